This is an optimization exercise on Yosys and OpenROAD, whose aim is small area, a short achievable clock period and few clock cycles, not a production implementation. RTL that was checked went through simulation tests only; none was proved equivalent to the original. Runs are listed by start time; runs that overlapped did not see each other's results, and the first one shown may already differ from the original design. The series may have gaps, and a smaller design here may also do less where the tests do not look. Only the layout flow was run in runs 3 to 7, 9 to 17, 19 to 24, 29 and 30; the RTL was not checked for function there.

--- flow/design.v ---
module ALU #(parameter WIDTH = 32)
            (input  logic [WIDTH-1:0] i_a,
             input  logic [WIDTH-1:0] i_b,
             input  logic [2:0]       i_alucontrol,
             output logic [WIDTH-1:0] o_result,
             output logic             o_zero);
  logic [WIDTH-1:0] b2, andresult, orresult, sumresult, sltresult;
    assign andresult = i_a & i_b;
    assign orresult = i_a | i_b;
    always_comb begin
        case(i_alucontrol[2])
            1'b1: b2 = ~i_b;
            1'b0: b2 = i_b;
        endcase
    end
    always_comb
/*verilator lint_off WIDTH*/
        sumresult = i_a + b2 + i_alucontrol[2];
    assign sltresult = sumresult[WIDTH-1];
/*verilator lint_on WIDTH*/
    always_comb
        case(i_alucontrol[1:0])
            2'b00: o_result = orresult;
            2'b01: o_result = andresult;
            2'b10: o_result = sumresult;
            2'b11: o_result = sltresult;
        endcase
  assign o_zero = (o_result==0);
endmodule
module ALUmux #  ( parameter WIDTH = 32) (
    input logic                 i_AluSrcA,
    input logic  [1:0]          i_AluSrcB,
    input logic  [WIDTH-1:0]    i_PC,
    input logic  [WIDTH-1:0]    i_RegA,
    input logic  [WIDTH-1:0]    i_RegB,
    input logic  [WIDTH-1:0]    i_Imm,
    output logic [WIDTH-1:0]    o_AluA,
    output logic [WIDTH-1:0]    o_AluB);
logic [WIDTH-1:0] imm_shift;
assign imm_shift = i_Imm;
always_comb begin
    /*verilator lint_off WIDTH*/
    case(i_AluSrcA)
        1'b0 : o_AluA = i_PC;
        1'b1 : o_AluA = i_RegA;
    endcase  
    case(i_AluSrcB)
        2'b00 : o_AluB = i_RegB;
        2'b01 : o_AluB = 'b1;
        2'b10 : o_AluB = i_Imm;
        2'b11 : o_AluB = imm_shift;
    endcase  
end
endmodule  
/*verilator lint_off UNUSED*/
module InstrDecoder #(parameter WIDTH = 32) (
    input logic                i_clk,
    input logic                i_reset,
    input logic                i_instrwrite,
    input logic                i_regdst,
    input logic  [WIDTH-1:0]   i_Memdata,
    output logic [4:0]         o_RegA_addr,
    output logic [4:0]         o_RegB_addr,
    output logic [4:0]         o_RegD_addr,
    output logic [5:0]         o_op,
    output logic [5:0]         o_funct,
    output logic [WIDTH-1:0]   o_Imm);
logic  [WIDTH-1:0] instruction;
always_ff @(posedge i_clk) begin
        if(i_instrwrite) begin
            instruction <= i_Memdata;
    end
end
assign o_RegA_addr = instruction[25:21];
assign o_RegB_addr = instruction[20:16];
assign o_RegD_addr = i_regdst ? instruction[15:11] : instruction[20:16];
assign o_op = instruction[WIDTH-1:WIDTH-6];
assign o_funct = instruction[5:0];
assign o_Imm = {16'b0, instruction[15:0]};
endmodule  
module PCdec #(parameter WIDTH = 32 ) (
    input logic                i_clk,
    input logic                i_reset,
    input logic                i_PCen,
    input logic                i_IorD,
    input logic [1:0]          i_PCsrc,
    input logic [WIDTH-1:0]    i_ALUresult,
    input logic [WIDTH-1:0]    i_Imm,
    output logic [WIDTH-1:0]   o_Address,
    output logic [WIDTH-1:0]   o_ALUout,
    output logic [WIDTH-1:0]   o_PC);
logic [WIDTH-1:0] ALU_sig;
always_ff @(posedge i_clk) begin
    if(i_reset) begin
        ALU_sig <= 'b0;
    end
    else begin
        ALU_sig <= i_ALUresult;
    end
end
always_ff @(posedge i_clk) begin
    if(i_reset) begin
        o_PC <= 'b0;
    end
    else begin
        if(i_PCen) begin
            case (i_PCsrc)
                2'b01 : o_PC <= ALU_sig;
                2'b10 : o_PC <= i_Imm;
                default : o_PC <= i_ALUresult;
            endcase
        end
    end
end
assign o_Address = i_IorD ? ALU_sig : o_PC;
assign o_ALUout = ALU_sig;
endmodule  
/*verilator lint_off WIDTH*/
/*verilator lint_off UNUSED*/
module Registers #(parameter WIDTH = 32) (
    input logic               i_clk,
    input logic               i_reset,
    input logic               i_regwrite,
    input logic               i_memtoreg,
    input logic [4:0]         i_RegA_addr,
    input logic [4:0]         i_RegB_addr,
    input logic [4:0]         i_RegD_addr,
    input logic  [WIDTH-1:0]  i_Memdata,
    input logic  [WIDTH-1:0]  i_ALUout,
    output logic [WIDTH-1:0]    o_RegA,
    output logic [WIDTH-1:0]    o_RegB);
    logic [WIDTH-1:0] RegTable [7:1];
    logic [WIDTH-1:0]    Data;
always_ff @(posedge i_clk) begin : proc_Data
    Data <= i_Memdata;
end
always_ff @(posedge i_clk) begin
    if (i_regwrite && (|i_RegD_addr[2:0])) begin
        if (i_memtoreg)
            RegTable[i_RegD_addr[2:0]] <= Data;
        else
            RegTable[i_RegD_addr[2:0]] <= i_ALUout;
    end
end
always_ff @(posedge i_clk) begin
        o_RegA <= 'b0;
        o_RegB <= 'b0;
        if (|i_RegA_addr[2:0])
            o_RegA <= RegTable[i_RegA_addr[2:0]];
        if (|i_RegB_addr[2:0])
            o_RegB <= RegTable[i_RegB_addr[2:0]];
    end
endmodule  
module Datapath #(parameter WIDTH = 32) (
    input logic              i_clk,
    input logic              i_reset,
    input logic              i_regwrite,
    input logic              i_memtoreg,
    input logic              i_regdst,
    input logic              i_instrwrite,
    input logic              i_PCen,
    input logic              i_IorD,
    input logic              i_AluSrcA,
    input logic  [1:0]       i_PCsrc,
    input logic  [1:0]       i_AluSrcB,
    input logic  [2:0]       i_alucontrol,
    output logic [5:0]       o_op,
    output logic [5:0]       o_funct,
    output logic             o_zero,
    input logic  [WIDTH-1:0] i_Memdata,
    output logic [WIDTH-1:0] o_WriteData,
    output logic [WIDTH-1:0] o_Address);
/*verilator lint_off UNDRIVEN*/
    logic [4:0]        RegA_addr;
    logic [4:0]        RegB_addr;
    logic [4:0]        RegD_addr;
    logic [WIDTH-1:0]  RegA;
    logic [WIDTH-1:0]  RegB;
    logic [WIDTH-1:0]  AluA;
    logic [WIDTH-1:0]  AluB;
    logic [WIDTH-1:0]  ALUresult;
    logic [WIDTH-1:0]  Imm;
    logic [WIDTH-1:0]  ALUout;
    logic [WIDTH-1:0]  PC;
Registers registers(
    .i_clk          ( i_clk ),   
    .i_reset        ( i_reset ),   
    .i_regwrite     ( i_regwrite ),   
    .i_memtoreg     ( i_memtoreg ),   
    .i_RegA_addr    ( RegA_addr ),   
    .i_RegB_addr    ( RegB_addr ),   
    .i_RegD_addr    ( RegD_addr ),   
    .i_Memdata      ( i_Memdata ),   
    .i_ALUout       ( ALUout ),   
    .o_RegA         ( RegA ),   
    .o_RegB         ( RegB )   
);
InstrDecoder instr_decoder(
    .i_clk          ( i_clk ),   
    .i_reset        ( i_reset ),   
    .i_instrwrite   ( i_instrwrite ),   
    .i_regdst       ( i_regdst ),   
    .i_Memdata      ( i_Memdata ),   
    .o_RegA_addr    ( RegA_addr ),   
    .o_RegB_addr    ( RegB_addr ),   
    .o_RegD_addr    ( RegD_addr ),   
    .o_Imm          ( Imm ),   
    .o_op           ( o_op ),   
    .o_funct        ( o_funct )   
);
PCdec pc_decoder(
    .i_clk          ( i_clk ),   
    .i_reset        ( i_reset ),   
    .i_PCen         ( i_PCen ),   
    .i_IorD         ( i_IorD ),   
    .i_PCsrc        ( i_PCsrc ),   
    .i_ALUresult    ( ALUresult ),   
    .i_Imm          ( Imm ),   
    .o_ALUout       ( ALUout ),   
    .o_PC           ( PC ),   
    .o_Address      ( o_Address )   
);
ALU alu(
    .i_a            ( AluA ),   
    .i_b            ( AluB ),   
    .i_alucontrol   ( i_alucontrol ),   
    .o_result       ( ALUresult ),   
    .o_zero         ( o_zero )   
);
ALUmux alu_mux(
    .i_AluSrcA      ( i_AluSrcA ),   
    .i_AluSrcB      ( i_AluSrcB ),   
    .i_PC           ( PC ),   
    .i_RegA         ( RegA ),   
    .i_RegB         ( RegB ),   
    .i_Imm          ( Imm ),   
    .o_AluA         ( AluA ),   
    .o_AluB         ( AluB )   
);
assign o_WriteData = RegB;
endmodule  
module ALUDec(
        input  logic [1:0] i_aluop,
        input  logic [5:0] i_funct,
        output logic [2:0] o_alucontrol);
typedef enum logic [5:0] {ADD = 6'b100000,
                          SUB = 6'b100010,
                          AND = 6'b100100,
                          OR  = 6'b100101,
                          SLT = 6'b101010} functcode;
always_comb
    case (i_aluop)
        2'b01 : o_alucontrol = 3'b110;
        2'b00 : o_alucontrol = 3'b010;
        default : case (i_funct)
            ADD : o_alucontrol = 3'b010;
            SUB : o_alucontrol = 3'b110;
            AND : o_alucontrol = 3'b001;
            OR  : o_alucontrol = 3'b000;
            SLT : o_alucontrol = 3'b111;
            default : o_alucontrol = 3'b010;
        endcase
    endcase
endmodule  
module StateMachine(
    input logic         i_clk,
    input logic         i_reset,
    input logic [5:0]   i_op,
    output logic        o_memwrite,
    output logic        o_alusrca,
    output logic        o_memtoreg,
    output logic        o_instrwrite,
    output logic        o_iord,
    output logic        o_pcwrite,
    output logic        o_regwrite,
    output logic        o_regdst,
    output logic        o_branch,
    output logic [1:0]  o_pcsrc,
    output logic [1:0]  o_alusrcb,
    output logic [1:0]  o_aluop);
typedef enum logic [3:0] {S_RESET = 4'b0000,
                          S_FETCH,
                          S_DECODE,
                          S_MEMADR,
                          S_LBRD,
                          S_LBWR,
                          S_SBWR,
                          S_RTYPEEX,
                          S_RTYPEWR,
                          S_BEQEX,
                          S_JEX} statetype;
statetype state, nextstate;
typedef enum logic [5:0] {LB    = 6'b100000,
                          SB    = 6'b101000,
                          RTYPE = 6'b000000,
                          BEQ   = 6'b000100,
                          J     = 6'b000010} opcode;
always_ff @(posedge i_clk)
    if(i_reset) begin
        state <= S_RESET;
    end
    else begin
        state <= nextstate;
    end
always_comb begin
    o_memwrite   = 'b0;
    o_alusrca    = 'b0;
    o_memtoreg   = 'b0;
    o_instrwrite = 'b0;
    o_iord       = 'b0;
    o_pcwrite    = 'b0;
    o_regwrite   = 'b0;
    o_regdst     = 'b0;
    o_branch     = 'b0;
    o_pcsrc      = 'b0;
    o_alusrcb    = 'b0;
    o_aluop      = 'b0;
    case (state)
        S_RESET: begin
            o_pcwrite = 1'b1;
            o_instrwrite = 1'b1;
            o_alusrcb = 2'b01;
            if(i_reset)
                nextstate = S_RESET;
            else begin
                nextstate = S_DECODE;
            end
        end
        S_FETCH: begin
            o_pcwrite = 1'b1;
            o_instrwrite = 1'b1;
            o_alusrcb = 2'b01;
            nextstate = S_DECODE;
        end
        S_DECODE: begin
            o_alusrcb = 2'b11;
            case (i_op)
                LB:     nextstate = S_MEMADR;
                SB:     nextstate = S_MEMADR;
                RTYPE:  nextstate = S_RTYPEEX;
                BEQ:    nextstate = S_BEQEX;
                J:      nextstate = S_JEX;
                default:    nextstate = S_FETCH;
            endcase
        end
        S_MEMADR: begin
            o_alusrca = 1'b1;
            o_alusrcb = 2'b10;
            case (i_op)
                LB:     nextstate = S_LBRD;
                SB:     nextstate = S_SBWR;
                default:    nextstate = S_FETCH;
            endcase
        end
        S_RTYPEEX: begin
            o_alusrca = 1'b1;
            o_aluop = 2'b10;
            nextstate = S_RTYPEWR;
        end
        S_BEQEX: begin
            o_alusrca = 1'b1;
            o_pcsrc = 2'b01;
            o_aluop = 2'b01;
            o_branch = 1'b1;
            nextstate = S_FETCH;
        end
        S_JEX: begin
            o_pcwrite = 1'b1;
            o_pcsrc = 2'b10;
            nextstate = S_FETCH;
        end
        S_LBRD: begin
            o_iord = 1'b1;
            nextstate = S_LBWR;
        end
        S_SBWR: begin
            o_memwrite = 1'b1;
            o_iord = 1'b1;
            nextstate = S_FETCH;
        end
        S_RTYPEWR: begin
            o_regwrite = 1'b1;
            o_regdst = 1'b1;
            nextstate = S_FETCH;
        end
        S_LBWR: begin
            o_memtoreg = 1'b1;
            o_regwrite = 1'b1;
            nextstate = S_FETCH;
        end
        default:    nextstate = S_FETCH;
    endcase
end
endmodule
module Controller(
    input logic         i_clk,
    input logic         i_reset,
    input logic         i_zero,
    input logic [5:0]   i_funct,
    input logic [5:0]   i_op,
    output logic        o_memwrite,
    output logic        o_alusrca,
    output logic        o_memtoreg,
    output logic        o_instrwrite,
    output logic        o_pcen,
    output logic        o_regwrite,
    output logic        o_regdst,
    output logic        o_iord,
    output logic [1:0]  o_pcsrc,
    output logic [1:0]  o_alusrcb,
    output logic [2:0]  o_alucontrol);
    logic [1:0]     aluop;
    logic           branch;
    logic           pcwrite;
ALUDec aludec(
    .i_aluop        ( aluop ),   
    .i_funct        ( i_funct ),   
    .o_alucontrol   ( o_alucontrol )   
    );
StateMachine fsm(
    .i_clk          ( i_clk ),   
    .i_reset        ( i_reset ),   
    .i_op           ( i_op ),   
    .o_memwrite     ( o_memwrite ),   
    .o_alusrca      ( o_alusrca ),   
    .o_memtoreg     ( o_memtoreg ),   
    .o_instrwrite   ( o_instrwrite ),   
    .o_iord         ( o_iord ),   
    .o_pcwrite      ( pcwrite ),   
    .o_regwrite     ( o_regwrite ),   
    .o_regdst       ( o_regdst ),   
    .o_branch       ( branch ),   
    .o_pcsrc        ( o_pcsrc ),   
    .o_alusrcb      ( o_alusrcb ),   
    .o_aluop        ( aluop )   
    );
assign o_pcen = pcwrite | (i_zero & branch);
endmodule  
module Processor #(parameter WIDTH = 32) (
    input logic                i_clk,
    input logic                i_reset,
    input logic [WIDTH-1:0]    i_ReadData,
    output logic               o_memwrite,
    output logic [WIDTH-1:0]   o_WriteData,
    output logic [WIDTH-1:0]   o_Address);
    logic       zero;
    logic [5:0] funct;
    logic [5:0] op;
    logic       alusrca;
    logic       memtoreg;
    logic       instrwrite;
    logic       pcen;
    logic       regwrite;
    logic       regdst;
    logic       iord;
    logic [1:0] pcsrc;
    logic [1:0] alusrcb;
    logic [2:0] alucontrol;
Datapath datapath_0 (
    .i_clk          ( i_clk ),   
    .i_reset        ( i_reset ),   
    .i_regwrite     ( regwrite ),   
    .i_memtoreg     ( memtoreg ),   
    .i_regdst       ( regdst ),   
    .i_instrwrite   ( instrwrite ),   
    .i_PCen         ( pcen ),   
    .i_IorD         ( iord ),   
    .i_AluSrcA      ( alusrca ),   
    .i_PCsrc        ( pcsrc ),   
    .i_AluSrcB      ( alusrcb ),   
    .i_alucontrol   ( alucontrol ),   
    .i_Memdata      ( i_ReadData ),   
    .o_op           ( op ),   
    .o_funct        ( funct ),   
    .o_zero         ( zero ),   
    .o_WriteData    ( o_WriteData ),   
    .o_Address      ( o_Address )   
);
Controller controller_0 (
    .i_clk          ( i_clk ),   
    .i_reset        ( i_reset ),   
    .i_zero         ( zero ),   
    .i_funct        ( funct ),   
    .i_op           ( op ),   
    .o_memwrite     ( o_memwrite ),   
    .o_alusrca      ( alusrca ),   
    .o_memtoreg     ( memtoreg ),   
    .o_instrwrite   ( instrwrite ),   
    .o_pcen         ( pcen ),   
    .o_regwrite     ( regwrite ),   
    .o_regdst       ( regdst ),   
    .o_iord         ( iord ),   
    .o_pcsrc        ( pcsrc ),   
    .o_alusrcb      ( alusrcb ),   
    .o_alucontrol   ( alucontrol )   
);
endmodule  
--- flow/run.sh ---
#!/bin/bash
# synth_recipe.tcl (not shown) runs the flow's synth.tcl, then flattens the netlist and writes it again
# the make line also repeats each setting of config.mk as NAME=value (left out here)
make -C /OpenROAD-flow-scripts/flow DESIGN_CONFIG=/design/flow/config.mk WORK_HOME=/design/flow/orfs CLKGATE_MAP_FILE= SYNTH_SCRIPT=/design/flow/synth_recipe.tcl finish
--- flow/config.mk ---
export PLATFORM = sky130hd
export DESIGN_NAME = Processor
export DESIGN_NICKNAME = Processor
export VERILOG_FILES = /design/flow/design.v
export SDC_FILE = /design/flow/constraint.sdc
export NUM_CORES = 4
export LEC_CHECK = 0
export CAP_MARGIN = 20
export CORE_MARGIN = 2
export CORE_UTILIZATION = 40
export SLEW_MARGIN = 20
--- flow/constraint.sdc ---
create_clock -name core_clock -period 7.0 [get_ports {i_clk}]
set_input_delay 1.4000 -clock core_clock [delete_from_list [all_inputs] [get_ports {i_clk}]]
set_output_delay 1.4000 -clock core_clock [all_outputs]
set_load 0.01 [all_outputs]
==> flow_summary.ini, run 1 <==
[clocking]
htreeDepth = 2
insertion_delay_ns = 0.56
holdBufCountCts = 0
cts_tree = done
clkTransAtPathRegs_ns = 0.06
post-cts-setup-buffer-count = 0
cts_buffers = 43
clockRootBuffer = clkbuf_16
cts.sinks = 416
clk_path_buf_depth = 3

[critical_path]
r2r_cells = 17
regToRegEndpoint = datapath_0.pc_decoder.o_PC[16]$_SDFFE_PP0P_
arrival_ns = 6.93
crit_path_start = controller_0.fsm.state[2]$_SDFF_PP0_
endpoint_kind = flip-flop
max_stage_delay_ns = 0.82
path_max_fanout = 33
endpoint = datapath_0.pc_decoder.o_PC[16]$_SDFFE_PP0P_
startpoint_type = flip-flop
cp_slowest_cell = or4_4
path_cells = nand3b_1, o41a_2, buf_4, xor2_1, ha_1, a21oi_1, o21ai_1, a31oi_1, a2111oi_0, nor3_1, nand4b_1, nor4_1, nand4_1, or4_4, buf_4, nor4_1, a211o_1
r2r-start = controller_0.fsm.state[2]$_SDFF_PP0_
r2r_slack_ns = 0.57
path_class = reg2reg
required_ns = 7.50

[placed_design]
io_buffer_count = 98
place_area_mm2 = 0.0232
place_hpwl_um = 46300
gp_congestion = 0.893

[sta]
finClkSkew_ns = 0.0149
setup_tns_ns = 0
fin_crit_ns = 6.43
rsz0062_at_grt = false
hold_viol_final = 0
tightest_slew_ns = 1.06
drv_slew = 0
setup_violations = 0
fmax_mhz = 156
slew_headroom_pct = 29.1
period_share_pct = 91.8

[global_routing]
grtUsageMet1_pct = 33.7
antenna_found_initial = 2
grt_overflow = 0
grt_first_pass_wirelength_um = 100000
use_met3_pct = 3.15
grt_pass1_vias = 15580
grt_max_degree = 79
grt.busiest_layer = met2
use_met2_pct = 37.9
track_usage_pct = 23.7

[die]
ioPinCount = 99
initial_core_util_pct = 40.7
rows = 84
die-area_mm2 = 0.0556
coreArea_mm2 = 0.0529
chipWidth_um = 236
die_h_um = 236

[synthesis]
syn_nets = 1919
postSynthCellCount = 1851
synth_warnings = 7
synth-edff-count = 252
ys_async_sr_fraction_pct = 0
ys_seq_area_share_pct = 50.5
ys_ff_latch = 416
synth_cell_types = 94
synthFlopType = edfxtp_1
syn_area_per_cell_um2 = 11.6
syn_area_mm2 = 0.0215

[detailed_routing]
first_iter_violations = 1875
totalWireLength_um = 67600
dr_total_vias = 16157
dr.pass1.iters = 8
via_per_inst = 6.18
drc_errors = 0
wire_per_inst_um = 25.8
final_antenna_net_count = 0

[layout]
fin_nets = 1960
drive_gt1_share_pct = 18.6
fin_area_mm2 = 0.0246
diodes = 0
area_growth_pct = 14.2

[job]
drv_cap = 0

[outcome]
status = finished clean

[hold_path]
hp-class = reg2reg
-- per-stage QoR --
stage / setup WS (ns) / hold slack [ns] / util (%) / cells
6_report: 0.573 / 0.571 / 46.4 / 2615
5_1_grt: 0.292 / 0.600 / 46.4 / 2615
4_1_cts: 0.383 / 0.569 / 46.4 / 2615
3_5_place_dp: 0.409 / 0.548 / 43.9 / 2535
3_3_place_gp: 0.543 / 0.544 / 43.9 / 2535
2_1_floorplan: 1.25 / 0.518 / - / 1851
-- per-layer routing --
layer	part of all wire, %	up-vias
li1	-	7242
met5	0	-
met3	7.2	104
met2	47	726
met1	44	8085
met4	2.3	0
-- worst min-delay path by stage --
stage | from | endpoint | cells past startpoint
2_1_floorplan | datapath_0.registers.RegTable[4][0]$_DFFE_PP_ | datapath_0.registers.o_RegA[0]$_SDFF_PN0_ | 2
3_3_place_gp | datapath_0.registers.RegTable[4][12]$_DFFE_PP_ | datapath_0.registers.o_RegA[12]$_SDFF_PN0_ | 2
3_5_place_dp | datapath_0.registers.RegTable[1][30]$_DFFE_PP_ | datapath_0.registers.o_RegB[30]$_SDFF_PN0_ | 2
4_1_cts | datapath_0.registers.RegTable[4][23]$_DFFE_PP_ | datapath_0.registers.o_RegA[23]$_SDFF_PN0_ | 2
5_1_grt | datapath_0.registers.RegTable[4][20]$_DFFE_PP_ | datapath_0.registers.o_RegA[20]$_SDFF_PN0_ | 2
6_report | datapath_0.registers.RegTable[4][20]$_DFFE_PP_ | datapath_0.registers.o_RegA[20]$_SDFF_PN0_ | 2
-- area by class of cell --
class,count,area (um^2)
clock buffers,64,1220
multi-input cells,1230,9940
repair buffers,145,1330
flip-flops and latches,416,10900
well taps,688,861
inverters,56,210
clock inverters,16,141
fillers,4746,28300
-- flip-flops by register name, indices dropped and copies added (netlist names) --
signal / flops
datapath_0.instr_decoder.instruction: 28
datapath_0.registers.o_RegA: 32
datapath_0.registers.RegTable: 224
datapath_0.registers.Data: 32
datapath_0.registers.o_RegB: 32
datapath_0.pc_decoder.ALU_sig: 32
datapath_0.pc_decoder.o_PC: 32
controller_0.fsm.state: 4
-- cell usage after synthesis, drive strengths merged (10+ instances only) --
master | n | area share (%)
nor2 | 64 | 1.1
a22oi | 54 | 1.9
o21ai | 83 | 2.0
nand2 | 151 | 2.6
xnor2 | 29 | 1.2
nor3 | 12 | 0.28
ha | 33 | 1.9
buf | 34 | 0.72
mux2 | 143 | 7.5
a211oi | 17 | 0.59
maj3 | 21 | 0.98
nand4 | 14 | 0.48
mux2i | 13 | 0.61
clkbuf | 115 | 2.0
edfxtp | 252 | 35
xor2 | 17 | 0.69
a211o | 22 | 0.90
nor4 | 20 | 0.61
o22ai | 14 | 0.41
and3 | 12 | 0.37
nor2b | 28 | 0.82
a21oi | 103 | 2.4
dfxtp | 164 | 15
a221oi | 48 | 2.0
a31oi | 14 | 0.41
or3 | 10 | 0.29
a21o | 11 | 0.38
mux4 | 64 | 6.7
and2 | 14 | 0.41
inv | 55 | 0.96
nand3 | 32 | 0.77
nor3b | 41 | 1.5
or4 | 12 | 0.42
-- layout by cell type (no fill, tap or decap), types with 39 or more instances in the layout --
cell type and n:
a21oi_1 103, nor2_1 56, o21ai_0 75, mux2_2 143, clkdlybuf4s50_1 97, nand2_1 151, clkbuf_16 44, dfxtp_1 163
buf_4 48, inv_1 53, a22oi_1 54, edfxtp_1 252, a221oi_1 47, mux4_2 64, nor3b_1 39
-- timing repair --
action | 4_1_cts | 5_1_grt
endpoints found under the hold margin | 0 | 0
setup endpoints to repair | 0 | 11
resized for setup | 0 | 1
-- worst max-delay path, delay by kind of cell, from the launching register on --
| family | cells | cell delay (ns) |
|---|---|---|
| DFF | 1 | 0.70 |
| and+or+nand+nor | 7 | 2.68 |
| AOI/OAI and AO/OA | 6 | 1.89 |
| xor gates and xnor gates | 1 | 0.17 |
| adders and majority gates | 1 | 0.41 |
| buffers and inverters | 2 | 0.54 |
-- logic make-up after synthesis --
kind of cell / synth area share (%)
flip-flops: 50.5
AO/OA/AOI/OAI: 15.3
AND/OR/NAND/NOR: 10.9
multiplexers: 14.8
XOR/XNOR: 1.87
adder cells (fa/ha/maj): 3.00
buffers and inverters: 3.71
Testbench counts, summed over its fixed seeds: cycles 79,598.
Power of run 1 is not shown: the default activity estimate is doubtful for this run.
==> run 2: changes to the inputs <==
==> flow/design.v (replaced) <==
module Processor #(parameter WIDTH = 32) (
    input  logic               i_clk,
    input  logic               i_reset,
    input  logic [WIDTH-1:0]   i_ReadData,
    output logic               o_memwrite,
    output logic [WIDTH-1:0]   o_WriteData,
    output logic [WIDTH-1:0]   o_Address);
    logic [15:0] pc;         
    logic        mem_ld;     
    logic        mem_st;     
    logic [31:0] ea;         
    logic [2:0]  rt_q;       
    logic [31:0] rf [1:7];
    wire        mem   = mem_ld | mem_st;
    wire [31:0] ins   = i_ReadData;
    wire [5:0]  op    = ins[31:26];
    wire [5:0]  funct = ins[5:0];
    wire [15:0] imm   = ins[15:0];
    wire is_r  = (op == 6'h00);
    wire is_lb = (op == 6'h20);
    wire is_sb = (op == 6'h28);
    wire is_bq = (op == 6'h04);
    wire is_j  = (op == 6'h02);
    wire [2:0]  ra = mem ? rt_q : ins[23:21];
    wire [2:0]  rb = ins[18:16];
    wire [31:0] a  = (ra == 3'd0) ? 32'd0 : rf[ra];
    wire [31:0] b  = (rb == 3'd0) ? 32'd0 : rf[rb];
    wire        f_sub = is_r & ((funct == 6'h22) | (funct == 6'h2A));
    wire        f_and = is_r & (funct == 6'h24);
    wire        f_or  = is_r & (funct == 6'h25);
    wire        f_slt = is_r & (funct == 6'h2A);
    wire [31:0] bop   = is_r ? (b ^ {32{f_sub}}) : {16'd0, imm};
    wire [31:0] sum   = a + bop + {31'd0, f_sub};
    logic [31:0] res;
    always_comb begin
        if (f_and)      res = a & b;
        else if (f_or)  res = a | b;
        else if (f_slt) res = {31'd0, sum[31]};
        else            res = sum;
    end
    wire [15:0] pc1   = pc + 16'd1;
    wire [15:0] btgt  = pc1 + imm;
    wire        taken = is_bq & (a == b);
    always_ff @(posedge i_clk) begin
        if (i_reset) begin
            pc     <= 16'd0;
            mem_ld <= 1'b0;
            mem_st <= 1'b0;
        end else if (mem) begin
            mem_ld <= 1'b0;
            mem_st <= 1'b0;
        end else begin
            mem_ld <= is_lb;
            mem_st <= is_sb;
            if (is_j)       pc <= imm;
            else if (taken) pc <= btgt;
            else            pc <= pc1;
        end
    end
    always_ff @(posedge i_clk) begin
        ea   <= sum;
        rt_q <= ins[18:16];
    end
    wire [2:0]  wa = mem_ld ? rt_q : ins[13:11];
    wire [31:0] wd = mem_ld ? ins : res;
    wire        we = mem_ld | (~mem & is_r);
    always_ff @(posedge i_clk) begin
        for (int i = 1; i < 8; i++)
            if (we && wa == i[2:0]) rf[i] <= wd;
    end
    assign o_memwrite  = mem_st;
    assign o_WriteData = a;
    assign o_Address   = mem ? ea : {16'd0, pc};
endmodule
==> run 2 against run 1 <==
Still clean. Flip-flop and latch count down 139. Non-clock buffer count increased by 82. Global-route usage up 3.7 points. Die area is 16% lower. Worst hold slack lost 0.018 ns. Register-to-register slack gained 0.66 ns. Wire length fell by 2.3%. Clock skew up 0.016 ns. Cell area decreased by 13%. Utilization is 1.6 points higher.
==> flow_summary.ini, run 2 <==
[outcome]
status = finished clean

[critical_path]
cp_slowest_cell = clkdlybuf4s50_1
endpoint_kind = output port
crit_path_start = i_ReadData[23]
path_cells = clkdlybuf4s50_1, inv_1, o21ai_2, buf_12, and2_1, buf_4, buf_4, a21oi_1, o21ai_0, a21oi_1, or3_1, inv_1, clkdlybuf4s50_1
path_delay_family = buffers and inverters
max_stage_delay_ns = 0.60
path_max_fanout = 27
required_ns = 5.60
startpoint_type = primary input
arrival_ns = 4.85
worst-path-buf-inv = 7
path_class = in2out
r2r-start = mem_ld$_SDFF_PP0_

[die]
rows = 77
chipWidth_um = 216
ioPinCount = 99
die_h_um = 216
initial_core_util_pct = 40.7
die-area_mm2 = 0.0468
coreArea_mm2 = 0.0443

[synthesis]
synth.area.top_cells = edfxtp_1 (37%), ha_1 (7.6%), dfxtp_1 (5.9%), a21oi_1 (5.1%), nand2_1 (4.7%)
synth-edff-count = 224
synth_warnings = 34
synthTopCellsByCount = nand2_1 (227), edfxtp_1 (224), a21oi_1 (182)
yosysMostFrequentCell = nand2_1
synth_top_cell_by_area = edfxtp_1
synth_fa_ha_area_share_pct = 7.97
postSynthCellCount = 1918
synth-xor-area-share_pct = 4.18
synth.area.mux_share_pct = 5.49
synthFlopType = edfxtp_1
syn_area_per_cell_um2 = 9.40
syn_nets = 2065
synth_top_family_by_area = compound AO/OA/AOI/OAI gates
synth_cell_types = 84
ys_seq_area_share_pct = 43.2
yosys.area.top_type_share_pct = 37.3
syn_area_mm2 = 0.0180
synth_compound_area_share_pct = 20.5
yosys.area_share.simple_pct = 13.2
ys_ff_latch = 277
ys_async_sr_fraction_pct = 0

[clocking]
post-cts-setup-buffer-count = 0
htreeDepth = 1
cts_tree = done
insertion_delay_ns = 0.60
clockRootBuffer = clkbuf_16
cts_buffers = 31
cts.sinks = 277
holdBufCountCts = 0
clk_path_buf_depth = 3
cts_resized = 0
clkTransAtPathRegs_ns = 0.06

[sta]
setup_tns_ns = 0
rsz0062_at_grt = false
fmax_mhz = 160
drv_slew = 0
hold_viol_final = 0
tightest_slew_ns = 1.04
fin_crit_ns = 6.25
worst_slack_ns = 0.754
finClkSkew_ns = 0.0313
period_share_pct = 89.2
slew_headroom_pct = 30.4
setup_violations = 0

[placed_design]
io_buffer_count = 98
placed_cells = 2622
gp_congestion = 0.973
place_hpwl_um = 48000
place_ws_ns = 0.285

[layout]
diodes = 0
top_regs = rf x224, ea x32, pc x16
layout_common_cells = nand2_1 (227), edfxtp_1 (224), a21oi_1 (182)
drive_gt1_share_pct = 11.3
layout_commonest_cell = nand2_1
fin_nets = 2210
layout.cells.non_filler = 2677
area_growth_pct = 18.2
fin_util_pct = 48.1
largest_reg_flops = 224

[job]
drv_cap = 0

[global_routing]
track_usage_pct = 27.4
antenna_found_initial = 0
grt_overflow = 0
grt_pass1_vias = 15339
grt_first_pass_wirelength_um = 96700
grt_max_degree = 59

[detailed_routing]
dr_total_vias = 16196
via_per_inst = 6.05
drc_errors = 0
first_iter_violations = 1875
wire_per_inst_um = 24.7
totalWireLength_um = 66000
dr.pass1.iters = 6
final_antenna_net_count = 0

[hold_path]
worstHoldStart = pc[6]$_SDFFE_PP0P_
hp-class = reg2reg
run 2: area by class of cell:
cell class / count / area (um^2)
sequential: 277 / 7790
clock buffer: 37 / 798
tap: 592 / 741
clock inverter: 18 / 153
fill: 4160 / 23000
timing repair buffer: 227 / 1980
multi-input combinational: 1393 / 9340
inverter: 133 / 499
run 2: worst paths after layout:
kind / end / slack, ns / cells after the start
setup / recovery: o_WriteData[26] / 0.75 / 13
hold / removal: pc[6]$_SDFFE_PP0P_ / 0.55 / 2
setup reg to reg: rf[1][25]$_DFFE_PP_ / 1.23 / 23
hold reg to reg: pc[6]$_SDFFE_PP0P_ / 0.55 / 2
run 2: through the flow:
stage | hold WS [ns] | instance area, um^2
2_1_floorplan | 0.504 | 18000
3_3_place_gp | 0.537 | 20400
3_5_place_dp | 0.541 | 20400
4_1_cts | 0.552 | 21300
5_1_grt | 0.591 | 21300
6_report | 0.553 | 21300
run 2: layer usage:
layer / GRT usage, % / part of all wire (%)
met2: 43.0 / 45
met5: 0 / 0
met3: 4.98 / 9.9
met4: 12.5 / 4.6
met1: 36.8 / 41
run 2: logic make-up (layout without fill, tap and decap cells):
| kind of cell | count (synthesis) | count (layout) |
|---|---|---|
| DFF | 277 | 277 |
| muxes | 93 | 93 |
| adders and majority gates | 113 | 113 |
| AOI/OAI and AO/OA | 566 | 566 |
| buffers and inverters | 248 | 415 |
| xor gates and xnor gates | 86 | 86 |
| and+or+nand+nor | 535 | 535 |
run 2: worst register-to-register path: cells and delay by family (launching register included):
family / cells / cell delay, ns
flip-flops: 1 / 0.40
AND/OR/NAND/NOR: 7 / 1.37
adder cells (fa/ha/maj): 1 / 0.40
AO/OA/AOI/OAI: 9 / 2.19
XOR/XNOR: 1 / 0.24
buffers and inverters: 5 / 0.90
Testbench counts for the RTL of run 2, summed over its fixed seeds: cycles 29,356.
Power of run 2 is not shown: the default activity estimate is doubtful for this run.
==> run 3: changes to the inputs <==
==> flow/design.v (replaced) <==
module Processor #(parameter WIDTH = 32) (
    input  logic               i_clk,
    input  logic               i_reset,
    input  logic [WIDTH-1:0]   i_ReadData,
    output logic               o_memwrite,
    output logic [WIDTH-1:0]   o_WriteData,
    output logic [WIDTH-1:0]   o_Address);
    logic [31:0] rf [1:7];
    logic [15:0] pc;         
    logic        e_r, e_ld, e_st, e_bq;    
    logic        e_sub, e_and, e_or, e_slt;
    logic [2:0]  e_rd;                     
    logic [31:0] opA, opB;
    logic [15:0] e_tgt;                    
    wire        e_mem = e_ld | e_st;
    wire [31:0] bop   = e_mem ? {16'd0, e_tgt} : (opB ^ {32{e_sub}});
    wire [31:0] sum   = opA + bop + {31'd0, e_sub};
    logic [31:0] res;
    always_comb begin
        if (e_and)      res = opA & opB;
        else if (e_or)  res = opA | opB;
        else if (e_slt) res = {31'd0, sum[31]};
        else            res = sum;
    end
    wire        e_taken = e_bq & (opA == opB);
    wire [31:0] ins   = i_ReadData;
    wire [5:0]  op    = ins[31:26];
    wire [5:0]  funct = ins[5:0];
    wire [15:0] imm   = ins[15:0];
    wire        f_v   = ~e_mem & ~e_taken;
    wire        is_r  = (op == 6'h00);
    wire        is_lb = (op == 6'h20);
    wire        is_sb = (op == 6'h28);
    wire        is_bq = (op == 6'h04);
    wire        is_j  = (op == 6'h02);
    wire [2:0]  ra = ins[23:21];
    wire [2:0]  rb = ins[18:16];
    wire [31:0] rfa = (ra == 3'd0) ? 32'd0 : rf[ra];
    wire [31:0] rfb = (rb == 3'd0) ? 32'd0 : rf[rb];
    wire        fwd_ok = e_r & (e_rd != 3'd0);
    wire [31:0] a = (fwd_ok && ra == e_rd) ? res : rfa;
    wire [31:0] b = (fwd_ok && rb == e_rd) ? res : rfb;
    wire [15:0] pc1 = pc + 16'd1;
    always_ff @(posedge i_clk) begin
        if (i_reset || !f_v) begin
            e_r  <= 1'b0;
            e_ld <= 1'b0;
            e_st <= 1'b0;
            e_bq <= 1'b0;
        end else begin
            e_r  <= is_r;
            e_ld <= is_lb;
            e_st <= is_sb;
            e_bq <= is_bq;
        end
    end
    always_ff @(posedge i_clk) begin
        e_sub <= is_r & ((funct == 6'h22) | (funct == 6'h2A));
        e_and <= is_r & (funct == 6'h24);
        e_or  <= is_r & (funct == 6'h25);
        e_slt <= is_r & (funct == 6'h2A);
        e_rd  <= is_r ? ins[13:11] : ins[18:16];
        opA   <= a;
        opB   <= b;
        e_tgt <= (is_lb | is_sb) ? imm : pc1 + imm;
    end
    always_ff @(posedge i_clk) begin
        if (i_reset)      pc <= 16'd0;
        else if (e_taken) pc <= e_tgt;
        else if (e_mem)   pc <= pc;
        else if (is_j)    pc <= imm;
        else              pc <= pc1;
    end
    wire [31:0] wd = e_ld ? ins : res;
    wire        we = (e_r | e_ld) & (e_rd != 3'd0);
    always_ff @(posedge i_clk) begin
        for (int i = 1; i < 8; i++)
            if (we && e_rd == i[2:0]) rf[i] <= wd;
    end
    assign o_memwrite  = e_st;
    assign o_WriteData = opB;
    assign o_Address   = e_mem ? sum : {16'd0, pc};
endmodule
--- a/flow/config.mk
+++ b/flow/config.mk
@@ -7,2 +7,3 @@
 export LEC_CHECK = 0
+export ABC_CLOCK_PERIOD_IN_PS = 3500
 export CAP_MARGIN = 20
@@ -10,2 +11,3 @@
 export CORE_UTILIZATION = 40
+export SETUP_SLACK_MARGIN = 3.0
 export SLEW_MARGIN = 20
==> run 3 against run 2 <==
Via count up 4.2%. Fmax increased by 21%. Cell area increased by 12%. Final cell count up 4.9%. Sequential share of layout area increased by 0.70 points. Clock skew down 0.0037 ns. Synthesized cell count increased by 4.7%. Worst setup slack improved by 1.1 ns. Critical path depth grew 4. Worst hold slack got worse by 0.071 ns. Utilization grew 0.61 points. Area after synthesis increased by 9.9%.
==> flow_summary.ini, run 3 <==
[outcome]
status = finished clean

[synthesis]
syn_area_per_cell_um2 = 9.86
synth.area.top_cells = edfxtp_1 (34%), dfxtp_1 (11%), ha_1 (6.9%), mux2i_1 (4.2%), a21oi_1 (4.1%)
syn_area_mm2 = 0.0198
synth-edff-count = 224
synth.area.mux_share_pct = 8.40
synthTopCellsByCount = edfxtp_1 (224), nand2_1 (176), a21oi_1 (162)
yosys.area_share.simple_pct = 11.4
synth_fa_ha_area_share_pct = 7.25
synthFlopType = edfxtp_1
yosysMostFrequentCell = edfxtp_1
synth_compound_area_share_pct = 19.5
synth_cell_types = 84
postSynthCellCount = 2009
synth_top_family_by_area = compound AO/OA/AOI/OAI gates
synth-xor-area-share_pct = 3.94
yosys.area.top_type_share_pct = 34.0
synth_top_cell_by_area = edfxtp_1
syn_nets = 2156
ys_ff_latch = 331
synth_warnings = 34
ys_async_sr_fraction_pct = 0
ys_seq_area_share_pct = 44.8

[critical_path]
crit_cells = 17
worst-path-buf-inv = 6
crit_path_start = e_st$_SDFF_PP0_
max_stage_delay_ns = 0.36
path_class = reg2out
path_max_fanout = 20
path_delay_family = buffers and inverters
r2r_cells = 17
startpoint_type = flip-flop
endpoint_kind = output port
path_cells = or2_4, buf_12, nand2_1, o21ai_0, ha_1, a21oi_1, nand2_1, o31ai_4, buf_4, buf_6, o21ai_4, buf_4, buf_6, a21boi_2, xor2_1, nor2_1, buf_2
cp_slowest_cell = ha_1
regToRegEndpoint = rf[3][10]$_DFFE_PP_
arrival_ns = 3.78
r2r_slack_ns = 2.86
required_ns = 5.60
r2r-start = e_st$_SDFF_PP0_

[die]
chipWidth_um = 227
ioPinCount = 99
initial_core_util_pct = 40.5
rows = 81
die_h_um = 227
coreArea_mm2 = 0.0490
die-area_mm2 = 0.0513

[detailed_routing]
dr_total_vias = 16883
wire_per_inst_um = 24.2
totalWireLength_um = 68000
drc_errors = 0
first_iter_violations = 1925
final_antenna_net_count = 0
dr.pass1.iters = 6
via_per_inst = 6.01

[clocking]
insertion_delay_ns = 0.57
htreeDepth = 2
clockRootBuffer = clkbuf_16
cts_buffers = 38
clk_path_buf_depth = 3
clkTransAtPathRegs_ns = 0.06
cts.sinks = 331
cts_tree = done
holdBufCountCts = 0

[hold_path]
hp-class = reg2reg
hold_path_depth = 2
worstHoldStart = e_tgt[2]$_DFF_P_
min_to = pc[2]$_SDFFE_PP0P_

[layout]
area_growth_pct = 20.3
layout_common_cells = edfxtp_1 (224), nand2_1 (170), a21oi_1 (145)
fin_nets = 2263
largest_reg_flops = 224
drive_gt1_share_pct = 18.2
top_regs = rf x224, opA x32, opB x32
layout_commonest_cell = edfxtp_1
diodes = 0

[sta]
fmax_mhz = 193
hold_viol_final = 0
slew_headroom_pct = 24.6
setup_violations = 0
tightest_slew_ns = 1.12
fin_crit_ns = 5.18
rsz0062_at_grt = true
setup_tns_ns = 0
drv_slew = 0
finClkSkew_ns = 0.0276
period_share_pct = 74.0

[global_routing]
grt_max_degree = 62
grt_first_pass_wirelength_um = 100000
antenna_found_initial = 1
grt_pass1_vias = 15976
track_usage_pct = 26.1
grt_overflow = 0

[placed_design]
place_hpwl_um = 46100
gp_congestion = 0.965
io_buffer_count = 98

[job]
drv_cap = 0
run 3: cell types whose count changed in the layout (fill, tap and decap cells not counted), sizes merged, moves of 37 or more:
cell,before,now
o22ai,20,76
inv,133,96
nand2,228,176
dfxtp,53,107
a211oi,16,53
o21ai,109,151
run 3: logic make-up after synthesis:
family,count (synthesis)
buffers and inverters,242
AND/OR/NAND/NOR,498
adder cells (fa/ha/maj),113
flip-flops,331
AO/OA/AOI/OAI,606
XOR/XNOR,89
multiplexers,130
run 3: tightest hold or removal path, stage by stage (launching register included):
cell	delay, ns
dfxtp_1	0.33
nand2_1	0.06
a21oi_1	0.05
run 3: cell type report:
type | count | area, um^2
Sequential cell | 331 | 8880
Multi-Input combinational cell | 1438 | 10800
Fill cell | 4474 | 25100
Inverter | 96 | 360
Clock inverter | 21 | 141
Tap cell | 664 | 831
Clock buffer | 48 | 1020
Timing Repair Buffer | 211 | 1790
run 3: per-layer routing:
metal,GRT usage [%],routed length [um],part of all wire [%]
met1,36.2,29200,43
met2,41.8,31300,46
met3,3.97,5620,8.3
met4,8.17,1950,2.9
met5,0,0,0
run 3: repair_timing:
action	CTS	global route
setup buffers	57	27
hold endpoints to repair	0	0
setup endpoints to repair	283	203
gates cloned	3	0
pin swaps	52	34
gates resized for setup	180	87
run 3: how the worst max path moves through the flow:
stage                    end
3_3_place_gp   o_Address[28]
5_1_grt        o_Address[30]
2_1_floorplan  o_Address[28]
6_report       o_Address[18]
3_5_place_dp   o_Address[28]
4_1_cts        o_Address[30]
run 3: through the flow:
step | setup slack, ns | util (%) | instance area, um^2 | hold slack (ns) | std cells
3_5_place_dp | 1.28 | 43.7 | 21400 | 0.477 | 2653
2_1_floorplan | 2.13 | - | 20000 | 0.432 | 2009
3_3_place_gp | 1.35 | 43.7 | 21400 | 0.476 | 2653
4_1_cts | 1.83 | 47.6 | 23300 | 0.486 | 2782
6_report | 1.82 | 48.7 | 23800 | 0.482 | 2809
5_1_grt | 1.73 | 48.7 | 23800 | 0.504 | 2809
Power of run 3 is not shown: the default activity estimate is doubtful for this run.
==> run 4: changes to the inputs <==
--- a/flow/config.mk
+++ b/flow/config.mk
@@ -7,3 +7,2 @@
 export LEC_CHECK = 0
-export ABC_CLOCK_PERIOD_IN_PS = 3500
 export CAP_MARGIN = 20
@@ -11,3 +10,2 @@
 export CORE_UTILIZATION = 40
-export SETUP_SLACK_MARGIN = 3.0
 export SLEW_MARGIN = 20
==> run 4 against run 3 <==
Still clean. Utilization shrank 2.5 points. Sequential share of layout area grew 1.9 points. Die area is the same. Synthesized cell count is the same. Wire length shrank 3.4%. Fmax shrank 17%. Final cell count shrank 2.9%. Via count shrank 3.3%. Global-route usage shrank 0.61 points. Register-to-register slack lost 0.72 ns.
==> flow_summary.ini, run 4 <==
[clocking]
post-cts-setup-buffer-count = 0
cts_tree = done
clkTransAtPathRegs_ns = 0.06
clockRootBuffer = clkbuf_16
clk_path_buf_depth = 3
cts_resized = 0
cts.sinks = 331
htreeDepth = 2
cts_buffers = 39
insertion_delay_ns = 0.56
holdBufCountCts = 0

[sta]
setup_tns_ns = 0
tightest_slew_ns = 1.09
fin_crit_ns = 6.23
finClkSkew_ns = 0.0227
drv_slew = 0
worst_slack_ns = 0.766
period_share_pct = 89.1
hold_viol_final = 0
fmax_mhz = 160
setup_violations = 0
rsz0062_at_grt = false
slew_headroom_pct = 26.7

[synthesis]
synthTopCellsByCount = edfxtp_1 (224), nand2_1 (176), a21oi_1 (162)
ys_ff_latch = 331
synth_cell_types = 84
synthFlopType = edfxtp_1
postSynthCellCount = 2009
ys_seq_area_share_pct = 44.8
syn_area_mm2 = 0.0198
yosys.area.top_type_share_pct = 34.0
ys_async_sr_fraction_pct = 0
syn_area_per_cell_um2 = 9.86
synth_top_cell_by_area = edfxtp_1
syn_nets = 2156
synth-edff-count = 224
synth.area.top_cells = edfxtp_1 (34%), dfxtp_1 (11%), ha_1 (6.9%), mux2i_1 (4.2%), a21oi_1 (4.1%)
yosysMostFrequentCell = edfxtp_1
synth_warnings = 34

[placed_design]
gp_congestion = 0.938
io_buffer_count = 98
place_hpwl_um = 45800
place_ws_ns = 1.31

[die]
die-area_mm2 = 0.0513
rows = 81
coreArea_mm2 = 0.0490
die_h_um = 227
initial_core_util_pct = 40.5
ioPinCount = 99
chipWidth_um = 227

[job]
drv_cap = 0

[outcome]
status = finished clean

[layout]
fin_util_pct = 46.2
fin_nets = 2182
multi_input_area_mm2 = 0.0101
register_area_mm2 = 0.00887
largest_reg_flops = 224
diodes = 0
layout_common_cells = edfxtp_1 (224), nand2_1 (176), a21oi_1 (162)
layout_commonest_cell = edfxtp_1
top_regs = rf x224, opA x32, opB x32
num-fill-cells = 4608
area_growth_pct = 14.3
drive_gt1_share_pct = 8.58

[detailed_routing]
drc_errors = 0
wire_per_inst_um = 24.1
final_antenna_net_count = 0
dr_total_vias = 16324
dr.pass1.iters = 6
totalWireLength_um = 65700
first_iter_violations = 1760
via_per_inst = 5.98

[global_routing]
antenna_found_initial = 0
track_usage_pct = 25.5
grt_max_degree = 75
grt_pass1_vias = 15437
grt_first_pass_wirelength_um = 97700
grt_overflow = 0

[critical_path]
startpoint_type = flip-flop
arrival_ns = 4.83
path_cells = or2_2, nand2_1, o21ai_0, fa_1, fa_1, a21oi_1, o22ai_1, o31ai_4, o311a_1, o21ai_1, a31o_2, a21oi_1, xor2_1, nor2_1, clkdlybuf4s50_1
cp_slowest_cell = clkdlybuf4s50_1
endpoint_kind = output port
path_class = reg2out
max_stage_delay_ns = 0.56
path_max_fanout = 24
required_ns = 5.60

[hold_path]
hp-class = reg2reg
[run 4: changes by cell type in the layout (fill, tap and decap cells not counted), sizes merged]
cell and delta:
clkbuf +5, buf -100, dlymetal6s2s -2, dlygate4sd2 -3
clkinv -10, bufbuf -1, or2 -2, clkinvlp +1
clkdlybuf4s50 +33, clkdlybuf4s15 -2
[run 4: per-stage QoR]
| step | std cells | instance area [um^2] | hold slack (ns) |
|---|---|---|---|
| 2_1_floorplan | 2009 | 19800 | 0.432 |
| 4_1_cts | 2727 | 22600 | 0.470 |
| 5_1_grt | 2728 | 22600 | 0.496 |
| 3_3_place_gp | 2657 | 21300 | 0.459 |
| 6_report | 2728 | 22600 | 0.471 |
| 3_5_place_dp | 2657 | 21300 | 0.461 |
[run 4: worst max-delay path: cells and delay by family (launching register included)]
kind | cells | cell delay, ns
AOI/OAI and AO/OA | 8 | 1.68
xor gates and xnor gates | 1 | 0.09
adders and majority gates | 2 | 0.89
buffers and inverters | 1 | 0.56
DFF | 1 | 0.33
and+or+nand+nor | 3 | 0.74
[run 4: kinds of logic (layout without fill, tap and decap cells)]
group | after synthesis | in the layout | share of synthesized area [%]
compound gates | 606 | 606 | 19.5
xor+xnor | 89 | 89 | 3.94
fa+ha+maj | 113 | 113 | 7.25
buf+inv | 242 | 297 | 4.71
flops | 331 | 331 | 44.8
mux | 130 | 130 | 8.40
simple gates | 498 | 498 | 11.4
[run 4: path summary, 6_finish.rpt]
check	startpoint	endpoint	slack (ns)	cells past startpoint
setup / recovery	e_st$_SDFF_PP0_	o_Address[28]	0.77	15
hold / removal	e_tgt[5]$_DFF_P_	pc[5]$_SDFFE_PP0P_	0.47	2
setup reg to reg	e_st$_SDFF_PP0_	rf[4][24]$_DFFE_PP_	2.14	14
hold reg to reg	e_tgt[5]$_DFF_P_	pc[5]$_SDFFE_PP0P_	0.47	2
[run 4: layout make-up]
| class | count | area share, % |
|---|---|---|
| Multi-Input combinational cell | 1436 | 44.5 |
| Timing Repair Buffer | 131 | 5.39 |
| Clock inverter | 12 | 0.409 |
| Inverter | 96 | 1.59 |
| Clock buffer | 58 | 5.26 |
| Tap cell | 664 | 3.67 |
| Sequential cell | 331 | 39.2 |
[run 4: layer usage]
layer | vias to the layer above | GRT usage, % | wire [um]
met5 | - | 0 | 0
li1 | 7496 | - | -
met3 | 112 | 5.24 | 5720
met4 | 0 | 7.51 | 1600
met1 | 7965 | 35.0 | 28300
met2 | 751 | 40.4 | 30100
Power of run 4 is not shown: the default activity estimate is doubtful for this run.
==> run 5: changes to the inputs <==
--- a/flow/design.v
+++ b/flow/design.v
@@ -14,4 +14,5 @@
     logic [15:0] e_tgt;                    
-    wire        e_mem = e_ld | e_st;
-    wire [31:0] bop   = e_mem ? {16'd0, e_tgt} : (opB ^ {32{e_sub}});
+    logic       e_mem;                     
+    wire [31:0] ea    = opA + {16'd0, e_tgt};
+    wire [31:0] bop   = opB ^ {32{e_sub}};
     wire [31:0] sum   = opA + bop + {31'd0, e_sub};
@@ -49,2 +50,3 @@
             e_bq <= 1'b0;
+            e_mem <= 1'b0;
         end else begin
@@ -54,2 +56,3 @@
             e_bq <= is_bq;
+            e_mem <= is_lb | is_sb;
         end
@@ -81,3 +84,3 @@
     assign o_WriteData = opB;
-    assign o_Address   = e_mem ? sum : {16'd0, pc};
+    assign o_Address   = e_mem ? ea : {16'd0, pc};
 endmodule
--- a/flow/config.mk
+++ b/flow/config.mk
@@ -7,2 +7,3 @@
 export LEC_CHECK = 0
+export ABC_CLOCK_PERIOD_IN_PS = 3000
 export CAP_MARGIN = 20
@@ -10,2 +11,3 @@
 export CORE_UTILIZATION = 40
+export SETUP_SLACK_MARGIN = 3.6
 export SLEW_MARGIN = 20
==> run 5 against run 4 <==
Clock skew is 0.0045 ns lower. First-iteration DRC count up 13%. Global-route usage is 0.49 points higher.
==> flow_summary.ini, run 5 <==
[outcome]
status = finished clean

[die]
die_h_um = 231
die-area_mm2 = 0.0532
ioPinCount = 99
rows = 83
initial_core_util_pct = 40.2
chipWidth_um = 231
coreArea_mm2 = 0.0511

[synthesis]
synth.area.top_cells = edfxtp_1 (33%), dfxtp_1 (11%), ha_1 (8.1%), mux2i_1 (4.7%), a21oi_1 (4.4%)
synth-edff-count = 224
synth_warnings = 34
syn_area_mm2 = 0.0205
yosysMostFrequentCell = edfxtp_1
synthTopCellsByCount = edfxtp_1 (224), a21oi_1 (179), nor2_1 (159)
yosys.area.top_type_share_pct = 32.7
synth_cell_types = 82
ys_ff_latch = 332
ys_seq_area_share_pct = 43.3
synth_top_cell_by_area = edfxtp_1
postSynthCellCount = 2045
syn_area_per_cell_um2 = 10.0
ys_async_sr_fraction_pct = 0
synthFlopType = edfxtp_1
syn_nets = 2215

[sta]
fin_crit_ns = 4.63
finClkSkew_ns = 0.0181
rsz0062_at_grt = true
slew_headroom_pct = 18.7
period_share_pct = 66.1
tightest_slew_ns = 1.21
drv_slew = 0
setup_violations = 0
hold_viol_final = 0
setup_tns_ns = 0
fmax_mhz = 216

[critical_path]
required_ns = 5.60
arrival_ns = 3.23
crit_path_start = opA[0]$_DFF_P_
path_max_fanout = 3
critPathMostFrequentCell = o21ai_2
max_stage_delay_ns = 0.46
cp_slowest_cell = or4b_1
startpoint_type = flip-flop
path_cells = ha_4, inv_2, fa_2, nor2b_2, o21ai_2, a21boi_2, o21a_1, buf_4, buf_6, nand3_2, a21oi_2, o21ai_2, or4b_1, o211ai_1, buf_2
endpoint_kind = output port
path_class = reg2out
r2r-start = e_sub$_DFF_P_

[placed_design]
io_buffer_count = 98
place_hpwl_um = 46900
gp_congestion = 0.946

[clocking]
htreeDepth = 2
clkTransAtPathRegs_ns = 0.06
cts.sinks = 332
clk_path_buf_depth = 3
cts_tree = done
clockRootBuffer = clkbuf_16
holdBufCountCts = 0
insertion_delay_ns = 0.56
cts_buffers = 39

[job]
drv_cap = 0

[detailed_routing]
drc_errors = 0
first_iter_violations = 1983
totalWireLength_um = 71700
final_antenna_net_count = 0
dr_total_vias = 17570
via_per_inst = 6.03
dr.pass1.iters = 6
wire_per_inst_um = 24.6

[global_routing]
grt_pass1_vias = 16709
grt_max_degree = 62
antenna_found_initial = 2
grt_overflow = 0
track_usage_pct = 25.9
grt_first_pass_wirelength_um = 105000

[layout]
largest_reg_flops = 224
layout_common_cells = edfxtp_1 (224), nor2_1 (154), a21oi_1 (152)
area_growth_pct = 28.0
top_regs = rf x224, opA x32, opB x32
layout_commonest_cell = edfxtp_1
drive_gt1_share_pct = 25.2
fin_nets = 2374

[hold_path]
hp-class = reg2reg
worstHoldStart = e_tgt[4]$_DFF_P_
## run 5: changes by cell type after synthesis, moves of 11 or more
cell and delta:
clkbuf_1 -25, ha_1 +23, mux2i_1 +13, a21oi_1 +17, nand2_1 -48, mux2_2 +17, xor2_1 +24, o21ai_0 -32
buf_2 -11, buf_1 +11
## run 5: worst paths after layout
check / end / slack [ns] / cells after the start
max: o_Address[12] / 2.37 / 15
min: pc[4]$_SDFFE_PP0P_ / 0.52 / 2
max reg2reg: rf[7][0]$_DFFE_PP_ / 3.29 / 15
min reg2reg: pc[4]$_SDFFE_PP0P_ / 0.52 / 2
## run 5: what timing repair did
item	4_1_cts	5_1_grt
pin swaps	96	97
buffers inserted	65	40
endpoints found under the setup margin	284	268
resized for setup	370	165
gates cloned	4	0
## run 5: area by class of cell
cell class / instances / area (um^2)
Timing Repair Buffer: 238 / 2260
Clock inverter: 15 / 156
Tap cell: 680 / 851
Inverter: 104 / 392
Multi-Input combinational cell: 1489 / 12600
Fill cell: 4441 / 24800
Sequential cell: 332 / 8920
Clock buffer: 54 / 1090
Antenna cell: 1 / 2.50
## run 5: kinds of logic after synthesis
group           share of synthesized area, %
compound gates                          18.0
xor+xnor                                4.43
fa+ha+maj                               8.39
buf+inv                                 4.13
flops                                   43.3
mux                                     10.3
simple gates                            11.5
## run 5: layer usage
| metal | vias up | track usage, % | wire length [um] |
|---|---|---|---|
| li1 | 7950 | - | - |
| met1 | 8672 | 36.5 | 30400 |
| met2 | 804 | 41.2 | 33100 |
| met3 | 144 | 3.71 | 5840 |
| met4 | 0 | 8.37 | 2410 |
| met5 | - | 0 | 0 |
## run 5: worst max-delay path, delay by kind of cell (launching register included)
| kind | cells | cell delay, ns |
|---|---|---|
| compound gates | 6 | 0.88 |
| fa+ha+maj | 2 | 0.36 |
| buf+inv | 4 | 0.50 |
| flops | 1 | 0.35 |
| simple gates | 3 | 0.59 |
## run 5: through the flow
| stage | worst slack (ns) | instances | util [%] | hold slack, ns | cell area [um^2] |
|---|---|---|---|---|---|
| 3_3_place_gp | 2.34 | 2734 | 43.7 | 0.489 | 22300 |
| 2_1_floorplan | 3.27 | 2045 | - | 0.458 | 20700 |
| 3_5_place_dp | 2.31 | 2734 | 43.7 | 0.501 | 22300 |
| 4_1_cts | 2.34 | 2872 | 49.4 | 0.516 | 25200 |
| 6_report | 2.37 | 2913 | 51.5 | 0.516 | 26300 |
| 5_1_grt | 2.29 | 2912 | 51.5 | 0.540 | 26300 |
Power of run 5 is not shown: the default activity estimate is doubtful for this run.
==> run 6: changes to the inputs <==
--- a/flow/config.mk
+++ b/flow/config.mk
@@ -7,3 +7,3 @@
 export LEC_CHECK = 0
-export ABC_CLOCK_PERIOD_IN_PS = 3000
+export ABC_CLOCK_PERIOD_IN_PS = 3500
 export CAP_MARGIN = 20
@@ -11,3 +11,3 @@
 export CORE_UTILIZATION = 40
-export SETUP_SLACK_MARGIN = 3.6
+export SETUP_SLACK_MARGIN = 3.0
 export SLEW_MARGIN = 20
==> run 6 against run 5 <==
Still clean on timing, DRC and antenna. Critical endpoint is now o_Address[24]. Global-route usage shrank 0.64 points. Via count fell by 2.7%. First-iteration DRC count fell by 12%. Area after synthesis unchanged. Critical path type unchanged. Worst setup slack better by 0.0011 ns. Synthesized cell count unchanged. Non-clock buffer count decreased by 56. Largest cell class unchanged.
==> flow_summary.ini, run 6 <==
[detailed_routing]
dr_total_vias = 17094
drc_errors = 0
via_per_inst = 5.99
first_iter_violations = 1738
dr.pass1.iters = 6
totalWireLength_um = 68900
wire_per_inst_um = 24.1
final_antenna_net_count = 0

[critical_path]
cp_slowest_cell = dfxtp_4
r2r_cells = 12
startpoint_type = flip-flop
path_class = reg2out
path_max_fanout = 5
max_stage_delay_ns = 0.37
path_cells = ha_4, inv_2, fa_2, nor2b_2, o21ai_2, a21boi_2, o21a_1, a21o_1, o41ai_4, buf_4, buf_6, or3_1, a21oi_1, buf_2
endpoint_kind = output port
required_ns = 5.60
arrival_ns = 3.22

[synthesis]
yosys.area.top_type_share_pct = 32.7
yosysMostFrequentCell = edfxtp_1
ys_seq_area_share_pct = 43.3
synth_warnings = 34
synth_top_cell_by_area = edfxtp_1
synthTopCellsByCount = edfxtp_1 (224), a21oi_1 (179), nor2_1 (159)
ys_async_sr_fraction_pct = 0
synth.area.top_cells = edfxtp_1 (33%), dfxtp_1 (11%), ha_1 (8.1%), mux2i_1 (4.7%), a21oi_1 (4.4%)
postSynthCellCount = 2045
synth-edff-count = 224
ys_ff_latch = 332
synthFlopType = edfxtp_1
syn_nets = 2215
synth_cell_types = 82
syn_area_mm2 = 0.0205
syn_area_per_cell_um2 = 10.0

[layout]
layout_common_cells = edfxtp_1 (224), a21oi_1 (171), nor2_1 (155)
num-fill-cells = 4644
top_regs = rf x224, opA x32, opB x32
area_growth_pct = 19.4
layout_commonest_cell = edfxtp_1
diodes = 0
drive_gt1_share_pct = 16.6
largest_reg_flops = 224
fin_util_pct = 48.0
fin_nets = 2317
register_area_mm2 = 0.00892
fin_area_mm2 = 0.0245
multi_input_area_mm2 = 0.0115

[hold_path]
hp-class = reg2reg
hold_path_depth = 2

[global_routing]
grt_first_pass_wirelength_um = 102000
grt_overflow = 0
antenna_found_initial = 1
grt_max_degree = 62
track_usage_pct = 25.3
grt_pass1_vias = 16360

[sta]
setup_violations = 0
period_share_pct = 66.1
slew_headroom_pct = 25.9
finClkSkew_ns = 0.0185
fin_crit_ns = 4.62
holdWs_ns = 0.492
setup_tns_ns = 0
hold_viol_final = 0
fmax_mhz = 216
tightest_slew_ns = 1.11
drv_slew = 0
rsz0062_at_grt = true

[placed_design]
place_hpwl_um = 47400
io_buffer_count = 98
place_area_mm2 = 0.0222
gp_congestion = 0.925

[die]
rows = 83
die_h_um = 231
die-area_mm2 = 0.0532
coreArea_mm2 = 0.0511
ioPinCount = 99
chipWidth_um = 231
initial_core_util_pct = 40.2

[clocking]
clockRootBuffer = clkbuf_16
insertion_delay_ns = 0.56
cts_buffers = 38
cts.sinks = 332
clk_path_buf_depth = 3
clkTransAtPathRegs_ns = 0.06
htreeDepth = 2
holdBufCountCts = 0
cts_tree = done

[outcome]
status = finished clean

[job]
drv_cap = 0
-- run 6: cell counts after synthesis --
No cell type changed its count.
-- run 6: path summary, 6_finish.rpt --
| path | end | startpoint | slack [ns] |
|---|---|---|---|
| setup / recovery | o_Address[24] | e_tgt[0]$_DFF_P_ | 2.38 |
| hold / removal | pc[6]$_SDFFE_PP0P_ | e_tgt[6]$_DFF_P_ | 0.49 |
| setup reg to reg | rf[3][24]$_DFFE_PP_ | e_sub$_DFF_P_ | 3.17 |
| hold reg to reg | pc[6]$_SDFFE_PP0P_ | e_tgt[6]$_DFF_P_ | 0.49 |
-- run 6: kinds of logic after synthesis --
family	count (synthesis)	share of synthesized area, %
compound gates	584	18.0
simple gates	498	11.5
flops	332	43.3
buf+inv	225	4.13
mux	166	10.3
fa+ha+maj	136	8.39
xor+xnor	104	4.43
-- run 6: metal layers --
layer  global-route usage [%]  part of all wire [%]
met4                     9.01                   3.6
met1                     34.0                    42
met3                     6.15                   9.2
met2                     39.8                    45
met5                        0                 0.016
-- run 6: repair_timing --
action,in CTS,in global routing
cloned,2,0
gates resized for setup,198,78
buffers inserted,28,21
pin swaps,37,41
hold endpoints to repair,0,0
endpoints found under the setup margin,223,192
-- run 6: per-stage QoR --
stage,cells,worst slack (ns)
finish,2856,2.38
floorplan,2045,3.09
global placement,2736,2.28
CTS,2835,2.34
global route,2856,2.27
detailed placement,2736,2.22
-- run 6: worst max-delay path: cells and delay by family (launching register included) --
kind / cells / cell delay (ns)
simple gates: 2 / 0.42
compound gates: 6 / 0.92
buf+inv: 4 / 0.48
fa+ha+maj: 2 / 0.47
flops: 1 / 0.37
-- run 6: layout make-up --
type	instances	area share, %
Tap cell	680	3.47
Inverter	104	1.59
Multi-Input combinational cell	1489	47.0
Clock buffer	46	4.23
Timing Repair Buffer	182	6.59
Sequential cell	332	36.4
Clock inverter	23	0.796
Power of run 6 is not shown: the default activity estimate is doubtful for this run.
==> run 7: changes to the inputs <==
--- a/flow/design.v
+++ b/flow/design.v
@@ -1 +1,10 @@
+module RdMux #(parameter WIDTH = 32) (
+    input  logic [7:0]       sel,
+    input  logic [WIDTH-1:0] f, r1, r2, r3, r4, r5, r6, r7,
+    output logic [WIDTH-1:0] q);
+    assign q = (f  & {WIDTH{sel[0]}}) | (r1 & {WIDTH{sel[1]}})
+             | (r2 & {WIDTH{sel[2]}}) | (r3 & {WIDTH{sel[3]}})
+             | (r4 & {WIDTH{sel[4]}}) | (r5 & {WIDTH{sel[5]}})
+             | (r6 & {WIDTH{sel[6]}}) | (r7 & {WIDTH{sel[7]}});
+endmodule
 module Processor #(parameter WIDTH = 32) (
@@ -15,3 +24,5 @@
     logic       e_mem;                     
-    wire [31:0] ea    = opA + {16'd0, e_tgt};
+    wire [16:0] ea_lo = {1'b0, opA[15:0]} + {1'b0, e_tgt};
+    wire [15:0] ea_hi1 = opA[31:16] + 16'd1;
+    wire [31:0] ea    = {ea_lo[16] ? ea_hi1 : opA[31:16], ea_lo[15:0]};
     wire [31:0] bop   = opB ^ {32{e_sub}};
@@ -25,3 +36,3 @@
     end
-    wire        e_taken = e_bq & (opA == opB);
+    wire        e_taken = e_bq & (sum == 32'd0);    
     wire [31:0] ins   = i_ReadData;
@@ -38,7 +49,19 @@
     wire [2:0]  rb = ins[18:16];
-    wire [31:0] rfa = (ra == 3'd0) ? 32'd0 : rf[ra];
-    wire [31:0] rfb = (rb == 3'd0) ? 32'd0 : rf[rb];
     wire        fwd_ok = e_r & (e_rd != 3'd0);
-    wire [31:0] a = (fwd_ok && ra == e_rd) ? res : rfa;
-    wire [31:0] b = (fwd_ok && rb == e_rd) ? res : rfb;
+    wire        fwd_a  = fwd_ok & (ra == e_rd);
+    wire        fwd_b  = fwd_ok & (rb == e_rd);
+    logic [7:0] sel_a, sel_b;
+    always_comb begin
+        sel_a[0] = fwd_a;
+        sel_b[0] = fwd_b;
+        for (int i = 1; i < 8; i++) begin
+            sel_a[i] = ~fwd_a & (ra == i[2:0]);
+            sel_b[i] = ~fwd_b & (rb == i[2:0]);
+        end
+    end
+    logic [31:0] a, b;
+    RdMux rd_a (.sel(sel_a), .f(res), .r1(rf[1]), .r2(rf[2]), .r3(rf[3]), .r4(rf[4]),
+                .r5(rf[5]), .r6(rf[6]), .r7(rf[7]), .q(a));
+    RdMux rd_b (.sel(sel_b), .f(res), .r1(rf[1]), .r2(rf[2]), .r3(rf[3]), .r4(rf[4]),
+                .r5(rf[5]), .r6(rf[6]), .r7(rf[7]), .q(b));
     wire [15:0] pc1 = pc + 16'd1;
@@ -60,3 +83,3 @@
     always_ff @(posedge i_clk) begin
-        e_sub <= is_r & ((funct == 6'h22) | (funct == 6'h2A));
+        e_sub <= is_bq | (is_r & ((funct == 6'h22) | (funct == 6'h2A)));
         e_and <= is_r & (funct == 6'h24);
--- a/flow/config.mk
+++ b/flow/config.mk
@@ -13 +13,3 @@
 export SLEW_MARGIN = 20
+export SYNTH_HIERARCHICAL = 1
+export SYNTH_MINIMUM_KEEP_SIZE = 0
==> run 7 against run 6 <==
Cell area shrank 8.8%. Register-to-register slack got worse by 0.07 ns. Utilization grew 1.4 points. Area after synthesis fell by 11%. Wire length decreased by 7.1%. Clock skew rose by 0.032 ns. Clock-buffer cell count did not move. Critical endpoint unchanged.
==> flow_summary.ini, run 7 <==
[synthesis]
synth-edff-count = 224
postSynthCellCount = 1680
synth-xor-area-share_pct = 5.41
syn_area_per_cell_um2 = 10.9
ys_async_sr_fraction_pct = 0
synth_warnings = 9
yosys.area_share.simple_pct = 11.8
syn_area_mm2 = 0.0183
synth_fa_ha_area_share_pct = 4.91
synth_cell_types = 68
synth_top_family_by_area = compound AO/OA/AOI/OAI gates
synthFlopType = edfxtp_1
ys_seq_area_share_pct = 48.6
ys_ff_latch = 332
synth_compound_area_share_pct = 22.2
synth.area.top_cells = edfxtp_1 (37%), dfxtp_1 (12%), a22oi_1 (11%), ha_1 (4.6%), nand4_1 (3.0%)
synthTopCellsByCount = a22oi_1 (258), edfxtp_1 (224), dfxtp_1 (108)
synth_top_cell_by_area = edfxtp_1
synth.area.mux_share_pct = 3.55
syn_nets = 1784
yosysMostFrequentCell = a22oi_1
yosys.area.top_type_share_pct = 36.7

[outcome]
status = finished clean

[layout]
top_regs = rf x224, opA x32, opB x32
drive_gt1_share_pct = 21.4
area_growth_pct = 22.2
largest_reg_flops = 224
layout.cells.non_filler = 2437
diodes = 0
fin_nets = 1913
layout_common_cells = a22oi_1 (258), edfxtp_1 (224), dfxtp_1 (97)
layout_commonest_cell = a22oi_1

[clocking]
cts.sinks = 332
cts_buffers = 37
clk_path_buf_depth = 3
holdBufCountCts = 0
htreeDepth = 2
clkTransAtPathRegs_ns = 0.06
cts_tree = done
clockRootBuffer = clkbuf_16
insertion_delay_ns = 0.58

[global_routing]
grt_pass1_vias = 14963
grtUsageMet1_pct = 37.0
grt_max_degree = 57
track_usage_pct = 26.3
grt_overflow = 0
use_met2_pct = 42.1
use_met3_pct = 3.58
antenna_found_initial = 1
grt_first_pass_wirelength_um = 93700
grt.busiest_layer = met2

[placed_design]
io_buffer_count = 98
placed_cells = 2316
place_hpwl_um = 43300
gp_congestion = 0.951
place_ws_ns = 1.33

[detailed_routing]
first_iter_violations = 1762
via_per_inst = 6.32
dr.pass1.iters = 6
drc_errors = 0
wire_per_inst_um = 26.2
totalWireLength_um = 63900
final_antenna_net_count = 0
dr_total_vias = 15405

[sta]
slew_headroom_pct = 26.2
finClkSkew_ns = 0.0501
hold_viol_final = 0
setup_tns_ns = 0
worst_slack_ns = 1.91
setup_violations = 0
period_share_pct = 72.7
fin_crit_ns = 5.09
holdWs_ns = 0.481
fmax_mhz = 197
tightest_slew_ns = 1.10
drv_slew = 0
rsz0062_at_grt = true

[critical_path]
path_class = reg2out
required_ns = 5.60
endpoint_kind = output port
startpoint_type = flip-flop
arrival_ns = 3.69
path_max_fanout = 3

[die]
coreArea_mm2 = 0.0453
rows = 78
chipWidth_um = 218
initial_core_util_pct = 40.4
die_h_um = 218
ioPinCount = 99
die-area_mm2 = 0.0475

[hold_path]
hp-class = reg2reg

[job]
drv_cap = 0
==> run 7: changes by cell type after synthesis, sizes merged, moves of 68 or more <==
cell	before	now
inv	101	33
nand4	8	89
nor2	159	81
mux2i	97	11
nand2	128	56
a22oi	11	258
a21oi	179	81
==> run 7: cell families (layout without fill, tap and decap cells) <==
| family | count (synthesis) | after routing |
|---|---|---|
| buffers and inverters | 134 | 289 |
| AOI/OAI and AO/OA | 571 | 571 |
| xor gates and xnor gates | 113 | 113 |
| DFF | 332 | 332 |
| muxes | 59 | 59 |
| and+or+nand+nor | 401 | 403 |
| adders and majority gates | 70 | 70 |
==> run 7: stage by stage <==
| step | utilization (%) | cell area [um^2] |
|---|---|---|
| after floorplan | - | 18400 |
| after global placement | 44.1 | 20000 |
| after detailed placement | 44.1 | 20000 |
| after CTS | 48.2 | 21800 |
| after global routing | 49.4 | 22400 |
| final | 49.4 | 22400 |
==> run 7: routing by layer <==
metal	vias to the layer above	share of wire (%)
met5	-	0
li1	6869	-
met1	7671	43
met4	0	2.6
met3	124	8.3
met2	741	46
==> run 7: per-module statistics from Yosys (local to each module, per instance) <==
| module | cell area [um^2] | cells |
|---|---|---|
| Processor | 15700 | 1312 |
| RdMux | 1320 | 184 |
==> run 7: worst paths after layout <==
kind	startpoint	to	slack (ns)	cells after the start
max	opA[0]$_DFF_P_	o_Address[24]	1.91	17
min reg2reg	rf[3][10]$_DFFE_PP_	opB[10]$_DFF_P_	0.48	2
max reg2reg	opB[8]$_DFF_P_	rf[3][25]$_DFFE_PP_	3.10	13
min	rf[3][10]$_DFFE_PP_	opB[10]$_DFF_P_	0.48	2
==> run 7: final cells by class <==
cell class | instances | area, um^2
repair buffers | 189 | 1700
well taps | 600 | 751
clock inverters | 21 | 294
multi-input cells | 1216 | 9600
clock buffers | 46 | 991
inverters | 33 | 124
flip-flops and latches | 332 | 8910
fillers | 4059 | 22900
==> run 7: what timing repair did <==
action	CTS	global route
hold endpoints to repair	0	0
setup endpoints to repair	209	155
buffers inserted	30	22
cloned	1	1
pin swaps	47	48
gates resized for setup	206	83
==> run 7: worst max-delay path, cell delays in order (launching register included) <==
cell and delay, ns:
dfxtp_4 0.36, ha_4 0.13, inv_2 0.03, fa_2 0.33, nor2b_1 0.13, o21a_1 0.17, o21ai_2 0.09, a21oi_2 0.18
a211oi_2 0.09, o41a_1 0.36, o21ai_4 0.24, buf_4 0.15, and3_4 0.23, buf_6 0.12, nand2_2 0.05, xnor2_1 0.13
and2_1 0.17, buf_2 0.14
Power of run 7 is not shown: the default activity estimate is doubtful for this run.
==> run 8: changes to the inputs <==
--- a/flow/design.v
+++ b/flow/design.v
@@ -24,5 +24,3 @@
     logic       e_mem;                     
-    wire [16:0] ea_lo = {1'b0, opA[15:0]} + {1'b0, e_tgt};
-    wire [15:0] ea_hi1 = opA[31:16] + 16'd1;
-    wire [31:0] ea    = {ea_lo[16] ? ea_hi1 : opA[31:16], ea_lo[15:0]};
+    wire [31:0] ea    = opA + {16'd0, e_tgt};
     wire [31:0] bop   = opB ^ {32{e_sub}};
==> run 8 against run 7 <==
Via count rose by 5.0%. Area after synthesis up 1.7%. Utilization fell by 0.72 points. Highest routed layer unchanged. Clock-buffer cell count up 1. Critical path depth decreased by 1. First-iteration DRC count rose by 26%. Wire length up 4.6%. Largest cell class unchanged. Global-route usage grew 0.64 points. Non-clock buffer count is 14 higher. Synthesized cell count up 5.5%. Die area increased by 1.7%.
==> flow_summary.ini, run 8 <==
[outcome]
status = finished clean

[layout]
fin_nets = 2003
largest_reg_flops = 224
layout_common_cells = a22oi_1 (256), edfxtp_1 (224), a21oi_1 (96)
drive_gt1_share_pct = 20.7
fin_util_pct = 48.7
layout_commonest_cell = a22oi_1
area_growth_pct = 21.0
diodes = 0
top_regs = rf x224, opA x32, opB x32

[die]
die_h_um = 220
rows = 79
coreArea_mm2 = 0.0463
die-area_mm2 = 0.0483
initial_core_util_pct = 40.2
ioPinCount = 99
chipWidth_um = 220

[detailed_routing]
first_iter_violations = 2219
dr.pass1.iters = 6
final_antenna_net_count = 0
totalWireLength_um = 66900
dr_total_vias = 16175
drc_errors = 0
via_per_inst = 6.38
wire_per_inst_um = 26.4

[synthesis]
postSynthCellCount = 1772
syn_nets = 1875
synth_top_cell_by_area = edfxtp_1
yosysMostFrequentCell = a22oi_1
ys_ff_latch = 332
synth.area.top_cells = edfxtp_1 (36%), dfxtp_1 (12%), a22oi_1 (10%), ha_1 (4.4%), nand4_1 (3.0%)
synth_warnings = 9
synth-edff-count = 224
ys_seq_area_share_pct = 47.8
syn_area_per_cell_um2 = 10.5
ys_async_sr_fraction_pct = 0
yosys.area.top_type_share_pct = 36.1
syn_area_mm2 = 0.0186
synth_cell_types = 74
synthFlopType = edfxtp_1
synthTopCellsByCount = a22oi_1 (256), edfxtp_1 (224), a21oi_1 (109)

[sta]
drv_slew = 0
fin_crit_ns = 4.74
setup_tns_ns = 0
rsz0062_at_grt = true
finClkSkew_ns = 0.0279
slew_headroom_pct = 33.7
hold_viol_final = 0
holdWs_ns = 0.500
tightest_slew_ns = 0.988
period_share_pct = 67.6
setup_violations = 0
fmax_mhz = 211

[clocking]
clk_path_buf_depth = 3
insertion_delay_ns = 0.58
cts.sinks = 332
clkTransAtPathRegs_ns = 0.06
htreeDepth = 2
clockRootBuffer = clkbuf_16
cts_tree = done
cts_buffers = 37
holdBufCountCts = 0

[global_routing]
grt_pass1_vias = 15393
antenna_found_initial = 2
grt_first_pass_wirelength_um = 96700
grt_overflow = 0
grt_max_degree = 63
track_usage_pct = 27.0

[job]
drv_cap = 0

[critical_path]
path_class = reg2out
path_max_fanout = 4
arrival_ns = 3.34
required_ns = 5.60
endpoint_kind = output port
startpoint_type = flip-flop

[placed_design]
place_hpwl_um = 44300
gp_congestion = 0.896
io_buffer_count = 98

[hold_path]
hp-class = reg2reg
==> run 8: cell count changes in the layout (fill, tap and decap cells not counted), moves of 10 or more <==
cell     previous run  this run
inv_1              31        63
a21oi_1            64        96
and2_1             17         7
o21a_1             30        15
buf_4              72        87
nand2_1            48        71
nand3_1            21        37
==> run 8: cell families after synthesis <==
family	Yosys count	synth area share (%)
buffers and inverters	183	4.49
muxes	64	3.75
DFF	332	47.8
AOI/OAI and AO/OA	612	22.9
adders and majority gates	69	4.76
xor gates and xnor gates	97	4.56
and+or+nand+nor	415	11.7
==> run 8: cell type report <==
type                    instances  area [um^2]
well taps                     607          759
inverters                      66          248
repair buffers                203         1730
clock buffers                  47          973
flip-flops and latches        332         8920
clock inverters                21          284
multi-input cells            1260         9600
fillers                      4173        23700
==> run 8: worst paths after layout <==
kind | cells after the start | to | slack (ns) | from
min | 2 | opB[21]$_DFF_P_ | 0.50 | rf[3][21]$_DFFE_PP_
max | 16 | o_Address[22] | 2.26 | opA[0]$_DFF_P_
max reg2reg | 14 | pc[7]$_SDFFE_PP0P_ | 3.02 | e_sub$_DFF_P_
min reg2reg | 2 | opB[21]$_DFF_P_ | 0.50 | rf[3][21]$_DFFE_PP_
==> run 8: per-module statistics from Yosys, one instance, submodules excluded <==
module	cell area [um^2]	flip-flops and latches	cells inside	times used
Processor	16000	332	1404	1
RdMux	1320	0	184	2
==> run 8: metal layers <==
metal	GRT usage, %	up-vias	part of all wire, %
li1	-	7202	-
met1	37.2	7946	42
met2	43.0	893	46
met3	4.78	134	10
met5	0	-	0
met4	8.72	0	2.7
==> run 8: worst max-delay path: stages, from the launching register on <==
cell and delay, ns:
dfxtp_4 0.37, ha_4 0.13, inv_2 0.03, fa_2 0.34, nor2b_2 0.15, o21ai_2 0.08, a21boi_2 0.22, o21ai_2 0.10
a21boi_2 0.21, o21bai_2 0.11, a21oi_4 0.22, buf_6 0.13, o31a_1 0.18, buf_4 0.15, o2111ai_2 0.10, nand3_1 0.13
buf_2 0.14
==> run 8: repair_timing <==
action / CTS / global route
gates resized for setup: 195 / 93
endpoints found under the setup margin: 145 / 123
setup buffers: 44 / 24
pin swaps: 51 / 51
hold endpoints to repair: 0 / 0
cloned: 2 / 1
==> run 8: through the flow <==
step                      worst slack [ns]  cells  area (um^2)
after detailed placement              1.72   2397        20100
after global placement                1.79   2397        20100
final                                 2.26   2536        22500
after global routing                  2.06   2536        22500
after floorplan                       3.00   1772        18600
after CTS                             2.11   2511        22000
Testbench counts for the RTL of run 8, summed over its fixed seeds: cycles 29,901.
Power of run 8 is not shown: the default activity estimate is doubtful for this run.
==> run 9: changes to the inputs <==
--- a/flow/design.v
+++ b/flow/design.v
@@ -1 +1,61 @@
+module Add32 #(parameter W = 32) (
+    input  logic [W-1:0] a,
+    input  logic [W-1:0] b,
+    input  logic         cin,
+    output logic [W-1:0] s,
+    output logic         cout);
+    localparam L = $clog2(W);
+    logic [W-1:0] p0;
+    logic [W-1:0] g [0:L];
+    logic [W-1:0] p [0:L];
+    always_comb begin
+        p0 = a ^ b;
+        g[0] = a & b;
+        g[0][0] = (a[0] & b[0]) | (p0[0] & cin);
+        p[0] = p0;
+        for (int l = 0; l < L; l++) begin
+            for (int i = 0; i < W; i++) begin
+                if ((i >> l) & 1) begin
+                    g[l+1][i] = g[l][i] | (p[l][i] & g[l][((i >> l) << l) - 1]);
+                    p[l+1][i] = p[l][i] & p[l][((i >> l) << l) - 1];
+                end else begin
+                    g[l+1][i] = g[l][i];
+                    p[l+1][i] = p[l][i];
+                end
+            end
+        end
+        s = p0 ^ {g[L][W-2:0], cin};
+        cout = g[L][W-1];
+    end
+endmodule
+module Add16 #(parameter W = 16) (
+    input  logic [W-1:0] a,
+    input  logic [W-1:0] b,
+    input  logic         cin,
+    output logic [W-1:0] s,
+    output logic         cout);
+    localparam L = $clog2(W);
+    logic [W-1:0] p0;
+    logic [W-1:0] g [0:L];
+    logic [W-1:0] p [0:L];
+    always_comb begin
+        p0 = a ^ b;
+        g[0] = a & b;
+        g[0][0] = (a[0] & b[0]) | (p0[0] & cin);
+        p[0] = p0;
+        for (int l = 0; l < L; l++) begin
+            for (int i = 0; i < W; i++) begin
+                if ((i >> l) & 1) begin
+                    g[l+1][i] = g[l][i] | (p[l][i] & g[l][((i >> l) << l) - 1]);
+                    p[l+1][i] = p[l][i] & p[l][((i >> l) << l) - 1];
+                end else begin
+                    g[l+1][i] = g[l][i];
+                    p[l+1][i] = p[l][i];
+                end
+            end
+        end
+        s = p0 ^ {g[L][W-2:0], cin};
+        cout = g[L][W-1];
+    end
+endmodule
 module RdMux #(parameter WIDTH = 32) (
@@ -24,5 +84,11 @@
     logic       e_mem;                     
-    wire [31:0] ea    = opA + {16'd0, e_tgt};
+    logic [15:0] ea_lo;
+    logic        ea_c;
+    Add16 add_ea (.a(opA[15:0]), .b(e_tgt), .cin(1'b0), .s(ea_lo), .cout(ea_c));
+    wire [15:0] ea_hi1 = opA[31:16] + 16'd1;
+    wire [31:0] ea    = {ea_c ? ea_hi1 : opA[31:16], ea_lo};
     wire [31:0] bop   = opB ^ {32{e_sub}};
-    wire [31:0] sum   = opA + bop + {31'd0, e_sub};
+    logic [31:0] sum;
+    logic        sum_c;
+    Add32 add_alu (.a(opA), .b(bop), .cin(e_sub), .s(sum), .cout(sum_c));
     logic [31:0] res;
--- a/flow/config.mk
+++ b/flow/config.mk
@@ -7,3 +7,2 @@
 export LEC_CHECK = 0
-export ABC_CLOCK_PERIOD_IN_PS = 3500
 export CAP_MARGIN = 20
==> run 9 against run 8 <==
Worst setup slack got worse by 0.12 ns. Global-route usage decreased by 1.4 points. Clock-buffer cell count is 2 higher. First-iteration DRC count decreased by 20%. Largest cell class unchanged. Fmax is 2.4% lower. Cell area decreased by 4.3%. Critical endpoint unchanged. Wire length decreased by 7.9%. Highest routed layer unchanged. Non-clock buffer count down 20. Utilization rose by 0.16 points. Synthesized cell count fell by 8.2%. Worst hold slack worse by 0.017 ns.
==> flow_summary.ini, run 9 <==
[outcome]
status = finished clean

[sta]
hold_viol_final = 0
setup_violations = 0
rsz0062_at_grt = true
holdWs_ns = 0.483
finClkSkew_ns = 0.0280
drv_slew = 0
period_share_pct = 69.3
slew_headroom_pct = 20.6
tightest_slew_ns = 1.18
setup_tns_ns = 0
fin_crit_ns = 4.85
fmax_mhz = 206

[layout]
largest_reg_flops = 224
top_regs = rf x224, opA x32, opB x32
fin_nets = 1861
layout_commonest_cell = a22oi_1
num-fill-cells = 3984
fin_area_mm2 = 0.0216
diodes = 0
layout.cells.non_filler = 2370
area_growth_pct = 20.8
layout_common_cells = a22oi_1 (257), edfxtp_1 (224), dfxtp_1 (102)
drive_gt1_share_pct = 19.7

[global_routing]
grt_first_pass_wirelength_um = 90100
grt_max_degree = 50
grt_overflow = 0
antenna_found_initial = 0
grt_pass1_vias = 14521
track_usage_pct = 25.6

[detailed_routing]
final_antenna_net_count = 0
dr_total_vias = 15064
drc_errors = 0
wire_per_inst_um = 26.0
dr.pass1.iters = 6
via_per_inst = 6.36
totalWireLength_um = 61600
first_iter_violations = 1784

[synthesis]
syn_area_mm2 = 0.0179
synth_warnings = 15
postSynthCellCount = 1626
syn_nets = 1737
syn_area_per_cell_um2 = 11.0

[clocking]
cts_buffers = 37
clockRootBuffer = clkbuf_16
insertion_delay_ns = 0.55
cts.sinks = 332
cts_tree = done
htreeDepth = 2
clk_path_buf_depth = 3
holdBufCountCts = 0
clkTransAtPathRegs_ns = 0.06

[critical_path]
path_delay_family = simple AND/OR/NAND/NOR gates
startpoint_type = flip-flop
worst-path-buf-inv = 2
endpoint_kind = output port
path_class = reg2out
required_ns = 5.60
arrival_ns = 3.45
max_stage_delay_ns = 0.44
path_cells = ha_1, a21oi_2, nor2b_1, a311o_1, o21a_1, or3_4, and3_4, buf_6, nand4_1, xor2_1, nor2_1, buf_2
path_max_fanout = 5
cp_slowest_cell = dfxtp_1

[placed_design]
gp_congestion = 0.932
io_buffer_count = 98
placed_cells = 2245
place_hpwl_um = 39800
place_area_mm2 = 0.0194

[die]
initial_core_util_pct = 40.5
chipWidth_um = 215
die_h_um = 215
ioPinCount = 99
die-area_mm2 = 0.0463
rows = 77
coreArea_mm2 = 0.0441

[hold_path]
hp-class = reg2reg

[job]
drv_cap = 0
run 9: worst min-delay path, cell delays in order (launching register included):
cell     delay [ns]
dfxtp_1        0.32
nand2_1        0.06
a21oi_1        0.05
run 9: final cells by class:
class	count	area [um^2]	area share, %
clock buffers	49	971	4.50
clock inverters	18	209	0.969
repair buffers	183	1640	7.59
well taps	592	741	3.44
flip-flops and latches	332	8900	41.3
inverters	41	154	0.714
multi-input cells	1155	8940	41.5
run 9: repair_timing:
item	4_1_cts	5_1_grt
setup buffers	38	16
endpoints found under the setup margin	294	149
gates cloned	4	0
gates resized for setup	198	65
endpoints found under the hold margin	0	0
pin swaps	45	36
run 9: layer usage:
layer	vias to the layer above	part of all wire (%)	GRT usage [%]	wire [um]
met5	-	0	0	0
met2	894	45	40.8	28000
li1	6602	-	-	-
met3	166	9.7	4.27	5980
met4	0	3.6	9.63	2240
met1	7402	41	34.9	25400
run 9: through the flow:
stage	setup slack [ns]	util, %
4_1_cts	2.08	47.9
6_report	2.15	48.9
3_3_place_gp	1.55	44.0
5_1_grt	1.99	48.9
3_5_place_dp	1.44	44.0
2_1_floorplan	2.88	-
run 9: path summary, 6_finish.rpt:
check / start / endpoint / slack [ns] / depth (start not counted)
setup / recovery: opA[7]$_DFF_P_ / o_Address[22] / 2.15 / 12
hold / removal: e_tgt[14]$_DFF_P_ / pc[14]$_SDFFE_PP0P_ / 0.48 / 2
setup reg to reg: e_sub$_DFF_P_ / pc[2]$_SDFFE_PP0P_ / 2.63 / 18
hold reg to reg: e_tgt[14]$_DFF_P_ / pc[14]$_SDFFE_PP0P_ / 0.48 / 2
Power of run 9 is not shown: the default activity estimate is doubtful for this run.
==> run 10: changes to the inputs <==
--- a/flow/design.v
+++ b/flow/design.v
@@ -80,3 +80,3 @@
     logic        e_sub, e_and, e_or, e_slt;
-    logic [2:0]  e_rd;                     
+    logic [7:1]  e_we;                     
     logic [31:0] opA, opB;
@@ -113,12 +113,11 @@
     wire [2:0]  rb = ins[18:16];
-    wire        fwd_ok = e_r & (e_rd != 3'd0);
-    wire        fwd_a  = fwd_ok & (ra == e_rd);
-    wire        fwd_b  = fwd_ok & (rb == e_rd);
     logic [7:0] sel_a, sel_b;
     always_comb begin
-        sel_a[0] = fwd_a;
-        sel_b[0] = fwd_b;
+        sel_a[0] = 1'b0;
+        sel_b[0] = 1'b0;
         for (int i = 1; i < 8; i++) begin
-            sel_a[i] = ~fwd_a & (ra == i[2:0]);
-            sel_b[i] = ~fwd_b & (rb == i[2:0]);
+            sel_a[i] = ~e_we[i] & (ra == i[2:0]);
+            sel_b[i] = ~e_we[i] & (rb == i[2:0]);
+            sel_a[0] = sel_a[0] | (e_we[i] & (ra == i[2:0]));
+            sel_b[0] = sel_b[0] | (e_we[i] & (rb == i[2:0]));
         end
@@ -138,2 +137,3 @@
             e_mem <= 1'b0;
+            e_we <= 7'd0;
         end else begin
@@ -144,2 +144,4 @@
             e_mem <= is_lb | is_sb;
+            for (int i = 1; i < 8; i++)
+                e_we[i] <= (is_r & ins[13:11] == i[2:0]) | (is_lb & ins[18:16] == i[2:0]);
         end
@@ -151,3 +153,2 @@
         e_slt <= is_r & (funct == 6'h2A);
-        e_rd  <= is_r ? ins[13:11] : ins[18:16];
         opA   <= a;
@@ -164,6 +165,5 @@
     wire [31:0] wd = e_ld ? ins : res;
-    wire        we = (e_r | e_ld) & (e_rd != 3'd0);
     always_ff @(posedge i_clk) begin
         for (int i = 1; i < 8; i++)
-            if (we && e_rd == i[2:0]) rf[i] <= wd;
+            if (e_we[i]) rf[i] <= wd;
     end
--- a/flow/config.mk
+++ b/flow/config.mk
@@ -10,3 +10,3 @@
 export CORE_UTILIZATION = 40
-export SETUP_SLACK_MARGIN = 3.0
+export SETUP_SLACK_MARGIN = 3.5
 export SLEW_MARGIN = 20
==> run 10 against run 9 <==
Still clean on timing, DRC and antenna. Clock-buffer cell count is 4 higher. Cell area up 5.4%. First-iteration DRC count rose by 0.95%. Worst setup slack lost 0.093 ns. Wire length rose by 2.7%. Critical path type unchanged.
==> flow_summary.ini, run 10 <==
[detailed_routing]
dr.pass1.iters = 6
final_antenna_net_count = 0
wire_per_inst_um = 26.3
totalWireLength_um = 63300
drc_errors = 0
via_per_inst = 6.31
dr_total_vias = 15173
first_iter_violations = 1801

[layout]
fin_area_mm2 = 0.0227
diodes = 0
area_growth_pct = 26.5
top_regs = rf x224, opA x32, opB x32
drive_gt1_share_pct = 25.3
largest_reg_flops = 224
fin_nets = 1894
layout_common_cells = a22oi_1 (246), edfxtp_1 (224), nor2_1 (103)
layout_commonest_cell = a22oi_1

[synthesis]
syn_nets = 1751
syn_area_mm2 = 0.0180
postSynthCellCount = 1640
syn_area_per_cell_um2 = 10.9
synth_warnings = 15

[global_routing]
grt_overflow = 0
grt_pass1_vias = 14659
track_usage_pct = 26.3
grt_first_pass_wirelength_um = 92700
antenna_found_initial = 0
grt_max_degree = 50

[critical_path]
r2r_slack_ns = 2.49
required_ns = 5.60
startpoint_type = flip-flop
cp_slowest_cell = or3_4
regToRegEndpoint = rf[2][29]$_DFFE_PP_
critPathMostFrequentCell = and3_4
r2r_cells = 21
max_stage_delay_ns = 0.43
endpoint_kind = output port
path_cells = ha_1, a21oi_2, nor2b_1, a311o_1, o21a_1, or3_4, and4_4, and3_4, and3_4, xnor2_2, nor2_1, buf_2
path_max_fanout = 4
r2r-start = e_sub$_DFF_P_
path_class = reg2out
arrival_ns = 3.55

[clocking]
insertion_delay_ns = 0.55
htreeDepth = 2
cts_tree = done
cts_buffers = 38
holdBufCountCts = 0
clk_path_buf_depth = 3
clkTransAtPathRegs_ns = 0.06
clockRootBuffer = clkbuf_16
cts.sinks = 335

[sta]
setup_violations = 0
drv_slew = 0
rsz0062_at_grt = true
setup_tns_ns = 0
fin_crit_ns = 4.95
tightest_slew_ns = 0.922
period_share_pct = 70.7
finClkSkew_ns = 0.0242
hold_viol_final = 0
slew_headroom_pct = 38.3
fmax_mhz = 202

[hold_path]
worstHoldStart = e_tgt[14]$_DFF_P_
min_to = pc[14]$_SDFFE_PP0P_
hold_path_depth = 2
hp-class = reg2reg

[die]
chipWidth_um = 216
rows = 77
die-area_mm2 = 0.0466
ioPinCount = 99
initial_core_util_pct = 40.6
coreArea_mm2 = 0.0442
die_h_um = 216

[placed_design]
place_hpwl_um = 38500
place_area_mm2 = 0.0196
io_buffer_count = 98
gp_congestion = 0.896

[job]
drv_cap = 0

[outcome]
status = finished clean
## run 10: final cells by class
cell class	count	area (um^2)
clock buffer	53	1050
clock inverter	17	229
fill	3771	21500
inverter	38	143
multi-input combinational	1166	9690
sequential	335	8970
tap	592	741
timing repair buffer	204	1890
## run 10: worst max path at each step
stage,startpoint,end,slack [ns],cells past startpoint
final,opA[7]$_DFF_P_,o_Address[31],2.05,12
after detailed placement,opA[0]$_DFF_P_,o_Address[27],1.85,14
after floorplan,e_tgt[0]$_DFF_P_,o_Address[31],2.63,15
after global routing,e_tgt[0]$_DFF_P_,o_Address[31],1.95,15
after CTS,e_tgt[0]$_DFF_P_,o_Address[31],2.07,15
after global placement,opA[0]$_DFF_P_,o_Address[27],1.86,14
## run 10: through the flow
step	instances	hold slack [ns]	setup slack, ns	util [%]
after global placement	2259	0.469	1.86	44.4
after detailed placement	2259	0.474	1.85	44.4
final	2405	0.488	2.05	51.4
after floorplan	1640	0.436	2.63	-
after CTS	2381	0.483	2.07	49.4
after global routing	2405	0.521	1.95	51.4
## run 10: critical path, delay by kind of cell, from the launching register on
kind                     cells  cell delay (ns)
XOR/XNOR                     1             0.13
buffers and inverters        1             0.16
adder cells (fa/ha/maj)      1             0.41
AO/OA/AOI/OAI                3             0.79
AND/OR/NAND/NOR              6             1.15
flip-flops                   1             0.36
## run 10: timing repair
| item | in CTS | in global routing |
|---|---|---|
| resized for setup | 230 | 141 |
| endpoints found under the setup margin | 296 | 306 |
| setup buffers | 47 | 23 |
| endpoints found under the hold margin | 0 | 0 |
| pin swaps | 73 | 77 |
| gates cloned | 5 | 0 |
## run 10: per-layer routing
metal / wire length [um] / part of all wire [%] / track usage [%]
met5: 0 / 0 / 0
met2: 28900 / 46 / 42.3
met4: 2130 / 3.4 / 8.48
met3: 5640 / 8.9 / 4.24
met1: 26600 / 42 / 36.1
Power of run 10 is not shown: the default activity estimate is doubtful for this run.
==> run 11: changes to the inputs <==
--- a/flow/config.mk
+++ b/flow/config.mk
@@ -10,3 +10,3 @@
 export CORE_UTILIZATION = 40
-export SETUP_SLACK_MARGIN = 3.5
+export SETUP_SLACK_MARGIN = 3.0
 export SLEW_MARGIN = 20
==> run 11 against run 10 <==
Still clean on timing, DRC and antenna. Via count is 1.2% lower. Worst setup slack worse by 0.018 ns. Area after synthesis stayed put. Worst hold slack worse by 0.0087 ns. Critical path type unchanged. Critical endpoint unchanged. Largest cell class unchanged. Highest routed layer unchanged.
==> flow_summary.ini, run 11 <==
[outcome]
status = finished clean

[critical_path]
required_ns = 5.60
r2r_slack_ns = 2.55
path_class = reg2out
startpoint_type = flip-flop
arrival_ns = 3.57
path_max_fanout = 4
endpoint_kind = output port

[detailed_routing]
dr.pass1.iters = 5
wl_met3_um = 6000
drc_errors = 0
final_antenna_net_count = 0
wire_per_inst_um = 26.6
totalWireLength_um = 62900
met2_length_um = 28600
first_iter_violations = 1873
top_layer_used = met4
via_per_inst = 6.33
dr_total_vias = 14993
wl_met1_um = 26100

[synthesis]
postSynthCellCount = 1640
synth_warnings = 15
syn_area_per_cell_um2 = 10.9
syn_nets = 1751
syn_area_mm2 = 0.0180

[sta]
period_share_pct = 70.9
worst_slack_ns = 2.03
rsz0062_at_grt = true
hold_viol_final = 0
setup_tns_ns = 0
slew_headroom_pct = 24.0
fin_crit_ns = 4.97
tightest_slew_ns = 1.13
finClkSkew_ns = 0.0223
drv_slew = 0
setup_violations = 0
fmax_mhz = 201

[layout]
layout.cells.non_filler = 2369
top_regs = rf x224, opA x32, opB x32
largest_reg_flops = 224
drive_gt1_share_pct = 20.0
fin_nets = 1860
layout_common_cells = a22oi_1 (257), edfxtp_1 (224), nor2_1 (109)
diodes = 0
num-fill-cells = 3925
layout_commonest_cell = a22oi_1
area_growth_pct = 20.9
fin_util_pct = 49.1

[die]
chipWidth_um = 216
initial_core_util_pct = 40.6
die_h_um = 216
coreArea_mm2 = 0.0442
rows = 77
ioPinCount = 99
die-area_mm2 = 0.0466

[global_routing]
grt_overflow = 0
track_usage_pct = 26.2
grt_pass1_vias = 14586
antenna_found_initial = 0
grt_first_pass_wirelength_um = 92100
grt_max_degree = 50

[job]
drv_cap = 0

[placed_design]
gp_congestion = 0.919
place_ws_ns = 1.76
io_buffer_count = 98
placed_cells = 2256
place_hpwl_um = 38400

[clocking]
cts.sinks = 335
cts_tree = done
clkTransAtPathRegs_ns = 0.06
htreeDepth = 2
insertion_delay_ns = 0.54
clk_path_buf_depth = 3
cts_buffers = 37
clockRootBuffer = clkbuf_16

[hold_path]
hp-class = reg2reg
-- run 11: changes by cell type in the layout (fill, tap and decap cells not counted), sizes merged --
cell | previous run | this run
clkbuf | 56 | 50
clkdlybuf4s15 | 2 | 0
dlygate4sd2 | 4 | 2
inv | 40 | 38
clkdlybuf4s50 | 62 | 69
bufbuf | 1 | 0
dlymetal6s2s | 3 | 1
buf | 129 | 97
clkinvlp | 3 | 2
clkinv | 7 | 12
-- run 11: layout make-up --
cell class                 instances  area (um^2)  area share, %
clock buffer                      48         1010           4.64
clock inverter                    19          238           1.09
inverter                          38          143          0.657
multi-input combinational       1166         9040           41.6
sequential                       335         8970           41.3
tap                              592          741           3.41
timing repair buffer             171         1570           7.23
-- run 11: path summary, 6_finish.rpt --
check,depth (start not counted),startpoint,endpoint
setup reg to reg,17,opB[0]$_DFF_P_,pc[3]$_SDFFE_PP0P_
hold reg to reg,2,e_tgt[1]$_DFF_P_,pc[1]$_SDFFE_PP0P_
setup / recovery,15,e_tgt[0]$_DFF_P_,o_Address[31]
hold / removal,2,e_tgt[1]$_DFF_P_,pc[1]$_SDFFE_PP0P_
-- run 11: critical path, cell delays in order, from the launching register on --
cell	delay (ns)
dfxtp_2	0.32
inv_2	0.05
fa_2	0.19
inv_2	0.04
fa_2	0.36
a211oi_4	0.26
o21ai_2	0.09
nor3b_4	0.17
o21a_1	0.20
or3_4	0.41
and4_4	0.18
and3_4	0.20
and3_4	0.18
xnor2_2	0.15
nor2_1	0.05
buf_2	0.17
-- run 11: timing repair --
| item | CTS | global route |
|---|---|---|
| setup endpoints to repair | 231 | 147 |
| hold buffers | 0 | 0 |
| pin swaps | 45 | 34 |
| buffers inserted | 29 | 12 |
| gates cloned | 4 | 0 |
| gates resized for setup | 177 | 74 |
-- run 11: metrics by stage --
| stage | area [um^2] | hold slack [ns] |
|---|---|---|
| after global placement | 19500 | 0.476 |
| final | 21700 | 0.480 |
| after floorplan | 18000 | 0.436 |
| after CTS | 21300 | 0.484 |
| after detailed placement | 19500 | 0.469 |
| after global routing | 21700 | 0.516 |
-- run 11: per-layer routing --
metal	track usage, %	vias up
met3	4.50	151
met1	35.8	7359
met4	10.0	0
met2	41.4	858
met5	0	-
li1	-	6625
Power of run 11 is not shown: the default activity estimate is doubtful for this run.
==> run 12: changes to the inputs <==
--- a/flow/design.v
+++ b/flow/design.v
@@ -78,8 +78,24 @@
     logic [15:0] pc;         
-    logic        e_r, e_ld, e_st, e_bq;    
+    logic        m_ld, m_st, m;            
+    logic [31:0] m_ea, m_sd;               
+    logic [7:1]  m_we;                     
+    logic        e_ld, e_st, e_bq;         
     logic        e_sub, e_and, e_or, e_slt;
     logic [7:1]  e_we;                     
+    logic [7:1]  e_lw;                     
+    logic [2:0]  e_rs, e_rt;
     logic [31:0] opA, opB;
     logic [15:0] e_tgt;                    
-    logic       e_mem;                     
+    wire [31:0] bop = opB ^ {32{e_sub}};
+    logic [31:0] sum;
+    logic        sum_c;
+    Add32 add_alu (.a(opA), .b(bop), .cin(e_sub), .s(sum), .cout(sum_c));
+    logic [31:0] res;
+    always_comb begin
+        if (e_and)      res = opA & opB;
+        else if (e_or)  res = opA | opB;
+        else if (e_slt) res = {31'd0, sum[31]};
+        else            res = sum;
+    end
+    wire        e_taken = ~m & e_bq & (opA == opB);
     logic [15:0] ea_lo;
@@ -88,15 +104,5 @@
     wire [15:0] ea_hi1 = opA[31:16] + 16'd1;
-    wire [31:0] ea    = {ea_c ? ea_hi1 : opA[31:16], ea_lo};
-    wire [31:0] bop   = opB ^ {32{e_sub}};
-    logic [31:0] sum;
-    logic        sum_c;
-    Add32 add_alu (.a(opA), .b(bop), .cin(e_sub), .s(sum), .cout(sum_c));
-    logic [31:0] res;
-    always_comb begin
-        if (e_and)      res = opA & opB;
-        else if (e_or)  res = opA | opB;
-        else if (e_slt) res = {31'd0, sum[31]};
-        else            res = sum;
-    end
-    wire        e_taken = e_bq & (sum == 32'd0);    
+    wire [31:0] ea     = {ea_c ? ea_hi1 : opA[31:16], ea_lo};
+    wire [31:0] wd   = m ? i_ReadData : res;
+    wire [7:1]  w_oh = m ? m_we : e_we;
     wire [31:0] ins   = i_ReadData;
@@ -105,3 +111,3 @@
     wire [15:0] imm   = ins[15:0];
-    wire        f_v   = ~e_mem & ~e_taken;
+    wire        f_v   = ~m & ~e_taken;
     wire        is_r  = (op == 6'h00);
@@ -111,4 +117,4 @@
     wire        is_j  = (op == 6'h02);
-    wire [2:0]  ra = ins[23:21];
-    wire [2:0]  rb = ins[18:16];
+    wire [2:0]  ra = m ? e_rs : ins[23:21];
+    wire [2:0]  rb = m ? e_rt : ins[18:16];
     logic [7:0] sel_a, sel_b;
@@ -118,6 +124,6 @@
         for (int i = 1; i < 8; i++) begin
-            sel_a[i] = ~e_we[i] & (ra == i[2:0]);
-            sel_b[i] = ~e_we[i] & (rb == i[2:0]);
-            sel_a[0] = sel_a[0] | (e_we[i] & (ra == i[2:0]));
-            sel_b[0] = sel_b[0] | (e_we[i] & (rb == i[2:0]));
+            sel_a[i] = ~w_oh[i] & (ra == i[2:0]);
+            sel_b[i] = ~w_oh[i] & (rb == i[2:0]);
+            sel_a[0] = sel_a[0] | (w_oh[i] & (ra == i[2:0]));
+            sel_b[0] = sel_b[0] | (w_oh[i] & (rb == i[2:0]));
         end
@@ -125,5 +131,5 @@
     logic [31:0] a, b;
-    RdMux rd_a (.sel(sel_a), .f(res), .r1(rf[1]), .r2(rf[2]), .r3(rf[3]), .r4(rf[4]),
+    RdMux rd_a (.sel(sel_a), .f(wd), .r1(rf[1]), .r2(rf[2]), .r3(rf[3]), .r4(rf[4]),
                 .r5(rf[5]), .r6(rf[6]), .r7(rf[7]), .q(a));
-    RdMux rd_b (.sel(sel_b), .f(res), .r1(rf[1]), .r2(rf[2]), .r3(rf[3]), .r4(rf[4]),
+    RdMux rd_b (.sel(sel_b), .f(wd), .r1(rf[1]), .r2(rf[2]), .r3(rf[3]), .r4(rf[4]),
                 .r5(rf[5]), .r6(rf[6]), .r7(rf[7]), .q(b));
@@ -131,4 +137,3 @@
     always_ff @(posedge i_clk) begin
-        if (i_reset || !f_v) begin
-            e_r  <= 1'b0;
+        if (i_reset) begin
             e_ld <= 1'b0;
@@ -136,22 +141,50 @@
             e_bq <= 1'b0;
-            e_mem <= 1'b0;
             e_we <= 7'd0;
+            e_lw <= 7'd0;
+        end else if (!m) begin
+            if (!f_v) begin
+                e_ld <= 1'b0;
+                e_st <= 1'b0;
+                e_bq <= 1'b0;
+                e_we <= 7'd0;
+                e_lw <= 7'd0;
+            end else begin
+                e_ld <= is_lb;
+                e_st <= is_sb;
+                e_bq <= is_bq;
+                for (int i = 1; i < 8; i++) begin
+                    e_we[i] <= is_r & (ins[13:11] == i[2:0]);
+                    e_lw[i] <= is_lb & (ins[18:16] == i[2:0]);
+                end
+            end
+        end
+    end
+    always_ff @(posedge i_clk) begin
+        opA <= a;
+        opB <= b;
+        if (!m) begin
+            e_sub <= is_r & ((funct == 6'h22) | (funct == 6'h2A));
+            e_and <= is_r & (funct == 6'h24);
+            e_or  <= is_r & (funct == 6'h25);
+            e_slt <= is_r & (funct == 6'h2A);
+            e_rs  <= ins[23:21];
+            e_rt  <= ins[18:16];
+            e_tgt <= (is_lb | is_sb) ? imm : pc1 + imm;
+        end
+    end
+    always_ff @(posedge i_clk) begin
+        if (i_reset || m) begin
+            m_ld <= 1'b0;
+            m_st <= 1'b0;
+            m    <= 1'b0;
         end else begin
-            e_r  <= is_r;
-            e_ld <= is_lb;
-            e_st <= is_sb;
-            e_bq <= is_bq;
-            e_mem <= is_lb | is_sb;
-            for (int i = 1; i < 8; i++)
-                e_we[i] <= (is_r & ins[13:11] == i[2:0]) | (is_lb & ins[18:16] == i[2:0]);
-        end
-    end
-    always_ff @(posedge i_clk) begin
-        e_sub <= is_bq | (is_r & ((funct == 6'h22) | (funct == 6'h2A)));
-        e_and <= is_r & (funct == 6'h24);
-        e_or  <= is_r & (funct == 6'h25);
-        e_slt <= is_r & (funct == 6'h2A);
-        opA   <= a;
-        opB   <= b;
-        e_tgt <= (is_lb | is_sb) ? imm : pc1 + imm;
+            m_ld <= e_ld;
+            m_st <= e_st;
+            m    <= e_ld | e_st;
+        end
+    end
+    always_ff @(posedge i_clk) begin
+        m_ea <= ea;
+        m_sd <= opB;
+        m_we <= e_lw;
     end
@@ -160,3 +193,3 @@
         else if (e_taken) pc <= e_tgt;
-        else if (e_mem)   pc <= pc;
+        else if (m)       pc <= pc;
         else if (is_j)    pc <= imm;
@@ -164,10 +197,9 @@
     end
-    wire [31:0] wd = e_ld ? ins : res;
     always_ff @(posedge i_clk) begin
         for (int i = 1; i < 8; i++)
-            if (e_we[i]) rf[i] <= wd;
-    end
-    assign o_memwrite  = e_st;
-    assign o_WriteData = opB;
-    assign o_Address   = e_mem ? ea : {16'd0, pc};
-endmodule
+            if (w_oh[i]) rf[i] <= wd;
+    end
+    assign o_memwrite  = m_st;
+    assign o_WriteData = m_sd;
+    assign o_Address   = m ? m_ea : {16'd0, pc};
+endmodule
--- a/flow/config.mk
+++ b/flow/config.mk
@@ -10,3 +10,3 @@
 export CORE_UTILIZATION = 40
-export SETUP_SLACK_MARGIN = 3.0
+export SETUP_SLACK_MARGIN = 3.5
 export SLEW_MARGIN = 20
==> run 12 against run 11 <==
Fmax rose by 26%. Sequential share of layout area rose by 1.6 points. Worst hold slack got worse by 0.13 ns. Worst setup slack improved by 1.0 ns. Still clean. Register-to-register slack improved by 0.50 ns. Synthesized cell count rose by 16%. Largest cell class is now registers. Wire length rose by 4.9%. Clock skew fell by 0.0024 ns. Critical path type is now reg2reg. Cell area rose by 16%. Clock-buffer cell count rose by 14. Global-route usage fell by 2.1 points. Via count rose by 9.7%.
==> flow_summary.ini, run 12 <==
[global_routing]
track_usage_pct = 24.0
use_met3_pct = 3.87
grt_pass1_vias = 16084
grt_first_pass_wirelength_um = 97900
grtUsageMet1_pct = 31.5
use_met2_pct = 39.1
antenna_found_initial = 0
grt.busiest_layer = met2
grt_max_degree = 65
grt_overflow = 0

[layout]
drive_gt1_share_pct = 14.5
diodes = 0
area_growth_pct = 20.0
fin_nets = 2219
layout_commonest_cell = a22oi_1
fin_area_mm2 = 0.0253
largest_reg_flops = 224
layout_common_cells = a22oi_1 (254), edfxtp_1 (244), dfxtp_1 (174)

[critical_path]
arrival_ns = 4.41
path_max_fanout = 16
path_class = reg2reg
regToRegEndpoint = opA[0]$_DFF_P_
required_ns = 7.46
r2r_cells = 17
r2r-start = e_sub$_DFFE_PN_
startpoint_type = flip-flop
r2r_slack_ns = 3.05
endpoint = opA[0]$_DFF_P_
endpoint_kind = flip-flop
crit_path_start = e_sub$_DFFE_PN_

[clocking]
clk_path_buf_depth = 3
cts.sinks = 420
clockRootBuffer = clkbuf_16
cts_tree = done
htreeDepth = 2
clkTransAtPathRegs_ns = 0.06
cts_buffers = 47
holdBufCountCts = 0
insertion_delay_ns = 0.59

[sta]
tightest_slew_ns = 0.930
finClkSkew_ns = 0.0199
period_share_pct = 56.5
hold_viol_final = 0
setup_violations = 0
fmax_mhz = 253
holdWs_ns = 0.353
drv_slew = 0
rsz0062_at_grt = true
slew_headroom_pct = 37.4
fin_crit_ns = 3.95
setup_tns_ns = 0

[die]
chipWidth_um = 234
rows = 84
die-area_mm2 = 0.0545
coreArea_mm2 = 0.0523
ioPinCount = 99
initial_core_util_pct = 40.3
die_h_um = 234

[detailed_routing]
dr_total_vias = 16450
totalWireLength_um = 66000
via_per_inst = 5.94
dr.pass1.iters = 7
first_iter_violations = 1850
final_antenna_net_count = 0
wire_per_inst_um = 23.8
drc_errors = 0

[synthesis]
synth_warnings = 15
postSynthCellCount = 1905
syn_area_mm2 = 0.0211
syn_area_per_cell_um2 = 11.1
syn_nets = 2080

[outcome]
status = finished clean

[placed_design]
place_area_mm2 = 0.0228
gp_congestion = 0.878
io_buffer_count = 98
place_hpwl_um = 40500

[hold_path]
hold_path_depth = 0
hp-class = reg2reg

[job]
drv_cap = 0
==> run 12: worst min-delay path by stage <==
stage                    startpoint               to  slack [ns]
5_1_grt        e_lw[5]$_SDFFE_PP0N_  m_we[5]$_DFF_P_        0.36
6_report       e_lw[2]$_SDFFE_PP0N_  m_we[2]$_DFF_P_        0.35
2_1_floorplan  e_lw[1]$_SDFFE_PP0N_  m_we[1]$_DFF_P_        0.33
3_5_place_dp   e_lw[2]$_SDFFE_PP0N_  m_we[2]$_DFF_P_        0.34
3_3_place_gp   e_lw[4]$_SDFFE_PP0N_  m_we[4]$_DFF_P_        0.34
4_1_cts        e_lw[2]$_SDFFE_PP0N_  m_we[2]$_DFF_P_        0.35
==> run 12: per-stage QoR <==
stage / worst slack [ns] / util (%) / cells
floorplan: 3.23 / - / 1905
global placement: 2.66 / 43.6 / 2628
detailed placement: 2.59 / 43.6 / 2628
CTS: 3.12 / 47.7 / 2752
global route: 2.87 / 48.3 / 2769
finish: 3.05 / 48.3 / 2769
==> run 12: routing by layer <==
layer,vias up,wire [um]
met5,-,0
met3,178,5750
met4,0,2610
li1,7430,-
met1,8030,27000
met2,812,30700
==> run 12: what timing repair did <==
action                     CTS  global route
gates cloned                 1             0
setup endpoints to repair  331           283
setup buffers               37            17
gates resized for setup     49            43
pin swaps                   59            34
==> run 12: area by class of cell <==
type                            instances  area [um^2]
Timing Repair Buffer                  188         1770
Fill cell                            4632        27000
Multi-Input combinational cell       1275         9690
Clock inverter                         24          360
Tap cell                              688          861
Inverter                              112          420
Clock buffer                           62         1340
Sequential cell                       420        10900
==> run 12: worst max-delay path, stage by stage, from the launching register on <==
cell and delay, ns:
edfxtp_1 0.43, buf_4 0.18, bufbuf_16 0.30, xor2_1 0.15
ha_1 0.36, a21oi_1 0.17, nand2_1 0.12, a221o_1 0.36
a41o_1 0.30, nor3_2 0.22, o31ai_2 0.10, xor2_1 0.16
a211oi_1 0.22, a211oi_1 0.07, a21oi_1 0.20, o21ai_2 0.13
a22oi_1 0.21, nand4_1 0.12
Power of run 12 is not shown: the default activity estimate is doubtful for this run.
==> run 13: changes to the inputs <==
--- a/flow/config.mk
+++ b/flow/config.mk
@@ -10,3 +10,3 @@
 export CORE_UTILIZATION = 40
-export SETUP_SLACK_MARGIN = 3.5
+export SETUP_SLACK_MARGIN = 3.0
 export SLEW_MARGIN = 20
==> run 13 against run 12 <==
Final cell count shrank 0.98%. Fmax shrank 0.37%. Worst hold slack gained 0.0039 ns.
==> flow_summary.ini, run 13 <==
[outcome]
status = finished clean

[die]
chipWidth_um = 234
ioPinCount = 99
die_h_um = 234
coreArea_mm2 = 0.0523
initial_core_util_pct = 40.3
rows = 84
die-area_mm2 = 0.0545

[critical_path]
max_stage_delay_ns = 0.63
r2r_cells = 19
path_class = reg2out
cp_slowest_cell = dfxtp_4
path_cells = buf_4, and2_1, clkdlybuf4s50_1
startpoint_type = flip-flop
endpoint_kind = output port
required_ns = 5.60
arrival_ns = 2.57
path_max_fanout = 40

[detailed_routing]
dr.pass1.iters = 5
dr_total_vias = 16383
via_per_inst = 5.97
totalWireLength_um = 66500
wire_per_inst_um = 24.3
final_antenna_net_count = 0
first_iter_violations = 1558
drc_errors = 0

[sta]
period_share_pct = 56.7
drv_slew = 0
hold_viol_final = 0
rsz0062_at_grt = true
tightest_slew_ns = 1.17
fmax_mhz = 252
slew_headroom_pct = 20.9
finClkSkew_ns = 0.0230
setup_violations = 0
fin_crit_ns = 3.97
setup_tns_ns = 0

[job]
drv_cap = 0

[global_routing]
grt_overflow = 0
grt_pass1_vias = 16076
track_usage_pct = 23.9
grt_first_pass_wirelength_um = 97600
antenna_found_initial = 1
grt_max_degree = 65

[synthesis]
syn_area_mm2 = 0.0211
syn_area_per_cell_um2 = 11.1
syn_nets = 2080
synth_warnings = 15
postSynthCellCount = 1905

[placed_design]
gp_congestion = 0.866
place_hpwl_um = 40700
io_buffer_count = 98

[clocking]
clkTransAtPathRegs_ns = 0.06
htreeDepth = 2
cts_tree = done
holdBufCountCts = 0
insertion_delay_ns = 0.60
clk_path_buf_depth = 3
cts.sinks = 420
clockRootBuffer = clkbuf_16
cts_buffers = 46

[layout]
area_growth_pct = 18.2
diodes = 0
layout_commonest_cell = a22oi_1
fin_nets = 2191
num-fill-cells = 4770
largest_reg_flops = 224
drive_gt1_share_pct = 12.5
layout_common_cells = a22oi_1 (248), edfxtp_1 (244), dfxtp_1 (174)

[hold_path]
hp-class = reg2reg
hold_path_depth = 0
## run 13: cell count changes in the layout (fill, tap and decap cells not counted), sizes merged
cell	before	now
clkinvlp	1	0
clkbuf	62	66
dlymetal6s2s	1	0
inv	119	116
clkinv	8	10
dlygate4sd2	1	0
bufinv	8	6
bufbuf	1	0
buf	89	63
clkdlybuf4s50	96	98
## run 13: final timing paths
| check | from | end | slack [ns] |
|---|---|---|---|
| max | m$_SDFF_PP0_ | o_Address[24] | 3.03 |
| min | e_lw[2]$_SDFFE_PP0N_ | m_we[2]$_DFF_P_ | 0.36 |
| max reg2reg | e_sub$_DFFE_PN_ | rf[3][0]$_DFFE_PP_ | 3.07 |
| min reg2reg | e_lw[2]$_SDFFE_PP0N_ | m_we[2]$_DFF_P_ | 0.36 |
## run 13: final cells by class
| cell class | count | area (um^2) | area share (%) |
|---|---|---|---|
| Inverter | 112 | 420 | 1.69 |
| Tap cell | 688 | 861 | 3.46 |
| Clock buffer | 66 | 1350 | 5.42 |
| Timing Repair Buffer | 161 | 1490 | 6.00 |
| Clock inverter | 20 | 290 | 1.17 |
| Multi-Input combinational cell | 1275 | 9630 | 38.7 |
| Sequential cell | 420 | 10900 | 43.6 |
## run 13: per-layer routing
| metal | up-vias | track usage [%] | share of wire, % |
|---|---|---|---|
| met4 | 0 | 9.67 | 3.2 |
| met5 | - | 0 | 0 |
| met1 | 8118 | 31.9 | 42 |
| met3 | 154 | 4.41 | 8.9 |
| li1 | 7366 | - | - |
| met2 | 745 | 38.3 | 46 |
## run 13: timing repair
action / in CTS / in global routing
pin swaps: 6 / 37
resized for setup: 29 / 64
buffers inserted: 11 / 19
endpoints found under the hold margin: 0 / 0
setup endpoints to repair: 256 / 227
## run 13: through the flow
step	utilization [%]	worst slack [ns]	std cells	instance area (um^2)	hold WS, ns
2_1_floorplan	-	3.00	1905	21100	0.331
3_3_place_gp	43.4	2.32	2625	22700	0.336
3_5_place_dp	43.4	2.18	2625	22700	0.342
4_1_cts	46.8	2.81	2722	24500	0.355
5_1_grt	47.6	2.89	2742	24900	0.357
6_report	47.6	3.03	2742	24900	0.357
## run 13: worst max-delay path, delay by kind of cell (launching register included)
kind / cells / cell delay (ns)
AND/OR/NAND/NOR: 1 / 0.24
flip-flops: 1 / 0.63
buffers and inverters: 2 / 1.09
Power of run 13 is not shown: the default activity estimate is doubtful for this run.
==> run 14: changes to the inputs <==
--- a/flow/design.v
+++ b/flow/design.v
@@ -61,4 +61,4 @@
 module RdMux #(parameter WIDTH = 32) (
-    input  logic [7:0]       sel,
-    input  logic [WIDTH-1:0] f, r1, r2, r3, r4, r5, r6, r7,
+    input  logic [8:0]       sel,
+    input  logic [WIDTH-1:0] f, g, r1, r2, r3, r4, r5, r6, r7,
     output logic [WIDTH-1:0] q);
@@ -67,3 +67,4 @@
              | (r4 & {WIDTH{sel[4]}}) | (r5 & {WIDTH{sel[5]}})
-             | (r6 & {WIDTH{sel[6]}}) | (r7 & {WIDTH{sel[7]}});
+             | (r6 & {WIDTH{sel[6]}}) | (r7 & {WIDTH{sel[7]}})
+             | (g  & {WIDTH{sel[8]}});
 endmodule
@@ -86,8 +87,8 @@
     logic [2:0]  e_rs, e_rt;
-    logic [31:0] opA, opB;
+    logic [31:0] opA;
+    logic [31:0] opB;                      
     logic [15:0] e_tgt;                    
-    wire [31:0] bop = opB ^ {32{e_sub}};
     logic [31:0] sum;
     logic        sum_c;
-    Add32 add_alu (.a(opA), .b(bop), .cin(e_sub), .s(sum), .cout(sum_c));
+    Add32 add_alu (.a(opA), .b(opB), .cin(e_sub), .s(sum), .cout(sum_c));
     logic [31:0] res;
@@ -99,8 +100,4 @@
     end
-    wire        e_taken = ~m & e_bq & (opA == opB);
-    logic [15:0] ea_lo;
-    logic        ea_c;
-    Add16 add_ea (.a(opA[15:0]), .b(e_tgt), .cin(1'b0), .s(ea_lo), .cout(ea_c));
-    wire [15:0] ea_hi1 = opA[31:16] + 16'd1;
-    wire [31:0] ea     = {ea_c ? ea_hi1 : opA[31:16], ea_lo};
+    wire        e_taken = ~m & e_bq & (sum == 32'd0);    
+    wire [31:0] ea = opA + {16'd0, e_tgt};
     wire [31:0] wd   = m ? i_ReadData : res;
@@ -119,6 +116,7 @@
     wire [2:0]  rb = m ? e_rt : ins[18:16];
-    logic [7:0] sel_a, sel_b;
-    always_comb begin
-        sel_a[0] = 1'b0;
-        sel_b[0] = 1'b0;
+    logic [8:0] sel_a, sel_b;
+    logic       fwd_a, fwd_b;
+    always_comb begin
+        fwd_a = 1'b0;
+        fwd_b = 1'b0;
         for (int i = 1; i < 8; i++) begin
@@ -126,11 +124,17 @@
             sel_b[i] = ~w_oh[i] & (rb == i[2:0]);
-            sel_a[0] = sel_a[0] | (w_oh[i] & (ra == i[2:0]));
-            sel_b[0] = sel_b[0] | (w_oh[i] & (rb == i[2:0]));
-        end
+            fwd_a = fwd_a | (w_oh[i] & (ra == i[2:0]));
+            fwd_b = fwd_b | (w_oh[i] & (rb == i[2:0]));
+        end
+        sel_a[0] = fwd_a & ~m;
+        sel_b[0] = fwd_b & ~m;
+        sel_a[8] = fwd_a & m;
+        sel_b[8] = fwd_b & m;
     end
     logic [31:0] a, b;
-    RdMux rd_a (.sel(sel_a), .f(wd), .r1(rf[1]), .r2(rf[2]), .r3(rf[3]), .r4(rf[4]),
-                .r5(rf[5]), .r6(rf[6]), .r7(rf[7]), .q(a));
-    RdMux rd_b (.sel(sel_b), .f(wd), .r1(rf[1]), .r2(rf[2]), .r3(rf[3]), .r4(rf[4]),
-                .r5(rf[5]), .r6(rf[6]), .r7(rf[7]), .q(b));
+    RdMux rd_a (.sel(sel_a), .f(res), .g(i_ReadData), .r1(rf[1]), .r2(rf[2]), .r3(rf[3]),
+                .r4(rf[4]), .r5(rf[5]), .r6(rf[6]), .r7(rf[7]), .q(a));
+    RdMux rd_b (.sel(sel_b), .f(res), .g(i_ReadData), .r1(rf[1]), .r2(rf[2]), .r3(rf[3]),
+                .r4(rf[4]), .r5(rf[5]), .r6(rf[6]), .r7(rf[7]), .q(b));
+    wire f_sub = is_bq | (is_r & ((funct == 6'h22) | (funct == 6'h2A)));
+    wire n_sub = m ? e_sub : f_sub;
     wire [15:0] pc1 = pc + 16'd1;
@@ -163,5 +167,5 @@
         opA <= a;
-        opB <= b;
+        opB <= b ^ {32{n_sub}};
         if (!m) begin
-            e_sub <= is_r & ((funct == 6'h22) | (funct == 6'h2A));
+            e_sub <= f_sub;
             e_and <= is_r & (funct == 6'h24);
@@ -169,4 +173,2 @@
             e_slt <= is_r & (funct == 6'h2A);
-            e_rs  <= ins[23:21];
-            e_rt  <= ins[18:16];
             e_tgt <= (is_lb | is_sb) ? imm : pc1 + imm;
@@ -187,4 +189,6 @@
         m_ea <= ea;
-        m_sd <= opB;
+        m_sd <= opB;             
         m_we <= e_lw;
+        e_rs <= ins[23:21];      
+        e_rt <= ins[18:16];
     end
--- a/flow/config.mk
+++ b/flow/config.mk
@@ -10,3 +10,3 @@
 export CORE_UTILIZATION = 40
-export SETUP_SLACK_MARGIN = 3.0
+export SETUP_SLACK_MARGIN = 3.3
 export SLEW_MARGIN = 20
==> run 14 against run 13 <==
Worst setup slack got worse by 0.36 ns. Critical endpoint is now e_we[2]$_SDFFE_PP0N_. Final cell count is 1.2% lower. Non-clock buffer count grew 33. Die area increased by 0.21%. Global-route usage grew 3.0 points.
==> flow_summary.ini, run 14 <==
[clocking]
clockRootBuffer = clkbuf_16
htreeDepth = 2
clk_path_buf_depth = 3
insertion_delay_ns = 0.59
cts_tree = done
cts.sinks = 420
cts_buffers = 46
clkTransAtPathRegs_ns = 0.06

[layout]
num-fill-cells = 4572
fin_nets = 2090
layout_commonest_cell = edfxtp_1
largest_reg_flops = 224
area_growth_pct = 22.6
multi_input_area_mm2 = 0.0105
register_area_mm2 = 0.0109
layout_common_cells = edfxtp_1 (243), dfxtp_1 (170), nand2_1 (101)
drive_gt1_share_pct = 21.0

[detailed_routing]
drc_errors = 0
met2_length_um = 32800
dr_total_vias = 17411
wl_met3_um = 8630
top_layer_used = met4
dr.pass1.iters = 7
via_per_inst = 6.43
totalWireLength_um = 74900
wl_met1_um = 30700
final_antenna_net_count = 0
wire_per_inst_um = 27.7
first_iter_violations = 2645

[placed_design]
gp_congestion = 0.927
io_buffer_count = 98
place_hpwl_um = 45700

[synthesis]
syn_area_mm2 = 0.0211
syn_nets = 1952
postSynthCellCount = 1844
synth_warnings = 12
syn_area_per_cell_um2 = 11.5

[die]
ioPinCount = 99
initial_core_util_pct = 40.3
die-area_mm2 = 0.0546
coreArea_mm2 = 0.0523
rows = 84
chipWidth_um = 234
die_h_um = 234

[critical_path]
endpoint_kind = flip-flop
startpoint_type = flip-flop
path_max_fanout = 6
path_class = reg2reg
required_ns = 7.52
arrival_ns = 4.85

[global_routing]
antenna_found_initial = 0
grt_max_degree = 59
grt_overflow = 0
track_usage_pct = 26.9
grt_pass1_vias = 16963
grt_first_pass_wirelength_um = 108000

[sta]
fin_crit_ns = 4.33
tightest_slew_ns = 1.27
hold_viol_final = 0
slew_headroom_pct = 15.5
rsz0062_at_grt = true
period_share_pct = 61.8
setup_tns_ns = 0
drv_slew = 0
finClkSkew_ns = 0.0148
fmax_mhz = 231
setup_violations = 0

[outcome]
status = finished clean

[job]
drv_cap = 0

[hold_path]
hp-class = reg2reg
==> run 14: final timing paths <==
check,startpoint,endpoint,slack (ns),depth (start not counted)
setup reg to reg,opA[0]$_DFF_P_,e_we[2]$_SDFFE_PP0N_,2.67,19
hold / removal,e_lw[7]$_SDFFE_PP0N_,m_we[7]$_DFF_P_,0.35,0
hold reg to reg,e_lw[7]$_SDFFE_PP0N_,m_we[7]$_DFF_P_,0.35,0
setup / recovery,opA[0]$_DFF_P_,e_we[2]$_SDFFE_PP0N_,2.67,19
==> run 14: metrics by stage <==
| step | setup WS, ns | area [um^2] | utilization [%] | cells | hold WS [ns] |
|---|---|---|---|---|---|
| global route | 2.59 | 25900 | 49.5 | 2707 | 0.354 |
| CTS | 2.78 | 25400 | 48.6 | 2693 | 0.350 |
| global placement | 2.17 | 22900 | 43.7 | 2564 | 0.341 |
| floorplan | 3.21 | 21100 | - | 1844 | 0.331 |
| detailed placement | 2.00 | 22900 | 43.7 | 2564 | 0.341 |
| finish | 2.67 | 25900 | 49.5 | 2708 | 0.348 |
==> run 14: final cells by class <==
| cell class | instances | area share, % |
|---|---|---|
| antenna | 1 | 0.00967 |
| inverter | 46 | 0.667 |
| multi-input combinational | 1274 | 40.6 |
| clock inverter | 20 | 0.957 |
| timing repair buffer | 194 | 7.43 |
| clock buffer | 65 | 5.12 |
| sequential | 420 | 41.9 |
| tap | 688 | 3.33 |
==> run 14: routing by layer <==
layer	global-route usage [%]	vias to the layer above
met5	0	-
met2	41.4	1108
met1	36.7	8571
met3	6.44	192
li1	-	7540
met4	10.1	0
==> run 14: repair_timing <==
item | 4_1_cts | 5_1_grt
buffers inserted | 39 | 12
pin swaps | 62 | 62
gates cloned | 5 | 2
hold buffers | 0 | 0
resized for setup | 127 | 66
setup endpoints to repair | 263 | 212
==> run 14: worst max-delay path: stages (launching register included) <==
cell and delay, ns:
dfxtp_2 0.33, inv_2 0.06, fa_2 0.19, inv_2 0.04, fa_2 0.34, a211oi_2 0.24, o211ai_2 0.16, buf_4 0.18
a211oi_4 0.31, nor2b_1 0.11, nor2_1 0.18, o21ai_0 0.15, xor2_1 0.31, nor4_1 0.08, nand3_1 0.21, nor3_4 0.09
buf_12 0.15, or4b_4 0.57, or3_4 0.42, a21oi_2 0.14
Power of run 14 is not shown: the default activity estimate is doubtful for this run.
==> run 15: changes to the inputs <==
--- a/flow/design.v
+++ b/flow/design.v
@@ -61,4 +61,4 @@
 module RdMux #(parameter WIDTH = 32) (
-    input  logic [8:0]       sel,
-    input  logic [WIDTH-1:0] f, g, r1, r2, r3, r4, r5, r6, r7,
+    input  logic [7:0]       sel,
+    input  logic [WIDTH-1:0] f, r1, r2, r3, r4, r5, r6, r7,
     output logic [WIDTH-1:0] q);
@@ -67,4 +67,3 @@
              | (r4 & {WIDTH{sel[4]}}) | (r5 & {WIDTH{sel[5]}})
-             | (r6 & {WIDTH{sel[6]}}) | (r7 & {WIDTH{sel[7]}})
-             | (g  & {WIDTH{sel[8]}});
+             | (r6 & {WIDTH{sel[6]}}) | (r7 & {WIDTH{sel[7]}});
 endmodule
@@ -116,7 +115,6 @@
     wire [2:0]  rb = m ? e_rt : ins[18:16];
-    logic [8:0] sel_a, sel_b;
-    logic       fwd_a, fwd_b;
-    always_comb begin
-        fwd_a = 1'b0;
-        fwd_b = 1'b0;
+    logic [7:0] sel_a, sel_b;
+    always_comb begin
+        sel_a[0] = 1'b0;
+        sel_b[0] = 1'b0;
         for (int i = 1; i < 8; i++) begin
@@ -124,15 +122,11 @@
             sel_b[i] = ~w_oh[i] & (rb == i[2:0]);
-            fwd_a = fwd_a | (w_oh[i] & (ra == i[2:0]));
-            fwd_b = fwd_b | (w_oh[i] & (rb == i[2:0]));
-        end
-        sel_a[0] = fwd_a & ~m;
-        sel_b[0] = fwd_b & ~m;
-        sel_a[8] = fwd_a & m;
-        sel_b[8] = fwd_b & m;
+            sel_a[0] = sel_a[0] | (w_oh[i] & (ra == i[2:0]));
+            sel_b[0] = sel_b[0] | (w_oh[i] & (rb == i[2:0]));
+        end
     end
     logic [31:0] a, b;
-    RdMux rd_a (.sel(sel_a), .f(res), .g(i_ReadData), .r1(rf[1]), .r2(rf[2]), .r3(rf[3]),
-                .r4(rf[4]), .r5(rf[5]), .r6(rf[6]), .r7(rf[7]), .q(a));
-    RdMux rd_b (.sel(sel_b), .f(res), .g(i_ReadData), .r1(rf[1]), .r2(rf[2]), .r3(rf[3]),
-                .r4(rf[4]), .r5(rf[5]), .r6(rf[6]), .r7(rf[7]), .q(b));
+    RdMux rd_a (.sel(sel_a), .f(wd), .r1(rf[1]), .r2(rf[2]), .r3(rf[3]), .r4(rf[4]),
+                .r5(rf[5]), .r6(rf[6]), .r7(rf[7]), .q(a));
+    RdMux rd_b (.sel(sel_b), .f(wd), .r1(rf[1]), .r2(rf[2]), .r3(rf[3]), .r4(rf[4]),
+                .r5(rf[5]), .r6(rf[6]), .r7(rf[7]), .q(b));
     wire f_sub = is_bq | (is_r & ((funct == 6'h22) | (funct == 6'h2A)));
==> run 15 against run 14 <==
Worst hold slack better by 0.0086 ns. Area after synthesis down 2.8%. Clock-buffer cell count increased by 4. Final cell count shrank 0.22%. Flip-flop and latch count unchanged. Synthesized cell count down 1.6%. Highest routed layer is now met5.
==> flow_summary.ini, run 15 <==
[global_routing]
antenna_found_initial = 2
grt_overflow = 0
grt_first_pass_wirelength_um = 100000
grt_pass1_vias = 16038
track_usage_pct = 25.1
grt_max_degree = 65

[critical_path]
arrival_ns = 4.79
startpoint_type = flip-flop
max_stage_delay_ns = 0.50
required_ns = 7.52
path_cells = ha_1, a21oi_1, o21ai_0, a221o_1, a41o_1, or3_4, a21oi_4, xnor2_2, nor4_2, nand4_1, nor3_4, buf_12, buf_8, or4b_4, or3_4, a21oi_2
path_class = reg2reg
endpoint_kind = flip-flop
cp_slowest_cell = or4b_4
path_max_fanout = 5
critPathMostFrequentCell = or3_4

[clocking]
clkTransAtPathRegs_ns = 0.06
clockRootBuffer = clkbuf_16
htreeDepth = 2
holdBufCountCts = 0
cts.sinks = 420
clk_path_buf_depth = 3
cts_buffers = 46
cts_tree = done
insertion_delay_ns = 0.59

[sta]
rsz0062_at_grt = true
worst_slack_ns = 2.73
fin_crit_ns = 4.27
period_share_pct = 60.9
drv_slew = 0
fmax_mhz = 234
setup_tns_ns = 0
hold_viol_final = 0
setup_violations = 0
tightest_slew_ns = 1.12
slew_headroom_pct = 24.7
finClkSkew_ns = 0.0293

[die]
rows = 83
chipWidth_um = 231
die-area_mm2 = 0.0531
ioPinCount = 99
initial_core_util_pct = 40.3
coreArea_mm2 = 0.0510
die_h_um = 231

[layout]
diodes = 0
drive_gt1_share_pct = 20.5
fin_area_mm2 = 0.0254
fin_nets = 2092
layout_commonest_cell = edfxtp_1
layout_common_cells = edfxtp_1 (243), a22oi_1 (234), dfxtp_1 (173)
num-fill-cells = 4422
area_growth_pct = 23.9
largest_reg_flops = 224

[outcome]
status = finished clean

[synthesis]
postSynthCellCount = 1814
syn_area_mm2 = 0.0205
syn_area_per_cell_um2 = 11.3
synth_warnings = 12
syn_nets = 1922

[placed_design]
gp_congestion = 0.919
place_area_mm2 = 0.0222
place_hpwl_um = 42900
place_ws_ns = 2.04
io_buffer_count = 98

[detailed_routing]
drc_errors = 0
dr_total_vias = 16474
final_antenna_net_count = 0
totalWireLength_um = 68700
dr.pass1.iters = 6
via_per_inst = 6.10
wire_per_inst_um = 25.4
first_iter_violations = 2104

[job]
drv_cap = 0

[hold_path]
hp-class = reg2reg
## run 15: stage by stage
step	hold WS [ns]	cells	utilization (%)
2_1_floorplan	0.331	1814	-
3_3_place_gp	0.347	2525	43.6
3_5_place_dp	0.350	2526	43.6
4_1_cts	0.359	2668	48.4
5_1_grt	0.360	2702	49.9
6_report	0.357	2702	49.9
## run 15: final timing paths
check / slack [ns] / to / cells after the start / from
max: 2.73 / e_we[2]$_SDFFE_PP0N_ / 16 / opA[23]$_DFF_P_
min: 0.36 / m_we[1]$_DFF_P_ / 0 / e_lw[1]$_SDFFE_PP0N_
max reg2reg: 2.73 / e_we[2]$_SDFFE_PP0N_ / 16 / opA[23]$_DFF_P_
min reg2reg: 0.36 / m_we[1]$_DFF_P_ / 0 / e_lw[1]$_SDFFE_PP0N_
## run 15: timing repair
item	CTS	global route
pin swaps	59	66
setup buffers	55	33
resized for setup	96	110
setup endpoints to repair	239	161
gates cloned	1	0
## run 15: cell type report
class	instances	area, um^2	area share (%)
repair buffers	223	2200	8.63
flip-flops and latches	420	10800	42.6
multi-input cells	1221	9680	38.1
clock buffers	69	1420	5.59
well taps	680	851	3.34
inverters	72	270	1.06
clock inverters	17	169	0.664
## run 15: critical path: cells and delay by family, from the launching register on
family	cells	cell delay, ns
AO/OA/AOI/OAI	6	1.45
XOR/XNOR	1	0.15
adder cells (fa/ha/maj)	1	0.34
buffers and inverters	2	0.25
flip-flops	1	0.45
AND/OR/NAND/NOR	6	1.56
## run 15: layer usage
metal  track usage, %  vias up  wire length (um)  share of wire, %
met5                0        -                16             0.023
met4             10.7        2              2680               3.9
met3             4.95      161              5800               8.4
met2             39.8      836             31500                46
met1             33.6     8166             28700                42
li1                 -     7309                 -                 -
Power of run 15 is not shown: the default activity estimate is doubtful for this run.
==> run 16: changes to the inputs <==
--- a/flow/design.v
+++ b/flow/design.v
@@ -79,3 +79,3 @@
     logic        m_ld, m_st, m;            
-    logic [31:0] m_ea, m_sd;               
+    logic [31:0] m_ea;                     
     logic [7:1]  m_we;                     
@@ -99,3 +99,3 @@
     end
-    wire        e_taken = ~m & e_bq & (sum == 32'd0);    
+    wire        e_taken = ~m & e_bq & (opA == opB);
     wire [31:0] ea = opA + {16'd0, e_tgt};
@@ -113,4 +113,5 @@
     wire        is_j  = (op == 6'h02);
+    wire        re = m | e_st;
     wire [2:0]  ra = m ? e_rs : ins[23:21];
-    wire [2:0]  rb = m ? e_rt : ins[18:16];
+    wire [2:0]  rb = re ? e_rt : ins[18:16];
     logic [7:0] sel_a, sel_b;
@@ -131,4 +132,4 @@
                 .r5(rf[5]), .r6(rf[6]), .r7(rf[7]), .q(b));
-    wire f_sub = is_bq | (is_r & ((funct == 6'h22) | (funct == 6'h2A)));
-    wire n_sub = m ? e_sub : f_sub;
+    wire f_sub = is_r & ((funct == 6'h22) | (funct == 6'h2A));
+    wire n_sub = re ? (m & e_sub) : f_sub;
     wire [15:0] pc1 = pc + 16'd1;
@@ -168,2 +169,3 @@
             e_tgt <= (is_lb | is_sb) ? imm : pc1 + imm;
+            e_rt  <= ins[18:16];
         end
@@ -183,6 +185,4 @@
         m_ea <= ea;
-        m_sd <= opB;             
         m_we <= e_lw;
         e_rs <= ins[23:21];      
-        e_rt <= ins[18:16];
     end
@@ -200,3 +200,3 @@
     assign o_memwrite  = m_st;
-    assign o_WriteData = m_sd;
+    assign o_WriteData = opB;
     assign o_Address   = m ? m_ea : {16'd0, pc};
==> run 16 against run 15 <==
Fmax is 7.1% higher. Critical path type unchanged. Via count grew 3.1%. Die area grew 1.0%. Utilization fell by 0.92 points. Still clean on timing, DRC and antenna. Global-route usage increased by 0.86 points. Critical path depth grew 4. Final cell count grew 2.5%. Wire length grew 4.1%. Largest cell class unchanged. Sequential share of layout area decreased by 1.9 points.
==> flow_summary.ini, run 16 <==
[sta]
drv_slew = 0
fin_crit_ns = 3.99
fmax_mhz = 251
setup_tns_ns = 0
period_share_pct = 56.9
setup_violations = 0
slew_headroom_pct = 19.1
rsz0062_at_grt = true
hold_viol_final = 0
finClkSkew_ns = 0.0354
tightest_slew_ns = 1.21

[layout]
register_area_mm2 = 0.0102
multi_input_area_mm2 = 0.0101
layout_common_cells = edfxtp_1 (247), a22oi_1 (244), dfxtp_1 (139)
area_growth_pct = 21.1
drive_gt1_share_pct = 15.7
fin_nets = 2225
diodes = 0
largest_reg_flops = 224
num-fill-cells = 4652
layout_commonest_cell = edfxtp_1

[hold_path]
min_to = m_we[5]$_DFF_P_
hp-class = reg2reg
worstHoldStart = e_lw[5]$_SDFFE_PP0N_
hold_path_depth = 0

[clocking]
cts_tree = done
cts_buffers = 45
htreeDepth = 2
clkTransAtPathRegs_ns = 0.06
holdBufCountCts = 0
clk_path_buf_depth = 3
cts.sinks = 388
clockRootBuffer = clkbuf_16
insertion_delay_ns = 0.60

[global_routing]
track_usage_pct = 26.0
antenna_found_initial = 0
grt_overflow = 0
grt_first_pass_wirelength_um = 105000
grt_pass1_vias = 16597
grt_max_degree = 49

[critical_path]
path_class = reg2reg
arrival_ns = 4.45
r2r_cells = 20
regToRegEndpoint = opB[0]$_DFF_P_
required_ns = 7.47
r2r_slack_ns = 3.01
r2r-start = e_sub$_DFFE_PN_
startpoint_type = flip-flop
path_max_fanout = 4
endpoint_kind = flip-flop

[placed_design]
place_hpwl_um = 44000
io_buffer_count = 98
gp_congestion = 0.894

[die]
rows = 83
chipWidth_um = 232
die-area_mm2 = 0.0537
coreArea_mm2 = 0.0513
die_h_um = 232
initial_core_util_pct = 40.4
ioPinCount = 99

[synthesis]
syn_area_mm2 = 0.0207
postSynthCellCount = 1905
syn_area_per_cell_um2 = 10.9
syn_nets = 2077
synth_warnings = 12

[outcome]
status = finished clean

[detailed_routing]
totalWireLength_um = 71500
first_iter_violations = 1746
drc_errors = 0
via_per_inst = 6.13
dr.pass1.iters = 6
dr_total_vias = 16989
final_antenna_net_count = 0
wire_per_inst_um = 25.8

[job]
drv_cap = 0
-- run 16: changes by cell type in the layout (fill, tap and decap cells not counted), moves of 13 or more --
cell       previous run  this run
a2111oi_2            15         0
a21o_2               21         0
dfxtp_1             173       139
ha_1                 66       129
inv_1                68        97
nand2_1              76        99
nor2b_1               5        33
o21ai_2               3        16
xor2_1               32        46
xor2_2               31        12
-- run 16: repair_timing --
action | CTS | global route
gates cloned | 2 | 1
gates resized for setup | 96 | 53
pin swaps | 41 | 44
setup buffers | 35 | 21
endpoints found under the setup margin | 247 | 183
-- run 16: area by class of cell --
class                      instances  area share, %
clock inverter                    32           1.62
clock buffer                      52           4.75
inverter                          99           1.48
tap                              680           3.39
multi-input combinational       1322           40.4
sequential                       388           40.8
timing repair buffer             197           7.58
-- run 16: per-layer routing --
metal	global-route usage (%)	part of all wire [%]	vias to the layer above
li1	-	-	7512
met1	34.5	41	8325
met2	41.1	45	938
met3	4.17	9.3	214
met4	13.0	5.0	0
met5	0	0	-
-- run 16: how the worst max path moves through the flow --
stage	start	cells past startpoint	end	slack, ns
after floorplan	opB[0]$_DFF_P_	19	opB[30]$_DFF_P_	3.33
after global placement	i_ReadData[29]	8	opB[18]$_DFF_P_	2.23
after detailed placement	i_ReadData[29]	8	opB[18]$_DFF_P_	2.11
after CTS	e_sub$_DFFE_PN_	19	opB[0]$_DFF_P_	3.01
after global routing	e_sub$_DFFE_PN_	20	opB[0]$_DFF_P_	2.80
final	e_sub$_DFFE_PN_	20	opB[0]$_DFF_P_	3.01
-- run 16: worst max-delay path, stage by stage (launching register included) --
cell and delay (ns):
edfxtp_1 0.42, inv_2 0.08, fa_2 0.19, inv_2 0.04, fa_2 0.38, a211oi_4 0.27
o211ai_4 0.16, a2111oi_4 0.33, buf_6 0.19, nor3_4 0.06, nor3_4 0.24, o31ai_2 0.11
xor2_1 0.17, buf_4 0.16, a211oi_2 0.23, a211oi_2 0.08, a211oi_2 0.24, a21oi_2 0.08
a22oi_2 0.16, nand4_1 0.11, xor2_1 0.16
-- run 16: through the flow --
step | hold WS, ns | cells | setup WS [ns] | utilization, % | instance area (um^2)
3_3_place_gp | 0.333 | 2626 | 2.23 | 43.6 | 22400
6_report | 0.338 | 2770 | 3.01 | 49.0 | 25100
5_1_grt | 0.343 | 2770 | 2.80 | 49.0 | 25100
3_5_place_dp | 0.341 | 2626 | 2.11 | 43.6 | 22400
2_1_floorplan | 0.324 | 1905 | 3.33 | - | 20700
4_1_cts | 0.348 | 2747 | 3.01 | 48.1 | 24700
Power of run 16 is not shown: the default activity estimate is doubtful for this run.
==> run 17: changes to the inputs <==
--- a/flow/config.mk
+++ b/flow/config.mk
@@ -10,3 +10,3 @@
 export CORE_UTILIZATION = 40
-export SETUP_SLACK_MARGIN = 3.3
+export SETUP_SLACK_MARGIN = 3.0
 export SLEW_MARGIN = 20
==> run 17 against run 16 <==
Still clean. First-iteration DRC count grew 19%. Register-to-register slack lost 0.08 ns. Area after synthesis is the same. Critical path depth is the same. Via count shrank 1.9%. Synthesized cell count is the same. Final cell count shrank 1.7%. Clock-buffer cell count grew 11. Wire length shrank 4.8%. Critical path type unchanged. Critical endpoint unchanged.
==> flow_summary.ini, run 17 <==
[outcome]
status = finished clean

[sta]
setup_violations = 0
period_share_pct = 58.1
fmax_mhz = 246
slew_headroom_pct = 21.1
setup_tns_ns = 0
rsz0062_at_grt = true
drv_slew = 0
tightest_slew_ns = 1.17
fin_crit_ns = 4.06
hold_viol_final = 0
finClkSkew_ns = 0.0256

[clocking]
clockRootBuffer = clkbuf_16
cts_tree = done
cts.sinks = 388
insertion_delay_ns = 0.58
holdBufCountCts = 0
clk_path_buf_depth = 3
clkTransAtPathRegs_ns = 0.06
htreeDepth = 2
cts_buffers = 42

[detailed_routing]
dr.pass1.iters = 8
first_iter_violations = 2076
totalWireLength_um = 68100
wl_met3_um = 5960
via_per_inst = 6.12
wire_per_inst_um = 25.0
drc_errors = 0
wl_met1_um = 27900
dr_total_vias = 16661
top_layer_used = met4
final_antenna_net_count = 0
met2_length_um = 31600

[critical_path]
regToRegEndpoint = opB[0]$_DFF_P_
startpoint_type = flip-flop
arrival_ns = 4.49
path_max_fanout = 3
r2r_slack_ns = 2.94
required_ns = 7.43
r2r_cells = 20
r2r-start = e_sub$_DFFE_PN_
endpoint_kind = flip-flop
path_class = reg2reg

[synthesis]
syn_area_per_cell_um2 = 10.9
syn_nets = 2077
syn_area_mm2 = 0.0207
synth_warnings = 12
postSynthCellCount = 1905

[die]
ioPinCount = 99
initial_core_util_pct = 40.4
rows = 83
die_h_um = 232
chipWidth_um = 232
coreArea_mm2 = 0.0513
die-area_mm2 = 0.0537

[hold_path]
min_to = m_we[4]$_DFF_P_
hold_path_depth = 0
worstHoldStart = e_lw[4]$_SDFFE_PP0N_
hp-class = reg2reg

[layout]
register_area_mm2 = 0.0102
num-fill-cells = 4721
layout_common_cells = a22oi_1 (254), edfxtp_1 (247), dfxtp_1 (139)
area_growth_pct = 16.9
drive_gt1_share_pct = 11.6
largest_reg_flops = 224
multi_input_area_mm2 = 0.00987
diodes = 0
fin_nets = 2184
layout_commonest_cell = a22oi_1

[global_routing]
grt_max_degree = 65
track_usage_pct = 24.8
grt_overflow = 0
grt_first_pass_wirelength_um = 99800
grt_pass1_vias = 16066
antenna_found_initial = 0

[placed_design]
place_hpwl_um = 43300
gp_congestion = 0.930
io_buffer_count = 98

[job]
drv_cap = 0
==> run 17: cell type report <==
class / instances / area share, %
clock buffer: 63 / 5.21
inverter: 99 / 1.53
clock inverter: 13 / 0.614
multi-input combinational: 1320 / 40.7
tap: 680 / 3.51
sequential: 388 / 42.3
timing repair buffer: 161 / 6.14
==> run 17: worst max-delay path by stage <==
stage / startpoint / endpoint / slack (ns) / cells after the start
2_1_floorplan: opB[0]$_DFF_P_ / opB[29]$_DFF_P_ / 3.26 / 18
3_3_place_gp: i_ReadData[29] / opB[0]$_DFF_P_ / 2.25 / 8
3_5_place_dp: opA[0]$_DFF_P_ / opB[31]$_DFF_P_ / 2.17 / 18
4_1_cts: e_sub$_DFFE_PN_ / opB[0]$_DFF_P_ / 2.86 / 20
5_1_grt: e_sub$_DFFE_PN_ / opB[0]$_DFF_P_ / 2.71 / 20
6_report: e_sub$_DFFE_PN_ / opB[0]$_DFF_P_ / 2.94 / 20
==> run 17: repair_timing <==
item                                    4_1_cts  5_1_grt
endpoints found under the setup margin      169       95
setup buffers                                13        9
pin swaps                                    19       21
resized for setup                            52       25
==> run 17: stage by stage <==
| step | std cells | setup slack (ns) | cell area, um^2 | hold slack [ns] | utilization, % |
|---|---|---|---|---|---|
| 6_report | 2724 | 2.94 | 24200 | 0.351 | 47.2 |
| 5_1_grt | 2724 | 2.71 | 24200 | 0.357 | 47.2 |
| 4_1_cts | 2715 | 2.86 | 24100 | 0.352 | 46.9 |
| 3_5_place_dp | 2626 | 2.17 | 22400 | 0.337 | 43.7 |
| 3_3_place_gp | 2626 | 2.25 | 22400 | 0.333 | 43.7 |
| 2_1_floorplan | 1905 | 3.26 | 20700 | 0.324 | - |
==> run 17: layer usage <==
| layer | vias up | GRT usage, % |
|---|---|---|
| li1 | 7396 | - |
| met2 | 880 | 40.2 |
| met3 | 190 | 4.10 |
| met5 | - | 0 |
| met4 | 0 | 10.5 |
| met1 | 8195 | 32.9 |
==> run 17: worst max-delay path, stage by stage, from the launching register on <==
cell       delay (ns)
edfxtp_1         0.40
inv_2            0.08
fa_2             0.20
inv_2            0.04
fa_2             0.36
a211oi_4         0.24
o211ai_2         0.17
a2111oi_4        0.33
buf_6            0.18
nor3_4           0.05
nor3_4           0.25
o31ai_2          0.10
xor2_1           0.16
buf_4            0.17
a211oi_4         0.24
a211oi_2         0.07
a211oi_2         0.25
a21oi_2          0.07
a22oi_1          0.20
nand4_1          0.17
xor2_1           0.19
Power of run 17 is not shown: the default activity estimate is doubtful for this run.
==> run 18: changes to the inputs <==
--- a/flow/design.v
+++ b/flow/design.v
@@ -1,2 +1,2 @@
-module Add32 #(parameter W = 32) (
+module Add32 #(parameter W = 32, parameter L = 5) (
     input  logic [W-1:0] a,
@@ -6,3 +6,2 @@
     output logic         cout);
-    localparam L = $clog2(W);
     logic [W-1:0] p0;
@@ -30,3 +29,3 @@
 endmodule
-module Add16 #(parameter W = 16) (
+module Add16 #(parameter W = 16, parameter L = 4) (
     input  logic [W-1:0] a,
@@ -36,3 +35,2 @@
     output logic         cout);
-    localparam L = $clog2(W);
     logic [W-1:0] p0;
@@ -79,3 +77,3 @@
     logic        m_ld, m_st, m;            
-    logic [31:0] m_ea;                     
+    logic [31:0] m_ea, m_sd;               
     logic [7:1]  m_we;                     
@@ -86,8 +84,8 @@
     logic [2:0]  e_rs, e_rt;
-    logic [31:0] opA;
-    logic [31:0] opB;                      
+    logic [31:0] opA, opB;
     logic [15:0] e_tgt;                    
+    wire [31:0] bop = opB ^ {32{e_sub}};
     logic [31:0] sum;
     logic        sum_c;
-    Add32 add_alu (.a(opA), .b(opB), .cin(e_sub), .s(sum), .cout(sum_c));
+    Add32 add_alu (.a(opA), .b(bop), .cin(e_sub), .s(sum), .cout(sum_c));
     logic [31:0] res;
@@ -100,3 +98,7 @@
     wire        e_taken = ~m & e_bq & (opA == opB);
-    wire [31:0] ea = opA + {16'd0, e_tgt};
+    logic [15:0] ea_lo;
+    logic        ea_c;
+    Add16 add_ea (.a(opA[15:0]), .b(e_tgt), .cin(1'b0), .s(ea_lo), .cout(ea_c));
+    wire [15:0] ea_hi1 = opA[31:16] + 16'd1;
+    wire [31:0] ea     = {ea_c ? ea_hi1 : opA[31:16], ea_lo};
     wire [31:0] wd   = m ? i_ReadData : res;
@@ -113,5 +115,4 @@
     wire        is_j  = (op == 6'h02);
-    wire        re = m | e_st;
     wire [2:0]  ra = m ? e_rs : ins[23:21];
-    wire [2:0]  rb = re ? e_rt : ins[18:16];
+    wire [2:0]  rb = m ? e_rt : ins[18:16];
     logic [7:0] sel_a, sel_b;
@@ -132,4 +133,2 @@
                 .r5(rf[5]), .r6(rf[6]), .r7(rf[7]), .q(b));
-    wire f_sub = is_r & ((funct == 6'h22) | (funct == 6'h2A));
-    wire n_sub = re ? (m & e_sub) : f_sub;
     wire [15:0] pc1 = pc + 16'd1;
@@ -162,5 +161,5 @@
         opA <= a;
-        opB <= b ^ {32{n_sub}};
+        opB <= b;
         if (!m) begin
-            e_sub <= f_sub;
+            e_sub <= is_r & ((funct == 6'h22) | (funct == 6'h2A));
             e_and <= is_r & (funct == 6'h24);
@@ -168,4 +167,5 @@
             e_slt <= is_r & (funct == 6'h2A);
+            e_rs  <= ins[23:21];
+            e_rt  <= ins[18:16];
             e_tgt <= (is_lb | is_sb) ? imm : pc1 + imm;
-            e_rt  <= ins[18:16];
         end
@@ -185,4 +185,4 @@
         m_ea <= ea;
+        m_sd <= opB;
         m_we <= e_lw;
-        e_rs <= ins[23:21];      
     end
@@ -200,3 +200,3 @@
     assign o_memwrite  = m_st;
-    assign o_WriteData = opB;
+    assign o_WriteData = m_sd;
     assign o_Address   = m ? m_ea : {16'd0, pc};
==> run 18 against run 17 <==
Worst hold slack improved by 0.0058 ns. Flip-flop and latch count increased by 32. Critical path depth decreased by 17. Utilization increased by 0.34 points. Synthesized cell count unchanged. Clock-buffer cell count increased by 3. Die area increased by 1.6%. Critical path type is now reg2out. Largest cell class unchanged. First-iteration DRC count decreased by 25%. Fmax increased by 2.5%. Still clean. Worst setup slack improved by 0.097 ns.
==> flow_summary.ini, run 18 <==
[outcome]
status = finished clean

[layout]
diodes = 0
num-fill-cells = 4770
layout_common_cells = a22oi_1 (248), edfxtp_1 (244), dfxtp_1 (174)
area_growth_pct = 18.2
fin_nets = 2191
layout.cells.non_filler = 2742
fin_util_pct = 47.6
layout_commonest_cell = a22oi_1
largest_reg_flops = 224
drive_gt1_share_pct = 12.5

[critical_path]
r2r_cells = 19
required_ns = 5.60
r2r_slack_ns = 3.07
startpoint_type = flip-flop
path_max_fanout = 40
endpoint_kind = output port
r2r-start = e_sub$_DFFE_PN_
path_class = reg2out
arrival_ns = 2.57
regToRegEndpoint = rf[3][0]$_DFFE_PP_

[sta]
hold_viol_final = 0
setup_violations = 0
rsz0062_at_grt = true
fmax_mhz = 252
setup_tns_ns = 0
drv_slew = 0
slew_headroom_pct = 20.9
period_share_pct = 56.7
fin_crit_ns = 3.97
finClkSkew_ns = 0.0230
tightest_slew_ns = 1.17

[synthesis]
synth_warnings = 15
syn_area_per_cell_um2 = 11.1
postSynthCellCount = 1905
syn_area_mm2 = 0.0211
syn_nets = 2080

[detailed_routing]
via_per_inst = 5.97
final_antenna_net_count = 0
first_iter_violations = 1558
dr.pass1.iters = 5
wire_per_inst_um = 24.3
dr_total_vias = 16383
totalWireLength_um = 66500
drc_errors = 0

[clocking]
cts_buffers = 46
insertion_delay_ns = 0.60
clockRootBuffer = clkbuf_16
cts.sinks = 420
cts_tree = done
holdBufCountCts = 0
htreeDepth = 2
clk_path_buf_depth = 3
clkTransAtPathRegs_ns = 0.06

[die]
die_h_um = 234
rows = 84
ioPinCount = 99
chipWidth_um = 234
initial_core_util_pct = 40.3
coreArea_mm2 = 0.0523
die-area_mm2 = 0.0545

[job]
drv_cap = 0

[placed_design]
placed_cells = 2625
place_hpwl_um = 40700
gp_congestion = 0.866
io_buffer_count = 98

[hold_path]
hold_path_depth = 0
hp-class = reg2reg
min_to = m_we[2]$_DFF_P_
worstHoldStart = e_lw[2]$_SDFFE_PP0N_

[global_routing]
grtUsageMet1_pct = 31.9
track_usage_pct = 23.9
grt_pass1_vias = 16076
grt.busiest_layer = met2
grt_max_degree = 65
grt_first_pass_wirelength_um = 97600
grt_overflow = 0
antenna_found_initial = 1
use_met2_pct = 38.3
use_met3_pct = 4.41
[run 18: critical path, cell delays in order (launching register included)]
cell and delay, ns:
dfxtp_4 0.63, buf_4 0.54, and2_1 0.24, clkdlybuf4s50_1 0.55
[run 18: repair_timing]
item,CTS,global route
pin swaps,6,37
buffers inserted,11,19
gates resized for setup,29,64
setup endpoints to repair,256,227
[run 18: metal layers]
metal	vias up	routed length (um)
met5	-	0
met4	0	2140
met3	154	5920
met2	745	30600
met1	8118	27800
li1	7366	-
[run 18: worst max-delay path by stage]
stage                          startpoint            endpoint  slack (ns)  depth (start not counted)
after global placement    e_sub$_DFFE_PN_     opB[26]$_DFF_P_        2.32                         16
final                        m$_SDFF_PP0_       o_Address[24]        3.03                          3
after floorplan           e_sub$_DFFE_PN_     opA[23]$_DFF_P_        3.00                         20
after global routing      e_sub$_DFFE_PN_  rf[3][0]$_DFFE_PP_        2.89                         19
after CTS                 e_sub$_DFFE_PN_     opB[29]$_DFF_P_        2.81                         19
after detailed placement  e_sub$_DFFE_PN_     opA[31]$_DFF_P_        2.18                         16
[run 18: cell type report]
type	count	area, um^2	area share, %
clock buffer	66	1350	5.42
clock inverter	20	290	1.17
inverter	112	420	1.69
multi-input combinational	1275	9630	38.7
sequential	420	10900	43.6
tap	688	861	3.46
timing repair buffer	161	1490	6.00
[run 18: per-stage QoR]
step                      setup slack [ns]  area, um^2  hold slack (ns)
after floorplan                       3.00       21100            0.331
after global placement                2.32       22700            0.336
after detailed placement              2.18       22700            0.342
after CTS                             2.81       24500            0.355
after global routing                  2.89       24900            0.357
final                                 3.03       24900            0.357
Testbench counts for the RTL of run 18, summed over its fixed seeds: cycles 29,933.
Power of run 18 is not shown: the default activity estimate is doubtful for this run.
==> run 19: changes to the inputs <==
--- a/flow/design.v
+++ b/flow/design.v
@@ -1,23 +1,49 @@
-module Add32 #(parameter W = 32, parameter L = 5) (
-    input  logic [W-1:0] a,
-    input  logic [W-1:0] b,
-    input  logic         cin,
-    output logic [W-1:0] s,
-    output logic         cout);
-    logic [W-1:0] p0;
-    logic [W-1:0] g [0:L];
-    logic [W-1:0] p [0:L];
-    always_comb begin
-        p0 = a ^ b;
-        g[0] = a & b;
-        g[0][0] = (a[0] & b[0]) | (p0[0] & cin);
-        p[0] = p0;
-        for (int l = 0; l < L; l++) begin
-            for (int i = 0; i < W; i++) begin
-                if ((i >> l) & 1) begin
-                    g[l+1][i] = g[l][i] | (p[l][i] & g[l][((i >> l) << l) - 1]);
-                    p[l+1][i] = p[l][i] & p[l][((i >> l) << l) - 1];
-                end else begin
-                    g[l+1][i] = g[l][i];
-                    p[l+1][i] = p[l][i];
+module GP (
+    input  logic a, b,
+    output logic g, p);
+    assign g = a & b;
+    assign p = a ^ b;
+endmodule
+module GNode (
+    input  logic gh, ph, gl,
+    output logic g);
+    assign g = gh | (ph & gl);
+endmodule
+module PGNode (
+    input  logic gh, ph, gl, pl,
+    output logic g, p);
+    assign g = gh | (ph & gl);
+    assign p = ph & pl;
+endmodule
+module Add32 (
+    input  logic [31:0] a,
+    input  logic [31:0] b,
+    input  logic        cin,
+    output logic [31:0] s);
+    logic [31:0] g [0:5];
+    logic [31:0] p [0:5];
+    logic [31:0] g0, p0;
+    genvar i, l;
+    generate
+        for (i = 0; i < 32; i++) begin : bit_gp
+            GP gp (.a(a[i]), .b(b[i]), .g(g0[i]), .p(p0[i]));
+        end
+        GNode n0 (.gh(g0[0]), .ph(p0[0]), .gl(cin), .g(g[0][0]));
+        assign p[0][0] = 1'b0;
+        for (i = 1; i < 32; i++) begin : bit_in
+            assign g[0][i] = g0[i];
+            assign p[0][i] = p0[i];
+        end
+        for (l = 0; l < 5; l++) begin : lvl
+            for (i = 0; i < 32; i++) begin : node
+                if (((i >> l) & 1) == 0) begin : pass
+                    assign g[l+1][i] = g[l][i];
+                    assign p[l+1][i] = p[l][i];
+                end else if (i < (2 << l)) begin : last
+                    GNode n (.gh(g[l][i]), .ph(p[l][i]), .gl(g[l][((i >> l) << l) - 1]),
+                             .g(g[l+1][i]));
+                    assign p[l+1][i] = 1'b0;
+                end else begin : mid
+                    PGNode n (.gh(g[l][i]), .ph(p[l][i]), .gl(g[l][((i >> l) << l) - 1]),
+                              .pl(p[l][((i >> l) << l) - 1]), .g(g[l+1][i]), .p(p[l+1][i]));
                 end
@@ -25,34 +51,4 @@
         end
-        s = p0 ^ {g[L][W-2:0], cin};
-        cout = g[L][W-1];
-    end
-endmodule
-module Add16 #(parameter W = 16, parameter L = 4) (
-    input  logic [W-1:0] a,
-    input  logic [W-1:0] b,
-    input  logic         cin,
-    output logic [W-1:0] s,
-    output logic         cout);
-    logic [W-1:0] p0;
-    logic [W-1:0] g [0:L];
-    logic [W-1:0] p [0:L];
-    always_comb begin
-        p0 = a ^ b;
-        g[0] = a & b;
-        g[0][0] = (a[0] & b[0]) | (p0[0] & cin);
-        p[0] = p0;
-        for (int l = 0; l < L; l++) begin
-            for (int i = 0; i < W; i++) begin
-                if ((i >> l) & 1) begin
-                    g[l+1][i] = g[l][i] | (p[l][i] & g[l][((i >> l) << l) - 1]);
-                    p[l+1][i] = p[l][i] & p[l][((i >> l) << l) - 1];
-                end else begin
-                    g[l+1][i] = g[l][i];
-                    p[l+1][i] = p[l][i];
-                end
-            end
-        end
-        s = p0 ^ {g[L][W-2:0], cin};
-        cout = g[L][W-1];
-    end
+    endgenerate
+    assign s = p0 ^ {g[5][30:0], cin};
 endmodule
@@ -77,3 +73,3 @@
     logic        m_ld, m_st, m;            
-    logic [31:0] m_ea, m_sd;               
+    logic [31:0] m_ea;                     
     logic [7:1]  m_we;                     
@@ -84,8 +80,7 @@
     logic [2:0]  e_rs, e_rt;
-    logic [31:0] opA, opB;
+    logic [31:0] opA;
+    logic [31:0] opB;                      
     logic [15:0] e_tgt;                    
-    wire [31:0] bop = opB ^ {32{e_sub}};
     logic [31:0] sum;
-    logic        sum_c;
-    Add32 add_alu (.a(opA), .b(bop), .cin(e_sub), .s(sum), .cout(sum_c));
+    Add32 add_alu (.a(opA), .b(opB), .cin(e_sub), .s(sum));
     logic [31:0] res;
@@ -98,7 +93,3 @@
     wire        e_taken = ~m & e_bq & (opA == opB);
-    logic [15:0] ea_lo;
-    logic        ea_c;
-    Add16 add_ea (.a(opA[15:0]), .b(e_tgt), .cin(1'b0), .s(ea_lo), .cout(ea_c));
-    wire [15:0] ea_hi1 = opA[31:16] + 16'd1;
-    wire [31:0] ea     = {ea_c ? ea_hi1 : opA[31:16], ea_lo};
+    wire [31:0] ea = opA + {16'd0, e_tgt};
     wire [31:0] wd   = m ? i_ReadData : res;
@@ -115,4 +106,5 @@
     wire        is_j  = (op == 6'h02);
+    wire        re = m | e_st;
     wire [2:0]  ra = m ? e_rs : ins[23:21];
-    wire [2:0]  rb = m ? e_rt : ins[18:16];
+    wire [2:0]  rb = re ? e_rt : ins[18:16];
     logic [7:0] sel_a, sel_b;
@@ -133,2 +125,4 @@
                 .r5(rf[5]), .r6(rf[6]), .r7(rf[7]), .q(b));
+    wire f_sub = is_r & ((funct == 6'h22) | (funct == 6'h2A));
+    wire n_sub = re ? (m & e_sub) : f_sub;
     wire [15:0] pc1 = pc + 16'd1;
@@ -161,5 +155,5 @@
         opA <= a;
-        opB <= b;
+        opB <= b ^ {32{n_sub}};
         if (!m) begin
-            e_sub <= is_r & ((funct == 6'h22) | (funct == 6'h2A));
+            e_sub <= f_sub;
             e_and <= is_r & (funct == 6'h24);
@@ -167,5 +161,4 @@
             e_slt <= is_r & (funct == 6'h2A);
-            e_rs  <= ins[23:21];
+            e_tgt <= (is_lb | is_sb) ? imm : pc1 + imm;
             e_rt  <= ins[18:16];
-            e_tgt <= (is_lb | is_sb) ? imm : pc1 + imm;
         end
@@ -185,4 +178,4 @@
         m_ea <= ea;
-        m_sd <= opB;
         m_we <= e_lw;
+        e_rs <= ins[23:21];      
     end
@@ -200,3 +193,3 @@
     assign o_memwrite  = m_st;
-    assign o_WriteData = m_sd;
+    assign o_WriteData = opB;
     assign o_Address   = m ? m_ea : {16'd0, pc};
--- a/flow/config.mk
+++ b/flow/config.mk
@@ -10,3 +10,3 @@
 export CORE_UTILIZATION = 40
-export SETUP_SLACK_MARGIN = 3.0
+export SETUP_SLACK_MARGIN = 3.4
 export SLEW_MARGIN = 20
==> run 19 against run 18 <==
Critical path depth rose by 14. Flip-flop and latch count fell by 32. Global-route usage rose by 0.42 points. Synthesized cell count fell by 0.37%. Largest cell class unchanged.
==> flow_summary.ini, run 19 <==
[clocking]
cts_tree = done
insertion_delay_ns = 0.57
cts.sinks = 388
clockRootBuffer = clkbuf_16
clkTransAtPathRegs_ns = 0.06
cts_buffers = 42
htreeDepth = 2
clk_path_buf_depth = 3
holdBufCountCts = 0

[die]
initial_core_util_pct = 40.7
ioPinCount = 99
rows = 83
die_h_um = 233
coreArea_mm2 = 0.0516
chipWidth_um = 233
die-area_mm2 = 0.0544

[global_routing]
grt_overflow = 0
antenna_found_initial = 0
grt_max_degree = 65
track_usage_pct = 24.3
grt_first_pass_wirelength_um = 99000
grt_pass1_vias = 15828

[placed_design]
io_buffer_count = 98
place_hpwl_um = 41100
gp_congestion = 0.858
placed_cells = 2618

[critical_path]
r2r-start = opB[0]$_DFF_P_
endpoint_kind = flip-flop
startpoint_type = flip-flop
max_stage_delay_ns = 0.35
r2r_cells = 17
r2r_slack_ns = 3.46
path_class = reg2reg
cp_slowest_cell = dfxtp_4
endpoint = opB[30]$_DFF_P_
crit_path_start = opB[0]$_DFF_P_
path_cells = ha_4, a21o_1, a21o_1, a21o_1, a21o_4, a21o_4, a21o_1, xor2_1, nor3b_1, a21oi_1, nor2_1, a21oi_1, o21ai_1, buf_4, a22oi_2, nand4_1, xor2_2
path_max_fanout = 8
critPathMostFrequentCell = a21o_1
arrival_ns = 3.97
required_ns = 7.43
regToRegEndpoint = opB[30]$_DFF_P_

[sta]
hold_viol_final = 0
setup_tns_ns = 0
period_share_pct = 50.5
slew_headroom_pct = 37.3
tightest_slew_ns = 0.930
rsz0062_at_grt = true
setup_violations = 0
fin_crit_ns = 3.54
holdWs_ns = 0.354
finClkSkew_ns = 0.0220
fmax_mhz = 283
drv_slew = 0

[synthesis]
synth.area.top_cells = edfxtp_1 (35%), dfxtp_1 (13%), a22oi_1 (9.1%), ha_1 (7.9%), a21o_1 (3.1%)
syn_area_per_cell_um2 = 11.1
synth-edff-count = 247
synth_cell_types = 70
postSynthCellCount = 1898
ys_async_sr_fraction_pct = 0
synth_warnings = 14
yosys.area.top_type_share_pct = 35.3
syn_area_mm2 = 0.0210
ys_seq_area_share_pct = 48.7
synthTopCellsByCount = a22oi_1 (256), edfxtp_1 (247), dfxtp_1 (141)
synthFlopType = edfxtp_1
yosysMostFrequentCell = a22oi_1
syn_nets = 2066
synth_top_cell_by_area = edfxtp_1
ys_ff_latch = 388

[detailed_routing]
totalWireLength_um = 66500
wire_per_inst_um = 24.5
via_per_inst = 5.97
dr_total_vias = 16232
drc_errors = 0
first_iter_violations = 1926
final_antenna_net_count = 0
dr.pass1.iters = 8

[layout]
diodes = 0
layout_common_cells = a22oi_1 (254), edfxtp_1 (247), ha_1 (131)
area_growth_pct = 16.7
layout_commonest_cell = a22oi_1
drive_gt1_share_pct = 13.7
layout.cells.non_filler = 2719
largest_reg_flops = 224
fin_nets = 2173
num-fill-cells = 4635

[job]
drv_cap = 0

[outcome]
status = finished clean

[hold_path]
hp-class = reg2reg
hold_path_depth = 0
-- run 19: repair_timing --
item	in CTS	in global routing
pin swaps	11	9
setup buffers	14	6
gates resized for setup	48	62
endpoints found under the setup margin	211	66
cloned	3	0
-- run 19: cell families after synthesis --
family | count (synthesis) | synth area share, %
compound gates | 579 | 18.9
simple gates | 450 | 11.5
flops | 388 | 48.7
buf+inv | 177 | 4.16
fa+ha+maj | 134 | 8.05
xor+xnor | 119 | 6.03
mux | 51 | 2.59
-- run 19: critical path, delay by kind of cell, from the launching register on --
family	cells	cell delay, ns
buf+inv	1	0.16
compound gates	10	1.89
flops	1	0.35
fa+ha+maj	1	0.24
xor+xnor	2	0.36
simple gates	3	0.37
-- run 19: area by class of cell --
cell class | instances | area (um^2) | area share (%)
clock inverter | 17 | 180 | 0.735
tap | 680 | 851 | 3.47
clock buffer | 61 | 1180 | 4.83
multi-input combinational | 1335 | 10200 | 41.6
inverter | 80 | 300 | 1.22
timing repair buffer | 158 | 1520 | 6.19
sequential | 388 | 10300 | 42.0
-- run 19: metal layers --
metal  global-route usage [%]  up-vias  wire length, um
met5                        0        -                0
met4                     8.00        0             1740
met3                     3.96      126             5420
met2                     39.4      739            30800
met1                     33.1     7987            28500
li1                         -     7380                -
-- run 19: worst min path at each step --
stage                               from              end  slack, ns
CTS                 e_lw[4]$_SDFFE_PP0N_  m_we[4]$_DFF_P_       0.35
global placement    e_lw[3]$_SDFFE_PP0N_  m_we[3]$_DFF_P_       0.34
detailed placement  e_lw[5]$_SDFFE_PP0N_  m_we[5]$_DFF_P_       0.34
floorplan           e_lw[5]$_SDFFE_PP0N_  m_we[5]$_DFF_P_       0.33
global route        e_lw[4]$_SDFFE_PP0N_  m_we[4]$_DFF_P_       0.36
finish              e_lw[4]$_SDFFE_PP0N_  m_we[4]$_DFF_P_       0.35
-- run 19: modules after synthesis, one instance, submodules excluded --
| module | flops+latches | times used | cell area (um^2) | cells inside |
|---|---|---|---|---|
| RdMux | 0 | 2 | 1320 | 184 |
| GNode | 0 | 31 | 7.51 | 1 |
| PGNode | 0 | 45 | 13.8 | 2 |
| Processor | 388 | 1 | 16800 | 1345 |
| Add32 | 0 | 1 | 280 | 32 |
| GP | 0 | 32 | 12.5 | 1 |
-- run 19: stage by stage --
step	utilization, %	area [um^2]	setup slack, ns
4_1_cts	47.2	24300	3.38
5_1_grt	47.5	24500	3.39
3_5_place_dp	43.9	22700	2.28
6_report	47.5	24500	3.46
3_3_place_gp	43.9	22700	2.42
2_1_floorplan	-	21000	3.53
Power of run 19 is not shown: the default activity estimate is doubtful for this run.
==> run 20: changes to the inputs <==
--- a/flow/design.v
+++ b/flow/design.v
@@ -85,12 +85,9 @@
     Add32 add_alu (.a(opA), .b(opB), .cin(e_sub), .s(sum));
-    logic [31:0] res;
-    always_comb begin
-        if (e_and)      res = opA & opB;
-        else if (e_or)  res = opA | opB;
-        else if (e_slt) res = {31'd0, sum[31]};
-        else            res = sum;
-    end
+    wire         e_ar = ~(e_and | e_or | e_slt);
+    wire [31:0]  lg   = ({32{e_and}} & (opA & opB)) | ({32{e_or}} & (opA | opB));
+    wire [31:0]  res  = ({32{e_ar}} & sum) | lg | {31'd0, e_slt & sum[31]};
     wire        e_taken = ~m & e_bq & (opA == opB);
     wire [31:0] ea = opA + {16'd0, e_tgt};
-    wire [31:0] wd   = m ? i_ReadData : res;
+    wire [31:0] wd   = ({32{~m & e_ar}} & sum) | ({32{~m}} & (lg | {31'd0, e_slt & sum[31]}))
+                     | ({32{m}} & i_ReadData);
     wire [7:1]  w_oh = m ? m_we : e_we;
==> run 20 against run 19 <==
Worst hold slack got worse by 0.012 ns. Worst setup slack got worse by 0.022 ns. Synthesized cell count fell by 1.9%. Final cell count fell by 1.7%. Global-route usage barely moved. Critical path depth fell by 5. Wire length rose by 0.26%. Cell area fell by 1.5%. Via count rose by 0.29%. Sequential share of layout area rose by 0.44 points. Largest cell class unchanged.
==> flow_summary.ini, run 20 <==
[outcome]
status = finished clean

[clocking]
htreeDepth = 2
clkTransAtPathRegs_ns = 0.07
cts_buffers = 41
cts.sinks = 388
cts_tree = done
clockRootBuffer = clkbuf_16
clk_path_buf_depth = 3
insertion_delay_ns = 0.59

[placed_design]
place_ws_ns = 1.87
io_buffer_count = 98
gp_congestion = 0.928
place_area_mm2 = 0.0224
place_hpwl_um = 42000

[global_routing]
grt_first_pass_wirelength_um = 98200
grt_pass1_vias = 15869
grt_overflow = 0
track_usage_pct = 24.3
antenna_found_initial = 0
grt_max_degree = 62

[synthesis]
yosysMostFrequentCell = a22oi_1
synthTopCellsByCount = a22oi_1 (257), edfxtp_1 (247), dfxtp_1 (141)
synth_cell_types = 65
syn_area_per_cell_um2 = 11.1
synth-edff-count = 247
postSynthCellCount = 1862
synthFlopType = edfxtp_1
ys_seq_area_share_pct = 49.5
syn_nets = 2030
ys_async_sr_fraction_pct = 0
synth_warnings = 14
syn_area_mm2 = 0.0207
synth.area.top_cells = edfxtp_1 (36%), dfxtp_1 (14%), a22oi_1 (9.3%), ha_1 (8.0%), xor2_1 (3.3%)
yosys.area.top_type_share_pct = 35.9
synth_top_cell_by_area = edfxtp_1
ys_ff_latch = 388

[detailed_routing]
first_iter_violations = 1803
dr_total_vias = 16279
wire_per_inst_um = 25.0
via_per_inst = 6.09
dr.pass1.iters = 6
final_antenna_net_count = 0
drc_errors = 0
totalWireLength_um = 66700

[die]
chipWidth_um = 231
die_h_um = 231
initial_core_util_pct = 40.4
die-area_mm2 = 0.0536
rows = 83
ioPinCount = 99
coreArea_mm2 = 0.0512

[layout]
multi_input_area_mm2 = 0.00990
register_area_mm2 = 0.0102
num-fill-cells = 4625
drive_gt1_share_pct = 10.1
area_growth_pct = 16.7
fin_area_mm2 = 0.0241
largest_reg_flops = 224
layout_common_cells = a22oi_1 (254), edfxtp_1 (247), dfxtp_1 (138)
fin_nets = 2127
layout_commonest_cell = a22oi_1
diodes = 0

[sta]
worst_slack_ns = 3.44
fin_crit_ns = 3.56
hold_viol_final = 0
slew_headroom_pct = 28.1
fmax_mhz = 281
setup_tns_ns = 0
rsz0062_at_grt = true
tightest_slew_ns = 1.07
holdWs_ns = 0.343
setup_violations = 0
finClkSkew_ns = 0.0213
period_share_pct = 50.8
drv_slew = 0

[critical_path]
crit_path_start = opA[0]$_DFF_P_
path_class = reg2reg
r2r_cells = 12
regToRegEndpoint = opA[31]$_DFF_P_
path_max_fanout = 16
r2r-start = opA[0]$_DFF_P_
endpoint_kind = flip-flop
endpoint = opA[31]$_DFF_P_
startpoint_type = flip-flop
r2r_slack_ns = 3.44
required_ns = 7.37
arrival_ns = 3.93

[job]
drv_cap = 0

[hold_path]
hp-class = reg2reg
==> run 20: cell type report <==
class                           count  area share (%)
Multi-Input combinational cell   1302            41.0
Timing Repair Buffer              146            5.93
Sequential cell                   388            42.4
Inverter                           80            1.24
Tap cell                          680            3.52
Clock inverter                     26            1.19
Clock buffer                       50            4.69
==> run 20: kinds of logic (layout without fill, tap and decap cells) <==
family	after synthesis	in the layout	share of synthesized area (%)
AOI/OAI and AO/OA	561	563	19.4
adders and majority gates	134	134	8.18
muxes	48	48	2.47
DFF	388	388	49.5
and+or+nand+nor	441	441	11.4
xor gates and xnor gates	116	116	4.98
buffers and inverters	174	302	4.04
==> run 20: what timing repair did <==
item | 4_1_cts | 5_1_grt
cloned | 1 | 2
buffers inserted | 7 | 6
endpoints found under the setup margin | 64 | 66
gates resized for setup | 24 | 31
pin swaps | 3 | 8
hold buffers | 0 | 0
==> run 20: worst min path at each step <==
| stage | endpoint | startpoint | slack [ns] | cells past startpoint |
|---|---|---|---|---|
| 2_1_floorplan | m_we[1]$_DFF_P_ | e_lw[1]$_SDFFE_PP0N_ | 0.33 | 0 |
| 3_5_place_dp | m_we[7]$_DFF_P_ | e_lw[7]$_SDFFE_PP0N_ | 0.34 | 0 |
| 4_1_cts | m_we[3]$_DFF_P_ | e_lw[3]$_SDFFE_PP0N_ | 0.34 | 0 |
| 5_1_grt | m_we[3]$_DFF_P_ | e_lw[3]$_SDFFE_PP0N_ | 0.34 | 0 |
| 6_report | m_we[3]$_DFF_P_ | e_lw[3]$_SDFFE_PP0N_ | 0.34 | 0 |
| 3_3_place_gp | m_we[5]$_DFF_P_ | e_lw[5]$_SDFFE_PP0N_ | 0.34 | 0 |
==> run 20: Yosys stat by module (local to each module, per instance) <==
| module | cell area, um^2 | flops+latches | cells |
|---|---|---|---|
| GNode | 7.51 | 0 | 1 |
| RdMux | 1320 | 0 | 184 |
| Add32 | 280 | 0 | 32 |
| GP | 12.5 | 0 | 1 |
| PGNode | 13.8 | 0 | 2 |
| Processor | 16500 | 388 | 1309 |
==> run 20: layer usage <==
layer	part of all wire [%]	vias to the layer above	wire [um]	GRT usage (%)
met2	46	823	30900	39.5
li1	-	7319	-	-
met1	42	7994	27900	32.4
met4	3.2	0	2150	9.80
met3	8.6	143	5730	3.79
met5	0	-	0	0
==> run 20: through the flow <==
stage	instances	utilization (%)
floorplan	1862	-
global placement	2580	43.7
detailed placement	2580	43.7
CTS	2664	46.8
global route	2672	47.2
finish	2672	47.2
==> run 20: critical path: stages, from the launching register on <==
cell and delay, ns:
dfxtp_2 0.34, ha_1 0.31, a21o_1 0.22, a21o_1 0.21, a21o_4 0.24, a21o_4 0.25
a21o_1 0.18, buf_6 0.17, a21o_1 0.20, xor2_2 0.25, a221o_2 0.49, a22oi_2 0.21
nand4_1 0.25
Power of run 20 is not shown: the default activity estimate is doubtful for this run.
==> run 21: changes to the inputs <==
--- a/flow/design.v
+++ b/flow/design.v
@@ -85,9 +85,12 @@
     Add32 add_alu (.a(opA), .b(opB), .cin(e_sub), .s(sum));
-    wire         e_ar = ~(e_and | e_or | e_slt);
-    wire [31:0]  lg   = ({32{e_and}} & (opA & opB)) | ({32{e_or}} & (opA | opB));
-    wire [31:0]  res  = ({32{e_ar}} & sum) | lg | {31'd0, e_slt & sum[31]};
+    logic [31:0] res;
+    always_comb begin
+        if (e_and)      res = opA & opB;
+        else if (e_or)  res = opA | opB;
+        else if (e_slt) res = {31'd0, sum[31]};
+        else            res = sum;
+    end
     wire        e_taken = ~m & e_bq & (opA == opB);
     wire [31:0] ea = opA + {16'd0, e_tgt};
-    wire [31:0] wd   = ({32{~m & e_ar}} & sum) | ({32{~m}} & (lg | {31'd0, e_slt & sum[31]}))
-                     | ({32{m}} & i_ReadData);
+    wire [31:0] wd   = m ? i_ReadData : res;
     wire [7:1]  w_oh = m ? m_we : e_we;
--- a/flow/config.mk
+++ b/flow/config.mk
@@ -10,3 +10,3 @@
 export CORE_UTILIZATION = 40
-export SETUP_SLACK_MARGIN = 3.4
+export SETUP_SLACK_MARGIN = 3.8
 export SLEW_MARGIN = 20
==> run 21 against run 20 <==
Non-clock buffer count rose by 84. Still clean. Die area rose by 1.5%. Wire length rose by 2.7%. Worst setup slack improved by 0.11 ns. Largest cell class is now multi-input gates. Area after synthesis rose by 1.6%.
==> flow_summary.ini, run 21 <==
[outcome]
status = finished clean

[synthesis]
synth-edff-count = 247
synthTopCellsByCount = a22oi_1 (256), edfxtp_1 (247), dfxtp_1 (141)
synth_warnings = 14
synth.area.top_cells = edfxtp_1 (35%), dfxtp_1 (13%), a22oi_1 (9.1%), ha_1 (7.9%), a21o_1 (3.1%)
yosysMostFrequentCell = a22oi_1
synthFlopType = edfxtp_1
synth_cell_types = 70
postSynthCellCount = 1898
syn_area_mm2 = 0.0210
syn_area_per_cell_um2 = 11.1
ys_async_sr_fraction_pct = 0
syn_nets = 2066
yosys.area.top_type_share_pct = 35.3
ys_seq_area_share_pct = 48.7
ys_ff_latch = 388
synth_top_cell_by_area = edfxtp_1

[global_routing]
grt_first_pass_wirelength_um = 102000
antenna_found_initial = 1
track_usage_pct = 24.9
grt_overflow = 0
grt_pass1_vias = 16626
grt_max_degree = 65

[critical_path]
path_class = reg2reg
startpoint_type = flip-flop
r2r-start = opB[0]$_DFF_P_
max_stage_delay_ns = 0.36
crit_path_start = opB[0]$_DFF_P_
path_max_fanout = 5
cp_slowest_cell = dfxtp_4
path_cells = ha_4, a21o_1, a21o_1, a21o_4, a21o_4, a21o_4, buf_12, a21o_1, xor2_1, a21oi_2, nor2_2, a21oi_2, o21ai_4, a22oi_2, nand4_1, xor2_2
endpoint_kind = flip-flop
required_ns = 7.45
arrival_ns = 3.90

[sta]
slew_headroom_pct = 36.6
drv_slew = 0
worst_slack_ns = 3.55
fmax_mhz = 290
setup_violations = 0
period_share_pct = 49.2
finClkSkew_ns = 0.0186
rsz0062_at_grt = true
tightest_slew_ns = 0.950
hold_viol_final = 0
fin_crit_ns = 3.45
setup_tns_ns = 0

[die]
ioPinCount = 99
initial_core_util_pct = 40.7
chipWidth_um = 233
die_h_um = 233
coreArea_mm2 = 0.0516
die-area_mm2 = 0.0544
rows = 83

[layout]
layout_common_cells = edfxtp_1 (247), a22oi_1 (226), ha_1 (124)
fin_area_mm2 = 0.0259
fin_nets = 2245
drive_gt1_share_pct = 21.1
layout_commonest_cell = edfxtp_1
num-fill-cells = 4487
largest_reg_flops = 224
area_growth_pct = 23.2

[clocking]
insertion_delay_ns = 0.57
clk_path_buf_depth = 3
cts_buffers = 40
clockRootBuffer = clkbuf_16
htreeDepth = 2
holdBufCountCts = 0
cts.sinks = 388
clkTransAtPathRegs_ns = 0.06
cts_tree = done

[placed_design]
place_area_mm2 = 0.0227
io_buffer_count = 98
gp_congestion = 0.866
place_ws_ns = 2.34
place_hpwl_um = 41400

[hold_path]
hp-class = reg2reg
worstHoldStart = e_lw[1]$_SDFFE_PP0N_

[job]
drv_cap = 0

[detailed_routing]
totalWireLength_um = 68500
dr.pass1.iters = 8
final_antenna_net_count = 0
first_iter_violations = 1898
dr_total_vias = 16703
drc_errors = 0
wire_per_inst_um = 24.6
via_per_inst = 5.99
==> run 21: layout make-up <==
class	instances	area, um^2	share of cell area (%)
antenna	1	2.50	0.00967
clock inverter	18	213	0.822
timing repair buffer	230	2310	8.92
multi-input combinational	1337	10800	41.8
clock buffer	55	1100	4.24
tap	680	851	3.29
inverter	80	300	1.16
sequential	388	10300	39.7
==> run 21: modules after synthesis (local to each module, per instance) <==
module | cells inside | times used
RdMux | 184 | 2
Add32 | 32 | 1
GNode | 1 | 31
Processor | 1345 | 1
PGNode | 2 | 45
GP | 1 | 32
==> run 21: final timing paths <==
path                            cells past startpoint              end  slack (ns)
worst max-delay path                               16  opB[25]$_DFF_P_        3.55
worst min-delay path                                0  m_we[1]$_DFF_P_        0.35
worst max register to register                     16  opB[25]$_DFF_P_        3.55
worst min register to register                      0  m_we[1]$_DFF_P_        0.35
==> run 21: cell families after synthesis <==
family          synth area share [%]
buf+inv                         4.16
flops                           48.7
mux                             2.59
xor+xnor                        6.03
fa+ha+maj                       8.05
simple gates                    11.5
compound gates                  18.9
==> run 21: metal layers <==
layer  vias to the layer above  track usage (%)  wire, um
li1                       7521                -         -
met1                      8166             33.3     28500
met2                       852             40.3     32000
met3                       164             4.06      5830
met4                         0             10.1      2190
met5                         -                0         0
==> run 21: timing repair <==
action,4_1_cts,5_1_grt
pin swaps,96,61
gates resized for setup,195,102
endpoints found under the setup margin,313,202
endpoints found under the hold margin,0,0
buffers inserted,77,18
gates cloned,6,1
==> run 21: critical path, delay by kind of cell, from the launching register on <==
| family | cells | cell delay, ns |
|---|---|---|
| xor+xnor | 2 | 0.38 |
| compound gates | 10 | 1.94 |
| fa+ha+maj | 1 | 0.24 |
| buf+inv | 1 | 0.14 |
| flops | 1 | 0.36 |
| simple gates | 2 | 0.26 |
==> run 21: metrics by stage <==
| stage | std cells | util, % | hold WS [ns] |
|---|---|---|---|
| after CTS | 2769 | 49.3 | 0.353 |
| after global placement | 2612 | 44.0 | 0.335 |
| after detailed placement | 2613 | 44.0 | 0.340 |
| after global routing | 2789 | 50.2 | 0.358 |
| after floorplan | 1898 | - | 0.331 |
| final | 2789 | 50.2 | 0.352 |
Power of run 21 is not shown: the default activity estimate is doubtful for this run.
==> run 22: changes to the inputs <==
--- a/flow/design.v
+++ b/flow/design.v
@@ -85,12 +85,9 @@
     Add32 add_alu (.a(opA), .b(opB), .cin(e_sub), .s(sum));
-    logic [31:0] res;
-    always_comb begin
-        if (e_and)      res = opA & opB;
-        else if (e_or)  res = opA | opB;
-        else if (e_slt) res = {31'd0, sum[31]};
-        else            res = sum;
-    end
+    wire         e_ar = ~(e_and | e_or | e_slt);
+    wire [31:0]  lg   = ({32{e_and}} & (opA & opB)) | ({32{e_or}} & (opA | opB));
+    wire [31:0]  res  = ({32{e_ar}} & sum) | lg | {31'd0, e_slt & sum[31]};
     wire        e_taken = ~m & e_bq & (opA == opB);
     wire [31:0] ea = opA + {16'd0, e_tgt};
-    wire [31:0] wd   = m ? i_ReadData : res;
+    wire [31:0] wd   = ({32{~m & e_ar}} & sum) | ({32{~m}} & (lg | {31'd0, e_slt & sum[31]}))
+                     | ({32{m}} & i_ReadData);
     wire [7:1]  w_oh = m ? m_we : e_we;
==> run 22 against run 21 <==
Still clean. Cell area fell by 2.1%. Clock-buffer cell count shrank 5. Die area shrank 1.5%. Flip-flop and latch count stayed put.
==> flow_summary.ini, run 22 <==
[outcome]
status = finished clean

[placed_design]
place_hpwl_um = 42000
io_buffer_count = 98
gp_congestion = 0.925

[sta]
setup_tns_ns = 0
hold_viol_final = 0
drv_slew = 0
tightest_slew_ns = 0.758
slew_headroom_pct = 49.2
fmax_mhz = 301
rsz0062_at_grt = true
finClkSkew_ns = 0.0559
fin_crit_ns = 3.32
setup_violations = 0
period_share_pct = 47.4

[clocking]
insertion_delay_ns = 0.60
clockRootBuffer = clkbuf_16
holdBufCountCts = 0
htreeDepth = 2
cts_buffers = 42
cts_tree = done
cts.sinks = 388
clk_path_buf_depth = 3
clkTransAtPathRegs_ns = 0.06

[die]
initial_core_util_pct = 40.4
die_h_um = 231
chipWidth_um = 231
die-area_mm2 = 0.0536
coreArea_mm2 = 0.0512
ioPinCount = 99
rows = 83

[synthesis]
ys_seq_area_share_pct = 49.5
synth_top_cell_by_area = edfxtp_1
ys_async_sr_fraction_pct = 0
syn_area_mm2 = 0.0207
synthTopCellsByCount = a22oi_1 (257), edfxtp_1 (247), dfxtp_1 (141)
syn_area_per_cell_um2 = 11.1
postSynthCellCount = 1862
syn_nets = 2030
synthFlopType = edfxtp_1
yosysMostFrequentCell = a22oi_1
yosys.area.top_type_share_pct = 35.9
synth-edff-count = 247
synth_warnings = 14
ys_ff_latch = 388
synth.area.top_cells = edfxtp_1 (36%), dfxtp_1 (14%), a22oi_1 (9.3%), ha_1 (8.0%), xor2_1 (3.3%)
synth_cell_types = 65

[critical_path]
r2r_slack_ns = 3.68
required_ns = 7.48
r2r_cells = 14
startpoint_type = flip-flop
max_stage_delay_ns = 0.44
arrival_ns = 3.80
path_cells = ha_4, a21o_1, a21o_1, a21o_1, a21o_4, a21o_4, buf_4, clkbuf_16, a21o_1, xor2_1, a221o_2, a22oi_2, nand4_1, xor2_1
path_class = reg2reg
path_max_fanout = 5
r2r-start = opA[0]$_DFF_P_
cp_slowest_cell = a221o_2
endpoint_kind = flip-flop
critPathMostFrequentCell = a21o_1
regToRegEndpoint = opB[18]$_DFF_P_

[hold_path]
hp-class = reg2reg
hold_path_depth = 0
min_to = m_we[7]$_DFF_P_
worstHoldStart = e_lw[7]$_SDFFE_PP0N_

[global_routing]
track_usage_pct = 24.3
grt_overflow = 0
grt_first_pass_wirelength_um = 98300
grt_pass1_vias = 15893
grt_max_degree = 46
antenna_found_initial = 0

[layout]
layout_common_cells = edfxtp_1 (247), a22oi_1 (233), dfxtp_1 (125)
drive_gt1_share_pct = 17.5
layout_commonest_cell = edfxtp_1
largest_reg_flops = 224
area_growth_pct = 22.5
fin_nets = 2205
diodes = 0

[job]
drv_cap = 0

[detailed_routing]
via_per_inst = 6.06
drc_errors = 0
dr_total_vias = 16667
wire_per_inst_um = 24.7
totalWireLength_um = 67900
final_antenna_net_count = 0
dr.pass1.iters = 8
first_iter_violations = 1801
## run 22: cell count changes in the layout (fill, tap and decap cells not counted), sizes merged, moves of 22 or more
cell | previous run | this run
o21ai | 55 | 31
a221o | 0 | 28
a21oi | 110 | 88
nor2b | 37 | 3
nand2b | 7 | 36
nor2 | 110 | 61
## run 22: critical path: cells and delay by family (launching register included)
kind | cells | cell delay, ns
AOI/OAI and AO/OA | 8 | 1.84
DFF | 1 | 0.37
xor gates and xnor gates | 2 | 0.34
buffers and inverters | 2 | 0.30
adders and majority gates | 1 | 0.25
and+or+nand+nor | 1 | 0.12
## run 22: how the worst max path moves through the flow
stage | from | end | slack, ns | cells after the start
detailed placement | i_ReadData[29] | opB[24]$_DFF_P_ | 1.98 | 8
global placement | i_ReadData[29] | opB[19]$_DFF_P_ | 2.06 | 8
floorplan | i_ReadData[29] | opB[10]$_DFF_P_ | 3.49 | 8
finish | opA[0]$_DFF_P_ | opB[18]$_DFF_P_ | 3.68 | 14
CTS | i_ReadData[16] | opB[30]$_DFF_P_ | 3.60 | 8
global route | opA[0]$_DFF_P_ | opB[18]$_DFF_P_ | 3.60 | 14
## run 22: logic make-up after synthesis
logic type,count (synthesis),share of synthesized area [%]
mux,48,2.47
fa+ha+maj,134,8.18
flops,388,49.5
xor+xnor,116,4.98
simple gates,441,11.4
compound gates,561,19.4
buf+inv,174,4.04
## run 22: cell type report
class | instances | area (um^2)
clock buffers | 50 | 1180
clock inverters | 28 | 303
fillers | 4484 | 25900
inverters | 80 | 300
multi-input cells | 1303 | 10200
flip-flops and latches | 388 | 10300
well taps | 680 | 851
repair buffers | 222 | 2210
## run 22: through the flow
| step | instance area [um^2] | setup slack, ns | util (%) | hold WS [ns] | instances |
|---|---|---|---|---|---|
| floorplan | 20700 | 3.49 | - | 0.331 | 1862 |
| global placement | 22400 | 2.06 | 43.7 | 0.335 | 2578 |
| detailed placement | 22400 | 1.98 | 43.7 | 0.340 | 2578 |
| CTS | 24500 | 3.60 | 47.8 | 0.354 | 2695 |
| global route | 25300 | 3.60 | 49.5 | 0.366 | 2751 |
| finish | 25300 | 3.68 | 49.5 | 0.355 | 2751 |
## run 22: modules after synthesis (local to each module, per instance)
module     cell area (um^2)  cells inside  copies in the design
Add32                   280            32                     1
GNode                  7.51             1                    31
GP                     12.5             1                    32
PGNode                 13.8             2                    45
Processor             16500          1309                     1
RdMux                  1320           184                     2
## run 22: what timing repair did
action,CTS,global route
gates resized for setup,124,122
pin swaps,25,65
setup endpoints to repair,255,126
gates cloned,2,4
buffers inserted,37,52
## run 22: metal layers
| layer | vias up | global-route usage (%) | part of all wire (%) |
|---|---|---|---|
| met4 | 0 | 9.13 | 2.9 |
| met1 | 8178 | 33.2 | 42 |
| met2 | 881 | 39.1 | 46 |
| li1 | 7474 | - | - |
| met5 | - | 0 | 0 |
| met3 | 134 | 3.62 | 8.7 |
Power of run 22 is not shown: the default activity estimate is doubtful for this run.
==> run 23: changes to the inputs <==
--- a/flow/design.v
+++ b/flow/design.v
@@ -82,3 +82,3 @@
     logic [31:0] opB;                      
-    logic [15:0] e_tgt;                    
+    logic [15:0] e_imm;                    
     logic [31:0] sum;
@@ -89,3 +89,4 @@
     wire        e_taken = ~m & e_bq & (opA == opB);
-    wire [31:0] ea = opA + {16'd0, e_tgt};
+    wire [31:0] ea = opA + {16'd0, e_imm};
+    wire [15:0] tgt = pc + e_imm;
     wire [31:0] wd   = ({32{~m & e_ar}} & sum) | ({32{~m}} & (lg | {31'd0, e_slt & sum[31]}))
@@ -158,3 +159,3 @@
             e_slt <= is_r & (funct == 6'h2A);
-            e_tgt <= (is_lb | is_sb) ? imm : pc1 + imm;
+            e_imm <= imm;
             e_rt  <= ins[18:16];
@@ -180,3 +181,3 @@
         if (i_reset)      pc <= 16'd0;
-        else if (e_taken) pc <= e_tgt;
+        else if (e_taken) pc <= tgt;
         else if (m)       pc <= pc;
==> flow/flow/run.sh (new file) <==
#!/bin/bash
# The standard layout (standard.sh, synthesis included, unchanged),
# except that the port buffers that buffer_ports inserts are buf_4 cells
# rather than the delay cells it picks by default.
set -euo pipefail
export BUFFER_PORTS_ARGS="-buffer_cell sky130_fd_sc_hd__buf_4"
bash standard.sh > standard.log 2>&1
==> flow/standard.sh (new file) <==
#!/bin/bash
# synth_recipe.tcl (not shown) runs the flow's synth.tcl, then flattens the netlist and writes it again
# the make line also repeats each setting of config.mk as NAME=value (left out here)
make -C /OpenROAD-flow-scripts/flow DESIGN_CONFIG=/design/flow/config.mk WORK_HOME=/design/flow/orfs CLKGATE_MAP_FILE= SYNTH_SCRIPT=/design/flow/synth_recipe.tcl "${@:-finish}"
--- a/flow/config.mk
+++ b/flow/config.mk
@@ -10,3 +10,3 @@
 export CORE_UTILIZATION = 40
-export SETUP_SLACK_MARGIN = 3.8
+export SETUP_SLACK_MARGIN = 3.4
 export SLEW_MARGIN = 20
removed: flow/run.sh
==> run 23 against run 22 <==
Critical path depth shrank 11. Clock-buffer cell count grew 9. Wire length shrank 2.6%. Cell area shrank 6.2%. Clock skew shrank 0.017 ns.
==> flow_summary.ini, run 23 <==
[outcome]
status = finished clean

[die]
chipWidth_um = 232
ioPinCount = 99
rows = 83
die-area_mm2 = 0.0537
initial_core_util_pct = 40.4
coreArea_mm2 = 0.0513
die_h_um = 232

[clocking]
holdBufCountCts = 0
htreeDepth = 2
clkTransAtPathRegs_ns = 0.06
clockRootBuffer = clkbuf_16
cts.sinks = 388
cts_tree = done
cts_buffers = 41
clk_path_buf_depth = 3
insertion_delay_ns = 0.59

[synthesis]
ys_async_sr_fraction_pct = 0
synth_warnings = 14
syn_area_per_cell_um2 = 11.4
yosysMostFrequentCell = a22oi_1
ys_seq_area_share_pct = 49.3
yosys.area.top_type_share_pct = 35.7
synthTopCellsByCount = a22oi_1 (263), edfxtp_1 (247), dfxtp_1 (141)
syn_nets = 1984
synth.area.top_cells = edfxtp_1 (36%), dfxtp_1 (14%), a22oi_1 (9.5%), ha_1 (7.7%), a21o_1 (3.4%)
synth-edff-count = 247
synthFlopType = edfxtp_1
ys_ff_latch = 388
synth_top_cell_by_area = edfxtp_1
synth_cell_types = 71
syn_area_mm2 = 0.0208
postSynthCellCount = 1820

[sta]
slew_headroom_pct = 27.8
drv_slew = 0
setup_violations = 0
finClkSkew_ns = 0.0385
tightest_slew_ns = 1.08
hold_viol_final = 0
fmax_mhz = 283
rsz0062_at_grt = false
fin_crit_ns = 3.53
period_share_pct = 50.4
setup_tns_ns = 0

[layout]
area_growth_pct = 14.5
layout_commonest_cell = a22oi_1
layout_common_cells = a22oi_1 (262), edfxtp_1 (247), dfxtp_1 (135), buf_4 (135), ha_1 (128)
num-fill-cells = 4633
fin_area_mm2 = 0.0238
fin_nets = 2073
diodes = 0
register_area_mm2 = 0.0102
multi_input_area_mm2 = 0.00982
drive_gt1_share_pct = 15.8
largest_reg_flops = 224

[detailed_routing]
dr.pass1.iters = 6
via_per_inst = 6.13
first_iter_violations = 1746
dr_total_vias = 16061
drc_errors = 0
wire_per_inst_um = 25.2
final_antenna_net_count = 0
totalWireLength_um = 66200

[global_routing]
track_usage_pct = 24.1
grt_pass1_vias = 15868
grt_first_pass_wirelength_um = 97400
grt_overflow = 0
grt_max_degree = 70
antenna_found_initial = 0

[critical_path]
path_delay_family = flip-flops
worst-path-buf-inv = 2
path_cells = buf_12, mux2_2, buf_4
startpoint_type = flip-flop
arrival_ns = 2.13
path_max_fanout = 69
cp_slowest_cell = dfxtp_4
path_class = reg2out
required_ns = 5.60
endpoint_kind = output port
max_stage_delay_ns = 0.60

[job]
drv_cap = 0

[placed_design]
place_hpwl_um = 41100
gp_congestion = 0.896
io_buffer_count = 98
place_area_mm2 = 0.0221

[hold_path]
hp-class = reg2reg
run 23: cell types whose count changed in the layout (fill, tap and decap cells not counted), sizes merged, moves of 9 or more:
cell           previous run  this run
or3                      10         1
dlymetal6s2s             11         0
dlygate4sd2              18         0
a21oi                    88        72
buf                     128       138
clkdlybuf4s15            10         0
nor3                     36        26
nand2                    91        74
mux2i                    24        10
clkdlybuf4s50            50         0
o21a                     15         4
run 23: logic make-up (layout without fill, tap and decap cells):
group	after synthesis	after routing	synth area share [%]
AOI/OAI and AO/OA	563	564	19.6
and+or+nand+nor	413	413	11.0
DFF	388	388	49.3
buffers and inverters	171	292	4.14
adders and majority gates	130	130	7.91
xor gates and xnor gates	117	117	6.02
muxes	38	38	2.00
run 23: area by class of cell:
cell class,count,area share (%)
flip-flops and latches,388,43.1
multi-input cells,1262,41.3
clock buffers,59,4.99
repair buffers,138,4.55
well taps,680,3.58
inverters,78,1.23
clock inverters,17,1.22
run 23: per-module statistics from Yosys, one instance, submodules excluded:
module / flip-flops and latches / cells
Add32: 0 / 32
PGNode: 0 / 2
GNode: 0 / 1
Processor: 388 / 1267
RdMux: 0 / 184
GP: 0 / 1
run 23: metal layers:
metal	GRT usage, %	wire (um)	vias up
li1	-	-	7152
met1	32.6	28100	7873
met2	37.8	29600	857
met3	3.98	5800	179
met4	11.2	2740	0
met5	0	0	-
run 23: worst paths after layout:
kind | start | to | slack, ns | cells after the start
max | m$_SDFF_PP0_ | o_Address[5] | 3.47 | 3
min | e_lw[7]$_SDFFE_PP0N_ | m_we[7]$_DFF_P_ | 0.35 | 0
max reg2reg | opB[0]$_DFF_P_ | opB[26]$_DFF_P_ | 3.48 | 12
min reg2reg | e_lw[7]$_SDFFE_PP0N_ | m_we[7]$_DFF_P_ | 0.35 | 0
run 23: per-stage QoR:
step | cells | hold WS (ns) | setup slack (ns) | util (%)
after CTS | 2614 | 0.354 | 3.40 | 46.1
after floorplan | 1820 | 0.331 | 3.77 | -
after global routing | 2622 | 0.361 | 3.38 | 46.3
final | 2622 | 0.354 | 3.47 | 46.3
after detailed placement | 2536 | 0.340 | 2.75 | 43.1
after global placement | 2536 | 0.337 | 2.99 | 43.1
run 23: repair_timing:
item | in CTS | in global routing
pin swaps | 0 | 7
setup endpoints to repair | 84 | 26
setup buffers | 2 | 7
cloned | 0 | 1
gates resized for setup | 9 | 12
run 23: worst reg2reg max path: stages, from the launching register on:
cell and delay, ns:
dfxtp_1 0.34, ha_1 0.32, a21o_1 0.22, a21o_1 0.21, a21o_4 0.24, a21o_4 0.27
a21o_2 0.33, a21o_1 0.20, xor2_1 0.16, a221o_1 0.46, a22oi_1 0.26, nand4_1 0.19
xor2_2 0.20
Power of run 23 is not shown: the default activity estimate is doubtful for this run.
==> run 24: changes to the inputs <==
==> flow/run.sh (new file) <==
#!/bin/bash
# synth_recipe.tcl (not shown) runs the flow's synth.tcl, then flattens the netlist and writes it again
# the make line also repeats each setting of config.mk as NAME=value (left out here)
make -C /OpenROAD-flow-scripts/flow DESIGN_CONFIG=/design/flow/config.mk WORK_HOME=/design/flow/orfs CLKGATE_MAP_FILE= SYNTH_SCRIPT=/design/flow/synth_recipe.tcl finish
removed: flow/flow/run.sh
removed: flow/standard.sh
==> run 24 against run 23 <==
First-iteration DRC count rose by 5.8%. Via count fell by 0.51%. Register-to-register slack improved by 0.04 ns. Flip-flop and latch count did not move. Worst hold slack improved by 0.0021 ns. Still clean. Critical path depth rose by 9. Synthesized cell count did not move. Final cell count rose by 0.46%. Non-clock buffer count rose by 13.
==> flow_summary.ini, run 24 <==
[outcome]
status = finished clean

[synthesis]
syn_area_per_cell_um2 = 11.4
synth_warnings = 14
syn_area_mm2 = 0.0208
synth-edff-count = 247
synth_cell_types = 71
yosysMostFrequentCell = a22oi_1
ys_seq_area_share_pct = 49.3
synthFlopType = edfxtp_1
synthTopCellsByCount = a22oi_1 (263), edfxtp_1 (247), dfxtp_1 (141)
yosys.area.top_type_share_pct = 35.7
postSynthCellCount = 1820
ys_ff_latch = 388
synth_top_cell_by_area = edfxtp_1
syn_nets = 1984
synth.area.top_cells = edfxtp_1 (36%), dfxtp_1 (14%), a22oi_1 (9.5%), ha_1 (7.7%), a21o_1 (3.4%)
ys_async_sr_fraction_pct = 0

[critical_path]
path_cells = ha_1, a21o_1, a21o_1, a21o_1, a21o_4, a21o_2, a21o_1, xor2_1, a221o_1, a22oi_1, nand4_1, xor2_2
arrival_ns = 3.92
cp_slowest_cell = a221o_1
critPathMostFrequentCell = a21o_1
r2r-start = opA[0]$_DFF_P_
endpoint_kind = flip-flop
crit_path_start = opA[0]$_DFF_P_
required_ns = 7.44
startpoint_type = flip-flop
path_max_fanout = 9
max_stage_delay_ns = 0.50
path_class = reg2reg

[global_routing]
grt_first_pass_wirelength_um = 96100
track_usage_pct = 23.8
grt_pass1_vias = 15242
grt_overflow = 0
antenna_found_initial = 0
grt_max_degree = 59

[detailed_routing]
dr_total_vias = 15979
totalWireLength_um = 65400
first_iter_violations = 1847
wl_met1_um = 27700
wl_met3_um = 6000
final_antenna_net_count = 0
met2_length_um = 30100
wire_per_inst_um = 24.8
dr.pass1.iters = 6
drc_errors = 0
via_per_inst = 6.07
top_layer_used = met4

[sta]
drv_slew = 0
period_share_pct = 49.7
tightest_slew_ns = 1.16
setup_violations = 0
rsz0062_at_grt = false
fin_crit_ns = 3.48
hold_viol_final = 0
fmax_mhz = 287
slew_headroom_pct = 21.6
setup_tns_ns = 0
finClkSkew_ns = 0.0168

[die]
die-area_mm2 = 0.0537
initial_core_util_pct = 40.4
rows = 83
die_h_um = 232
ioPinCount = 99
coreArea_mm2 = 0.0513
chipWidth_um = 232

[layout]
drive_gt1_share_pct = 10.9
layout_common_cells = a22oi_1 (263), edfxtp_1 (247), dfxtp_1 (139)
largest_reg_flops = 224
diodes = 0
fin_nets = 2087
area_growth_pct = 15.5
num-fill-cells = 4637
layout_commonest_cell = a22oi_1

[clocking]
insertion_delay_ns = 0.56
clkTransAtPathRegs_ns = 0.06
holdBufCountCts = 0
cts.sinks = 388
htreeDepth = 2
clockRootBuffer = clkbuf_16
cts_tree = done
clk_path_buf_depth = 3
cts_buffers = 41

[placed_design]
gp_congestion = 0.956
io_buffer_count = 98
place_hpwl_um = 40800

[hold_path]
hp-class = reg2reg
worstHoldStart = e_lw[4]$_SDFFE_PP0N_

[job]
drv_cap = 0
[run 24: modules after synthesis (local to each module, per instance)]
| module | flops+latches | cells | times used |
|---|---|---|---|
| PGNode | 0 | 2 | 45 |
| Processor | 388 | 1267 | 1 |
| Add32 | 0 | 32 | 1 |
| GP | 0 | 1 | 32 |
| RdMux | 0 | 184 | 2 |
| GNode | 0 | 1 | 31 |
[run 24: final cells by class]
type / count / area (um^2) / area share (%)
clock buffers: 57 / 1100 / 4.57
multi-input cells: 1263 / 9840 / 41.0
well taps: 680 / 851 / 3.55
clock inverters: 17 / 196 / 0.819
repair buffers: 151 / 1460 / 6.07
inverters: 78 / 293 / 1.22
flip-flops and latches: 388 / 10200 / 42.7
[run 24: final timing paths]
path,end,slack [ns],depth (start not counted)
min reg2reg,m_we[4]$_DFF_P_,0.36,0
max,opB[22]$_DFF_P_,3.52,12
min,m_we[4]$_DFF_P_,0.36,0
max reg2reg,opB[22]$_DFF_P_,3.52,12
[run 24: cells by family (layout without fill, tap and decap cells)]
group | Yosys count | after routing | share of synthesized area (%)
multiplexers | 38 | 38 | 2.00
buffers and inverters | 171 | 303 | 4.14
flip-flops | 388 | 388 | 49.3
AO/OA/AOI/OAI | 563 | 565 | 19.6
adder cells (fa/ha/maj) | 130 | 130 | 7.91
AND/OR/NAND/NOR | 413 | 413 | 11.0
XOR/XNOR | 117 | 117 | 6.02
[run 24: critical path: cells and delay by family (launching register included)]
family	cells	cell delay (ns)
flops	1	0.35
fa+ha+maj	1	0.33
xor+xnor	2	0.35
simple gates	1	0.16
compound gates	8	2.17
[run 24: routing by layer]
layer  track usage (%)  vias to the layer above
li1                  -                     7179
met1              33.0                     7881
met2              38.3                      810
met3              3.68                      109
met4              7.31                        0
met5                 0                        -
[run 24: stage by stage]
stage / std cells / hold slack, ns / setup WS [ns] / instance area [um^2] / util [%]
global route: 2634 / 0.365 / 3.40 / 24000 / 46.7
detailed placement: 2536 / 0.343 / 2.35 / 22400 / 43.6
CTS: 2616 / 0.354 / 3.41 / 23800 / 46.3
finish: 2634 / 0.356 / 3.52 / 24000 / 46.7
floorplan: 1820 / 0.331 / 3.77 / 20800 / -
global placement: 2536 / 0.338 / 2.49 / 22400 / 43.6
[run 24: what timing repair did]
action | 4_1_cts | 5_1_grt
setup endpoints to repair | 111 | 30
resized for setup | 14 | 7
setup buffers | 5 | 17
pin swaps | 0 | 7
cloned | 1 | 1
Power of run 24 is not shown: the default activity estimate is doubtful for this run.
==> run 25: changes to the inputs <==
--- a/flow/design.v
+++ b/flow/design.v
@@ -5,2 +5,7 @@
     assign p = a ^ b;
+endmodule
+module Maj (
+    input  logic a, b, c,
+    output logic g);
+    assign g = (a & b) | (a & c) | (b & c);
 endmodule
@@ -30,3 +35,3 @@
         end
-        GNode n0 (.gh(g0[0]), .ph(p0[0]), .gl(cin), .g(g[0][0]));
+        Maj n0 (.a(a[0]), .b(b[0]), .c(cin), .g(g[0][0]));
         assign p[0][0] = 1'b0;
@@ -55,9 +60,8 @@
 module RdMux #(parameter WIDTH = 32) (
-    input  logic [7:0]       sel,
-    input  logic [WIDTH-1:0] f, r1, r2, r3, r4, r5, r6, r7,
+    input  logic [7:1]       sel,
+    input  logic [WIDTH-1:0] r1, r2, r3, r4, r5, r6, r7,
     output logic [WIDTH-1:0] q);
-    assign q = (f  & {WIDTH{sel[0]}}) | (r1 & {WIDTH{sel[1]}})
-             | (r2 & {WIDTH{sel[2]}}) | (r3 & {WIDTH{sel[3]}})
-             | (r4 & {WIDTH{sel[4]}}) | (r5 & {WIDTH{sel[5]}})
-             | (r6 & {WIDTH{sel[6]}}) | (r7 & {WIDTH{sel[7]}});
+    assign q = (r1 & {WIDTH{sel[1]}}) | (r2 & {WIDTH{sel[2]}}) | (r3 & {WIDTH{sel[3]}})
+             | (r4 & {WIDTH{sel[4]}}) | (r5 & {WIDTH{sel[5]}}) | (r6 & {WIDTH{sel[6]}})
+             | (r7 & {WIDTH{sel[7]}});
 endmodule
@@ -118,7 +122,9 @@
     end
-    logic [31:0] a, b;
-    RdMux rd_a (.sel(sel_a), .f(wd), .r1(rf[1]), .r2(rf[2]), .r3(rf[3]), .r4(rf[4]),
-                .r5(rf[5]), .r6(rf[6]), .r7(rf[7]), .q(a));
-    RdMux rd_b (.sel(sel_b), .f(wd), .r1(rf[1]), .r2(rf[2]), .r3(rf[3]), .r4(rf[4]),
-                .r5(rf[5]), .r6(rf[6]), .r7(rf[7]), .q(b));
+    logic [31:0] qa, qb;
+    RdMux rd_a (.sel(sel_a[7:1]), .r1(rf[1]), .r2(rf[2]), .r3(rf[3]), .r4(rf[4]),
+                .r5(rf[5]), .r6(rf[6]), .r7(rf[7]), .q(qa));
+    RdMux rd_b (.sel(sel_b[7:1]), .r1(rf[1]), .r2(rf[2]), .r3(rf[3]), .r4(rf[4]),
+                .r5(rf[5]), .r6(rf[6]), .r7(rf[7]), .q(qb));
+    wire [31:0] a = ({32{sel_a[0]}} & wd) | qa;
+    wire [31:0] b = ({32{sel_b[0]}} & wd) | qb;
     wire f_sub = is_r & ((funct == 6'h22) | (funct == 6'h2A));
--- a/flow/config.mk
+++ b/flow/config.mk
@@ -10,3 +10,3 @@
 export CORE_UTILIZATION = 40
-export SETUP_SLACK_MARGIN = 3.4
+export SETUP_SLACK_MARGIN = 3.5
 export SLEW_MARGIN = 20
==> run 25 against run 24 <==
Utilization increased by 0.45 points. Register-to-register slack improved by 0.07 ns. Critical path depth decreased by 4. Die area decreased by 1.4%. Clock skew about the same. Wire length decreased by 2.6%. Area after synthesis decreased by 1.4%. Final cell count decreased by 1.2%.
==> flow_summary.ini, run 25 <==
[detailed_routing]
first_iter_violations = 1769
wire_per_inst_um = 24.5
via_per_inst = 5.99
drc_errors = 0
totalWireLength_um = 63700
dr_total_vias = 15590
dr.pass1.iters = 8
final_antenna_net_count = 0

[clocking]
cts.sinks = 388
clk_path_buf_depth = 3
clockRootBuffer = clkbuf_16
cts_tree = done
htreeDepth = 2
cts_buffers = 42
insertion_delay_ns = 0.58
clkTransAtPathRegs_ns = 0.06

[synthesis]
synth_cell_types = 79
synth.area.top_cells = edfxtp_1 (36%), dfxtp_1 (14%), ha_1 (7.8%), a22oi_1 (5.0%), a21o_1 (4.3%)
postSynthCellCount = 1803
synth_top_cell_by_area = edfxtp_1
yosys.area.top_type_share_pct = 36.3
syn_nets = 1967
syn_area_mm2 = 0.0205
ys_seq_area_share_pct = 50.0
synthTopCellsByCount = edfxtp_1 (247), dfxtp_1 (141), a22oi_1 (135)
synthFlopType = edfxtp_1
synth_warnings = 14
ys_async_sr_fraction_pct = 0
ys_ff_latch = 388
syn_area_per_cell_um2 = 11.3
yosysMostFrequentCell = edfxtp_1
synth-edff-count = 247

[layout]
layout_commonest_cell = edfxtp_1
drive_gt1_share_pct = 10.7
fin_util_pct = 47.2
fin_nets = 2061
largest_reg_flops = 224
fin_area_mm2 = 0.0238
area_growth_pct = 16.2
diodes = 0
layout_common_cells = edfxtp_1 (247), dfxtp_1 (139), a22oi_1 (135)
num-fill-cells = 4509

[die]
ioPinCount = 99
initial_core_util_pct = 40.6
coreArea_mm2 = 0.0504
die-area_mm2 = 0.0530
die_h_um = 230
rows = 82
chipWidth_um = 230

[sta]
setup_violations = 0
rsz0062_at_grt = false
tightest_slew_ns = 1.05
setup_tns_ns = 0
worst_slack_ns = 3.52
drv_slew = 0
hold_viol_final = 0
fmax_mhz = 288
slew_headroom_pct = 29.6
finClkSkew_ns = 0.0164
fin_crit_ns = 3.48
period_share_pct = 49.7

[critical_path]
startpoint_type = primary input
required_ns = 7.46
path_class = in2reg
r2r_slack_ns = 3.59
endpoint_kind = flip-flop
arrival_ns = 3.94
path_max_fanout = 32

[placed_design]
io_buffer_count = 98
place_area_mm2 = 0.0221
gp_congestion = 0.892
place_ws_ns = 2.48
place_hpwl_um = 39000

[global_routing]
grt_first_pass_wirelength_um = 94300
antenna_found_initial = 1
grt_overflow = 0
grt_pass1_vias = 15386
track_usage_pct = 23.4
grt_max_degree = 44

[hold_path]
hp-class = reg2reg

[job]
drv_cap = 0

[outcome]
status = finished clean
-- run 25: changes by cell type after synthesis, moves of 22 or more --
cell / before / now
a21oi_2: 0 / 30
a222oi_1: 1 / 65
a22oi_1: 263 / 135
nand4_1: 72 / 6
xor2_2: 30 / 0
nand3_1: 20 / 81
a21o_1: 94 / 116
xnor2_1: 40 / 69
-- run 25: layer usage --
metal  vias to the layer above  GRT usage (%)  wire length, um
met3                       123           3.83             5360
met2                       739           37.8            29200
met5                         -              0               10
met1                      7630           31.6            27200
met4                         2           9.13             1900
li1                       7096              -                -
-- run 25: final timing paths --
kind	end	cells past startpoint	startpoint
worst min register to register	m_we[3]$_DFF_P_	0	e_lw[3]$_SDFFE_PP0N_
worst max-delay path	opB[16]$_DFF_P_	8	i_ReadData[17]
worst min-delay path	m_we[3]$_DFF_P_	0	e_lw[3]$_SDFFE_PP0N_
worst max register to register	opB[18]$_DFF_P_	12	opA[2]$_DFF_P_
-- run 25: layout make-up --
type	instances	area (um^2)	share of cell area, %
repair buffers	142	1390	5.85
clock inverters	15	223	0.937
multi-input cells	1241	9580	40.3
inverters	82	308	1.30
well taps	672	841	3.54
flip-flops and latches	388	10200	43.1
clock buffers	63	1180	4.96
-- run 25: repair_timing --
action	4_1_cts	5_1_grt
endpoints found under the setup margin	94	49
pin swaps	2	3
gates resized for setup	10	10
cloned	1	1
buffers inserted	6	4
hold buffers	0	0
-- run 25: through the flow --
step                      instances  hold WS [ns]
after floorplan                1803         0.331
after CTS                      2598         0.354
final                          2603         0.353
after global placement         2513         0.337
after detailed placement       2513         0.340
after global routing           2603         0.365
-- run 25: kinds of logic (layout without fill, tap and decap cells) --
| logic type | Yosys count | count (layout) | synth area share [%] |
|---|---|---|---|
| AO/OA/AOI/OAI | 548 | 549 | 20.6 |
| AND/OR/NAND/NOR | 413 | 413 | 10.6 |
| flip-flops | 388 | 388 | 50.0 |
| buffers and inverters | 175 | 302 | 3.91 |
| adder cells (fa/ha/maj) | 131 | 131 | 8.08 |
| XOR/XNOR | 114 | 114 | 4.88 |
| multiplexers | 34 | 34 | 1.82 |
-- run 25: critical path, cell delays in order --
cell and delay [ns]:
clkdlybuf4s50_1 0.65, mux2_4 0.42, mux2_1 0.23, o22ai_2 0.09, a21oi_4 0.11, buf_4 0.58, a21oi_2 0.22, xnor2_1 0.18
-- run 25: modules after synthesis (local to each module, per instance) --
module     flops+latches  area [um^2]  cells inside
Add32                  0          280            32
Processor            388        16800          1320
PGNode                 0         13.8             2
RdMux                  0         1080           149
GP                     0         12.5             1
Maj                    0         11.3             1
GNode                  0         7.51             1
Testbench counts for the RTL of run 25, summed over its fixed seeds: cycles 29,933.
Power of run 25 is not shown: the default activity estimate is doubtful for this run.
==> run 26: changes to the inputs <==
==> flow/flow/run.sh (new file) <==
#!/bin/bash
# The standard layout (standard.sh, synthesis included, unchanged),
# except that the port buffers that buffer_ports inserts are buf_4 cells
# rather than the delay cells it picks by default.
set -euo pipefail
export BUFFER_PORTS_ARGS="-buffer_cell sky130_fd_sc_hd__buf_4"
bash standard.sh > standard.log 2>&1
==> flow/standard.sh (new file) <==
#!/bin/bash
# synth_recipe.tcl (not shown) runs the flow's synth.tcl, then flattens the netlist and writes it again
# the make line also repeats each setting of config.mk as NAME=value (left out here)
make -C /OpenROAD-flow-scripts/flow DESIGN_CONFIG=/design/flow/config.mk WORK_HOME=/design/flow/orfs CLKGATE_MAP_FILE= SYNTH_SCRIPT=/design/flow/synth_recipe.tcl "${@:-finish}"
--- a/flow/config.mk
+++ b/flow/config.mk
@@ -10,3 +10,3 @@
 export CORE_UTILIZATION = 40
-export SETUP_SLACK_MARGIN = 3.5
+export SETUP_SLACK_MARGIN = 3.8
 export SLEW_MARGIN = 20
removed: flow/run.sh
==> run 26 against run 25 <==
Final cell count grew 0.38%. Clock skew grew 0.0073 ns. Area after synthesis is the same. Worst setup slack gained 0.35 ns. Utilization is essentially flat. Die area is the same. Non-clock buffer count grew 10. Largest cell class unchanged.
==> flow_summary.ini, run 26 <==
[outcome]
status = finished clean

[layout]
largest_reg_flops = 224
num-fill-cells = 4570
drive_gt1_share_pct = 17.5
fin_nets = 2071
diodes = 0
register_area_mm2 = 0.0102
multi_input_area_mm2 = 0.00961
area_growth_pct = 16.1
layout_common_cells = edfxtp_1 (247), buf_4 (145), dfxtp_1 (136)
layout_commonest_cell = edfxtp_1

[critical_path]
path_cells = maj3_2, a21o_1, a21o_1, a21o_4, a21o_4, a21o_1, xor2_2, a222oi_1, o21ai_2, buf_4
cp_slowest_cell = edfxtp_1
required_ns = 7.31
endpoint_kind = flip-flop
path_max_fanout = 16
path_class = reg2reg
max_stage_delay_ns = 0.45
critPathMostFrequentCell = a21o_1
startpoint_type = flip-flop
arrival_ns = 3.44

[synthesis]
syn_area_per_cell_um2 = 11.3
ys_seq_area_share_pct = 50.0
yosysMostFrequentCell = edfxtp_1
ys_async_sr_fraction_pct = 0
synth_compound_area_share_pct = 20.6
synth_fa_ha_area_share_pct = 8.08
synth_warnings = 14
synth_cell_types = 79
ys_ff_latch = 388
yosys.area.top_type_share_pct = 36.3
synth_top_family_by_area = compound AO/OA/AOI/OAI gates
syn_area_mm2 = 0.0205
synth-xor-area-share_pct = 4.88
syn_nets = 1967
synth_top_cell_by_area = edfxtp_1
synth-edff-count = 247
synth.area.top_cells = edfxtp_1 (36%), dfxtp_1 (14%), ha_1 (7.8%), a22oi_1 (5.0%), a21o_1 (4.3%)
synthTopCellsByCount = edfxtp_1 (247), dfxtp_1 (141), a22oi_1 (135)
synth.area.mux_share_pct = 1.82
postSynthCellCount = 1803
synthFlopType = edfxtp_1
yosys.area_share.simple_pct = 10.6

[detailed_routing]
dr_total_vias = 15603
drc_errors = 0
wire_per_inst_um = 24.5
final_antenna_net_count = 0
first_iter_violations = 1914
via_per_inst = 5.97
dr.pass1.iters = 9
totalWireLength_um = 64000

[clocking]
clkTransAtPathRegs_ns = 0.06
insertion_delay_ns = 0.57
clk_path_buf_depth = 3
htreeDepth = 2
cts_tree = done
cts_buffers = 42
cts.sinks = 388
clockRootBuffer = clkbuf_16

[die]
ioPinCount = 99
initial_core_util_pct = 40.6
die-area_mm2 = 0.0530
rows = 82
chipWidth_um = 230
die_h_um = 230
coreArea_mm2 = 0.0504

[sta]
fin_crit_ns = 3.13
finClkSkew_ns = 0.0237
tightest_slew_ns = 1.03
slew_headroom_pct = 31.0
rsz0062_at_grt = false
setup_tns_ns = 0
fmax_mhz = 320
drv_slew = 0
setup_violations = 0
hold_viol_final = 0
period_share_pct = 44.7
worst_slack_ns = 3.87

[global_routing]
grt_max_degree = 41
track_usage_pct = 23.2
grt_first_pass_wirelength_um = 93400
antenna_found_initial = 0
grt_pass1_vias = 15031
grt_overflow = 0

[job]
drv_cap = 0

[hold_path]
hp-class = reg2reg

[placed_design]
io_buffer_count = 98
gp_congestion = 0.872
place_ws_ns = 2.82
place_hpwl_um = 39300
## run 26: modules after synthesis (local to each module, per instance)
module     cell area (um^2)  cells
RdMux                  1080    149
Processor             16800   1320
Maj                    11.3      1
GP                     12.5      1
GNode                  7.51      1
Add32                   280     32
PGNode                 13.8      2
## run 26: worst paths after layout
path | startpoint | end | slack [ns] | depth (start not counted)
hold / removal | e_lw[6]$_SDFFE_PP0N_ | m_we[6]$_DFF_P_ | 0.35 | 0
setup reg to reg | e_sub$_DFFE_PN_ | rf[3][0]$_DFFE_PP_ | 3.87 | 10
hold reg to reg | e_lw[6]$_SDFFE_PP0N_ | m_we[6]$_DFF_P_ | 0.35 | 0
setup / recovery | e_sub$_DFFE_PN_ | rf[3][0]$_DFFE_PP_ | 3.87 | 10
## run 26: final cells by class
type                       count  share of cell area, %
sequential                   388                   43.2
multi-input combinational   1241                   40.4
timing repair buffer         152                   5.18
clock buffer                  57                   5.18
tap                          672                   3.54
inverter                      82                   1.33
clock inverter                21                   1.16
## run 26: routing by layer
layer	global-route usage, %	share of wire, %	up-vias
met4	8.41	2.7	0
met1	31.9	42	7550
met2	37.1	46	831
met5	0	0	-
li1	-	-	7107
met3	3.61	9.3	115
## run 26: stage by stage
stage                     utilization (%)  area [um^2]  hold slack [ns]  cells
after CTS                            46.8        23600            0.350   2599
after global placement               43.4        21900            0.335   2511
after floorplan                         -        20500            0.331   1803
after detailed placement             43.4        21900            0.334   2511
final                                47.1        23700            0.352   2613
after global routing                 47.1        23700            0.361   2613
## run 26: timing repair
item | 4_1_cts | 5_1_grt
buffers inserted | 9 | 13
cloned | 1 | 1
endpoints found under the hold margin | 0 | 0
setup endpoints to repair | 221 | 44
pin swaps | 2 | 4
hold buffers | 0 | 0
gates resized for setup | 14 | 22
## run 26: worst max-delay path: cells and delay by family (launching register included)
family / cells / cell delay [ns]
buffers and inverters: 1 / 0.19
AO/OA/AOI/OAI: 7 / 1.68
XOR/XNOR: 1 / 0.18
flip-flops: 1 / 0.45
adder cells (fa/ha/maj): 1 / 0.35
## run 26: cells by family (layout without fill, tap and decap cells)
family / after synthesis / after routing
compound gates: 548 / 549
xor+xnor: 114 / 114
fa+ha+maj: 131 / 131
buf+inv: 175 / 312
flops: 388 / 388
mux: 34 / 34
simple gates: 413 / 413
Power of run 26 is not shown: the default activity estimate is doubtful for this run.
==> run 27: changes to the inputs <==
==> flow/run.sh (new file) <==
#!/bin/bash
# synth_recipe.tcl (not shown) runs the flow's synth.tcl, then flattens the netlist and writes it again
# the make line also repeats each setting of config.mk as NAME=value (left out here)
make -C /OpenROAD-flow-scripts/flow DESIGN_CONFIG=/design/flow/config.mk WORK_HOME=/design/flow/orfs CLKGATE_MAP_FILE= SYNTH_SCRIPT=/design/flow/synth_recipe.tcl finish
removed: flow/flow/run.sh
removed: flow/standard.sh
==> run 27 against run 26 <==
Synthesized cell count is the same. Non-clock buffer count grew 9. Clock-buffer cell count grew 6. Still clean. Clock skew shrank 0.0052 ns. First-iteration DRC count shrank 5.6%. Fmax shrank 1.3%. Highest routed layer unchanged. Utilization grew 0.89 points.
==> flow_summary.ini, run 27 <==
[outcome]
status = finished clean

[hold_path]
min_to = m_we[3]$_DFF_P_
worstHoldStart = e_lw[3]$_SDFFE_PP0N_
hp-class = reg2reg
hold_path_depth = 0

[placed_design]
gp_congestion = 0.892
place_area_mm2 = 0.0221
io_buffer_count = 98
place_hpwl_um = 39000

[critical_path]
startpoint_type = flip-flop
cp_slowest_cell = clkdlybuf4s50_1
r2r-start = opA[0]$_DFF_P_
max_stage_delay_ns = 0.53
worst-path-buf-inv = 2
required_ns = 5.60
arrival_ns = 1.77
path_cells = buf_6, and2_1, clkdlybuf4s50_1
r2r_cells = 12
r2r_slack_ns = 3.87
endpoint_kind = output port
path_delay_family = buffers and inverters
path_max_fanout = 13
regToRegEndpoint = opA[0]$_DFF_P_
path_class = reg2out

[synthesis]
syn_nets = 1967
synthTopCellsByCount = edfxtp_1 (247), dfxtp_1 (141), a22oi_1 (135)
synthFlopType = edfxtp_1
synth_warnings = 14
synth_top_cell_by_area = edfxtp_1
ys_ff_latch = 388
synth.area.top_cells = edfxtp_1 (36%), dfxtp_1 (14%), ha_1 (7.8%), a22oi_1 (5.0%), a21o_1 (4.3%)
yosys.area.top_type_share_pct = 36.3
yosysMostFrequentCell = edfxtp_1
postSynthCellCount = 1803
synth-edff-count = 247
ys_async_sr_fraction_pct = 0
syn_area_per_cell_um2 = 11.3
synth_cell_types = 79
ys_seq_area_share_pct = 50.0
syn_area_mm2 = 0.0205

[global_routing]
grt_pass1_vias = 15526
antenna_found_initial = 0
grt_first_pass_wirelength_um = 95300
grt_max_degree = 45
grt_overflow = 0
track_usage_pct = 23.7

[die]
die-area_mm2 = 0.0530
chipWidth_um = 230
rows = 82
die_h_um = 230
initial_core_util_pct = 40.6
ioPinCount = 99
coreArea_mm2 = 0.0504

[layout]
largest_reg_flops = 224
drive_gt1_share_pct = 12.3
diodes = 0
num-fill-cells = 4462
fin_area_mm2 = 0.0242
area_growth_pct = 18.3
fin_util_pct = 48.0
layout_common_cells = edfxtp_1 (247), a22oi_1 (135), dfxtp_1 (134)
layout_commonest_cell = edfxtp_1
fin_nets = 2080

[clocking]
cts_tree = done
clk_path_buf_depth = 3
insertion_delay_ns = 0.58
htreeDepth = 2
clkTransAtPathRegs_ns = 0.06
holdBufCountCts = 0
clockRootBuffer = clkbuf_16
cts_buffers = 42
cts.sinks = 388

[sta]
slew_headroom_pct = 27.4
tightest_slew_ns = 1.08
fmax_mhz = 315
hold_viol_final = 0
finClkSkew_ns = 0.0186
rsz0062_at_grt = true
drv_slew = 0
setup_violations = 0
fin_crit_ns = 3.17
setup_tns_ns = 0
period_share_pct = 45.3

[detailed_routing]
final_antenna_net_count = 0
dr.pass1.iters = 8
totalWireLength_um = 64100
drc_errors = 0
via_per_inst = 6.01
dr_total_vias = 15764
wire_per_inst_um = 24.4
first_iter_violations = 1807

[job]
drv_cap = 0
==> run 27: cell count changes in the layout (fill, tap and decap cells not counted), sizes merged, moves of 6 or more <==
cell	change
dlygate4sd2	+11
buf	-90
clkdlybuf4s50	+64
clkbuf	+6
dlymetal6s2s	+21
==> run 27: stage by stage <==
| stage | hold WS, ns | instances | worst slack (ns) |
|---|---|---|---|
| 3_5_place_dp | 0.340 | 2513 | 2.48 |
| 5_1_grt | 0.365 | 2622 | 3.76 |
| 6_report | 0.354 | 2622 | 3.83 |
| 4_1_cts | 0.354 | 2610 | 3.60 |
| 3_3_place_gp | 0.337 | 2513 | 2.62 |
| 2_1_floorplan | 0.331 | 1803 | 3.85 |
==> run 27: worst max path at each step <==
| stage | start | to | slack (ns) | cells after the start |
|---|---|---|---|---|
| CTS | m$_SDFF_PP0_ | o_Address[2] | 3.60 | 3 |
| floorplan | m$_SDFF_PP0_ | o_Address[14] | 3.85 | 6 |
| detailed placement | i_ReadData[28] | opB[0]$_DFF_P_ | 2.48 | 6 |
| global route | m$_SDFF_PP0_ | o_Address[25] | 3.76 | 3 |
| finish | m$_SDFF_PP0_ | o_Address[25] | 3.83 | 3 |
| global placement | i_ReadData[28] | opB[17]$_DFF_P_ | 2.62 | 6 |
==> run 27: cell type report <==
type | instances | area (um^2) | share of cell area [%]
Clock buffer | 63 | 1180 | 4.88
Clock inverter | 15 | 223 | 0.920
Inverter | 82 | 308 | 1.27
Multi-Input combinational cell | 1241 | 9650 | 39.9
Sequential cell | 388 | 10300 | 42.4
Tap cell | 672 | 841 | 3.47
Timing Repair Buffer | 161 | 1740 | 7.21
==> run 27: per-layer routing <==
metal / track usage [%] / vias up / share of wire (%)
met4: 9.35 / 0 / 3.0
li1: - / 7141 / -
met2: 38.2 / 750 / 46
met3: 3.83 / 117 / 8.1
met1: 32.0 / 7756 / 43
met5: 0 / - / 0
==> run 27: Yosys stat by module, one instance, submodules excluded <==
module | area (um^2) | times used | cells | flip-flops and latches
Add32 | 280 | 1 | 32 | 0
GP | 12.5 | 32 | 1 | 0
GNode | 7.51 | 30 | 1 | 0
Processor | 16800 | 1 | 1320 | 388
PGNode | 13.8 | 45 | 2 | 0
Maj | 11.3 | 1 | 1 | 0
RdMux | 1080 | 2 | 149 | 0
==> run 27: what timing repair did <==
action	CTS	global route
setup buffers	16	12
pin swaps	8	11
gates resized for setup	49	41
endpoints found under the setup margin	137	103
cloned	3	0
==> run 27: cell families after synthesis <==
family | synth area share (%)
adder cells (fa/ha/maj) | 8.08
multiplexers | 1.82
flip-flops | 50.0
AND/OR/NAND/NOR | 10.6
AO/OA/AOI/OAI | 20.6
buffers and inverters | 3.91
XOR/XNOR | 4.88
Power of run 27 is not shown: the default activity estimate is doubtful for this run.
==> run 28: changes to the inputs <==
--- a/flow/config.mk
+++ b/flow/config.mk
@@ -10,3 +10,3 @@
 export CORE_UTILIZATION = 40
-export SETUP_SLACK_MARGIN = 3.8
+export SETUP_SLACK_MARGIN = 4.2
 export SLEW_MARGIN = 20
==> run 28 against run 27 <==
Still clean. Die area did not move. Global-route usage rose by 2.3 points. Register-to-register slack improved by 0.04 ns. Area after synthesis did not move. Flip-flop and latch count did not move. Critical endpoint is now o_Address[8]. Highest routed layer unchanged.
==> flow_summary.ini, run 28 <==
[outcome]
status = finished clean

[critical_path]
arrival_ns = 1.71
max_stage_delay_ns = 0.41
startpoint_type = flip-flop
required_ns = 5.60
endpoint_kind = output port
path_max_fanout = 7
path_cells = buf_12, buf_12, mux2_4, buf_6
critPathMostFrequentCell = buf_12
cp_slowest_cell = dfxtp_4
crit_cells = 4
path_delay_family = flip-flops
worst-path-buf-inv = 3
path_class = reg2out
r2r_cells = 11

[clocking]
cts_tree = done
clkTransAtPathRegs_ns = 0.06
insertion_delay_ns = 0.60
clockRootBuffer = clkbuf_16
cts_buffers = 42
clk_path_buf_depth = 3
cts.sinks = 388
htreeDepth = 2

[detailed_routing]
totalWireLength_um = 72500
drc_errors = 0
final_antenna_net_count = 0
via_per_inst = 6.22
first_iter_violations = 2547
wire_per_inst_um = 26.7
dr.pass1.iters = 9
dr_total_vias = 16860

[synthesis]
syn_area_mm2 = 0.0205
synth-edff-count = 247
syn_area_per_cell_um2 = 11.3
synth.area.top_cells = edfxtp_1 (36%), dfxtp_1 (14%), ha_1 (7.8%), a22oi_1 (5.0%), a21o_1 (4.3%)
ys_ff_latch = 388
synth_top_cell_by_area = edfxtp_1
syn_nets = 1967
ys_seq_area_share_pct = 50.0
synthTopCellsByCount = edfxtp_1 (247), dfxtp_1 (141), a22oi_1 (135)
postSynthCellCount = 1803
ys_async_sr_fraction_pct = 0
synth_cell_types = 79
synth_warnings = 14
yosys.area.top_type_share_pct = 36.3
yosysMostFrequentCell = edfxtp_1
synthFlopType = edfxtp_1

[sta]
fmax_mhz = 321
setup_tns_ns = 0
drv_slew = 0
fin_crit_ns = 3.11
rsz0062_at_grt = true
period_share_pct = 44.5
slew_headroom_pct = 55.8
hold_viol_final = 0
setup_violations = 0
finClkSkew_ns = 0.0371
tightest_slew_ns = 0.663

[die]
rows = 82
die-area_mm2 = 0.0530
chipWidth_um = 230
coreArea_mm2 = 0.0504
ioPinCount = 99
initial_core_util_pct = 40.6
die_h_um = 230

[layout]
num-fill-cells = 4281
layout_commonest_cell = edfxtp_1
multi_input_area_mm2 = 0.0103
largest_reg_flops = 224
drive_gt1_share_pct = 23.3
fin_nets = 2168
register_area_mm2 = 0.0103
layout_common_cells = edfxtp_1 (247), a22oi_1 (132), ha_1 (128)
area_growth_pct = 27.5

[hold_path]
hold_path_depth = 0
hp-class = reg2reg

[global_routing]
grt_first_pass_wirelength_um = 103000
use_met3_pct = 5.95
track_usage_pct = 26.1
grt_overflow = 0
antenna_found_initial = 2
grt.busiest_layer = met2
grt_max_degree = 47
use_met2_pct = 39.9
grtUsageMet1_pct = 35.6
grt_pass1_vias = 16039

[job]
drv_cap = 0

[placed_design]
gp_congestion = 0.876
io_buffer_count = 98
place_hpwl_um = 39800
[run 28: routing by layer]
layer,vias to the layer above,routed length [um]
met3,171,8130
li1,7346,-
met1,8295,29400
met5,-,0
met4,0,2870
met2,1048,32100
[run 28: per-module statistics from Yosys, one instance, submodules excluded]
| module | times used | flops+latches | area, um^2 |
|---|---|---|---|
| GNode | 30 | 0 | 7.51 |
| PGNode | 45 | 0 | 13.8 |
| RdMux | 2 | 0 | 1080 |
| Maj | 1 | 0 | 11.3 |
| Processor | 1 | 388 | 16800 |
| Add32 | 1 | 0 | 280 |
| GP | 32 | 0 | 12.5 |
[run 28: kinds of logic after synthesis]
group | synth area share (%)
fa+ha+maj | 8.08
flops | 50.0
compound gates | 20.6
xor+xnor | 4.88
simple gates | 10.6
mux | 1.82
buf+inv | 3.91
[run 28: worst reg2reg max path, cell delays in order (launching register included)]
cell and delay (ns):
edfxtp_1 0.42, maj3_2 0.35, a21o_1 0.20, a21o_1 0.19, a21o_4 0.24, a21o_1 0.18
buf_12 0.14, buf_6 0.12, a21o_1 0.17, xor2_2 0.19, a221o_2 0.50, buf_4 0.18
[run 28: area by class of cell]
class                   instances  share of cell area [%]
flip-flops and latches        388                    39.5
multi-input cells            1253                    39.4
repair buffers                237                    10.9
clock buffers                  54                    4.39
well taps                     672                    3.22
clock inverters                24                    1.32
inverters                      82                    1.18
diodes                          2                  0.0192
[run 28: final timing paths]
path / start / slack, ns / endpoint
worst min-delay path: e_lw[4]$_SDFFE_PP0N_ / 0.35 / m_we[4]$_DFF_P_
worst min register to register: e_lw[4]$_SDFFE_PP0N_ / 0.35 / m_we[4]$_DFF_P_
worst max register to register: e_sub$_DFFE_PN_ / 3.91 / rf[1][19]$_DFFE_PP_
worst max-delay path: m$_SDFF_PP0_ / 3.89 / o_Address[8]
[run 28: timing repair]
action | 4_1_cts | 5_1_grt
gates resized for setup | 403 | 116
setup buffers | 52 | 34
setup endpoints to repair | 298 | 269
hold buffers | 0 | 0
gates cloned | 26 | 5
pin swaps | 56 | 59
[run 28: per-stage QoR]
stage | util (%) | setup slack (ns) | hold slack, ns | instance area (um^2) | instances
3_5_place_dp | 44.1 | 2.56 | 0.337 | 22200 | 2515
4_1_cts | 50.3 | 3.86 | 0.353 | 25300 | 2671
6_report | 51.8 | 3.89 | 0.353 | 26100 | 2712
2_1_floorplan | - | 4.17 | 0.331 | 20600 | 1803
3_3_place_gp | 44.1 | 2.60 | 0.336 | 22200 | 2515
5_1_grt | 51.8 | 3.84 | 0.365 | 26100 | 2710
Power of run 28 is not shown: the default activity estimate is doubtful for this run.
==> run 29: changes to the inputs <==
--- a/flow/design.v
+++ b/flow/design.v
@@ -43,3 +43,3 @@
             for (i = 0; i < 32; i++) begin : node
-                if (((i >> l) & 1) == 0) begin : pass
+                if (i < (1 << l)) begin : pass
                     assign g[l+1][i] = g[l][i];
@@ -47,3 +47,3 @@
                 end else if (i < (2 << l)) begin : last
-                    GNode n (.gh(g[l][i]), .ph(p[l][i]), .gl(g[l][((i >> l) << l) - 1]),
+                    GNode n (.gh(g[l][i]), .ph(p[l][i]), .gl(g[l][i - (1 << l)]),
                              .g(g[l+1][i]));
@@ -51,4 +51,4 @@
                 end else begin : mid
-                    PGNode n (.gh(g[l][i]), .ph(p[l][i]), .gl(g[l][((i >> l) << l) - 1]),
-                              .pl(p[l][((i >> l) << l) - 1]), .g(g[l+1][i]), .p(p[l+1][i]));
+                    PGNode n (.gh(g[l][i]), .ph(p[l][i]), .gl(g[l][i - (1 << l)]),
+                              .pl(p[l][i - (1 << l)]), .g(g[l+1][i]), .p(p[l+1][i]));
                 end
==> flow/flow/run.sh (new file) <==
#!/bin/bash
# The standard layout (standard.sh, synthesis included, unchanged),
# except that the port buffers that buffer_ports inserts are buf_4 cells
# rather than the delay cells it picks by default.
set -euo pipefail
export BUFFER_PORTS_ARGS="-buffer_cell sky130_fd_sc_hd__buf_4"
bash standard.sh > standard.log 2>&1
==> flow/standard.sh (new file) <==
#!/bin/bash
# synth_recipe.tcl (not shown) runs the flow's synth.tcl, then flattens the netlist and writes it again
# the make line also repeats each setting of config.mk as NAME=value (left out here)
make -C /OpenROAD-flow-scripts/flow DESIGN_CONFIG=/design/flow/config.mk WORK_HOME=/design/flow/orfs CLKGATE_MAP_FILE= SYNTH_SCRIPT=/design/flow/synth_recipe.tcl "${@:-finish}"
removed: flow/run.sh
==> run 29 against run 28 <==
Clock skew fell by 0.0079 ns. Global-route usage decreased by 0.26 points. Worst setup slack better by 0.067 ns. Utilization decreased by 1.9 points. Critical path depth unchanged. Register-to-register slack better by 0.23 ns. First-iteration DRC count decreased by 11%. Fmax up 2.2%. Sequential share of layout area is 0.20 points higher. Die area up 3.2%. Via count increased by 1.3%.
==> flow_summary.ini, run 29 <==
[synthesis]
syn_nets = 2070
synth_top_cell_by_area = edfxtp_1
synthTopCellsByCount = edfxtp_1 (247), a21o_1 (168), dfxtp_1 (141)
yosysMostFrequentCell = edfxtp_1
syn_area_per_cell_um2 = 11.1
postSynthCellCount = 1906
synth-edff-count = 247
ys_seq_area_share_pct = 48.5
synthFlopType = edfxtp_1
syn_area_mm2 = 0.0211
yosys.area.top_type_share_pct = 35.1
synth.area.top_cells = edfxtp_1 (35%), dfxtp_1 (13%), ha_1 (7.6%), a21o_1 (6.0%), a22oi_1 (4.6%)
ys_async_sr_fraction_pct = 0
synth_warnings = 14
synth_cell_types = 71
ys_ff_latch = 388

[die]
die-area_mm2 = 0.0547
rows = 84
chipWidth_um = 234
initial_core_util_pct = 40.4
ioPinCount = 99
coreArea_mm2 = 0.0523
die_h_um = 234

[sta]
drv_slew = 0
finClkSkew_ns = 0.0292
hold_viol_final = 0
fmax_mhz = 328
fin_crit_ns = 3.04
slew_headroom_pct = 49.0
period_share_pct = 43.5
setup_violations = 0
holdWs_ns = 0.353
rsz0062_at_grt = true
tightest_slew_ns = 0.757
setup_tns_ns = 0

[detailed_routing]
dr_total_vias = 17087
wire_per_inst_um = 26.7
totalWireLength_um = 74600
met2_length_um = 36200
drc_errors = 0
wl_met1_um = 29600
dr.pass1.iters = 6
final_antenna_net_count = 0
via_per_inst = 6.11
first_iter_violations = 2256
wl_met3_um = 6530
top_layer_used = met4

[layout]
fin_nets = 2239
area_growth_pct = 23.5
drive_gt1_share_pct = 24.2
num-fill-cells = 4618
diodes = 0
fin_util_pct = 49.9
layout_commonest_cell = edfxtp_1
largest_reg_flops = 224
layout_common_cells = edfxtp_1 (247), a21o_1 (164), buf_4 (154)

[placed_design]
place_hpwl_um = 47600
gp_congestion = 1.03
io_buffer_count = 98

[global_routing]
grt_pass1_vias = 16296
grt_max_degree = 37
grt_first_pass_wirelength_um = 105000
antenna_found_initial = 0
grt_overflow = 0
track_usage_pct = 25.8

[clocking]
clk_path_buf_depth = 3
clockRootBuffer = clkbuf_16
cts_buffers = 42
insertion_delay_ns = 0.59
cts_tree = done
clkTransAtPathRegs_ns = 0.07
holdBufCountCts = 0
htreeDepth = 2
cts.sinks = 388

[critical_path]
path_class = reg2out
cp_slowest_cell = dfxtp_4
worst-path-buf-inv = 3
max_stage_delay_ns = 0.38
path_max_fanout = 4
path_delay_family = flip-flops
required_ns = 5.60
path_cells = buf_12, buf_16, mux2_4, buf_6
startpoint_type = flip-flop
arrival_ns = 1.64
endpoint_kind = output port

[hold_path]
hp-class = reg2reg

[outcome]
status = finished clean

[job]
drv_cap = 0
==> run 29: cell count changes in the layout (fill, tap and decap cells not counted), sizes merged, moves of 6 or more <==
cell           change
a21o              +52
and2              +51
buf               +37
dlygate4sd2       -35
clkdlybuf4s50     -19
a221o             -13
nand2             +13
nor2               -9
bufinv             -6
==> run 29: logic make-up after synthesis <==
group	synth area share (%)
AOI/OAI and AO/OA	21.4
and+or+nand+nor	11.6
DFF	48.5
buffers and inverters	3.76
adders and majority gates	7.82
xor gates and xnor gates	4.93
muxes	2.01
==> run 29: cell type report <==
type	count	area [um^2]	share of cell area, %
repair buffers	213	2210	8.47
well taps	688	861	3.30
flip-flops and latches	388	10400	39.7
clock buffers	56	1160	4.46
multi-input cells	1347	11000	42.1
inverters	83	315	1.21
clock inverters	22	191	0.733
==> run 29: layer usage <==
layer | GRT usage, % | up-vias
met5 | 0 | -
met4 | 8.78 | 0
met3 | 4.52 | 128
met2 | 42.9 | 873
met1 | 34.0 | 8477
li1 | - | 7609
==> run 29: through the flow <==
| stage | setup WS (ns) | cells | area (um^2) |
|---|---|---|---|
| CTS | 3.94 | 2754 | 25100 |
| global route | 3.92 | 2797 | 26100 |
| finish | 3.96 | 2797 | 26100 |
| detailed placement | 3.02 | 2636 | 22600 |
| global placement | 3.06 | 2636 | 22600 |
| floorplan | 4.21 | 1906 | 21200 |
==> run 29: repair_timing <==
action                                  CTS  global route
endpoints found under the hold margin     0             0
endpoints found under the setup margin  254           146
pin swaps                                16            43
gates resized for setup                 169           106
buffers inserted                         34            35
cloned                                    6             8
==> run 29: path summary, 6_finish.rpt <==
| check | start | to | slack (ns) | depth (start not counted) |
|---|---|---|---|---|
| min reg2reg | e_lw[1]$_SDFFE_PP0N_ | m_we[1]$_DFF_P_ | 0.35 | 0 |
| max | m$_SDFF_PP0_ | o_Address[3] | 3.96 | 4 |
| min | e_lw[1]$_SDFFE_PP0N_ | m_we[1]$_DFF_P_ | 0.35 | 0 |
| max reg2reg | opB[8]$_DFF_P_ | rf[7][0]$_DFFE_PP_ | 4.14 | 10 |
==> run 29: Yosys stat by module (local to each module, per instance), a selection <==
module	cells	area [um^2]
Add32	32	280
GP	1	12.5
Maj	1	11.3
PGNode	2	13.8
Processor	1325	16700
RdMux	149	1080
Power of run 29 is not shown: the default activity estimate is doubtful for this run.
==> run 30: changes to the inputs <==
==> flow/run.sh (new file) <==
#!/bin/bash
# synth_recipe.tcl (not shown) runs the flow's synth.tcl, then flattens the netlist and writes it again
# the make line also repeats each setting of config.mk as NAME=value (left out here)
make -C /OpenROAD-flow-scripts/flow DESIGN_CONFIG=/design/flow/config.mk WORK_HOME=/design/flow/orfs CLKGATE_MAP_FILE= SYNTH_SCRIPT=/design/flow/synth_recipe.tcl finish
--- a/flow/config.mk
+++ b/flow/config.mk
@@ -10,3 +10,3 @@
 export CORE_UTILIZATION = 40
-export SETUP_SLACK_MARGIN = 4.2
+export SETUP_SLACK_MARGIN = 3.9
 export SLEW_MARGIN = 20
removed: flow/flow/run.sh
removed: flow/standard.sh
==> run 30 against run 29 <==
Cell area fell by 4.8%. Non-clock buffer count fell by 50. Critical endpoint is now o_Address[5]. Fmax fell by 4.5%. Via count fell by 3.7%. Clock-buffer cell count fell by 6. Area after synthesis did not move. Wire length fell by 6.6%. Sequential share of layout area rose by 1.6 points. Utilization fell by 2.4 points. Clock skew fell by 0.0068 ns. Worst setup slack got worse by 0.14 ns.
==> flow_summary.ini, run 30 <==
[outcome]
status = finished clean

[sta]
finClkSkew_ns = 0.0224
slew_headroom_pct = 42.3
rsz0062_at_grt = true
tightest_slew_ns = 0.860
setup_tns_ns = 0
hold_viol_final = 0
drv_slew = 0
fmax_mhz = 314
period_share_pct = 45.6
setup_violations = 0
fin_crit_ns = 3.19

[layout]
drive_gt1_share_pct = 13.1
area_growth_pct = 17.6
fin_nets = 2189
fin_util_pct = 47.5
largest_reg_flops = 224
layout_commonest_cell = edfxtp_1
num-fill-cells = 4730
layout_common_cells = edfxtp_1 (247), a21o_1 (168), a22oi_1 (130)

[synthesis]
ys_ff_latch = 388
syn_nets = 2070
ys_async_sr_fraction_pct = 0
synth.area.top_cells = edfxtp_1 (35%), dfxtp_1 (13%), ha_1 (7.6%), a21o_1 (6.0%), a22oi_1 (4.6%)
synthTopCellsByCount = edfxtp_1 (247), a21o_1 (168), dfxtp_1 (141)
yosysMostFrequentCell = edfxtp_1
postSynthCellCount = 1906
synth_warnings = 14
synth_cell_types = 71
synthFlopType = edfxtp_1
yosys.area.top_type_share_pct = 35.1
synth-edff-count = 247
syn_area_mm2 = 0.0211
ys_seq_area_share_pct = 48.5
synth_top_cell_by_area = edfxtp_1
syn_area_per_cell_um2 = 11.1

[placed_design]
gp_congestion = 0.954
io_buffer_count = 98
place_hpwl_um = 46600

[detailed_routing]
wire_per_inst_um = 25.4
first_iter_violations = 1819
dr_total_vias = 16450
final_antenna_net_count = 0
via_per_inst = 5.99
dr.pass1.iters = 8
drc_errors = 0
totalWireLength_um = 69700

[global_routing]
grt_first_pass_wirelength_um = 101000
track_usage_pct = 25.0
grt_max_degree = 37
grt_pass1_vias = 16042
antenna_found_initial = 1
grt_overflow = 0

[die]
coreArea_mm2 = 0.0523
initial_core_util_pct = 40.4
chipWidth_um = 234
rows = 84
die_h_um = 234
ioPinCount = 99
die-area_mm2 = 0.0547

[critical_path]
max_stage_delay_ns = 0.41
path_max_fanout = 10
endpoint_kind = output port
startpoint_type = flip-flop
r2r-start = m$_SDFF_PP0_
arrival_ns = 1.79
required_ns = 5.60
path_class = reg2out
r2r_cells = 9
cp_slowest_cell = dfxtp_4
regToRegEndpoint = opA[23]$_DFF_P_
path_cells = buf_12, mux2_2, dlygate4sd2_1
r2r_slack_ns = 3.94

[job]
drv_cap = 0

[clocking]
clockRootBuffer = clkbuf_16
clkTransAtPathRegs_ns = 0.06
cts_tree = done
insertion_delay_ns = 0.59
htreeDepth = 2
cts.sinks = 388
cts_buffers = 42
clk_path_buf_depth = 3

[hold_path]
worstHoldStart = e_lw[3]$_SDFFE_PP0N_
min_to = m_we[3]$_DFF_P_
hold_path_depth = 0
hp-class = reg2reg
## run 30: cell counts after synthesis
No cell type changed its count.
## run 30: per-layer routing
metal / global-route usage, % / routed length (um) / up-vias
met1: 31.7 / 28400 / 8103
li1: - / - / 7520
met4: 9.53 / 2460 / 0
met5: 0 / 0 / -
met3: 5.05 / 5500 / 118
met2: 41.9 / 33300 / 709
## run 30: kinds of logic after synthesis
family,synth area share [%]
AO/OA/AOI/OAI,21.4
flip-flops,48.5
adder cells (fa/ha/maj),7.82
XOR/XNOR,4.93
buffers and inverters,3.76
AND/OR/NAND/NOR,11.6
multiplexers,2.01
## run 30: final cells by class
type                            instances  area, um^2  share of cell area, %
Inverter                               83         312                   1.25
Timing Repair Buffer                  163        1710                   6.89
Tap cell                              688         861                   3.46
Clock buffer                           50        1080                   4.35
Multi-Input combinational cell       1347       10300                   41.6
Antenna cell                            1        2.50                 0.0101
Clock inverter                         28         270                   1.09
Sequential cell                       388       10300                   41.3
## run 30: what timing repair did
item / 4_1_cts / 5_1_grt
pin swaps: 5 / 7
hold buffers: 0 / 0
setup endpoints to repair: 143 / 82
resized for setup: 137 / 38
setup buffers: 14 / 12
gates cloned: 4 / 3
## run 30: Yosys stat by module (local to each module, per instance)
module	cells	cell area, um^2
Add32	32	280
PGNode	2	13.8
RdMux	149	1080
GNode	1	7.51
GP	1	12.5
Maj	1	11.3
Processor	1325	16700
## run 30: through the flow
step	setup slack [ns]	cell area (um^2)	hold WS [ns]	cells
after floorplan	3.91	21100	0.331	1906
after global placement	2.56	22800	0.334	2636
after detailed placement	2.53	22800	0.340	2636
after CTS	3.68	24600	0.352	2732
after global routing	3.78	24900	0.356	2747
final	3.81	24900	0.349	2748
## run 30: worst max-delay path by stage
stage	slack [ns]	cells past startpoint	from	endpoint
finish	3.81	3	m$_SDFF_PP0_	o_Address[5]
global route	3.78	3	m$_SDFF_PP0_	o_Address[5]
CTS	3.68	4	m$_SDFF_PP0_	o_Address[14]
detailed placement	2.53	6	i_ReadData[28]	opB[25]$_DFF_P_
global placement	2.56	6	i_ReadData[28]	opB[26]$_DFF_P_
floorplan	3.91	8	i_ReadData[17]	opB[18]$_DFF_P_
## run 30: critical path: cells and delay by family (launching register included)
kind     cells  cell delay (ns)
mux          1             0.35
buf+inv      2             0.44
flops        1             0.41
Power of run 30 is not shown: the default activity estimate is doubtful for this run.
==> run 31: changes to the inputs <==
--- a/flow/design.v
+++ b/flow/design.v
@@ -43,3 +43,3 @@
             for (i = 0; i < 32; i++) begin : node
-                if (i < (1 << l)) begin : pass
+                if (((i >> l) & 1) == 0) begin : pass
                     assign g[l+1][i] = g[l][i];
@@ -47,3 +47,3 @@
                 end else if (i < (2 << l)) begin : last
-                    GNode n (.gh(g[l][i]), .ph(p[l][i]), .gl(g[l][i - (1 << l)]),
+                    GNode n (.gh(g[l][i]), .ph(p[l][i]), .gl(g[l][((i >> l) << l) - 1]),
                              .g(g[l+1][i]));
@@ -51,4 +51,4 @@
                 end else begin : mid
-                    PGNode n (.gh(g[l][i]), .ph(p[l][i]), .gl(g[l][i - (1 << l)]),
-                              .pl(p[l][i - (1 << l)]), .g(g[l+1][i]), .p(p[l+1][i]));
+                    PGNode n (.gh(g[l][i]), .ph(p[l][i]), .gl(g[l][((i >> l) << l) - 1]),
+                              .pl(p[l][((i >> l) << l) - 1]), .g(g[l+1][i]), .p(p[l+1][i]));
                 end
@@ -77,3 +77,3 @@
     logic        m_ld, m_st, m;            
-    logic [31:0] m_ea;                     
+    logic [31:0] addr;                     
     logic [7:1]  m_we;                     
@@ -181,3 +181,2 @@
     always_ff @(posedge i_clk) begin
-        m_ea <= ea;
         m_we <= e_lw;
@@ -185,8 +184,14 @@
     end
-    always_ff @(posedge i_clk) begin
-        if (i_reset)      pc <= 16'd0;
-        else if (e_taken) pc <= tgt;
-        else if (m)       pc <= pc;
-        else if (is_j)    pc <= imm;
-        else              pc <= pc1;
+    logic [15:0] pc_n;
+    always_comb begin
+        if (i_reset)      pc_n = 16'd0;
+        else if (e_taken) pc_n = tgt;
+        else if (m)       pc_n = pc;
+        else if (is_j)    pc_n = imm;
+        else              pc_n = pc1;
+    end
+    wire m_n = ~i_reset & ~m & (e_ld | e_st);
+    always_ff @(posedge i_clk) begin
+        pc   <= pc_n;
+        addr <= m_n ? ea : {16'd0, pc_n};
     end
@@ -198,3 +203,3 @@
     assign o_WriteData = opB;
-    assign o_Address   = m ? m_ea : {16'd0, pc};
-endmodule
+    assign o_Address   = addr;
+endmodule
==> flow/flow/run.sh (new file) <==
#!/bin/bash
# The standard layout (standard.sh, synthesis included, unchanged),
# except that the port buffers that buffer_ports inserts are buf_4 cells
# rather than the delay cells it picks by default.
set -euo pipefail
export BUFFER_PORTS_ARGS="-buffer_cell sky130_fd_sc_hd__buf_4"
bash standard.sh > standard.log 2>&1
==> flow/standard.sh (new file) <==
#!/bin/bash
# synth_recipe.tcl (not shown) runs the flow's synth.tcl, then flattens the netlist and writes it again
# the make line also repeats each setting of config.mk as NAME=value (left out here)
make -C /OpenROAD-flow-scripts/flow DESIGN_CONFIG=/design/flow/config.mk WORK_HOME=/design/flow/orfs CLKGATE_MAP_FILE= SYNTH_SCRIPT=/design/flow/synth_recipe.tcl "${@:-finish}"
removed: flow/run.sh
==> run 31 against run 30 <==
Wire length down 4.5%. Highest routed layer unchanged. Clock-buffer cell count up 12. Still clean on timing, DRC and antenna. Sequential share of layout area up 1.9 points. Synthesized cell count down 4.6%. Largest cell class is now registers. Fmax up 3.1%. Critical path type is now reg2reg. Worst setup slack better by 0.097 ns. Global-route usage down 0.32 points. Register-to-register slack worse by 0.03 ns.
==> flow_summary.ini, run 31 <==
[global_routing]
grt_max_degree = 91
track_usage_pct = 24.7
grt_pass1_vias = 15813
grt_first_pass_wirelength_um = 99200
antenna_found_initial = 1
grt_overflow = 0

[die]
initial_core_util_pct = 40.7
coreArea_mm2 = 0.0503
die_h_um = 230
rows = 82
chipWidth_um = 230
ioPinCount = 99
die-area_mm2 = 0.0529

[synthesis]
syn_area_mm2 = 0.0204
ys_ff_latch = 388
synthFlopType = edfxtp_1
synth-edff-count = 247
synth_warnings = 14
yosys.area.top_type_share_pct = 36.3
ys_async_sr_fraction_pct = 0
synth_top_cell_by_area = edfxtp_1
postSynthCellCount = 1819
synthTopCellsByCount = edfxtp_1 (247), dfxtp_1 (141), a22oi_1 (130)
syn_nets = 1983
yosysMostFrequentCell = edfxtp_1
syn_area_per_cell_um2 = 11.2
ys_seq_area_share_pct = 50.1
synth.area.top_cells = edfxtp_1 (36%), dfxtp_1 (14%), ha_1 (7.8%), a22oi_1 (4.8%), a21o_1 (4.2%)
synth_cell_types = 76

[detailed_routing]
dr.pass1.iters = 8
drc_errors = 0
first_iter_violations = 2207
via_per_inst = 6.11
final_antenna_net_count = 0
totalWireLength_um = 66600
dr_total_vias = 16147
wire_per_inst_um = 25.2

[sta]
worst_slack_ns = 3.91
rsz0062_at_grt = true
tightest_slew_ns = 0.916
drv_slew = 0
setup_violations = 0
fin_crit_ns = 3.09
hold_viol_final = 0
setup_tns_ns = 0
fmax_mhz = 323
finClkSkew_ns = 0.0204
period_share_pct = 44.2
slew_headroom_pct = 38.5

[placed_design]
place_area_mm2 = 0.0219
io_buffer_count = 98
place_hpwl_um = 42800
gp_congestion = 0.892
place_ws_ns = 2.97
placed_cells = 2534

[clocking]
cts.sinks = 388
clkTransAtPathRegs_ns = 0.06
cts_buffers = 42
cts_tree = done
clk_path_buf_depth = 3
clockRootBuffer = clkbuf_16
htreeDepth = 2
holdBufCountCts = 0
insertion_delay_ns = 0.58

[job]
drv_cap = 0

[hold_path]
hp-class = reg2reg

[layout]
layout_common_cells = edfxtp_1 (247), buf_4 (139), a22oi_1 (130)
fin_area_mm2 = 0.0238
layout_commonest_cell = edfxtp_1
largest_reg_flops = 224
multi_input_area_mm2 = 0.00964
layout.cells.non_filler = 2642
drive_gt1_share_pct = 18.7
register_area_mm2 = 0.0103
area_growth_pct = 16.5
fin_nets = 2099
num-fill-cells = 4576

[critical_path]
path_class = reg2reg
required_ns = 7.33
r2r_slack_ns = 3.91
path_max_fanout = 6
max_stage_delay_ns = 0.48
path_cells = ha_1, and2_1, a21o_1, a21o_4, a21o_1, buf_8, buf_12, a21o_1, xor2_1, a221o_2, buf_4
endpoint_kind = flip-flop
arrival_ns = 3.42
cp_slowest_cell = dfxtp_1
startpoint_type = flip-flop
critPathMostFrequentCell = a21o_1

[outcome]
status = finished clean
-- run 31: changes by cell type after synthesis, sizes merged, moves of 5 or more --
cell and change:
nand3 +7, o22ai +8, and2 -66, clkbuf -5
xor2 +29, xnor2 -41, o21ai +5, mux2 -12
a21o -54, mux2i +6, nor2 -5, nand2 +21
-- run 31: Yosys stat by module (local to each module, per instance) --
module | cell area, um^2 | cells | times used
Add32 | 280 | 32 | 1
GP | 12.5 | 1 | 32
GNode | 7.51 | 1 | 30
RdMux | 1080 | 149 | 2
Maj | 11.3 | 1 | 1
Processor | 16700 | 1336 | 1
PGNode | 13.8 | 2 | 45
-- run 31: final timing paths --
path	start	cells past startpoint	to
min	e_lw[2]$_SDFFE_PP0N_	0	m_we[2]$_DFF_P_
min reg2reg	e_lw[2]$_SDFFE_PP0N_	0	m_we[2]$_DFF_P_
max	opB[2]$_DFF_P_	11	rf[2][26]$_DFFE_PP_
max reg2reg	opB[2]$_DFF_P_	11	rf[2][26]$_DFFE_PP_
-- run 31: cell type report --
class | instances | share of cell area [%]
flip-flops and latches | 388 | 43.2
multi-input cells | 1257 | 40.5
repair buffers | 159 | 5.64
clock buffers | 62 | 5.03
well taps | 672 | 3.53
inverters | 87 | 1.37
clock inverters | 16 | 0.762
diodes | 1 | 0.0105
-- run 31: cells by family (layout without fill, tap and decap cells) --
logic type / Yosys count / count (layout) / share of synthesized area [%]
multiplexers: 32 / 32 / 1.68
AND/OR/NAND/NOR: 431 / 431 / 10.8
adder cells (fa/ha/maj): 131 / 131 / 8.08
buffers and inverters: 175 / 324 / 4.05
AO/OA/AOI/OAI: 555 / 556 / 20.7
XOR/XNOR: 107 / 107 / 4.58
other: 0 / 1 / 0
flip-flops: 388 / 388 / 50.1
-- run 31: what timing repair did --
item / 4_1_cts / 5_1_grt
gates resized for setup: 54 / 29
endpoints found under the hold margin: 0 / 0
cloned: 1 / 0
pin swaps: 18 / 21
setup endpoints to repair: 215 / 104
buffers inserted: 14 / 14
-- run 31: critical path, delay by kind of cell, from the launching register on --
| family | cells | cell delay, ns |
|---|---|---|
| AOI/OAI and AO/OA | 5 | 1.24 |
| xor gates and xnor gates | 1 | 0.16 |
| adders and majority gates | 1 | 0.33 |
| buffers and inverters | 3 | 0.48 |
| DFF | 1 | 0.48 |
| and+or+nand+nor | 1 | 0.15 |
-- run 31: metal layers --
| layer | vias up | global-route usage [%] | wire (um) |
|---|---|---|---|
| met2 | 816 | 38.5 | 30200 |
| met4 | 0 | 10.7 | 2470 |
| li1 | 7211 | - | - |
| met3 | 151 | 3.98 | 5920 |
| met1 | 7969 | 33.9 | 28000 |
| met5 | - | 0 | 0 |
-- run 31: per-stage QoR --
| step | utilization, % | hold slack, ns |
|---|---|---|
| after CTS | 46.9 | 0.355 |
| after floorplan | - | 0.331 |
| final | 47.4 | 0.355 |
| after detailed placement | 43.5 | 0.343 |
| after global routing | 47.4 | 0.361 |
| after global placement | 43.5 | 0.339 |
Testbench counts for the RTL of run 31, summed over its fixed seeds: cycles 29,933.
Power of run 31 is not shown: the default activity estimate is doubtful for this run.
==> run 32: changes to the inputs <==
--- a/flow/config.mk
+++ b/flow/config.mk
@@ -10,3 +10,3 @@
 export CORE_UTILIZATION = 40
-export SETUP_SLACK_MARGIN = 3.9
+export SETUP_SLACK_MARGIN = 4.3
 export SLEW_MARGIN = 20
==> run 32 against run 31 <==
Cell area rose by 6.9%. Fmax up 1.9%. Final cell count grew 2.6%. Synthesized cell count unchanged. Critical path type unchanged.
==> flow_summary.ini, run 32 <==
[detailed_routing]
drc_errors = 0
dr.pass1.iters = 6
via_per_inst = 6.20
wire_per_inst_um = 27.0
dr_total_vias = 16797
totalWireLength_um = 73300
final_antenna_net_count = 0
first_iter_violations = 2334

[placed_design]
place_hpwl_um = 42700
io_buffer_count = 98
gp_congestion = 0.954

[sta]
drv_slew = 0
period_share_pct = 43.3
hold_viol_final = 0
rsz0062_at_grt = true
slew_headroom_pct = 41.2
fmax_mhz = 330
setup_violations = 0
finClkSkew_ns = 0.0222
tightest_slew_ns = 0.879
fin_crit_ns = 3.03
setup_tns_ns = 0

[layout]
drive_gt1_share_pct = 26.6
layout_common_cells = edfxtp_1 (247), buf_4 (162), ha_1 (123)
multi_input_area_mm2 = 0.0104
fin_nets = 2169
layout_commonest_cell = edfxtp_1
num-fill-cells = 4408
diodes = 0
area_growth_pct = 24.6
largest_reg_flops = 224
register_area_mm2 = 0.0103

[critical_path]
startpoint_type = flip-flop
path_delay_family = compound AO/OA/AOI/OAI gates
path_max_fanout = 8
endpoint_kind = flip-flop
arrival_ns = 3.38
critPathMostFrequentCell = a21o_4
cp_slowest_cell = a221o_2
path_cells = maj3_2, a21o_1, a21o_4, a21o_4, a21o_4, buf_6, a21o_1, xor2_2, a221o_2, buf_4
worst-path-buf-inv = 2
required_ns = 7.35
path_class = reg2reg
max_stage_delay_ns = 0.46

[clocking]
insertion_delay_ns = 0.59
clockRootBuffer = clkbuf_16
holdBufCountCts = 0
clk_path_buf_depth = 3
cts.sinks = 388
cts_buffers = 42
htreeDepth = 2
cts_tree = done
clkTransAtPathRegs_ns = 0.06

[synthesis]
postSynthCellCount = 1819
syn_area_per_cell_um2 = 11.2
synth_top_cell_by_area = edfxtp_1
ys_async_sr_fraction_pct = 0
synth-edff-count = 247
synthTopCellsByCount = edfxtp_1 (247), dfxtp_1 (141), a22oi_1 (130)
synthFlopType = edfxtp_1
syn_area_mm2 = 0.0204
synth_cell_types = 76
synth_warnings = 14
syn_nets = 1983
synth.area.top_cells = edfxtp_1 (36%), dfxtp_1 (14%), ha_1 (7.8%), a22oi_1 (4.8%), a21o_1 (4.2%)
yosys.area.top_type_share_pct = 36.3
ys_seq_area_share_pct = 50.1
ys_ff_latch = 388
yosysMostFrequentCell = edfxtp_1

[die]
initial_core_util_pct = 40.7
die_h_um = 230
chipWidth_um = 230
coreArea_mm2 = 0.0503
rows = 82
die-area_mm2 = 0.0529
ioPinCount = 99

[global_routing]
antenna_found_initial = 0
grt_first_pass_wirelength_um = 104000
track_usage_pct = 26.6
grt_pass1_vias = 16290
grt_max_degree = 62
grt_overflow = 0

[hold_path]
hp-class = reg2reg

[job]
drv_cap = 0

[outcome]
status = finished clean
-- run 32: changes by cell type in the layout (fill, tap and decap cells not counted), sizes merged --
cell	delta
a21o	+1
a221o	+11
buf	+57
bufinv	+4
clkbuf	-2
clkinv	+3
clkinvlp	-3
diode	-1
inv	-2
nand2	+1
-- run 32: cell type report --
| class | instances | area share [%] |
|---|---|---|
| multi-input combinational | 1270 | 41.0 |
| sequential | 388 | 40.5 |
| timing repair buffer | 216 | 8.09 |
| clock buffer | 60 | 4.67 |
| tap | 672 | 3.30 |
| inverter | 87 | 1.29 |
| clock inverter | 18 | 1.14 |
-- run 32: Yosys stat by module (local to each module, per instance) --
module | flops+latches | copies in the design
Add32 | 0 | 1
Maj | 0 | 1
PGNode | 0 | 45
RdMux | 0 | 2
Processor | 388 | 1
GP | 0 | 32
GNode | 0 | 30
-- run 32: cell families (layout without fill, tap and decap cells) --
group / Yosys count / count (layout) / synth area share (%)
AO/OA/AOI/OAI: 555 / 568 / 20.7
AND/OR/NAND/NOR: 431 / 432 / 10.8
flip-flops: 388 / 388 / 50.1
buffers and inverters: 175 / 381 / 4.05
adder cells (fa/ha/maj): 131 / 131 / 8.08
XOR/XNOR: 107 / 107 / 4.58
multiplexers: 32 / 32 / 1.68
-- run 32: metal layers --
metal | GRT usage, % | share of wire, % | vias up
met1 | 35.8 | 41 | 8293
met4 | 9.46 | 3.2 | 0
met2 | 42.6 | 46 | 952
li1 | - | - | 7388
met5 | 0 | 0 | -
met3 | 5.12 | 10 | 164
-- run 32: repair_timing --
item / 4_1_cts / 5_1_grt
setup buffers: 42 / 42
resized for setup: 131 / 87
cloned: 14 / 3
pin swaps: 74 / 80
setup endpoints to repair: 295 / 254
-- run 32: final timing paths --
| check | from | end | slack [ns] | depth (start not counted) |
|---|---|---|---|---|
| hold reg to reg | e_lw[6]$_SDFFE_PP0N_ | m_we[6]$_DFF_P_ | 0.35 | 0 |
| hold / removal | e_lw[6]$_SDFFE_PP0N_ | m_we[6]$_DFF_P_ | 0.35 | 0 |
| setup / recovery | e_sub$_DFFE_PN_ | rf[6][23]$_DFFE_PP_ | 3.97 | 10 |
| setup reg to reg | e_sub$_DFFE_PN_ | rf[6][23]$_DFFE_PP_ | 3.97 | 10 |
-- run 32: per-stage QoR --
| stage | cell area, um^2 | util [%] | hold WS [ns] | setup slack [ns] | cells |
|---|---|---|---|---|---|
| 2_1_floorplan | 20800 | - | 0.331 | 4.16 | 1819 |
| 3_3_place_gp | 22100 | 44.0 | 0.336 | 2.95 | 2532 |
| 3_5_place_dp | 22100 | 44.0 | 0.337 | 2.92 | 2532 |
| 4_1_cts | 24800 | 49.2 | 0.350 | 3.92 | 2666 |
| 5_1_grt | 25500 | 50.7 | 0.356 | 3.91 | 2711 |
| 6_report | 25500 | 50.7 | 0.349 | 3.97 | 2711 |
Power of run 32 is not shown: the default activity estimate is doubtful for this run.
==> run 33: changes to the inputs <==
--- a/flow/config.mk
+++ b/flow/config.mk
@@ -10,3 +10,3 @@
 export CORE_UTILIZATION = 40
-export SETUP_SLACK_MARGIN = 4.3
+export SETUP_SLACK_MARGIN = 4.1
 export SLEW_MARGIN = 20
==> run 33 against run 32 <==
Sequential share of layout area increased by 1.8 points. Synthesized cell count unchanged. Area after synthesis unchanged. Wire length decreased by 6.0%.
==> flow_summary.ini, run 33 <==
[detailed_routing]
final_antenna_net_count = 0
wire_per_inst_um = 25.9
via_per_inst = 6.12
dr.pass1.iters = 7
totalWireLength_um = 68900
drc_errors = 0
dr_total_vias = 16245
first_iter_violations = 2133

[synthesis]
postSynthCellCount = 1819
synth.area.top_cells = edfxtp_1 (36%), dfxtp_1 (14%), ha_1 (7.8%), a22oi_1 (4.8%), a21o_1 (4.2%)
syn_area_per_cell_um2 = 11.2
synth_top_cell_by_area = edfxtp_1
synthTopCellsByCount = edfxtp_1 (247), dfxtp_1 (141), a22oi_1 (130)
yosysMostFrequentCell = edfxtp_1
synth_warnings = 14
syn_area_mm2 = 0.0204
synthFlopType = edfxtp_1
yosys.area.top_type_share_pct = 36.3
ys_ff_latch = 388
syn_nets = 1983
synth_cell_types = 76
synth-edff-count = 247
ys_seq_area_share_pct = 50.1
ys_async_sr_fraction_pct = 0

[die]
coreArea_mm2 = 0.0503
initial_core_util_pct = 40.7
ioPinCount = 99
die_h_um = 230
chipWidth_um = 230
rows = 82
die-area_mm2 = 0.0529

[critical_path]
endpoint_kind = flip-flop
required_ns = 7.34
path_class = reg2reg
path_max_fanout = 8
arrival_ns = 3.26
startpoint_type = flip-flop
r2r_slack_ns = 4.08

[job]
drv_cap = 0

[sta]
tightest_slew_ns = 0.884
rsz0062_at_grt = true
hold_viol_final = 0
setup_violations = 0
period_share_pct = 41.7
drv_slew = 0
slew_headroom_pct = 40.8
finClkSkew_ns = 0.0202
fin_crit_ns = 2.92
fmax_mhz = 342
setup_tns_ns = 0

[global_routing]
track_usage_pct = 25.0
grt_overflow = 0
grt_max_degree = 40
antenna_found_initial = 1
grt_pass1_vias = 15805
grt_first_pass_wirelength_um = 100000

[clocking]
cts.sinks = 388
insertion_delay_ns = 0.58
cts_buffers = 42
clockRootBuffer = clkbuf_16
clk_path_buf_depth = 3
clkTransAtPathRegs_ns = 0.06
htreeDepth = 2
cts_tree = done
holdBufCountCts = 0

[layout]
layout_common_cells = edfxtp_1 (247), buf_4 (135), a22oi_1 (130)
drive_gt1_share_pct = 20.6
layout_commonest_cell = edfxtp_1
fin_nets = 2112
area_growth_pct = 18.8
largest_reg_flops = 224

[placed_design]
io_buffer_count = 98
gp_congestion = 0.902
place_hpwl_um = 42500

[hold_path]
hp-class = reg2reg

[outcome]
status = finished clean
## run 33: kinds of logic (layout without fill, tap and decap cells)
family	Yosys count	count (layout)	share of synthesized area [%]
compound gates	555	558	20.7
xor+xnor	107	107	4.58
fa+ha+maj	131	131	8.08
buf+inv	175	334	4.05
flops	388	388	50.1
mux	32	32	1.68
other cells	0	2	0
simple gates	431	431	10.8
## run 33: stage by stage
stage | hold WS, ns | instance area [um^2] | util, % | instances | setup WS, ns
6_report | 0.352 | 24300 | 48.3 | 2655 | 4.08
5_1_grt | 0.357 | 24300 | 48.3 | 2654 | 4.03
4_1_cts | 0.348 | 23800 | 47.4 | 2632 | 4.04
3_5_place_dp | 0.338 | 21900 | 43.5 | 2532 | 3.07
3_3_place_gp | 0.335 | 21900 | 43.5 | 2532 | 3.18
2_1_floorplan | 0.331 | 20500 | - | 1819 | 4.10
## run 33: path summary, 6_finish.rpt
| path | endpoint | depth (start not counted) | start |
|---|---|---|---|
| setup reg to reg | rf[4][29]$_DFFE_PP_ | 9 | e_sub$_DFFE_PN_ |
| hold reg to reg | m_we[6]$_DFF_P_ | 0 | e_lw[6]$_SDFFE_PP0N_ |
| setup / recovery | rf[4][29]$_DFFE_PP_ | 9 | e_sub$_DFFE_PN_ |
| hold / removal | m_we[6]$_DFF_P_ | 0 | e_lw[6]$_SDFFE_PP0N_ |
## run 33: area by class of cell
type,count,area [um^2]
tap,672,841
clock buffer,60,1200
fill,4532,26000
sequential,388,10300
inverter,87,330
clock inverter,17,160
antenna,2,5.00
timing repair buffer,170,1570
multi-input combinational,1259,9890
## run 33: per-module statistics from Yosys, one instance, submodules excluded
module / flip-flops and latches / times used / cells inside / cell area, um^2
RdMux: 0 / 2 / 149 / 1080
Processor: 388 / 1 / 1336 / 16700
GP: 0 / 32 / 1 / 12.5
Maj: 0 / 1 / 1 / 11.3
GNode: 0 / 30 / 1 / 7.51
Add32: 0 / 1 / 32 / 280
PGNode: 0 / 45 / 2 / 13.8
## run 33: per-layer routing
layer / routed length [um] / track usage [%] / vias up
met5: 0 / 0 / -
met4: 2220 / 9.38 / 0
met3: 5900 / 3.06 / 136
met2: 31200 / 39.3 / 850
met1: 29600 / 35.4 / 8026
li1: - / - / 7233
## run 33: timing repair
action                     CTS  global route
setup endpoints to repair  244           156
gates cloned                 2             4
pin swaps                   25            41
setup buffers               21            17
resized for setup           84            57
## run 33: worst max-delay path: stages (launching register included)
cell and delay [ns]:
edfxtp_1 0.40, maj3_2 0.32, a21o_1 0.22, a21o_1 0.21, a21o_4 0.24, a21o_4 0.26
a21o_1 0.22, xor2_4 0.17, a221o_2 0.44, buf_4 0.18
Power of run 33 is not shown: the default activity estimate is doubtful for this run.
==> run 34: changes to the inputs <==
--- a/flow/config.mk
+++ b/flow/config.mk
@@ -9,3 +9,4 @@
 export CORE_MARGIN = 2
-export CORE_UTILIZATION = 40
+export CORE_UTILIZATION = 55
+export PLACE_DENSITY = 0.7
 export SETUP_SLACK_MARGIN = 4.1
==> run 34 against run 33 <==
Still clean on timing, DRC and antenna. Flip-flop and latch count unchanged. Area after synthesis unchanged. Register-to-register slack worse by 0.11 ns. Clock skew up 0.0024 ns. First-iteration DRC count up 2.3%. Die area down 27%. Cell area down 1.5%. Wire length down 4.9%. Worst setup slack worse by 0.11 ns. Critical endpoint is now opA[0]$_DFF_P_.
==> flow_summary.ini, run 34 <==
[outcome]
status = finished clean

[die]
ioPinCount = 99
die-area_mm2 = 0.0387
rows = 70
chipWidth_um = 197
coreArea_mm2 = 0.0366
die_h_um = 197
initial_core_util_pct = 55.8

[global_routing]
use_met2_pct = 55.1
grt_max_degree = 59
grt.busiest_layer = met2
antenna_found_initial = 1
use_met3_pct = 5.99
grt_overflow = 0
grt_pass1_vias = 16226
grt_first_pass_wirelength_um = 97500
track_usage_pct = 33.5
grtUsageMet1_pct = 42.3

[clocking]
holdBufCountCts = 0
clockRootBuffer = clkbuf_16
insertion_delay_ns = 0.58
cts_buffers = 42
clk_path_buf_depth = 3
clkTransAtPathRegs_ns = 0.06
cts_tree = done
htreeDepth = 2
cts.sinks = 388

[synthesis]
syn_area_mm2 = 0.0204
synth-xor-area-share_pct = 4.58
synth_warnings = 14
synth-edff-count = 247
synth_top_cell_by_area = edfxtp_1
yosys.area_share.simple_pct = 10.8
synth_fa_ha_area_share_pct = 8.08
synthFlopType = edfxtp_1
ys_seq_area_share_pct = 50.1
ys_async_sr_fraction_pct = 0
synth_compound_area_share_pct = 20.7
syn_area_per_cell_um2 = 11.2
yosysMostFrequentCell = edfxtp_1
synth_cell_types = 76
synthTopCellsByCount = edfxtp_1 (247), dfxtp_1 (141), a22oi_1 (130)
synth.area.top_cells = edfxtp_1 (36%), dfxtp_1 (14%), ha_1 (7.8%), a22oi_1 (4.8%), a21o_1 (4.2%)
synth_top_family_by_area = compound AO/OA/AOI/OAI gates
postSynthCellCount = 1819
synth.area.mux_share_pct = 1.68
syn_nets = 1983
yosys.area.top_type_share_pct = 36.3
ys_ff_latch = 388

[sta]
setup_tns_ns = 0
finClkSkew_ns = 0.0226
hold_viol_final = 0
period_share_pct = 43.3
fmax_mhz = 330
setup_violations = 0
slew_headroom_pct = 52.1
drv_slew = 0
fin_crit_ns = 3.03
rsz0062_at_grt = true
tightest_slew_ns = 0.719

[critical_path]
required_ns = 7.47
path_max_fanout = 16
path_class = reg2reg
endpoint_kind = flip-flop
r2r_cells = 12
startpoint_type = flip-flop
r2r_slack_ns = 3.97
arrival_ns = 3.50

[placed_design]
io_buffer_count = 98
place_area_mm2 = 0.0216
place_hpwl_um = 40300
gp_congestion = 0.927

[layout]
fin_area_mm2 = 0.0239
layout_common_cells = edfxtp_1 (247), buf_4 (137), a22oi_1 (130)
diodes = 0
area_growth_pct = 16.9
fin_nets = 2108
largest_reg_flops = 224
layout_commonest_cell = edfxtp_1
drive_gt1_share_pct = 19.7

[hold_path]
hold_path_depth = 0
hp-class = reg2reg

[detailed_routing]
via_per_inst = 6.69
dr.pass1.iters = 8
first_iter_violations = 2181
drc_errors = 0
totalWireLength_um = 65500
dr_total_vias = 16362
wire_per_inst_um = 26.8
final_antenna_net_count = 0

[job]
drv_cap = 0
[run 34: metrics by stage]
stage	setup slack [ns]	util, %	hold WS, ns	cells
3_5_place_dp	3.01	59.1	0.338	2332
2_1_floorplan	4.10	-	0.331	1819
3_3_place_gp	3.11	59.1	0.333	2332
5_1_grt	3.87	65.3	0.359	2445
6_report	3.97	65.3	0.352	2445
4_1_cts	3.94	64.3	0.351	2428
[run 34: final timing paths]
kind	from	end
worst max-delay path	e_sub$_DFFE_PN_	opA[0]$_DFF_P_
worst min-delay path	e_lw[5]$_SDFFE_PP0N_	m_we[5]$_DFF_P_
worst max register to register	e_sub$_DFFE_PN_	opA[0]$_DFF_P_
worst min register to register	e_lw[5]$_SDFFE_PP0N_	m_we[5]$_DFF_P_
[run 34: cells by family (layout without fill, tap and decap cells)]
family          Yosys count  after routing
compound gates          555            556
xor+xnor                107            107
buf+inv                 175            332
simple gates            431            431
fa+ha+maj               131            131
mux                      32             32
flops                   388            388
[run 34: worst max-delay path, cell delays in order, from the launching register on]
cell,delay [ns]
edfxtp_1,0.42
maj3_2,0.33
a21o_1,0.20
a21o_1,0.21
a21o_4,0.24
a21o_1,0.19
buf_12,0.16
a21o_1,0.19
xor2_2,0.21
a222oi_1,0.33
o21ai_2,0.14
buf_6,0.17
a21o_1,0.15
[run 34: layout make-up]
type                            instances  area (um^2)
Fill cell                            2788        12700
Sequential cell                       388        10300
Multi-Input combinational cell       1257         9780
Timing Repair Buffer                  168         1500
Clock buffer                           56         1170
Tap cell                              468          586
Inverter                               87          328
Clock inverter                         21          272
[run 34: metal layers]
layer | wire length (um) | part of all wire [%]
met1 | 24800 | 38
met2 | 31100 | 47
met3 | 6600 | 10
met4 | 2940 | 4.5
met5 | 17 | 0.026
[run 34: timing repair]
action / 4_1_cts / 5_1_grt
resized for setup: 71 / 35
gates cloned: 1 / 1
setup buffers: 18 / 16
pin swaps: 21 / 32
endpoints found under the setup margin: 230 / 217
[run 34: per-module statistics from Yosys (local to each module, per instance), a selection]
module	flip-flops and latches	copies in the design	area (um^2)
Add32	0	1	280
GNode	0	30	7.51
GP	0	32	12.5
Maj	0	1	11.3
PGNode	0	45	13.8
RdMux	0	2	1080
Power of run 34 is not shown: the default activity estimate is doubtful for this run.
==> run 35: changes to the inputs <==
--- a/flow/config.mk
+++ b/flow/config.mk
@@ -9,5 +9,4 @@
 export CORE_MARGIN = 2
-export CORE_UTILIZATION = 55
-export PLACE_DENSITY = 0.7
-export SETUP_SLACK_MARGIN = 4.1
+export CORE_UTILIZATION = 40
+export SETUP_SLACK_MARGIN = 4.2
 export SLEW_MARGIN = 20
==> run 35 against run 34 <==
Still clean. Sequential share of layout area down 1.3 points. Flip-flop and latch count unchanged. Die area grew 37%. Register-to-register slack worse by 0.04 ns. Fmax fell by 1.4%. Non-clock buffer count increased by 19. Via count is 0.11% higher. First-iteration DRC count decreased by 1.0%. Cell area increased by 3.4%. Critical endpoint is now rf[4][21]$_DFFE_PP_.
==> flow_summary.ini, run 35 <==
[synthesis]
ys_async_sr_fraction_pct = 0
synth_warnings = 14
synth_compound_area_share_pct = 20.7
syn_nets = 1983
synthFlopType = edfxtp_1
syn_area_mm2 = 0.0204
ys_ff_latch = 388
yosys.area.top_type_share_pct = 36.3
postSynthCellCount = 1819
synth_top_cell_by_area = edfxtp_1
synth.area.mux_share_pct = 1.68
synthTopCellsByCount = edfxtp_1 (247), dfxtp_1 (141), a22oi_1 (130)
synth_fa_ha_area_share_pct = 8.08
synth-edff-count = 247
synth-xor-area-share_pct = 4.58
yosysMostFrequentCell = edfxtp_1
synth_cell_types = 76
synth.area.top_cells = edfxtp_1 (36%), dfxtp_1 (14%), ha_1 (7.8%), a22oi_1 (4.8%), a21o_1 (4.2%)
syn_area_per_cell_um2 = 11.2
yosys.area_share.simple_pct = 10.8
synth_top_family_by_area = compound AO/OA/AOI/OAI gates
ys_seq_area_share_pct = 50.1

[critical_path]
critPathMostFrequentCell = a21o_4
max_stage_delay_ns = 0.47
arrival_ns = 3.41
r2r_slack_ns = 3.93
path_cells = maj3_2, a21o_1, a21o_4, a21o_4, buf_12, a21o_4, a21o_1, xor2_2, a221o_2, buf_6
endpoint_kind = flip-flop
r2r-start = e_sub$_DFFE_PN_
cp_slowest_cell = edfxtp_1
startpoint_type = flip-flop
worst-path-buf-inv = 2
r2r_cells = 10
path_max_fanout = 8
required_ns = 7.34
regToRegEndpoint = rf[4][21]$_DFFE_PP_
path_delay_family = compound AO/OA/AOI/OAI gates
path_class = reg2reg

[layout]
fin_nets = 2133
largest_reg_flops = 224
area_growth_pct = 20.9
drive_gt1_share_pct = 22.5
multi_input_area_mm2 = 0.00999
register_area_mm2 = 0.0103
num-fill-cells = 4514
layout_commonest_cell = edfxtp_1
layout_common_cells = edfxtp_1 (247), buf_4 (135), a22oi_1 (130)
fin_util_pct = 49.2

[clocking]
clockRootBuffer = clkbuf_16
insertion_delay_ns = 0.58
clkTransAtPathRegs_ns = 0.06
clk_path_buf_depth = 3
htreeDepth = 2
cts_tree = done
holdBufCountCts = 0
cts_buffers = 42
cts.sinks = 388

[sta]
slew_headroom_pct = 55.5
finClkSkew_ns = 0.0201
fin_crit_ns = 3.07
period_share_pct = 43.9
fmax_mhz = 326
hold_viol_final = 0
setup_tns_ns = 0
setup_violations = 0
tightest_slew_ns = 0.649
drv_slew = 0
rsz0062_at_grt = true

[placed_design]
gp_congestion = 0.908
io_buffer_count = 98
place_hpwl_um = 42300

[detailed_routing]
dr.pass1.iters = 8
wl_met1_um = 29100
totalWireLength_um = 69600
first_iter_violations = 2159
final_antenna_net_count = 0
top_layer_used = met4
wire_per_inst_um = 26.0
dr_total_vias = 16380
wl_met3_um = 6950
drc_errors = 0
met2_length_um = 32000
via_per_inst = 6.12

[die]
initial_core_util_pct = 40.7
die_h_um = 230
rows = 82
ioPinCount = 99
chipWidth_um = 230
coreArea_mm2 = 0.0503
die-area_mm2 = 0.0529

[hold_path]
worstHoldStart = e_lw[3]$_SDFFE_PP0N_
hold_path_depth = 0
min_to = m_we[3]$_DFF_P_
hp-class = reg2reg

[global_routing]
grt_overflow = 0
grt_max_degree = 44
grt_pass1_vias = 16123
grt_first_pass_wirelength_um = 101000
antenna_found_initial = 1
track_usage_pct = 25.4

[outcome]
status = finished clean

[job]
drv_cap = 0
-- run 35: cell counts after synthesis --
No cell type changed its count.
-- run 35: cells by family (layout without fill, tap and decap cells) --
family	after synthesis	after routing
XOR/XNOR	107	107
multiplexers	32	32
AND/OR/NAND/NOR	431	431
buffers and inverters	175	352
other	0	1
flip-flops	388	388
adder cells (fa/ha/maj)	131	131
AO/OA/AOI/OAI	555	562
-- run 35: area by class of cell --
type	instances	share of cell area, %
sequential	388	41.7
clock buffer	55	4.74
clock inverter	23	1.22
multi-input combinational	1263	40.4
antenna	1	0.0101
timing repair buffer	187	7.24
inverter	87	1.33
tap	672	3.40
-- run 35: metrics by stage --
step	hold WS (ns)	instances	cell area (um^2)	setup WS, ns
after floorplan	0.331	1819	20500	4.16
after CTS	0.352	2652	24200	3.87
after global routing	0.360	2676	24700	3.90
after global placement	0.337	2532	21900	3.08
after detailed placement	0.339	2532	21900	3.01
final	0.352	2676	24700	3.93
-- run 35: how the worst max path moves through the flow --
stage | slack (ns) | from | cells after the start | to
finish | 3.93 | e_sub$_DFFE_PN_ | 10 | rf[4][21]$_DFFE_PP_
global placement | 3.08 | i_ReadData[17] | 8 | opB[31]$_DFF_P_
global route | 3.90 | e_sub$_DFFE_PN_ | 11 | opB[27]$_DFF_P_
CTS | 3.87 | e_sub$_DFFE_PN_ | 10 | rf[1][0]$_DFFE_PP_
floorplan | 4.16 | i_ReadData[27] | 7 | opB[30]$_DFF_P_
detailed placement | 3.01 | i_ReadData[17] | 8 | opB[30]$_DFF_P_
-- run 35: routing by layer --
layer | vias to the layer above | track usage [%]
met3 | 114 | 4.79
met1 | 8102 | 35.3
li1 | 7292 | -
met4 | 0 | 6.96
met5 | - | 0
met2 | 872 | 40.7
-- run 35: repair_timing --
action,CTS,global route
buffers inserted,36,19
endpoints found under the setup margin,255,253
resized for setup,94,77
pin swaps,45,55
cloned,6,4
-- run 35: per-module statistics from Yosys (local to each module, per instance) --
module,area (um^2),flops+latches
Processor,16700,388
GNode,7.51,0
Add32,280,0
RdMux,1080,0
GP,12.5,0
PGNode,13.8,0
Maj,11.3,0
Power of run 35 is not shown: the default activity estimate is doubtful for this run.

static timing again, ports no longer ideal:
Ports are ideal in the flow. The routed layouts listed here were re-timed in OpenROAD.
Step 1, drivers: a clkbuf_16 drives i_clk and a buf_2 each remaining input, both assumed.
Step 2 adds t to the input delays and takes it off the output delays; t is the mean of the earliest and latest rising clock arrival at the registers after step 1. Input paths then give back, and output paths get back, about the clock's delay inside the block.
Three values: ideal, step 1, step 2; two values: the first two.
run | shift t [ns] | slack for setup (ns) | worst data-port slew with drivers (ns)
run 1 | 0.607 | 0.573 / 0.573 / 0.573 | 0.05
run 2 | 0.651 | 0.754 / 0.729 / 0.152 | 0.06
run 3 | 0.617 | 1.823 / 1.762 / 2.379 | 0.04
run 4 | 0.601 | 0.766 / 0.713 / 1.314 | 0.04
run 5 | 0.615 | 2.374 / 2.313 / 2.928 | 0.06
run 6 | 0.611 | 2.375 / 2.313 / 2.534 | 0.05
run 7 | 0.609 | 1.912 / 1.856 / 2.466 | 0.05
run 8 | 0.619 | 2.265 / 2.207 / 2.579 | 0.04
run 9 | 0.589 | 2.146 / 2.089 / 2.479 | 0.04
run 10 | 0.596 | 2.053 / 1.997 / 2.489 | 0.04
run 11 | 0.593 | 2.035 / 1.976 / 2.547 | 0.04
run 12 | 0.639 | 3.048 / 3.048 / 2.989 | 0.05
run 13 | 0.641 | 3.033 / 2.976 / 2.579 | 0.05
run 14 | 0.641 | 2.672 / 2.672 / 2.516 | 0.04
run 15 | 0.634 | 2.734 / 2.734 / 2.673 | 0.07
run 16 | 0.638 | 3.015 / 3.015 / 2.660 | 0.05
run 17 | 0.621 | 2.936 / 2.936 / 2.489 | 0.04
run 18 | 0.641 | 3.033 / 2.976 / 2.579 | 0.05
run 19 | 0.619 | 3.464 / 3.461 / 2.909 | 0.07
run 20 | 0.635 | 3.442 / 3.442 / 2.897 | 0.06
run 21 | 0.617 | 3.554 / 3.554 / 3.121 | 0.08
run 22 | 0.629 | 3.680 / 3.643 / 3.152 | 0.07
run 23 | 0.629 | 3.472 / 3.415 / 3.236 | 0.04
run 24 | 0.604 | 3.518 / 3.470 / 2.963 | 0.04
run 25 | 0.631 | 3.522 / 3.526 / 2.912 | 0.04
run 26 | 0.613 | 3.870 / 3.815 / 3.299 | 0.04
run 27 | 0.627 | 3.829 / 3.774 / 3.315 | 0.04
run 28 | 0.637 | 3.888 / 3.834 / 3.601 | 0.03
run 29 | 0.641 | 3.955 / 3.890 / 3.640 | 0.10
run 30 | 0.641 | 3.811 / 3.749 / 3.305 | 0.11
run 31 | 0.633 | 3.908 / 3.908 / 3.393 | 0.09
run 32 | 0.641 | 3.966 / 3.966 / 3.516 | 0.08
run 33 | 0.630 | 4.079 / 4.079 / 3.453 | 0.12
run 34 | 0.625 | 3.971 / 3.971 / 3.502 | 0.06
run 35 | 0.634 | 3.930 / 3.930 / 3.563 | 0.08
After both steps every run listed still meets setup and hold. For run 33, which loses most, drivers alone change the setup slack by 0.000 ns; drivers and shift together by -0.626 ns.
